What follows belongs to an exercise in optimizing a design on an open flow for small area; a production flow would make more cautious choices.
Where RTL was checked, it was by simulation tests only, not by an equivalence proof against the original.
The runs stand in the order in which they began. Some may have run side by side, so a run need not build on the results above it, and the first need not be the original design.
Not every run is shown, and edits may drop behaviour that the tests do not exercise.
For runs 1, 3 to 7, 12 to 14, 20, 28, 29, 32 and 35, only the layout was checked, not whether the RTL still works.
Power figures rest on the tool's default switching activity, not on a simulated workload.

## design/flow/design.v

```verilog
module uart_rx #(
    parameter CLK_FREQ = 50000000,
    parameter BAUD_RATE = 115200
) (
    input wire clk,
    input wire rst,
    input wire rx,
    output reg [7:0] data,
    output reg valid
);
    localparam CLKS_PER_BIT = CLK_FREQ / BAUD_RATE;
    localparam IDLE = 0;
    localparam START = 1;
    localparam DATA = 2;
    localparam STOP = 3;
    reg [1:0] state;
    reg [15:0] clk_count;
    reg [2:0] bit_index;
    always @(posedge clk) begin
        if (rst) begin
            valid <= 0;
            state <= IDLE;
            clk_count <= 0;
            bit_index <= 0;
        end else begin
        valid <= 0;
        case (state)
            IDLE: begin
                clk_count <= 0;
                bit_index <= 0;
                if (rx == 0) state <= START;
            end
            START: begin
                if (clk_count == (CLKS_PER_BIT / 2)) begin
                    if (rx == 0) begin
                        clk_count <= 0;
                        state <= DATA;
                    end else begin
                        state <= IDLE;
                    end
                end else begin
                    clk_count <= clk_count + 1;
                end
            end
            DATA: begin
                if (clk_count == CLKS_PER_BIT) begin
                    clk_count <= 0;
                    data[bit_index] <= rx;
                    if (bit_index == 7) begin
                        bit_index <= 0;
                        state <= STOP;
                    end else begin
                        bit_index <= bit_index + 1;
                    end
                end else begin
                    clk_count <= clk_count + 1;
                end
            end
            STOP: begin
                if (clk_count == CLKS_PER_BIT) begin
                    valid <= 1;
                    state <= IDLE;
                end else begin
                    clk_count <= clk_count + 1;
                end
            end
        endcase
        end
    end
endmodule
module uart_tx #(
    parameter CLK_FREQ = 50000000,
    parameter BAUD_RATE = 115200
) (
    input wire clk,
    input wire rst,
    input wire start,
    input wire [7:0] data,
    output reg tx,
    output reg busy
);
    localparam CLKS_PER_BIT = CLK_FREQ / BAUD_RATE;
    localparam IDLE = 0;
    localparam START = 1;
    localparam DATA = 2;
    localparam STOP = 3;
    reg [1:0] state;
    reg [15:0] clk_count;
    reg [2:0] bit_index;
    reg [7:0] data_reg;
    always @(posedge clk) begin
        if (rst) begin
            tx <= 1;
            busy <= 0;
            state <= IDLE;
            clk_count <= 0;
            bit_index <= 0;
        end else begin
        case (state)
            IDLE: begin
                tx <= 1;
                busy <= 0;
                if (start) begin
                    data_reg <= data;
                    state <= START;
                    busy <= 1;
                    clk_count <= 0;
                end
            end
            START: begin
                tx <= 0;
                if (clk_count == CLKS_PER_BIT) begin
                    clk_count <= 0;
                    state <= DATA;
                    bit_index <= 0;
                end else begin
                    clk_count <= clk_count + 1;
                end
            end
            DATA: begin
                tx <= data_reg[bit_index];
                if (clk_count == CLKS_PER_BIT) begin
                    clk_count <= 0;
                    if (bit_index == 7) begin
                        state <= STOP;
                    end else begin
                        bit_index <= bit_index + 1;
                    end
                end else begin
                    clk_count <= clk_count + 1;
                end
            end
            STOP: begin
                tx <= 1;
                if (clk_count == CLKS_PER_BIT) begin
                    state <= IDLE;
                    busy <= 0;
                end else begin
                    clk_count <= clk_count + 1;
                end
            end
        endcase
        end
    end
endmodule
module firepi_top (
    input  clk_50mhz,
    input  rst,  
    input  uart_rx,  
    output uart_tx,
    input  uart1_rx,  
    output uart1_tx,
    output led_out,  
    output led_solved  
);
    reg [24:0] counter;
    always @(posedge clk_50mhz) counter <= rst ? 25'd0 : counter + 1;
    wire slow_clk = counter[22];
    wire [7:0] rx_byte;
    wire rx_valid;
    reg [7:0] tx_byte;
    reg tx_start;
    wire tx_busy;
    uart_rx #(.CLK_FREQ(50000000), .BAUD_RATE(115200)) u_rx (
        .clk(clk_50mhz),
        .rst(rst),
        .rx(uart_rx),
        .data(rx_byte),
        .valid(rx_valid)
    );
    uart_tx #(.CLK_FREQ(50000000), .BAUD_RATE(115200)) u_tx (
        .clk(clk_50mhz),
        .rst(rst),
        .start(tx_start),
        .data(tx_byte),
        .tx(uart_tx),
        .busy(tx_busy)
    );
    wire [7:0] rx1_byte;
    wire rx1_valid;
    reg [7:0] tx1_byte;
    reg tx1_start;
    wire tx1_busy;
    uart_rx #(.CLK_FREQ(50000000), .BAUD_RATE(115200)) u_rx1 (
        .clk(clk_50mhz),
        .rst(rst),
        .rx(uart1_rx),
        .data(rx1_byte),
        .valid(rx1_valid)
    );
    uart_tx #(.CLK_FREQ(50000000), .BAUD_RATE(115200)) u_tx1 (
        .clk(clk_50mhz),
        .rst(rst),
        .start(tx1_start),
        .data(tx1_byte),
        .tx(uart1_tx),
        .busy(tx1_busy)
    );
    reg signed [15:0] amp [0:3]; 
    localparam signed [15:0] INV_SQRT_2 = 11586;
    localparam signed [15:0] ONE = 16384;
    localparam S_IDLE = 0;
    localparam S_READ_CMD = 1;
    localparam S_GET_ARG1 = 2;
    localparam S_GET_ARG2 = 3;
    localparam S_EXEC_H = 4;
    localparam S_EXEC_CNOT = 5;
    localparam S_EXEC_MEASURE_CALC = 6;
    localparam S_SEND_RESP = 7;
    localparam S_WAIT_TX_START = 8;
    localparam S_RESET_Q = 9;
    localparam S_WAIT_TX_END = 10;
    localparam S_EXEC_MEASURE_DECIDE = 11;
    localparam S_SYNC_PREPARE = 12;
    localparam S_SYNC_HEADER_WAIT_START = 13;
    localparam S_SYNC_HEADER_WAIT_END = 14;
    localparam S_SYNC_SEND_BODY = 15;
    localparam S_SYNC_BODY_WAIT_START = 16;
    localparam S_SYNC_BODY_WAIT_END = 17;
    localparam S_APPLY_REMOTE = 18;
    reg [4:0] state;
    reg [7:0] cmd_reg;
    reg [7:0] arg1;
    reg [7:0] arg2;
    reg [7:0] resp_buffer [0:3];  
    reg [2:0] resp_idx;
    reg [2:0] resp_len;
    reg processing;
    reg green_state;  
    reg [7:0] sync_tx_buf [0:9];
    reg [3:0] sync_tx_idx;
    reg [7:0] sync_rx_buf [0:9];
    reg [3:0] sync_rx_idx;
    reg remote_update_ready;
    reg [1:0] rx1_state;  
    always @(posedge clk_50mhz) begin
        if (rst) begin
            sync_rx_idx <= 0;
            rx1_state <= 0;
            remote_update_ready <= 0;
        end else begin
        if (rx1_valid) begin
            case (rx1_state)
                0: begin  
                    if (rx1_byte == 8'hAA) begin
                        sync_rx_idx <= 0;
                        rx1_state <= 1;
                    end
                end
                1: begin  
                    sync_rx_buf[sync_rx_idx] <= rx1_byte;
                    if (sync_rx_idx == 9) begin
                        remote_update_ready <= 1;
                        rx1_state <= 0;
                    end else begin
                        sync_rx_idx <= sync_rx_idx + 1;
                    end
                end
            endcase
        end
        if (state == S_APPLY_REMOTE) begin
            remote_update_ready <= 0;
        end
        end
    end
    reg [15:0] lfsr;
    always @(posedge clk_50mhz) begin
        if (rst) lfsr <= 16'hACE1;
        else lfsr <= {lfsr[14:0], lfsr[15] ^ lfsr[13] ^ lfsr[12] ^ lfsr[10]};
    end
    reg [31:0] meas_sq0, meas_sq1, meas_sq2, meas_sq3;
    reg [15:0] meas_rnd;
    always @(posedge clk_50mhz) begin
        if (rst) begin
            amp[0] <= ONE; amp[1] <= 0; amp[2] <= 0; amp[3] <= 0;
            tx_start <= 0;
            tx1_start <= 0;
            state <= S_IDLE;
            resp_idx <= 0;
            resp_len <= 0;
            processing <= 0;
            green_state <= 1;
            sync_tx_idx <= 0;
        end else begin
        tx_start <= 0;
        tx1_start <= 0;
        case (state)
            S_IDLE: begin
                processing <= 0;
                if (remote_update_ready) begin
                    processing <= 1;
                    state <= S_APPLY_REMOTE;
                end else if (rx_valid) begin
                    cmd_reg <= rx_byte;
                    processing <= 1;
                    state <= S_READ_CMD;
                end
            end
            S_APPLY_REMOTE: begin
                amp[0] <= {sync_rx_buf[0], sync_rx_buf[1]};
                amp[1] <= {sync_rx_buf[2], sync_rx_buf[3]};
                amp[2] <= {sync_rx_buf[4], sync_rx_buf[5]};
                amp[3] <= {sync_rx_buf[6], sync_rx_buf[7]};
                green_state <= sync_rx_buf[8][0];
                state <= S_IDLE;
            end
            S_READ_CMD: begin
                case (cmd_reg)
                    "r": state <= S_RESET_Q;  
                    "h": state <= S_GET_ARG1;  
                    "c": state <= S_GET_ARG1;  
                    "m": state <= S_EXEC_MEASURE_CALC;  
                    "e": begin
                        resp_buffer[0] <= "K"; resp_buffer[1] <= "\r"; resp_buffer[2] <= "\n";
                        resp_len <= 3;
                        resp_idx <= 0;
                        state <= S_SYNC_PREPARE;
                    end
                    default: state <= S_IDLE;
                endcase
            end
            S_GET_ARG1: begin
                if (rx_valid) begin
                    arg1 <= rx_byte;  
                    if (cmd_reg == "h") state <= S_EXEC_H;
                    else if (cmd_reg == "c") state <= S_GET_ARG2;
                end
            end
            S_GET_ARG2: begin
                if (rx_valid) begin
                    arg2 <= rx_byte;
                    state <= S_EXEC_CNOT;
                end
            end
            S_RESET_Q: begin
                amp[0] <= ONE; amp[1] <= 0; amp[2] <= 0; amp[3] <= 0;
                green_state <= 1;
                resp_buffer[0] <= "K"; resp_buffer[1] <= "\r"; resp_buffer[2] <= "\n";
                resp_len <= 3;
                resp_idx <= 0;
                state <= S_SEND_RESP;
            end
            S_EXEC_H: begin
                green_state <= 0;  
                if (arg1 == "0") begin
                    amp[0] <= ($signed({{16{amp[0][15]}}, amp[0]}) + $signed({{16{amp[1][15]}}, amp[1]})) * $signed({{16{INV_SQRT_2[15]}}, INV_SQRT_2}) >>> 14;
                    amp[1] <= ($signed({{16{amp[0][15]}}, amp[0]}) - $signed({{16{amp[1][15]}}, amp[1]})) * $signed({{16{INV_SQRT_2[15]}}, INV_SQRT_2}) >>> 14;
                    amp[2] <= ($signed({{16{amp[2][15]}}, amp[2]}) + $signed({{16{amp[3][15]}}, amp[3]})) * $signed({{16{INV_SQRT_2[15]}}, INV_SQRT_2}) >>> 14;
                    amp[3] <= ($signed({{16{amp[2][15]}}, amp[2]}) - $signed({{16{amp[3][15]}}, amp[3]})) * $signed({{16{INV_SQRT_2[15]}}, INV_SQRT_2}) >>> 14;
                end else if (arg1 == "1") begin
                    amp[0] <= ($signed({{16{amp[0][15]}}, amp[0]}) + $signed({{16{amp[2][15]}}, amp[2]})) * $signed({{16{INV_SQRT_2[15]}}, INV_SQRT_2}) >>> 14;
                    amp[2] <= ($signed({{16{amp[0][15]}}, amp[0]}) - $signed({{16{amp[2][15]}}, amp[2]})) * $signed({{16{INV_SQRT_2[15]}}, INV_SQRT_2}) >>> 14;
                    amp[1] <= ($signed({{16{amp[1][15]}}, amp[1]}) + $signed({{16{amp[3][15]}}, amp[3]})) * $signed({{16{INV_SQRT_2[15]}}, INV_SQRT_2}) >>> 14;
                    amp[3] <= ($signed({{16{amp[1][15]}}, amp[1]}) - $signed({{16{amp[3][15]}}, amp[3]})) * $signed({{16{INV_SQRT_2[15]}}, INV_SQRT_2}) >>> 14;
                end
                resp_buffer[0] <= "K"; resp_buffer[1] <= "\r"; resp_buffer[2] <= "\n";
                resp_len <= 3;
                resp_idx <= 0;
                state <= S_SEND_RESP;
            end
            S_EXEC_CNOT: begin
                green_state <= 0;  
                if (arg1 == "0" && arg2 == "1") begin
                    amp[1] <= amp[3];
                    amp[3] <= amp[1];
                end else if (arg1 == "1" && arg2 == "0") begin
                    amp[2] <= amp[3];
                    amp[3] <= amp[2];
                end
                resp_buffer[0] <= "K"; resp_buffer[1] <= "\r"; resp_buffer[2] <= "\n";
                resp_len <= 3;
                resp_idx <= 0;
                state <= S_SEND_RESP;
            end
            S_EXEC_MEASURE_CALC: begin
                meas_sq0 <= $signed({{16{amp[0][15]}}, amp[0]}) * $signed({{16{amp[0][15]}}, amp[0]});
                meas_sq1 <= $signed({{16{amp[1][15]}}, amp[1]}) * $signed({{16{amp[1][15]}}, amp[1]});
                meas_sq2 <= $signed({{16{amp[2][15]}}, amp[2]}) * $signed({{16{amp[2][15]}}, amp[2]});
                meas_sq3 <= $signed({{16{amp[3][15]}}, amp[3]}) * $signed({{16{amp[3][15]}}, amp[3]});
                meas_rnd <= lfsr;
                state <= S_EXEC_MEASURE_DECIDE;
            end
            S_EXEC_MEASURE_DECIDE: begin
                if (meas_rnd[13:0] < (meas_sq0 >> 14)) begin
                    resp_buffer[0] <= "0"; resp_buffer[1] <= "0";
                    amp[0] <= ONE; amp[1] <= 0; amp[2] <= 0; amp[3] <= 0;
                end else if (meas_rnd[13:0] < ((meas_sq0 + meas_sq1) >> 14)) begin
                    resp_buffer[0] <= "0"; resp_buffer[1] <= "1";
                    amp[0] <= 0; amp[1] <= ONE; amp[2] <= 0; amp[3] <= 0;
                end else if (meas_rnd[13:0] < ((meas_sq0 + meas_sq1 + meas_sq2) >> 14)) begin
                    resp_buffer[0] <= "1"; resp_buffer[1] <= "0";
                    amp[0] <= 0; amp[1] <= 0; amp[2] <= ONE; amp[3] <= 0;
                end else begin
                    resp_buffer[0] <= "1"; resp_buffer[1] <= "1";
                    amp[0] <= 0; amp[1] <= 0; amp[2] <= 0; amp[3] <= ONE;
                end
                resp_buffer[2] <= "\r"; 
                resp_buffer[3] <= "\n";
                resp_len <= 4;
                resp_idx <= 0;
                green_state <= 1;  
                state <= S_SYNC_PREPARE;  
            end
            S_SYNC_PREPARE: begin
                sync_tx_buf[0] <= amp[0][15:8]; sync_tx_buf[1] <= amp[0][7:0];
                sync_tx_buf[2] <= amp[1][15:8]; sync_tx_buf[3] <= amp[1][7:0];
                sync_tx_buf[4] <= amp[2][15:8]; sync_tx_buf[5] <= amp[2][7:0];
                sync_tx_buf[6] <= amp[3][15:8]; sync_tx_buf[7] <= amp[3][7:0];
                sync_tx_buf[8] <= {7'b0, green_state};
                sync_tx_buf[9] <= 8'h00;  
                sync_tx_idx <= 0;
                if (!tx1_busy) begin
                    tx1_byte <= 8'hAA;
                    tx1_start <= 1;
                    state <= S_SYNC_HEADER_WAIT_START;
                end
            end
            S_SYNC_HEADER_WAIT_START: begin
                tx1_start <= 0;
                if (tx1_busy) state <= S_SYNC_HEADER_WAIT_END;
            end
            S_SYNC_HEADER_WAIT_END: begin
                if (!tx1_busy) begin
                    state <= S_SYNC_SEND_BODY;
                end
            end
            S_SYNC_SEND_BODY: begin
                if (!tx1_busy) begin
                    tx1_byte <= sync_tx_buf[sync_tx_idx];
                    tx1_start <= 1;
                    state <= S_SYNC_BODY_WAIT_START;
                end
            end
            S_SYNC_BODY_WAIT_START: begin
                tx1_start <= 0;
                if (tx1_busy) state <= S_SYNC_BODY_WAIT_END;
            end
            S_SYNC_BODY_WAIT_END: begin
                if (!tx1_busy) begin
                    if (sync_tx_idx < 9) begin
                        sync_tx_idx <= sync_tx_idx + 1;
                        state <= S_SYNC_SEND_BODY;
                    end else begin
                        state <= S_SEND_RESP;
                    end
                end
            end
            S_SEND_RESP: begin
                if (!tx_busy) begin
                    tx_byte <= resp_buffer[resp_idx];
                    tx_start <= 1;
                    state <= S_WAIT_TX_START;
                end
            end
            S_WAIT_TX_START: begin
                tx_start <= 0;
                if (tx_busy) state <= S_WAIT_TX_END;
            end
            S_WAIT_TX_END: begin
                if (!tx_busy) begin
                    if (resp_idx < resp_len - 1) begin
                        resp_idx <= resp_idx + 1;
                        state <= S_SEND_RESP;
                    end else begin
                        state <= S_IDLE;
                    end
                end
            end
        endcase
        end
    end
    assign led_solved = (!processing) && green_state;
    assign led_out = processing ? counter[22] : (!green_state);
endmodule
```

## design/flow/run.sh

```bash
#!/bin/bash
# synth_recipe.tcl (not shown) runs the flow's synth.tcl, then flattens the netlist and writes it again
# the make line also repeats each setting of config.mk as NAME=value (left out here)
make -C /OpenROAD-flow-scripts/flow DESIGN_CONFIG=/design/flow/config.mk WORK_HOME=/design/flow/orfs CLKGATE_MAP_FILE= SYNTH_SCRIPT=/design/flow/synth_recipe.tcl finish
```

## design/flow/config.mk

```make
export PLATFORM = sky130hd
export DESIGN_NAME = firepi_top
export DESIGN_NICKNAME = firepi_top
export VERILOG_FILES = /design/flow/design.v
export SDC_FILE = /design/flow/constraint.sdc
export NUM_CORES = 4
export LEC_CHECK = 0
export CAP_MARGIN = 20
export CORE_MARGIN = 2
export CORE_UTILIZATION = 40
export SLEW_MARGIN = 20
```

## design/flow/constraint.sdc

```tcl
create_clock -name core_clock -period 20.0 [get_ports {clk_50mhz}]
set_input_delay 4.0000 -clock core_clock [delete_from_list [all_inputs] [get_ports {clk_50mhz}]]
set_output_delay 4.0000 -clock core_clock [all_outputs]
set_load 0.01 [all_outputs]
```

==> metrics.yaml, run 1 <==
worstReg2RegStart: "amp[0][1]$_SDFFE_PP0P_"
clock_latency_ns: 0.70
hold_buffers: 0
skew_ns: 0.0437
tightest_slew_ns: 1.23
worst_hold_slack_ns: 0.417
hp-start: "lfsr[14]$_SDFF_PP0_"
syn_nets: 11600
num_vias: 62300
grt_first_pass_wirelength_um: 371000
cts-root-buf: "clkbuf_16"
synth.distinct_cells: 94
reg_top3: "sync_rx_buf x65, sync_tx_buf x65, amp x64"
gp_congestion: 0.932
cts_num_sinks: 526
die_area_um2: 217000
min_path_type: "reg2reg"
post_cts_buffers: 0
synthArstFlopShare_pct: 0
nets: 11600
multi_input_area_um2: 62600
core_area_um2: 212000
fin_crit_sh_pct: 51.4
cap_violations: 0
via_per_inst: 5.22
rsz0062_at_grt: "false"
synthCells: 9108
yosysSeqAreaShare_pct: 16.0
drive_gt1_share_pct: 3.50
die_h_um: 465
synth-edff-count: 309
slowest_delay_ns: 0.93
drt.antenna.violating_nets: 0
io_buffers: 7
reg2reg_to: "amp[0][15]$_SDFFE_PP0P_"
cts_tree: "done"
critPathKind: "reg2reg"
hold_depth: 1
drc_errors: 0
fin_tns_setup_ns: 0
critPathCaptureType: "flop"
hold_viol: 0
die_w_um: 465
first_iter_violations: 4365
crit_path_max_fanout: 18
totalWireLength_um: 235000
grt_pass1_vias: 65200
drv_slew: 0
yosysWarningCount: 6
grt_overflow: 0
detailed_place_hpwl_um: 193000
syn_area_per_cell_um2: 9.35
wl_per_cell_um: 19.7
required_ns: 20.58
io_pins: 8
h-tree-depth: 3
relSlewSlack_pct: 17.7
syn-cell-area_um2: 85100
cts_buffers: 66
clkTransAtPathRegs_ns: 0.06
hold_end: "lfsr[15]$_SDFF_PP1_"
fillers: 20600
track_usage_pct: 22.0
finalCriticalPeriod_ns: 10.28
regArea_um2: 13600
post_cts_resized: 0
max_freq_mhz: 97.3
status: "finished clean"
drt_pre_antenna_iters: 8
worstRegToRegCells: 34
grt_max_degree: 73
synthFlopType: "edfxtp_1"
slowest_stage: "dfxtp_1"
start_kind: "flop"
worst_ep_arrival_time_ns: 10.86
finalSetupViolations: 0
rows: 169
reg2reg_slack_ns: 9.72
initial_core_util_pct: 40.2
clock_path_buffers: 3
area_growth_pct: 6.80
synth-seq-cells: 526
grt_antenna_before_repair: 15
[cells in the final DEF, fill, tap and decap left out, drive strengths merged, types with 35 or more instances in the layout]
cell,n
inv,2180
ha,1292
fa,1205
nor2,623
nand2,520
a21oi,342
xnor2,320
edfxtp,309
o21ai,218
dfxtp,217
xor2,197
a21o,134
nor3,131
nand3,115
buf,105
nand2b,83
clkbuf,78
nor2b,71
and2,62
a211oi,60
a221oi,56
o21bai,50
o21a,50
and3,42
nand4,41
a31oi,39
or3,38
o211ai,35
[worst max path at each step]
stage / start / endpoint / cells after the start
floorplan: amp[2][3]$_SDFFE_PP0P_ / amp[0][15]$_SDFFE_PP0P_ / 38
global placement: amp[0][1]$_SDFFE_PP0P_ / amp[0][15]$_SDFFE_PP0P_ / 34
detailed placement: amp[0][1]$_SDFFE_PP0P_ / amp[0][15]$_SDFFE_PP0P_ / 34
CTS: amp[0][1]$_SDFFE_PP0P_ / amp[0][14]$_SDFFE_PP1P_ / 35
global route: amp[0][1]$_SDFFE_PP0P_ / amp[0][15]$_SDFFE_PP0P_ / 34
finish: amp[0][1]$_SDFFE_PP0P_ / amp[0][15]$_SDFFE_PP0P_ / 34
[metal layers]
| metal | global-route usage (%) | up-vias | part of all wire (%) |
|---|---|---|---|
| met4 | 8.66 | 8 | 4.5 |
| li1 | - | 29200 | - |
| met1 | 29.2 | 30800 | 43 |
| met5 | 0 | - | 0.020 |
| met3 | 3.72 | 442 | 6.8 |
| met2 | 35.7 | 1851 | 45 |
[area by class of cell]
class / count / share of cell area, %
Multi-Input combinational cell: 6179 / 68.8
Clock inverter: 41 / 0.418
Timing Repair Buffer: 111 / 0.937
Clock buffer: 78 / 1.95
Inverter: 2182 / 9.01
Tap cell: 2821 / 3.88
Sequential cell: 526 / 15.0
Antenna cell: 2 / 0.00550
[cells in the mapped netlist, types with 13 or more instances]
library cell / instances / area share, %
inv_1: 2163 / 9.5
ha_1: 1292 / 19
fa_1: 1205 / 28
nor2_1: 623 / 2.7
nand2_1: 520 / 2.3
a21oi_1: 339 / 2.0
xnor2_1: 320 / 3.3
edfxtp_1: 309 / 11
dfxtp_1: 217 / 5.1
o21ai_0: 213 / 1.3
clkbuf_1: 204 / 0.90
xor2_1: 197 / 2.0
a21o_1: 134 / 1.2
nor3_1: 131 / 0.77
nand3_1: 114 / 0.67
nand2b_1: 83 / 0.61
nor2b_1: 71 / 0.52
and2_1: 62 / 0.46
a211oi_1: 59 / 0.52
a221oi_1: 54 / 0.56
o21a_1: 50 / 0.44
o21bai_1: 50 / 0.44
and3_1: 42 / 0.31
nand4_1: 41 / 0.30
a31oi_1: 38 / 0.28
or3_1: 38 / 0.28
o211ai_1: 34 / 0.30
mux2i_1: 32 / 0.38
nor4_1: 32 / 0.24
or2_2: 29 / 0.21
a22oi_1: 28 / 0.25
a222oi_1: 20 / 0.24
nand3b_1: 15 / 0.13
o31a_1: 15 / 0.15
o31ai_1: 15 / 0.13
a221o_1: 14 / 0.16
mux2_2: 14 / 0.19
nor3b_1: 14 / 0.12
a211o_1: 13 / 0.13
clkinv_1: 13 / 0.057
o22ai_1: 13 / 0.096
[through the flow]
stage | instance area, µm² | utilization [%] | instances | worst slack (ns)
6_report | 90900 | 42.9 | 11900 | 9.72
5_1_grt | 90900 | 42.9 | 11900 | 9.01
4_1_cts | 90900 | 42.9 | 11900 | 9.77
3_5_place_dp | 88800 | 41.9 | 11800 | 9.84
3_3_place_gp | 88700 | 41.9 | 11800 | 9.90
2_1_floorplan | 85100 | - | 9108 | 11.43
[kinds of logic after synthesis]
kind of cell | Yosys count | share of synthesized area (%)
xor gates and xnor gates | 519 | 5.37
and+or+nand+nor | 1869 | 10.2
AOI/OAI and AO/OA | 1244 | 9.82
DFF | 526 | 16.0
adders and majority gates | 2497 | 47.3
muxes | 50 | 0.667
buffers and inverters | 2403 | 10.6
[worst max-delay path: cells and delay by family, from the launching register on]
family / cells / cell delay (ns)
and+or+nand+nor: 5 / 0.74
AOI/OAI and AO/OA: 13 / 2.92
buffers and inverters: 6 / 1.19
xor gates and xnor gates: 2 / 0.75
DFF: 1 / 0.93
adders and majority gates: 8 / 3.65
Power of run 1 is not shown: default switching activity piles up to over one toggle a cycle in this logic, so the estimate is an artifact.
==> inputs of run 2 (changes only) <==
==> design/flow/design.v (replaced) <==
module uart_rx (
    input  wire       clk,
    input  wire       rst,
    input  wire       rx,
    output reg  [7:0] data,
    output reg        valid
);
    reg [1:0] state;    
    reg [8:0] cnt;
    reg [2:0] bi;
    wire hit = (cnt == 9'd434);
    always @(posedge clk) begin
        if (rst) begin
            valid <= 1'b0;
            state <= 2'd0;
            cnt   <= 9'd217;
            bi    <= 3'd0;
        end else begin
            valid <= 1'b0;
            case (state)
                2'd0: begin
                    cnt <= 9'd217;
                    if (!rx) state <= 2'd1;
                end
                2'd1: begin
                    if (hit) begin
                        cnt <= 9'd0;
                        state <= rx ? 2'd0 : 2'd2;
                    end else cnt <= cnt + 9'd1;
                end
                2'd2: begin
                    if (hit) begin
                        cnt <= 9'd0;
                        data <= {rx, data[7:1]};
                        bi <= bi + 3'd1;
                        if (bi == 3'd7) state <= 2'd3;
                    end else cnt <= cnt + 9'd1;
                end
                2'd3: begin
                    if (hit) begin
                        valid <= 1'b1;
                        state <= 2'd0;
                    end else cnt <= cnt + 9'd1;
                end
            endcase
        end
    end
endmodule
module firepi_top (
    input  clk_50mhz,
    input  rst,  
    input  uart_rx,  
    output uart_tx,
    input  uart1_rx,  
    output uart1_tx,
    output led_out,  
    output led_solved  
);
    wire clk = clk_50mhz;
    reg [22:0] cnt;
    always @(posedge clk) cnt <= rst ? 23'd0 : cnt + 23'd1;
    wire [4:0] ph  = cnt[4:0];
    wire [3:0] ph4 = cnt[3:0];
    wire lowh = ~ph[4];
    wire k0   = (ph == 5'd0);
    wire kend = (ph == 5'd31);
    reg [15:0] lfsr;
    always @(posedge clk)
        if (rst) lfsr <= 16'hACE1;
        else lfsr <= {lfsr[14:0], lfsr[15] ^ lfsr[13] ^ lfsr[12] ^ lfsr[10]};
    wire [7:0] rxd0, rxd1;
    wire rxv0, rxv1;
    uart_rx u_rx0 (.clk(clk), .rst(rst), .rx(uart_rx),  .data(rxd0), .valid(rxv0));
    uart_rx u_rx1 (.clk(clk), .rst(rst), .rx(uart1_rx), .data(rxd1), .valid(rxv1));
    reg [15:0] a0, a1, a2, a3;    
    reg [15:0] b0, b1, b2, b3;    
    reg        gbuf;              
    reg [31:0] acc;               
    wire [3:0] ap = {a3[0], a2[0], a1[0], a0[0]};
    wire [3:0] bp = {b3[0], b2[0], b1[0], b0[0]};
    reg  [3:0] ain, bin;
    reg        accin;
    always @(posedge clk) begin
        a0 <= {ain[0], a0[15:1]};
        a1 <= {ain[1], a1[15:1]};
        a2 <= {ain[2], a2[15:1]};
        a3 <= {ain[3], a3[15:1]};
        b0 <= {bin[0], b0[15:1]};
        b1 <= {bin[1], b1[15:1]};
        b2 <= {bin[2], b2[15:1]};
        b3 <= {bin[3], b3[15:1]};
        acc <= {accin, acc[31:1]};
    end
    localparam S_IDLE = 5'd0,  S_RDR = 5'd1,  S_RDH = 5'd2,  S_RDC = 5'd3,
               S_RDM  = 5'd4,  S_RDE = 5'd5,  S_RDX = 5'd6,  S_A1H = 5'd7,
               S_A1C  = 5'd8,  S_A2Z = 5'd9,  S_A2O = 5'd10, S_A2X = 5'd11,
               S_EXR  = 5'd12, S_EXG = 5'd13, S_MC  = 5'd14, S_MD  = 5'd15,
               S_TX   = 5'd16, S_AP  = 5'd17;
    localparam L_NONE = 3'd0, L_SW13 = 3'd1, L_SW23 = 3'd2, L_H0 = 3'd3,
               L_H1 = 3'd4, L_MEAS = 3'd5;
    reg [4:0] st;
    reg processing, green, meas;
    reg [3:0] tbyte, tslot;
    reg [8:0] tcnt;
    reg txr, nb;
    wire tend = (tcnt == 9'd434);
    reg fr;
    reg [3:0] idx;
    reg ready;
    reg wpend, wact;
    reg blkp, bact, bcopy, fwd;
    reg [1:0] o;
    reg [2:0] lop;
    reg lact, pro;
    reg [1:0] sub, hi;
    reg [3:0] j;
    reg carry, prev, mcur, mnext, ep, eq;
    reg [13:0] rr;
    localparam [15:0] C4 = 16'd46344;    
    wire isH  = (lop == L_H0) | (lop == L_H1);
    wire h1   = (lop == L_H1);
    wire isM  = (lop == L_MEAS);
    wire isSW = (lop == L_SW13) | (lop == L_SW23);
    wire [1:0] hp = hi[0] ? (h1 ? 2'd1 : 2'd2) : 2'd0;
    wire [1:0] hq = hi[0] ? 2'd3 : (h1 ? 2'd2 : 2'd1);
    wire bf1 = isH & (sub == 2'd0);
    wire bf2 = isH & (sub == 2'd1);
    wire hornH = isH & sub[1];
    wire inj  = isM & (sub == 2'd3);
    wire horn = hornH | (isM & ~pro);
    wire [1:0] xsel = isM ? sub : ((sub == 2'd3) ? hq : hp);
    wire xr = ap[xsel];
    wire qr = ap[hq];
    wire ext = (isH & (sub == 2'd3)) ? eq : ep;
    wire xk = lowh ? xr : ext;
    wire mbit = isH ? C4[j] : mcur;
    wire neg = isM & (j == 4'd15) & ~inj;
    wire first = (j == 4'd15) & (isH | (sub == 2'd0));
    wire dbl = isH | (sub == 2'd0);
    wire accp = acc[0];
    wire pm = mbit & xk;
    wire injb = (ph < 5'd14) ? ~rr[ph[3:0]] : 1'b1;
    wire fa_a = bf1 ? xr : bf2 ? accp : first ? 1'b0 : dbl ? (k0 ? 1'b0 : prev) : accp;
    wire fa_b = bf1 ? qr : bf2 ? ~qr : inj ? injb : (neg ? ~pm : pm);
    wire cin = k0 ? (bf2 | neg) : carry;
    wire sum = fa_a ^ fa_b ^ cin;
    wire cout = (fa_a & fa_b) | (cin & (fa_a ^ fa_b));
    reg [1:0] ni;
    reg [3:0] nj;
    always @(*) begin
        if (pro) begin ni = 2'd0; nj = 4'd15; end
        else if (sub != 2'd3 && sub < hi) begin ni = sub + 2'd1; nj = j; end
        else if (sub != 2'd3 && j == 4'd14) begin ni = 2'd3; nj = j; end
        else if (j != 4'd0) begin ni = 2'd0; nj = j - 4'd1; end
        else begin ni = 2'd0; nj = 4'd15; end
    end
    wire runend = isM & ~pro & (sub == hi) & (j == 4'd0);
    wire blkreq = (st == S_AP) | (st == S_RDR);
    wire [3:0] wk = idx - 4'd1;
    integer g;
    always @(*) begin
        ain = ap;
        for (g = 0; g < 4; g = g + 1) begin
            bin[g] = bp[g];
            if (wact && lowh && wk[2:1] == g && ph4[3] == ~wk[0])
                bin[g] = rxd1[ph4[2:0]];
        end
        if (bact && lowh) begin
            for (g = 0; g < 4; g = g + 1)
                ain[g] = bcopy ? (fwd ? bin[g] : bp[g]) : ((o == g) && (ph4 == 4'd14));
        end else if (lact) begin
            if (isSW && lowh) begin
                if (lop == L_SW13) begin ain[1] = ap[3]; ain[3] = ap[1]; end
                else begin ain[2] = ap[3]; ain[3] = ap[2]; end
            end
            if (isH) begin
                if (bf1 && lowh) ain[hp] = sum;
                if (bf2 && lowh) ain[hq] = sum;
                if (hornH && j == 4'd0 && !lowh) ain[sub[0] ? hq : hp] = sum;
            end
        end
        accin = accp;
        if (lact && horn) accin = sum;
        else if (lact && bf1 && lowh) accin = xr;
    end
    reg [7:0] cbyte;
    always @(*) begin
        case (tbyte)
            4'd0:  cbyte = 8'hAA;
            4'd9:  cbyte = {7'b0, green};
            4'd11: cbyte = {7'b0011000, o[1]};
            4'd12: cbyte = meas ? {7'b0011000, o[0]} : 8'h4B;
            4'd13: cbyte = 8'h0D;
            4'd14: cbyte = 8'h0A;
            default: cbyte = 8'h00;
        endcase
    end
    wire [2:0] nd = tslot[2:0] - 3'd1;           
    wire ampbyte = (tbyte >= 4'd1) && (tbyte <= 4'd8);
    wire [1:0] tring = (tbyte[2:0] - 3'd1) >> 1;
    wire tcap = ~ampbyte | (ph4 == {tbyte[0], nd});
    assign uart1_tx = txr | (tbyte > 4'd10);
    assign uart_tx  = txr | (tbyte <= 4'd10);
    assign led_solved = (!processing) && green;
    assign led_out = processing ? cnt[22] : (!green);
    always @(posedge clk) begin
        if (rst) begin
            st <= S_IDLE;
            processing <= 1'b0;
            green <= 1'b1;
            meas <= 1'b0;
            tbyte <= 4'd15;
            tslot <= 4'd0;
            tcnt <= 9'd0;
            txr <= 1'b1;
            fr <= 1'b0;
            idx <= 4'd0;
            ready <= 1'b0;
            wpend <= 1'b0;
            wact <= 1'b0;
            blkp <= 1'b1;
            bcopy <= 1'b0;
            bact <= 1'b0;
            o <= 2'd0;
            lop <= L_NONE;
            lact <= 1'b0;
        end else begin
            if (rxv1) begin
                if (!fr) begin
                    if (rxd1 == 8'hAA) begin idx <= 4'd0; fr <= 1'b1; end
                end else begin
                    if (idx == 4'd8) gbuf <= rxd1[0];
                    if (idx[3] == 1'b0) wpend <= 1'b1;
                    if (idx == 4'd9) begin ready <= 1'b1; fr <= 1'b0; end
                    else idx <= idx + 4'd1;
                end
            end
            if (st == S_AP) ready <= 1'b0;
            if (kend) begin
                wact <= wpend;
                if (wpend) wpend <= 1'b0;
            end else if (ph == 5'd15) wact <= 1'b0;
            case (st)
                S_IDLE: begin
                    processing <= 1'b0;
                    if (ready) begin
                        processing <= 1'b1;
                        st <= S_AP;
                    end else if (rxv0) begin
                        processing <= 1'b1;
                        case (rxd0)
                            "r": st <= S_RDR;
                            "h": st <= S_RDH;
                            "c": st <= S_RDC;
                            "m": st <= S_RDM;
                            "e": st <= S_RDE;
                            default: st <= S_RDX;
                        endcase
                    end
                end
                S_AP: begin
                    green <= gbuf;
                    blkp <= 1'b1;
                    bcopy <= 1'b1;
                    fwd <= wpend;
                    st <= S_IDLE;
                end
                S_RDR: begin
                    blkp <= 1'b1;
                    bcopy <= 1'b0;
                    o <= 2'd0;
                    st <= S_EXR;
                end
                S_RDH: st <= S_A1H;
                S_RDC: st <= S_A1C;
                S_RDM: st <= S_MC;
                S_RDX: st <= S_IDLE;
                S_RDE: begin
                    meas <= 1'b0;
                    tbyte <= 4'd0; tslot <= 4'd0; tcnt <= 9'd432;
                    st <= S_TX;
                end
                S_A1H: if (rxv0) begin
                    if (rxd0 == "0") lop <= L_H0;
                    else if (rxd0 == "1") lop <= L_H1;
                    sub <= 2'd0; hi <= 2'd0; j <= 4'd15; pro <= 1'b0;
                    st <= S_EXG;
                end
                S_A1C: if (rxv0) begin
                    st <= (rxd0 == "0") ? S_A2Z : (rxd0 == "1") ? S_A2O : S_A2X;
                end
                S_A2Z, S_A2O, S_A2X: if (rxv0) begin
                    if (st == S_A2Z && rxd0 == "1") lop <= L_SW13;
                    else if (st == S_A2O && rxd0 == "0") lop <= L_SW23;
                    st <= S_EXG;
                end
                S_EXR: begin
                    green <= 1'b1;
                    meas <= 1'b0;
                    tbyte <= 4'd12; tslot <= 4'd0; tcnt <= 9'd432;
                    st <= S_TX;
                end
                S_EXG: begin
                    green <= 1'b0;
                    meas <= 1'b0;
                    tbyte <= 4'd12; tslot <= 4'd0; tcnt <= 9'd432;
                    st <= S_TX;
                end
                S_MC: begin
                    rr <= lfsr[13:0];
                    lop <= L_MEAS;
                    sub <= 2'd0; hi <= 2'd0; j <= 4'd15; pro <= 1'b1;
                    st <= S_MD;
                end
                S_MD: begin
                    green <= 1'b1;
                    meas <= 1'b1;
                    tbyte <= 4'd0; tslot <= 4'd0; tcnt <= 9'd432;
                    st <= S_TX;
                end
                S_TX: begin
                    if (tslot >= 4'd1 && tslot <= 4'd8 && tcap)
                        nb <= ampbyte ? ap[tring] : cbyte[nd];
                    if (tend) begin
                        tcnt <= 9'd0;
                        tslot <= tslot + 4'd1;
                        if (tslot == 4'd0) txr <= 1'b0;
                        else if (tslot <= 4'd8) txr <= nb;
                        else if (tslot == 4'd9) txr <= 1'b1;
                        else begin
                            tslot <= 4'd0;
                            tcnt <= 9'd432;
                            if (tbyte == 4'd14) begin
                                tbyte <= 4'd15;
                                st <= S_IDLE;
                            end else if (tbyte == 4'd10 && !meas)
                                tbyte <= 4'd12;
                            else
                                tbyte <= tbyte + 4'd1;
                        end
                    end else tcnt <= tcnt + 9'd1;
                end
                default: st <= S_IDLE;
            endcase
            if (kend) begin
                bact <= blkp;
                if (blkp && !blkreq) blkp <= 1'b0;
                if (!blkp && lop != L_NONE && !lact) lact <= 1'b1;
            end
            if (lact) begin
                carry <= cout;
                prev <= accp;
                if (bf1 && ph == 5'd15) ep <= fa_a ^ fa_b ^ cout;
                if (bf2 && ph == 5'd15) eq <= fa_a ^ fa_b ^ cout;
                if (isM && ph == 5'd15) ep <= xr;
                if (isM && lowh && ph4 == nj) mnext <= ap[ni];
                if (kend) begin
                    mcur <= mnext;
                    if (isSW) begin
                        lop <= L_NONE; lact <= 1'b0;
                    end else if (isH) begin
                        case (sub)
                            2'd0: sub <= 2'd1;
                            2'd1: begin sub <= 2'd2; j <= 4'd15; end
                            2'd2: begin
                                j <= j - 4'd1;
                                if (j == 4'd0) sub <= 2'd3;
                            end
                            2'd3: begin
                                j <= j - 4'd1;
                                if (j == 4'd0) begin
                                    sub <= 2'd0;
                                    hi <= 2'd1;
                                    if (hi[0]) begin lop <= L_NONE; lact <= 1'b0; end
                                end
                            end
                        endcase
                    end else if (isM) begin
                        pro <= 1'b0;
                        sub <= ni;
                        j <= nj;
                        if (runend) begin
                            if (!sum) begin
                                o <= hi;
                                lop <= L_NONE; lact <= 1'b0;
                                blkp <= 1'b1; bcopy <= 1'b0;
                            end else if (hi == 2'd2) begin
                                o <= 2'd3;
                                lop <= L_NONE; lact <= 1'b0;
                                blkp <= 1'b1; bcopy <= 1'b0;
                            end else hi <= hi + 2'd1;
                        end
                    end
                end
            end
        end
    end
endmodule
==> run 2 against run 1 <==
  * Via count shrank 84%
  * Non-clock buffer count shrank 96
  * Global-route usage shrank 5.6 points
  * Setup slack better by 4.0 ns
  * Maximum frequency grew 64%
  * Final area decreased by 84%
  * Critical path depth shrank 29
  * Area after synthesis decreased by 84%
  * Worst hold slack worse by 0.098 ns
  * Routed wire length down 88%
  * Critical path type is now reg2out
  * Largest cell class is now sequential cells
  * Highest routed layer is now met4
==> metrics.yaml, run 2 <==
drv_slew: 0
combPwrFrac_pct: 13.1
finalSetupViolations: 0
dpl_cell_area_um2: 13700
synthMuxAreaShare_pct: 3.50
fin_tns_setup_ns: 0
met3_usage_pct: 2.96
reg2reg_to: "lact$_SDFF_PP0_"
p_leak_nw: 5.55
dp_cells: 1765
min_path_type: "reg2reg"
start_kind: "flop"
status: "finished clean"
grtUsageMet1_pct: 22.8
rows: 66
track_usage_pct: 16.4
synth.area.top_cells: "dfxtp_1 41%, edfxtp_1 11%, ha_1 5.1%"
yosysWarningCount: 2
hold_end: "a1[8]$_DFF_P_"
drc_errors: 0
cts_buffers: 36
p_int_mw: 1.15
synth_top_area_share_pct: 40.7
rsz0062_at_grt: "false"
synth-simple-area-share_pct: 19.5
cts_tree: "done"
worstRegToRegCells: 15
hold_depth: 0
grt.busiest_layer: "met2"
relSlewSlack_pct: 30.9
final_common_cell: "dfxtp_1"
h-tree-depth: 2
fin_crit_sh_pct: 31.4
grt_max_degree: 63
grt_overflow: 0
cap_violations: 0
grt_first_pass_wirelength_um: 47700
fin_area_um2: 14900
post_cts_buffers: 0
synth-edff-count: 48
final_cells: 1830
hp-start: "a1[9]$_DFF_P_"
finalPower_mw: 1.58
detailed_place_hpwl_um: 19200
cts_num_sinks: 320
synth_top_family_by_area: "simple AND/OR/NAND/NOR gates"
top_register: "acc"
cts-root-buf: "clkbuf_16"
reg_top3: "acc x32, cnt x23"
die_w_um: 187
fin_util_pct: 45.6
totalWireLength_um: 28500
max_freq_mhz: 159
worst_hold_slack_ns: 0.319
critPathKind: "reg2out"
switching_share_pct: 27.5
tightest_slew_ns: 1.03
grt_antenna_before_repair: 0
drt.antenna.violating_nets: 0
switchingPower_mw: 0.436
synth.distinct_cells: 92
reg2reg_slack_ns: 15.08
crit_path_max_fanout: 6
wl_per_cell_um: 15.6
hold_viol: 0
place_ws_ns: 13.74
synth-xor-area-share_pct: 2.29
io_pins: 8
yosys.cell_count.top_type: "dfxtp_1"
use_met2_pct: 25.4
drive_gt1_share_pct: 7.56
synthFlopType: "dfxtp_1"
syn_nets: 1431
io_buffers: 7
skew_ns: 0.0138
initial_core_util_pct: 40.9
die_h_um: 187
finalCriticalPeriod_ns: 6.27
drt_pre_antenna_iters: 5
gp_congestion: 0.873
clock_path_buffers: 3
power.density_nw_per_um2: 106
largest_reg_flops: 32
synthArstFlopShare_pct: 0
worst_ep_arrival_time_ns: 2.27
syn-cell-area_um2: 13400
synth_commonest_cells: "272 x dfxtp_1, 134 x nor2_1, 108 x nand2_1, 107 x a21oi_1, 84 x o21ai_0"
clock_latency_ns: 0.52
synth_top_cell_by_area: "dfxtp_1"
pwr-share-seq_pct: 45.0
required_ns: 16.00
grt_pass1_vias: 9410
nets: 1421
synth-compound-area-share_pct: 13.9
critPathCaptureType: "primary output"
synthCells: 1371
synth-seq-cells: 320
clkTransAtPathRegs_ns: 0.06
syn_area_per_cell_um2: 9.75
p_clk_share_pct: 41.8
area_growth_pct: 11.6
yosysSeqAreaShare_pct: 51.5
worstReg2RegStart: "sub[0]$_DFFE_PN_"
layout_common_cells: "272 x dfxtp_1, 134 x nor2_1, 108 x nand2_1"
num_vias: 9871
die_area_um2: 34900
first_iter_violations: 712
via_per_inst: 5.39
n_antenna_cell: 0
fin_ws_ns: 13.73
synth_adder_area_share_pct: 5.35
vdd_drop_max_uv: 63.9
hold_buffers: 0
fillers: 3188
core_area_um2: 32700
post_cts_resized: 0
==> run 2: cell count changes in the layout (fill, tap and decap cells not counted), sizes merged, moves of 96 or more <==
cell,delta
ha,-1238
xor2,-178
a21o,-130
nor3,-96
xnor2,-304
inv,-2122
a21oi,-234
fa,-1203
o21ai,-133
edfxtp,-261
buf,-96
nor2,-489
nand2,-412
==> run 2: how the worst max path moves through the flow <==
stage | start | slack [ns] | endpoint | cells after the start
floorplan | rst | 14.37 | rr[0]$_DFFE_PP_ | 4
global placement | rst | 13.75 | u_rx0.data[0]$_DFFE_PP_ | 5
detailed placement | rst | 13.74 | u_rx1.data[1]$_DFFE_PP_ | 5
CTS | tbyte[0]$_SDFFE_PP1P_ | 13.74 | uart_tx | 5
global route | tbyte[0]$_SDFFE_PP1P_ | 13.59 | uart_tx | 5
finish | tbyte[0]$_SDFFE_PP1P_ | 13.73 | uart_tx | 5
==> run 2: layout make-up <==
type / count / area (µm²) / share of cell area (%)
flip-flops and latches: 320 / 6890 / 46.1
multi-input cells: 934 / 5960 / 39.9
clock buffers: 43 / 980 / 6.56
well taps: 442 / 553 / 3.71
clock inverters: 22 / 220 / 1.48
inverters: 54 / 203 / 1.36
repair buffers: 15 / 125 / 0.838
==> run 2: worst max-delay path, stage by stage (launching register included) <==
cell and delay [ns]:
dfxtp_1 0.45, inv_1 0.15, nor2_1 0.21, o21ai_0 0.16, or2_2 0.31, clkdlybuf4s50_1 0.48
==> run 2: per-layer routing <==
metal  up-vias  wire length [µm]
li1       4890                 -
met1      4725             13900
met2       201             12500
met3        55              1270
met4         0               747
met5         -                 0
==> run 2: cells by family (layout without fill, tap and decap cells) <==
logic type | count (synthesis) | count (layout)
compound gates | 302 | 302
xor+xnor | 35 | 35
fa+ha+maj | 56 | 56
buf+inv | 117 | 134
flops | 320 | 320
mux | 35 | 35
simple gates | 506 | 506
==> run 2: power by group through the flow <==
stage	Combinational, mW	Sequential (mW)	Clock (mW)
finish	0.208	0.713	0.662
detailed placement	0.205	0.726	0
global placement	0.203	0.726	0
CTS	0.206	0.711	0.679
global route	0.234	0.717	0.708
floorplan	0.179	0.700	0
==> inputs of run 3 (changes only) <==
==> design/flow/design.v (replaced) <==
module uart_rx (
    input  wire       clk,
    input  wire       rst,
    input  wire       rx,
    output reg  [7:0] data,
    output reg        valid
);
    reg [1:0] state;    
    reg [8:0] tmr;
    reg [2:0] bi;
    wire hit = (tmr == 9'h093);
    wire [8:0] step = {tmr[7:0], tmr[8] ^ tmr[4]};
    always @(posedge clk) begin
        if (state == 2'd0) tmr <= 9'h1B2;
        else if (hit) tmr <= 9'h1FF;
        else tmr <= step;
        if (state == 2'd2 && hit) data <= {rx, data[7:1]};
    end
    always @(posedge clk) begin
        if (rst) begin
            valid <= 1'b0;
            state <= 2'd0;
            bi    <= 3'd0;
        end else begin
            valid <= (state == 2'd3) && hit;
            case (state)
                2'd0: if (!rx) state <= 2'd1;
                2'd1: if (hit) state <= rx ? 2'd0 : 2'd2;
                2'd2: if (hit) begin
                    bi <= bi + 3'd1;
                    if (bi == 3'd7) state <= 2'd3;
                end
                2'd3: if (hit) state <= 2'd0;
            endcase
        end
    end
endmodule
module firepi_top (
    input  clk_50mhz,
    input  rst,  
    input  uart_rx,  
    output uart_tx,
    input  uart1_rx,  
    output uart1_tx,
    output led_out,  
    output led_solved  
);
    wire clk = clk_50mhz;
    reg [4:0] ph;
    always @(posedge clk) ph <= rst ? 5'd0 : ph + 5'd1;
    wire [3:0] ph4 = ph[3:0];
    wire lowh = ~ph[4];
    wire k0   = (ph == 5'd0);
    wire kend = (ph == 5'd31);
    reg [21:0] dbs;      
    reg blink;           
    wire dbz = (dbs[20:0] == 21'd0);
    always @(posedge clk) begin
        if (rst) begin
            dbs <= 22'd1;
            blink <= 1'b0;
        end else begin
            dbs <= {dbs[20:0], dbs[21] ^ dbs[20] ^ dbz};
            if (dbz && !dbs[21]) blink <= ~blink;
        end
    end
    reg [15:0] lfsr;
    always @(posedge clk)
        if (rst) lfsr <= 16'hACE1;
        else lfsr <= {lfsr[14:0], lfsr[15] ^ lfsr[13] ^ lfsr[12] ^ lfsr[10]};
    wire [7:0] rxd0, rxd1;
    wire rxv0, rxv1;
    uart_rx u_rx0 (.clk(clk), .rst(rst), .rx(uart_rx),  .data(rxd0), .valid(rxv0));
    uart_rx u_rx1 (.clk(clk), .rst(rst), .rx(uart1_rx), .data(rxd1), .valid(rxv1));
    reg [15:0] a0, a1, a2, a3;    
    reg [15:0] b0, b1, b2, b3;    
    reg        gbuf;              
    reg [31:0] acc;               
    wire [3:0] ap = {a3[0], a2[0], a1[0], a0[0]};
    wire [3:0] bp = {b3[0], b2[0], b1[0], b0[0]};
    reg  [3:0] ain, bin;
    reg        accin;
    always @(posedge clk) begin
        a0 <= {ain[0], a0[15:1]};
        a1 <= {ain[1], a1[15:1]};
        a2 <= {ain[2], a2[15:1]};
        a3 <= {ain[3], a3[15:1]};
        b0 <= {bin[0], b0[15:1]};
        b1 <= {bin[1], b1[15:1]};
        b2 <= {bin[2], b2[15:1]};
        b3 <= {bin[3], b3[15:1]};
        acc <= {accin, acc[31:1]};
    end
    localparam S_IDLE = 5'd0,  S_RDR = 5'd1,  S_RDH = 5'd2,  S_RDC = 5'd3,
               S_RDM  = 5'd4,  S_RDE = 5'd5,  S_RDX = 5'd6,  S_A1H = 5'd7,
               S_A1C  = 5'd8,  S_A2Z = 5'd9,  S_A2O = 5'd10, S_A2X = 5'd11,
               S_EXR  = 5'd12, S_EXG = 5'd13, S_MC  = 5'd14, S_MD  = 5'd15,
               S_TX   = 5'd16, S_AP  = 5'd17;
    localparam L_NONE = 3'd0, L_SW13 = 3'd1, L_SW23 = 3'd2, L_H0 = 3'd3,
               L_H1 = 3'd4, L_MEAS = 3'd5;
    reg [4:0] st;
    reg processing, green, meas;
    reg [3:0] tbyte, tslot;
    reg [8:0] tmr;
    reg txr, nb;
    wire tend = (tmr == 9'h093);
    reg fr;
    reg [3:0] idx;
    reg ready;
    reg wpend, wact;
    reg blkp, bact, bcopy, fwd;
    reg [1:0] o;
    reg [2:0] lop;
    reg lact, pro;
    reg [1:0] sub, hi;
    reg [3:0] j;
    reg carry, prev, mcur, mnext, ep, eq;
    reg [13:0] rr;
    localparam [15:0] C4 = 16'd46344;    
    wire isH  = (lop == L_H0) | (lop == L_H1);
    wire h1   = (lop == L_H1);
    wire isM  = (lop == L_MEAS);
    wire isSW = (lop == L_SW13) | (lop == L_SW23);
    wire mv   = isH | isSW;              
    wire st0  = mv & (sub == 2'd0);
    wire st1  = mv & (sub == 2'd1);
    wire [1:0] hp = hi[0] ? (h1 ? 2'd1 : 2'd2) : 2'd0;
    wire [1:0] hq = hi[0] ? 2'd3 : (h1 ? 2'd2 : 2'd1);
    wire hornH = isH & sub[1];
    wire inj  = isM & (sub == 2'd3);
    wire horn = hornH | (isM & ~pro);
    reg [1:0] ni;
    reg [3:0] nj;
    always @(*) begin
        if (pro) begin ni = 2'd0; nj = 4'd15; end
        else if (sub != 2'd3 && sub < hi) begin ni = sub + 2'd1; nj = j; end
        else if (sub != 2'd3 && j == 4'd14) begin ni = 2'd3; nj = j; end
        else if (j != 4'd0) begin ni = 2'd0; nj = j - 4'd1; end
        else begin ni = 2'd0; nj = 4'd15; end
    end
    wire runend = isM & ~pro & (sub == hi) & (j == 4'd0);
    wire [1:0] tring;
    wire [1:0] xsel = isSW ? 2'd3 : isM ? sub : ((sub == 2'd3) ? hq : hp);
    wire [1:0] qsel = !lact ? tring : isSW ? (lop == L_SW13 ? 2'd1 : 2'd2) : isH ? hq : ni;
    wire xr = ap[xsel];
    wire qr = ap[qsel];
    wire ext = (isH & (sub == 2'd3)) ? eq : ep;
    wire xk = lowh ? xr : ext;
    wire mbit = isH ? C4[j] : mcur;
    wire neg = isM & (j == 4'd15) & ~inj;
    wire first = (j == 4'd15) & (isH | (sub == 2'd0));
    wire dbl = isH | (sub == 2'd0);
    wire accp = acc[0];
    wire pm = mbit & xk;
    wire injb = (ph < 5'd14) ? ~rr[ph[3:0]] : 1'b1;
    wire fa_a = st0 ? (isH & xr) : st1 ? accp :
                first ? 1'b0 : dbl ? (k0 ? 1'b0 : prev) : accp;
    wire fa_b = st0 ? qr : st1 ? (isH & ~qr) : inj ? injb : (neg ? ~pm : pm);
    wire cin = k0 ? ((st1 & isH) | neg) : carry;
    wire sum = fa_a ^ fa_b ^ cin;
    wire cout = (fa_a & fa_b) | (cin & (fa_a ^ fa_b));
    wire we_x = lact & ((st0 & lowh) | (hornH & (j == 4'd0) & ~lowh));
    wire we_q = lact & st1 & lowh;
    wire blkreq = (st == S_AP) | (st == S_RDR);
    wire [3:0] wk = idx - 4'd1;
    wire wdat = rxd1[ph4[2:0]];
    integer g;
    always @(*) begin
        for (g = 0; g < 4; g = g + 1) begin
            bin[g] = (wact && lowh && wk[2:1] == g && ph4[3] == ~wk[0]) ? wdat : bp[g];
            if (bact && lowh)
                ain[g] = bcopy ? (fwd ? bin[g] : bp[g]) : ((o == g) && (ph4 == 4'd14));
            else if ((we_x && xsel == g) || (we_q && qsel == g))
                ain[g] = sum;
            else
                ain[g] = ap[g];
        end
        accin = accp;
        if (lact && horn) accin = sum;
        else if (lact && st0 && lowh) accin = xr;
    end
    reg [7:0] cbyte;
    always @(*) begin
        case (tbyte)
            4'd0:  cbyte = 8'hAA;
            4'd9:  cbyte = {7'b0, green};
            4'd11: cbyte = {7'b0011000, o[1]};
            4'd12: cbyte = meas ? {7'b0011000, o[0]} : 8'h4B;
            4'd13: cbyte = 8'h0D;
            4'd14: cbyte = 8'h0A;
            default: cbyte = 8'h00;
        endcase
    end
    wire [2:0] nd = tslot[2:0] - 3'd1;           
    wire ampbyte = (tbyte >= 4'd1) && (tbyte <= 4'd8);
    assign tring = (tbyte[2:0] - 3'd1) >> 1;
    wire tcap = ~ampbyte | (ph4 == {tbyte[0], nd});
    assign uart1_tx = txr | (tbyte > 4'd10);
    assign uart_tx  = txr | (tbyte <= 4'd10);
    assign led_solved = (!processing) && green;
    assign led_out = processing ? blink : (!green);
    always @(posedge clk) begin
        if (st != S_TX) tmr <= 9'h1A4;        
        else if (tend) tmr <= (tslot == 4'd10) ? 9'h1A4 : 9'h1FF;
        else tmr <= {tmr[7:0], tmr[8] ^ tmr[4]};
        if (st != S_TX) tslot <= 4'd0;
        else if (tend) tslot <= (tslot == 4'd10) ? 4'd0 : tslot + 4'd1;
        if (tslot >= 4'd1 && tslot <= 4'd8 && tcap)
            nb <= ampbyte ? qr : cbyte[nd];
    end
    always @(posedge clk) begin
        if (rst) begin
            st <= S_IDLE;
            processing <= 1'b0;
            green <= 1'b1;
            txr <= 1'b1;
            fr <= 1'b0;
            ready <= 1'b0;
            wpend <= 1'b0;
            wact <= 1'b0;
            blkp <= 1'b1;
            bcopy <= 1'b0;
            bact <= 1'b0;
            o <= 2'd0;
            lop <= L_NONE;
            lact <= 1'b0;
        end else begin
            if (rxv1) begin
                if (!fr) begin
                    if (rxd1 == 8'hAA) begin idx <= 4'd0; fr <= 1'b1; end
                end else begin
                    if (idx == 4'd8) gbuf <= rxd1[0];
                    if (idx[3] == 1'b0) wpend <= 1'b1;
                    if (idx == 4'd9) begin ready <= 1'b1; fr <= 1'b0; end
                    else idx <= idx + 4'd1;
                end
            end
            if (st == S_AP) ready <= 1'b0;
            if (kend) begin
                wact <= wpend;
                if (wpend) wpend <= 1'b0;
            end else if (ph == 5'd15) wact <= 1'b0;
            case (st)
                S_IDLE: begin
                    processing <= 1'b0;
                    if (ready) begin
                        processing <= 1'b1;
                        st <= S_AP;
                    end else if (rxv0) begin
                        processing <= 1'b1;
                        case (rxd0)
                            "r": st <= S_RDR;
                            "h": st <= S_RDH;
                            "c": st <= S_RDC;
                            "m": st <= S_RDM;
                            "e": st <= S_RDE;
                            default: st <= S_RDX;
                        endcase
                    end
                end
                S_AP: begin
                    green <= gbuf;
                    blkp <= 1'b1;
                    bcopy <= 1'b1;
                    fwd <= wpend;
                    st <= S_IDLE;
                end
                S_RDR: begin
                    blkp <= 1'b1;
                    bcopy <= 1'b0;
                    o <= 2'd0;
                    st <= S_EXR;
                end
                S_RDH: st <= S_A1H;
                S_RDC: st <= S_A1C;
                S_RDM: st <= S_MC;
                S_RDX: st <= S_IDLE;
                S_RDE: begin
                    meas <= 1'b0;
                    tbyte <= 4'd0;
                    st <= S_TX;
                end
                S_A1H: if (rxv0) begin
                    if (rxd0 == "0") lop <= L_H0;
                    else if (rxd0 == "1") lop <= L_H1;
                    st <= S_EXG;
                end
                S_A1C: if (rxv0) begin
                    st <= (rxd0 == "0") ? S_A2Z : (rxd0 == "1") ? S_A2O : S_A2X;
                end
                S_A2Z, S_A2O, S_A2X: if (rxv0) begin
                    if (st == S_A2Z && rxd0 == "1") lop <= L_SW13;
                    else if (st == S_A2O && rxd0 == "0") lop <= L_SW23;
                    st <= S_EXG;
                end
                S_EXR: begin
                    green <= 1'b1;
                    meas <= 1'b0;
                    tbyte <= 4'd12;
                    st <= S_TX;
                end
                S_EXG: begin
                    green <= 1'b0;
                    meas <= 1'b0;
                    tbyte <= 4'd12;
                    st <= S_TX;
                end
                S_MC: begin
                    rr <= lfsr[13:0];
                    lop <= L_MEAS;
                    st <= S_MD;
                end
                S_MD: begin
                    green <= 1'b1;
                    meas <= 1'b1;
                    tbyte <= 4'd0;
                    st <= S_TX;
                end
                S_TX: begin
                    if (tend) begin
                        if (tslot == 4'd0) txr <= 1'b0;
                        else if (tslot <= 4'd8) txr <= nb;
                        else if (tslot == 4'd9) txr <= 1'b1;
                        else begin
                            if (tbyte == 4'd14) st <= S_IDLE;
                            else if (tbyte == 4'd10 && !meas) tbyte <= 4'd12;
                            else tbyte <= tbyte + 4'd1;
                        end
                    end
                end
                default: st <= S_IDLE;
            endcase
            if (kend) begin
                bact <= blkp;
                if (blkp && !blkreq) blkp <= 1'b0;
                if (!blkp && lop != L_NONE && !lact) begin
                    lact <= 1'b1;
                    sub <= 2'd0; hi <= 2'd0; j <= 4'd15; pro <= 1'b1;
                end
            end
            if (lact && kend) begin
                mcur <= mnext;
                if (isSW) begin
                    sub <= 2'd1;
                    if (sub[0]) begin lop <= L_NONE; lact <= 1'b0; end
                end else if (isH) begin
                    case (sub)
                        2'd0: sub <= 2'd1;
                        2'd1: sub <= 2'd2;
                        2'd2: begin
                            j <= j - 4'd1;
                            if (j == 4'd0) sub <= 2'd3;
                        end
                        2'd3: begin
                            j <= j - 4'd1;
                            if (j == 4'd0) begin
                                sub <= 2'd0;
                                hi <= 2'd1;
                                if (hi[0]) begin lop <= L_NONE; lact <= 1'b0; end
                            end
                        end
                    endcase
                end else if (isM) begin
                    pro <= 1'b0;
                    sub <= ni;
                    j <= nj;
                    if (runend) begin
                        if (!sum || hi == 2'd2) begin
                            o <= sum ? 2'd3 : hi;
                            lop <= L_NONE; lact <= 1'b0;
                            blkp <= 1'b1; bcopy <= 1'b0;
                        end else hi <= hi + 2'd1;
                    end
                end
            end
        end
    end
    always @(posedge clk) begin
        carry <= cout;
        prev <= accp;
        if (lact && ph == 5'd15) begin
            if (st0 && isH) ep <= fa_a ^ fa_b ^ cout;
            if (st1 && isH) eq <= fa_a ^ fa_b ^ cout;
            if (isM) ep <= xr;
        end
        if (lact && isM && lowh && ph4 == nj) mnext <= qr;
    end
endmodule
--- a/design/flow/config.mk
+++ b/design/flow/config.mk
@@ -7,2 +7,3 @@
 export LEC_CHECK = 0
+export ABC_AREA = 1
 export CAP_MARGIN = 20
@@ -10,2 +11,3 @@
 export CORE_UTILIZATION = 40
+export CTS_BUF_LIST = sky130_fd_sc_hd__clkbuf_2
 export SLEW_MARGIN = 20
==> run 3 against run 2 <==
  * Clock skew rose by 0.076 ns
  * Global-route usage fell by 0.75 points
  * Via count fell by 14%
  * Clock power fell by 38%
  * Clock-buffer cell count rose by 73
  * Critical path depth rose by 1
  * Die area fell by 11%
  * Sequential cell count rose by 5
  * Power fell by 18%
==> metrics.yaml, run 3 <==
drt_pre_antenna_iters: 5
die_h_um: 176
syn_area_per_cell_um2: 9.32
synth-edff-count: 55
clkTransAtPathRegs_ns: 0.10
synth_top_cell_by_area: "dfxtp_1"
clock_latency_ns: 0.86
fin_util_pct: 44.9
start_kind: "flop"
grt_max_degree: 66
path_cells: "inv_1 -> nand2_1 -> nor3_1 -> nor2_1 -> nand2_1 -> clkdlybuf4s50_1"
reg2reg_slack_ns: 15.94
via_per_inst: 4.76
rsz0062_at_grt: "false"
hold_viol: 0
drive_gt1_share_pct: 12.6
num_vias: 8491
tightest_slew_ns: 0.832
fin_ws_ns: 13.53
dpl_cell_area_um2: 12300
drt.antenna.violating_nets: 0
synth.distinct_cells: 58
slowest_stage: "clkdlybuf4s50_1"
largest_reg_flops: 32
slowest_delay_ns: 0.52
vdd_drop_max_uv: 36.0
yosys.cell_count.top_type: "dfxtp_1"
worst_ep_arrival_time_ns: 2.47
max_freq_mhz: 154
totalWireLength_um: 23100
finalSetupViolations: 0
synth_commonest_cells: "270 x dfxtp_1, 181 x inv_1, 180 x nand2_1, 151 x nor2_1, 73 x o21ai_0"
area_growth_pct: 9.81
synth_top_area_share_pct: 45.7
final_common_cell: "dfxtp_1"
crit_top_cell: "nand2_1"
fin_crit_sh_pct: 32.4
critPathCaptureType: "primary output"
power.density_nw_per_um2: 99.6
yosysSeqAreaShare_pct: 59.7
crit_buf_inv: 2
syn-cell-area_um2: 11800
hold_end: "a3[14]$_DFF_P_"
layout_common_cells: "270 x dfxtp_1, 181 x inv_1, 180 x nand2_1"
die_w_um: 176
place_ws_ns: 14.15
io_pins: 8
post_cts_buffers: 0
syn_nets: 1309
io_buffers: 7
core_area_um2: 28900
hp-start: "a3[15]$_DFF_P_"
detailed_place_hpwl_um: 16100
min_path_type: "reg2reg"
first_iter_violations: 535
cts_tree: "done"
status: "finished clean"
worst_hold_slack_ns: 0.269
crit_family: "buffers and inverters"
worstReg2RegStart: "ph[0]$_SDFF_PP0_"
wl_per_cell_um: 13.0
reg_top3: "acc x32, dbs x22"
worstRegToRegCells: 15
synthArstFlopShare_pct: 0
hold_buffers: 0
critPathKind: "reg2out"
p_leak_nw: 5.54
grt_overflow: 0
crit_path_max_fanout: 8
clock_path_buffers: 3
cts_buffers: 79
rows: 62
post_cts_resized: 0
gp_congestion: 0.881
grt_first_pass_wirelength_um: 39200
initial_core_util_pct: 40.9
fin_area_um2: 13000
fin_tns_setup_ns: 0
skew_ns: 0.0901
grt_antenna_before_repair: 2
cap_violations: 0
synth.area.top_cells: "dfxtp_1 46%, edfxtp_1 14%, inv_1 5.7%"
finalCriticalPeriod_ns: 6.47
nets: 1377
relSlewSlack_pct: 44.5
cts_num_sinks: 325
drc_errors: 0
h-tree-depth: 3
yosysWarningCount: 2
top_register: "acc"
grt_pass1_vias: 8293
die_area_um2: 31000
hold_depth: 0
reg2reg_to: "hi[0]$_DFFE_PN_"
cts-root-buf: "clkbuf_2"
drv_slew: 0
synthCells: 1270
synthFlopType: "dfxtp_1"
synth-seq-cells: 325
required_ns: 16.00
track_usage_pct: 15.6
## run 3: cell count changes after synthesis, sizes merged, moves of 10 or more
cell,delta
a21oi,-38
mux2,-11
nand2,+83
clkbuf,-34
nand2b,-15
and3,-20
inv,+136
or3,-12
mux2i,-16
nor2,+21
ha,-21
nor3,-10
a31oi,-12
nor2b,-27
## run 3: worst max-delay path by stage
stage	cells after the start	from	slack, ns	to
after floorplan	3	rst	14.60	rr[0]$_DFFE_PP_
after global placement	5	rst	14.23	idx[0]$_SDFFCE_PN0P_
after detailed placement	5	rst	14.15	idx[0]$_SDFFCE_PN0P_
after CTS	6	tbyte[2]$_DFFE_PP_	13.43	uart_tx
after global routing	6	tbyte[2]$_DFFE_PP_	13.27	uart_tx
final	6	tbyte[2]$_DFFE_PP_	13.53	uart_tx
## run 3: kinds of logic (layout without fill, tap and decap cells)
| kind of cell | Yosys count | count (layout) | share of synthesized area (%) |
|---|---|---|---|
| XOR/XNOR | 18 | 18 | 1.33 |
| multiplexers | 1 | 1 | 0.0952 |
| flip-flops | 325 | 325 | 59.7 |
| buffers and inverters | 213 | 341 | 7.02 |
| adder cells (fa/ha/maj) | 35 | 35 | 3.83 |
| AND/OR/NAND/NOR | 474 | 474 | 17.9 |
| other | 0 | 2 | 0 |
| AO/OA/AOI/OAI | 204 | 204 | 10.1 |
## run 3: metal layers
layer  vias to the layer above  track usage [%]  wire length [µm]
li1                       4344                -                 -
met5                         -                0                 0
met4                         0             7.33               546
met3                        41             3.51              1380
met1                      3889             21.3             11100
met2                       217             23.5             10100
## run 3: layout make-up
cell class                      instances  area (µm²)
Timing Repair Buffer                    9        80.1
Clock buffer                          116         581
Inverter                              191         722
Clock inverter                         25         116
Sequential cell                       325        7060
Antenna cell                            2        5.00
Tap cell                              384         480
Fill cell                            2820       15900
Multi-Input combinational cell        732        3950
## run 3: where the power goes
| part | total [mW] | leakage [nW] | internal, mW | switching [mW] |
|---|---|---|---|---|
| Clock | 0.408 | 0.527 | 0.157 | 0.251 |
| Combinational | 0.167 | 2.33 | 0.0535 | 0.113 |
| Sequential | 0.720 | 2.69 | 0.695 | 0.0242 |
| Total | 1.29 | 5.54 | 0.906 | 0.388 |
## run 3: per-stage QoR
stage	std cells	power [mW]
CTS	1782	1.32
global placement	1641	0.898
floorplan	1270	0.857
detailed placement	1641	0.900
finish	1784	1.29
global route	1784	1.39
==> inputs of run 4 (changes only) <==
--- a/design/flow/config.mk
+++ b/design/flow/config.mk
@@ -11,3 +11,3 @@
 export CORE_UTILIZATION = 40
-export CTS_BUF_LIST = sky130_fd_sc_hd__clkbuf_2
+export CTS_BUF_LIST = sky130_fd_sc_hd__clkbuf_4
 export SLEW_MARGIN = 20
==> run 4 against run 3 <==
  * Global-route usage up 0.17 points
  * Critical path depth did not move
  * Sequential cell count is the same
  * Clock-buffer cell count down 4
  * Clock power grew 28%
  * Cell count down 0.28%
  * Via count up 0.48%
  * Register-to-register slack worse by 0.05 ns
  * Worst hold slack improved by 0.019 ns
  * Routed wire length rose by 1.1%
  * Non-clock buffer count unchanged
  * First-iteration DRC count up 8.4%
==> metrics.yaml, run 4 <==
status: "finished clean"
crit_path_max_fanout: 8
syn_area_per_cell_um2: 9.32
num_vias: 8532
synth_top_cell_by_area: "dfxtp_1"
clock_latency_ns: 0.71
drt_pre_antenna_iters: 5
finalSetupViolations: 0
syn_nets: 1309
synth_commonest_cells: "270 x dfxtp_1, 181 x inv_1, 180 x nand2_1, 151 x nor2_1, 73 x o21ai_0"
wl_met1_um: 11100
yosysSeqAreaShare_pct: 59.7
totalWireLength_um: 23400
finalCriticalPeriod_ns: 6.30
p_clk_share_pct: 37.0
drt.antenna.violating_nets: 0
relSlewSlack_pct: 45.0
fin_ws_ns: 13.70
fin_tns_setup_ns: 0
synth-seq-cells: 325
synthCells: 1270
combPwrFrac_pct: 11.9
synth-edff-count: 55
track_usage_pct: 15.8
detailed_place_hpwl_um: 16100
clock_path_buffers: 3
die_area_um2: 31000
largest_reg_flops: 32
dp_cells: 1641
max_freq_mhz: 159
grt_first_pass_wirelength_um: 39400
top_register: "acc"
synthArstFlopShare_pct: 0
p_int_mw: 1.02
final_common_cell: "dfxtp_1"
yosys.cell_count.top_type: "dfxtp_1"
required_ns: 16.00
pwr-share-seq_pct: 51.1
rsz0062_at_grt: "false"
hold_viol: 0
nets: 1379
die_w_um: 176
grt_pass1_vias: 8333
io_pins: 8
drc_errors: 0
start_kind: "flop"
highest_layer: "met4"
crit_top_cell: "nand2_1"
worstReg2RegStart: "ph[0]$_SDFF_PP0_"
worst_ep_arrival_time_ns: 2.30
vdd_drop_max_uv: 39.1
synth.area.top_cells: "dfxtp_1 46%, edfxtp_1 14%, inv_1 5.7%"
reg_top3: "acc x32, dbs x22"
area_growth_pct: 12.2
min_path_type: "reg2reg"
p_leak_nw: 5.60
fin_util_pct: 45.9
initial_core_util_pct: 40.9
final_cells: 1779
clkTransAtPathRegs_ns: 0.07
die_h_um: 176
tightest_slew_ns: 0.823
drv_slew: 0
core_area_um2: 28900
grt_max_degree: 66
via_per_inst: 4.80
rows: 62
skew_ns: 0.0620
post_cts_buffers: 0
yosysWarningCount: 2
grt_antenna_before_repair: 2
slowest_delay_ns: 0.52
layout_common_cells: "270 x dfxtp_1, 181 x inv_1, 180 x nand2_1"
critPathLaunch: "tbyte[2]$_DFFE_PP_"
grt_overflow: 0
cts_buffers: 81
power.density_nw_per_um2: 106
cts_num_sinks: 325
synth.distinct_cells: 58
slowest_stage: "clkdlybuf4s50_1"
critPathKind: "reg2out"
h-tree-depth: 3
cts-root-buf: "clkbuf_4"
synthFlopType: "dfxtp_1"
switching_share_pct: 27.6
fin_crit_sh_pct: 31.5
place_ws_ns: 14.15
syn-cell-area_um2: 11800
hold_buffers: 0
routed-wl-met2_um: 10100
gp_congestion: 0.881
path_cells: "inv_1 -> nand2_1 -> nor3_1 -> nor2_1 -> nand2_1 -> clkdlybuf4s50_1"
drive_gt1_share_pct: 12.6
hp-start: "a3[15]$_DFF_P_"
io_buffers: 7
post_cts_resized: 0
fillers: 2811
cap_violations: 0
cts_tree: "done"
synth_top_area_share_pct: 45.7
critPathCaptureType: "primary output"
met3_length_um: 1410
first_iter_violations: 580
wl_per_cell_um: 13.1
switchingPower_mw: 0.390
run 4: cell counts after synthesis:
Identical to the previous run, type by type.
run 4: kinds of logic after synthesis:
family / synth area share [%]
AOI/OAI and AO/OA: 10.1
adders and majority gates: 3.83
xor gates and xnor gates: 1.33
muxes: 0.0952
buffers and inverters: 7.02
DFF: 59.7
and+or+nand+nor: 17.9
run 4: worst paths after layout:
kind	to	slack, ns	depth (start not counted)
worst max-delay path	uart_tx	13.70	6
worst min-delay path	a3[14]$_DFF_P_	0.29	0
worst max register to register	hi[0]$_DFFE_PN_	15.89	17
worst min register to register	a3[14]$_DFF_P_	0.29	0
run 4: final cells by class:
class / count / area, µm² / share of cell area (%)
clock buffer: 112 / 841 / 6.33
tap: 384 / 480 / 3.62
inverter: 191 / 722 / 5.44
clock inverter: 21 / 133 / 0.999
timing repair buffer: 9 / 80.1 / 0.603
antenna: 5 / 12.5 / 0.0943
multi-input combinational: 732 / 3950 / 29.8
sequential: 325 / 7060 / 53.2
run 4: stage by stage:
stage | total power, mW | hold slack, ns | area (µm²)
after floorplan | 0.857 | 0.310 | 11800
after global placement | 0.898 | 0.310 | 12300
after detailed placement | 0.900 | 0.312 | 12300
after CTS | 1.43 | 0.284 | 13300
after global routing | 1.50 | 0.308 | 13300
final | 1.41 | 0.288 | 13300
run 4: power by group through the flow:
stage          clock, mW  combinational [mW]  sequential, mW
2_1_floorplan          0               0.131           0.725
3_3_place_gp           0               0.164           0.734
3_5_place_dp           0               0.166           0.734
4_1_cts            0.546               0.168           0.720
5_1_grt            0.583               0.194           0.725
6_report           0.523               0.168           0.721
run 4: metal layers:
| layer | track usage (%) | up-vias |
|---|---|---|
| met2 | 23.6 | 204 |
| li1 | - | 4349 |
| met5 | 0 | - |
| met1 | 21.1 | 3916 |
| met4 | 7.64 | 0 |
| met3 | 4.41 | 63 |
run 4: critical path: cells and delay by family, from the launching register on:
kind,cells,cell delay (ns)
buf+inv,2,0.65
flops,1,0.50
simple gates,4,0.45
==> inputs of run 5 (changes only) <==
--- a/design/flow/config.mk
+++ b/design/flow/config.mk
@@ -11,3 +11,5 @@
 export CORE_UTILIZATION = 40
-export CTS_BUF_LIST = sky130_fd_sc_hd__clkbuf_4
+export CTS_BUF_LIST = sky130_fd_sc_hd__clkbuf_8
+export CTS_CLUSTER_DIAMETER = 50
+export CTS_CLUSTER_SIZE = 20
 export SLEW_MARGIN = 20
==> run 5 against run 4 <==
  * Clock skew is 0.025 ns lower
  * Via count is 4.8% lower
  * Largest power group unchanged
  * Cell count fell by 4.8%
  * Setup slack improved by 0.070 ns
  * Still clean
  * Sequential cell count is the same
==> metrics.yaml, run 5 <==
synth-edff-count: 55
routed-wl-met2_um: 9490
crit_top_cell: "nand2_1"
syn_nets: 1309
start_kind: "flop"
slowest_delay_ns: 0.52
combPwrFrac_pct: 12.7
highest_layer: "met4"
crit_path_max_fanout: 8
die_h_um: 176
crit_buf_inv: 2
synthFlopType: "dfxtp_1"
syn_area_per_cell_um2: 9.32
finalPower_mw: 1.31
via_per_inst: 4.80
totalWireLength_um: 22400
yosysSeqAreaShare_pct: 59.7
top_register: "acc"
power.density_nw_per_um2: 101
yosysWarningCount: 2
drive_gt1_share_pct: 7.87
yosys.cell_count.top_type: "dfxtp_1"
synth.distinct_cells: 58
cts_tree: "done"
post_cts_buffers: 0
critPathCaptureType: "primary output"
fin_crit_sh_pct: 31.2
rsz0062_at_grt: "false"
area_growth_pct: 9.55
required_ns: 16.00
hold_viol: 0
final_common_cell: "dfxtp_1"
n_antenna_cell: 0
finalCriticalPeriod_ns: 6.23
relSlewSlack_pct: 46.6
cap_violations: 0
grt_antenna_before_repair: 1
layout_common_cells: "270 x dfxtp_1, 183 x inv_1, 180 x nand2_1"
io_pins: 8
io_buffers: 7
die_w_um: 176
status: "finished clean"
synth_commonest_cells: "270 x dfxtp_1, 181 x inv_1, 180 x nand2_1, 151 x nor2_1, 73 x o21ai_0"
die_area_um2: 31000
pwr-share-seq_pct: 55.0
p_clk_share_pct: 32.3
hp-start: "a1[9]$_DFF_P_"
synth-seq-cells: 325
min_path_type: "reg2reg"
detailed_place_hpwl_um: 16100
skew_ns: 0.0367
grt_pass1_vias: 7696
worst_ep_arrival_time_ns: 2.23
core_area_um2: 28900
vdd_drop_max_uv: 44.5
wl_per_cell_um: 13.3
drt.antenna.violating_nets: 0
fin_tns_setup_ns: 0
critPathLaunch: "tbyte[2]$_DFFE_PP_"
synth_top_area_share_pct: 45.7
crit_family: "buffers and inverters"
drt_pre_antenna_iters: 5
synthCells: 1270
wl_met1_um: 11000
p_leak_nw: 5.37
post_cts_resized: 0
syn-cell-area_um2: 11800
drc_errors: 0
switchingPower_mw: 0.392
synth_top_cell_by_area: "dfxtp_1"
num_vias: 8126
cts-root-buf: "clkbuf_8"
synthArstFlopShare_pct: 0
max_freq_mhz: 160
cts_num_sinks: 325
h-tree-depth: 1
initial_core_util_pct: 40.9
cts_buffers: 29
switching_share_pct: 29.9
path_cells: "inv_1 -> nand2_1 -> nor3_1 -> nor2_1 -> nand2_1 -> clkdlybuf4s50_1"
clock_latency_ns: 0.61
slowest_stage: "edfxtp_1"
critPathKind: "reg2out"
first_iter_violations: 628
worstReg2RegStart: "ph[0]$_SDFF_PP0_"
gp_congestion: 0.881
finalSetupViolations: 0
grt_first_pass_wirelength_um: 38000
p_int_mw: 0.918
reg2reg_slack_ns: 15.92
track_usage_pct: 15.0
largest_reg_flops: 32
grt_max_degree: 66
clkTransAtPathRegs_ns: 0.11
synth.area.top_cells: "dfxtp_1 46%, edfxtp_1 14%, inv_1 5.7%"
reg_top3: "acc x32, dbs x22"
clock_path_buffers: 3
tightest_slew_ns: 0.799
rows: 62
drv_slew: 0
met3_length_um: 1320
grt_overflow: 0
hold_buffers: 0
nets: 1327
## run 5: cell count changes in the layout (fill, tap and decap cells not counted), moves of 2 or more
cell      before  now
clkbuf_4     112    0
clkinv_2       3    1
clkinv_4       2    0
inv_12         0    4
inv_1        181  183
clkinv_8       0    2
clkinv_1      13    2
inv_8          0    8
clkbuf_8       0   31
diode_2        5    0
## run 5: final cells by class
| cell class | count | area, µm² |
|---|---|---|
| Clock buffer | 31 | 427 |
| Clock inverter | 21 | 244 |
| Fill cell | 2799 | 16000 |
| Inverter | 191 | 722 |
| Multi-Input combinational cell | 732 | 3950 |
| Sequential cell | 325 | 7060 |
| Tap cell | 384 | 480 |
| Timing Repair Buffer | 9 | 80.1 |
## run 5: logic make-up (layout without fill, tap and decap cells)
family                     count (synthesis)  in the layout  synth area share (%)
AOI/OAI and AO/OA                        204            204                  10.1
buffers and inverters                    213            252                  7.02
xor gates and xnor gates                  18             18                  1.33
adders and majority gates                 35             35                  3.83
and+or+nand+nor                          474            474                  17.9
muxes                                      1              1                0.0952
DFF                                      325            325                  59.7
## run 5: through the flow
stage	instances	utilization (%)	setup slack, ns	hold slack (ns)	instance area (µm²)
2_1_floorplan	1270	-	14.60	0.310	11800
3_3_place_gp	1641	42.4	14.23	0.310	12300
3_5_place_dp	1641	42.4	14.15	0.312	12300
4_1_cts	1693	44.8	13.73	0.327	13000
5_1_grt	1693	44.8	13.56	0.328	13000
6_report	1693	44.8	13.77	0.324	13000
## run 5: metal layers
metal  track usage, %  vias up
li1                 -     4193
met1             21.4     3713
met2             22.8      175
met3             2.97       45
met4             4.75        0
met5                0        -
## run 5: worst register-to-register path, delay by kind of cell (launching register included)
family	cells	cell delay (ns)
adders and majority gates	1	0.64
DFF	1	0.85
buffers and inverters	2	0.57
AOI/OAI and AO/OA	5	0.96
and+or+nand+nor	9	0.78
## run 5: path summary, 6_finish.rpt
kind                                         to  cells after the start
worst max-delay path                    uart_tx                      6
worst min register to register    a1[8]$_DFF_P_                      0
worst min-delay path              a1[8]$_DFF_P_                      0
worst max register to register  hi[0]$_DFFE_PN_                     17
## run 5: power groups by stage
stage / clock, mW / combinational [mW] / sequential, mW
after detailed placement: 0 / 0.166 / 0.734
after global routing: 0.468 / 0.193 / 0.725
after CTS: 0.441 / 0.167 / 0.719
final: 0.423 / 0.166 / 0.720
after global placement: 0 / 0.164 / 0.734
after floorplan: 0 / 0.131 / 0.725
==> inputs of run 6 (changes only) <==
--- a/design/flow/config.mk
+++ b/design/flow/config.mk
@@ -11,5 +11,5 @@
 export CORE_UTILIZATION = 40
-export CTS_BUF_LIST = sky130_fd_sc_hd__clkbuf_8
-export CTS_CLUSTER_DIAMETER = 50
-export CTS_CLUSTER_SIZE = 20
+export CTS_BUF_LIST = sky130_fd_sc_hd__clkbuf_16
+export CTS_CLUSTER_DIAMETER = 60
+export CTS_CLUSTER_SIZE = 30
 export SLEW_MARGIN = 20
==> run 6 against run 5 <==
  * Global-route usage hardly changed
  * First-iteration DRC count is 2.9% lower
  * Worst hold slack worse by 0.0037 ns
  * Area after synthesis did not move
  * Utilization increased by 1.1 points
  * Critical endpoint unchanged
  * Critical path type unchanged
  * Power rose by 10%
  * Largest power group unchanged
  * Largest cell class unchanged
  * Synthesized cell count did not move
  * Sequential share of layout area is 1.3 points lower
==> metrics.yaml, run 6 <==
status: "finished clean"
syn_area_per_cell_um2: 9.32
slowest_stage: "clkdlybuf4s50_1"
synthFlopType: "dfxtp_1"
track_usage_pct: 15.0
nets: 1322
crit_family: "buffers and inverters"
fin_area_um2: 13300
grt_max_degree: 66
grt_pass1_vias: 7697
gp_congestion: 0.881
multi_input_area_um2: 3950
use_met2_pct: 23.2
drv_slew: 0
fin_util_pct: 45.9
relSlewSlack_pct: 46.4
met3_usage_pct: 2.73
post_cts_resized: 0
totalWireLength_um: 22600
clkTransAtPathRegs_ns: 0.10
worstReg2RegStart: "ph[0]$_SDFF_PP0_"
yosysSeqAreaShare_pct: 59.7
finalSetupViolations: 0
crit_path_max_fanout: 8
vdd_drop_max_uv: 52.9
detailed_place_hpwl_um: 16100
final_common_cell: "dfxtp_1"
hp-start: "b2[13]$_DFF_P_"
tightest_slew_ns: 0.803
crit_top_cell: "nand2_1"
largest_reg_flops: 32
yosysWarningCount: 2
n_antenna_cell: 0
syn-cell-area_um2: 11800
clock_latency_ns: 0.55
cts_num_sinks: 325
synth_commonest_cells: "270 x dfxtp_1, 181 x inv_1, 180 x nand2_1, 151 x nor2_1, 73 x o21ai_0"
min_path_type: "reg2reg"
rows: 62
grtUsageMet1_pct: 21.4
p_leak_nw: 5.47
grt.busiest_layer: "met2"
hold_buffers: 0
synth.distinct_cells: 58
synthArstFlopShare_pct: 0
power.density_nw_per_um2: 108
required_ns: 16.00
io_buffers: 7
critPathKind: "reg2out"
max_freq_mhz: 162
top_register: "acc"
crit_buf_inv: 2
grt_antenna_before_repair: 1
via_per_inst: 4.81
critPathCaptureType: "primary output"
grt_overflow: 0
clock_path_buffers: 3
cts_buffers: 24
rsz0062_at_grt: "false"
finalCriticalPeriod_ns: 6.15
dpl_cell_area_um2: 12300
final_cells: 1684
synth_top_area_share_pct: 45.7
critPathLaunch: "tbyte[2]$_DFFE_PP_"
layout_common_cells: "270 x dfxtp_1, 181 x inv_1, 180 x nand2_1"
synth_top_cell_by_area: "dfxtp_1"
worst_ep_arrival_time_ns: 2.15
syn_nets: 1309
drt.antenna.violating_nets: 0
finalPower_mw: 1.44
initial_core_util_pct: 40.9
skew_ns: 0.0263
synth-edff-count: 55
h-tree-depth: 1
area_growth_pct: 12.3
num_vias: 8097
core_area_um2: 28900
die_h_um: 176
die_w_um: 176
start_kind: "flop"
dp_cells: 1641
first_iter_violations: 610
io_pins: 8
reg_top3: "acc x32, dbs x22"
cap_violations: 0
drt_pre_antenna_iters: 5
wl_per_cell_um: 13.4
slowest_delay_ns: 0.52
hold_viol: 0
cts_tree: "done"
fin_tns_setup_ns: 0
synthCells: 1270
die_area_um2: 31000
grt_first_pass_wirelength_um: 38000
synth.area.top_cells: "dfxtp_1 46%, edfxtp_1 14%, inv_1 5.7%"
regArea_um2: 7060
drc_errors: 0
yosys.cell_count.top_type: "dfxtp_1"
reg2reg_slack_ns: 15.96
post_cts_buffers: 0
synth-seq-cells: 325
path_cells: "inv_1 -> nand2_1 -> nor3_1 -> nor2_1 -> nand2_1 -> clkdlybuf4s50_1"
fillers: 2754
cts-root-buf: "clkbuf_16"
drive_gt1_share_pct: 7.38
fin_crit_sh_pct: 30.8
## run 6: cell counts after synthesis
Identical to the previous run, type by type.
## run 6: power by group
group	total (mW)	internal, mW	switching, mW
sequential	0.720	0.695	0.0241
combinational	0.167	0.0534	0.114
clock	0.555	0.269	0.286
## run 6: per-layer routing
layer	up-vias	part of all wire (%)
met5	-	0
met3	40	5.9
li1	4166	-
met2	165	43
met1	3726	49
met4	0	2.8
## run 6: layout make-up
class                      count  share of cell area [%]
clock buffer                  26                    4.90
multi-input combinational    732                    29.7
inverter                     191                    5.43
timing repair buffer           9                   0.603
tap                          384                    3.62
clock inverter                17                    2.62
sequential                   325                    53.1
## run 6: per-stage QoR
step                      setup WS, ns  hold WS, ns
after floorplan                  14.60        0.310
after global placement           14.23        0.310
after detailed placement         14.15        0.312
after CTS                        13.84        0.329
after global routing             13.67        0.331
final                            13.85        0.320
## run 6: final timing paths
path / to / depth (start not counted)
worst max-delay path: uart_tx / 6
worst min-delay path: b2[12]$_DFF_P_ / 0
worst max register to register: hi[0]$_DFFE_PN_ / 17
worst min register to register: b2[12]$_DFF_P_ / 0
## run 6: logic make-up after synthesis
family / after synthesis / share of synthesized area (%)
AO/OA/AOI/OAI: 204 / 10.1
XOR/XNOR: 18 / 1.33
adder cells (fa/ha/maj): 35 / 3.83
buffers and inverters: 213 / 7.02
flip-flops: 325 / 59.7
multiplexers: 1 / 0.0952
AND/OR/NAND/NOR: 474 / 17.9
==> inputs of run 7 (changes only) <==
--- a/design/flow/design.v
+++ b/design/flow/design.v
@@ -7,12 +7,11 @@
 );
-    reg [1:0] state;    
+    reg [3:0] rs;
     reg [8:0] tmr;
-    reg [2:0] bi;
+    wire idle = (rs == 4'd1);
     wire hit = (tmr == 9'h093);
-    wire [8:0] step = {tmr[7:0], tmr[8] ^ tmr[4]};
     always @(posedge clk) begin
-        if (state == 2'd0) tmr <= 9'h1B2;
+        if (idle) tmr <= 9'h1B2;
         else if (hit) tmr <= 9'h1FF;
-        else tmr <= step;
-        if (state == 2'd2 && hit) data <= {rx, data[7:1]};
+        else tmr <= {tmr[7:0], tmr[8] ^ tmr[4]};
+        if (rs[3] && hit) data <= {rx, data[7:1]};
     end
@@ -21,15 +20,11 @@
             valid <= 1'b0;
-            state <= 2'd0;
-            bi    <= 3'd0;
+            rs <= 4'd1;
         end else begin
-            valid <= (state == 2'd3) && hit;
-            case (state)
-                2'd0: if (!rx) state <= 2'd1;
-                2'd1: if (hit) state <= rx ? 2'd0 : 2'd2;
-                2'd2: if (hit) begin
-                    bi <= bi + 3'd1;
-                    if (bi == 3'd7) state <= 2'd3;
-                end
-                2'd3: if (hit) state <= 2'd0;
-            endcase
+            valid <= (rs == 4'd0) && hit;
+            if (idle) begin
+                if (!rx) rs <= 4'd7;
+            end else if (hit) begin
+                if (rs == 4'd7 && rx) rs <= 4'd1;
+                else rs <= rs + 4'd1;
+            end
         end
@@ -93,10 +88,9 @@
     end
-    localparam S_IDLE = 5'd0,  S_RDR = 5'd1,  S_RDH = 5'd2,  S_RDC = 5'd3,
-               S_RDM  = 5'd4,  S_RDE = 5'd5,  S_RDX = 5'd6,  S_A1H = 5'd7,
-               S_A1C  = 5'd8,  S_A2Z = 5'd9,  S_A2O = 5'd10, S_A2X = 5'd11,
-               S_EXR  = 5'd12, S_EXG = 5'd13, S_MC  = 5'd14, S_MD  = 5'd15,
-               S_TX   = 5'd16, S_AP  = 5'd17;
-    localparam L_NONE = 3'd0, L_SW13 = 3'd1, L_SW23 = 3'd2, L_H0 = 3'd3,
-               L_H1 = 3'd4, L_MEAS = 3'd5;
-    reg [4:0] st;
+    localparam S_IDLE = 4'd0,  S_RDR = 4'd1,  S_RDM = 4'd2,  S_RDE = 4'd3,
+               S_RDX  = 4'd4,  S_A1H = 4'd5,  S_A1C = 4'd6,  S_A2Z = 4'd7,
+               S_A2O  = 4'd8,  S_A2X = 4'd9,  S_EXR = 4'd10, S_EXG = 4'd11,
+               S_MC   = 4'd12, S_MD  = 4'd13, S_TX  = 4'd14, S_AP  = 4'd15;
+    localparam L_NONE = 3'd0, L_SW13 = 3'd2, L_SW23 = 3'd3, L_H0 = 3'd4,
+               L_H1 = 3'd5, L_MEAS = 3'd6;
+    reg [3:0] st;
     reg processing, green, meas;
@@ -113,3 +107,3 @@
     reg [2:0] lop;
-    reg lact, pro;
+    reg lact;
     reg [1:0] sub, hi;
@@ -119,6 +113,7 @@
     localparam [15:0] C4 = 16'd46344;    
-    wire isH  = (lop == L_H0) | (lop == L_H1);
-    wire h1   = (lop == L_H1);
-    wire isM  = (lop == L_MEAS);
-    wire isSW = (lop == L_SW13) | (lop == L_SW23);
+    wire isH  = lop[2] & ~lop[1];
+    wire h1   = lop[0];
+    wire isM  = lop[2] & lop[1];
+    wire isSW = ~lop[2] & lop[1];
+    wire pro  = (hi == 2'd3);           
     wire mv   = isH | isSW;              
@@ -143,3 +138,3 @@
     wire [1:0] xsel = isSW ? 2'd3 : isM ? sub : ((sub == 2'd3) ? hq : hp);
-    wire [1:0] qsel = !lact ? tring : isSW ? (lop == L_SW13 ? 2'd1 : 2'd2) : isH ? hq : ni;
+    wire [1:0] qsel = !lact ? tring : isSW ? {lop[0], ~lop[0]} : isH ? hq : ni;
     wire xr = ap[xsel];
@@ -183,9 +178,9 @@
     always @(*) begin
-        case (tbyte)
-            4'd0:  cbyte = 8'hAA;
-            4'd9:  cbyte = {7'b0, green};
-            4'd11: cbyte = {7'b0011000, o[1]};
-            4'd12: cbyte = meas ? {7'b0011000, o[0]} : 8'h4B;
-            4'd13: cbyte = 8'h0D;
-            4'd14: cbyte = 8'h0A;
+        case (tbyte[2:0])
+            3'd7: cbyte = 8'hAA;
+            3'd0: cbyte = {7'b0, green};
+            3'd2: cbyte = {7'b0011000, o[1]};
+            3'd3: cbyte = meas ? {7'b0011000, o[0]} : 8'h4B;
+            3'd4: cbyte = 8'h0D;
+            3'd5: cbyte = 8'h0A;
             default: cbyte = 8'h00;
@@ -193,8 +188,9 @@
     end
-    wire [2:0] nd = tslot[2:0] - 3'd1;           
-    wire ampbyte = (tbyte >= 4'd1) && (tbyte <= 4'd8);
-    assign tring = (tbyte[2:0] - 3'd1) >> 1;
-    wire tcap = ~ampbyte | (ph4 == {tbyte[0], nd});
-    assign uart1_tx = txr | (tbyte > 4'd10);
-    assign uart_tx  = txr | (tbyte <= 4'd10);
+    wire [2:0] nd = tslot[2:0];                   
+    wire ampbyte = tbyte[3];
+    assign tring = tbyte[2:1];
+    wire tcap = ~ampbyte | (ph4 == {~tbyte[0], nd});
+    wire ans = ~tbyte[3] & (tbyte[2:1] == 2'b01 || tbyte[2:1] == 2'b10);
+    assign uart1_tx = txr | ans;
+    assign uart_tx  = txr | ~ans;
     assign led_solved = (!processing) && green;
@@ -203,7 +199,7 @@
         if (st != S_TX) tmr <= 9'h1A4;        
-        else if (tend) tmr <= (tslot == 4'd10) ? 9'h1A4 : 9'h1FF;
+        else if (tend) tmr <= (tslot == 4'd9) ? 9'h1A4 : 9'h1FF;
         else tmr <= {tmr[7:0], tmr[8] ^ tmr[4]};
-        if (st != S_TX) tslot <= 4'd0;
-        else if (tend) tslot <= (tslot == 4'd10) ? 4'd0 : tslot + 4'd1;
-        if (tslot >= 4'd1 && tslot <= 4'd8 && tcap)
+        if (st != S_TX) tslot <= 4'd15;
+        else if (tend) tslot <= (tslot == 4'd9) ? 4'd15 : tslot + 4'd1;
+        if (!tslot[3] && tcap)
             nb <= ampbyte ? qr : cbyte[nd];
@@ -252,4 +248,4 @@
                             "r": st <= S_RDR;
-                            "h": st <= S_RDH;
-                            "c": st <= S_RDC;
+                            "h": st <= S_A1H;
+                            "c": st <= S_A1C;
                             "m": st <= S_RDM;
@@ -273,4 +269,2 @@
                 end
-                S_RDH: st <= S_A1H;
-                S_RDC: st <= S_A1C;
                 S_RDM: st <= S_MC;
@@ -279,3 +273,3 @@
                     meas <= 1'b0;
-                    tbyte <= 4'd0;
+                    tbyte <= 4'd7;
                     st <= S_TX;
@@ -298,3 +292,3 @@
                     meas <= 1'b0;
-                    tbyte <= 4'd12;
+                    tbyte <= 4'd3;
                     st <= S_TX;
@@ -304,3 +298,3 @@
                     meas <= 1'b0;
-                    tbyte <= 4'd12;
+                    tbyte <= 4'd3;
                     st <= S_TX;
@@ -315,3 +309,3 @@
                     meas <= 1'b1;
-                    tbyte <= 4'd0;
+                    tbyte <= 4'd7;
                     st <= S_TX;
@@ -320,8 +314,8 @@
                     if (tend) begin
-                        if (tslot == 4'd0) txr <= 1'b0;
-                        else if (tslot <= 4'd8) txr <= nb;
-                        else if (tslot == 4'd9) txr <= 1'b1;
+                        if (tslot == 4'd15) txr <= 1'b0;
+                        else if (!tslot[3]) txr <= nb;
+                        else if (tslot == 4'd8) txr <= 1'b1;
                         else begin
-                            if (tbyte == 4'd14) st <= S_IDLE;
-                            else if (tbyte == 4'd10 && !meas) tbyte <= 4'd12;
+                            if (tbyte == 4'd5) st <= S_IDLE;
+                            else if (tbyte == 4'd1 && !meas) tbyte <= 4'd3;
                             else tbyte <= tbyte + 4'd1;
@@ -337,3 +331,3 @@
                     lact <= 1'b1;
-                    sub <= 2'd0; hi <= 2'd0; j <= 4'd15; pro <= 1'b1;
+                    sub <= 2'd0; hi <= {2{lop[2] & lop[1]}}; j <= 4'd15;
                 end
@@ -363,3 +357,3 @@
                 end else if (isM) begin
-                    pro <= 1'b0;
+                    if (pro) hi <= 2'd0;
                     sub <= ni;
--- a/design/flow/config.mk
+++ b/design/flow/config.mk
@@ -11,5 +11,5 @@
 export CORE_UTILIZATION = 40
-export CTS_BUF_LIST = sky130_fd_sc_hd__clkbuf_16
-export CTS_CLUSTER_DIAMETER = 60
-export CTS_CLUSTER_SIZE = 30
+export CTS_BUF_LIST = sky130_fd_sc_hd__clkbuf_4
+export CTS_CLUSTER_DIAMETER = 40
+export CTS_CLUSTER_SIZE = 10
 export SLEW_MARGIN = 20
==> run 7 against run 6 <==
  * Worst hold slack improved by 0.0029 ns
  * Area after synthesis shrank 1.7%
  * Utilization shrank 1.7 points
  * Largest cell class unchanged
  * Clock-buffer cell count rose by 28
  * Clock skew rose by 0.0017 ns
  * First-iteration DRC count decreased by 26%
  * Synthesized cell count is 2.4% lower
  * Clock power down 32%
  * Still clean on timing, DRC and antenna
  * Sequential cell count is 4 lower
  * Critical path depth is 2 lower
  * Via count decreased by 1.3%
==> metrics.yaml, run 7 <==
grt_first_pass_wirelength_um: 36400
drc_errors: 0
power.density_nw_per_um2: 99.7
max_freq_mhz: 162
totalWireLength_um: 21500
critPathKind: "reg2out"
yosys.cell_count.top_type: "dfxtp_1"
tightest_slew_ns: 0.956
vdd_drop_max_uv: 34.6
gp_congestion: 0.870
drive_gt1_share_pct: 9.82
yosysWarningCount: 2
finalSetupViolations: 0
synth-xor-area-share_pct: 1.51
synth-simple-area-share_pct: 18.8
synth-compound-area-share_pct: 8.42
synth_adder_area_share_pct: 4.65
p_leak_nw: 5.41
clock_path_buffers: 3
synth-seq-cells: 321
drt.antenna.violating_nets: 0
fin_tns_setup_ns: 0
core_area_um2: 28700
drv_slew: 0
relSlewSlack_pct: 35.9
layout_common_cells: "267 x dfxtp_1, 183 x nand2_1, 176 x inv_1"
grt_pass1_vias: 7607
grt_antenna_before_repair: 1
hold_depth: 0
cts_buffers: 45
critPathLaunch: "tbyte[2]$_DFFE_PP_"
slowest_delay_ns: 0.52
status: "finished clean"
syn-cell-area_um2: 11600
skew_ns: 0.0280
required_ns: 16.00
crit_top_cell: "nand2_1"
clock_latency_ns: 0.65
synthFlopType: "dfxtp_1"
hold_end: "b3[5]$_DFF_P_"
cts_num_sinks: 321
crit_path_max_fanout: 8
area_growth_pct: 9.07
hold_buffers: 0
synth-edff-count: 54
cap_violations: 0
critPathCaptureType: "primary output"
reg_top3: "acc x32, dbs x22"
grt_overflow: 0
synthMuxAreaShare_pct: 0
start_kind: "flop"
syn_nets: 1286
rows: 62
die_h_um: 175
worstReg2RegStart: "ph[0]$_SDFF_PP0_"
synth.area.top_cells: "dfxtp_1 46%, edfxtp_1 14%, nand2_1 5.9%"
die_area_um2: 30500
fin_crit_sh_pct: 30.9
synth.distinct_cells: 52
io_pins: 8
wl_per_cell_um: 12.7
synthArstFlopShare_pct: 0
reg2reg_slack_ns: 15.86
finalCriticalPeriod_ns: 6.18
nets: 1325
fin_ws_ns: 13.82
die_w_um: 175
cts_tree: "done"
synthCells: 1240
track_usage_pct: 14.5
synth_top_cell_by_area: "dfxtp_1"
initial_core_util_pct: 40.5
post_cts_buffers: 0
drt_pre_antenna_iters: 7
rsz0062_at_grt: "false"
synth_top_area_share_pct: 45.9
synth_commonest_cells: "267 x dfxtp_1, 183 x nand2_1, 176 x inv_1, 139 x nor2_1, 69 x nand3_1"
min_path_type: "reg2reg"
detailed_place_hpwl_um: 15300
slowest_stage: "clkdlybuf4s50_1"
place_ws_ns: 13.71
hp-start: "b3[6]$_DFF_P_"
synth_top_family_by_area: "simple AND/OR/NAND/NOR gates"
post_cts_resized: 0
via_per_inst: 4.73
worst_ep_arrival_time_ns: 2.18
grt_max_degree: 61
path_cells: "ha_1 -> nand2_1 -> nand2_1 -> clkdlybuf4s50_1"
yosysSeqAreaShare_pct: 59.9
num_vias: 7989
first_iter_violations: 453
reg2reg_to: "lact$_SDFF_PP0_"
worstRegToRegCells: 16
io_buffers: 7
hold_viol: 0
largest_reg_flops: 32
clkTransAtPathRegs_ns: 0.10
top_register: "acc"
cts-root-buf: "clkbuf_4"
h-tree-depth: 2
syn_area_per_cell_um2: 9.38
final_common_cell: "dfxtp_1"
run 7: changes by cell type in the layout (fill, tap and decap cells not counted), moves of 6 or more:
cell / delta
a21oi_1: -20
nand3_1: +21
clkinv_16: -7
o21ai_0: -21
or2_2: +6
nand4_1: +6
clkbuf_4: +54
ha_1: +7
nor4_1: -10
nor2_1: -12
clkbuf_16: -26
run 7: per-stage QoR:
step           cells  total power, mW  hold slack [ns]  area [µm²]  util, %
2_1_floorplan   1240            0.856            0.310       11600        -
3_3_place_gp    1616            0.899            0.310       12100     42.2
3_5_place_dp    1616            0.902            0.312       12100     42.2
4_1_cts         1687             1.28            0.326       12700     44.2
5_1_grt         1688             1.34            0.333       12700     44.2
6_report        1688             1.26            0.323       12700     44.2
run 7: final cells by class:
class / instances / area [µm²]
flip-flops and latches: 321 / 6970
well taps: 384 / 480
multi-input cells: 713 / 3880
clock inverters: 17 / 163
fillers: 2810 / 16000
inverters: 190 / 713
repair buffers: 8 / 72.6
clock buffers: 54 / 405
diodes: 1 / 2.50
run 7: how the worst max path moves through the flow:
stage                            to  cells past startpoint
2_1_floorplan       rr[0]$_DFFE_PP_                      4
3_3_place_gp   idx[1]$_SDFFCE_PN0P_                      5
3_5_place_dp   idx[1]$_SDFFCE_PN0P_                      5
4_1_cts                    uart1_tx                      4
5_1_grt                    uart1_tx                      4
6_report                   uart1_tx                      4
run 7: logic make-up (layout without fill, tap and decap cells):
group,count (synthesis),in the layout
other,0,1
buffers and inverters,206,269
xor gates and xnor gates,20,20
AOI/OAI and AO/OA,165,165
DFF,321,321
adders and majority gates,42,42
and+or+nand+nor,486,486
run 7: worst max-delay path, delay by kind of cell, from the launching register on:
family        cells  cell delay (ns)
fa+ha+maj         1             0.37
simple gates      2             0.12
buf+inv           1             0.52
flops             1             0.51
run 7: power breakdown:
part	internal [mW]	switching, mW	total (mW)
clock network	0.159	0.218	0.377
logic	0.0602	0.111	0.172
registers	0.691	0.0250	0.716
run 7: layer usage:
| layer | GRT usage [%] | up-vias | wire length, µm | part of all wire, % |
|---|---|---|---|---|
| met2 | 22.7 | 168 | 9440 | 44 |
| met3 | 3.28 | 44 | 1080 | 5.0 |
| met4 | 5.03 | 0 | 526 | 2.5 |
| met5 | 0 | - | 0 | 0 |
| met1 | 19.8 | 3653 | 10400 | 49 |
| li1 | - | 4124 | - | - |
==> inputs of run 8 (changes only) <==
--- a/design/flow/design.v
+++ b/design/flow/design.v
@@ -117,3 +117,3 @@
     wire isSW = ~lop[2] & lop[1];
-    wire pro  = (hi == 2'd3);           
+    wire pro  = (hi == 2'd3);            
     wire mv   = isH | isSW;              
@@ -124,16 +124,10 @@
     wire hornH = isH & sub[1];
-    wire inj  = isM & (sub == 2'd3);
-    wire horn = hornH | (isM & ~pro);
-    reg [1:0] ni;
-    reg [3:0] nj;
-    always @(*) begin
-        if (pro) begin ni = 2'd0; nj = 4'd15; end
-        else if (sub != 2'd3 && sub < hi) begin ni = sub + 2'd1; nj = j; end
-        else if (sub != 2'd3 && j == 4'd14) begin ni = 2'd3; nj = j; end
-        else if (j != 4'd0) begin ni = 2'd0; nj = j - 4'd1; end
-        else begin ni = 2'd0; nj = 4'd15; end
-    end
-    wire runend = isM & ~pro & (sub == hi) & (j == 4'd0);
+    wire mhorn = isM & ~pro & ~sub[0];
+    wire madd  = isM & ~pro & sub[0];
+    wire horn = hornH | mhorn;
+    wire [1:0] ni = pro ? 2'd0 : sub[0] ? hi + 2'd1 : hi;
+    wire [3:0] nj = (pro | sub[0]) ? 4'd15 : j - 4'd1;
     wire [1:0] tring;
-    wire [1:0] xsel = isSW ? 2'd3 : isM ? sub : ((sub == 2'd3) ? hq : hp);
+    wire [1:0] xsel = isSW ? 2'd3 : isM ? (madd ? {2{ph[4]}} : hi) :
+                      ((sub == 2'd3) ? hq : hp);
     wire [1:0] qsel = !lact ? tring : isSW ? {lop[0], ~lop[0]} : isH ? hq : ni;
@@ -144,11 +138,12 @@
     wire mbit = isH ? C4[j] : mcur;
-    wire neg = isM & (j == 4'd15) & ~inj;
-    wire first = (j == 4'd15) & (isH | (sub == 2'd0));
-    wire dbl = isH | (sub == 2'd0);
+    wire neg = mhorn & (j == 4'd15);
+    wire first = (j == 4'd15) & horn;
     wire accp = acc[0];
     wire pm = mbit & xk;
-    wire injb = (ph < 5'd14) ? ~rr[ph[3:0]] : 1'b1;
-    wire fa_a = st0 ? (isH & xr) : st1 ? accp :
-                first ? 1'b0 : dbl ? (k0 ? 1'b0 : prev) : accp;
-    wire fa_b = st0 ? qr : st1 ? (isH & ~qr) : inj ? injb : (neg ? ~pm : pm);
+    wire [15:0] rpos = {rr[1:0], 2'b00, rr[13:2]};
+    wire injb = (ph < 5'd14) ? 1'b0 : (ph >= 5'd28) ? 1'b1 : rpos[ph[3:0]];
+    wire fa_a = st0 ? (isH & xr) : (st1 | madd) ? accp :
+                (horn & ~first & ~k0) ? prev : 1'b0;
+    wire fa_b = st0 ? qr : st1 ? (isH & ~qr) :
+                madd ? ((hi == 2'd0) ? injb : xr) : (neg ? ~pm : pm);
     wire cin = k0 ? ((st1 & isH) | neg) : carry;
@@ -156,3 +151,3 @@
     wire cout = (fa_a & fa_b) | (cin & (fa_a ^ fa_b));
-    wire we_x = lact & ((st0 & lowh) | (hornH & (j == 4'd0) & ~lowh));
+    wire we_x = lact & ((st0 & lowh) | (hornH & (j == 4'd0) & ~lowh) | madd);
     wire we_q = lact & st1 & lowh;
@@ -302,3 +297,3 @@
                 S_MC: begin
-                    rr <= lfsr[13:0];
+                    rr <= ~lfsr[13:0];
                     lop <= L_MEAS;
@@ -358,5 +353,7 @@
                     if (pro) hi <= 2'd0;
-                    sub <= ni;
-                    j <= nj;
-                    if (runend) begin
+                    else if (!sub[0]) begin
+                        j <= j - 4'd1;
+                        if (j == 4'd0) sub <= 2'd1;
+                    end else begin
+                        sub <= 2'd0;
                         if (!sum || hi == 2'd2) begin
==> run 8 against run 7 <==
  * Final area is 0.97% lower
  * Setup slack gained 0.044 ns
  * Largest power group unchanged
  * Global-route usage decreased by 0.17 points
  * Routed wire length fell by 2.3%
  * Maximum frequency is 0.71% higher
  * Highest routed layer unchanged
  * Sequential share of layout area increased by 0.54 points
  * Area after synthesis decreased by 1.4%
  * Via count shrank 3.7%
  * Clock-buffer cell count rose by 2
  * Sequential cell count unchanged
==> metrics.yaml, run 8 <==
status: "finished clean"
totalWireLength_um: 21000
regArea_um2: 6970
clkTransAtPathRegs_ns: 0.11
io_pins: 8
drc_errors: 0
p_leak_nw: 5.26
yosysSeqAreaShare_pct: 60.7
required_ns: 16.00
largest_reg_flops: 32
clock_path_buffers: 3
syn_nets: 1248
worst_hold_slack_ns: 0.307
dpl_cell_area_um2: 11900
clock_latency_ns: 0.67
layout_common_cells: "267 x dfxtp_1, 183 x nand2_1, 160 x inv_1"
post_cts_buffers: 0
rows: 62
synthArstFlopShare_pct: 0
synth.distinct_cells: 50
syn_area_per_cell_um2: 9.50
cts-root-buf: "clkbuf_4"
syn-cell-area_um2: 11500
die_area_um2: 30100
fin_tns_setup_ns: 0
cts_num_sinks: 321
detailed_place_hpwl_um: 14600
grt_max_degree: 55
synth_adder_area_share_pct: 4.06
area_growth_pct: 9.52
yosysWarningCount: 2
wl_per_cell_um: 12.7
max_freq_mhz: 163
rsz0062_at_grt: "false"
final_cells: 1655
die_h_um: 173
cts_buffers: 44
core_area_um2: 28500
min_path_type: "reg2reg"
synth-xor-area-share_pct: 1.60
synth.area.top_cells: "dfxtp_1 47%, edfxtp_1 14%, nand2_1 6.0%"
fillers: 2763
skew_ns: 0.0570
finalCriticalPeriod_ns: 6.14
tightest_slew_ns: 0.778
reg_top3: "acc x32, dbs x22"
nets: 1284
yosys.cell_count.top_type: "dfxtp_1"
num_vias: 7690
via_per_inst: 4.65
grt_first_pass_wirelength_um: 35600
synth-edff-count: 54
dp_cells: 1582
drt.antenna.violating_nets: 0
vdd_drop_max_uv: 56.7
fin_crit_sh_pct: 30.7
drive_gt1_share_pct: 11.3
synthMuxAreaShare_pct: 0
fin_area_um2: 12600
io_buffers: 7
die_w_um: 173
cts_tree: "done"
grt_overflow: 0
synth-simple-area-share_pct: 18.1
top_register: "acc"
gp_congestion: 0.888
synth-compound-area-share_pct: 8.62
worst_ep_arrival_time_ns: 2.14
first_iter_violations: 402
cap_violations: 0
synthFlopType: "dfxtp_1"
drv_slew: 0
critPathCaptureType: "primary output"
hold_viol: 0
critPathKind: "reg2out"
synth_top_cell_by_area: "dfxtp_1"
synth-seq-cells: 321
synth_top_family_by_area: "simple AND/OR/NAND/NOR gates"
finalPower_mw: 1.30
synth_top_area_share_pct: 46.6
multi_input_area_um2: 3720
crit_path_max_fanout: 8
synthCells: 1208
h-tree-depth: 2
grt_pass1_vias: 7392
hold_buffers: 0
finalSetupViolations: 0
synth_commonest_cells: "267 x dfxtp_1, 183 x nand2_1, 160 x inv_1, 123 x nor2_1, 68 x nand3_1"
drt_pre_antenna_iters: 5
start_kind: "flop"
post_cts_resized: 0
initial_core_util_pct: 40.3
power.density_nw_per_um2: 103
final_common_cell: "dfxtp_1"
grt_antenna_before_repair: 1
track_usage_pct: 14.3
relSlewSlack_pct: 48.1
run 8: cell types whose count changed in the layout (fill, tap and decap cells not counted), moves of 5 or more:
| cell | previous run | this run |
|---|---|---|
| o22ai_1 | 10 | 3 |
| nand2_2 | 5 | 10 |
| nor4_1 | 7 | 12 |
| ha_1 | 40 | 34 |
| inv_2 | 12 | 22 |
| nor3_1 | 20 | 13 |
| o21ai_0 | 52 | 57 |
| nor2_1 | 138 | 122 |
| inv_1 | 176 | 160 |
run 8: final timing paths:
kind	startpoint	end	slack [ns]	cells after the start
worst max-delay path	tbyte[2]$_DFFE_PP_	uart1_tx	13.86	4
worst min-delay path	a1[14]$_DFF_P_	a1[13]$_DFF_P_	0.31	0
worst max register to register	lop[1]$_SDFF_PP0_	hi[0]$_DFFE_PN_	15.65	24
worst min register to register	a1[14]$_DFF_P_	a1[13]$_DFF_P_	0.31	0
run 8: cell type report:
type                            count  share of cell area (%)
Clock inverter                     16                    1.59
Clock buffer                       56                    3.35
Multi-Input combinational cell    684                    29.6
Sequential cell                   321                    55.4
Antenna cell                        1                  0.0199
Timing Repair Buffer                9                   0.637
Tap cell                          384                    3.82
Inverter                          184                    5.52
run 8: logic make-up (layout without fill, tap and decap cells):
group	count (synthesis)	after routing
simple gates	462	462
flops	321	321
buf+inv	203	265
compound gates	165	165
fa+ha+maj	36	36
xor+xnor	21	21
other cells	0	1
run 8: power breakdown:
group | switching [mW] | internal, mW
Sequential | 0.0260 | 0.690
Clock | 0.220 | 0.188
Combinational | 0.112 | 0.0640
run 8: layer usage:
| layer | share of wire, % | up-vias | track usage [%] | wire (µm) |
|---|---|---|---|---|
| li1 | - | 4019 | - | - |
| met1 | 50 | 3496 | 20.1 | 10500 |
| met2 | 43 | 128 | 21.8 | 9000 |
| met3 | 4.7 | 47 | 3.09 | 986 |
| met4 | 2.4 | 0 | 5.12 | 512 |
| met5 | 0 | - | 0 | 0 |
run 8: through the flow:
step	util (%)	setup slack, ns
floorplan	-	14.60
global placement	41.9	14.35
detailed placement	41.9	14.32
CTS	44.1	13.78
global route	44.1	13.73
finish	44.1	13.86
run 8: critical path, stage by stage (launching register included):
cell	delay [ns]
edfxtp_1	0.50
ha_1	0.35
nand2_1	0.05
nand2_1	0.05
clkdlybuf4s50_1	0.52
==> inputs of run 9 (changes only) <==
--- a/design/flow/config.mk
+++ b/design/flow/config.mk
@@ -11,5 +11,5 @@
 export CORE_UTILIZATION = 40
-export CTS_BUF_LIST = sky130_fd_sc_hd__clkbuf_4
-export CTS_CLUSTER_DIAMETER = 40
-export CTS_CLUSTER_SIZE = 10
+export CTS_BUF_LIST = sky130_fd_sc_hd__clkbuf_8
+export CTS_CLUSTER_DIAMETER = 60
+export CTS_CLUSTER_SIZE = 16
 export SLEW_MARGIN = 20
==> run 9 against run 8 <==
  * Still clean on timing, DRC and antenna
  * Die area stayed put
  * Sequential power hardly changed
  * Routed wire length is 1.4% lower
  * Area after synthesis stayed put
  * First-iteration DRC count is 1.2% higher
  * Clock-buffer cell count is 26 lower
  * Largest power group unchanged
  * Highest routed layer unchanged
==> metrics.yaml, run 9 <==
synth-edff-count: 54
critPathCaptureType: "primary output"
synthFlopType: "dfxtp_1"
reg2reg_to: "hi[0]$_DFFE_PN_"
drc_errors: 0
synth_top_cell_by_area: "dfxtp_1"
critPathKind: "reg2out"
syn_area_per_cell_um2: 9.50
largest_reg_flops: 32
final_common_cell: "dfxtp_1"
worstRegToRegCells: 24
syn_nets: 1248
critPathLaunch: "tbyte[2]$_DFFE_PP_"
fin_util_pct: 43.7
io_buffers: 7
max_freq_mhz: 165
core_area_um2: 28500
synth.distinct_cells: 50
relSlewSlack_pct: 47.3
drv_slew: 0
initial_core_util_pct: 40.3
n_antenna_cell: 0
die_h_um: 173
grt_antenna_before_repair: 0
skew_ns: 0.0272
post_cts_buffers: 0
fillers: 2780
h-tree-depth: 1
grt_first_pass_wirelength_um: 35100
required_ns: 16.00
first_iter_violations: 407
cts_buffers: 26
totalWireLength_um: 20700
post_cts_resized: 0
grt_max_degree: 55
drive_gt1_share_pct: 8.64
synth_commonest_cells: "267 x dfxtp_1, 183 x nand2_1, 160 x inv_1, 123 x nor2_1, 68 x nand3_1"
start_kind: "flop"
grt_overflow: 0
yosys.cell_count.top_type: "dfxtp_1"
worstReg2RegStart: "lop[1]$_SDFF_PP0_"
cts-root-buf: "clkbuf_8"
detailed_place_hpwl_um: 14600
reg2reg_slack_ns: 15.70
cts_tree: "done"
hold_buffers: 0
min_path_type: "reg2reg"
drt.antenna.violating_nets: 0
multi_input_area_um2: 3720
path_cells: "ha_1 -> nand2_1 -> nand2_1 -> clkdlybuf4s50_1"
finalCriticalPeriod_ns: 6.05
slowest_delay_ns: 0.52
worst_ep_arrival_time_ns: 2.05
tightest_slew_ns: 0.790
grt_pass1_vias: 7254
rows: 62
rsz0062_at_grt: "false"
area_growth_pct: 8.33
finalSetupViolations: 0
synth_top_area_share_pct: 46.6
yosysSeqAreaShare_pct: 60.7
top_register: "acc"
crit_top_cell: "nand2_1"
clock_path_buffers: 3
fin_area_um2: 12400
status: "finished clean"
slowest_stage: "clkdlybuf4s50_1"
cap_violations: 0
synth.area.top_cells: "dfxtp_1 47%, edfxtp_1 14%, nand2_1 6.0%"
syn-cell-area_um2: 11500
cts_num_sinks: 321
endpoint: "uart1_tx"
via_per_inst: 4.67
dpl_cell_area_um2: 11900
crit_family: "buffers and inverters"
crit_path_max_fanout: 8
crit_buf_inv: 1
nets: 1266
vdd_drop_max_uv: 59.9
crit_cells: 4
fin_crit_sh_pct: 30.2
drt_pre_antenna_iters: 5
die_w_um: 173
yosysWarningCount: 2
gp_congestion: 0.888
synthArstFlopShare_pct: 0
num_vias: 7574
wl_per_cell_um: 12.7
reg_top3: "acc x32, dbs x22"
clkTransAtPathRegs_ns: 0.10
io_pins: 8
layout_common_cells: "267 x dfxtp_1, 183 x nand2_1, 166 x inv_1"
power.density_nw_per_um2: 99.6
fin_tns_setup_ns: 0
regArea_um2: 6970
synth-seq-cells: 321
die_area_um2: 30100
p_leak_nw: 5.18
synthCells: 1208
clock_latency_ns: 0.58
track_usage_pct: 14.0
hold_viol: 0
run 9: metrics by stage:
stage	hold slack [ns]	power (mW)	std cells	setup WS [ns]
6_report	0.307	1.24	1623	13.95
5_1_grt	0.312	1.31	1623	13.84
4_1_cts	0.313	1.25	1623	13.89
3_5_place_dp	0.312	0.906	1582	14.32
3_3_place_gp	0.311	0.903	1582	14.35
2_1_floorplan	0.310	0.865	1208	14.60
run 9: layer usage:
metal / vias up / track usage [%] / share of wire [%]
met5: - / 0 / 0
met3: 37 / 2.46 / 4.5
met1: 3473 / 20.3 / 50
met4: 0 / 4.27 / 2.6
met2: 114 / 21.5 / 43
li1: 3950 / - / -
run 9: worst min path at each step:
stage	from	end	slack, ns	cells after the start
floorplan	a0[1]$_DFF_P_	a0[0]$_DFF_P_	0.31	0
global placement	b0[6]$_DFF_P_	b0[5]$_DFF_P_	0.31	0
detailed placement	a2[1]$_DFF_P_	a2[0]$_DFF_P_	0.31	0
CTS	a1[11]$_DFF_P_	a1[10]$_DFF_P_	0.31	0
global route	a1[11]$_DFF_P_	a1[10]$_DFF_P_	0.31	0
finish	a1[11]$_DFF_P_	a1[10]$_DFF_P_	0.31	0
run 9: area by class of cell:
class / count / area share [%]
flip-flops and latches: 321 / 56.1
multi-input cells: 684 / 29.9
inverters: 184 / 5.58
well taps: 384 / 3.87
clock buffers: 30 / 3.32
repair buffers: 9 / 0.644
clock inverters: 11 / 0.594
run 9: logic make-up after synthesis:
group           Yosys count  share of synthesized area [%]
xor+xnor                 21                           1.60
compound gates          165                           8.62
flops                   321                           60.7
fa+ha+maj                36                           4.06
simple gates            462                           18.1
buf+inv                 203                           6.86
run 9: report_power, final:
part	internal (mW)	switching, mW
registers	0.690	0.0255
clock network	0.140	0.207
logic	0.0640	0.111
==> inputs of run 10 (changes only) <==
--- a/design/flow/design.v
+++ b/design/flow/design.v
@@ -32,2 +32,65 @@
 endmodule
+module uart_rx_cmd (
+    input  wire       clk,
+    input  wire       rst,
+    input  wire       rx,
+    output reg  [2:0] cls,
+    output reg        valid
+);
+    reg [3:0] rs;
+    reg [8:0] tmr;
+    reg [3:0] lo;
+    reg ok;
+    wire idle = (rs == 4'd1);
+    wire hit = (tmr == 9'h093);
+    wire g6 = (lo == 4'h8) | (lo == 4'h3) | (lo == 4'hD) | (lo == 4'h5);
+    wire g3 = (lo[3:1] == 3'd0);
+    reg want;
+    always @(*) begin
+        case (rs[1:0])
+            2'd0: want = ~g6;
+            2'd1: want = 1'b1;
+            2'd2: want = ~g3;
+            default: want = 1'b0;
+        endcase
+    end
+    always @(*) begin
+        if (!ok) cls = 3'd0;
+        else case (lo)
+            4'h0: cls = 3'd1;
+            4'h1: cls = 3'd2;
+            4'h2: cls = 3'd3;
+            4'h8: cls = 3'd4;
+            4'h3: cls = 3'd5;
+            4'hD: cls = 3'd6;
+            4'h5: cls = 3'd7;
+            default: cls = 3'd0;
+        endcase
+    end
+    always @(posedge clk) begin
+        if (idle) tmr <= 9'h1B2;
+        else if (hit) tmr <= 9'h1FF;
+        else tmr <= {tmr[7:0], tmr[8] ^ tmr[4]};
+        if (rs[3] && hit) begin
+            if (!rs[2]) begin
+                lo <= {rx, lo[3:1]};
+                ok <= 1'b1;
+            end else if (rx != want) ok <= 1'b0;
+        end
+    end
+    always @(posedge clk) begin
+        if (rst) begin
+            valid <= 1'b0;
+            rs <= 4'd1;
+        end else begin
+            valid <= (rs == 4'd0) && hit;
+            if (idle) begin
+                if (!rx) rs <= 4'd7;
+            end else if (hit) begin
+                if (rs == 4'd7 && rx) rs <= 4'd1;
+                else rs <= rs + 4'd1;
+            end
+        end
+    end
+endmodule
 module firepi_top (
@@ -65,5 +128,6 @@
         else lfsr <= {lfsr[14:0], lfsr[15] ^ lfsr[13] ^ lfsr[12] ^ lfsr[10]};
-    wire [7:0] rxd0, rxd1;
+    wire [7:0] rxd1;
+    wire [2:0] cls;      
     wire rxv0, rxv1;
-    uart_rx u_rx0 (.clk(clk), .rst(rst), .rx(uart_rx),  .data(rxd0), .valid(rxv0));
+    uart_rx_cmd u_rx0 (.clk(clk), .rst(rst), .rx(uart_rx), .cls(cls), .valid(rxv0));
     uart_rx u_rx1 (.clk(clk), .rst(rst), .rx(uart1_rx), .data(rxd1), .valid(rxv1));
@@ -89,7 +153,7 @@
     localparam S_IDLE = 4'd0,  S_RDR = 4'd1,  S_RDM = 4'd2,  S_RDE = 4'd3,
-               S_RDX  = 4'd4,  S_A1H = 4'd5,  S_A1C = 4'd6,  S_A2Z = 4'd7,
-               S_A2O  = 4'd8,  S_A2X = 4'd9,  S_EXR = 4'd10, S_EXG = 4'd11,
+               S_RDX  = 4'd4,  S_A1  = 4'd5,  S_A2  = 4'd6,
+               S_EXR  = 4'd10, S_EXG = 4'd11,
                S_MC   = 4'd12, S_MD  = 4'd13, S_TX  = 4'd14, S_AP  = 4'd15;
-    localparam L_NONE = 3'd0, L_SW13 = 3'd2, L_SW23 = 3'd3, L_H0 = 3'd4,
-               L_H1 = 3'd5, L_MEAS = 3'd6;
+    localparam L_NONE = 3'd0, L_SWX = 3'd1, L_SW13 = 3'd2, L_SW23 = 3'd3,
+               L_H0 = 3'd4, L_H1 = 3'd5, L_MEAS = 3'd6;
     reg [3:0] st;
@@ -130,4 +194,4 @@
     wire [1:0] tring;
-    wire [1:0] xsel = isSW ? 2'd3 : isM ? (madd ? {2{ph[4]}} : hi) :
-                      ((sub == 2'd3) ? hq : hp);
+    wire [1:0] xsel = isSW ? (sub[0] ? {lop[0], ~lop[0]} : 2'd3) :
+                      isM ? (madd ? {2{ph[4]}} : hi) : (sub[0] ? hq : hp);
     wire [1:0] qsel = !lact ? tring : isSW ? {lop[0], ~lop[0]} : isH ? hq : ni;
@@ -146,3 +210,3 @@
                 (horn & ~first & ~k0) ? prev : 1'b0;
-    wire fa_b = st0 ? qr : st1 ? (isH & ~qr) :
+    wire fa_b = st0 ? qr : st1 ? (isH & ~xr) :
                 madd ? ((hi == 2'd0) ? injb : xr) : (neg ? ~pm : pm);
@@ -151,4 +215,3 @@
     wire cout = (fa_a & fa_b) | (cin & (fa_a ^ fa_b));
-    wire we_x = lact & ((st0 & lowh) | (hornH & (j == 4'd0) & ~lowh) | madd);
-    wire we_q = lact & st1 & lowh;
+    wire we_x = lact & (((st0 | st1) & lowh) | (hornH & (j == 4'd0) & ~lowh) | madd);
     wire blkreq = (st == S_AP) | (st == S_RDR);
@@ -162,3 +225,3 @@
                 ain[g] = bcopy ? (fwd ? bin[g] : bp[g]) : ((o == g) && (ph4 == 4'd14));
-            else if ((we_x && xsel == g) || (we_q && qsel == g))
+            else if (we_x && xsel == g)
                 ain[g] = sum;
@@ -241,8 +304,8 @@
                         processing <= 1'b1;
-                        case (rxd0)
-                            "r": st <= S_RDR;
-                            "h": st <= S_A1H;
-                            "c": st <= S_A1C;
-                            "m": st <= S_RDM;
-                            "e": st <= S_RDE;
+                        case (cls)
+                            3'd3: st <= S_RDR;
+                            3'd4: begin st <= S_A1; lop <= L_H0; end
+                            3'd5: begin st <= S_A1; lop <= L_SWX; end
+                            3'd6: st <= S_RDM;
+                            3'd7: st <= S_RDE;
                             default: st <= S_RDX;
@@ -271,13 +334,14 @@
                 end
-                S_A1H: if (rxv0) begin
-                    if (rxd0 == "0") lop <= L_H0;
-                    else if (rxd0 == "1") lop <= L_H1;
-                    st <= S_EXG;
-                end
-                S_A1C: if (rxv0) begin
-                    st <= (rxd0 == "0") ? S_A2Z : (rxd0 == "1") ? S_A2O : S_A2X;
+                S_A1: if (rxv0) begin
+                    if (lop[2]) begin
+                        lop <= (cls == 3'd1) ? L_H0 : (cls == 3'd2) ? L_H1 : L_NONE;
+                        st <= S_EXG;
+                    end else begin
+                        lop <= (cls == 3'd1) ? L_SW13 : (cls == 3'd2) ? L_SW23 : L_SWX;
+                        st <= S_A2;
+                    end
                 end
-                S_A2Z, S_A2O, S_A2X: if (rxv0) begin
-                    if (st == S_A2Z && rxd0 == "1") lop <= L_SW13;
-                    else if (st == S_A2O && rxd0 == "0") lop <= L_SW23;
+                S_A2: if (rxv0) begin
+                    if (!((lop == L_SW13 && cls == 3'd2) || (lop == L_SW23 && cls == 3'd1)))
+                        lop <= L_NONE;
                     st <= S_EXG;
@@ -324,3 +388,3 @@
                 if (blkp && !blkreq) blkp <= 1'b0;
-                if (!blkp && lop != L_NONE && !lact) begin
+                if (!blkp && lop != L_NONE && !lact && st != S_A1 && st != S_A2) begin
                     lact <= 1'b1;
--- a/design/flow/config.mk
+++ b/design/flow/config.mk
@@ -12,4 +12,4 @@
 export CTS_BUF_LIST = sky130_fd_sc_hd__clkbuf_8
-export CTS_CLUSTER_DIAMETER = 60
-export CTS_CLUSTER_SIZE = 16
+export CTS_CLUSTER_DIAMETER = 80
+export CTS_CLUSTER_SIZE = 18
 export SLEW_MARGIN = 20
==> run 10 against run 9 <==
  * Via count is 0.98% higher
  * Sequential share of layout area fell by 0.22 points
  * Still clean on timing, DRC and antenna
  * Routed wire length up 0.59%
  * First-iteration DRC count rose by 45%
  * Synthesized cell count grew 0.17%
  * Power is 9.2% lower
  * Utilization is 0.31 points higher
  * Critical path depth stayed put
  * Sequential cell count shrank 3
==> metrics.yaml, run 10 <==
status: "finished clean"
clock_latency_ns: 0.56
synthFlopType: "dfxtp_1"
h-tree-depth: 1
syn_nets: 1252
min_path_type: "reg2reg"
n_antenna_cell: 0
fin_ws_ns: 13.90
regArea_um2: 6880
synth_adder_area_share_pct: 4.28
finalSetupViolations: 0
hold_viol: 0
die_area_um2: 30000
power.density_nw_per_um2: 91.3
dp_cells: 1579
worst_ep_arrival_time_ns: 2.10
relSlewSlack_pct: 34.6
skew_ns: 0.0221
io_pins: 8
finalCriticalPeriod_ns: 6.10
cts_buffers: 22
synth-xor-area-share_pct: 1.76
cts-root-buf: "clkbuf_8"
synth-edff-count: 51
synth_top_cell_by_area: "dfxtp_1"
place_ws_ns: 13.98
drc_errors: 0
gp_congestion: 0.902
hold_buffers: 0
tightest_slew_ns: 0.978
largest_reg_flops: 32
syn_area_per_cell_um2: 9.46
first_iter_violations: 592
post_cts_resized: 0
layout_common_cells: "267 x dfxtp_1, 190 x inv_1, 155 x nand2_1"
grt_pass1_vias: 7208
p_leak_nw: 5.15
fin_tns_setup_ns: 0
wl_per_cell_um: 12.9
yosysWarningCount: 3
detailed_place_hpwl_um: 15100
synth-simple-area-share_pct: 16.4
fin_crit_sh_pct: 30.5
grt_first_pass_wirelength_um: 34900
initial_core_util_pct: 40.9
start_kind: "flop"
die_h_um: 173
drv_slew: 0
via_per_inst: 4.74
yosys.cell_count.top_type: "dfxtp_1"
die_w_um: 173
crit_path_max_fanout: 9
fillers: 2719
post_cts_buffers: 0
grt_overflow: 0
vdd_drop_max_uv: 46.8
cts_num_sinks: 318
final_cells: 1614
area_growth_pct: 7.58
yosysSeqAreaShare_pct: 60.1
grt_max_degree: 51
synthMuxAreaShare_pct: 0.295
multi_input_area_um2: 3720
synthArstFlopShare_pct: 0
synthCells: 1210
synth-seq-cells: 318
synth_top_family_by_area: "simple AND/OR/NAND/NOR gates"
synth.area.top_cells: "dfxtp_1 47%, edfxtp_1 13%, inv_1 6.0%"
cts_tree: "done"
required_ns: 16.00
syn-cell-area_um2: 11400
rsz0062_at_grt: "false"
max_freq_mhz: 164
drt.antenna.violating_nets: 0
totalWireLength_um: 20800
final_common_cell: "dfxtp_1"
core_area_um2: 28000
critPathKind: "reg2out"
track_usage_pct: 13.9
critPathCaptureType: "primary output"
reg_top3: "acc x32, dbs x22"
rows: 61
drt_pre_antenna_iters: 5
num_vias: 7648
synth_commonest_cells: "267 x dfxtp_1, 184 x inv_1, 155 x nand2_1, 127 x nor2_1, 80 x o21ai_0"
synth-compound-area-share_pct: 9.75
cap_violations: 0
top_register: "acc"
grt_antenna_before_repair: 0
nets: 1267
synth.distinct_cells: 55
fin_util_pct: 44.0
drive_gt1_share_pct: 6.55
synth_top_area_share_pct: 46.7
clock_path_buffers: 3
io_buffers: 7
clkTransAtPathRegs_ns: 0.10
run 10: cell count changes in the layout (fill, tap and decap cells not counted), sizes merged, moves of 6 or more:
cell / before / now
nand2: 195 / 167
nand4: 24 / 18
nor3: 13 / 22
a211oi: 8 / 2
or2: 12 / 6
clkbuf: 30 / 24
o21ai: 68 / 90
a31oi: 3 / 9
inv: 191 / 206
nand3: 71 / 58
run 10: area by class of cell:
| type | instances | share of cell area, % |
|---|---|---|
| clock buffers | 24 | 2.68 |
| clock inverters | 11 | 0.670 |
| inverters | 198 | 6.10 |
| multi-input cells | 676 | 30.2 |
| flip-flops and latches | 318 | 55.8 |
| well taps | 378 | 3.84 |
| repair buffers | 9 | 0.650 |
run 10: cell families (layout without fill, tap and decap cells):
kind of cell	after synthesis	in the layout
adders and majority gates	38	38
buffers and inverters	216	242
AOI/OAI and AO/OA	195	195
xor gates and xnor gates	23	23
DFF	318	318
muxes	3	3
and+or+nand+nor	417	417
run 10: power by group:
group          switching, mW  leakage, nW  internal (mW)
clock network          0.194        0.232          0.125
registers             0.0200         2.64          0.676
logic                 0.0708         2.28         0.0383
run 10: worst paths after layout:
kind	slack [ns]	depth (start not counted)	startpoint	endpoint
max	13.90	4	tbyte[2]$_DFFE_PP_	uart1_tx
min	0.33	0	acc[5]$_DFF_P_	acc[4]$_DFF_P_
max reg2reg	15.70	25	lop[2]$_SDFF_PP0_	hi[1]$_DFFE_PN_
min reg2reg	0.33	0	acc[5]$_DFF_P_	acc[4]$_DFF_P_
run 10: per-stage QoR:
stage / total power, mW / cell area, µm² / hold slack, ns
floorplan: 0.793 / 11400 / 0.310
global placement: 0.819 / 11900 / 0.310
detailed placement: 0.820 / 11900 / 0.312
CTS: 1.14 / 12300 / 0.328
global route: 1.19 / 12300 / 0.337
finish: 1.13 / 12300 / 0.325
run 10: per-layer routing:
layer / share of wire [%] / up-vias / GRT usage (%)
li1: - / 3942 / -
met1: 51 / 3529 / 19.6
met2: 42 / 145 / 22.1
met3: 5.0 / 32 / 2.15
met4: 1.8 / 0 / 3.64
met5: 0 / - / 0
run 10: critical path: stages (launching register included):
cell             delay, ns
edfxtp_1              0.55
ha_1                  0.37
nand2_1               0.06
nand2_1               0.05
clkdlybuf4s50_1       0.52
==> inputs of run 11 (changes only) <==
--- a/design/flow/config.mk
+++ b/design/flow/config.mk
@@ -11,5 +11,5 @@
 export CORE_UTILIZATION = 40
-export CTS_BUF_LIST = sky130_fd_sc_hd__clkbuf_8
+export CTS_BUF_LIST = sky130_fd_sc_hd__clkbuf_8 sky130_fd_sc_hd__clkbuf_16
 export CTS_CLUSTER_DIAMETER = 80
-export CTS_CLUSTER_SIZE = 18
+export CTS_CLUSTER_SIZE = 24
 export SLEW_MARGIN = 20
==> run 11 against run 10 <==
  * Register-to-register slack better by 0.03 ns
  * Final area up 1.2%
  * Worst hold slack better by 0.0010 ns
  * Clock power up 22%
  * Setup slack better by 0.060 ns
  * Clock-buffer cell count down 5
  * Non-clock buffer count unchanged
  * Sequential power about the same
  * Synthesized cell count unchanged
  * First-iteration DRC count up 0.84%
  * Critical endpoint unchanged
  * Sequential cell count unchanged
==> metrics.yaml, run 11 <==
synthFlopType: "dfxtp_1"
wl_per_cell_um: 12.9
critPathKind: "reg2out"
clock_path_buffers: 3
critPathLaunch: "tbyte[2]$_DFFE_PP_"
cts_buffers: 18
finalSetupViolations: 0
drv_slew: 0
crit_top_cell: "nand2_1"
area_growth_pct: 8.93
via_per_inst: 4.74
syn_nets: 1252
slowest_stage: "edfxtp_1"
power.density_nw_per_um2: 95.9
rsz0062_at_grt: "false"
dpl_cell_area_um2: 11900
path_cells: "ha_1 -> nand2_1 -> nand2_1 -> clkdlybuf4s50_1"
initial_core_util_pct: 40.9
skew_ns: 0.0157
slowest_delay_ns: 0.54
drt.antenna.violating_nets: 0
start_kind: "flop"
post_cts_resized: 0
syn_area_per_cell_um2: 9.46
fin_crit_sh_pct: 30.2
critPathCaptureType: "primary output"
cts_tree: "done"
die_area_um2: 30000
reg_top3: "acc x32, dbs x22"
post_cts_buffers: 0
drive_gt1_share_pct: 6.26
worstReg2RegStart: "lop[2]$_SDFF_PP0_"
worst_hold_slack_ns: 0.326
grt_overflow: 0
clock_latency_ns: 0.51
syn-cell-area_um2: 11400
grt_max_degree: 51
grt_antenna_before_repair: 0
io_pins: 8
synth_commonest_cells: "267 x dfxtp_1, 184 x inv_1, 155 x nand2_1, 127 x nor2_1, 80 x o21ai_0"
fin_area_um2: 12500
cap_violations: 0
synthCells: 1210
status: "finished clean"
top_register: "acc"
worstRegToRegCells: 25
worst_ep_arrival_time_ns: 2.04
tightest_slew_ns: 0.979
n_antenna_cell: 0
synth_top_cell_by_area: "dfxtp_1"
reg2reg_to: "hi[1]$_DFFE_PN_"
final_common_cell: "dfxtp_1"
yosysSeqAreaShare_pct: 60.1
max_freq_mhz: 166
grt_first_pass_wirelength_um: 34800
crit_path_max_fanout: 9
fin_tns_setup_ns: 0
relSlewSlack_pct: 34.5
die_h_um: 173
synthArstFlopShare_pct: 0
finalCriticalPeriod_ns: 6.04
fin_util_pct: 44.5
synth.area.top_cells: "dfxtp_1 47%, edfxtp_1 13%, inv_1 6.0%"
largest_reg_flops: 32
synth-edff-count: 51
rows: 61
clkTransAtPathRegs_ns: 0.09
endpoint: "uart1_tx"
drc_errors: 0
first_iter_violations: 597
layout_common_cells: "267 x dfxtp_1, 188 x inv_1, 155 x nand2_1"
io_buffers: 7
detailed_place_hpwl_um: 15100
reg2reg_slack_ns: 15.73
gp_congestion: 0.902
cts_num_sinks: 318
yosysWarningCount: 3
die_w_um: 173
finalPower_mw: 1.20
hold_buffers: 0
track_usage_pct: 13.8
grt_pass1_vias: 7177
synth_top_area_share_pct: 46.7
num_vias: 7626
cts-root-buf: "clkbuf_16"
h-tree-depth: 1
min_path_type: "reg2reg"
synth-seq-cells: 318
drt_pre_antenna_iters: 5
p_leak_nw: 5.21
totalWireLength_um: 20700
synth.distinct_cells: 55
core_area_um2: 28000
vdd_drop_max_uv: 50.9
yosys.cell_count.top_type: "dfxtp_1"
required_ns: 16.00
nets: 1263
hold_viol: 0
[run 11: worst max-delay path, delay by kind of cell, from the launching register on]
family / cells / cell delay (ns)
flip-flops: 1 / 0.54
buffers and inverters: 1 / 0.52
adder cells (fa/ha/maj): 1 / 0.37
AND/OR/NAND/NOR: 2 / 0.11
[run 11: per-layer routing]
layer,up-vias,GRT usage [%],routed length [µm]
met3,30,1.93,1080
met1,3504,19.6,10300
met4,0,3.71,410
met2,161,22.2,8870
met5,-,0,0
li1,3931,-,-
[run 11: cell families after synthesis]
family	Yosys count	synth area share (%)
flops	318	60.1
fa+ha+maj	38	4.28
xor+xnor	23	1.76
simple gates	417	16.4
mux	3	0.295
buf+inv	216	7.41
compound gates	195	9.75
[run 11: how the worst min path moves through the flow]
stage,startpoint,end,cells after the start
floorplan,a0[1]$_DFF_P_,a0[0]$_DFF_P_,0
global placement,a1[7]$_DFF_P_,a1[6]$_DFF_P_,0
detailed placement,a0[4]$_DFF_P_,a0[3]$_DFF_P_,0
CTS,a3[14]$_DFF_P_,a3[13]$_DFF_P_,0
global route,b3[2]$_DFF_P_,b3[1]$_DFF_P_,0
finish,a3[14]$_DFF_P_,a3[13]$_DFF_P_,0
[run 11: final cells by class]
class / count / area (µm²)
clock buffers: 19 / 475
clock inverters: 10 / 91.3
fillers: 2699 / 15500
inverters: 198 / 751
multi-input cells: 676 / 3720
flip-flops and latches: 318 / 6880
well taps: 378 / 473
repair buffers: 9 / 80.1
[run 11: stage by stage]
stage	instances	worst slack (ns)
floorplan	1210	14.58
CTS	1608	13.94
finish	1608	13.96
global placement	1579	14.03
detailed placement	1579	13.98
global route	1608	13.88
[run 11: power by group]
group	internal (mW)	leakage (nW)	total (mW)	switching (mW)
sequential	0.676	2.64	0.696	0.0199
clock	0.190	0.293	0.391	0.202
combinational	0.0383	2.28	0.109	0.0709
==> inputs of run 12 (changes only) <==
--- a/design/flow/design.v
+++ b/design/flow/design.v
@@ -152,6 +152,5 @@
     end
-    localparam S_IDLE = 4'd0,  S_RDR = 4'd1,  S_RDM = 4'd2,  S_RDE = 4'd3,
-               S_RDX  = 4'd4,  S_A1  = 4'd5,  S_A2  = 4'd6,
-               S_EXR  = 4'd10, S_EXG = 4'd11,
-               S_MC   = 4'd12, S_MD  = 4'd13, S_TX  = 4'd14, S_AP  = 4'd15;
+    localparam S_IDLE = 4'd0, S_D1 = 4'd1, S_D2 = 4'd2, S_D3 = 4'd3,
+               S_A1   = 4'd4, S_A2 = 4'd5, S_RDX = 4'd6, S_AP = 4'd7,
+               S_TX   = 4'd8;
     localparam L_NONE = 3'd0, L_SWX = 3'd1, L_SW13 = 3'd2, L_SW23 = 3'd3,
@@ -216,3 +215,3 @@
     wire we_x = lact & (((st0 | st1) & lowh) | (hornH & (j == 4'd0) & ~lowh) | madd);
-    wire blkreq = (st == S_AP) | (st == S_RDR);
+    wire blkreq = (st == S_AP) | ((st == S_IDLE) & ~ready & rxv0 & (cls == 3'd3));
     wire [3:0] wk = idx - 4'd1;
@@ -305,7 +304,23 @@
                         case (cls)
-                            3'd3: st <= S_RDR;
-                            3'd4: begin st <= S_A1; lop <= L_H0; end
-                            3'd5: begin st <= S_A1; lop <= L_SWX; end
-                            3'd6: st <= S_RDM;
-                            3'd7: st <= S_RDE;
+                            3'd3: begin      
+                                green <= 1'b1; meas <= 1'b0; tbyte <= 4'd3;
+                                blkp <= 1'b1; bcopy <= 1'b0; o <= 2'd0;
+                                st <= S_D2;
+                            end
+                            3'd4: begin      
+                                green <= 1'b0; meas <= 1'b0; tbyte <= 4'd3;
+                                lop <= L_H0; st <= S_A1;
+                            end
+                            3'd5: begin      
+                                green <= 1'b0; meas <= 1'b0; tbyte <= 4'd3;
+                                lop <= L_SWX; st <= S_A1;
+                            end
+                            3'd6: begin      
+                                green <= 1'b1; meas <= 1'b1; tbyte <= 4'd7;
+                                lop <= L_MEAS; st <= S_D3;
+                            end
+                            3'd7: begin      
+                                meas <= 1'b0; tbyte <= 4'd7;
+                                st <= S_D1;
+                            end
                             default: st <= S_RDX;
@@ -321,15 +336,3 @@
                 end
-                S_RDR: begin
-                    blkp <= 1'b1;
-                    bcopy <= 1'b0;
-                    o <= 2'd0;
-                    st <= S_EXR;
-                end
-                S_RDM: st <= S_MC;
                 S_RDX: st <= S_IDLE;
-                S_RDE: begin
-                    meas <= 1'b0;
-                    tbyte <= 4'd7;
-                    st <= S_TX;
-                end
                 S_A1: if (rxv0) begin
@@ -337,3 +340,3 @@
                         lop <= (cls == 3'd1) ? L_H0 : (cls == 3'd2) ? L_H1 : L_NONE;
-                        st <= S_EXG;
+                        st <= S_D1;
                     end else begin
@@ -346,27 +349,10 @@
                         lop <= L_NONE;
-                    st <= S_EXG;
+                    st <= S_D1;
                 end
-                S_EXR: begin
-                    green <= 1'b1;
-                    meas <= 1'b0;
-                    tbyte <= 4'd3;
-                    st <= S_TX;
-                end
-                S_EXG: begin
-                    green <= 1'b0;
-                    meas <= 1'b0;
-                    tbyte <= 4'd3;
-                    st <= S_TX;
-                end
-                S_MC: begin
+                S_D3: st <= S_D2;
+                S_D2: begin
                     rr <= ~lfsr[13:0];
-                    lop <= L_MEAS;
-                    st <= S_MD;
-                end
-                S_MD: begin
-                    green <= 1'b1;
-                    meas <= 1'b1;
-                    tbyte <= 4'd7;
-                    st <= S_TX;
+                    st <= S_D1;
                 end
+                S_D1: st <= S_TX;
                 S_TX: begin
--- a/design/flow/config.mk
+++ b/design/flow/config.mk
@@ -10,6 +10,7 @@
 export CORE_MARGIN = 2
-export CORE_UTILIZATION = 40
-export CTS_BUF_LIST = sky130_fd_sc_hd__clkbuf_8 sky130_fd_sc_hd__clkbuf_16
+export CORE_UTILIZATION = 65
+export CTS_BUF_LIST = sky130_fd_sc_hd__clkbuf_8
 export CTS_CLUSTER_DIAMETER = 80
-export CTS_CLUSTER_SIZE = 24
+export CTS_CLUSTER_SIZE = 20
+export PLACE_DENSITY = 0.75
 export SLEW_MARGIN = 20
==> run 12 against run 11 <==
  * Power shrank 4.3%
  * Cell count shrank 9.5%
  * Still clean
  * Largest cell class unchanged
  * First-iteration DRC count shrank 8.4%
  * Synthesized cell count is essentially flat
  * Non-clock buffer count is the same
==> metrics.yaml, run 12 <==
status: "finished clean"
drv_slew: 0
max_freq_mhz: 166
fin_crit_sh_pct: 30.2
relSlewSlack_pct: 32.0
die_area_um2: 18600
cts_tree: "done"
synth_top_cell_by_area: "dfxtp_1"
final_common_cell: "dfxtp_1"
layout_common_cells: "267 x dfxtp_1, 186 x inv_1, 181 x nand2_1"
num_vias: 7593
crit_family: "buffers and inverters"
grt_pass1_vias: 7195
syn_nets: 1251
required_ns: 16.00
critPathCaptureType: "primary output"
synthArstFlopShare_pct: 0
gp_congestion: 0.927
min_path_type: "reg2reg"
area_growth_pct: 5.33
synth-edff-count: 51
cts-root-buf: "clkbuf_8"
rows: 48
drc_errors: 0
h-tree-depth: 1
cap_violations: 0
post_cts_buffers: 0
synthCells: 1209
clkTransAtPathRegs_ns: 0.12
largest_reg_flops: 32
grt_first_pass_wirelength_um: 33400
cts_num_sinks: 318
grt_max_degree: 55
syn-cell-area_um2: 11400
reg2reg_to: "hi[1]$_DFFE_PN_"
syn_area_per_cell_um2: 9.42
synthFlopType: "dfxtp_1"
hold_buffers: 0
worstReg2RegStart: "ph[0]$_SDFF_PP0_"
worst_ep_arrival_time_ns: 2.03
power.density_nw_per_um2: 95.4
fin_util_pct: 69.6
via_per_inst: 5.22
reg_top3: "acc x32, dbs x22"
grt_overflow: 0
hp-start: "b1[5]$_DFF_P_"
cts_buffers: 20
yosys.cell_count.top_type: "dfxtp_1"
detailed_place_hpwl_um: 14400
die_h_um: 136
track_usage_pct: 22.3
io_buffers: 7
wl_per_cell_um: 13.9
tightest_slew_ns: 1.02
hold_viol: 0
drive_gt1_share_pct: 5.69
vdd_drop_max_uv: 80.5
synth-seq-cells: 318
post_cts_resized: 0
drt.antenna.violating_nets: 0
final_cells: 1455
finalSetupViolations: 0
yosysWarningCount: 3
hold_depth: 0
crit_cells: 4
skew_ns: 0.0250
totalWireLength_um: 20200
crit_buf_inv: 1
grt_antenna_before_repair: 0
yosysSeqAreaShare_pct: 60.4
rsz0062_at_grt: "false"
synth.area.top_cells: "dfxtp_1 47%, edfxtp_1 13%, nand2_1 6.0%"
slowest_delay_ns: 0.52
slowest_stage: "clkdlybuf4s50_1"
initial_core_util_pct: 66.1
clock_path_buffers: 3
drt_pre_antenna_iters: 5
p_leak_nw: 5.14
fin_tns_setup_ns: 0
first_iter_violations: 547
n_antenna_cell: 0
nets: 1263
critPathKind: "reg2out"
start_kind: "flop"
die_w_um: 136
core_area_um2: 17200
clock_latency_ns: 0.55
crit_top_cell: "nand2_1"
synth_top_area_share_pct: 46.9
io_pins: 8
crit_path_max_fanout: 7
top_register: "acc"
synth_commonest_cells: "267 x dfxtp_1, 181 x nand2_1, 180 x inv_1, 125 x nor2_1, 63 x o21ai_0"
finalCriticalPeriod_ns: 6.03
synth.distinct_cells: 55
reg2reg_slack_ns: 15.63
hold_end: "b1[4]$_DFF_P_"
dp_cells: 1424
path_cells: "ha_1 -> nand2_1 -> nand2_1 -> clkdlybuf4s50_1"
worstRegToRegCells: 21
run 12: cell types whose count changed after synthesis, sizes merged, moves of 3 or more:
cell   change
nand2     +25
o21ai     -19
inv       -13
nor3       +6
xor2       -6
nor2       -4
a31oi      -3
nor4       +3
or2        +3
run 12: area by class of cell:
cell class	count	area [µm²]
clock inverters	10	52.6
multi-input cells	686	3720
repair buffers	9	80.1
fillers	1351	5240
inverters	186	698
flip-flops and latches	318	6880
well taps	225	282
clock buffers	21	289
run 12: worst max-delay path by stage:
stage,from,to,slack (ns)
after detailed placement,rst,idx[2]$_SDFFCE_PN0P_,14.20
after global placement,rst,idx[0]$_SDFFCE_PN0P_,14.29
after floorplan,rst,rr[0]$_DFFE_PP_,14.60
final,tbyte[2]$_DFFE_PP_,uart1_tx,13.97
after CTS,tbyte[2]$_DFFE_PP_,uart1_tx,13.93
after global routing,tbyte[2]$_DFFE_PP_,uart1_tx,13.89
run 12: kinds of logic (layout without fill, tap and decap cells):
| logic type | Yosys count | in the layout | synth area share, % |
|---|---|---|---|
| muxes | 3 | 3 | 0.297 |
| buffers and inverters | 205 | 226 | 6.97 |
| and+or+nand+nor | 450 | 450 | 17.6 |
| AOI/OAI and AO/OA | 177 | 177 | 9.13 |
| xor gates and xnor gates | 18 | 18 | 1.38 |
| adders and majority gates | 38 | 38 | 4.31 |
| DFF | 318 | 318 | 60.4 |
run 12: layer usage:
metal | GRT usage [%] | vias up | part of all wire, %
li1 | - | 3946 | -
met1 | 30.6 | 3442 | 48
met2 | 36.6 | 165 | 45
met3 | 3.28 | 40 | 4.6
met4 | 7.06 | 0 | 2.4
met5 | 0 | - | 0
run 12: report_power, final:
part | total, mW | leakage (nW) | internal [mW] | switching (mW)
registers | 0.709 | 2.64 | 0.686 | 0.0235
logic | 0.150 | 2.30 | 0.0516 | 0.0984
clock network | 0.286 | 0.200 | 0.0997 | 0.186
run 12: per-stage QoR:
stage          worst slack [ns]  hold slack, ns  power (mW)  cell area [µm²]
5_1_grt                   13.89           0.330        1.21            12000
6_report                  13.97           0.320        1.15            12000
3_3_place_gp              14.29           0.310       0.869            11700
3_5_place_dp              14.20           0.312       0.874            11700
2_1_floorplan             14.60           0.310       0.835            11400
4_1_cts                   13.93           0.328        1.16            12000
==> inputs of run 13 (changes only) <==
--- a/design/flow/config.mk
+++ b/design/flow/config.mk
@@ -13,3 +13,3 @@
 export CTS_CLUSTER_DIAMETER = 80
-export CTS_CLUSTER_SIZE = 20
+export CTS_CLUSTER_SIZE = 18
 export PLACE_DENSITY = 0.75
==> run 13 against run 12 <==
  * Still clean on timing, DRC and antenna
  * Clock skew increased by 0.011 ns
  * Sequential cell count did not move
  * Register-to-register slack got worse by 0.03 ns
  * Cell count is 0.14% higher
  * Critical endpoint unchanged
  * Largest cell class unchanged
  * Highest routed layer unchanged
==> metrics.yaml, run 13 <==
critPathCaptureType: "primary output"
synth_top_area_share_pct: 46.9
syn_nets: 1251
fin_util_pct: 69.6
relSlewSlack_pct: 31.8
hold_viol: 0
status: "finished clean"
fillers: 1347
gp_congestion: 0.927
synthCells: 1209
io_pins: 8
die_w_um: 136
finalCriticalPeriod_ns: 6.01
critPathKind: "reg2out"
track_usage_pct: 22.4
cts_buffers: 21
clkTransAtPathRegs_ns: 0.11
worstReg2RegStart: "lop[2]$_SDFF_PP0_"
totalWireLength_um: 20100
via_per_inst: 5.23
drt.antenna.violating_nets: 0
fin_tns_setup_ns: 0
synth.distinct_cells: 55
worst_hold_slack_ns: 0.324
yosysWarningCount: 3
reg_top3: "acc x32, dbs x22"
final_cells: 1457
synth.area.top_cells: "dfxtp_1 47%, edfxtp_1 13%, nand2_1 6.0%"
post_cts_resized: 0
initial_core_util_pct: 66.1
hold_buffers: 0
die_h_um: 136
wl_per_cell_um: 13.8
min_path_type: "reg2reg"
cts_tree: "done"
first_iter_violations: 585
post_cts_buffers: 0
synth_top_cell_by_area: "dfxtp_1"
layout_common_cells: "267 x dfxtp_1, 190 x inv_1, 181 x nand2_1"
cap_violations: 0
cts_num_sinks: 318
grt_first_pass_wirelength_um: 33600
grt_overflow: 0
cts-root-buf: "clkbuf_8"
fin_area_um2: 12000
synth-edff-count: 51
fin_ws_ns: 13.99
io_buffers: 7
finalSetupViolations: 0
skew_ns: 0.0360
nets: 1264
area_growth_pct: 5.32
finalPower_mw: 1.14
crit_path_max_fanout: 7
dp_cells: 1424
clock_latency_ns: 0.56
start_kind: "flop"
largest_reg_flops: 32
num_vias: 7626
max_freq_mhz: 166
core_area_um2: 17200
power.density_nw_per_um2: 95.2
clock_path_buffers: 3
drc_errors: 0
detailed_place_hpwl_um: 14400
yosys.cell_count.top_type: "dfxtp_1"
drv_slew: 0
final_common_cell: "dfxtp_1"
rows: 48
syn_area_per_cell_um2: 9.42
synthFlopType: "dfxtp_1"
fin_crit_sh_pct: 30.0
grt_pass1_vias: 7189
vdd_drop_max_uv: 79.5
p_leak_nw: 5.15
syn-cell-area_um2: 11400
tightest_slew_ns: 1.02
grt_antenna_before_repair: 0
top_register: "acc"
rsz0062_at_grt: "false"
grt_max_degree: 55
synth_commonest_cells: "267 x dfxtp_1, 181 x nand2_1, 180 x inv_1, 125 x nor2_1, 63 x o21ai_0"
critPathLaunch: "tbyte[2]$_DFFE_PP_"
yosysSeqAreaShare_pct: 60.4
hp-start: "b2[7]$_DFF_P_"
drive_gt1_share_pct: 5.52
synth-seq-cells: 318
required_ns: 16.00
h-tree-depth: 1
place_ws_ns: 14.20
dpl_cell_area_um2: 11700
drt_pre_antenna_iters: 5
die_area_um2: 18600
n_antenna_cell: 0
worst_ep_arrival_time_ns: 2.01
synthArstFlopShare_pct: 0
run 13: cell counts after synthesis:
No cell type changed its count.
run 13: critical path, cell delays in order, from the launching register on:
cell,delay [ns]
edfxtp_1,0.51
ha_1,0.35
nand2_1,0.05
nand2_1,0.05
clkdlybuf4s50_1,0.52
run 13: final cells by class:
type | count | area [µm²] | area share (%)
multi-input combinational | 686 | 3720 | 31.0
clock buffer | 21 | 289 | 2.41
timing repair buffer | 9 | 80.1 | 0.667
sequential | 318 | 6880 | 57.3
tap | 225 | 282 | 2.35
inverter | 186 | 698 | 5.82
clock inverter | 12 | 51.3 | 0.428
run 13: logic make-up (layout without fill, tap and decap cells):
group / count (synthesis) / in the layout / share of synthesized area (%)
muxes: 3 / 3 / 0.297
buffers and inverters: 205 / 228 / 6.97
DFF: 318 / 318 / 60.4
AOI/OAI and AO/OA: 177 / 177 / 9.13
adders and majority gates: 38 / 38 / 4.31
and+or+nand+nor: 450 / 450 / 17.6
xor gates and xnor gates: 18 / 18 / 1.38
run 13: final timing paths:
kind                                   endpoint  cells past startpoint  slack [ns]
worst max-delay path                   uart1_tx                      4       13.99
worst min-delay path              b2[6]$_DFF_P_                      0        0.32
worst max register to register  hi[1]$_DFFE_PN_                     27       15.60
worst min register to register    b2[6]$_DFF_P_                      0        0.32
run 13: power by group:
part / internal (mW) / total (mW) / switching [mW]
Clock: 0.0989 / 0.283 / 0.184
Sequential: 0.686 / 0.709 / 0.0234
Combinational: 0.0516 / 0.150 / 0.0982
run 13: layer usage:
metal	wire, µm	global-route usage, %
met2	9120	36.8
met1	9570	30.6
met4	463	6.19
met5	0	0
met3	976	4.10
==> inputs of run 14 (changes only) <==
--- a/design/flow/config.mk
+++ b/design/flow/config.mk
@@ -10,7 +10,7 @@
 export CORE_MARGIN = 2
-export CORE_UTILIZATION = 65
+export CORE_UTILIZATION = 70
 export CTS_BUF_LIST = sky130_fd_sc_hd__clkbuf_8
-export CTS_CLUSTER_DIAMETER = 80
+export CTS_CLUSTER_DIAMETER = 60
 export CTS_CLUSTER_SIZE = 18
-export PLACE_DENSITY = 0.75
+export PLACE_DENSITY = 0.85
 export SLEW_MARGIN = 20
==> run 14 against run 13 <==
  * Still clean
  * First-iteration DRC count is 20% higher
  * Non-clock buffer count is 1 higher
  * Power is 2.7% higher
  * Register-to-register slack hardly changed
  * Clock power is 9.2% higher
  * Synthesized cell count stayed put
  * Clock skew is 0.011 ns lower
  * Combinational power hardly changed
  * Sequential share of layout area is 0.26 points lower
  * Critical endpoint unchanged
  * Largest power group unchanged
  * Highest routed layer unchanged
==> metrics.yaml, run 14 <==
gp_congestion: 0.987
fin_tns_setup_ns: 0
crit_top_cell: "nand2_1"
largest_reg_flops: 32
p_leak_nw: 5.18
core_area_um2: 15900
slowest_delay_ns: 0.53
worst_ep_arrival_time_ns: 2.03
finalCriticalPeriod_ns: 6.03
clkTransAtPathRegs_ns: 0.10
num_vias: 7930
syn_nets: 1251
relSlewSlack_pct: 36.2
critPathCaptureType: "primary output"
h-tree-depth: 1
highest_layer: "met4"
initial_core_util_pct: 71.7
finalSetupViolations: 0
hold_viol: 0
totalWireLength_um: 21100
status: "finished clean"
wl_per_cell_um: 14.5
cap_violations: 0
first_iter_violations: 702
worst_hold_slack_ns: 0.327
grt_max_degree: 55
io_pins: 8
drt.antenna.violating_nets: 0
drc_errors: 0
path_cells: "ha_1 -> nand2_1 -> nand2_1 -> clkdlybuf4s50_1"
grt_overflow: 0
final_cells: 1452
dp_cells: 1416
drive_gt1_share_pct: 5.99
cts_tree: "done"
syn_area_per_cell_um2: 9.42
synthArstFlopShare_pct: 0
post_cts_resized: 0
synth_top_cell_by_area: "dfxtp_1"
die_area_um2: 17300
cts_buffers: 23
min_path_type: "reg2reg"
post_cts_buffers: 0
drv_slew: 0
yosys.cell_count.top_type: "dfxtp_1"
layout_common_cells: "267 x dfxtp_1, 188 x inv_1, 181 x nand2_1"
fillers: 1123
reg_top3: "acc x32, dbs x22"
slowest_stage: "clkdlybuf4s50_1"
max_freq_mhz: 166
required_ns: 16.00
power.density_nw_per_um2: 97.3
start_kind: "flop"
synth-seq-cells: 318
clock_latency_ns: 0.56
hold_buffers: 0
clock_path_buffers: 3
via_per_inst: 5.46
cts-root-buf: "clkbuf_8"
die_h_um: 132
yosysWarningCount: 3
cts_num_sinks: 318
io_buffers: 7
rsz0062_at_grt: "false"
drt_pre_antenna_iters: 6
final_common_cell: "dfxtp_1"
synth.distinct_cells: 55
fin_util_pct: 75.9
synthFlopType: "dfxtp_1"
track_usage_pct: 24.3
synth.area.top_cells: "dfxtp_1 47%, edfxtp_1 13%, nand2_1 6.0%"
synth-edff-count: 51
grt_antenna_before_repair: 0
synth_top_area_share_pct: 46.9
detailed_place_hpwl_um: 15100
die_w_um: 132
wl_met1_um: 9250
nets: 1267
grt_pass1_vias: 7617
tightest_slew_ns: 0.953
top_register: "acc"
vdd_drop_max_uv: 109
crit_path_max_fanout: 7
rows: 46
synthCells: 1209
yosysSeqAreaShare_pct: 60.4
n_antenna_cell: 0
met3_length_um: 1170
critPathKind: "reg2out"
fin_crit_sh_pct: 30.2
synth_commonest_cells: "267 x dfxtp_1, 181 x nand2_1, 180 x inv_1, 125 x nor2_1, 63 x o21ai_0"
grt_first_pass_wirelength_um: 34900
skew_ns: 0.0254
area_growth_pct: 5.80
routed-wl-met2_um: 9830
syn-cell-area_um2: 11400
-- run 14: cell counts after synthesis --
Identical to the previous run, type by type.
-- run 14: kinds of logic after synthesis --
| group | share of synthesized area [%] |
|---|---|
| AO/OA/AOI/OAI | 9.13 |
| buffers and inverters | 6.97 |
| multiplexers | 0.297 |
| flip-flops | 60.4 |
| AND/OR/NAND/NOR | 17.6 |
| adder cells (fa/ha/maj) | 4.31 |
| XOR/XNOR | 1.38 |
-- run 14: per-stage QoR --
stage | instance area (µm²) | setup slack (ns) | power (mW)
3_3_place_gp | 11700 | 13.82 | 0.867
4_1_cts | 12100 | 13.94 | 1.18
5_1_grt | 12100 | 13.89 | 1.23
2_1_floorplan | 11400 | 14.60 | 0.835
6_report | 12100 | 13.97 | 1.17
3_5_place_dp | 11700 | 13.63 | 0.874
-- run 14: critical path: cells and delay by family, from the launching register on --
family	cells	cell delay, ns
and+or+nand+nor	2	0.12
adders and majority gates	1	0.35
buffers and inverters	1	0.53
DFF	1	0.50
-- run 14: path summary, 6_finish.rpt --
kind                            from              end  slack [ns]  cells past startpoint
setup reg to reg   lop[2]$_SDFF_PP0_  hi[1]$_DFFE_PN_       15.60                     27
setup / recovery  tbyte[2]$_DFFE_PP_         uart1_tx       13.97                      4
hold reg to reg        a2[8]$_DFF_P_    a2[7]$_DFF_P_        0.33                      0
hold / removal         a2[8]$_DFF_P_    a2[7]$_DFF_P_        0.33                      0
-- run 14: layout make-up --
class                           count  area [µm²]  share of cell area [%]
Clock buffer                       23         317                    2.63
Inverter                          186         698                    5.79
Sequential cell                   318        6880                    57.1
Timing Repair Buffer               10        87.6                   0.727
Tap cell                          216         270                    2.24
Clock inverter                     13        82.6                   0.685
Multi-Input combinational cell    686        3720                    30.9
-- run 14: layer usage --
metal	up-vias	GRT usage, %
met5	-	0
met4	0	9.78
met3	68	3.74
met2	240	40.7
met1	3673	31.8
li1	3949	-
-- run 14: power by group --
group	switching, mW	total, mW	internal, mW
clock	0.198	0.309	0.112
combinational	0.101	0.153	0.0521
sequential	0.0239	0.710	0.686
==> inputs of run 15 (changes only) <==
--- a/design/flow/design.v
+++ b/design/flow/design.v
@@ -155,3 +155,3 @@
                S_TX   = 4'd8;
-    localparam L_NONE = 3'd0, L_SWX = 3'd1, L_SW13 = 3'd2, L_SW23 = 3'd3,
+    localparam L_NONE = 3'd0, L_SWX = 3'd1, L_SW13 = 3'd3, L_SW23 = 3'd2,
                L_H0 = 3'd4, L_H1 = 3'd5, L_MEAS = 3'd6;
@@ -193,5 +193,4 @@
     wire [1:0] tring;
-    wire [1:0] xsel = isSW ? (sub[0] ? {lop[0], ~lop[0]} : 2'd3) :
-                      isM ? (madd ? {2{ph[4]}} : hi) : (sub[0] ? hq : hp);
-    wire [1:0] qsel = !lact ? tring : isSW ? {lop[0], ~lop[0]} : isH ? hq : ni;
+    wire [1:0] xsel = isM ? (madd ? {2{ph[4]}} : hi) : (sub[0] ? hq : hp);
+    wire [1:0] qsel = !lact ? tring : isM ? ni : hq;
     wire xr = ap[xsel];
@@ -223,3 +222,3 @@
             if (bact && lowh)
-                ain[g] = bcopy ? (fwd ? bin[g] : bp[g]) : ((o == g) && (ph4 == 4'd14));
+                ain[g] = bcopy ? bp[g] : ((o == g) && (ph4 == 4'd14));
             else if (we_x && xsel == g)
@@ -333,3 +332,3 @@
                     bcopy <= 1'b1;
-                    fwd <= wpend;
+                    fwd <= wpend;    
                     st <= S_IDLE;
@@ -372,7 +371,7 @@
             if (kend) begin
-                bact <= blkp;
-                if (blkp && !blkreq) blkp <= 1'b0;
+                bact <= blkp & ~(bcopy & fwd & wpend);
+                if (blkp && !blkreq && !(bcopy && fwd && wpend)) blkp <= 1'b0;
                 if (!blkp && lop != L_NONE && !lact && st != S_A1 && st != S_A2) begin
                     lact <= 1'b1;
-                    sub <= 2'd0; hi <= {2{lop[2] & lop[1]}}; j <= 4'd15;
+                    sub <= 2'd0; hi <= {lop[2] & lop[1], lop[1]}; j <= 4'd15;
                 end
--- a/design/flow/config.mk
+++ b/design/flow/config.mk
@@ -10,7 +10,6 @@
 export CORE_MARGIN = 2
-export CORE_UTILIZATION = 70
-export CTS_BUF_LIST = sky130_fd_sc_hd__clkbuf_8
-export CTS_CLUSTER_DIAMETER = 60
-export CTS_CLUSTER_SIZE = 18
-export PLACE_DENSITY = 0.85
+export CORE_UTILIZATION = 40
+export CTS_BUF_LIST = sky130_fd_sc_hd__clkbuf_16
+export CTS_CLUSTER_DIAMETER = 120
+export CTS_CLUSTER_SIZE = 28
 export SLEW_MARGIN = 20
==> run 15 against run 14 <==
  * Final area increased by 1.4%
  * Combinational power increased by 12%
  * Clock skew increased by 0.0027 ns
  * Sequential power increased by 1%
  * Global-route usage decreased by 10 points
  * Utilization decreased by 32 points
  * Highest routed layer unchanged
==> metrics.yaml, run 15 <==
status: "finished clean"
hold_viol: 0
start_kind: "flop"
io_buffers: 7
top_register: "acc"
synth-seq-cells: 318
initial_core_util_pct: 40.7
fin_ws_ns: 13.98
dpl_cell_area_um2: 11800
crit_path_max_fanout: 7
area_growth_pct: 7.85
synth_commonest_cells: "267 x dfxtp_1, 184 x inv_1, 165 x nand2_1, 134 x nor2_1, 69 x o21ai_0"
reg2reg_to: "hi[1]$_DFFE_PN_"
power.density_nw_per_um2: 99.6
cap_violations: 0
worstReg2RegStart: "ph[0]$_SDFF_PP0_"
detailed_place_hpwl_um: 14500
via_per_inst: 4.75
p_leak_nw: 5.14
fin_area_um2: 12200
reg_top3: "acc x32, dbs x22"
track_usage_pct: 14.0
cts_num_sinks: 318
p_clk_share_pct: 27.1
fillers: 2731
synth-simple-area-share_pct: 17.5
synth-compound-area-share_pct: 9.03
nets: 1257
totalWireLength_um: 20500
multi_input_area_um2: 3650
synth_adder_area_share_pct: 4.33
vdd_drop_max_uv: 75.2
n_antenna_cell: 0
synthCells: 1208
p_int_mw: 0.890
cts-root-buf: "clkbuf_16"
grt_pass1_vias: 7055
synth_top_area_share_pct: 47.2
syn_nets: 1250
reg2reg_slack_ns: 15.93
synth_top_family_by_area: "simple AND/OR/NAND/NOR gates"
grt_antenna_before_repair: 0
finalCriticalPeriod_ns: 6.02
clock_path_buffers: 3
place_ws_ns: 14.31
drv_slew: 0
fin_tns_setup_ns: 0
regArea_um2: 6880
max_freq_mhz: 166
cts_tree: "done"
tightest_slew_ns: 0.995
synth-edff-count: 51
drt.antenna.violating_nets: 0
hold_buffers: 0
gp_congestion: 0.918
synth_top_cell_by_area: "dfxtp_1"
grt_overflow: 0
endpoint: "uart1_tx"
first_iter_violations: 443
critPathLaunch: "tbyte[2]$_DFFE_PP_"
switchingPower_mw: 0.328
cts_buffers: 15
layout_common_cells: "267 x dfxtp_1, 191 x inv_1, 165 x nand2_1"
num_vias: 7600
pwr-share-seq_pct: 58.9
synthArstFlopShare_pct: 0
die_w_um: 172
h-tree-depth: 1
fin_util_pct: 43.9
required_ns: 16.00
fin_crit_sh_pct: 30.1
clkTransAtPathRegs_ns: 0.12
finalSetupViolations: 0
yosysSeqAreaShare_pct: 60.7
post_cts_resized: 0
finalPower_mw: 1.22
relSlewSlack_pct: 33.4
synth.distinct_cells: 51
final_common_cell: "dfxtp_1"
min_path_type: "reg2reg"
io_pins: 8
critPathKind: "reg2out"
drc_errors: 0
rsz0062_at_grt: "false"
syn-cell-area_um2: 11300
synth-xor-area-share_pct: 1.39
yosys.cell_count.top_type: "dfxtp_1"
worstRegToRegCells: 19
largest_reg_flops: 32
synth.area.top_cells: "dfxtp_1 47%, edfxtp_1 14%, inv_1 6.1%"
critPathCaptureType: "primary output"
rows: 61
switching_share_pct: 26.9
core_area_um2: 27900
clock_latency_ns: 0.51
worst_ep_arrival_time_ns: 2.02
grt_max_degree: 58
combPwrFrac_pct: 14.0
skew_ns: 0.0280
wl_per_cell_um: 12.8
yosysWarningCount: 3
synthMuxAreaShare_pct: 0
drt_pre_antenna_iters: 5
die_h_um: 172
drive_gt1_share_pct: 4.50
syn_area_per_cell_um2: 9.38
die_area_um2: 29700
post_cts_buffers: 0
synthFlopType: "dfxtp_1"
grt_first_pass_wirelength_um: 33900
-- run 15: changes by cell type after synthesis, moves of 4 or more --
cell / before / now
inv_1: 180 / 184
nand2_1: 181 / 165
nor2_4: 0 / 4
buf_1: 0 / 4
nor4_1: 14 / 18
o21ai_0: 63 / 69
nor2_1: 125 / 134
a21oi_1: 52 / 57
-- run 15: layout make-up --
| cell class | instances | area share, % |
|---|---|---|
| sequential | 318 | 56.2 |
| clock inverter | 8 | 0.379 |
| multi-input combinational | 679 | 29.9 |
| clock buffer | 15 | 3.07 |
| tap | 378 | 3.87 |
| inverter | 192 | 5.92 |
| timing repair buffer | 9 | 0.655 |
-- run 15: power groups by stage --
stage	combinational (mW)	sequential, mW	clock, mW
3_5_place_dp	0.171	0.732	0
6_report	0.171	0.717	0.330
3_3_place_gp	0.168	0.731	0
4_1_cts	0.172	0.717	0.344
5_1_grt	0.195	0.723	0.366
2_1_floorplan	0.134	0.722	0
-- run 15: through the flow --
| stage | hold slack (ns) | instances |
|---|---|---|
| 2_1_floorplan | 0.310 | 1208 |
| 3_3_place_gp | 0.311 | 1576 |
| 3_5_place_dp | 0.312 | 1576 |
| 4_1_cts | 0.329 | 1599 |
| 5_1_grt | 0.334 | 1599 |
| 6_report | 0.322 | 1599 |
-- run 15: per-layer routing --
metal / share of wire (%) / wire [µm] / GRT usage (%) / up-vias
met2: 44 / 9000 / 22.5 / 121
met5: 0 / 0 / 0 / -
li1: - / - / - / 3915
met3: 3.2 / 663 / 1.90 / 29
met1: 51 / 10400 / 19.7 / 3535
met4: 2.3 / 462 / 3.91 / 0
-- run 15: cells by family after synthesis --
logic type	Yosys count
fa+ha+maj	38
buf+inv	211
flops	318
simple gates	443
compound gates	180
xor+xnor	18
-- run 15: worst min-delay path by stage --
stage | startpoint | endpoint | slack (ns) | depth (start not counted)
2_1_floorplan | a0[1]$_DFF_P_ | a0[0]$_DFF_P_ | 0.31 | 0
3_5_place_dp | a2[1]$_DFF_P_ | a2[0]$_DFF_P_ | 0.31 | 0
6_report | acc[31]$_DFF_P_ | acc[30]$_DFF_P_ | 0.32 | 0
3_3_place_gp | a2[4]$_DFF_P_ | a2[3]$_DFF_P_ | 0.31 | 0
4_1_cts | acc[31]$_DFF_P_ | acc[30]$_DFF_P_ | 0.33 | 0
5_1_grt | acc[29]$_DFF_P_ | acc[28]$_DFF_P_ | 0.33 | 0
-- run 15: worst max-delay path: stages (launching register included) --
cell and delay (ns):
edfxtp_1 0.51, ha_1 0.35, nand2_1 0.06, nand2_1 0.06
clkdlybuf4s50_1 0.52
==> inputs of run 16 (changes only) <==
--- a/design/flow/config.mk
+++ b/design/flow/config.mk
@@ -11,5 +11,5 @@
 export CORE_UTILIZATION = 40
-export CTS_BUF_LIST = sky130_fd_sc_hd__clkbuf_16
-export CTS_CLUSTER_DIAMETER = 120
-export CTS_CLUSTER_SIZE = 28
+export CTS_BUF_LIST = sky130_fd_sc_hd__clkbuf_8
+export CTS_CLUSTER_DIAMETER = 80
+export CTS_CLUSTER_SIZE = 14
 export SLEW_MARGIN = 20
==> run 16 against run 15 <==
  * Clock-buffer cell count up 13
  * Synthesized cell count unchanged
  * Maximum frequency decreased by 0.87%
  * Sequential share of layout area barely moved
  * Clock skew is 0.0042 ns lower
  * Global-route usage up 0.15 points
  * Combinational power is essentially flat
  * Sequential power hardly changed
  * Die area unchanged
  * Power fell by 0.91%
  * Register-to-register slack gained 0.05 ns
  * First-iteration DRC count down 0.90%
  * Critical path type unchanged
  * Highest routed layer unchanged
==> metrics.yaml, run 16 <==
n_antenna_cell: 0
syn_nets: 1250
grt_pass1_vias: 7198
synth-simple-area-share_pct: 17.5
synthMuxAreaShare_pct: 0
cts_tree: "done"
largest_reg_flops: 32
synth_adder_area_share_pct: 4.33
relSlewSlack_pct: 32.7
synth-compound-area-share_pct: 9.03
synth_commonest_cells: "267 x dfxtp_1, 184 x inv_1, 165 x nand2_1, 134 x nor2_1, 69 x o21ai_0"
syn_area_per_cell_um2: 9.38
post_cts_buffers: 0
status: "finished clean"
synthFlopType: "dfxtp_1"
crit_buf_inv: 1
clkTransAtPathRegs_ns: 0.10
synth_top_family_by_area: "simple AND/OR/NAND/NOR gates"
p_leak_nw: 5.16
drv_slew: 0
via_per_inst: 4.75
yosysSeqAreaShare_pct: 60.7
wl_per_cell_um: 12.8
endpoint: "uart1_tx"
drt_pre_antenna_iters: 4
cts-root-buf: "clkbuf_8"
detailed_place_hpwl_um: 14500
initial_core_util_pct: 40.7
gp_congestion: 0.918
crit_family: "buffers and inverters"
synthCells: 1208
post_cts_resized: 0
fin_tns_setup_ns: 0
synth-seq-cells: 318
drt.antenna.violating_nets: 0
critPathKind: "reg2out"
grt_first_pass_wirelength_um: 34300
die_area_um2: 29700
required_ns: 16.00
min_path_type: "reg2reg"
first_iter_violations: 439
synth-xor-area-share_pct: 1.39
io_buffers: 7
dpl_cell_area_um2: 11800
layout_common_cells: "267 x dfxtp_1, 195 x inv_1, 165 x nand2_1"
crit_cells: 4
fin_area_um2: 12200
worstRegToRegCells: 19
slowest_stage: "clkdlybuf4s50_1"
synth_top_cell_by_area: "dfxtp_1"
critPathCaptureType: "primary output"
reg2reg_to: "hi[1]$_DFFE_PN_"
cap_violations: 0
worst_ep_arrival_time_ns: 2.07
area_growth_pct: 7.89
finalSetupViolations: 0
h-tree-depth: 1
drive_gt1_share_pct: 5.42
reg_top3: "acc x32, dbs x22"
synth.distinct_cells: 51
die_w_um: 172
clock_path_buffers: 3
finalCriticalPeriod_ns: 6.07
grt_overflow: 0
slowest_delay_ns: 0.52
hold_viol: 0
tightest_slew_ns: 1.01
synth-edff-count: 51
core_area_um2: 27900
yosysWarningCount: 3
syn-cell-area_um2: 11300
skew_ns: 0.0238
crit_path_max_fanout: 7
final_common_cell: "dfxtp_1"
io_pins: 8
rows: 61
top_register: "acc"
fin_util_pct: 43.9
synthArstFlopShare_pct: 0
power.density_nw_per_um2: 98.7
yosys.cell_count.top_type: "dfxtp_1"
rsz0062_at_grt: "false"
grt_max_degree: 58
drc_errors: 0
clock_latency_ns: 0.57
synth_top_area_share_pct: 47.2
crit_top_cell: "nand2_1"
cts_num_sinks: 318
critPathLaunch: "tbyte[2]$_DFFE_PP_"
nets: 1268
max_freq_mhz: 165
die_h_um: 172
worstReg2RegStart: "ph[0]$_SDFF_PP0_"
fin_crit_sh_pct: 30.3
path_cells: "ha_1 -> nand2_1 -> nand2_1 -> clkdlybuf4s50_1"
grt_antenna_before_repair: 0
track_usage_pct: 14.1
vdd_drop_max_uv: 59.1
hold_buffers: 0
synth.area.top_cells: "dfxtp_1 47%, edfxtp_1 14%, inv_1 6.1%"
cts_buffers: 26
reg2reg_slack_ns: 15.98
num_vias: 7675
totalWireLength_um: 20700
start_kind: "flop"
[run 16: cell types whose count changed in the layout (fill, tap and decap cells not counted), sizes merged]
cell | previous run | this run
clkbuf | 15 | 28
inv | 199 | 202
[run 16: final cells by class]
class	instances	area, µm²
Tap cell	378	473
Multi-Input combinational cell	679	3650
Sequential cell	318	6880
Fill cell	2728	15600
Clock inverter	11	41.3
Clock buffer	28	385
Timing Repair Buffer	9	80.1
Inverter	192	723
[run 16: per-stage QoR]
stage | setup WS [ns] | hold slack (ns) | total power [mW] | instances
after floorplan | 14.59 | 0.310 | 0.856 | 1208
after global placement | 14.33 | 0.311 | 0.899 | 1576
after detailed placement | 14.31 | 0.312 | 0.903 | 1576
after CTS | 13.90 | 0.319 | 1.22 | 1615
after global routing | 13.83 | 0.328 | 1.28 | 1615
final | 13.93 | 0.320 | 1.21 | 1615
[run 16: layer usage]
metal | global-route usage [%] | vias to the layer above | routed length (µm)
li1 | - | 3941 | -
met1 | 19.7 | 3583 | 10500
met2 | 22.5 | 112 | 9000
met3 | 2.22 | 39 | 638
met4 | 4.46 | 0 | 563
met5 | 0 | - | 0
[run 16: how the worst min path moves through the flow]
stage	startpoint	endpoint	slack, ns	cells after the start
after global placement	a2[4]$_DFF_P_	a2[3]$_DFF_P_	0.31	0
after global routing	a1[13]$_DFF_P_	a1[12]$_DFF_P_	0.33	0
after CTS	acc[31]$_DFF_P_	acc[30]$_DFF_P_	0.32	0
after detailed placement	a2[1]$_DFF_P_	a2[0]$_DFF_P_	0.31	0
final	acc[31]$_DFF_P_	acc[30]$_DFF_P_	0.32	0
after floorplan	a0[1]$_DFF_P_	a0[0]$_DFF_P_	0.31	0
[run 16: power breakdown]
part | total (mW) | switching (mW) | leakage, nW | internal [mW]
Clock | 0.320 | 0.193 | 0.260 | 0.127
Combinational | 0.170 | 0.111 | 2.28 | 0.0597
Sequential | 0.717 | 0.0269 | 2.63 | 0.690
Total | 1.21 | 0.331 | 5.16 | 0.876
[run 16: cells by family after synthesis]
| kind of cell | count (synthesis) |
|---|---|
| AOI/OAI and AO/OA | 180 |
| xor gates and xnor gates | 18 |
| adders and majority gates | 38 |
| buffers and inverters | 211 |
| DFF | 318 |
| and+or+nand+nor | 443 |
==> inputs of run 17 (changes only) <==
--- a/design/flow/design.v
+++ b/design/flow/design.v
@@ -8,3 +8,4 @@
     reg [3:0] rs;
-    reg [8:0] tmr;
+    reg [8:0] tq;       
+    wire [8:0] tmr = tq ^ 9'h0AA;
     wire idle = (rs == 4'd1);
@@ -12,5 +13,3 @@
     always @(posedge clk) begin
-        if (idle) tmr <= 9'h1B2;
-        else if (hit) tmr <= 9'h1FF;
-        else tmr <= {tmr[7:0], tmr[8] ^ tmr[4]};
+        tq <= (idle ? 9'h1B2 : hit ? 9'h1FF : {tmr[7:0], tmr[8] ^ tmr[4]}) ^ 9'h0AA;
         if (rs[3] && hit) data <= {rx, data[7:1]};
@@ -40,3 +39,4 @@
     reg [3:0] rs;
-    reg [8:0] tmr;
+    reg [8:0] tq;       
+    wire [8:0] tmr = tq ^ 9'h0AA;
     reg [3:0] lo;
@@ -70,5 +70,3 @@
     always @(posedge clk) begin
-        if (idle) tmr <= 9'h1B2;
-        else if (hit) tmr <= 9'h1FF;
-        else tmr <= {tmr[7:0], tmr[8] ^ tmr[4]};
+        tq <= (idle ? 9'h1B2 : hit ? 9'h1FF : {tmr[7:0], tmr[8] ^ tmr[4]}) ^ 9'h0AA;
         if (rs[3] && hit) begin
@@ -107,3 +105,3 @@
     reg [4:0] ph;
-    always @(posedge clk) ph <= rst ? 5'd0 : ph + 5'd1;
+    always @(posedge clk) ph <= ph + 5'd1;
     wire [3:0] ph4 = ph[3:0];
@@ -112,4 +110,7 @@
     wire kend = (ph == 5'd31);
-    reg [21:0] dbs;      
+    localparam [21:0] DINV = 22'h2AAAAA;
+    localparam [15:0] LINV = 16'hAAAA;
+    reg [21:0] dbq;      
     reg blink;           
+    wire [21:0] dbs = dbq ^ DINV;
     wire dbz = (dbs[20:0] == 21'd0);
@@ -117,6 +118,6 @@
         if (rst) begin
-            dbs <= 22'd1;
+            dbq <= 22'd1 ^ DINV;
             blink <= 1'b0;
         end else begin
-            dbs <= {dbs[20:0], dbs[21] ^ dbs[20] ^ dbz};
+            dbq <= {dbs[20:0], dbs[21] ^ dbs[20] ^ dbz} ^ DINV;
             if (dbz && !dbs[21]) blink <= ~blink;
@@ -124,6 +125,7 @@
     end
-    reg [15:0] lfsr;
+    reg [15:0] lfq;      
+    wire [15:0] lfsr = lfq ^ LINV;
     always @(posedge clk)
-        if (rst) lfsr <= 16'hACE1;
-        else lfsr <= {lfsr[14:0], lfsr[15] ^ lfsr[13] ^ lfsr[12] ^ lfsr[10]};
+        if (rst) lfq <= 16'hACE1 ^ LINV;
+        else lfq <= {lfsr[14:0], lfsr[15] ^ lfsr[13] ^ lfsr[12] ^ lfsr[10]} ^ LINV;
     wire [7:0] rxd1;
@@ -160,3 +162,4 @@
     reg [3:0] tbyte, tslot;
-    reg [8:0] tmr;
+    reg [8:0] tq;        
+    wire [8:0] tmr = tq ^ 9'h0AA;
     reg txr, nb;
@@ -254,5 +257,4 @@
     always @(posedge clk) begin
-        if (st != S_TX) tmr <= 9'h1A4;        
-        else if (tend) tmr <= (tslot == 4'd9) ? 9'h1A4 : 9'h1FF;
-        else tmr <= {tmr[7:0], tmr[8] ^ tmr[4]};
+        tq <= ((st != S_TX) ? 9'h1A4 : tend ? ((tslot == 4'd9) ? 9'h1A4 : 9'h1FF) :
+               {tmr[7:0], tmr[8] ^ tmr[4]}) ^ 9'h0AA;
         if (st != S_TX) tslot <= 4'd15;
@@ -270,4 +272,2 @@
             ready <= 1'b0;
-            wpend <= 1'b0;
-            wact <= 1'b0;
             blkp <= 1'b1;
@@ -284,3 +284,2 @@
                     if (idx == 4'd8) gbuf <= rxd1[0];
-                    if (idx[3] == 1'b0) wpend <= 1'b1;
                     if (idx == 4'd9) begin ready <= 1'b1; fr <= 1'b0; end
@@ -290,6 +289,2 @@
             if (st == S_AP) ready <= 1'b0;
-            if (kend) begin
-                wact <= wpend;
-                if (wpend) wpend <= 1'b0;
-            end else if (ph == 5'd15) wact <= 1'b0;
             case (st)
@@ -417,2 +412,8 @@
     end
+    always @(posedge clk) begin
+        if (rxv1 && fr && !idx[3]) wpend <= 1'b1;
+        else if (kend) wpend <= 1'b0;
+        if (kend) wact <= wpend;
+        else if (ph == 5'd15) wact <= 1'b0;
+    end
     always @(posedge clk) begin
--- a/design/flow/config.mk
+++ b/design/flow/config.mk
@@ -11,5 +11,5 @@
 export CORE_UTILIZATION = 40
-export CTS_BUF_LIST = sky130_fd_sc_hd__clkbuf_8
-export CTS_CLUSTER_DIAMETER = 80
-export CTS_CLUSTER_SIZE = 14
+export CTS_BUF_LIST = sky130_fd_sc_hd__clkbuf_16
+export CTS_CLUSTER_DIAMETER = 120
+export CTS_CLUSTER_SIZE = 28
 export SLEW_MARGIN = 20
==> run 17 against run 16 <==
  * Sequential cell count unchanged
  * Critical path type unchanged
  * Clock-buffer cell count shrank 13
  * Via count decreased by 4.7%
  * Largest cell class unchanged
  * Power is 3.5% lower
  * Worst hold slack better by 0.0033 ns
  * Critical path depth did not move
  * Sequential power is 1% lower
  * Utilization decreased by 0.20 points
==> metrics.yaml, run 17 <==
hp-start: "b3[8]$_DFF_P_"
synth-seq-cells: 318
syn_nets: 1204
relSlewSlack_pct: 30.4
synth_top_cell_by_area: "dfxtp_1"
syn_area_per_cell_um2: 9.63
die_area_um2: 29300
finalSetupViolations: 0
synth-edff-count: 52
final_cells: 1552
critPathCaptureType: "primary output"
cap_violations: 0
dpl_cell_area_um2: 11600
crit_buf_inv: 1
track_usage_pct: 13.8
status: "finished clean"
reg2reg_to: "hi[0]$_DFFE_PN_"
vdd_drop_max_uv: 64.6
area_growth_pct: 7.92
slowest_stage: "edfxtp_1"
synth.area.top_cells: "dfxtp_1 48%, edfxtp_1 14%, nand2_1 5.8%"
fin_area_um2: 12100
crit_family: "flip-flops"
tightest_slew_ns: 1.04
synthCells: 1162
drc_errors: 0
place_ws_ns: 13.89
h-tree-depth: 1
final_common_cell: "dfxtp_1"
drt.antenna.violating_nets: 0
crit_cells: 4
fin_ws_ns: 13.99
synthArstFlopShare_pct: 0
io_pins: 8
skew_ns: 0.0216
rows: 61
num_vias: 7312
largest_reg_flops: 32
synth_commonest_cells: "266 x dfxtp_1, 172 x nand2_1, 138 x inv_1, 128 x nor2_1, 63 x a21oi_1"
cts_num_sinks: 318
grt_max_degree: 43
post_cts_buffers: 0
reg_top3: "acc x32, dbq x22"
start_kind: "flop"
dp_cells: 1528
fin_util_pct: 43.7
required_ns: 16.00
yosys.cell_count.top_type: "dfxtp_1"
slowest_delay_ns: 0.53
gp_congestion: 0.859
drv_slew: 0
grt_pass1_vias: 6742
via_per_inst: 4.71
hold_viol: 0
worstReg2RegStart: "ph[0]$_DFF_P_"
crit_path_max_fanout: 9
synth_top_area_share_pct: 47.6
yosysWarningCount: 3
detailed_place_hpwl_um: 14000
die_h_um: 171
hold_depth: 0
drive_gt1_share_pct: 4.86
clock_path_buffers: 3
grt_first_pass_wirelength_um: 33200
first_iter_violations: 496
critPathLaunch: "tbyte[2]$_DFFE_PP_"
fin_crit_sh_pct: 30.1
critPathKind: "reg2out"
drt_pre_antenna_iters: 5
hold_buffers: 0
grt_overflow: 0
finalCriticalPeriod_ns: 6.01
clkTransAtPathRegs_ns: 0.11
cts_tree: "done"
max_freq_mhz: 166
layout_common_cells: "266 x dfxtp_1, 172 x nand2_1, 146 x inv_1"
cts_buffers: 15
core_area_um2: 27600
clock_latency_ns: 0.49
io_buffers: 7
fillers: 2703
nets: 1209
initial_core_util_pct: 40.5
path_cells: "ha_1 -> nand2_1 -> nand2_1 -> clkdlybuf4s50_1"
syn-cell-area_um2: 11200
synthFlopType: "dfxtp_1"
cts-root-buf: "clkbuf_16"
post_cts_resized: 0
wl_per_cell_um: 12.7
p_leak_nw: 4.96
hold_end: "b3[7]$_DFF_P_"
power.density_nw_per_um2: 96.4
synth.distinct_cells: 50
grt_antenna_before_repair: 0
n_antenna_cell: 0
top_register: "acc"
reg2reg_slack_ns: 15.94
rsz0062_at_grt: "false"
worstRegToRegCells: 17
die_w_um: 171
fin_tns_setup_ns: 0
totalWireLength_um: 19700
crit_top_cell: "nand2_1"
yosysSeqAreaShare_pct: 61.6
min_path_type: "reg2reg"
worst_ep_arrival_time_ns: 2.01
==> run 17: cell count changes after synthesis, sizes merged, moves of 5 or more <==
| cell | change |
|---|---|
| xor2 | +7 |
| nor4 | -6 |
| nand2 | +5 |
| nor2 | -6 |
| o21ai | -5 |
| a21oi | +5 |
| inv | -44 |
==> run 17: where the power goes <==
group	internal [mW]	total, mW	leakage, nW	switching [mW]
logic	0.0451	0.126	2.09	0.0812
registers	0.685	0.708	2.62	0.0231
clock network	0.141	0.330	0.237	0.189
==> run 17: kinds of logic (layout without fill, tap and decap cells) <==
kind of cell | after synthesis | after routing | share of synthesized area (%)
xor gates and xnor gates | 23 | 23 | 1.80
adders and majority gates | 38 | 38 | 4.38
and+or+nand+nor | 437 | 437 | 17.4
buffers and inverters | 170 | 182 | 5.87
AOI/OAI and AO/OA | 176 | 176 | 8.97
DFF | 318 | 318 | 61.6
==> run 17: worst max path at each step <==
stage,endpoint
after CTS,uart1_tx
after floorplan,rr[0]$_DFFE_PP_
after detailed placement,tbyte[0]$_SDFFCE_PP1P_
final,uart1_tx
after global placement,tbyte[0]$_SDFFCE_PP1P_
after global routing,uart1_tx
==> run 17: area by class of cell <==
| type | instances | area (µm²) | area share, % |
|---|---|---|---|
| clock inverters | 9 | 50.0 | 0.415 |
| clock buffers | 15 | 375 | 3.11 |
| flip-flops and latches | 318 | 6890 | 57.0 |
| repair buffers | 9 | 85.1 | 0.705 |
| inverters | 149 | 559 | 4.63 |
| well taps | 378 | 473 | 3.92 |
| multi-input cells | 674 | 3640 | 30.2 |
==> run 17: worst reg2reg max path, delay by kind of cell, from the launching register on <==
| kind | cells | cell delay, ns |
|---|---|---|
| DFF | 1 | 0.80 |
| AOI/OAI and AO/OA | 5 | 0.81 |
| and+or+nand+nor | 9 | 1.12 |
| buffers and inverters | 2 | 0.61 |
| adders and majority gates | 1 | 0.50 |
==> run 17: metrics by stage <==
stage	hold slack [ns]	power, mW
floorplan	0.310	0.817
global placement	0.310	0.848
detailed placement	0.312	0.850
CTS	0.322	1.18
global route	0.322	1.23
finish	0.323	1.16
==> run 17: layer usage <==
metal	GRT usage, %	wire length (µm)	share of wire [%]
met1	20.2	10100	51
met2	21.3	8430	43
met5	0	0	0
met3	2.02	690	3.5
met4	3.98	475	2.4
==> inputs of run 18 (changes only) <==
--- a/design/flow/config.mk
+++ b/design/flow/config.mk
@@ -11,5 +11,5 @@
 export CORE_UTILIZATION = 40
-export CTS_BUF_LIST = sky130_fd_sc_hd__clkbuf_16
-export CTS_CLUSTER_DIAMETER = 120
-export CTS_CLUSTER_SIZE = 28
+export CTS_BUF_LIST = sky130_fd_sc_hd__clkbuf_8
+export CTS_CLUSTER_DIAMETER = 80
+export CTS_CLUSTER_SIZE = 14
 export SLEW_MARGIN = 20
==> run 18 against run 17 <==
  * Utilization barely moved
  * Combinational power is essentially flat
  * Clock power decreased by 4%
  * Critical endpoint unchanged
  * Cell count rose by 1.0%
  * Die area stayed put
  * Clock-buffer cell count grew 12
==> metrics.yaml, run 18 <==
initial_core_util_pct: 40.5
finalSetupViolations: 0
synth-compound-area-share_pct: 8.97
post_cts_buffers: 0
start_kind: "flop"
synth_top_family_by_area: "simple AND/OR/NAND/NOR gates"
skew_ns: 0.0230
tightest_slew_ns: 1.05
synthFlopType: "dfxtp_1"
cts_buffers: 26
syn_nets: 1204
n_antenna_cell: 0
grt_pass1_vias: 6881
dp_cells: 1528
yosysWarningCount: 3
critPathCaptureType: "primary output"
clock_path_buffers: 3
cts_tree: "done"
synth_top_area_share_pct: 47.6
min_path_type: "reg2reg"
power.density_nw_per_um2: 95.5
relSlewSlack_pct: 29.8
rows: 61
crit_path_max_fanout: 9
grt_first_pass_wirelength_um: 33800
reg_top3: "acc x32, dbq x22"
cap_violations: 0
cts-root-buf: "clkbuf_8"
grt_overflow: 0
layout_common_cells: "266 x dfxtp_1, 172 x nand2_1, 150 x inv_1"
crit_buf_inv: 1
grt_max_degree: 43
top_register: "acc"
yosysSeqAreaShare_pct: 61.6
largest_reg_flops: 32
yosys.cell_count.top_type: "dfxtp_1"
core_area_um2: 27600
nets: 1220
worst_ep_arrival_time_ns: 2.08
max_freq_mhz: 165
gp_congestion: 0.859
post_cts_resized: 0
path_cells: "ha_1 -> nand2_1 -> nand2_1 -> clkdlybuf4s50_1"
crit_family: "flip-flops"
hold_buffers: 0
required_ns: 16.00
hold_viol: 0
final_cells: 1568
h-tree-depth: 1
finalCriticalPeriod_ns: 6.08
die_w_um: 171
cts_num_sinks: 318
drc_errors: 0
area_growth_pct: 7.88
status: "finished clean"
synth_top_cell_by_area: "dfxtp_1"
final_common_cell: "dfxtp_1"
slowest_delay_ns: 0.52
syn_area_per_cell_um2: 9.63
drt.antenna.violating_nets: 0
dpl_cell_area_um2: 11600
die_h_um: 171
synth-xor-area-share_pct: 1.80
num_vias: 7376
critPathKind: "reg2out"
grt_antenna_before_repair: 0
synthMuxAreaShare_pct: 0
crit_top_cell: "nand2_1"
via_per_inst: 4.70
rsz0062_at_grt: "false"
drv_slew: 0
reg2reg_slack_ns: 15.92
synthCells: 1162
first_iter_violations: 460
worst_hold_slack_ns: 0.321
fin_crit_sh_pct: 30.4
track_usage_pct: 14.1
slowest_stage: "edfxtp_1"
synth-edff-count: 52
clkTransAtPathRegs_ns: 0.10
clock_latency_ns: 0.57
synthArstFlopShare_pct: 0
synth-seq-cells: 318
p_leak_nw: 4.98
io_pins: 8
vdd_drop_max_uv: 59.9
io_buffers: 7
drive_gt1_share_pct: 5.80
synth.area.top_cells: "dfxtp_1 48%, edfxtp_1 14%, nand2_1 5.8%"
fin_tns_setup_ns: 0
synth_commonest_cells: "266 x dfxtp_1, 172 x nand2_1, 138 x inv_1, 128 x nor2_1, 63 x a21oi_1"
totalWireLength_um: 20100
syn-cell-area_um2: 11200
synth-simple-area-share_pct: 17.4
synth.distinct_cells: 50
synth_adder_area_share_pct: 4.38
detailed_place_hpwl_um: 14000
die_area_um2: 29300
drt_pre_antenna_iters: 5
wl_per_cell_um: 12.8
fin_area_um2: 12100
-- run 18: power by group --
part / leakage, nW / internal (mW) / total (mW) / switching, mW
logic: 2.09 / 0.0451 / 0.127 / 0.0815
registers: 2.62 / 0.685 / 0.708 / 0.0232
clock network: 0.262 / 0.124 / 0.318 / 0.194
total: 4.98 / 0.854 / 1.15 / 0.299
-- run 18: cells by family after synthesis --
kind of cell	count (synthesis)
AOI/OAI and AO/OA	176
xor gates and xnor gates	23
adders and majority gates	38
buffers and inverters	170
DFF	318
and+or+nand+nor	437
-- run 18: layout make-up --
| cell class | instances | area [µm²] |
|---|---|---|
| clock buffer | 27 | 372 |
| clock inverter | 13 | 50.0 |
| fill | 2717 | 15600 |
| inverter | 149 | 559 |
| multi-input combinational | 674 | 3640 |
| sequential | 318 | 6890 |
| tap | 378 | 473 |
| timing repair buffer | 9 | 85.1 |
-- run 18: per-stage QoR --
step                total power, mW  setup slack [ns]  utilization (%)
detailed placement            0.850             13.89             42.2
global route                   1.22             13.77             43.7
CTS                            1.17             13.88             43.7
finish                         1.15             13.92             43.7
global placement              0.848             13.97             42.2
floorplan                     0.817             14.64                -
-- run 18: metal layers --
layer,vias to the layer above,track usage (%),share of wire (%),routed length (µm)
met5,-,0,0,0
met4,0,4.46,2.3,471
met3,31,2.16,4.1,832
met2,118,21.5,43,8620
met1,3402,20.5,51,10200
li1,3825,-,-,-
-- run 18: worst paths after layout --
kind,end,depth (start not counted),from
max,uart1_tx,4,tbyte[2]$_DFFE_PP_
min,b1[12]$_DFF_P_,0,b1[13]$_DFF_P_
max reg2reg,hi[0]$_DFFE_PN_,17,ph[0]$_DFF_P_
min reg2reg,b1[12]$_DFF_P_,0,b1[13]$_DFF_P_
==> inputs of run 19 (changes only) <==
--- a/design/flow/design.v
+++ b/design/flow/design.v
@@ -104,4 +104,6 @@
     wire clk = clk_50mhz;
-    reg [4:0] ph;
-    always @(posedge clk) ph <= ph + 5'd1;
+    reg [8:0] pc;        
+    always @(posedge clk) pc <= pc + 9'd1;
+    wire [4:0] ph = pc[4:0];
+    wire [3:0] bk = pc[8:5];
     wire [3:0] ph4 = ph[3:0];
@@ -175,3 +177,2 @@
     reg [1:0] sub, hi;
-    reg [3:0] j;
     reg carry, prev, mcur, mnext, ep, eq;
@@ -183,3 +184,2 @@
     wire isSW = ~lop[2] & lop[1];
-    wire pro  = (hi == 2'd3);            
     wire mv   = isH | isSW;              
@@ -189,18 +189,21 @@
     wire [1:0] hq = hi[0] ? 2'd3 : (h1 ? 2'd2 : 2'd1);
-    wire hornH = isH & sub[1];
-    wire mhorn = isM & ~pro & ~sub[0];
-    wire madd  = isM & ~pro & sub[0];
+    wire hornH = isH & (sub == 2'd3);
+    wire mhorn = isM & (sub == 2'd1);
+    wire madd  = isM & (sub == 2'd2);
     wire horn = hornH | mhorn;
-    wire [1:0] ni = pro ? 2'd0 : sub[0] ? hi + 2'd1 : hi;
-    wire [3:0] nj = (pro | sub[0]) ? 4'd15 : j - 4'd1;
+    wire [3:0] j = ~bk;
+    wire bfirst = (bk == 4'd0);
+    wire blast = (bk == 4'd15);
+    wire [3:0] nj = ~(bk + 4'd1);
     wire [1:0] tring;
-    wire [1:0] xsel = isM ? (madd ? {2{ph[4]}} : hi) : (sub[0] ? hq : hp);
-    wire [1:0] qsel = !lact ? tring : isM ? ni : hq;
+    wire [1:0] xsel = isM ? (madd ? {2{ph[4]}} : hi) :
+                      ((sub == 2'd1) | (sub[1] & hi[1])) ? hq : hp;
+    wire [1:0] qsel = !lact ? tring : isM ? hi : hq;
     wire xr = ap[xsel];
     wire qr = ap[qsel];
-    wire ext = (isH & (sub == 2'd3)) ? eq : ep;
+    wire ext = (isH & hi[1]) ? eq : ep;
     wire xk = lowh ? xr : ext;
     wire mbit = isH ? C4[j] : mcur;
-    wire neg = mhorn & (j == 4'd15);
-    wire first = (j == 4'd15) & horn;
+    wire neg = mhorn & bfirst;
+    wire first = bfirst & horn;
     wire accp = acc[0];
@@ -216,3 +219,3 @@
     wire cout = (fa_a & fa_b) | (cin & (fa_a ^ fa_b));
-    wire we_x = lact & (((st0 | st1) & lowh) | (hornH & (j == 4'd0) & ~lowh) | madd);
+    wire we_x = lact & (((st0 | st1) & lowh) | (hornH & blast & ~lowh) | madd);
     wire blkreq = (st == S_AP) | ((st == S_IDLE) & ~ready & rxv0 & (cls == 3'd3));
@@ -370,3 +373,3 @@
                     lact <= 1'b1;
-                    sub <= 2'd0; hi <= {lop[2] & lop[1], lop[1]}; j <= 4'd15;
+                    sub <= 2'd0; hi <= {1'b0, lop[1] & ~lop[2]};
                 end
@@ -382,11 +385,8 @@
                         2'd1: sub <= 2'd2;
-                        2'd2: begin
-                            j <= j - 4'd1;
-                            if (j == 4'd0) sub <= 2'd3;
-                        end
-                        2'd3: begin
-                            j <= j - 4'd1;
-                            if (j == 4'd0) begin
+                        2'd2: if (blast) sub <= 2'd3;
+                        2'd3: if (blast) begin
+                            hi[1] <= ~hi[1];
+                            if (hi[1]) begin
                                 sub <= 2'd0;
-                                hi <= 2'd1;
+                                hi[0] <= 1'b1;
                                 if (hi[0]) begin lop <= L_NONE; lact <= 1'b0; end
@@ -396,6 +396,6 @@
                 end else if (isM) begin
-                    if (pro) hi <= 2'd0;
-                    else if (!sub[0]) begin
-                        j <= j - 4'd1;
-                        if (j == 4'd0) sub <= 2'd1;
+                    if (sub == 2'd0) begin
+                        if (blast) sub <= 2'd1;
+                    end else if (sub == 2'd1) begin
+                        if (blast) sub <= 2'd2;
                     end else begin
==> run 19 against run 18 <==
  * Die area decreased by 1.5%
  * Via count decreased by 2.0%
  * First-iteration DRC count increased by 26%
  * Cell count decreased by 4.3%
  * Synthesized cell count decreased by 2.5%
  * Power increased by 3.0%
  * Clock-buffer cell count unchanged
  * Global-route usage decreased by 0.21 points
  * Critical path type unchanged
  * Largest cell class unchanged
  * Highest routed layer unchanged
==> metrics.yaml, run 19 <==
synthFlopType: "dfxtp_1"
track_usage_pct: 13.9
rows: 60
path_cells: "ha_1 -> nand2_1 -> nand2_1 -> clkdlybuf4s50_1"
yosysSeqAreaShare_pct: 62.2
layout_common_cells: "270 x dfxtp_1, 161 x nand2_1, 146 x inv_1"
area_growth_pct: 7.79
worst_ep_arrival_time_ns: 2.07
hold_viol: 0
yosysWarningCount: 3
syn-cell-area_um2: 11000
totalWireLength_um: 19800
first_iter_violations: 579
nets: 1189
synth_top_area_share_pct: 49.1
grt_first_pass_wirelength_um: 32900
reg_top3: "acc x32, dbq x22"
crit_family: "buffers and inverters"
grt_overflow: 0
h-tree-depth: 1
core_area_um2: 27000
dp_cells: 1461
critPathKind: "reg2out"
final_cells: 1500
vdd_drop_max_uv: 75.9
endpoint: "uart1_tx"
finalSetupViolations: 0
synth_top_cell_by_area: "dfxtp_1"
drt.antenna.violating_nets: 0
reg2reg_to: "lop[1]$_SDFF_PP0_"
worst_hold_slack_ns: 0.312
crit_path_max_fanout: 9
synth-seq-cells: 318
status: "finished clean"
cts_buffers: 26
slowest_stage: "clkdlybuf4s50_1"
synth-edff-count: 48
rsz0062_at_grt: "false"
wl_per_cell_um: 13.2
p_leak_nw: 4.92
synth.area.top_cells: "dfxtp_1 49%, edfxtp_1 13%, nand2_1 5.5%"
io_pins: 8
min_path_type: "reg2reg"
final_common_cell: "dfxtp_1"
largest_reg_flops: 32
grt_antenna_before_repair: 0
worstRegToRegCells: 16
die_w_um: 170
crit_cells: 4
drv_slew: 0
crit_buf_inv: 1
gp_congestion: 0.906
cts_num_sinks: 318
critPathLaunch: "tbyte[2]$_DFFE_PP_"
fin_util_pct: 43.9
fin_crit_sh_pct: 30.3
num_vias: 7232
die_h_um: 170
grt_pass1_vias: 6730
critPathCaptureType: "primary output"
synthArstFlopShare_pct: 0
cts_tree: "done"
reg2reg_slack_ns: 15.83
initial_core_util_pct: 40.8
drc_errors: 0
finalCriticalPeriod_ns: 6.07
drt_pre_antenna_iters: 5
n_antenna_cell: 0
synthCells: 1133
cap_violations: 0
required_ns: 16.00
post_cts_buffers: 0
worstReg2RegStart: "pc[0]$_DFF_P_"
syn_nets: 1173
crit_top_cell: "nand2_1"
detailed_place_hpwl_um: 13700
top_register: "acc"
drive_gt1_share_pct: 5.52
clock_path_buffers: 3
post_cts_resized: 0
skew_ns: 0.0274
fin_tns_setup_ns: 0
clkTransAtPathRegs_ns: 0.10
power.density_nw_per_um2: 99.9
synth_commonest_cells: "270 x dfxtp_1, 161 x nand2_1, 136 x inv_1, 114 x nor2_1, 64 x nand3_1"
io_buffers: 7
die_area_um2: 28900
via_per_inst: 4.82
relSlewSlack_pct: 49.4
hold_buffers: 0
max_freq_mhz: 165
syn_area_per_cell_um2: 9.72
slowest_delay_ns: 0.53
synth.distinct_cells: 50
grt_max_degree: 45
start_kind: "flop"
clock_latency_ns: 0.56
tightest_slew_ns: 0.758
cts-root-buf: "clkbuf_8"
yosys.cell_count.top_type: "dfxtp_1"
run 19: layout make-up:
cell class / instances / area [µm²]
Clock buffer: 27 / 372
Clock inverter: 11 / 67.6
Fill cell: 2585 / 15200
Inverter: 143 / 537
Multi-Input combinational cell: 651 / 3530
Sequential cell: 318 / 6850
Tap cell: 341 / 427
Timing Repair Buffer: 9 / 92.6
run 19: how the worst min path moves through the flow:
stage / startpoint / to / slack [ns] / cells after the start
6_report: b1[3]$_DFF_P_ / b1[2]$_DFF_P_ / 0.31 / 0
4_1_cts: b1[3]$_DFF_P_ / b1[2]$_DFF_P_ / 0.32 / 0
2_1_floorplan: a0[1]$_DFF_P_ / a0[0]$_DFF_P_ / 0.31 / 0
5_1_grt: a3[15]$_DFF_P_ / a3[14]$_DFF_P_ / 0.32 / 0
3_3_place_gp: b2[7]$_DFF_P_ / b2[6]$_DFF_P_ / 0.31 / 0
3_5_place_dp: a3[3]$_DFF_P_ / a3[2]$_DFF_P_ / 0.31 / 0
run 19: kinds of logic (layout without fill, tap and decap cells):
kind of cell / Yosys count / in the layout / synth area share (%)
AO/OA/AOI/OAI: 164 / 164 / 8.45
XOR/XNOR: 28 / 28 / 2.23
adder cells (fa/ha/maj): 36 / 36 / 4.23
buffers and inverters: 164 / 190 / 5.80
flip-flops: 318 / 318 / 62.2
multiplexers: 1 / 1 / 0.0909
AND/OR/NAND/NOR: 422 / 422 / 17.0
run 19: power breakdown:
part,total [mW],switching (mW),leakage [nW],internal [mW]
clock network,0.327,0.191,0.262,0.136
logic,0.143,0.0933,2.04,0.0501
registers,0.717,0.0268,2.62,0.690
total,1.19,0.311,4.92,0.876
run 19: worst reg2reg max path, stage by stage, from the launching register on:
cell	delay, ns
dfxtp_1	0.82
inv_1	0.48
ha_1	0.34
nand3_1	0.09
nor2_1	0.10
nor4b_1	0.36
a21oi_1	0.07
nand2_1	0.12
inv_1	0.07
fa_1	0.68
nor2_1	0.10
inv_1	0.08
nand3_1	0.08
o21ai_0	0.11
a21oi_1	0.10
o21ai_0	0.36
a21oi_1	0.08
run 19: per-layer routing:
layer	vias up	track usage (%)	routed length [µm]
li1	3741	-	-
met1	3345	19.5	9940
met2	116	21.9	8590
met3	30	2.33	812
met4	0	4.50	477
met5	-	0	0
run 19: metrics by stage:
| step | setup slack (ns) | total power, mW | cell area, µm² |
|---|---|---|---|
| after detailed placement | 13.69 | 0.875 | 11400 |
| after CTS | 13.89 | 1.20 | 11900 |
| after floorplan | 14.61 | 0.836 | 11000 |
| final | 13.93 | 1.19 | 11900 |
| after global routing | 13.84 | 1.26 | 11900 |
| after global placement | 13.78 | 0.874 | 11400 |
==> inputs of run 20 (changes only) <==
--- a/design/flow/design.v
+++ b/design/flow/design.v
@@ -169,3 +169,4 @@
     reg fr;
-    reg [3:0] idx;
+    reg [3:0] idx;       
+    wire [3:0] nidx = idx + 4'd1;
     reg ready;
@@ -221,3 +222,3 @@
     wire blkreq = (st == S_AP) | ((st == S_IDLE) & ~ready & rxv0 & (cls == 3'd3));
-    wire [3:0] wk = idx - 4'd1;
+    wire [3:0] wk = idx;
     wire wdat = rxd1[ph4[2:0]];
@@ -284,7 +285,7 @@
                 if (!fr) begin
-                    if (rxd1 == 8'hAA) begin idx <= 4'd0; fr <= 1'b1; end
+                    if (rxd1 == 8'hAA) begin idx <= 4'd15; fr <= 1'b1; end
                 end else begin
-                    if (idx == 4'd8) gbuf <= rxd1[0];
-                    if (idx == 4'd9) begin ready <= 1'b1; fr <= 1'b0; end
-                    else idx <= idx + 4'd1;
+                    if (nidx == 4'd8) gbuf <= rxd1[0];
+                    if (nidx == 4'd9) begin ready <= 1'b1; fr <= 1'b0; end
+                    idx <= nidx;
                 end
@@ -413,3 +414,3 @@
     always @(posedge clk) begin
-        if (rxv1 && fr && !idx[3]) wpend <= 1'b1;
+        if (rxv1 && fr && !nidx[3]) wpend <= 1'b1;
         else if (kend) wpend <= 1'b0;
--- a/design/flow/config.mk
+++ b/design/flow/config.mk
@@ -11,5 +11,5 @@
 export CORE_UTILIZATION = 40
-export CTS_BUF_LIST = sky130_fd_sc_hd__clkbuf_8
-export CTS_CLUSTER_DIAMETER = 80
-export CTS_CLUSTER_SIZE = 14
+export CTS_BUF_LIST = sky130_fd_sc_hd__clkbuf_16
+export CTS_CLUSTER_DIAMETER = 120
+export CTS_CLUSTER_SIZE = 24
 export SLEW_MARGIN = 20
==> run 20 against run 19 <==
  * Combinational power rose by 13%
  * Clock skew fell by 0.0050 ns
  * Largest power group unchanged
  * Critical endpoint unchanged
  * Sequential power barely moved
  * Still clean on timing, DRC and antenna
  * Largest cell class unchanged
==> metrics.yaml, run 20 <==
final_cells: 1484
grt_first_pass_wirelength_um: 33600
status: "finished clean"
syn-cell-area_um2: 11000
synthArstFlopShare_pct: 0
cts_tree: "done"
n_antenna_cell: 0
rsz0062_at_grt: "false"
fin_tns_setup_ns: 0
critPathCaptureType: "primary output"
grtUsageMet1_pct: 21.0
drc_errors: 0
track_usage_pct: 14.2
grt_max_degree: 42
die_w_um: 170
final_common_cell: "dfxtp_1"
grt_antenna_before_repair: 0
synth.distinct_cells: 52
synth_commonest_cells: "270 x dfxtp_1, 169 x nand2_1, 134 x inv_1, 105 x nor2_1, 62 x o21ai_0"
fillers: 2594
pwr-share-seq_pct: 58.1
largest_reg_flops: 32
num_vias: 7222
skew_ns: 0.0224
p_int_mw: 0.902
clock_path_buffers: 3
synth.area.top_cells: "dfxtp_1 49%, edfxtp_1 13%, nand2_1 5.8%"
worst_ep_arrival_time_ns: 2.02
hold_viol: 0
detailed_place_hpwl_um: 13900
grt_overflow: 0
die_area_um2: 28900
syn_area_per_cell_um2: 9.75
switching_share_pct: 26.7
crit_path_max_fanout: 9
cts_buffers: 17
h-tree-depth: 1
cts-root-buf: "clkbuf_16"
finalCriticalPeriod_ns: 6.02
die_h_um: 170
min_path_type: "reg2reg"
yosys.cell_count.top_type: "dfxtp_1"
hold_depth: 0
synthFlopType: "dfxtp_1"
p_leak_nw: 4.93
syn_nets: 1168
hold_buffers: 0
clock_latency_ns: 0.50
vdd_drop_max_uv: 68.8
tightest_slew_ns: 0.853
yosysWarningCount: 3
synthCells: 1129
cap_violations: 0
gp_congestion: 0.908
cts_num_sinks: 318
fin_crit_sh_pct: 30.1
worstRegToRegCells: 14
yosysSeqAreaShare_pct: 62.2
synth_top_area_share_pct: 49.1
drt_pre_antenna_iters: 5
post_cts_resized: 0
drt.antenna.violating_nets: 0
worst_hold_slack_ns: 0.321
synth_top_cell_by_area: "dfxtp_1"
nets: 1176
relSlewSlack_pct: 42.6
dp_cells: 1459
switchingPower_mw: 0.328
synth-edff-count: 48
finalSetupViolations: 0
max_freq_mhz: 166
fin_ws_ns: 13.98
combPwrFrac_pct: 13.2
drv_slew: 0
area_growth_pct: 8.12
rows: 60
place_ws_ns: 13.87
core_area_um2: 27000
start_kind: "flop"
layout_common_cells: "270 x dfxtp_1, 169 x nand2_1, 141 x inv_1"
critPathKind: "reg2out"
reg2reg_slack_ns: 16.16
io_buffers: 7
p_clk_share_pct: 28.7
first_iter_violations: 587
io_pins: 8
wl_per_cell_um: 13.3
synth-seq-cells: 318
grt.busiest_layer: "met2"
met3_usage_pct: 2.05
drive_gt1_share_pct: 5.07
required_ns: 16.00
totalWireLength_um: 19800
initial_core_util_pct: 40.8
reg_top3: "acc x32, dbq x22"
top_register: "acc"
grt_pass1_vias: 6755
clkTransAtPathRegs_ns: 0.10
via_per_inst: 4.87
power.density_nw_per_um2: 103
post_cts_buffers: 0
use_met2_pct: 21.5
## run 20: cell count changes after synthesis, sizes merged, moves of 3 or more
cell	before	now
nand4	16	27
nand2	170	180
o22ai	6	3
o21ai	66	72
nand3	68	60
nor4	11	8
nor2	117	109
o211ai	7	10
nor3	27	19
## run 20: per-layer routing
layer  wire length (µm)  vias to the layer above
met5                  0                        -
met4                486                        0
met3                790                       31
met2               8260                      128
met1              10200                     3351
li1                   -                     3712
## run 20: worst paths after layout
check,to,from
hold reg to reg,b1[0]$_DFF_P_,b1[1]$_DFF_P_
hold / removal,b1[0]$_DFF_P_,b1[1]$_DFF_P_
setup reg to reg,hi[1]$_DFFE_PN_,lop[2]$_SDFF_PP0_
setup / recovery,uart1_tx,tbyte[2]$_DFFE_PP_
## run 20: worst max-delay path, stage by stage, from the launching register on
cell             delay, ns
edfxtp_1              0.53
ha_1                  0.36
nand2_1               0.06
nand2_1               0.05
clkdlybuf4s50_1       0.52
## run 20: power groups by stage
stage,combinational (mW),sequential [mW],clock [mW]
4_1_cts,0.163,0.716,0.368
5_1_grt,0.191,0.722,0.392
6_report,0.162,0.715,0.353
3_5_place_dp,0.163,0.730,0
2_1_floorplan,0.128,0.723,0
3_3_place_gp,0.161,0.730,0
## run 20: kinds of logic after synthesis
logic type	Yosys count	synth area share, %
simple gates	416	17.1
flops	318	62.2
compound gates	165	8.40
buf+inv	165	5.81
fa+ha+maj	35	4.12
xor+xnor	29	2.31
mux	1	0.0910
## run 20: cell type report
cell class | instances | area, µm² | area share, %
clock buffers | 17 | 425 | 3.58
clock inverters | 8 | 46.3 | 0.389
inverters | 145 | 547 | 4.60
multi-input cells | 646 | 3520 | 29.6
flip-flops and latches | 318 | 6850 | 57.5
well taps | 341 | 427 | 3.59
repair buffers | 9 | 85.1 | 0.715
## run 20: per-stage QoR
stage / util (%) / instance area [µm²] / power, mW
after CTS: 44.1 / 11900 / 1.25
after global routing: 44.1 / 11900 / 1.30
final: 44.1 / 11900 / 1.23
after global placement: 42.4 / 11400 / 0.890
after detailed placement: 42.4 / 11400 / 0.893
after floorplan: - / 11000 / 0.851
==> inputs of run 21 (changes only) <==
--- a/design/flow/design.v
+++ b/design/flow/design.v
@@ -194,6 +194,5 @@
     wire horn = hornH | mhorn;
-    wire [3:0] j = ~bk;
-    wire bfirst = (bk == 4'd0);
-    wire blast = (bk == 4'd15);
-    wire [3:0] nj = ~(bk + 4'd1);
+    wire [3:0] j = 4'd0 - bk;
+    wire bfirst = (bk == 4'd1);
+    wire blast = (bk == 4'd0);
     wire [1:0] tring;
@@ -427,3 +426,3 @@
         end
-        if (lact && isM && lowh && ph4 == nj) mnext <= qr;
+        if (lact && isM && lowh && ph4 == ~bk) mnext <= qr;
     end
--- a/design/flow/config.mk
+++ b/design/flow/config.mk
@@ -11,5 +11,5 @@
 export CORE_UTILIZATION = 40
-export CTS_BUF_LIST = sky130_fd_sc_hd__clkbuf_16
-export CTS_CLUSTER_DIAMETER = 120
-export CTS_CLUSTER_SIZE = 24
+export CTS_BUF_LIST = sky130_fd_sc_hd__clkbuf_8
+export CTS_CLUSTER_DIAMETER = 80
+export CTS_CLUSTER_SIZE = 14
 export SLEW_MARGIN = 20
==> run 21 against run 20 <==
  * Clock skew increased by 0.0017 ns
  * Global-route usage increased by 0.078 points
  * Routed wire length increased by 1.2%
  * Final area decreased by 0.34%
  * Area after synthesis decreased by 0.11%
  * Largest cell class unchanged
  * Critical endpoint unchanged
  * Non-clock buffer count unchanged
  * Power decreased by 4.3%
  * Sequential cell count unchanged
  * Worst hold slack got worse by 0.0028 ns
  * Highest routed layer unchanged
==> metrics.yaml, run 21 <==
status: "finished clean"
reg_top3: "acc x32, dbq x22"
grt_pass1_vias: 6996
grt_first_pass_wirelength_um: 33600
clock_path_buffers: 3
finalSetupViolations: 0
synth-compound-area-share_pct: 8.20
die_h_um: 170
crit_buf_inv: 1
totalWireLength_um: 20000
drt_pre_antenna_iters: 6
grt_overflow: 0
synth-simple-area-share_pct: 17.6
synth_top_cell_by_area: "dfxtp_1"
crit_path_max_fanout: 9
rsz0062_at_grt: "false"
drc_errors: 0
hold_viol: 0
dpl_cell_area_um2: 11400
required_ns: 16.00
cts_tree: "done"
synthFlopType: "dfxtp_1"
synth_adder_area_share_pct: 3.78
post_cts_buffers: 0
via_per_inst: 4.88
drive_gt1_share_pct: 6.48
synth-xor-area-share_pct: 2.07
syn_nets: 1164
top_register: "acc"
synth_top_area_share_pct: 49.2
first_iter_violations: 485
num_vias: 7310
synth_top_family_by_area: "simple AND/OR/NAND/NOR gates"
detailed_place_hpwl_um: 14000
power.density_nw_per_um2: 99.3
synth-edff-count: 48
clock_latency_ns: 0.58
regArea_um2: 6850
synthMuxAreaShare_pct: 0.307
die_w_um: 170
fillers: 2550
synth-seq-cells: 318
post_cts_resized: 0
drt.antenna.violating_nets: 0
yosysSeqAreaShare_pct: 62.3
cts-root-buf: "clkbuf_8"
max_freq_mhz: 164
p_leak_nw: 4.89
skew_ns: 0.0241
cap_violations: 0
synthArstFlopShare_pct: 0
wl_per_cell_um: 13.3
slowest_stage: "edfxtp_1"
fin_crit_sh_pct: 30.5
multi_input_area_um2: 3520
synth_commonest_cells: "270 x dfxtp_1, 179 x nand2_1, 133 x inv_1, 104 x nor2_1, 62 x o21ai_0"
h-tree-depth: 1
layout_common_cells: "270 x dfxtp_1, 179 x nand2_1, 144 x inv_1"
nets: 1182
grt_antenna_before_repair: 0
rows: 60
synthCells: 1128
fin_area_um2: 11900
drv_slew: 0
hold_buffers: 0
finalPower_mw: 1.18
yosys.cell_count.top_type: "dfxtp_1"
syn_area_per_cell_um2: 9.74
final_common_cell: "dfxtp_1"
io_pins: 8
clkTransAtPathRegs_ns: 0.10
relSlewSlack_pct: 46.1
crit_family: "flip-flops"
grt_max_degree: 40
slowest_delay_ns: 0.53
largest_reg_flops: 32
finalCriticalPeriod_ns: 6.11
yosysWarningCount: 3
worst_ep_arrival_time_ns: 2.11
vdd_drop_max_uv: 66.3
core_area_um2: 27000
n_antenna_cell: 0
worst_hold_slack_ns: 0.318
track_usage_pct: 14.2
start_kind: "flop"
synth.area.top_cells: "dfxtp_1 49%, edfxtp_1 13%, nand2_1 6.1%"
initial_core_util_pct: 40.8
die_area_um2: 28800
min_path_type: "reg2reg"
crit_top_cell: "nand2_1"
fin_tns_setup_ns: 0
gp_congestion: 0.896
syn-cell-area_um2: 11000
path_cells: "ha_1 -> nand2_1 -> nand2_1 -> clkdlybuf4s50_1"
critPathCaptureType: "primary output"
area_growth_pct: 7.88
tightest_slew_ns: 0.801
cts_num_sinks: 318
cts_buffers: 27
io_buffers: 7
critPathKind: "reg2out"
synth.distinct_cells: 51
[run 21: cell count changes after synthesis, moves of 4 or more]
cell and delta:
nand4_1 +4, a21oi_1 -4, clkbuf_1 -4, nand2_1 +10
[run 21: per-layer routing]
layer  part of all wire (%)  track usage (%)
met5                      0                0
met4                    1.9             3.90
met3                    4.2             2.22
met2                     43             22.5
met1                     51             20.3
[run 21: cells by family (layout without fill, tap and decap cells)]
kind of cell	Yosys count	in the layout
xor+xnor	26	26
fa+ha+maj	32	32
flops	318	318
mux	3	3
compound gates	159	159
buf+inv	163	193
simple gates	427	427
[run 21: worst paths after layout]
check / from / endpoint / slack (ns) / cells past startpoint
worst min register to register: a1[15]$_DFF_P_ / a1[14]$_DFF_P_ / 0.32 / 0
worst max register to register: lop[2]$_SDFF_PP0_ / lop[1]$_SDFF_PP0_ / 16.00 / 16
worst min-delay path: a1[15]$_DFF_P_ / a1[14]$_DFF_P_ / 0.32 / 0
worst max-delay path: tbyte[2]$_DFFE_PP_ / uart1_tx / 13.89 / 4
[run 21: area by class of cell]
cell class / instances / area share (%)
timing repair buffer: 9 / 0.718
clock inverter: 14 / 0.633
sequential: 318 / 57.7
clock buffer: 27 / 3.13
multi-input combinational: 647 / 29.7
tap: 341 / 3.60
inverter: 143 / 4.53
[run 21: power by group]
part	total [mW]	leakage [nW]	internal, mW	switching, mW
clock	0.328	0.271	0.128	0.201
combinational	0.138	2.02	0.0489	0.0895
sequential	0.711	2.61	0.685	0.0253
total	1.18	4.89	0.862	0.315
[run 21: through the flow]
step	worst slack, ns	util [%]	std cells
after floorplan	14.79	-	1128
after global placement	14.02	42.3	1458
after detailed placement	13.99	42.3	1458
after CTS	13.85	44.0	1499
after global routing	13.79	44.0	1499
final	13.89	44.0	1499
==> inputs of run 22 (changes only) <==
--- a/design/flow/config.mk
+++ b/design/flow/config.mk
@@ -8,3 +8,3 @@
 export ABC_AREA = 1
-export CAP_MARGIN = 20
+export CAP_MARGIN = 0
 export CORE_MARGIN = 2
@@ -14,2 +14,2 @@
 export CTS_CLUSTER_SIZE = 14
-export SLEW_MARGIN = 20
+export SLEW_MARGIN = 0
==> run 22 against run 21 <==
  * Worst hold slack is essentially flat
  * Power is essentially flat
  * Clock-buffer cell count unchanged
  * Die area is the same
  * Sequential power about the same
  * Area after synthesis unchanged
  * First-iteration DRC count unchanged
  * Synthesized cell count unchanged
  * Non-clock buffer count did not move
  * Highest routed layer unchanged
==> metrics.yaml, run 22 <==
io_buffers: 7
endpoint: "uart1_tx"
slowest_delay_ns: 0.53
grt_pass1_vias: 6996
p_clk_share_pct: 27.9
num_vias: 7315
skew_ns: 0.0249
first_iter_violations: 485
pwr-share-seq_pct: 60.4
synth-edff-count: 48
n_antenna_cell: 0
critPathLaunch: "tbyte[2]$_DFFE_PP_"
initial_core_util_pct: 40.8
worstReg2RegStart: "lop[2]$_SDFF_PP0_"
gp_congestion: 0.896
synthCells: 1128
totalWireLength_um: 20000
post_cts_buffers: 0
dp_cells: 1458
detailed_place_hpwl_um: 14000
vdd_drop_max_uv: 66.3
syn_nets: 1164
synth.distinct_cells: 51
yosysSeqAreaShare_pct: 62.3
min_path_type: "reg2reg"
yosys.cell_count.top_type: "dfxtp_1"
drt.antenna.violating_nets: 0
worstRegToRegCells: 16
cts_num_sinks: 318
drv_slew: 0
cap_violations: 0
hp-start: "a1[15]$_DFF_P_"
clock_latency_ns: 0.58
nets: 1182
power.density_nw_per_um2: 99.3
crit_path_max_fanout: 9
drive_gt1_share_pct: 6.39
final_cells: 1499
largest_reg_flops: 32
cts_buffers: 27
grt_max_degree: 40
p_leak_nw: 4.89
cts_tree: "done"
hold_viol: 0
reg2reg_to: "lop[1]$_SDFF_PP0_"
relSlewSlack_pct: 25.7
layout_common_cells: "270 x dfxtp_1, 179 x nand2_1, 144 x inv_1"
die_w_um: 170
yosysWarningCount: 3
crit_family: "flip-flops"
reg2reg_slack_ns: 16.02
die_h_um: 170
synth_commonest_cells: "270 x dfxtp_1, 179 x nand2_1, 133 x inv_1, 104 x nor2_1, 62 x o21ai_0"
synth_top_cell_by_area: "dfxtp_1"
switchingPower_mw: 0.315
slowest_stage: "edfxtp_1"
crit_top_cell: "nand2_1"
cts-root-buf: "clkbuf_8"
synth-seq-cells: 318
clock_path_buffers: 3
h-tree-depth: 1
rows: 60
crit_cells: 4
grt_first_pass_wirelength_um: 33600
critPathKind: "reg2out"
switching_share_pct: 26.8
drc_errors: 0
synth_top_area_share_pct: 49.2
post_cts_resized: 0
track_usage_pct: 14.2
grt_antenna_before_repair: 0
critPathCaptureType: "primary output"
die_area_um2: 28800
core_area_um2: 27000
rsz0062_at_grt: "false"
worst_ep_arrival_time_ns: 2.11
final_common_cell: "dfxtp_1"
synthArstFlopShare_pct: 0
grt_overflow: 0
syn_area_per_cell_um2: 9.74
fillers: 2549
finalCriticalPeriod_ns: 6.11
top_register: "acc"
finalSetupViolations: 0
syn-cell-area_um2: 11000
synth.area.top_cells: "dfxtp_1 49%, edfxtp_1 13%, nand2_1 6.1%"
reg_top3: "acc x32, dbq x22"
combPwrFrac_pct: 11.7
via_per_inst: 4.88
path_cells: "ha_1 -> nand2_1 -> nand2_1 -> clkdlybuf4s50_1"
fin_tns_setup_ns: 0
io_pins: 8
required_ns: 16.00
start_kind: "flop"
status: "finished clean"
synthFlopType: "dfxtp_1"
p_int_mw: 0.862
area_growth_pct: 7.85
wl_per_cell_um: 13.3
fin_crit_sh_pct: 30.5
tightest_slew_ns: 1.11
crit_buf_inv: 1
max_freq_mhz: 164
drt_pre_antenna_iters: 5
hold_buffers: 0
clkTransAtPathRegs_ns: 0.10
==> run 22: cell counts after synthesis <==
No cell type changed its count.
==> run 22: cell type report <==
class                           instances  area (µm²)  share of cell area, %
Multi-Input combinational cell        647        3510                   29.6
Sequential cell                       318        6850                   57.8
Clock inverter                         14        75.1                  0.633
Tap cell                              341         427                   3.60
Clock buffer                           27         372                   3.13
Timing Repair Buffer                    9        85.1                  0.718
Inverter                              143         537                   4.53
==> run 22: worst min path at each step <==
stage / cells after the start / endpoint
global placement: 0 / a3[13]$_DFF_P_
detailed placement: 0 / acc[23]$_DFF_P_
floorplan: 0 / a0[0]$_DFF_P_
CTS: 0 / b1[7]$_DFF_P_
finish: 0 / a1[14]$_DFF_P_
global route: 0 / a2[8]$_DFF_P_
==> run 22: cell families after synthesis <==
group           count (synthesis)  synth area share, %
buf+inv                       163                 5.75
xor+xnor                       26                 2.07
flops                         318                 62.3
compound gates                159                 8.20
fa+ha+maj                      32                 3.78
simple gates                  427                 17.6
mux                             3                0.307
==> run 22: metal layers <==
layer  global-route usage, %  up-vias  part of all wire, %  routed length (µm)
met5                       0        -                    0                   0
met4                    3.90        0                  1.9                 376
met3                    2.22       32                  4.3                 853
met2                    22.5      146                   43                8560
met1                    20.3     3422                   51               10200
li1                        -     3715                    -                   -
==> run 22: worst register-to-register path: stages (launching register included) <==
cell      delay, ns
dfxtp_1        0.42
ha_1           0.46
inv_1          0.25
o21ai_0        0.20
o22ai_1        0.11
o21ai_0        0.65
nor2_1         0.15
inv_1          0.09
nand2_1        0.07
fa_1           0.58
nor2_1         0.15
inv_1          0.06
nand3_1        0.09
o21ai_0        0.09
nand3_1        0.09
o311ai_0       0.25
a21oi_1        0.20
==> run 22: stage by stage <==
step	instance area (µm²)	hold slack (ns)	worst slack [ns]	util, %	power [mW]
floorplan	11000	0.310	14.79	-	0.827
finish	11900	0.318	13.89	44.0	1.18
CTS	11900	0.324	13.85	44.0	1.20
global placement	11400	0.310	14.02	42.3	0.862
global route	11900	0.336	13.79	44.0	1.25
detailed placement	11400	0.312	13.99	42.3	0.864
==> run 22: power groups by stage <==
stage | clock network, mW | logic, mW | registers [mW]
final | 0.328 | 0.138 | 0.711
after global routing | 0.371 | 0.161 | 0.715
after CTS | 0.345 | 0.140 | 0.711
after detailed placement | 0 | 0.139 | 0.725
after global placement | 0 | 0.136 | 0.725
after floorplan | 0 | 0.109 | 0.719
==> inputs of run 23 (changes only) <==
--- a/design/flow/config.mk
+++ b/design/flow/config.mk
@@ -8,3 +8,3 @@
 export ABC_AREA = 1
-export CAP_MARGIN = 0
+export CAP_MARGIN = 20
 export CORE_MARGIN = 2
@@ -12,4 +12,4 @@
 export CTS_BUF_LIST = sky130_fd_sc_hd__clkbuf_8
-export CTS_CLUSTER_DIAMETER = 80
-export CTS_CLUSTER_SIZE = 14
-export SLEW_MARGIN = 0
+export CTS_CLUSTER_DIAMETER = 50
+export CTS_CLUSTER_SIZE = 16
+export SLEW_MARGIN = 20
==> run 23 against run 22 <==
  * Clock power up 13%
  * Critical path depth unchanged
  * Sequential share of layout area down 0.56 points
  * Clock skew shrank 0.0093 ns
  * Sequential cell count unchanged
  * Sequential power is essentially flat
  * Area after synthesis unchanged
  * Non-clock buffer count is the same
  * First-iteration DRC count down 5.4%
  * Clock-buffer cell count up 3
  * Worst hold slack better by 0.0055 ns
  * Largest cell class unchanged
  * Highest routed layer unchanged
==> metrics.yaml, run 23 <==
clock_latency_ns: 0.59
synthFlopType: "dfxtp_1"
synth-compound-area-share_pct: 8.20
critPathCaptureType: "primary output"
path_cells: "ha_1 -> nand2_1 -> nand2_1 -> clkdlybuf4s50_1"
worstRegToRegCells: 16
fin_area_um2: 12000
drive_gt1_share_pct: 7.73
finalCriticalPeriod_ns: 6.11
yosys.cell_count.top_type: "dfxtp_1"
min_path_type: "reg2reg"
clock_path_buffers: 3
synth.area.top_cells: "dfxtp_1 49%, edfxtp_1 13%, nand2_1 6.1%"
clkTransAtPathRegs_ns: 0.09
hold_depth: 0
synth.distinct_cells: 51
worst_ep_arrival_time_ns: 2.11
fin_tns_setup_ns: 0
area_growth_pct: 8.91
syn_area_per_cell_um2: 9.74
relSlewSlack_pct: 48.9
final_common_cell: "dfxtp_1"
grt_pass1_vias: 6954
tightest_slew_ns: 0.756
nets: 1184
via_per_inst: 4.83
slowest_delay_ns: 0.53
hold_viol: 0
hold_buffers: 0
max_freq_mhz: 164
cts_buffers: 29
top_register: "acc"
h-tree-depth: 1
post_cts_resized: 0
cts-root-buf: "clkbuf_8"
synth_adder_area_share_pct: 3.78
synth_top_family_by_area: "simple AND/OR/NAND/NOR gates"
drt_pre_antenna_iters: 6
initial_core_util_pct: 40.8
fin_crit_sh_pct: 30.6
skew_ns: 0.0156
required_ns: 16.00
fin_ws_ns: 13.89
rows: 60
yosysWarningCount: 3
totalWireLength_um: 19800
p_leak_nw: 4.92
synth-edff-count: 48
finalSetupViolations: 0
grt_antenna_before_repair: 0
power.density_nw_per_um2: 102
layout_common_cells: "270 x dfxtp_1, 179 x nand2_1, 136 x inv_1"
gp_congestion: 0.896
cap_violations: 0
largest_reg_flops: 32
grt_first_pass_wirelength_um: 33300
die_h_um: 170
drv_slew: 0
n_antenna_cell: 0
slowest_stage: "edfxtp_1"
fillers: 2537
io_pins: 8
synth-xor-area-share_pct: 2.07
syn-cell-area_um2: 11000
yosysSeqAreaShare_pct: 62.3
wl_per_cell_um: 13.2
post_cts_buffers: 0
critPathKind: "reg2out"
status: "finished clean"
crit_path_max_fanout: 9
cts_tree: "done"
synth_top_area_share_pct: 49.2
syn_nets: 1164
synth_commonest_cells: "270 x dfxtp_1, 179 x nand2_1, 133 x inv_1, 104 x nor2_1, 62 x o21ai_0"
detailed_place_hpwl_um: 14000
synthMuxAreaShare_pct: 0.307
first_iter_violations: 459
dpl_cell_area_um2: 11400
synth_top_cell_by_area: "dfxtp_1"
grt_max_degree: 40
num_vias: 7272
synth-simple-area-share_pct: 17.6
reg_top3: "acc x32, dbq x22"
worst_hold_slack_ns: 0.324
synthArstFlopShare_pct: 0
crit_top_cell: "nand2_1"
die_area_um2: 28800
finalPower_mw: 1.22
rsz0062_at_grt: "false"
grt_overflow: 0
drt.antenna.violating_nets: 0
cts_num_sinks: 318
core_area_um2: 27000
track_usage_pct: 14.1
place_ws_ns: 13.99
die_w_um: 170
vdd_drop_max_uv: 70.1
io_buffers: 7
start_kind: "flop"
synth-seq-cells: 318
drc_errors: 0
synthCells: 1128
run 23: cell count changes in the layout (fill, tap and decap cells not counted), sizes merged:
cell	change
clkbuf	+3
clkinvlp	+1
clkinv	+5
inv	-2
run 23: stage by stage:
stage,util [%],cells
2_1_floorplan,-,1128
3_3_place_gp,42.3,1458
3_5_place_dp,42.3,1458
4_1_cts,44.4,1506
5_1_grt,44.4,1506
6_report,44.4,1506
run 23: worst paths after layout:
path	startpoint	to	slack [ns]
hold / removal	a1[6]$_DFF_P_	a1[5]$_DFF_P_	0.32
setup / recovery	tbyte[2]$_DFFE_PP_	uart1_tx	13.89
setup reg to reg	lop[2]$_SDFF_PP0_	lop[1]$_SDFF_PP0_	16.02
hold reg to reg	a1[6]$_DFF_P_	a1[5]$_DFF_P_	0.32
run 23: worst max-delay path: cells and delay by family (launching register included):
kind	cells	cell delay, ns
AND/OR/NAND/NOR	2	0.11
flip-flops	1	0.53
adder cells (fa/ha/maj)	1	0.37
buffers and inverters	1	0.52
run 23: cells by family (layout without fill, tap and decap cells):
kind of cell	count (synthesis)	count (layout)
adders and majority gates	32	32
muxes	3	3
xor gates and xnor gates	26	26
AOI/OAI and AO/OA	159	159
buffers and inverters	163	200
DFF	318	318
and+or+nand+nor	427	427
run 23: where the power goes:
| group | internal [mW] | total (mW) | switching (mW) |
|---|---|---|---|
| registers | 0.685 | 0.711 | 0.0252 |
| logic | 0.0489 | 0.138 | 0.0891 |
| clock network | 0.149 | 0.372 | 0.222 |
run 23: per-layer routing:
metal | routed length [µm] | part of all wire [%] | track usage [%]
met1 | 10100 | 51 | 19.9
met4 | 416 | 2.1 | 3.90
met2 | 8490 | 43 | 22.3
met5 | 0 | 0 | 0
met3 | 844 | 4.3 | 2.52
run 23: cell type report:
cell class / count / area, µm² / share of cell area [%]
flip-flops and latches: 318 / 6850 / 57.2
well taps: 341 / 427 / 3.56
multi-input cells: 647 / 3520 / 29.4
inverters: 143 / 537 / 4.48
clock inverters: 18 / 148 / 1.23
clock buffers: 30 / 413 / 3.45
repair buffers: 9 / 85.1 / 0.711
==> inputs of run 24 (changes only) <==
--- a/design/flow/config.mk
+++ b/design/flow/config.mk
@@ -8,8 +8,9 @@
 export ABC_AREA = 1
-export CAP_MARGIN = 20
+export CAP_MARGIN = 0
 export CORE_MARGIN = 2
-export CORE_UTILIZATION = 40
+export CORE_UTILIZATION = 60
 export CTS_BUF_LIST = sky130_fd_sc_hd__clkbuf_8
-export CTS_CLUSTER_DIAMETER = 50
-export CTS_CLUSTER_SIZE = 16
-export SLEW_MARGIN = 20
+export CTS_CLUSTER_DIAMETER = 80
+export CTS_CLUSTER_SIZE = 14
+export PLACE_DENSITY = 0.7
+export SLEW_MARGIN = 0
==> run 24 against run 23 <==
  * Worst hold slack got worse by 0.017 ns
  * Non-clock buffer count unchanged
  * Clock skew is 0.019 ns higher
  * Setup slack better by 0.0045 ns
  * Clock power fell by 13%
  * Sequential share of layout area rose by 1.3 points
  * Area after synthesis stayed put
  * Sequential power hardly changed
  * First-iteration DRC count grew 17%
  * Synthesized cell count is the same
  * Via count is 0.73% higher
  * Highest routed layer unchanged
==> metrics.yaml, run 24 <==
status: "finished clean"
required_ns: 16.00
relSlewSlack_pct: 30.4
crit_path_max_fanout: 9
grt_antenna_before_repair: 0
totalWireLength_um: 19100
synth_top_area_share_pct: 49.2
cts-root-buf: "clkbuf_8"
synth.area.top_cells: "dfxtp_1 49%, edfxtp_1 13%, nand2_1 6.1%"
gp_congestion: 0.941
hold_depth: 0
syn-cell-area_um2: 11000
post_cts_resized: 0
grt_overflow: 0
h-tree-depth: 1
crit_top_cell: "nand2_1"
syn_nets: 1164
synth-seq-cells: 318
synth_commonest_cells: "270 x dfxtp_1, 179 x nand2_1, 133 x inv_1, 104 x nor2_1, 62 x o21ai_0"
rows: 49
core_area_um2: 18000
largest_reg_flops: 32
synthCells: 1128
yosysSeqAreaShare_pct: 62.3
area_growth_pct: 6.47
critPathKind: "reg2out"
grt_pass1_vias: 6676
drc_errors: 0
vdd_drop_max_uv: 88.7
cap_violations: 0
die_h_um: 139
met3_usage_pct: 3.75
hold_viol: 0
finalPower_mw: 1.17
cts_num_sinks: 318
drt_pre_antenna_iters: 5
rsz0062_at_grt: "false"
synthFlopType: "dfxtp_1"
cts_tree: "done"
worst_hold_slack_ns: 0.306
nets: 1181
worstReg2RegStart: "lop[2]$_SDFF_PP0_"
critPathCaptureType: "primary output"
die_area_um2: 19400
max_freq_mhz: 164
power.density_nw_per_um2: 100
reg_top3: "acc x32, dbq x22"
start_kind: "flop"
drive_gt1_share_pct: 6.23
io_pins: 8
crit_family: "flip-flops"
yosysWarningCount: 3
grt.busiest_layer: "met2"
reg2reg_to: "hi[1]$_DFFE_PN_"
grt_first_pass_wirelength_um: 31800
synth.distinct_cells: 51
initial_core_util_pct: 61.2
p_leak_nw: 4.88
reg2reg_slack_ns: 15.91
io_buffers: 7
yosys.cell_count.top_type: "dfxtp_1"
hp-start: "b0[3]$_DFF_P_"
synth_top_cell_by_area: "dfxtp_1"
top_register: "acc"
die_w_um: 139
fin_area_um2: 11700
worstRegToRegCells: 15
use_met2_pct: 30.3
n_antenna_cell: 0
post_cts_buffers: 0
drt.antenna.violating_nets: 0
fin_crit_sh_pct: 30.5
synth-edff-count: 48
finalSetupViolations: 0
clock_latency_ns: 0.58
final_common_cell: "dfxtp_1"
worst_ep_arrival_time_ns: 2.11
synthArstFlopShare_pct: 0
layout_common_cells: "270 x dfxtp_1, 179 x nand2_1, 143 x inv_1"
finalCriticalPeriod_ns: 6.11
syn_area_per_cell_um2: 9.74
hold_end: "b0[2]$_DFF_P_"
fin_tns_setup_ns: 0
num_vias: 7325
grtUsageMet1_pct: 29.0
min_path_type: "reg2reg"
tightest_slew_ns: 1.04
first_iter_violations: 538
cts_buffers: 26
slowest_stage: "edfxtp_1"
track_usage_pct: 19.7
clock_path_buffers: 3
clkTransAtPathRegs_ns: 0.11
path_cells: "ha_1 -> nand2_1 -> nand2_1 -> clkdlybuf4s50_1"
fin_util_pct: 65.1
detailed_place_hpwl_um: 13400
dpl_cell_area_um2: 11300
hold_buffers: 0
via_per_inst: 5.29
crit_buf_inv: 1
grt_max_degree: 40
slowest_delay_ns: 0.54
wl_per_cell_um: 13.8
drv_slew: 0
skew_ns: 0.0348
[run 24: cell count changes in the layout (fill, tap and decap cells not counted)]
cell	delta
bufinv_16	+1
inv_6	-3
inv_1	+7
clkinv_2	-1
clkinv_8	-1
inv_4	-2
inv_8	-3
clkbuf_8	-4
clkinv_4	-3
nor2_1	+1
nor2_2	-1
clkinvlp_4	-1
[run 24: layout make-up]
class / instances / area (µm²)
sequential: 318 / 6850
fill: 1529 / 6260
multi-input combinational: 647 / 3510
inverter: 143 / 537
clock buffer: 26 / 358
tap: 229 / 287
timing repair buffer: 9 / 85.1
clock inverter: 12 / 76.3
[run 24: stage by stage]
stage	instances	setup slack, ns
floorplan	1128	14.79
detailed placement	1346	14.00
finish	1384	13.89
CTS	1384	13.86
global placement	1346	14.03
global route	1384	13.77
[run 24: logic make-up (layout without fill, tap and decap cells)]
kind of cell,after synthesis,count (layout),synth area share [%]
flip-flops,318,318,62.3
AO/OA/AOI/OAI,159,159,8.20
XOR/XNOR,26,26,2.07
buffers and inverters,163,190,5.75
AND/OR/NAND/NOR,427,427,17.6
adder cells (fa/ha/maj),32,32,3.78
multiplexers,3,3,0.307
[run 24: worst register-to-register path: stages, from the launching register on]
cell and delay, ns:
dfxtp_1 0.43, ha_1 0.46, inv_1 0.25, o21ai_0 0.24
o22ai_1 0.11, o21ai_0 0.71, nor2_1 0.17, inv_1 0.09
nand2_1 0.08, fa_1 0.58, nor2_1 0.14, inv_1 0.06
nor3_1 0.21, o211ai_1 0.14, nand3_1 0.09, o21ai_0 0.09
[run 24: power breakdown]
group	leakage, nW	switching, mW	total (mW)	internal [mW]
sequential	2.61	0.0256	0.711	0.685
clock	0.259	0.191	0.324	0.133
combinational	2.02	0.0888	0.138	0.0488
[run 24: worst max-delay path by stage]
stage                        from  cells after the start  slack, ns                   end
3_5_place_dp                  rst                      6      14.00  idx[1]$_SDFFCE_PN1P_
2_1_floorplan                 rst                      2      14.79       rr[0]$_DFFE_PP_
3_3_place_gp                  rst                      6      14.03  idx[1]$_SDFFCE_PN1P_
5_1_grt        tbyte[2]$_DFFE_PP_                      4      13.77              uart1_tx
4_1_cts        tbyte[2]$_DFFE_PP_                      4      13.86              uart1_tx
6_report       tbyte[2]$_DFFE_PP_                      4      13.89              uart1_tx
[run 24: per-layer routing]
layer,up-vias,share of wire [%]
li1,3729,-
met1,3365,49
met2,199,43
met3,32,6.3
met4,0,1.8
met5,-,0
==> inputs of run 25 (changes only) <==
--- a/design/flow/design.v
+++ b/design/flow/design.v
@@ -178,3 +178,3 @@
     reg [1:0] sub, hi;
-    reg carry, prev, mcur, mnext, ep, eq;
+    reg carry, prev, mcur, ep, eq;
     reg [13:0] rr;
@@ -209,3 +209,3 @@
     wire accp = acc[0];
-    wire pm = mbit & xk;
+    wire pm = (isM & ~lowh) ? ep : (mbit & xk);
     wire [15:0] rpos = {rr[1:0], 2'b00, rr[13:2]};
@@ -377,3 +377,2 @@
             if (lact && kend) begin
-                mcur <= mnext;
                 if (isSW) begin
@@ -424,5 +423,5 @@
             if (st1 && isH) eq <= fa_a ^ fa_b ^ cout;
-            if (isM) ep <= xr;
+            if (isM) ep <= xr & mcur;
         end
-        if (lact && isM && lowh && ph4 == ~bk) mnext <= qr;
+        if (lact && isM && !lowh && ph4 == ~bk) mcur <= qr;
     end
--- a/design/flow/config.mk
+++ b/design/flow/config.mk
@@ -8,5 +8,5 @@
 export ABC_AREA = 1
-export CAP_MARGIN = 0
+export CAP_MARGIN = 20
 export CORE_MARGIN = 2
-export CORE_UTILIZATION = 60
+export CORE_UTILIZATION = 40
 export CTS_BUF_LIST = sky130_fd_sc_hd__clkbuf_8
@@ -14,3 +14,2 @@
 export CTS_CLUSTER_SIZE = 14
-export PLACE_DENSITY = 0.7
-export SLEW_MARGIN = 0
+export SLEW_MARGIN = 20
==> run 25 against run 24 <==
  * Clock-buffer cell count grew 1
  * Die area grew 47%
  * Largest power group unchanged
  * Highest routed layer unchanged
  * Clock skew shrank 0.017 ns
  * Final area grew 0.47%
  * Critical path type unchanged
  * Critical endpoint unchanged
==> metrics.yaml, run 25 <==
n_antenna_cell: 0
path_cells: "ha_1 -> nand2_1 -> nand2_1 -> clkdlybuf4s50_1"
drt_pre_antenna_iters: 5
fin_util_pct: 43.7
final_common_cell: "dfxtp_1"
grt_overflow: 0
yosysWarningCount: 3
area_growth_pct: 7.87
dp_cells: 1448
die_area_um2: 28600
grt_max_degree: 42
syn-cell-area_um2: 10900
die_h_um: 169
crit_buf_inv: 1
crit_family: "flip-flops"
clock_path_buffers: 3
initial_core_util_pct: 40.6
synthArstFlopShare_pct: 0
max_freq_mhz: 165
via_per_inst: 4.86
synth.area.top_cells: "dfxtp_1 50%, edfxtp_1 13%, nand2_1 5.5%"
synth.distinct_cells: 54
post_cts_resized: 0
hold_buffers: 0
syn_area_per_cell_um2: 9.75
power.density_nw_per_um2: 99.4
synthFlopType: "dfxtp_1"
grt_antenna_before_repair: 0
cap_violations: 0
reg_top3: "acc x32, dbq x22"
status: "finished clean"
crit_path_max_fanout: 9
hold_viol: 0
fin_ws_ns: 13.93
post_cts_buffers: 0
fin_crit_sh_pct: 30.4
relSlewSlack_pct: 49.3
vdd_drop_max_uv: 68.2
nets: 1171
yosys.cell_count.top_type: "dfxtp_1"
synth_top_area_share_pct: 49.6
slowest_stage: "edfxtp_1"
tightest_slew_ns: 0.753
crit_top_cell: "nand2_1"
slowest_delay_ns: 0.52
finalCriticalPeriod_ns: 6.07
min_path_type: "reg2reg"
first_iter_violations: 477
synthCells: 1118
syn_nets: 1154
totalWireLength_um: 19600
grt_pass1_vias: 6732
yosysSeqAreaShare_pct: 62.5
clkTransAtPathRegs_ns: 0.09
place_ws_ns: 13.92
fin_tns_setup_ns: 0
drc_errors: 0
drv_slew: 0
worst_ep_arrival_time_ns: 2.07
skew_ns: 0.0174
cts_num_sinks: 317
wl_per_cell_um: 13.2
track_usage_pct: 13.9
synth_commonest_cells: "270 x dfxtp_1, 161 x nand2_1, 138 x inv_1, 113 x nor2_1, 69 x o21ai_0"
drive_gt1_share_pct: 5.33
final_cells: 1485
reg2reg_slack_ns: 15.72
critPathCaptureType: "primary output"
required_ns: 16.00
synth-edff-count: 47
drt.antenna.violating_nets: 0
start_kind: "flop"
cts-root-buf: "clkbuf_8"
finalSetupViolations: 0
io_buffers: 7
cts_buffers: 26
synth_top_cell_by_area: "dfxtp_1"
critPathKind: "reg2out"
rsz0062_at_grt: "false"
grt_first_pass_wirelength_um: 32800
h-tree-depth: 1
layout_common_cells: "270 x dfxtp_1, 161 x nand2_1, 147 x inv_1"
clock_latency_ns: 0.57
num_vias: 7213
synth-seq-cells: 317
rows: 60
top_register: "acc"
gp_congestion: 0.869
die_w_um: 169
core_area_um2: 26900
p_leak_nw: 4.81
largest_reg_flops: 32
cts_tree: "done"
io_pins: 8
detailed_place_hpwl_um: 13700
-- run 25: changes by cell type in the layout (fill, tap and decap cells not counted), sizes merged, moves of 4 or more --
cell	previous run	this run
nand2	190	171
nor2	108	116
nand4	30	24
o31ai	0	6
nand3	56	46
nor4	7	11
nor3	22	17
a21oi	54	65
-- run 25: worst paths after layout --
| kind | start | cells after the start | to |
|---|---|---|---|
| worst max-delay path | tbyte[2]$_DFFE_PP_ | 4 | uart1_tx |
| worst min-delay path | a3[15]$_DFF_P_ | 0 | a3[14]$_DFF_P_ |
| worst max register to register | pc[0]$_DFF_P_ | 14 | lop[0]$_SDFF_PP0_ |
| worst min register to register | a3[15]$_DFF_P_ | 0 | a3[14]$_DFF_P_ |
-- run 25: routing by layer --
metal  vias up  GRT usage (%)  part of all wire (%)
met4         0           4.94                   2.7
met1      3360           19.9                    51
li1       3703              -                     -
met5         -              0                     0
met3        40           2.15                   3.3
met2       110           21.5                    43
-- run 25: power breakdown --
part	internal (mW)	switching [mW]	total, mW
clock network	0.123	0.191	0.314
logic	0.0498	0.0897	0.140
registers	0.688	0.0277	0.715
total	0.861	0.308	1.17
-- run 25: area by class of cell --
| type | instances | area [µm²] |
|---|---|---|
| clock buffers | 27 | 372 |
| multi-input cells | 637 | 3460 |
| well taps | 341 | 427 |
| flip-flops and latches | 317 | 6820 |
| inverters | 144 | 541 |
| fillers | 2598 | 15100 |
| repair buffers | 9 | 105 |
| clock inverters | 10 | 41.3 |
-- run 25: through the flow --
stage	cell area [µm²]	hold WS [ns]	power, mW
final	11800	0.317	1.17
after global routing	11800	0.329	1.24
after CTS	11800	0.321	1.19
after detailed placement	11300	0.312	0.870
after global placement	11300	0.310	0.868
after floorplan	10900	0.310	0.833
-- run 25: cells by family after synthesis --
family,synth area share [%]
AO/OA/AOI/OAI,9.61
XOR/XNOR,2.01
adder cells (fa/ha/maj),3.81
buffers and inverters,5.77
flip-flops,62.5
AND/OR/NAND/NOR,16.3
==> inputs of run 26 (changes only) <==
--- a/design/flow/config.mk
+++ b/design/flow/config.mk
@@ -10,3 +10,3 @@
 export CORE_MARGIN = 2
-export CORE_UTILIZATION = 40
+export CORE_UTILIZATION = 60
 export CTS_BUF_LIST = sky130_fd_sc_hd__clkbuf_8
@@ -14,2 +14,3 @@
 export CTS_CLUSTER_SIZE = 14
+export PLACE_DENSITY = 0.7
 export SLEW_MARGIN = 20
==> run 26 against run 25 <==
  * Critical endpoint unchanged
  * Routed wire length decreased by 1.6%
  * Sequential cell count unchanged
  * Non-clock buffer count decreased by 1
  * Register-to-register slack got worse by 0.12 ns
  * Largest cell class unchanged
  * Critical path depth unchanged
  * Die area decreased by 33%
  * Clock skew increased by 0.0054 ns
  * Highest routed layer unchanged
  * Clock-buffer cell count decreased by 1
==> metrics.yaml, run 26 <==
dp_cells: 1335
largest_reg_flops: 32
hold_buffers: 0
syn-cell-area_um2: 10900
gp_congestion: 0.953
fin_crit_sh_pct: 30.4
synthArstFlopShare_pct: 0
tightest_slew_ns: 0.998
rows: 49
clock_path_buffers: 3
fillers: 1465
worst_ep_arrival_time_ns: 2.08
layout_common_cells: "270 x dfxtp_1, 161 x nand2_1, 147 x inv_1"
synth_top_area_share_pct: 49.6
grt_overflow: 0
grt_first_pass_wirelength_um: 33000
totalWireLength_um: 19200
hp-start: "b2[8]$_DFF_P_"
area_growth_pct: 6.58
finalCriticalPeriod_ns: 6.08
synthCells: 1118
fin_tns_setup_ns: 0
h-tree-depth: 1
power.density_nw_per_um2: 102
synth.distinct_cells: 54
rsz0062_at_grt: "false"
via_per_inst: 5.25
clkTransAtPathRegs_ns: 0.09
detailed_place_hpwl_um: 13500
io_pins: 8
cts-root-buf: "clkbuf_8"
die_w_um: 139
drv_slew: 0
synth_top_cell_by_area: "dfxtp_1"
crit_path_max_fanout: 9
critPathKind: "reg2out"
io_buffers: 7
cts_tree: "done"
reg_top3: "acc x32, dbq x22"
relSlewSlack_pct: 33.0
die_area_um2: 19300
initial_core_util_pct: 60.9
grt_antenna_before_repair: 0
synthFlopType: "dfxtp_1"
cts_num_sinks: 317
track_usage_pct: 20.4
min_path_type: "reg2reg"
grt_max_degree: 42
num_vias: 7211
start_kind: "flop"
syn_area_per_cell_um2: 9.75
final_common_cell: "dfxtp_1"
synth_commonest_cells: "270 x dfxtp_1, 161 x nand2_1, 138 x inv_1, 113 x nor2_1, 69 x o21ai_0"
critPathCaptureType: "primary output"
status: "finished clean"
wl_per_cell_um: 14.0
finalPower_mw: 1.18
worstReg2RegStart: "pc[0]$_DFF_P_"
drt.antenna.violating_nets: 0
max_freq_mhz: 164
synth-seq-cells: 317
vdd_drop_max_uv: 99.3
synth.area.top_cells: "dfxtp_1 50%, edfxtp_1 13%, nand2_1 5.5%"
critPathLaunch: "tbyte[2]$_DFFE_PP_"
cap_violations: 0
p_leak_nw: 4.81
core_area_um2: 17900
n_antenna_cell: 0
final_cells: 1373
post_cts_resized: 0
syn_nets: 1154
grt_pass1_vias: 6947
skew_ns: 0.0228
yosysWarningCount: 3
cts_buffers: 26
nets: 1170
drc_errors: 0
yosysSeqAreaShare_pct: 62.5
post_cts_buffers: 0
clock_latency_ns: 0.58
die_h_um: 139
first_iter_violations: 450
hold_viol: 0
drive_gt1_share_pct: 5.16
top_register: "acc"
required_ns: 16.00
synth-edff-count: 47
finalSetupViolations: 0
yosys.cell_count.top_type: "dfxtp_1"
drt_pre_antenna_iters: 4
==> run 26: cell types whose count changed in the layout (fill, tap and decap cells not counted) <==
cell | previous run | this run
nor2_1 | 112 | 113
clkinv_8 | 0 | 1
clkbuf_8 | 27 | 26
clkinvlp_4 | 1 | 0
clkinv_1 | 2 | 3
bufinv_16 | 0 | 1
nor2_2 | 4 | 3
buf_16 | 1 | 0
==> run 26: area by class of cell <==
| cell class | instances | area [µm²] | area share, % |
|---|---|---|---|
| Clock inverter | 12 | 83.8 | 0.722 |
| Tap cell | 229 | 287 | 2.47 |
| Clock buffer | 26 | 358 | 3.08 |
| Inverter | 144 | 541 | 4.65 |
| Sequential cell | 317 | 6820 | 58.7 |
| Timing Repair Buffer | 8 | 77.6 | 0.668 |
| Multi-Input combinational cell | 637 | 3450 | 29.7 |
==> run 26: worst max-delay path: stages, from the launching register on <==
cell and delay [ns]:
edfxtp_1 0.53, ha_1 0.36, nand2_1 0.05, nand2_1 0.05, clkdlybuf4s50_1 0.52
==> run 26: metrics by stage <==
stage / instance area [µm²] / hold slack (ns) / utilization [%] / setup slack (ns)
floorplan: 10900 / 0.310 / - / 14.79
global placement: 11200 / 0.310 / 62.4 / 13.75
global route: 11600 / 0.323 / 64.9 / 13.70
detailed placement: 11200 / 0.312 / 62.4 / 13.69
CTS: 11600 / 0.320 / 64.9 / 13.87
finish: 11600 / 0.317 / 64.9 / 13.92
==> run 26: metal layers <==
metal  share of wire, %  global-route usage, %
met3                4.3                   3.56
met2                 43                   32.0
met5                  0                      0
met1                 51                   29.6
met4                2.1                   5.32
==> run 26: path summary, 6_finish.rpt <==
| check | slack, ns | cells past startpoint | to |
|---|---|---|---|
| setup / recovery | 13.92 | 4 | uart1_tx |
| hold / removal | 0.32 | 0 | b2[7]$_DFF_P_ |
| setup reg to reg | 15.60 | 14 | lop[0]$_SDFF_PP0_ |
| hold reg to reg | 0.32 | 0 | b2[7]$_DFF_P_ |
==> run 26: power by group <==
| part | switching (mW) | internal [mW] | leakage [nW] |
|---|---|---|---|
| sequential | 0.0285 | 0.688 | 2.60 |
| combinational | 0.0912 | 0.0494 | 1.95 |
| clock | 0.191 | 0.133 | 0.261 |
==> run 26: kinds of logic after synthesis <==
kind of cell	synth area share (%)
XOR/XNOR	2.01
buffers and inverters	5.77
AND/OR/NAND/NOR	16.3
AO/OA/AOI/OAI	9.61
adder cells (fa/ha/maj)	3.81
flip-flops	62.5
==> inputs of run 27 (changes only) <==
--- a/design/flow/config.mk
+++ b/design/flow/config.mk
@@ -10,7 +10,6 @@
 export CORE_MARGIN = 2
-export CORE_UTILIZATION = 60
+export CORE_UTILIZATION = 40
 export CTS_BUF_LIST = sky130_fd_sc_hd__clkbuf_8
 export CTS_CLUSTER_DIAMETER = 80
-export CTS_CLUSTER_SIZE = 14
-export PLACE_DENSITY = 0.7
+export CTS_CLUSTER_SIZE = 15
 export SLEW_MARGIN = 20
==> run 27 against run 26 <==
  * Via count is 0.36% lower
  * Sequential cell count stayed put
  * Non-clock buffer count rose by 1
  * Cell count grew 8.1%
==> metrics.yaml, run 27 <==
status: "finished clean"
drv_slew: 0
core_area_um2: 26900
layout_common_cells: "270 x dfxtp_1, 161 x nand2_1, 148 x inv_1"
crit_family: "flip-flops"
cap_violations: 0
p_clk_share_pct: 26.6
skew_ns: 0.0241
totalWireLength_um: 19600
cts_num_sinks: 317
crit_buf_inv: 1
clock_latency_ns: 0.57
p_leak_nw: 4.81
min_path_type: "reg2reg"
slowest_delay_ns: 0.52
via_per_inst: 4.84
syn_nets: 1154
fin_ws_ns: 13.93
synth_top_family_by_area: "simple AND/OR/NAND/NOR gates"
hp-start: "a3[15]$_DFF_P_"
place_ws_ns: 13.92
synth.distinct_cells: 54
fin_crit_sh_pct: 30.3
dp_cells: 1448
clkTransAtPathRegs_ns: 0.11
critPathKind: "reg2out"
synth-edff-count: 47
relSlewSlack_pct: 47.8
wl_met1_um: 9940
hold_end: "a3[14]$_DFF_P_"
area_growth_pct: 7.74
cts-root-buf: "clkbuf_8"
n_antenna_cell: 0
finalSetupViolations: 0
highest_layer: "met4"
synth.area.top_cells: "dfxtp_1 50%, edfxtp_1 13%, nand2_1 5.5%"
clock_path_buffers: 3
synth_top_area_share_pct: 49.6
grt_pass1_vias: 6750
nets: 1170
met3_length_um: 629
reg2reg_to: "lop[0]$_SDFF_PP0_"
p_int_mw: 0.854
top_register: "acc"
drc_errors: 0
largest_reg_flops: 32
hold_viol: 0
die_w_um: 169
post_cts_resized: 0
synth-xor-area-share_pct: 2.01
combPwrFrac_pct: 12.0
worstRegToRegCells: 14
yosys.cell_count.top_type: "dfxtp_1"
wl_per_cell_um: 13.2
grt_first_pass_wirelength_um: 32800
synth-compound-area-share_pct: 9.61
synth_adder_area_share_pct: 3.81
required_ns: 16.00
grt_max_degree: 42
rsz0062_at_grt: "false"
drt.antenna.violating_nets: 0
vdd_drop_max_uv: 60.0
crit_top_cell: "nand2_1"
yosysWarningCount: 3
hold_depth: 0
synthCells: 1118
initial_core_util_pct: 40.6
final_common_cell: "dfxtp_1"
synth-seq-cells: 317
power.density_nw_per_um2: 99.2
rows: 60
grt_antenna_before_repair: 0
grt_overflow: 0
die_area_um2: 28600
first_iter_violations: 415
io_pins: 8
critPathCaptureType: "primary output"
post_cts_buffers: 0
tightest_slew_ns: 0.781
pwr-share-seq_pct: 61.4
cts_buffers: 25
worst_ep_arrival_time_ns: 2.07
slowest_stage: "edfxtp_1"
fin_tns_setup_ns: 0
syn-cell-area_um2: 10900
crit_path_max_fanout: 9
track_usage_pct: 14.0
worst_hold_slack_ns: 0.309
drive_gt1_share_pct: 5.16
synth-simple-area-share_pct: 16.3
worstReg2RegStart: "pc[0]$_DFF_P_"
finalCriticalPeriod_ns: 6.07
synthFlopType: "dfxtp_1"
start_kind: "flop"
synthArstFlopShare_pct: 0
io_buffers: 7
gp_congestion: 0.869
syn_area_per_cell_um2: 9.75
synth_top_cell_by_area: "dfxtp_1"
hold_buffers: 0
drt_pre_antenna_iters: 4
cts_tree: "done"
max_freq_mhz: 165
detailed_place_hpwl_um: 13700
synth_commonest_cells: "270 x dfxtp_1, 161 x nand2_1, 138 x inv_1, 113 x nor2_1, 69 x o21ai_0"
h-tree-depth: 1
num_vias: 7185
routed-wl-met2_um: 8460
reg2reg_slack_ns: 15.62
switching_share_pct: 26.7
path_cells: "ha_1 -> nand2_1 -> nand2_1 -> clkdlybuf4s50_1"
switchingPower_mw: 0.311
final_cells: 1484
synthMuxAreaShare_pct: 0
yosysSeqAreaShare_pct: 62.5
reg_top3: "acc x32, dbq x22"
die_h_um: 169
[run 27: cell counts after synthesis]
No cell type changed its count.
[run 27: layout make-up]
cell class | count | area [µm²]
repair buffers | 9 | 105
flip-flops and latches | 317 | 6820
fillers | 2614 | 15100
clock buffers | 25 | 344
well taps | 341 | 427
clock inverters | 11 | 53.8
inverters | 144 | 541
multi-input cells | 637 | 3460
[run 27: logic make-up after synthesis]
family,Yosys count
adders and majority gates,32
and+or+nand+nor,397
xor gates and xnor gates,25
DFF,317
buffers and inverters,164
AOI/OAI and AO/OA,183
[run 27: how the worst max path moves through the flow]
stage                      endpoint  cells past startpoint               start
finish                     uart1_tx                      4  tbyte[2]$_DFFE_PP_
global route               uart1_tx                      4  tbyte[2]$_DFFE_PP_
CTS                        uart1_tx                      4  tbyte[2]$_DFFE_PP_
detailed placement   meas$_DFFE_PP_                      5                 rst
global placement     gbuf$_DFFE_PP_                      5                 rst
floorplan           rr[0]$_DFFE_PP_                      2                 rst
[run 27: per-stage QoR]
stage / cell area [µm²] / util [%] / power, mW
6_report: 11700 / 43.7 / 1.16
5_1_grt: 11700 / 43.7 / 1.23
4_1_cts: 11700 / 43.7 / 1.18
3_5_place_dp: 11300 / 42.2 / 0.870
3_3_place_gp: 11300 / 42.1 / 0.868
2_1_floorplan: 10900 / - / 0.833
[run 27: worst reg2reg max path: cells and delay by family, from the launching register on]
family	cells	cell delay, ns
flops	1	0.85
buf+inv	2	0.74
compound gates	3	0.72
simple gates	7	0.84
fa+ha+maj	2	1.10
[run 27: per-layer routing]
layer / vias up / global-route usage [%]
met3: 37 / 2.20
met2: 104 / 21.6
met5: - / 0
li1: 3695 / -
met1: 3349 / 19.8
met4: 0 / 5.13
[run 27: power groups by stage]
| stage | sequential (mW) | combinational, mW | clock (mW) |
|---|---|---|---|
| after global routing | 0.721 | 0.163 | 0.347 |
| after global placement | 0.730 | 0.139 | 0 |
| final | 0.715 | 0.140 | 0.310 |
| after floorplan | 0.722 | 0.111 | 0 |
| after detailed placement | 0.730 | 0.141 | 0 |
| after CTS | 0.715 | 0.142 | 0.323 |
==> inputs of run 28 (changes only) <==
--- a/design/flow/design.v
+++ b/design/flow/design.v
@@ -4,2 +4,3 @@
     input  wire       rx,
+    input  wire       rot,
     output reg  [7:0] data,
@@ -15,2 +16,3 @@
         if (rs[3] && hit) data <= {rx, data[7:1]};
+        else if (rot) data <= {data[0], data[7:1]};
     end
@@ -136,3 +138,4 @@
     uart_rx_cmd u_rx0 (.clk(clk), .rst(rst), .rx(uart_rx), .cls(cls), .valid(rxv0));
-    uart_rx u_rx1 (.clk(clk), .rst(rst), .rx(uart1_rx), .data(rxd1), .valid(rxv1));
+    wire wrot;
+    uart_rx u_rx1 (.clk(clk), .rst(rst), .rx(uart1_rx), .rot(wrot), .data(rxd1), .valid(rxv1));
     reg [15:0] a0, a1, a2, a3;    
@@ -222,3 +225,4 @@
     wire [3:0] wk = idx;
-    wire wdat = rxd1[ph4[2:0]];
+    assign wrot = wact & lowh;
+    wire wdat = rxd1[0];
     integer g;
--- a/design/flow/config.mk
+++ b/design/flow/config.mk
@@ -13,3 +13,3 @@
 export CTS_CLUSTER_DIAMETER = 80
-export CTS_CLUSTER_SIZE = 15
+export CTS_CLUSTER_SIZE = 14
 export SLEW_MARGIN = 20
==> run 28 against run 27 <==
  * Setup slack worse by 0.092 ns
  * Power increased by 2.3%
  * Non-clock buffer count did not move
  * Critical path depth is the same
  * Area after synthesis is 1.8% higher
  * Maximum frequency shrank 1.5%
  * Utilization grew 0.45 points
  * Die area increased by 1.7%
  * Global-route usage is essentially flat
  * Clock skew is 0.020 ns higher
  * Routed wire length increased by 0.72%
  * Critical path type unchanged
  * Largest cell class unchanged
  * Largest power group unchanged
  * Highest routed layer unchanged
==> metrics.yaml, run 28 <==
fin_util_pct: 44.1
clock_path_buffers: 3
yosys.cell_count.top_type: "dfxtp_1"
syn-cell-area_um2: 11100
fin_crit_sh_pct: 30.8
post_cts_resized: 0
synthArstFlopShare_pct: 0
drive_gt1_share_pct: 8.02
synth.area.top_cells: "dfxtp_1 49%, edfxtp_1 13%, nand2_1 5.6%"
cts_buffers: 26
area_growth_pct: 7.86
relSlewSlack_pct: 47.4
synthFlopType: "dfxtp_1"
rows: 60
worst_ep_arrival_time_ns: 2.16
drc_errors: 0
p_leak_nw: 4.92
die_w_um: 171
worst_hold_slack_ns: 0.308
io_pins: 8
cts_num_sinks: 317
drt.antenna.violating_nets: 0
cts_tree: "done"
skew_ns: 0.0439
n_antenna_cell: 0
start_kind: "flop"
die_area_um2: 29100
nets: 1183
num_vias: 7216
synth.distinct_cells: 58
largest_reg_flops: 32
finalCriticalPeriod_ns: 6.16
critPathCaptureType: "primary output"
required_ns: 16.00
rsz0062_at_grt: "false"
place_ws_ns: 13.50
fin_ws_ns: 13.84
status: "finished clean"
die_h_um: 171
grt_pass1_vias: 7028
clock_latency_ns: 0.58
wl_per_cell_um: 12.9
yosysSeqAreaShare_pct: 61.5
synth-edff-count: 47
post_cts_buffers: 0
h-tree-depth: 1
min_path_type: "reg2reg"
grt_overflow: 0
syn_nets: 1169
tightest_slew_ns: 0.780
synth_commonest_cells: "270 x dfxtp_1, 165 x nand2_1, 125 x inv_1, 111 x nor2_1, 61 x nand3_1"
io_buffers: 7
drv_slew: 0
hold_buffers: 0
layout_common_cells: "270 x dfxtp_1, 165 x nand2_1, 137 x inv_1"
via_per_inst: 4.71
fin_tns_setup_ns: 0
yosysWarningCount: 3
reg_top3: "acc x32, dbq x22"
synth_top_area_share_pct: 48.7
clkTransAtPathRegs_ns: 0.10
hold_depth: 0
final_common_cell: "dfxtp_1"
power.density_nw_per_um2: 99.6
track_usage_pct: 14.0
drt_pre_antenna_iters: 5
crit_path_max_fanout: 9
hold_viol: 0
cap_violations: 0
finalSetupViolations: 0
totalWireLength_um: 19700
detailed_place_hpwl_um: 13800
grt_first_pass_wirelength_um: 33300
worstRegToRegCells: 16
initial_core_util_pct: 40.9
cts-root-buf: "clkbuf_8"
synth-seq-cells: 317
vdd_drop_max_uv: 62.7
syn_area_per_cell_um2: 9.80
critPathKind: "reg2out"
top_register: "acc"
fillers: 2626
core_area_um2: 27100
synth_top_cell_by_area: "dfxtp_1"
synthCells: 1132
grt_max_degree: 43
gp_congestion: 0.896
max_freq_mhz: 162
grt_antenna_before_repair: 0
first_iter_violations: 364
==> run 28: changes by cell type after synthesis, sizes merged, moves of 5 or more <==
cell,delta
a21oi,-11
nand3,+21
buf,+5
nand2,+12
nor4,-6
o21ai,-7
==> run 28: routing by layer <==
metal,vias to the layer above,track usage (%),routed length (µm)
met5,-,0,0
met4,0,4.68,537
met3,36,2.61,882
met2,122,22.5,8640
met1,3321,19.0,9670
li1,3737,-,-
==> run 28: cell type report <==
class	count	area [µm²]	area share, %
Sequential cell	317	6820	57.0
Multi-Input combinational cell	650	3610	30.2
Inverter	142	551	4.60
Tap cell	372	465	3.89
Clock buffer	28	385	3.22
Timing Repair Buffer	9	85.1	0.711
Clock inverter	13	50.0	0.418
==> run 28: critical path, stage by stage, from the launching register on <==
cell	delay, ns
edfxtp_1	0.54
ha_1	0.39
nand2_1	0.06
nand2_1	0.06
clkdlybuf4s50_1	0.52
==> run 28: path summary, 6_finish.rpt <==
kind	from	slack, ns	end
max	tbyte[2]$_DFFE_PP_	13.84	uart1_tx
min	a2[9]$_DFF_P_	0.31	a2[8]$_DFF_P_
max reg2reg	lop[2]$_SDFF_PP0_	15.78	hi[1]$_DFFE_PN_
min reg2reg	a2[9]$_DFF_P_	0.31	a2[8]$_DFF_P_
==> run 28: stage by stage <==
stage          cells  instance area [µm²]  power (mW)
6_report        1531                12000        1.19
5_1_grt         1531                12000        1.26
4_1_cts         1531                12000        1.21
3_5_place_dp    1490                11500       0.889
3_3_place_gp    1490                11500       0.886
2_1_floorplan   1132                11100       0.849
==> run 28: cell families after synthesis <==
family / count (synthesis) / synth area share [%]
AND/OR/NAND/NOR: 426 / 17.9
flip-flops: 317 / 61.5
AO/OA/AOI/OAI: 168 / 8.96
buffers and inverters: 165 / 6.01
adder cells (fa/ha/maj): 33 / 3.86
XOR/XNOR: 23 / 1.82
==> run 28: report_power, final <==
part           internal (mW)  leakage [nW]  switching, mW
clock                  0.128         0.269          0.191
sequential             0.685          2.57         0.0263
combinational         0.0557          2.08          0.106
total                  0.868          4.92          0.323
==> inputs of run 29 (changes only) <==
--- a/design/flow/design.v
+++ b/design/flow/design.v
@@ -4,3 +4,2 @@
     input  wire       rx,
-    input  wire       rot,
     output reg  [7:0] data,
@@ -16,3 +15,2 @@
         if (rs[3] && hit) data <= {rx, data[7:1]};
-        else if (rot) data <= {data[0], data[7:1]};
     end
@@ -138,4 +136,3 @@
     uart_rx_cmd u_rx0 (.clk(clk), .rst(rst), .rx(uart_rx), .cls(cls), .valid(rxv0));
-    wire wrot;
-    uart_rx u_rx1 (.clk(clk), .rst(rst), .rx(uart1_rx), .rot(wrot), .data(rxd1), .valid(rxv1));
+    uart_rx u_rx1 (.clk(clk), .rst(rst), .rx(uart1_rx), .data(rxd1), .valid(rxv1));
     reg [15:0] a0, a1, a2, a3;    
@@ -177,3 +174,2 @@
     reg blkp, bact, bcopy, fwd;
-    reg [1:0] o;
     reg [2:0] lop;
@@ -225,4 +221,3 @@
     wire [3:0] wk = idx;
-    assign wrot = wact & lowh;
-    wire wdat = rxd1[0];
+    wire wdat = rxd1[ph4[2:0]];
     integer g;
@@ -232,3 +227,3 @@
             if (bact && lowh)
-                ain[g] = bcopy ? bp[g] : ((o == g) && (ph4 == 4'd14));
+                ain[g] = bcopy ? bp[g] : ((hi == g) && (ph4 == 4'd14));
             else if (we_x && xsel == g)
@@ -247,4 +242,4 @@
             3'd0: cbyte = {7'b0, green};
-            3'd2: cbyte = {7'b0011000, o[1]};
-            3'd3: cbyte = meas ? {7'b0011000, o[0]} : 8'h4B;
+            3'd2: cbyte = {7'b0011000, hi[1]};
+            3'd3: cbyte = meas ? {7'b0011000, hi[0]} : 8'h4B;
             3'd4: cbyte = 8'h0D;
@@ -282,3 +277,3 @@
             bact <= 1'b0;
-            o <= 2'd0;
+            hi <= 2'd0;
             lop <= L_NONE;
@@ -307,3 +302,3 @@
                                 green <= 1'b1; meas <= 1'b0; tbyte <= 4'd3;
-                                blkp <= 1'b1; bcopy <= 1'b0; o <= 2'd0;
+                                blkp <= 1'b1; bcopy <= 1'b0; hi <= 2'd0;
                                 st <= S_D2;
@@ -405,7 +400,7 @@
                         sub <= 2'd0;
+                        if (sum) hi <= hi + 2'd1;
                         if (!sum || hi == 2'd2) begin
-                            o <= sum ? 2'd3 : hi;
                             lop <= L_NONE; lact <= 1'b0;
                             blkp <= 1'b1; bcopy <= 1'b0;
-                        end else hi <= hi + 2'd1;
+                        end
                     end
==> run 29 against run 28 <==
  * Sequential cell count down 2
  * Register-to-register slack better by 0.41 ns
  * Setup slack better by 0.099 ns
  * Clock skew down 0.015 ns
  * Clock power down 2%
  * Final area down 1.7%
  * Area after synthesis down 1.3%
  * Sequential power down 1%
  * Critical endpoint unchanged
  * Largest cell class unchanged
  * Highest routed layer unchanged
==> metrics.yaml, run 29 <==
power.density_nw_per_um2: 98.1
post_cts_resized: 0
dp_cells: 1467
clock_latency_ns: 0.57
worstReg2RegStart: "lop[1]$_SDFF_PP0_"
cts_tree: "done"
rsz0062_at_grt: "false"
io_buffers: 7
synthArstFlopShare_pct: 0
drive_gt1_share_pct: 6.45
critPathLaunch: "tbyte[2]$_DFFE_PP_"
num_vias: 7282
post_cts_buffers: 0
io_pins: 8
switchingPower_mw: 0.308
n_antenna_cell: 0
clkTransAtPathRegs_ns: 0.10
synth.area.top_cells: "dfxtp_1 49%, edfxtp_1 12%, nand2_1 6.2%"
synth_top_area_share_pct: 49.3
drt_pre_antenna_iters: 5
die_area_um2: 28700
gp_congestion: 0.897
tightest_slew_ns: 0.923
place_ws_ns: 13.99
cts_num_sinks: 315
min_path_type: "reg2reg"
drc_errors: 0
path_cells: "ha_1 -> nand2_1 -> nand2_1 -> clkdlybuf4s50_1"
yosys.cell_count.top_type: "dfxtp_1"
track_usage_pct: 14.4
switching_share_pct: 26.6
finalSetupViolations: 0
final_cells: 1504
synth_commonest_cells: "270 x dfxtp_1, 182 x nand2_1, 133 x inv_1, 118 x nor2_1, 58 x o21ai_0"
use_met2_pct: 22.0
grt.busiest_layer: "met2"
final_common_cell: "dfxtp_1"
worst_ep_arrival_time_ns: 2.06
wl_per_cell_um: 13.4
fin_tns_setup_ns: 0
p_int_mw: 0.847
synth_top_cell_by_area: "dfxtp_1"
start_kind: "flop"
yosysWarningCount: 3
die_w_um: 169
crit_buf_inv: 1
finalPower_mw: 1.15
finalCriticalPeriod_ns: 6.06
detailed_place_hpwl_um: 14200
synth.distinct_cells: 53
cap_violations: 0
required_ns: 16.00
grt_antenna_before_repair: 0
nets: 1192
hp-start: "a1[10]$_DFF_P_"
grt_pass1_vias: 6893
critPathKind: "reg2out"
p_leak_nw: 4.87
crit_family: "buffers and inverters"
drt.antenna.violating_nets: 0
grtUsageMet1_pct: 20.8
slowest_stage: "clkdlybuf4s50_1"
initial_core_util_pct: 40.6
p_clk_share_pct: 27.1
drv_slew: 0
fillers: 2607
pwr-share-seq_pct: 60.9
crit_path_max_fanout: 8
syn_area_per_cell_um2: 9.62
combPwrFrac_pct: 12.1
reg_top3: "acc x32, dbq x22"
top_register: "acc"
crit_top_cell: "nand2_1"
core_area_um2: 27000
status: "finished clean"
syn-cell-area_um2: 11000
via_per_inst: 4.84
largest_reg_flops: 32
critPathCaptureType: "primary output"
syn_nets: 1177
max_freq_mhz: 165
die_h_um: 169
area_growth_pct: 7.37
hold_buffers: 0
rows: 60
synth-seq-cells: 315
cts-root-buf: "clkbuf_8"
synthFlopType: "dfxtp_1"
fin_crit_sh_pct: 30.3
relSlewSlack_pct: 37.9
synth-edff-count: 45
vdd_drop_max_uv: 83.3
clock_path_buffers: 3
skew_ns: 0.0289
grt_max_degree: 39
grt_overflow: 0
fin_ws_ns: 13.94
cts_buffers: 26
slowest_delay_ns: 0.52
totalWireLength_um: 20200
h-tree-depth: 1
synthCells: 1139
grt_first_pass_wirelength_um: 34100
yosysSeqAreaShare_pct: 61.7
hold_viol: 0
met3_usage_pct: 2.61
layout_common_cells: "270 x dfxtp_1, 182 x nand2_1, 142 x inv_1"
first_iter_violations: 459
## run 29: power groups by stage
stage	Sequential, mW	Clock [mW]	Combinational, mW
2_1_floorplan	0.710	0	0.108
3_3_place_gp	0.716	0	0.136
3_5_place_dp	0.717	0	0.139
4_1_cts	0.702	0.330	0.139
5_1_grt	0.708	0.354	0.161
6_report	0.702	0.313	0.139
## run 29: final cells by class
class                   count  area [µm²]  area share [%]
repair buffers              9        85.1           0.723
well taps                 341         427            3.63
clock buffers              26         358            3.04
flip-flops and latches    315        6760            57.5
inverters                 145         547            4.65
multi-input cells         657        3540            30.1
clock inverters            11        51.3           0.436
## run 29: path summary, 6_finish.rpt
check                                          to  slack (ns)  cells after the start
worst max-delay path                     uart1_tx       13.94                      4
worst min-delay path                a1[9]$_DFF_P_        0.32                      0
worst max register to register  lop[0]$_SDFF_PP0_       16.19                     24
worst min register to register      a1[9]$_DFF_P_        0.32                      0
## run 29: logic make-up after synthesis
logic type / share of synthesized area [%]
AND/OR/NAND/NOR: 17.6
flip-flops: 61.7
adder cells (fa/ha/maj): 4.02
AO/OA/AOI/OAI: 8.80
XOR/XNOR: 1.84
buffers and inverters: 6.05
## run 29: metal layers
metal  up-vias  share of wire, %
met5         -                 0
met3        36               4.5
met1      3374                50
met4         0               2.0
li1       3730                 -
met2       142                43
## run 29: metrics by stage
stage	hold slack, ns	util [%]	instance area [µm²]
after floorplan	0.310	-	11000
after global placement	0.310	42.1	11300
after detailed placement	0.312	42.1	11300
after CTS	0.320	43.6	11800
after global routing	0.330	43.6	11800
final	0.315	43.6	11800
==> inputs of run 30 (changes only) <==
--- a/design/flow/design.v
+++ b/design/flow/design.v
@@ -4,2 +4,3 @@
     input  wire       rx,
+    input  wire       rot,
     output reg  [7:0] data,
@@ -15,2 +16,3 @@
         if (rs[3] && hit) data <= {rx, data[7:1]};
+        else if (rot) data <= {data[0], data[7:1]};
     end
@@ -136,3 +138,4 @@
     uart_rx_cmd u_rx0 (.clk(clk), .rst(rst), .rx(uart_rx), .cls(cls), .valid(rxv0));
-    uart_rx u_rx1 (.clk(clk), .rst(rst), .rx(uart1_rx), .data(rxd1), .valid(rxv1));
+    wire wrot;
+    uart_rx u_rx1 (.clk(clk), .rst(rst), .rx(uart1_rx), .rot(wrot), .data(rxd1), .valid(rxv1));
     reg [15:0] a0, a1, a2, a3;    
@@ -221,3 +224,4 @@
     wire [3:0] wk = idx;
-    wire wdat = rxd1[ph4[2:0]];
+    assign wrot = wact & lowh;
+    wire wdat = rxd1[0];
     integer g;
==> run 30 against run 29 <==
  * Register-to-register slack lost 0.10 ns
  * Non-clock buffer count grew 1
  * Maximum frequency shrank 0.57%
  * Still clean
  * Clock-buffer cell count grew 1
  * Area after synthesis is 0.70% lower
  * Global-route usage down 0.35 points
  * Final area shrank 0.33%
  * Die area decreased by 0.68%
  * Via count fell by 0.66%
  * Utilization rose by 0.10 points
  * Largest cell class unchanged
  * First-iteration DRC count is 10% lower
  * Clock power hardly changed
  * Largest power group unchanged
==> metrics.yaml, run 30 <==
detailed_place_hpwl_um: 13800
drt_pre_antenna_iters: 5
io_pins: 8
first_iter_violations: 413
rows: 60
fin_crit_sh_pct: 30.5
vdd_drop_max_uv: 71.0
wl_met1_um: 9730
wl_per_cell_um: 13.1
synth_commonest_cells: "270 x dfxtp_1, 174 x nand2_1, 141 x inv_1, 111 x nor2_1, 57 x nand3_1"
area_growth_pct: 7.76
min_path_type: "reg2reg"
worst_hold_slack_ns: 0.301
syn-cell-area_um2: 10900
clock_latency_ns: 0.57
syn_area_per_cell_um2: 9.71
track_usage_pct: 14.0
grt_pass1_vias: 6907
relSlewSlack_pct: 43.1
via_per_inst: 4.86
cts_buffers: 26
finalCriticalPeriod_ns: 6.09
critPathCaptureType: "primary output"
yosysWarningCount: 3
drv_slew: 0
h-tree-depth: 1
cts-root-buf: "clkbuf_8"
p_leak_nw: 4.88
layout_common_cells: "270 x dfxtp_1, 174 x nand2_1, 151 x inv_1"
num_vias: 7234
synth_top_area_share_pct: 49.7
synth.area.top_cells: "dfxtp_1 50%, edfxtp_1 12%, nand2_1 6.0%"
finalPower_mw: 1.18
synthArstFlopShare_pct: 0
drt.antenna.violating_nets: 0
syn_nets: 1158
synth.distinct_cells: 52
top_register: "acc"
fillers: 2579
initial_core_util_pct: 40.6
die_area_um2: 28500
grt_antenna_before_repair: 0
start_kind: "flop"
grt_overflow: 0
hold_buffers: 0
n_antenna_cell: 0
dp_cells: 1451
grt_max_degree: 44
synth-edff-count: 45
dpl_cell_area_um2: 11300
worst_ep_arrival_time_ns: 2.09
drc_errors: 0
required_ns: 16.00
clock_path_buffers: 3
final_common_cell: "dfxtp_1"
finalSetupViolations: 0
critPathKind: "reg2out"
hold_viol: 0
met3_length_um: 875
reg2reg_slack_ns: 16.09
synth-seq-cells: 315
yosys.cell_count.top_type: "dfxtp_1"
gp_congestion: 0.911
reg_top3: "acc x32, dbq x22"
rsz0062_at_grt: "false"
cts_num_sinks: 315
highest_layer: "met4"
die_w_um: 169
grt_first_pass_wirelength_um: 33000
cts_tree: "done"
clkTransAtPathRegs_ns: 0.11
crit_path_max_fanout: 8
synthFlopType: "dfxtp_1"
fin_tns_setup_ns: 0
skew_ns: 0.0428
post_cts_resized: 0
tightest_slew_ns: 0.846
drive_gt1_share_pct: 5.57
cap_violations: 0
max_freq_mhz: 164
fin_ws_ns: 13.91
largest_reg_flops: 32
io_buffers: 7
final_cells: 1490
status: "finished clean"
fin_util_pct: 43.7
synth_top_cell_by_area: "dfxtp_1"
place_ws_ns: 13.96
power.density_nw_per_um2: 101
fin_area_um2: 11700
routed-wl-met2_um: 8460
synthCells: 1120
yosysSeqAreaShare_pct: 62.1
nets: 1177
die_h_um: 169
totalWireLength_um: 19600
post_cts_buffers: 0
core_area_um2: 26800
-- run 30: changes by cell type after synthesis, moves of 4 or more --
cell	before	now
nor4_1	5	11
nand3_1	52	57
inv_1	133	141
nand2_1	182	174
nor2_1	118	111
inv_2	11	6
o211ai_1	12	16
o21ai_1	9	1
a21oi_1	48	43
a31oi_1	7	12
o22ai_1	9	4
buf_1	4	0
-- run 30: worst paths after layout --
path	startpoint	to	cells after the start
min	b0[1]$_DFF_P_	b0[0]$_DFF_P_	0
max reg2reg	lop[2]$_SDFF_PP0_	lact$_SDFF_PP0_	22
max	tbyte[2]$_DFFE_PP_	uart1_tx	4
min reg2reg	b0[1]$_DFF_P_	b0[0]$_DFF_P_	0
-- run 30: where the power goes --
part / internal (mW) / switching [mW] / total (mW) / leakage, nW
logic: 0.0538 / 0.102 / 0.156 / 2.07
clock network: 0.124 / 0.191 / 0.314 / 0.252
registers: 0.683 / 0.0266 / 0.709 / 2.56
-- run 30: cell type report --
cell class              count  area, µm²  share of cell area (%)
well taps                 341        427                    3.64
flip-flops and latches    315       6760                    57.6
inverters                 149        559                    4.77
clock inverters            11       46.3                   0.395
repair buffers             10       92.6                   0.790
clock buffers              27        372                    3.17
multi-input cells         637       3470                    29.6
-- run 30: critical path, stage by stage, from the launching register on --
cell and delay, ns:
edfxtp_1 0.53, ha_1 0.35, nand2_1 0.06, nand2_1 0.06
clkdlybuf4s50_1 0.53
-- run 30: routing by layer --
metal  vias up  global-route usage [%]
li1       3693                       -
met1      3364                    19.5
met2       136                    22.2
met3        41                    2.57
met4         0                    4.24
met5         -                       0
-- run 30: logic make-up after synthesis --
| group | synth area share [%] |
|---|---|
| xor gates and xnor gates | 1.85 |
| AOI/OAI and AO/OA | 8.96 |
| adders and majority gates | 4.05 |
| DFF | 62.1 |
| buffers and inverters | 5.99 |
| and+or+nand+nor | 17.0 |
==> inputs of run 31 (changes only) <==
--- a/design/flow/design.v
+++ b/design/flow/design.v
@@ -169,3 +169,3 @@
     wire [8:0] tmr = tq ^ 9'h0AA;
-    reg txr, nb;
+    reg txr;
     wire tend = (tmr == 9'h093);
@@ -180,3 +180,3 @@
     reg [1:0] sub, hi;
-    reg carry, prev, mcur, ep, eq;
+    reg carry, prev, mcur, ep;
     reg [13:0] rr;
@@ -205,3 +205,3 @@
     wire qr = ap[qsel];
-    wire ext = (isH & hi[1]) ? eq : ep;
+    wire ext = (isH & hi[1]) ? mcur : ep;
     wire xk = lowh ? xr : ext;
@@ -267,4 +267,2 @@
         else if (tend) tslot <= (tslot == 4'd9) ? 4'd15 : tslot + 4'd1;
-        if (!tslot[3] && tcap)
-            nb <= ampbyte ? qr : cbyte[nd];
     end
@@ -360,3 +358,3 @@
                         if (tslot == 4'd15) txr <= 1'b0;
-                        else if (!tslot[3]) txr <= nb;
+                        else if (!tslot[3]) txr <= ampbyte ? ep : cbyte[nd];
                         else if (tslot == 4'd8) txr <= 1'b1;
@@ -425,3 +423,3 @@
             if (st0 && isH) ep <= fa_a ^ fa_b ^ cout;
-            if (st1 && isH) eq <= fa_a ^ fa_b ^ cout;
+            if (st1 && isH) mcur <= fa_a ^ fa_b ^ cout;
             if (isM) ep <= xr & mcur;
@@ -429,2 +427,3 @@
         if (lact && isM && !lowh && ph4 == ~bk) mcur <= qr;
+        if (ampbyte && !tslot[3] && tcap) ep <= qr;
     end
==> run 31 against run 30 <==
  * Utilization is 0.43 points higher
  * Still clean on timing, DRC and antenna
  * Setup slack gained 0.011 ns
  * Final area fell by 1.3%
  * Routed wire length rose by 1.3%
  * Synthesized cell count shrank 0.89%
  * Power decreased by 3.9%
  * Clock power hardly changed
  * Clock skew is 0.00084 ns higher
  * Sequential cell count is 2 lower
  * Sequential share of layout area up 0.22 points
  * Die area down 1.4%
  * Via count fell by 0.11%
==> metrics.yaml, run 31 <==
status: "finished clean"
synthArstFlopShare_pct: 0
p_leak_nw: 4.73
die_area_um2: 28100
grt_first_pass_wirelength_um: 33300
worst_ep_arrival_time_ns: 2.08
crit_family: "flip-flops"
worstReg2RegStart: "lop[2]$_SDFF_PP0_"
hold_end: "a3[2]$_DFF_P_"
syn-cell-area_um2: 10700
fin_crit_sh_pct: 30.4
final_common_cell: "dfxtp_1"
num_vias: 7226
area_growth_pct: 7.95
start_kind: "flop"
slowest_delay_ns: 0.54
cts_buffers: 26
skew_ns: 0.0437
first_iter_violations: 478
reg2reg_to: "lop[2]$_SDFF_PP0_"
h-tree-depth: 1
syn_nets: 1148
drt.antenna.violating_nets: 0
drive_gt1_share_pct: 5.00
place_ws_ns: 13.79
io_buffers: 7
via_per_inst: 4.90
drc_errors: 0
reg2reg_slack_ns: 16.25
detailed_place_hpwl_um: 13800
wl_per_cell_um: 13.4
max_freq_mhz: 164
initial_core_util_pct: 40.9
synth_commonest_cells: "270 x dfxtp_1, 177 x nand2_1, 132 x inv_1, 103 x nor2_1, 70 x nand3_1"
post_cts_resized: 0
synthFlopType: "dfxtp_1"
post_cts_buffers: 0
clock_latency_ns: 0.58
cts-root-buf: "clkbuf_8"
largest_reg_flops: 32
drv_slew: 0
critPathKind: "reg2out"
finalSetupViolations: 0
fin_ws_ns: 13.92
power.density_nw_per_um2: 97.9
relSlewSlack_pct: 56.5
clkTransAtPathRegs_ns: 0.12
drt_pre_antenna_iters: 5
crit_top_cell: "nand2_1"
grt_antenna_before_repair: 0
n_antenna_cell: 0
die_h_um: 168
gp_congestion: 0.911
yosysSeqAreaShare_pct: 62.5
hold_depth: 0
track_usage_pct: 14.2
vdd_drop_max_uv: 56.3
synth_top_area_share_pct: 50.4
worstRegToRegCells: 18
crit_path_max_fanout: 10
clock_path_buffers: 3
hold_buffers: 0
critPathCaptureType: "primary output"
core_area_um2: 26200
top_register: "acc"
layout_common_cells: "270 x dfxtp_1, 177 x nand2_1, 140 x inv_1"
yosys.cell_count.top_type: "dfxtp_1"
finalCriticalPeriod_ns: 6.08
synth.distinct_cells: 52
hold_viol: 0
hp-start: "a3[3]$_DFF_P_"
synth_top_cell_by_area: "dfxtp_1"
syn_area_per_cell_um2: 9.66
slowest_stage: "edfxtp_1"
die_w_um: 168
synth-edff-count: 43
required_ns: 16.00
reg_top3: "acc x32, dbq x22"
tightest_slew_ns: 0.649
fin_tns_setup_ns: 0
rsz0062_at_grt: "false"
cap_violations: 0
rows: 59
synth-seq-cells: 313
grt_pass1_vias: 6890
min_path_type: "reg2reg"
grt_overflow: 0
yosysWarningCount: 3
path_cells: "ha_1 -> nand2_1 -> nand2_1 -> clkdlybuf4s50_1"
cts_tree: "done"
grt_max_degree: 42
synthCells: 1110
io_pins: 8
synth.area.top_cells: "dfxtp_1 50%, edfxtp_1 12%, nand2_1 6.2%"
crit_buf_inv: 1
nets: 1168
cts_num_sinks: 313
totalWireLength_um: 19800
==> run 31: changes by cell type in the layout (fill, tap and decap cells not counted), moves of 8 or more <==
cell and delta:
a21oi_1 +14, a31oi_1 -9, inv_1 -11, nand3_1 +13, nor2_1 -9, o211ai_1 -8
==> run 31: metal layers <==
metal / up-vias / wire [µm] / track usage [%]
li1: 3680 / - / -
met1: 3375 / 9860 / 20.1
met2: 135 / 8660 / 22.5
met3: 36 / 852 / 2.36
met4: 0 / 442 / 3.86
met5: - / 0 / 0
==> run 31: metrics by stage <==
stage / cells / total power [mW] / instance area, µm² / hold slack [ns] / utilization, %
after floorplan: 1110 / 0.797 / 10700 / 0.310 / -
final: 1475 / 1.13 / 11600 / 0.301 / 44.2
after detailed placement: 1437 / 0.831 / 11200 / 0.312 / 42.6
after CTS: 1475 / 1.15 / 11600 / 0.309 / 44.2
after global placement: 1437 / 0.830 / 11200 / 0.310 / 42.6
after global routing: 1475 / 1.20 / 11600 / 0.315 / 44.2
==> run 31: worst max path at each step <==
| stage | startpoint | endpoint | slack, ns | cells after the start |
|---|---|---|---|---|
| after global routing | tbyte[2]$_DFFE_PP_ | uart1_tx | 13.77 | 4 |
| after floorplan | rst | tbyte[0]$_SDFFCE_PP1P_ | 14.64 | 3 |
| after global placement | rst | idx[0]$_SDFFCE_PN1P_ | 13.84 | 6 |
| after CTS | tbyte[2]$_DFFE_PP_ | uart1_tx | 13.86 | 4 |
| after detailed placement | rst | idx[2]$_SDFFCE_PN1P_ | 13.79 | 6 |
| final | tbyte[2]$_DFFE_PP_ | uart1_tx | 13.92 | 4 |
==> run 31: cell type report <==
type	count	area [µm²]
clock buffers	27	372
fillers	2527	14600
flip-flops and latches	313	6700
repair buffers	10	92.6
well taps	335	419
multi-input cells	642	3430
inverters	137	514
clock inverters	11	45.0
==> run 31: power breakdown <==
part / switching (mW) / internal, mW
clock network: 0.192 / 0.124
logic: 0.0816 / 0.0430
registers: 0.0226 / 0.671
total: 0.296 / 0.837
==> run 31: cell families (layout without fill, tap and decap cells) <==
kind of cell / after synthesis / in the layout / share of synthesized area [%]
buffers and inverters: 155 / 185 / 5.53
muxes: 1 / 1 / 0.105
AOI/OAI and AO/OA: 165 / 165 / 8.90
and+or+nand+nor: 423 / 423 / 17.3
xor gates and xnor gates: 19 / 19 / 1.55
adders and majority gates: 34 / 34 / 4.11
DFF: 313 / 313 / 62.5
==> inputs of run 32 (changes only) <==
--- a/design/flow/design.v
+++ b/design/flow/design.v
@@ -37,2 +37,6 @@
     input  wire       rx,
+    input  wire       ld,
+    input  wire       hold,
+    input  wire [4:0] ldv,
+    output wire [4:0] keep,
     output reg  [2:0] cls,
@@ -47,2 +51,3 @@
     wire hit = (tmr == 9'h093);
+    assign keep = {ok, lo};
     wire g6 = (lo == 4'h8) | (lo == 4'h3) | (lo == 4'hD) | (lo == 4'h5);
@@ -73,3 +78,4 @@
         tq <= (idle ? 9'h1B2 : hit ? 9'h1FF : {tmr[7:0], tmr[8] ^ tmr[4]}) ^ 9'h0AA;
-        if (rs[3] && hit) begin
+        if (ld) {ok, lo} <= ldv;
+        else if (rs[3] && hit && !hold) begin
             if (!rs[2]) begin
@@ -137,3 +143,7 @@
     wire rxv0, rxv1;
-    uart_rx_cmd u_rx0 (.clk(clk), .rst(rst), .rx(uart_rx), .cls(cls), .valid(rxv0));
+    wire rld, rhold;
+    wire [13:0] nrn;     
+    wire [4:0] rkeep;
+    uart_rx_cmd u_rx0 (.clk(clk), .rst(rst), .rx(uart_rx), .ld(rld), .hold(rhold),
+                       .ldv(nrn[4:0]), .keep(rkeep), .cls(cls), .valid(rxv0));
     wire wrot;
@@ -181,3 +191,4 @@
     reg carry, prev, mcur, ep;
-    reg [13:0] rr;
+    reg [8:0] rr;        
+    wire [13:0] nr = {rr, rkeep};
     localparam [15:0] C4 = 16'd46344;    
@@ -212,3 +223,3 @@
     wire pm = (isM & ~lowh) ? ep : (mbit & xk);
-    wire [15:0] rpos = {rr[1:0], 2'b00, rr[13:2]};
+    wire [15:0] rpos = {nr[1:0], 2'b00, nr[13:2]};
     wire injb = (ph < 5'd14) ? 1'b0 : (ph >= 5'd28) ? 1'b1 : rpos[ph[3:0]];
@@ -222,2 +233,5 @@
     wire we_x = lact & (((st0 | st1) & lowh) | (hornH & blast & ~lowh) | madd);
+    assign nrn = ~lfsr[13:0];
+    assign rld = (st == S_D2);
+    assign rhold = isM;
     wire blkreq = (st == S_AP) | ((st == S_IDLE) & ~ready & rxv0 & (cls == 3'd3));
@@ -351,3 +365,3 @@
                 S_D2: begin
-                    rr <= ~lfsr[13:0];
+                    rr <= nrn[13:5];
                     st <= S_D1;
==> run 32 against run 31 <==
  * Sequential share of layout area is 1.5 points lower
  * Highest routed layer unchanged
  * Global-route usage is 0.20 points lower
  * Sequential cell count is 5 lower
  * Critical path depth stayed put
  * Routed wire length is 1.5% lower
  * Power is 1.6% higher
  * Cell count is 0.68% higher
  * Final area is 0.35% higher
==> metrics.yaml, run 32 <==
status: "finished clean"
syn_area_per_cell_um2: 9.66
synth-edff-count: 38
track_usage_pct: 14.0
drc_errors: 0
via_per_inst: 4.80
cap_violations: 0
detailed_place_hpwl_um: 13800
yosys.cell_count.top_type: "dfxtp_1"
grt_antenna_before_repair: 0
vdd_drop_max_uv: 56.6
rows: 60
grt_overflow: 0
reg_top3: "acc x32, dbq x22"
relSlewSlack_pct: 58.5
synthCells: 1113
drive_gt1_share_pct: 8.65
rsz0062_at_grt: "false"
fin_crit_sh_pct: 30.7
cts_tree: "done"
totalWireLength_um: 19500
clkTransAtPathRegs_ns: 0.11
first_iter_violations: 529
drt.antenna.violating_nets: 0
initial_core_util_pct: 40.4
grt_max_degree: 42
die_h_um: 168
drt_pre_antenna_iters: 5
skew_ns: 0.0524
syn_nets: 1151
start_kind: "flop"
synth.area.top_cells: "dfxtp_1 50%, edfxtp_1 11%, nand2_1 6.1%"
synthArstFlopShare_pct: 0
worst_ep_arrival_time_ns: 2.14
cts-root-buf: "clkbuf_8"
synth_top_cell_by_area: "dfxtp_1"
cts_num_sinks: 308
fin_area_um2: 11600
critPathKind: "reg2out"
io_buffers: 7
h-tree-depth: 1
die_area_um2: 28200
power.density_nw_per_um2: 99.2
dpl_cell_area_um2: 11200
clock_latency_ns: 0.60
cts_buffers: 27
largest_reg_flops: 32
layout_common_cells: "270 x dfxtp_1, 176 x nand2_1, 119 x inv_1"
gp_congestion: 0.904
final_common_cell: "dfxtp_1"
tightest_slew_ns: 0.620
nets: 1170
crit_path_max_fanout: 8
die_w_um: 168
required_ns: 16.00
min_path_type: "reg2reg"
p_leak_nw: 4.80
num_vias: 7128
synth_top_area_share_pct: 50.3
finalCriticalPeriod_ns: 6.14
synth-seq-cells: 308
fillers: 2565
critPathCaptureType: "primary output"
io_pins: 8
n_antenna_cell: 0
yosysSeqAreaShare_pct: 60.9
finalSetupViolations: 0
clock_path_buffers: 3
post_cts_resized: 0
core_area_um2: 26700
grt_pass1_vias: 6747
wl_per_cell_um: 13.1
top_register: "acc"
max_freq_mhz: 163
synth.distinct_cells: 57
grt_first_pass_wirelength_um: 32600
area_growth_pct: 7.99
synthFlopType: "dfxtp_1"
finalPower_mw: 1.15
drv_slew: 0
hold_viol: 0
hold_buffers: 0
fin_tns_setup_ns: 0
synth_commonest_cells: "270 x dfxtp_1, 176 x nand2_1, 110 x inv_1, 109 x nor2_1, 64 x nand3_1"
yosysWarningCount: 3
post_cts_buffers: 0
syn-cell-area_um2: 10800
[run 32: cell types whose count changed in the layout (fill, tap and decap cells not counted), moves of 6 or more]
cell	change
o21ai_0	-8
nor2_1	+7
a21oi_1	-13
inv_1	-21
o21ai_1	+15
o211ai_1	+6
nor3_1	-12
nand3_1	-6
inv_2	+18
[run 32: through the flow]
| step | util [%] | worst slack (ns) | std cells | hold WS [ns] |
|---|---|---|---|---|
| final | 43.6 | 13.86 | 1485 | 0.296 |
| after global routing | 43.6 | 13.74 | 1485 | 0.316 |
| after CTS | 43.6 | 13.83 | 1485 | 0.294 |
| after detailed placement | 41.9 | 14.15 | 1444 | 0.312 |
| after global placement | 41.9 | 14.18 | 1444 | 0.310 |
| after floorplan | - | 15.00 | 1113 | 0.310 |
[run 32: power by group]
group | total [mW] | switching, mW | internal [mW]
clock network | 0.325 | 0.197 | 0.127
registers | 0.685 | 0.0241 | 0.661
logic | 0.142 | 0.0924 | 0.0492
total | 1.15 | 0.314 | 0.838
[run 32: final timing paths]
check	cells after the start	slack, ns	start	to
max	4	13.86	tbyte[2]$_DFFE_PP_	uart1_tx
min	0	0.30	b1[7]$_DFF_P_	b1[6]$_DFF_P_
max reg2reg	26	16.28	lop[2]$_SDFF_PP0_	lop[2]$_SDFF_PP0_
min reg2reg	0	0.30	b1[7]$_DFF_P_	b1[6]$_DFF_P_
[run 32: logic make-up (layout without fill, tap and decap cells)]
kind of cell / count (synthesis) / in the layout / synth area share [%]
muxes: 2 / 2 / 0.198
xor gates and xnor gates: 21 / 21 / 1.71
DFF: 308 / 308 / 60.9
buffers and inverters: 154 / 185 / 5.68
adders and majority gates: 34 / 34 / 4.10
and+or+nand+nor: 428 / 428 / 18.2
AOI/OAI and AO/OA: 166 / 166 / 9.23
[run 32: worst max-delay path, cell delays in order (launching register included)]
cell,delay (ns)
edfxtp_1,0.52
ha_1,0.38
nand2_1,0.06
nand2_1,0.05
clkdlybuf4s50_1,0.52
[run 32: final cells by class]
| class | instances | area (µm²) | area share, % |
|---|---|---|---|
| Sequential cell | 308 | 6550 | 56.4 |
| Multi-Input combinational cell | 651 | 3600 | 31.0 |
| Inverter | 135 | 509 | 4.38 |
| Tap cell | 341 | 427 | 3.67 |
| Clock buffer | 27 | 372 | 3.20 |
| Timing Repair Buffer | 9 | 85.1 | 0.733 |
| Clock inverter | 14 | 77.6 | 0.668 |
[run 32: routing by layer]
metal | share of wire, % | vias up | global-route usage (%)
li1 | - | 3690 | -
met1 | 51 | 3269 | 19.9
met2 | 42 | 117 | 21.2
met3 | 3.8 | 52 | 2.40
met4 | 3.5 | 0 | 5.37
met5 | 0 | - | 0
==> inputs of run 33 (changes only) <==
--- a/design/flow/design.v
+++ b/design/flow/design.v
@@ -37,6 +37,2 @@
     input  wire       rx,
-    input  wire       ld,
-    input  wire       hold,
-    input  wire [4:0] ldv,
-    output wire [4:0] keep,
     output reg  [2:0] cls,
@@ -51,3 +47,2 @@
     wire hit = (tmr == 9'h093);
-    assign keep = {ok, lo};
     wire g6 = (lo == 4'h8) | (lo == 4'h3) | (lo == 4'hD) | (lo == 4'h5);
@@ -78,4 +73,3 @@
         tq <= (idle ? 9'h1B2 : hit ? 9'h1FF : {tmr[7:0], tmr[8] ^ tmr[4]}) ^ 9'h0AA;
-        if (ld) {ok, lo} <= ldv;
-        else if (rs[3] && hit && !hold) begin
+        if (rs[3] && hit) begin
             if (!rs[2]) begin
@@ -143,7 +137,3 @@
     wire rxv0, rxv1;
-    wire rld, rhold;
-    wire [13:0] nrn;     
-    wire [4:0] rkeep;
-    uart_rx_cmd u_rx0 (.clk(clk), .rst(rst), .rx(uart_rx), .ld(rld), .hold(rhold),
-                       .ldv(nrn[4:0]), .keep(rkeep), .cls(cls), .valid(rxv0));
+    uart_rx_cmd u_rx0 (.clk(clk), .rst(rst), .rx(uart_rx), .cls(cls), .valid(rxv0));
     wire wrot;
@@ -191,4 +181,3 @@
     reg carry, prev, mcur, ep;
-    reg [8:0] rr;        
-    wire [13:0] nr = {rr, rkeep};
+    reg [13:0] rr;
     localparam [15:0] C4 = 16'd46344;    
@@ -223,3 +212,3 @@
     wire pm = (isM & ~lowh) ? ep : (mbit & xk);
-    wire [15:0] rpos = {nr[1:0], 2'b00, nr[13:2]};
+    wire [15:0] rpos = {rr[1:0], 2'b00, rr[13:2]};
     wire injb = (ph < 5'd14) ? 1'b0 : (ph >= 5'd28) ? 1'b1 : rpos[ph[3:0]];
@@ -233,5 +222,2 @@
     wire we_x = lact & (((st0 | st1) & lowh) | (hornH & blast & ~lowh) | madd);
-    assign nrn = ~lfsr[13:0];
-    assign rld = (st == S_D2);
-    assign rhold = isM;
     wire blkreq = (st == S_AP) | ((st == S_IDLE) & ~ready & rxv0 & (cls == 3'd3));
@@ -365,3 +351,3 @@
                 S_D2: begin
-                    rr <= nrn[13:5];
+                    rr <= ~lfsr[13:0];
                     st <= S_D1;
--- a/design/flow/config.mk
+++ b/design/flow/config.mk
@@ -11,5 +11,5 @@
 export CORE_UTILIZATION = 40
-export CTS_BUF_LIST = sky130_fd_sc_hd__clkbuf_8
+export CTS_BUF_LIST = sky130_fd_sc_hd__clkbuf_4 sky130_fd_sc_hd__clkbuf_8
 export CTS_CLUSTER_DIAMETER = 80
-export CTS_CLUSTER_SIZE = 14
+export CTS_CLUSTER_SIZE = 12
 export SLEW_MARGIN = 20
==> run 33 against run 32 <==
  * Synthesized cell count is 0.27% lower
  * Non-clock buffer count rose by 1
  * Maximum frequency grew 0.78%
  * Clock skew down 0.026 ns
  * Utilization is 1.0 points higher
  * Cell count fell by 0.20%
  * Routed wire length increased by 1.9%
  * Power grew 2.6%
  * Critical path depth stayed put
  * Global-route usage up 0.30 points
  * Highest routed layer unchanged
==> metrics.yaml, run 33 <==
post_cts_resized: 0
multi_input_area_um2: 3430
die_area_um2: 28100
n_antenna_cell: 0
grt_overflow: 0
start_kind: "flop"
syn_nets: 1148
pwr-share-seq_pct: 58.7
synth_commonest_cells: "270 x dfxtp_1, 177 x nand2_1, 132 x inv_1, 103 x nor2_1, 70 x nand3_1"
wl_met1_um: 9830
highest_layer: "met4"
drv_slew: 0
via_per_inst: 4.88
crit_family: "flip-flops"
first_iter_violations: 394
clock_latency_ns: 0.58
io_buffers: 7
yosysSeqAreaShare_pct: 62.5
clock_path_buffers: 3
finalSetupViolations: 0
synthArstFlopShare_pct: 0
yosys.cell_count.top_type: "dfxtp_1"
largest_reg_flops: 32
path_cells: "ha_1 -> nand2_1 -> nand2_1 -> clkdlybuf4s50_1"
tightest_slew_ns: 0.644
finalCriticalPeriod_ns: 6.09
crit_top_cell: "nand2_1"
fin_tns_setup_ns: 0
gp_congestion: 0.911
finalPower_mw: 1.18
critPathCaptureType: "primary output"
crit_buf_inv: 1
fin_crit_sh_pct: 30.5
synth-seq-cells: 313
synthCells: 1110
die_w_um: 168
combPwrFrac_pct: 10.5
top_register: "acc"
fillers: 2544
critPathKind: "reg2out"
slowest_delay_ns: 0.54
track_usage_pct: 14.3
p_clk_share_pct: 30.8
cts-root-buf: "clkbuf_8"
slowest_stage: "edfxtp_1"
clkTransAtPathRegs_ns: 0.10
totalWireLength_um: 19900
skew_ns: 0.0269
worst_hold_slack_ns: 0.313
synthFlopType: "dfxtp_1"
status: "finished clean"
wl_per_cell_um: 13.4
required_ns: 16.00
synth.distinct_cells: 52
power.density_nw_per_um2: 101
yosysWarningCount: 3
cts_num_sinks: 313
post_cts_buffers: 0
syn-cell-area_um2: 10700
cts_tree: "done"
core_area_um2: 26200
regArea_um2: 6700
p_int_mw: 0.880
hold_viol: 0
detailed_place_hpwl_um: 13800
drive_gt1_share_pct: 6.28
switchingPower_mw: 0.301
routed-wl-met2_um: 8730
final_common_cell: "dfxtp_1"
synth.area.top_cells: "dfxtp_1 50%, edfxtp_1 12%, nand2_1 6.2%"
die_h_um: 168
vdd_drop_max_uv: 60.5
num_vias: 7227
max_freq_mhz: 164
rsz0062_at_grt: "false"
crit_path_max_fanout: 10
switching_share_pct: 25.5
worst_ep_arrival_time_ns: 2.09
rows: 59
grt_antenna_before_repair: 0
initial_core_util_pct: 40.9
reg2reg_slack_ns: 16.26
drc_errors: 0
min_path_type: "reg2reg"
synth-edff-count: 43
grt_max_degree: 42
area_growth_pct: 9.06
synth_top_cell_by_area: "dfxtp_1"
cts_buffers: 30
drt.antenna.violating_nets: 0
io_pins: 8
met3_length_um: 1060
nets: 1172
cap_violations: 0
grt_first_pass_wirelength_um: 33500
layout_common_cells: "270 x dfxtp_1, 177 x nand2_1, 132 x inv_1"
syn_area_per_cell_um2: 9.66
relSlewSlack_pct: 56.8
p_leak_nw: 4.77
grt_pass1_vias: 6926
hold_buffers: 0
h-tree-depth: 1
synth_top_area_share_pct: 50.4
drt_pre_antenna_iters: 7
reg_top3: "acc x32, dbq x22"
-- run 33: routing by layer --
layer / global-route usage [%] / vias to the layer above
met2: 23.0 / 146
met3: 2.74 / 21
met4: 2.68 / 0
met5: 0 / -
met1: 20.2 / 3371
li1: - / 3689
-- run 33: path summary, 6_finish.rpt --
path	startpoint	to	cells after the start
worst max-delay path	tbyte[2]$_DFFE_PP_	uart1_tx	4
worst min-delay path	a3[3]$_DFF_P_	a3[2]$_DFF_P_	0
worst max register to register	lop[2]$_SDFF_PP0_	lop[2]$_SDFF_PP0_	18
worst min register to register	a3[3]$_DFF_P_	a3[2]$_DFF_P_	0
-- run 33: cell families after synthesis --
group	synth area share, %
flip-flops	62.5
adder cells (fa/ha/maj)	4.11
AO/OA/AOI/OAI	8.90
AND/OR/NAND/NOR	17.3
buffers and inverters	5.53
multiplexers	0.105
XOR/XNOR	1.55
-- run 33: stage by stage --
step	utilization, %	instance area [µm²]	cells	setup slack (ns)
2_1_floorplan	-	10700	1110	14.64
3_3_place_gp	42.6	11200	1437	13.84
3_5_place_dp	42.6	11200	1437	13.79
4_1_cts	44.6	11700	1482	13.84
5_1_grt	44.6	11700	1482	13.75
6_report	44.6	11700	1482	13.91
-- run 33: layout make-up --
| class | instances | area share [%] |
|---|---|---|
| Sequential cell | 313 | 57.3 |
| Multi-Input combinational cell | 642 | 29.4 |
| Clock buffer | 44 | 4.48 |
| Inverter | 137 | 4.40 |
| Tap cell | 335 | 3.58 |
| Timing Repair Buffer | 10 | 0.792 |
| Clock inverter | 1 | 0.0963 |
-- run 33: power by group through the flow --
stage               Combinational (mW)  Sequential, mW  Clock [mW]
global route                     0.144           0.698       0.404
detailed placement               0.123           0.708           0
global placement                 0.123           0.707           0
floorplan                       0.0959           0.701           0
CTS                              0.125           0.693       0.379
finish                           0.124           0.694       0.363
==> inputs of run 34 (changes only) <==
--- a/design/flow/config.mk
+++ b/design/flow/config.mk
@@ -10,6 +10,7 @@
 export CORE_MARGIN = 2
-export CORE_UTILIZATION = 40
-export CTS_BUF_LIST = sky130_fd_sc_hd__clkbuf_4 sky130_fd_sc_hd__clkbuf_8
+export CORE_UTILIZATION = 60
+export CTS_BUF_LIST = sky130_fd_sc_hd__clkbuf_8
 export CTS_CLUSTER_DIAMETER = 80
-export CTS_CLUSTER_SIZE = 12
+export CTS_CLUSTER_SIZE = 16
+export PLACE_DENSITY = 0.7
 export SLEW_MARGIN = 20
==> run 34 against run 33 <==
  * Synthesized cell count unchanged
  * Clock skew shrank 0.0067 ns
  * Clock-buffer cell count down 21
  * Via count decreased by 1.5%
  * Utilization rose by 21 points
  * Combinational power barely moved
  * Die area is 33% lower
  * Critical path type unchanged
  * Critical endpoint unchanged
  * Largest cell class unchanged
  * Highest routed layer unchanged
==> metrics.yaml, run 34 <==
die_area_um2: 19000
cts-root-buf: "clkbuf_8"
switching_share_pct: 25.8
fin_ws_ns: 13.90
finalSetupViolations: 0
fin_area_um2: 11400
relSlewSlack_pct: 34.0
critPathCaptureType: "primary output"
p_int_mw: 0.821
top_register: "acc"
track_usage_pct: 20.2
io_buffers: 7
required_ns: 16.00
place_ws_ns: 13.66
hp-start: "b1[6]$_DFF_P_"
p_leak_nw: 4.70
synthArstFlopShare_pct: 0
highest_layer: "met4"
cts_num_sinks: 313
finalCriticalPeriod_ns: 6.10
post_cts_buffers: 0
area_growth_pct: 6.15
yosysSeqAreaShare_pct: 62.5
crit_top_cell: "nand2_1"
critPathKind: "reg2out"
grt_first_pass_wirelength_um: 30800
multi_input_area_um2: 3430
syn_nets: 1148
met3_length_um: 845
synth_top_area_share_pct: 50.4
p_clk_share_pct: 26.4
synth-seq-cells: 313
tightest_slew_ns: 0.986
rows: 48
path_cells: "ha_1 -> nand2_1 -> nand2_1 -> clkdlybuf4s50_1"
slowest_stage: "edfxtp_1"
die_h_um: 138
switchingPower_mw: 0.286
finalPower_mw: 1.11
regArea_um2: 6700
synthCells: 1110
wl_per_cell_um: 13.6
combPwrFrac_pct: 11.1
layout_common_cells: "270 x dfxtp_1, 177 x nand2_1, 141 x inv_1"
hold_viol: 0
drt.antenna.violating_nets: 0
pwr-share-seq_pct: 62.6
clock_path_buffers: 3
vdd_drop_max_uv: 87.8
first_iter_violations: 485
max_freq_mhz: 164
min_path_type: "reg2reg"
synth.area.top_cells: "dfxtp_1 50%, edfxtp_1 12%, nand2_1 6.2%"
power.density_nw_per_um2: 97.3
wl_met1_um: 9190
synth_top_cell_by_area: "dfxtp_1"
fillers: 1450
drc_errors: 0
cts_tree: "done"
rsz0062_at_grt: "false"
grt_overflow: 0
grt_max_degree: 42
totalWireLength_um: 18600
synth_commonest_cells: "270 x dfxtp_1, 177 x nand2_1, 132 x inv_1, 103 x nor2_1, 70 x nand3_1"
yosysWarningCount: 3
synth.distinct_cells: 52
h-tree-depth: 1
grt_antenna_before_repair: 0
detailed_place_hpwl_um: 13200
io_pins: 8
synth-edff-count: 43
largest_reg_flops: 32
final_common_cell: "dfxtp_1"
fin_crit_sh_pct: 30.5
die_w_um: 138
cap_violations: 0
via_per_inst: 5.23
nets: 1164
drv_slew: 0
skew_ns: 0.0201
drt_pre_antenna_iters: 5
dpl_cell_area_um2: 11000
yosys.cell_count.top_type: "dfxtp_1"
hold_buffers: 0
num_vias: 7119
drive_gt1_share_pct: 4.41
n_antenna_cell: 0
slowest_delay_ns: 0.56
grt_pass1_vias: 6677
reg_top3: "acc x32, dbq x22"
crit_path_max_fanout: 10
cts_buffers: 23
worstReg2RegStart: "lop[2]$_SDFF_PP0_"
post_cts_resized: 0
routed-wl-met2_um: 8030
fin_tns_setup_ns: 0
syn-cell-area_um2: 10700
syn_area_per_cell_um2: 9.66
status: "finished clean"
clock_latency_ns: 0.55
start_kind: "flop"
clkTransAtPathRegs_ns: 0.11
synthFlopType: "dfxtp_1"
critPathLaunch: "tbyte[2]$_DFFE_PP_"
worst_ep_arrival_time_ns: 2.10
core_area_um2: 17400
gp_congestion: 0.912
initial_core_util_pct: 61.8
==> run 34: worst paths after layout <==
| path | slack, ns | depth (start not counted) | to |
|---|---|---|---|
| max reg2reg | 16.34 | 18 | lop[2]$_SDFF_PP0_ |
| min reg2reg | 0.31 | 0 | b1[5]$_DFF_P_ |
| min | 0.31 | 0 | b1[5]$_DFF_P_ |
| max | 13.90 | 4 | uart1_tx |
==> run 34: through the flow <==
stage               cells  hold slack, ns  util [%]
global route         1360           0.326      65.6
global placement     1326           0.310      63.4
detailed placement   1326           0.312      63.4
finish               1360           0.314      65.6
CTS                  1360           0.318      65.6
floorplan            1110           0.310         -
==> run 34: routing by layer <==
metal  up-vias  track usage, %
met5         -               0
met1      3256            28.3
li1       3675               -
met3        38            3.53
met4         0            6.76
met2       150            31.7
==> run 34: logic make-up after synthesis <==
kind of cell / count (synthesis) / share of synthesized area, %
adder cells (fa/ha/maj): 34 / 4.11
AO/OA/AOI/OAI: 165 / 8.90
XOR/XNOR: 19 / 1.55
buffers and inverters: 155 / 5.53
multiplexers: 1 / 0.105
AND/OR/NAND/NOR: 423 / 17.3
flip-flops: 313 / 62.5
==> run 34: worst max-delay path, delay by kind of cell, from the launching register on <==
kind | cells | cell delay, ns
flip-flops | 1 | 0.56
buffers and inverters | 1 | 0.53
adder cells (fa/ha/maj) | 1 | 0.37
AND/OR/NAND/NOR | 2 | 0.10
==> run 34: final cells by class <==
cell class	count	share of cell area, %
Tap cell	225	2.47
Inverter	137	4.52
Clock inverter	11	0.473
Clock buffer	23	2.78
Timing Repair Buffer	9	0.748
Sequential cell	313	58.8
Multi-Input combinational cell	642	30.2
==> run 34: power groups by stage <==
stage          clock, mW  combinational [mW]  sequential, mW
2_1_floorplan          0              0.0959           0.701
3_3_place_gp           0               0.119           0.707
3_5_place_dp           0               0.122           0.708
4_1_cts            0.302               0.123           0.693
5_1_grt            0.326               0.143           0.698
6_report           0.292               0.123           0.693
==> inputs of run 35 (changes only) <==
--- a/design/flow/design.v
+++ b/design/flow/design.v
@@ -37,2 +37,6 @@
     input  wire       rx,
+    input  wire       ld,
+    input  wire       hold,
+    input  wire [4:0] ldv,
+    output wire [4:0] keep,
     output reg  [2:0] cls,
@@ -47,2 +51,3 @@
     wire hit = (tmr == 9'h093);
+    assign keep = {ok, lo};
     wire g6 = (lo == 4'h8) | (lo == 4'h3) | (lo == 4'hD) | (lo == 4'h5);
@@ -73,3 +78,4 @@
         tq <= (idle ? 9'h1B2 : hit ? 9'h1FF : {tmr[7:0], tmr[8] ^ tmr[4]}) ^ 9'h0AA;
-        if (rs[3] && hit) begin
+        if (ld) {ok, lo} <= ldv;
+        else if (rs[3] && hit && !hold) begin
             if (!rs[2]) begin
@@ -137,3 +143,7 @@
     wire rxv0, rxv1;
-    uart_rx_cmd u_rx0 (.clk(clk), .rst(rst), .rx(uart_rx), .cls(cls), .valid(rxv0));
+    wire rld, rhold;
+    wire [13:0] nrn;     
+    wire [4:0] rkeep;
+    uart_rx_cmd u_rx0 (.clk(clk), .rst(rst), .rx(uart_rx), .ld(rld), .hold(rhold),
+                       .ldv(nrn[4:0]), .keep(rkeep), .cls(cls), .valid(rxv0));
     wire wrot;
@@ -181,3 +191,4 @@
     reg carry, prev, mcur, ep;
-    reg [13:0] rr;
+    reg [8:0] rr;        
+    wire [13:0] nr = {rr, rkeep};
     localparam [15:0] C4 = 16'd46344;    
@@ -212,3 +223,3 @@
     wire pm = (isM & ~lowh) ? ep : (mbit & xk);
-    wire [15:0] rpos = {rr[1:0], 2'b00, rr[13:2]};
+    wire [15:0] rpos = {nr[1:0], 2'b00, nr[13:2]};
     wire injb = (ph < 5'd14) ? 1'b0 : (ph >= 5'd28) ? 1'b1 : rpos[ph[3:0]];
@@ -222,2 +233,5 @@
     wire we_x = lact & (((st0 | st1) & lowh) | (hornH & blast & ~lowh) | madd);
+    assign nrn = ~lfsr[13:0];
+    assign rld = (st == S_D2);
+    assign rhold = isM;
     wire blkreq = (st == S_AP) | ((st == S_IDLE) & ~ready & rxv0 & (cls == 3'd3));
@@ -351,3 +365,3 @@
                 S_D2: begin
-                    rr <= ~lfsr[13:0];
+                    rr <= nrn[13:5];
                     st <= S_D1;
==> run 35 against run 34 <==
  * Synthesized cell count up 0.27%
  * Cell count is essentially flat
  * Maximum frequency rose by 0.73%
  * Sequential power shrank 1%
  * Routed wire length increased by 1.5%
  * Sequential cell count shrank 5
  * Critical path depth did not move
  * Still clean on timing, DRC and antenna
  * Area after synthesis up 0.30%
  * Sequential share of layout area decreased by 1.4 points
  * Largest power group unchanged
  * Largest cell class unchanged
  * Clock-buffer cell count unchanged
  * Non-clock buffer count unchanged
==> metrics.yaml, run 35 <==
status: "finished clean"
reg_top3: "acc x32, dbq x22"
totalWireLength_um: 18800
num_vias: 7194
min_path_type: "reg2reg"
grt_pass1_vias: 6625
crit_cells: 4
die_w_um: 138
crit_path_max_fanout: 8
hold_depth: 0
required_ns: 16.00
fin_area_um2: 11400
synth_top_cell_by_area: "dfxtp_1"
yosysWarningCount: 3
critPathCaptureType: "primary output"
hold_buffers: 0
slowest_stage: "edfxtp_1"
fillers: 1441
synthFlopType: "dfxtp_1"
synth_top_area_share_pct: 50.3
nets: 1166
hold_viol: 0
die_area_um2: 19000
finalSetupViolations: 0
grt_antenna_before_repair: 0
layout_common_cells: "270 x dfxtp_1, 176 x nand2_1, 117 x inv_1"
start_kind: "flop"
p_leak_nw: 4.76
tightest_slew_ns: 0.630
synth_commonest_cells: "270 x dfxtp_1, 176 x nand2_1, 110 x inv_1, 109 x nor2_1, 64 x nand3_1"
crit_family: "flip-flops"
cts_buffers: 23
syn_nets: 1151
power.density_nw_per_um2: 98.2
rsz0062_at_grt: "false"
wl_per_cell_um: 13.8
vdd_drop_max_uv: 90.9
crit_buf_inv: 1
slowest_delay_ns: 0.52
drt_pre_antenna_iters: 5
synth-edff-count: 38
h-tree-depth: 1
via_per_inst: 5.29
grt_max_degree: 42
core_area_um2: 17400
clock_path_buffers: 3
detailed_place_hpwl_um: 13600
worst_ep_arrival_time_ns: 2.06
synthCells: 1113
relSlewSlack_pct: 57.8
syn-cell-area_um2: 10800
n_antenna_cell: 0
synth-seq-cells: 308
fin_tns_setup_ns: 0
first_iter_violations: 428
post_cts_buffers: 0
synthArstFlopShare_pct: 0
cts-root-buf: "clkbuf_8"
yosys.cell_count.top_type: "dfxtp_1"
largest_reg_flops: 32
worstRegToRegCells: 26
track_usage_pct: 20.5
grt_first_pass_wirelength_um: 31100
skew_ns: 0.0357
drc_errors: 0
clkTransAtPathRegs_ns: 0.11
rows: 48
path_cells: "ha_1 -> nand2_1 -> nand2_1 -> clkdlybuf4s50_1"
multi_input_area_um2: 3600
crit_top_cell: "nand2_1"
drt.antenna.violating_nets: 0
area_growth_pct: 5.91
cts_tree: "done"
fin_crit_sh_pct: 30.3
regArea_um2: 6550
finalCriticalPeriod_ns: 6.06
yosysSeqAreaShare_pct: 60.9
top_register: "acc"
syn_area_per_cell_um2: 9.66
io_pins: 8
drv_slew: 0
post_cts_resized: 0
gp_congestion: 0.928
die_h_um: 138
final_common_cell: "dfxtp_1"
cap_violations: 0
clock_latency_ns: 0.56
dpl_cell_area_um2: 11000
grt_overflow: 0
synth.distinct_cells: 57
max_freq_mhz: 165
io_buffers: 7
synth.area.top_cells: "dfxtp_1 50%, edfxtp_1 11%, nand2_1 6.1%"
cts_num_sinks: 308
drive_gt1_share_pct: 8.19
critPathKind: "reg2out"
initial_core_util_pct: 61.7
[run 35: cell types whose count changed after synthesis, sizes merged, moves of 5 or more]
cell / change
xnor2: +5
nor4: +5
edfxtp: -5
nor2: +10
o21ai: +8
nand2: +7
a21oi: -10
nor3: -10
o211ai: +6
[run 35: cells by family after synthesis]
kind of cell               Yosys count  synth area share (%)
AOI/OAI and AO/OA                  166                  9.23
xor gates and xnor gates            21                  1.71
and+or+nand+nor                    428                  18.2
buffers and inverters              154                  5.68
DFF                                308                  60.9
adders and majority gates           34                  4.10
muxes                                2                 0.198
[run 35: metal layers]
| metal | vias to the layer above | part of all wire (%) | GRT usage [%] |
|---|---|---|---|
| li1 | 3674 | - | - |
| met1 | 3301 | 49 | 29.6 |
| met2 | 185 | 43 | 32.2 |
| met3 | 34 | 5.2 | 3.22 |
| met4 | 0 | 2.4 | 6.12 |
| met5 | - | 0 | 0 |
[run 35: final timing paths]
path                      start                end  slack (ns)
max          tbyte[2]$_DFFE_PP_           uart1_tx       13.94
min              a1[13]$_DFF_P_     a1[12]$_DFF_P_        0.32
max reg2reg   lop[2]$_SDFF_PP0_  lop[2]$_SDFF_PP0_       16.33
min reg2reg      a1[13]$_DFF_P_     a1[12]$_DFF_P_        0.32
[run 35: layout make-up]
cell class	instances	share of cell area, %
Tap cell	225	2.47
Multi-Input combinational cell	651	31.6
Inverter	135	4.47
Timing Repair Buffer	9	0.747
Sequential cell	308	57.5
Clock inverter	10	0.472
Clock buffer	23	2.78
[run 35: power breakdown]
part	switching, mW	internal [mW]	total, mW
Sequential	0.0242	0.661	0.686
Combinational	0.0933	0.0492	0.142
Clock	0.182	0.108	0.291
[run 35: per-stage QoR]
step | hold slack (ns) | total power, mW | worst slack (ns) | instances | util (%)
2_1_floorplan | 0.310 | 0.806 | 15.00 | 1113 | -
3_3_place_gp | 0.310 | 0.838 | 14.23 | 1328 | 63.3
3_5_place_dp | 0.312 | 0.840 | 14.19 | 1328 | 63.3
4_1_cts | 0.328 | 1.13 | 13.91 | 1361 | 65.4
5_1_grt | 0.335 | 1.18 | 13.83 | 1361 | 65.4
6_report | 0.321 | 1.12 | 13.94 | 1361 | 65.4
==> inputs of run 36 (changes only) <==
--- a/design/flow/design.v
+++ b/design/flow/design.v
@@ -37,6 +37,2 @@
     input  wire       rx,
-    input  wire       ld,
-    input  wire       hold,
-    input  wire [4:0] ldv,
-    output wire [4:0] keep,
     output reg  [2:0] cls,
@@ -51,3 +47,2 @@
     wire hit = (tmr == 9'h093);
-    assign keep = {ok, lo};
     wire g6 = (lo == 4'h8) | (lo == 4'h3) | (lo == 4'hD) | (lo == 4'h5);
@@ -78,4 +73,3 @@
         tq <= (idle ? 9'h1B2 : hit ? 9'h1FF : {tmr[7:0], tmr[8] ^ tmr[4]}) ^ 9'h0AA;
-        if (ld) {ok, lo} <= ldv;
-        else if (rs[3] && hit && !hold) begin
+        if (rs[3] && hit) begin
             if (!rs[2]) begin
@@ -143,7 +137,3 @@
     wire rxv0, rxv1;
-    wire rld, rhold;
-    wire [13:0] nrn;     
-    wire [4:0] rkeep;
-    uart_rx_cmd u_rx0 (.clk(clk), .rst(rst), .rx(uart_rx), .ld(rld), .hold(rhold),
-                       .ldv(nrn[4:0]), .keep(rkeep), .cls(cls), .valid(rxv0));
+    uart_rx_cmd u_rx0 (.clk(clk), .rst(rst), .rx(uart_rx), .cls(cls), .valid(rxv0));
     wire wrot;
@@ -191,4 +181,3 @@
     reg carry, prev, mcur, ep;
-    reg [8:0] rr;        
-    wire [13:0] nr = {rr, rkeep};
+    reg [13:0] rr;
     localparam [15:0] C4 = 16'd46344;    
@@ -223,3 +212,3 @@
     wire pm = (isM & ~lowh) ? ep : (mbit & xk);
-    wire [15:0] rpos = {nr[1:0], 2'b00, nr[13:2]};
+    wire [15:0] rpos = {rr[1:0], 2'b00, rr[13:2]};
     wire injb = (ph < 5'd14) ? 1'b0 : (ph >= 5'd28) ? 1'b1 : rpos[ph[3:0]];
@@ -233,5 +222,2 @@
     wire we_x = lact & (((st0 | st1) & lowh) | (hornH & blast & ~lowh) | madd);
-    assign nrn = ~lfsr[13:0];
-    assign rld = (st == S_D2);
-    assign rhold = isM;
     wire blkreq = (st == S_AP) | ((st == S_IDLE) & ~ready & rxv0 & (cls == 3'd3));
@@ -365,3 +351,3 @@
                 S_D2: begin
-                    rr <= nrn[13:5];
+                    rr <= ~lfsr[13:0];
                     st <= S_D1;
--- a/design/flow/config.mk
+++ b/design/flow/config.mk
@@ -10,3 +10,3 @@
 export CORE_MARGIN = 2
-export CORE_UTILIZATION = 60
+export CORE_UTILIZATION = 70
 export CTS_BUF_LIST = sky130_fd_sc_hd__clkbuf_8
@@ -14,3 +14,3 @@
 export CTS_CLUSTER_SIZE = 16
-export PLACE_DENSITY = 0.7
+export PLACE_DENSITY = 0.8
 export SLEW_MARGIN = 20
==> run 36 against run 35 <==
  * Setup slack got worse by 0.020 ns
  * Largest cell class unchanged
  * Still clean on timing, DRC and antenna
  * Non-clock buffer count did not move
  * Register-to-register slack got worse by 0.23 ns
  * Final area fell by 0.34%
  * Critical endpoint unchanged
  * Sequential share of layout area rose by 1.5 points
  * Global-route usage rose by 3.9 points
  * Utilization rose by 9.8 points
  * Critical path depth did not move
  * First-iteration DRC count fell by 8.2%
  * Sequential cell count rose by 5
==> metrics.yaml, run 36 <==
status: "finished clean"
skew_ns: 0.0229
worst_ep_arrival_time_ns: 2.08
area_growth_pct: 5.87
post_cts_buffers: 0
totalWireLength_um: 19400
grt_overflow: 0
clkTransAtPathRegs_ns: 0.10
cts_buffers: 23
die_area_um2: 16300
core_area_um2: 15100
start_kind: "flop"
synth-seq-cells: 313
layout_common_cells: "270 x dfxtp_1, 177 x nand2_1, 142 x inv_1"
synthFlopType: "dfxtp_1"
drc_errors: 0
drv_slew: 0
synthArstFlopShare_pct: 0
cap_violations: 0
grt_pass1_vias: 7023
cts_num_sinks: 313
h-tree-depth: 1
rows: 45
num_vias: 7253
reg_top3: "acc x32, dbq x22"
drive_gt1_share_pct: 4.49
tightest_slew_ns: 1.02
io_buffers: 7
clock_path_buffers: 3
wl_per_cell_um: 14.6
synth-edff-count: 43
clock_latency_ns: 0.55
power.density_nw_per_um2: 98.0
detailed_place_hpwl_um: 13900
via_per_inst: 5.47
finalCriticalPeriod_ns: 6.08
cts-root-buf: "clkbuf_8"
max_freq_mhz: 165
final_common_cell: "dfxtp_1"
synth.area.top_cells: "dfxtp_1 50%, edfxtp_1 12%, nand2_1 6.2%"
reg2reg_slack_ns: 16.10
hold_buffers: 0
hp-start: "a1[13]$_DFF_P_"
fin_util_pct: 75.2
fin_crit_sh_pct: 30.4
hold_depth: 0
first_iter_violations: 393
relSlewSlack_pct: 31.6
fin_tns_setup_ns: 0
min_path_type: "reg2reg"
hold_viol: 0
yosys.cell_count.top_type: "dfxtp_1"
n_antenna_cell: 0
largest_reg_flops: 32
die_h_um: 128
yosysWarningCount: 3
initial_core_util_pct: 71.1
track_usage_pct: 24.5
reg2reg_to: "lop[2]$_SDFF_PP0_"
p_leak_nw: 4.71
grt_first_pass_wirelength_um: 32700
worstReg2RegStart: "lop[2]$_SDFF_PP0_"
synth_top_area_share_pct: 50.4
yosysSeqAreaShare_pct: 62.5
critPathKind: "reg2out"
die_w_um: 128
crit_path_max_fanout: 10
rsz0062_at_grt: "false"
critPathCaptureType: "primary output"
syn_area_per_cell_um2: 9.66
synth_top_cell_by_area: "dfxtp_1"
finalSetupViolations: 0
required_ns: 16.00
cts_tree: "done"
grt_antenna_before_repair: 0
syn_nets: 1148
gp_congestion: 0.939
vdd_drop_max_uv: 91.9
drt_pre_antenna_iters: 5
post_cts_resized: 0
synth.distinct_cells: 52
synthCells: 1110
synth_commonest_cells: "270 x dfxtp_1, 177 x nand2_1, 132 x inv_1, 103 x nor2_1, 70 x nand3_1"
top_register: "acc"
nets: 1164
grt_max_degree: 42
drt.antenna.violating_nets: 0
worstRegToRegCells: 18
hold_end: "a1[12]$_DFF_P_"
syn-cell-area_um2: 10700
io_pins: 8
run 36: cells by family after synthesis:
group | share of synthesized area [%]
AO/OA/AOI/OAI | 8.90
flip-flops | 62.5
buffers and inverters | 5.53
XOR/XNOR | 1.55
adder cells (fa/ha/maj) | 4.11
AND/OR/NAND/NOR | 17.3
multiplexers | 0.105
run 36: worst max-delay path by stage:
stage / start / endpoint / depth (start not counted) / slack, ns
2_1_floorplan: rst / tbyte[0]$_SDFFCE_PP1P_ / 3 / 14.64
3_3_place_gp: rst / tbyte[0]$_SDFFCE_PP1P_ / 5 / 13.79
3_5_place_dp: rst / tbyte[3]$_SDFFCE_PP0P_ / 5 / 13.62
4_1_cts: tbyte[2]$_DFFE_PP_ / uart1_tx / 4 / 13.90
5_1_grt: tbyte[2]$_DFFE_PP_ / uart1_tx / 4 / 13.79
6_report: tbyte[2]$_DFFE_PP_ / uart1_tx / 4 / 13.92
run 36: through the flow:
| step | total power, mW | setup slack, ns | hold slack [ns] | area, µm² | instances |
|---|---|---|---|---|---|
| 2_1_floorplan | 0.797 | 14.64 | 0.310 | 10700 | 1110 |
| 3_3_place_gp | 0.824 | 13.79 | 0.310 | 11000 | 1289 |
| 3_5_place_dp | 0.829 | 13.62 | 0.312 | 11000 | 1289 |
| 4_1_cts | 1.12 | 13.90 | 0.323 | 11300 | 1325 |
| 5_1_grt | 1.17 | 13.79 | 0.334 | 11400 | 1325 |
| 6_report | 1.11 | 13.92 | 0.325 | 11400 | 1325 |
run 36: layout make-up:
type                            instances  area [µm²]
Inverter                              137         514
Timing Repair Buffer                    9        85.1
Sequential cell                       313        6700
Clock buffer                           24         330
Clock inverter                         12        56.3
Multi-Input combinational cell        642        3430
Fill cell                            1095        3740
Tap cell                              188         235
run 36: where the power goes:
part | total (mW) | switching (mW) | internal, mW
Combinational | 0.124 | 0.0818 | 0.0423
Clock | 0.295 | 0.183 | 0.112
Sequential | 0.694 | 0.0227 | 0.671
run 36: layer usage:
layer / share of wire, % / global-route usage (%)
met1: 46 / 32.5
met2: 46 / 41.1
met3: 4.4 / 4.01
met4: 3.3 / 8.21
met5: 0 / 0
run 36: critical path, cell delays in order (launching register included):
cell and delay, ns:
edfxtp_1 0.55, ha_1 0.36, nand2_1 0.05, nand2_1 0.05
clkdlybuf4s50_1 0.52
==> inputs of run 37 (changes only) <==
--- a/design/flow/config.mk
+++ b/design/flow/config.mk
@@ -10,7 +10,7 @@
 export CORE_MARGIN = 2
-export CORE_UTILIZATION = 70
+export CORE_UTILIZATION = 60
 export CTS_BUF_LIST = sky130_fd_sc_hd__clkbuf_8
 export CTS_CLUSTER_DIAMETER = 80
-export CTS_CLUSTER_SIZE = 16
-export PLACE_DENSITY = 0.8
+export CTS_CLUSTER_SIZE = 17
+export PLACE_DENSITY = 0.7
 export SLEW_MARGIN = 20
==> run 37 against run 36 <==
  * First-iteration DRC count up 7.4%
  * Setup slack worse by 0.028 ns
  * Highest routed layer unchanged
  * Combinational power about the same
  * Clock skew up 0.0097 ns
  * Largest power group unchanged
  * Area after synthesis unchanged
  * Maximum frequency down 0.46%
  * Still clean
  * Routed wire length down 4.1%
  * Sequential power about the same
==> metrics.yaml, run 37 <==
status: "finished clean"
gp_congestion: 0.912
hp-start: "b3[1]$_DFF_P_"
finalPower_mw: 1.10
hold_buffers: 0
die_h_um: 138
synth_top_cell_by_area: "dfxtp_1"
h-tree-depth: 1
hold_depth: 0
grt_max_degree: 42
slowest_delay_ns: 0.56
clkTransAtPathRegs_ns: 0.11
use_met2_pct: 31.6
power.density_nw_per_um2: 97.0
final_common_cell: "dfxtp_1"
critPathCaptureType: "primary output"
via_per_inst: 5.26
clock_latency_ns: 0.56
crit_buf_inv: 1
dp_cells: 1326
combPwrFrac_pct: 11.1
grt_antenna_before_repair: 0
die_w_um: 138
clock_path_buffers: 3
core_area_um2: 17400
met3_usage_pct: 3.16
grt_first_pass_wirelength_um: 30700
io_pins: 8
p_clk_share_pct: 26.0
reg_top3: "acc x32, dbq x22"
path_cells: "ha_1 -> nand2_1 -> nand2_1 -> clkdlybuf4s50_1"
crit_family: "flip-flops"
relSlewSlack_pct: 30.7
synth.distinct_cells: 52
pwr-share-seq_pct: 62.9
fin_ws_ns: 13.89
drt_pre_antenna_iters: 5
reg2reg_to: "lop[2]$_SDFF_PP0_"
syn_area_per_cell_um2: 9.66
synth_commonest_cells: "270 x dfxtp_1, 177 x nand2_1, 132 x inv_1, 103 x nor2_1, 70 x nand3_1"
critPathLaunch: "tbyte[2]$_DFFE_PP_"
grtUsageMet1_pct: 28.2
reg2reg_slack_ns: 16.30
synthArstFlopShare_pct: 0
switchingPower_mw: 0.285
drv_slew: 0
worstReg2RegStart: "lop[2]$_SDFF_PP0_"
n_antenna_cell: 0
cts-root-buf: "clkbuf_8"
synth_top_area_share_pct: 50.4
synth-seq-cells: 313
drive_gt1_share_pct: 4.32
cap_violations: 0
max_freq_mhz: 164
cts_tree: "done"
critPathKind: "reg2out"
fin_util_pct: 65.5
synthFlopType: "dfxtp_1"
area_growth_pct: 5.99
die_area_um2: 19000
rows: 48
skew_ns: 0.0326
p_leak_nw: 4.69
nets: 1163
drc_errors: 0
synth.area.top_cells: "dfxtp_1 50%, edfxtp_1 12%, nand2_1 6.2%"
grt_pass1_vias: 6674
crit_path_max_fanout: 10
post_cts_resized: 0
io_buffers: 7
yosys.cell_count.top_type: "dfxtp_1"
initial_core_util_pct: 61.8
fin_tns_setup_ns: 0
fin_crit_sh_pct: 30.5
largest_reg_flops: 32
top_register: "acc"
grt.busiest_layer: "met2"
totalWireLength_um: 18600
syn_nets: 1148
slowest_stage: "edfxtp_1"
worst_ep_arrival_time_ns: 2.11
place_ws_ns: 13.66
dpl_cell_area_um2: 11000
hold_viol: 0
final_cells: 1358
drt.antenna.violating_nets: 0
grt_overflow: 0
vdd_drop_max_uv: 77.3
required_ns: 16.00
layout_common_cells: "270 x dfxtp_1, 177 x nand2_1, 140 x inv_1"
switching_share_pct: 25.9
finalSetupViolations: 0
worst_hold_slack_ns: 0.314
fillers: 1444
synth-edff-count: 43
post_cts_buffers: 0
tightest_slew_ns: 1.04
num_vias: 7143
first_iter_violations: 422
finalCriticalPeriod_ns: 6.11
min_path_type: "reg2reg"
wl_per_cell_um: 13.7
worstRegToRegCells: 18
syn-cell-area_um2: 10700
synthCells: 1110
cts_buffers: 22
detailed_place_hpwl_um: 13200
yosysWarningCount: 3
start_kind: "flop"
crit_top_cell: "nand2_1"
track_usage_pct: 20.1
rsz0062_at_grt: "false"
yosysSeqAreaShare_pct: 62.5
p_int_mw: 0.817
cts_num_sinks: 313
fin_area_um2: 11400
hold_end: "b3[0]$_DFF_P_"
run 37: changes by cell type in the layout (fill, tap and decap cells not counted):
cell / change
clkinvlp_4: -1
inv_6: +1
clkbuf_8: -2
inv_1: -2
run 37: layout make-up:
type	instances	area, µm²	share of cell area [%]
Sequential cell	313	6700	58.9
Multi-Input combinational cell	642	3430	30.2
Inverter	137	514	4.53
Clock buffer	22	303	2.66
Tap cell	225	282	2.48
Timing Repair Buffer	9	85.1	0.749
Clock inverter	10	50.0	0.440
run 37: per-layer routing:
metal | up-vias | share of wire (%) | wire length, µm
met5 | - | 0 | 0
met4 | 0 | 3.2 | 597
met3 | 46 | 4.2 | 774
met2 | 139 | 43 | 7980
met1 | 3283 | 50 | 9210
li1 | 3675 | - | -
run 37: worst max path at each step:
stage / endpoint / slack (ns) / cells after the start
finish: uart1_tx / 13.89 / 4
detailed placement: tbyte[3]$_SDFFCE_PP0P_ / 13.66 / 5
global placement: tbyte[0]$_SDFFCE_PP1P_ / 13.77 / 5
floorplan: tbyte[0]$_SDFFCE_PP1P_ / 14.64 / 3
global route: uart1_tx / 13.78 / 4
CTS: uart1_tx / 13.87 / 4
run 37: logic make-up (layout without fill, tap and decap cells):
logic type / Yosys count / in the layout / share of synthesized area (%)
AND/OR/NAND/NOR: 423 / 423 / 17.3
buffers and inverters: 155 / 178 / 5.53
AO/OA/AOI/OAI: 165 / 165 / 8.90
adder cells (fa/ha/maj): 34 / 34 / 4.11
flip-flops: 313 / 313 / 62.5
XOR/XNOR: 19 / 19 / 1.55
multiplexers: 1 / 1 / 0.105
run 37: power by group through the flow:
stage | Combinational (mW) | Sequential [mW] | Clock, mW
final | 0.123 | 0.693 | 0.286
after global routing | 0.143 | 0.698 | 0.316
after CTS | 0.123 | 0.693 | 0.297
after detailed placement | 0.122 | 0.708 | 0
after global placement | 0.119 | 0.707 | 0
after floorplan | 0.0959 | 0.701 | 0

==> afterwards: timing with drivers on the ports <==
In the flow no input, the clock included, has a driving cell. The finished layouts below were timed again as built, in two steps. Step 1 assumes that a clkbuf_16 drives the clock port and a buf_2 every other input. Step 2, shift: input delay + t, output delay - t, t = (earliest + latest rising clock arrival at the registers) / 2. This alone moves slack from input paths to output paths. Slacks: ideal / step 1 / step 2; pairs: ideal / step 1.
run | t, ns | setup slack, ns | pins driven straight from the clock port
run 1 | 0.744 | 9.722 / 9.722 / 9.722 | 1
run 2 | 0.560 | 13.727 / 13.680 / 13.778 | 1
run 3 | 0.852 | 13.527 / 13.485 / 14.175 | 1
run 4 | 0.724 | 13.697 / 13.651 / 14.163 | 1
run 5 | 0.638 | 13.766 / 13.721 / 14.208 | 1
run 6 | 0.583 | 13.846 / 13.799 / 14.168 | 1
run 7 | 0.685 | 13.820 / 13.775 / 13.730 | 1
run 8 | 0.688 | 13.864 / 13.825 / 14.312 | 1
run 9 | 0.608 | 13.951 / 13.908 / 14.343 | 1
run 10 | 0.587 | 13.900 / 13.860 / 14.044 | 1
run 11 | 0.542 | 13.960 / 13.916 / 14.052 | 1
run 12 | 0.580 | 13.967 / 13.926 / 14.205 | 1
run 13 | 0.577 | 13.991 / 13.952 / 14.216 | 1
run 14 | 0.581 | 13.965 / 13.929 / 13.648 | 1
run 15 | 0.541 | 13.983 / 13.935 / 14.338 | 1
run 16 | 0.602 | 13.930 / 13.890 / 14.331 | 1
run 17 | 0.530 | 13.990 / 13.945 / 13.907 | 1
run 18 | 0.597 | 13.924 / 13.882 / 13.893 | 1
run 19 | 0.592 | 13.933 / 13.890 / 13.996 | 1
run 20 | 0.540 | 13.976 / 13.930 / 13.899 | 1
run 21 | 0.615 | 13.893 / 13.846 / 13.999 | 1
run 22 | 0.615 | 13.893 / 13.847 / 14.001 | 1
run 23 | 0.630 | 13.889 / 13.843 / 14.015 | 1
run 24 | 0.598 | 13.894 / 13.853 / 14.000 | 1
run 25 | 0.599 | 13.925 / 13.881 / 13.993 | 1
run 26 | 0.601 | 13.919 / 13.883 / 13.343 | 1
run 27 | 0.601 | 13.934 / 13.890 / 13.986 | 1
run 28 | 0.601 | 13.842 / 13.798 / 13.515 | 1
run 29 | 0.597 | 13.942 / 13.902 / 13.984 | 1
run 30 | 0.593 | 13.907 / 13.864 / 13.988 | 1
run 31 | 0.596 | 13.918 / 13.876 / 13.793 | 1
run 32 | 0.605 | 13.858 / 13.818 / 14.137 | 1
run 33 | 0.601 | 13.906 / 13.867 / 13.806 | 1
run 34 | 0.579 | 13.898 / 13.857 / 13.811 | 1
run 35 | 0.583 | 13.942 / 13.904 / 14.177 | 1
run 36 | 0.580 | 13.923 / 13.883 / 13.772 | 1
run 37 | 0.578 | 13.895 / 13.857 / 13.784 | 1
After both steps setup and hold are still met in every run listed. For run 26, which loses most, drivers alone change the setup slack by -0.036 ns; drivers and shift together by -0.576 ns.
